What follows belongs to an exercise in optimizing a design on an open flow for small area; a production flow would make more cautious choices.
Only simulation tests tie the RTL to the original design; equivalence was not proved.
The runs stand in the order in which they began. Some may have run side by side, so a run need not build on the results above it, and the first need not be the original design.
Some runs may be left out. An edit can pass the tests and still lose a function that they never use.
Power figures rest on the tool's default switching activity, not on a simulated workload.

<file path="design/flow/run.sh">
#!/bin/bash
# synth_recipe.tcl (not shown) runs the flow's synth.tcl, then flattens the netlist and writes it again
# the make line also repeats each setting of config.mk as NAME=value (left out here)
make -C /OpenROAD-flow-scripts/flow DESIGN_CONFIG=/design/flow/config.mk WORK_HOME=/design/flow/orfs CLKGATE_MAP_FILE= SYNTH_SCRIPT=/design/flow/synth_recipe.tcl finish
</file>
<file path="design/flow/config.mk">
export PLATFORM = sky130hd
export DESIGN_NAME = rx_descrambler
export DESIGN_NICKNAME = rx_descrambler
export VERILOG_FILES = /design/flow/design.v
export SDC_FILE = /design/flow/constraint.sdc
export NUM_CORES = 4
export LEC_CHECK = 0
export CAP_MARGIN = 20
export CORE_MARGIN = 2
export CORE_UTILIZATION = 40
export SLEW_MARGIN = 20
</file>
<file path="design/flow/constraint.sdc">
create_clock -name core_clock -period 12.0 [get_ports {clk}]
set_input_delay 2.4000 -clock core_clock [delete_from_list [all_inputs] [get_ports {clk}]]
set_output_delay 2.4000 -clock core_clock [all_outputs]
set_load 0.01 [all_outputs]
</file>
<file path="design/flow/design.v">
module LFSR_8(scrambler_reset, reset_n, pclk, data_out);
  input scrambler_reset, reset_n, pclk;
  output wire [7:0] data_out;
  reg [15:0] lfsr_q, lfsr_c;
  reg [7:0] data_c;
  wire [15:0] lfsr_e = scrambler_reset ? 16'hFFFF : lfsr_q;
  always @(*) begin
    lfsr_c[0] = lfsr_e[ 8];
    lfsr_c[1] = lfsr_e[ 9];
    lfsr_c[2] = lfsr_e[10];
    lfsr_c[3] = lfsr_e[ 8] ^ lfsr_e[11];
    lfsr_c[4] = lfsr_e[ 8] ^ lfsr_e[ 9] ^ lfsr_e[12];
    lfsr_c[5] = lfsr_e[ 8] ^ lfsr_e[ 9] ^ lfsr_e[10] ^ lfsr_e[13];
    lfsr_c[6] = lfsr_e[ 9] ^ lfsr_e[10] ^ lfsr_e[11] ^ lfsr_e[14];
    lfsr_c[7] = lfsr_e[10] ^ lfsr_e[11] ^ lfsr_e[12] ^ lfsr_e[15];
    lfsr_c[8] = lfsr_e[ 0] ^ lfsr_e[11] ^ lfsr_e[12] ^ lfsr_e[13];
    lfsr_c[9] = lfsr_e[ 1] ^ lfsr_e[12] ^ lfsr_e[13] ^ lfsr_e[14];
    lfsr_c[10] = lfsr_e[2] ^ lfsr_e[13] ^ lfsr_e[14] ^ lfsr_e[15];
    lfsr_c[11] = lfsr_e[3] ^ lfsr_e[14] ^ lfsr_e[15];
    lfsr_c[12] = lfsr_e[4] ^ lfsr_e[15];
    lfsr_c[13] = lfsr_e[5];
    lfsr_c[14] = lfsr_e[6];
    lfsr_c[15] = lfsr_e[7];
    data_c[0] = lfsr_e[15];
    data_c[1] = lfsr_e[14];
    data_c[2] = lfsr_e[13];
    data_c[3] = lfsr_e[12];
    data_c[4] = lfsr_e[11];
    data_c[5] = lfsr_e[10];
    data_c[6] = lfsr_e[9];
    data_c[7] = lfsr_e[8];
  end
  always @(posedge pclk or negedge reset_n)
    if(~reset_n) 
      lfsr_q <= 16'hFFFF; 
    else
      lfsr_q <= lfsr_c ;
	assign data_out = data_c;
endmodule
module LFSR_16(scrambler_reset, reset_n, pclk, data_out);
  input scrambler_reset, reset_n, pclk;
  output wire [15:0] data_out;
  reg [15:0] lfsr_q, lfsr_c;
  reg [15:0] data_c;
  wire [15:0] lfsr_e = scrambler_reset ? 16'hFFFF : lfsr_q;
  always @(*) begin
    lfsr_c[0] = lfsr_e[ 0] ^ lfsr_e[11] ^ lfsr_e[12] ^ lfsr_e[13];
    lfsr_c[1] = lfsr_e[ 1] ^ lfsr_e[12] ^ lfsr_e[13] ^ lfsr_e[14];
    lfsr_c[2] = lfsr_e[ 2] ^ lfsr_e[13] ^ lfsr_e[14] ^ lfsr_e[15];
    lfsr_c[3] = lfsr_e[ 0] ^ lfsr_e[ 3] ^ lfsr_e[11] ^ lfsr_e[12] ^ lfsr_e[13] ^ lfsr_e[14] ^ lfsr_e[15];
    lfsr_c[4] = lfsr_e[ 0] ^ lfsr_e[ 1] ^ lfsr_e[ 4] ^ lfsr_e[11] ^ lfsr_e[14] ^ lfsr_e[15];
    lfsr_c[5] = lfsr_e[ 0] ^ lfsr_e[ 1] ^ lfsr_e[ 2] ^ lfsr_e[ 5] ^ lfsr_e[11] ^ lfsr_e[13] ^ lfsr_e[15];
    lfsr_c[6] = lfsr_e[ 1] ^ lfsr_e[ 2] ^ lfsr_e[ 3] ^ lfsr_e[ 6] ^ lfsr_e[12] ^ lfsr_e[14];
    lfsr_c[7] = lfsr_e[ 2] ^ lfsr_e[ 3] ^ lfsr_e[ 4] ^ lfsr_e[ 7] ^ lfsr_e[13] ^ lfsr_e[15];
    lfsr_c[8] = lfsr_e[ 3] ^ lfsr_e[ 4] ^ lfsr_e[ 5] ^ lfsr_e[ 8] ^ lfsr_e[14];
    lfsr_c[9] = lfsr_e[ 4] ^ lfsr_e[ 5] ^ lfsr_e[ 6] ^ lfsr_e[ 9] ^ lfsr_e[15];
    lfsr_c[10] = lfsr_e[5] ^ lfsr_e[ 6] ^ lfsr_e[ 7] ^ lfsr_e[10];
    lfsr_c[11] = lfsr_e[6] ^ lfsr_e[ 7] ^ lfsr_e[ 8] ^ lfsr_e[11];
    lfsr_c[12] = lfsr_e[7] ^ lfsr_e[ 8] ^ lfsr_e[ 9] ^ lfsr_e[12];
    lfsr_c[13] = lfsr_e[8] ^ lfsr_e[ 9] ^ lfsr_e[10] ^ lfsr_e[13];
    lfsr_c[14] = lfsr_e[9] ^ lfsr_e[10] ^ lfsr_e[11] ^ lfsr_e[14];
    lfsr_c[15] = lfsr_e[10] ^ lfsr_e[11] ^ lfsr_e[12] ^ lfsr_e[15];
    data_c[0] = lfsr_e[15];
    data_c[1] = lfsr_e[14];
    data_c[2] = lfsr_e[13];
    data_c[3] = lfsr_e[12];
    data_c[4] = lfsr_e[11];
    data_c[5] = lfsr_e[10];
    data_c[6] = lfsr_e[9];
    data_c[7] = lfsr_e[8];
    data_c[8] = lfsr_e[7];
    data_c[9] = lfsr_e[6];
    data_c[10] = lfsr_e[5];
    data_c[11] = lfsr_e[4] ^ lfsr_e[15];
    data_c[12] = lfsr_e[3] ^ lfsr_e[14] ^ lfsr_e[15];
    data_c[13] = lfsr_e[2] ^ lfsr_e[13] ^ lfsr_e[14] ^ lfsr_e[15];
    data_c[14] = lfsr_e[1] ^ lfsr_e[12] ^ lfsr_e[13] ^ lfsr_e[14];
    data_c[15] = lfsr_e[0] ^ lfsr_e[11] ^ lfsr_e[12] ^ lfsr_e[13];
  end
  always @(posedge pclk or negedge reset_n)
    if(~reset_n) 
      lfsr_q <= 16'hFFFF;
    else
      lfsr_q <= lfsr_c ;
	assign data_out = data_c;
endmodule
module LFSR_32(scrambler_reset, reset_n, pclk, data_out);
  input scrambler_reset, reset_n, pclk;
  output wire [31:0] data_out;
  reg [15:0] lfsr_q, lfsr_c;
  reg [31:0] data_c;
  wire [15:0] lfsr_e = scrambler_reset ? 16'hFFFF : lfsr_q;
  always @(*) begin
    lfsr_c[0]  = lfsr_e[0] ^ lfsr_e[6] ^ lfsr_e[ 8] ^ lfsr_e[10];
    lfsr_c[1]  = lfsr_e[1] ^ lfsr_e[7] ^ lfsr_e[ 9] ^ lfsr_e[11];
    lfsr_c[2]  = lfsr_e[2] ^ lfsr_e[8] ^ lfsr_e[10] ^ lfsr_e[12];
    lfsr_c[3]  = lfsr_e[3] ^ lfsr_e[6] ^ lfsr_e[ 8] ^ lfsr_e[ 9] ^ lfsr_e[10] ^ lfsr_e[11] ^ lfsr_e[13];
    lfsr_c[4]  = lfsr_e[4] ^ lfsr_e[6] ^ lfsr_e[ 7] ^ lfsr_e[ 8] ^ lfsr_e[ 9] ^ lfsr_e[11] ^ lfsr_e[12] ^ lfsr_e[14];
    lfsr_c[5]  = lfsr_e[5] ^ lfsr_e[6] ^ lfsr_e[ 7] ^ lfsr_e[ 9] ^ lfsr_e[12] ^ lfsr_e[13] ^ lfsr_e[15];
    lfsr_c[6]  = lfsr_e[0] ^ lfsr_e[6] ^ lfsr_e[ 7] ^ lfsr_e[ 8] ^ lfsr_e[10] ^ lfsr_e[13] ^ lfsr_e[14];
    lfsr_c[7]  = lfsr_e[1] ^ lfsr_e[7] ^ lfsr_e[ 8] ^ lfsr_e[ 9] ^ lfsr_e[11] ^ lfsr_e[14] ^ lfsr_e[15];
    lfsr_c[8]  = lfsr_e[0] ^ lfsr_e[2] ^ lfsr_e[ 8] ^ lfsr_e[ 9] ^ lfsr_e[10] ^ lfsr_e[12] ^ lfsr_e[15];
    lfsr_c[9]  = lfsr_e[1] ^ lfsr_e[3] ^ lfsr_e[ 9] ^ lfsr_e[10] ^ lfsr_e[11] ^ lfsr_e[13];
    lfsr_c[10] = lfsr_e[0] ^ lfsr_e[2] ^ lfsr_e[ 4] ^ lfsr_e[10] ^ lfsr_e[11] ^ lfsr_e[12] ^ lfsr_e[14];
    lfsr_c[11] = lfsr_e[1] ^ lfsr_e[3] ^ lfsr_e[ 5] ^ lfsr_e[11] ^ lfsr_e[12] ^ lfsr_e[13] ^ lfsr_e[15];
    lfsr_c[12] = lfsr_e[2] ^ lfsr_e[4] ^ lfsr_e[ 6] ^ lfsr_e[12] ^ lfsr_e[13] ^ lfsr_e[14];
    lfsr_c[13] = lfsr_e[3] ^ lfsr_e[5] ^ lfsr_e[ 7] ^ lfsr_e[13] ^ lfsr_e[14] ^ lfsr_e[15];
    lfsr_c[14] = lfsr_e[4] ^ lfsr_e[6] ^ lfsr_e[ 8] ^ lfsr_e[14] ^ lfsr_e[15];
    lfsr_c[15] = lfsr_e[5] ^ lfsr_e[7] ^ lfsr_e[ 9] ^ lfsr_e[15];
    data_c[0]  = lfsr_e[15];
    data_c[1]  = lfsr_e[14];
    data_c[2]  = lfsr_e[13];
    data_c[3]  = lfsr_e[12];
    data_c[4]  = lfsr_e[11];
    data_c[5]  = lfsr_e[10];
    data_c[6]  = lfsr_e[ 9];
    data_c[7]  = lfsr_e[ 8];
    data_c[8]  = lfsr_e[ 7];
    data_c[9]  = lfsr_e[ 6];
    data_c[10] = lfsr_e[ 5];
    data_c[11] = lfsr_e[ 4] ^ lfsr_e[15];
    data_c[12] = lfsr_e[ 3] ^ lfsr_e[14] ^ lfsr_e[15];
    data_c[13] = lfsr_e[ 2] ^ lfsr_e[13] ^ lfsr_e[14] ^ lfsr_e[15];
    data_c[14] = lfsr_e[ 1] ^ lfsr_e[12] ^ lfsr_e[13] ^ lfsr_e[14];
    data_c[15] = lfsr_e[ 0] ^ lfsr_e[11] ^ lfsr_e[12] ^ lfsr_e[13];
    data_c[16] = lfsr_e[10] ^ lfsr_e[11] ^ lfsr_e[12] ^ lfsr_e[15];
    data_c[17] = lfsr_e[ 9] ^ lfsr_e[10] ^ lfsr_e[11] ^ lfsr_e[14];
    data_c[18] = lfsr_e[ 8] ^ lfsr_e[ 9] ^ lfsr_e[10] ^ lfsr_e[13];
    data_c[19] = lfsr_e[ 7] ^ lfsr_e[ 8] ^ lfsr_e[ 9] ^ lfsr_e[12];
    data_c[20] = lfsr_e[ 6] ^ lfsr_e[ 7] ^ lfsr_e[ 8] ^ lfsr_e[11];
    data_c[21] = lfsr_e[ 5] ^ lfsr_e[ 6] ^ lfsr_e[ 7] ^ lfsr_e[10];
    data_c[22] = lfsr_e[ 4] ^ lfsr_e[ 5] ^ lfsr_e[ 6] ^ lfsr_e[ 9] ^ lfsr_e[15];
    data_c[23] = lfsr_e[ 3] ^ lfsr_e[ 4] ^ lfsr_e[ 5] ^ lfsr_e[ 8] ^ lfsr_e[14];
    data_c[24] = lfsr_e[ 2] ^ lfsr_e[ 3] ^ lfsr_e[ 4] ^ lfsr_e[ 7] ^ lfsr_e[13] ^ lfsr_e[15];
    data_c[25] = lfsr_e[ 1] ^ lfsr_e[ 2] ^ lfsr_e[ 3] ^ lfsr_e[ 6] ^ lfsr_e[12] ^ lfsr_e[14];
    data_c[26] = lfsr_e[ 0] ^ lfsr_e[ 1] ^ lfsr_e[ 2] ^ lfsr_e[ 5] ^ lfsr_e[11] ^ lfsr_e[13] ^ lfsr_e[15];
    data_c[27] = lfsr_e[ 0] ^ lfsr_e[ 1] ^ lfsr_e[ 4] ^ lfsr_e[10] ^ lfsr_e[12] ^ lfsr_e[14];
    data_c[28] = lfsr_e[ 0] ^ lfsr_e[ 3] ^ lfsr_e[ 9] ^ lfsr_e[11] ^ lfsr_e[13];
    data_c[29] = lfsr_e[ 2] ^ lfsr_e[ 8] ^ lfsr_e[10] ^ lfsr_e[12];
    data_c[30] = lfsr_e[ 1] ^ lfsr_e[ 7] ^ lfsr_e[ 9] ^ lfsr_e[11];
    data_c[31] = lfsr_e[ 0] ^ lfsr_e[ 6] ^ lfsr_e[ 8] ^ lfsr_e[10];
  end
  always @(posedge pclk or negedge reset_n) 
	begin
		if(!reset_n)
			lfsr_q <= 16'hFFFF;
		else
			lfsr_q <= lfsr_c ;
	end
  assign data_out = data_c;
endmodule
module LFSR_8_gen3 #(parameter [23:0] seedValue = 24'h1dbfbc) (scrambler_reset, reset_n, pclk, data_out);
  input scrambler_reset, reset_n, pclk;
  output wire [7:0] data_out;
  reg [22:0] lfsr_q,lfsr_c;
  reg [7:0] data_c;
  wire [22:0] lfsr_e = scrambler_reset ? seedValue[22:0] : lfsr_q;
  always @(*) begin
    lfsr_c[0] = lfsr_e[15] ^  lfsr_e[17] ^ lfsr_e[19] ^ lfsr_e[21] ^ lfsr_e[22];
    lfsr_c[1] = lfsr_e[16] ^  lfsr_e[18] ^ lfsr_e[20] ^ lfsr_e[22];
    lfsr_c[2] = lfsr_e[15] ^  lfsr_e[22];
    lfsr_c[3] = lfsr_e[16];
    lfsr_c[4] = lfsr_e[17];
    lfsr_c[5] = lfsr_e[15] ^  lfsr_e[17] ^ lfsr_e[18] ^ lfsr_e[19] ^ lfsr_e[21] ^ lfsr_e[22];
    lfsr_c[6] = lfsr_e[16] ^  lfsr_e[18] ^ lfsr_e[19] ^ lfsr_e[20] ^ lfsr_e[22];
    lfsr_c[7] = lfsr_e[17] ^  lfsr_e[19] ^ lfsr_e[20] ^ lfsr_e[21];
    lfsr_c[8] =  lfsr_e[0] ^  lfsr_e[15] ^ lfsr_e[17] ^ lfsr_e[18] ^ lfsr_e[19] ^ lfsr_e[20];
    lfsr_c[9] =  lfsr_e[1] ^  lfsr_e[16] ^ lfsr_e[18] ^ lfsr_e[19] ^ lfsr_e[20] ^ lfsr_e[21];
    lfsr_c[10] = lfsr_e[2] ^  lfsr_e[17] ^ lfsr_e[19] ^ lfsr_e[20] ^ lfsr_e[21] ^ lfsr_e[22];
    lfsr_c[11] = lfsr_e[3] ^  lfsr_e[18] ^ lfsr_e[20] ^ lfsr_e[21] ^ lfsr_e[22];
    lfsr_c[12] = lfsr_e[4] ^  lfsr_e[19] ^ lfsr_e[21] ^ lfsr_e[22];
    lfsr_c[13] = lfsr_e[5] ^  lfsr_e[20] ^ lfsr_e[22];
    lfsr_c[14] = lfsr_e[6] ^  lfsr_e[21];
    lfsr_c[15] = lfsr_e[7] ^  lfsr_e[22];
    lfsr_c[16] = lfsr_e[8] ^  lfsr_e[15] ^ lfsr_e[17] ^ lfsr_e[19] ^ lfsr_e[21] ^ lfsr_e[22];
    lfsr_c[17] = lfsr_e[9] ^  lfsr_e[16] ^ lfsr_e[18] ^ lfsr_e[20] ^ lfsr_e[22];
    lfsr_c[18] = lfsr_e[10] ^ lfsr_e[17] ^ lfsr_e[19] ^ lfsr_e[21];
    lfsr_c[19] = lfsr_e[11] ^ lfsr_e[18] ^ lfsr_e[20] ^ lfsr_e[22];
    lfsr_c[20] = lfsr_e[12] ^ lfsr_e[19] ^ lfsr_e[21];
    lfsr_c[21] = lfsr_e[13] ^ lfsr_e[15] ^ lfsr_e[17] ^ lfsr_e[19] ^ lfsr_e[20] ^ lfsr_e[21];
    lfsr_c[22] = lfsr_e[14] ^ lfsr_e[16] ^ lfsr_e[18] ^ lfsr_e[20] ^ lfsr_e[21] ^ lfsr_e[22];
    data_c[0] = lfsr_e[22];
    data_c[1] = lfsr_e[21];
    data_c[2] = lfsr_e[20] ^ lfsr_e[22];
    data_c[3] = lfsr_e[19] ^ lfsr_e[21];
    data_c[4] = lfsr_e[18] ^ lfsr_e[20] ^ lfsr_e[22];
    data_c[5] = lfsr_e[17] ^ lfsr_e[19] ^ lfsr_e[21];
    data_c[6] = lfsr_e[16] ^ lfsr_e[18] ^ lfsr_e[20] ^ lfsr_e[22];
    data_c[7] = lfsr_e[15] ^ lfsr_e[17] ^ lfsr_e[19] ^ lfsr_e[21] ^ lfsr_e[22];
  end
  always @(posedge pclk or negedge reset_n) begin
    if(~reset_n) 
      lfsr_q <= seedValue[22:0]; 
    else
      lfsr_q <= lfsr_c ;
  end
  assign data_out = data_c;
endmodule
module LFSR_16_gen3 #(parameter [23:0] seedValue = 24'h1dbfbc) (scrambler_reset, reset_n, pclk, data_out);
  input scrambler_reset, reset_n, pclk;
  output wire [15:0] data_out;
  reg [22:0] lfsr_q,lfsr_c;
  reg [15:0] data_c;
  wire [22:0] lfsr_e = scrambler_reset ? seedValue[22:0] : lfsr_q;
  always @(*) begin
    lfsr_c[0] =  lfsr_e[7] ^   lfsr_e[9] ^ lfsr_e[11] ^ lfsr_e[13] ^ lfsr_e[14] ^ lfsr_e[15] ^ lfsr_e[17] ^ lfsr_e[18] ^ lfsr_e[19];
    lfsr_c[1] =  lfsr_e[8] ^  lfsr_e[10] ^ lfsr_e[12] ^ lfsr_e[14] ^ lfsr_e[15] ^ lfsr_e[16] ^ lfsr_e[18] ^ lfsr_e[19] ^ lfsr_e[20];
    lfsr_c[2] =  lfsr_e[7] ^  lfsr_e[14] ^ lfsr_e[16] ^ lfsr_e[18] ^ lfsr_e[20] ^ lfsr_e[21];
    lfsr_c[3] =  lfsr_e[8] ^  lfsr_e[15] ^ lfsr_e[17] ^ lfsr_e[19] ^ lfsr_e[21] ^ lfsr_e[22];
    lfsr_c[4] =  lfsr_e[9] ^  lfsr_e[16] ^ lfsr_e[18] ^ lfsr_e[20] ^ lfsr_e[22];
    lfsr_c[5] =  lfsr_e[7] ^   lfsr_e[9] ^ lfsr_e[10] ^ lfsr_e[11] ^ lfsr_e[13] ^ lfsr_e[14] ^ lfsr_e[15] ^ lfsr_e[18] ^ lfsr_e[21];
    lfsr_c[6] =  lfsr_e[8] ^  lfsr_e[10] ^ lfsr_e[11] ^ lfsr_e[12] ^ lfsr_e[14] ^ lfsr_e[15] ^ lfsr_e[16] ^ lfsr_e[19] ^ lfsr_e[22];
    lfsr_c[7] =  lfsr_e[9] ^  lfsr_e[11] ^ lfsr_e[12] ^ lfsr_e[13] ^ lfsr_e[15] ^ lfsr_e[16] ^ lfsr_e[17] ^ lfsr_e[20];
    lfsr_c[8] =  lfsr_e[7] ^   lfsr_e[9] ^ lfsr_e[10] ^ lfsr_e[11] ^ lfsr_e[12] ^ lfsr_e[15] ^ lfsr_e[16] ^ lfsr_e[19] ^ lfsr_e[21];
    lfsr_c[9] =  lfsr_e[8] ^  lfsr_e[10] ^ lfsr_e[11] ^ lfsr_e[12] ^ lfsr_e[13] ^ lfsr_e[16] ^ lfsr_e[17] ^ lfsr_e[20] ^ lfsr_e[22];
    lfsr_c[10] = lfsr_e[9] ^  lfsr_e[11] ^ lfsr_e[12] ^ lfsr_e[13] ^ lfsr_e[14] ^ lfsr_e[17] ^ lfsr_e[18] ^ lfsr_e[21];
    lfsr_c[11] = lfsr_e[10] ^ lfsr_e[12] ^ lfsr_e[13] ^ lfsr_e[14] ^ lfsr_e[15] ^ lfsr_e[18] ^ lfsr_e[19] ^ lfsr_e[22];
    lfsr_c[12] = lfsr_e[11] ^ lfsr_e[13] ^ lfsr_e[14] ^ lfsr_e[15] ^ lfsr_e[16] ^ lfsr_e[19] ^ lfsr_e[20];
    lfsr_c[13] = lfsr_e[12] ^ lfsr_e[14] ^ lfsr_e[15] ^ lfsr_e[16] ^ lfsr_e[17] ^ lfsr_e[20] ^ lfsr_e[21];
    lfsr_c[14] = lfsr_e[13] ^ lfsr_e[15] ^ lfsr_e[16] ^ lfsr_e[17] ^ lfsr_e[18] ^ lfsr_e[21] ^ lfsr_e[22];
    lfsr_c[15] = lfsr_e[14] ^ lfsr_e[16] ^ lfsr_e[17] ^ lfsr_e[18] ^ lfsr_e[19] ^ lfsr_e[22];
    lfsr_c[16] = lfsr_e[0] ^   lfsr_e[7] ^  lfsr_e[9] ^ lfsr_e[11] ^ lfsr_e[13] ^ lfsr_e[14] ^ lfsr_e[20];
    lfsr_c[17] = lfsr_e[1] ^   lfsr_e[8] ^ lfsr_e[10] ^ lfsr_e[12] ^ lfsr_e[14] ^ lfsr_e[15] ^ lfsr_e[21];
    lfsr_c[18] = lfsr_e[2] ^   lfsr_e[9] ^ lfsr_e[11] ^ lfsr_e[13] ^ lfsr_e[15] ^ lfsr_e[16] ^ lfsr_e[22];
    lfsr_c[19] = lfsr_e[3] ^  lfsr_e[10] ^ lfsr_e[12] ^ lfsr_e[14] ^ lfsr_e[16] ^ lfsr_e[17];
    lfsr_c[20] = lfsr_e[4] ^  lfsr_e[11] ^ lfsr_e[13] ^ lfsr_e[15] ^ lfsr_e[17] ^ lfsr_e[18];
    lfsr_c[21] = lfsr_e[5] ^   lfsr_e[7] ^  lfsr_e[9] ^ lfsr_e[11] ^ lfsr_e[12] ^ lfsr_e[13] ^ lfsr_e[15] ^ lfsr_e[16] ^ lfsr_e[17];
    lfsr_c[22] = lfsr_e[6] ^   lfsr_e[8] ^ lfsr_e[10] ^ lfsr_e[12] ^ lfsr_e[13] ^ lfsr_e[14] ^ lfsr_e[16] ^ lfsr_e[17] ^ lfsr_e[18];
    data_c[0] =  lfsr_e[22];
    data_c[1] =  lfsr_e[21];
    data_c[2] =  lfsr_e[20] ^ lfsr_e[22];
    data_c[3] =  lfsr_e[19] ^ lfsr_e[21];
    data_c[4] =  lfsr_e[18] ^ lfsr_e[20] ^ lfsr_e[22];
    data_c[5] =  lfsr_e[17] ^ lfsr_e[19] ^ lfsr_e[21];
    data_c[6] =  lfsr_e[16] ^ lfsr_e[18] ^ lfsr_e[20] ^ lfsr_e[22];
    data_c[7] =  lfsr_e[15] ^ lfsr_e[17] ^ lfsr_e[19] ^ lfsr_e[21] ^ lfsr_e[22];
    data_c[8] =  lfsr_e[14] ^ lfsr_e[16] ^ lfsr_e[18] ^ lfsr_e[20] ^ lfsr_e[21] ^ lfsr_e[22];
    data_c[9] =  lfsr_e[13] ^ lfsr_e[15] ^ lfsr_e[17] ^ lfsr_e[19] ^ lfsr_e[20] ^ lfsr_e[21];
    data_c[10] = lfsr_e[12] ^ lfsr_e[14] ^ lfsr_e[16] ^ lfsr_e[18] ^ lfsr_e[19] ^ lfsr_e[20] ^ lfsr_e[22];
    data_c[11] = lfsr_e[11] ^ lfsr_e[13] ^ lfsr_e[15] ^ lfsr_e[17] ^ lfsr_e[18] ^ lfsr_e[19] ^ lfsr_e[21] ^ lfsr_e[22];
    data_c[12] = lfsr_e[10] ^ lfsr_e[12] ^ lfsr_e[14] ^ lfsr_e[16] ^ lfsr_e[17] ^ lfsr_e[18] ^ lfsr_e[20] ^ lfsr_e[21] ^ lfsr_e[22];
    data_c[13] =  lfsr_e[9] ^ lfsr_e[11] ^ lfsr_e[13] ^ lfsr_e[15] ^ lfsr_e[16] ^ lfsr_e[17] ^ lfsr_e[19] ^ lfsr_e[20] ^ lfsr_e[21];
    data_c[14] =  lfsr_e[8] ^ lfsr_e[10] ^ lfsr_e[12] ^ lfsr_e[14] ^ lfsr_e[15] ^ lfsr_e[16] ^ lfsr_e[18] ^ lfsr_e[19] ^ lfsr_e[20];
    data_c[15] =  lfsr_e[7] ^  lfsr_e[9] ^ lfsr_e[11] ^ lfsr_e[13] ^ lfsr_e[14] ^ lfsr_e[15] ^ lfsr_e[17] ^ lfsr_e[18] ^ lfsr_e[19];
  end
  always @(posedge pclk or negedge reset_n) begin
    if(~reset_n) 
      lfsr_q <= seedValue[22:0]; 
    else
      lfsr_q <= lfsr_c ;
  end
  assign data_out = data_c;
endmodule
module LFSR_32_gen3 #(parameter [23:0] seedValue = 24'h1dbfbc) (scrambler_reset, reset_n, pclk, data_out);
  input scrambler_reset, reset_n, pclk;
  output wire [31:0] data_out;
  reg [22:0] lfsr_q,lfsr_c;
  reg [31:0] data_c;
  wire [22:0] lfsr_e = scrambler_reset ? seedValue[22:0] : lfsr_q;
  always @(*) begin
    lfsr_c[0] =  lfsr_e[1] ^ lfsr_e[2] ^ lfsr_e[3] ^ lfsr_e[11] ^ lfsr_e[13] ^ lfsr_e[14] ^ lfsr_e[16] ^ lfsr_e[18] ^ lfsr_e[20] ^ lfsr_e[21] ^ lfsr_e[22];
    lfsr_c[1] =  lfsr_e[0] ^ lfsr_e[2] ^ lfsr_e[3] ^  lfsr_e[4] ^ lfsr_e[12] ^ lfsr_e[14] ^ lfsr_e[15] ^ lfsr_e[17] ^ lfsr_e[19] ^ lfsr_e[21] ^ lfsr_e[22];
    lfsr_c[2] =  lfsr_e[0] ^ lfsr_e[2] ^ lfsr_e[4] ^  lfsr_e[5] ^ lfsr_e[11] ^ lfsr_e[14] ^ lfsr_e[15] ^ lfsr_e[21];
    lfsr_c[3] =  lfsr_e[1] ^ lfsr_e[3] ^ lfsr_e[5] ^  lfsr_e[6] ^ lfsr_e[12] ^ lfsr_e[15] ^ lfsr_e[16] ^ lfsr_e[22];
    lfsr_c[4] =  lfsr_e[0] ^ lfsr_e[2] ^ lfsr_e[4] ^  lfsr_e[6] ^  lfsr_e[7] ^ lfsr_e[13] ^ lfsr_e[16] ^ lfsr_e[17];
    lfsr_c[5] =  lfsr_e[2] ^ lfsr_e[5] ^ lfsr_e[7] ^  lfsr_e[8] ^ lfsr_e[11] ^ lfsr_e[13] ^ lfsr_e[16] ^ lfsr_e[17] ^ lfsr_e[20] ^ lfsr_e[21] ^ lfsr_e[22];
    lfsr_c[6] =  lfsr_e[0] ^ lfsr_e[3] ^ lfsr_e[6] ^  lfsr_e[8] ^  lfsr_e[9] ^ lfsr_e[12] ^ lfsr_e[14] ^ lfsr_e[17] ^ lfsr_e[18] ^ lfsr_e[21] ^ lfsr_e[22];
    lfsr_c[7] =  lfsr_e[0] ^ lfsr_e[1] ^ lfsr_e[4] ^  lfsr_e[7] ^  lfsr_e[9] ^ lfsr_e[10] ^ lfsr_e[13] ^ lfsr_e[15] ^ lfsr_e[18] ^ lfsr_e[19] ^ lfsr_e[22];
    lfsr_c[8] =  lfsr_e[0] ^ lfsr_e[3] ^ lfsr_e[5] ^  lfsr_e[8] ^ lfsr_e[10] ^ lfsr_e[13] ^ lfsr_e[18] ^ lfsr_e[19] ^ lfsr_e[21] ^ lfsr_e[22];
    lfsr_c[9] =  lfsr_e[0] ^ lfsr_e[1] ^ lfsr_e[4] ^  lfsr_e[6] ^  lfsr_e[9] ^ lfsr_e[11] ^ lfsr_e[14] ^ lfsr_e[19] ^ lfsr_e[20] ^ lfsr_e[22];
    lfsr_c[10] = lfsr_e[1] ^ lfsr_e[2] ^ lfsr_e[5] ^  lfsr_e[7] ^ lfsr_e[10] ^ lfsr_e[12] ^ lfsr_e[15] ^ lfsr_e[20] ^ lfsr_e[21];
    lfsr_c[11] = lfsr_e[2] ^ lfsr_e[3] ^ lfsr_e[6] ^  lfsr_e[8] ^ lfsr_e[11] ^ lfsr_e[13] ^ lfsr_e[16] ^ lfsr_e[21] ^ lfsr_e[22];
    lfsr_c[12] = lfsr_e[0] ^ lfsr_e[3] ^ lfsr_e[4] ^  lfsr_e[7] ^  lfsr_e[9] ^ lfsr_e[12] ^ lfsr_e[14] ^ lfsr_e[17] ^ lfsr_e[22];
    lfsr_c[13] = lfsr_e[0] ^ lfsr_e[1] ^ lfsr_e[4] ^  lfsr_e[5] ^  lfsr_e[8] ^ lfsr_e[10] ^ lfsr_e[13] ^ lfsr_e[15] ^ lfsr_e[18];
    lfsr_c[14] = lfsr_e[0] ^ lfsr_e[1] ^ lfsr_e[2] ^  lfsr_e[5] ^  lfsr_e[6] ^  lfsr_e[9] ^ lfsr_e[11] ^ lfsr_e[14] ^ lfsr_e[16] ^ lfsr_e[19];
    lfsr_c[15] = lfsr_e[0] ^ lfsr_e[1] ^ lfsr_e[2] ^  lfsr_e[3] ^  lfsr_e[6] ^  lfsr_e[7] ^ lfsr_e[10] ^ lfsr_e[12] ^ lfsr_e[15] ^ lfsr_e[17] ^ lfsr_e[20];
    lfsr_c[16] = lfsr_e[4] ^ lfsr_e[7] ^ lfsr_e[8] ^ lfsr_e[14] ^ lfsr_e[20] ^ lfsr_e[22];
    lfsr_c[17] = lfsr_e[5] ^ lfsr_e[8] ^ lfsr_e[9] ^ lfsr_e[15] ^ lfsr_e[21];
    lfsr_c[18] = lfsr_e[0] ^ lfsr_e[6] ^ lfsr_e[9] ^ lfsr_e[10] ^ lfsr_e[16] ^ lfsr_e[22];
    lfsr_c[19] = lfsr_e[0] ^ lfsr_e[1] ^ lfsr_e[7] ^ lfsr_e[10] ^ lfsr_e[11] ^ lfsr_e[17];
    lfsr_c[20] = lfsr_e[1] ^ lfsr_e[2] ^ lfsr_e[8] ^ lfsr_e[11] ^ lfsr_e[12] ^ lfsr_e[18];
    lfsr_c[21] = lfsr_e[0] ^ lfsr_e[1] ^ lfsr_e[9] ^ lfsr_e[11] ^ lfsr_e[12] ^ lfsr_e[14] ^ lfsr_e[16] ^ lfsr_e[18] ^ lfsr_e[19] ^ lfsr_e[20] ^ lfsr_e[21] ^ lfsr_e[22];
    lfsr_c[22] = lfsr_e[0] ^ lfsr_e[1] ^ lfsr_e[2] ^ lfsr_e[10] ^ lfsr_e[12] ^ lfsr_e[13] ^ lfsr_e[15] ^ lfsr_e[17] ^ lfsr_e[19] ^ lfsr_e[20] ^ lfsr_e[21] ^ lfsr_e[22];
    data_c[0] =  lfsr_e[22];
    data_c[1] =  lfsr_e[21];
    data_c[2] =  lfsr_e[20] ^ lfsr_e[22];
    data_c[3] =  lfsr_e[19] ^ lfsr_e[21];
    data_c[4] =  lfsr_e[18] ^ lfsr_e[20] ^ lfsr_e[22];
    data_c[5] =  lfsr_e[17] ^ lfsr_e[19] ^ lfsr_e[21];
    data_c[6] =  lfsr_e[16] ^ lfsr_e[18] ^ lfsr_e[20] ^ lfsr_e[22];
    data_c[7] =  lfsr_e[15] ^ lfsr_e[17] ^ lfsr_e[19] ^ lfsr_e[21] ^ lfsr_e[22];
    data_c[8] =  lfsr_e[14] ^ lfsr_e[16] ^ lfsr_e[18] ^ lfsr_e[20] ^ lfsr_e[21] ^ lfsr_e[22];
    data_c[9] =  lfsr_e[13] ^ lfsr_e[15] ^ lfsr_e[17] ^ lfsr_e[19] ^ lfsr_e[20] ^ lfsr_e[21];
    data_c[10] = lfsr_e[12] ^ lfsr_e[14] ^ lfsr_e[16] ^ lfsr_e[18] ^ lfsr_e[19] ^ lfsr_e[20] ^ lfsr_e[22];
    data_c[11] = lfsr_e[11] ^ lfsr_e[13] ^ lfsr_e[15] ^ lfsr_e[17] ^ lfsr_e[18] ^ lfsr_e[19] ^ lfsr_e[21] ^ lfsr_e[22];
    data_c[12] = lfsr_e[10] ^ lfsr_e[12] ^ lfsr_e[14] ^ lfsr_e[16] ^ lfsr_e[17] ^ lfsr_e[18] ^ lfsr_e[20] ^ lfsr_e[21] ^ lfsr_e[22];
    data_c[13] =  lfsr_e[9] ^ lfsr_e[11] ^ lfsr_e[13] ^ lfsr_e[15] ^ lfsr_e[16] ^ lfsr_e[17] ^ lfsr_e[19] ^ lfsr_e[20] ^ lfsr_e[21];
    data_c[14] =  lfsr_e[8] ^ lfsr_e[10] ^ lfsr_e[12] ^ lfsr_e[14] ^ lfsr_e[15] ^ lfsr_e[16] ^ lfsr_e[18] ^ lfsr_e[19] ^ lfsr_e[20];
    data_c[15] =  lfsr_e[7] ^  lfsr_e[9] ^ lfsr_e[11] ^ lfsr_e[13] ^ lfsr_e[14] ^ lfsr_e[15] ^ lfsr_e[17] ^ lfsr_e[18] ^ lfsr_e[19];
    data_c[16] =  lfsr_e[6] ^  lfsr_e[8] ^ lfsr_e[10] ^ lfsr_e[12] ^ lfsr_e[13] ^ lfsr_e[14] ^ lfsr_e[16] ^ lfsr_e[17] ^ lfsr_e[18];
    data_c[17] =  lfsr_e[5] ^  lfsr_e[7] ^  lfsr_e[9] ^ lfsr_e[11] ^ lfsr_e[12] ^ lfsr_e[13] ^ lfsr_e[15] ^ lfsr_e[16] ^ lfsr_e[17];
    data_c[18] =  lfsr_e[4] ^  lfsr_e[6] ^  lfsr_e[8] ^ lfsr_e[10] ^ lfsr_e[11] ^ lfsr_e[12] ^ lfsr_e[14] ^ lfsr_e[15] ^ lfsr_e[16];
    data_c[19] =  lfsr_e[3] ^  lfsr_e[5] ^  lfsr_e[7] ^  lfsr_e[9] ^ lfsr_e[10] ^ lfsr_e[11] ^ lfsr_e[13] ^ lfsr_e[14] ^ lfsr_e[15];
    data_c[20] =  lfsr_e[2] ^  lfsr_e[4] ^  lfsr_e[6] ^  lfsr_e[8] ^  lfsr_e[9] ^ lfsr_e[10] ^ lfsr_e[12] ^ lfsr_e[13] ^ lfsr_e[14] ^ lfsr_e[22];
    data_c[21] =  lfsr_e[1] ^  lfsr_e[3] ^  lfsr_e[5] ^  lfsr_e[7] ^  lfsr_e[8] ^  lfsr_e[9] ^ lfsr_e[11] ^ lfsr_e[12] ^ lfsr_e[13] ^ lfsr_e[21];
    data_c[22] =  lfsr_e[0] ^  lfsr_e[2] ^  lfsr_e[4] ^  lfsr_e[6] ^  lfsr_e[7] ^  lfsr_e[8] ^ lfsr_e[10] ^ lfsr_e[11] ^ lfsr_e[12] ^ lfsr_e[20] ^ lfsr_e[22];
    data_c[23] =  lfsr_e[1] ^  lfsr_e[3] ^  lfsr_e[5] ^  lfsr_e[6] ^  lfsr_e[7] ^  lfsr_e[9] ^ lfsr_e[10] ^ lfsr_e[11] ^ lfsr_e[19] ^ lfsr_e[21] ^ lfsr_e[22];
    data_c[24] =  lfsr_e[0] ^  lfsr_e[2] ^  lfsr_e[4] ^  lfsr_e[5] ^  lfsr_e[6] ^  lfsr_e[8] ^  lfsr_e[9] ^ lfsr_e[10] ^ lfsr_e[18] ^ lfsr_e[20] ^ lfsr_e[21];
    data_c[25] =  lfsr_e[1] ^  lfsr_e[3] ^  lfsr_e[4] ^  lfsr_e[5] ^  lfsr_e[7] ^  lfsr_e[8] ^  lfsr_e[9] ^ lfsr_e[17] ^ lfsr_e[19] ^ lfsr_e[20] ^ lfsr_e[22];
    data_c[26] =  lfsr_e[0] ^  lfsr_e[2] ^  lfsr_e[3] ^  lfsr_e[4] ^  lfsr_e[6] ^  lfsr_e[7] ^  lfsr_e[8] ^ lfsr_e[16] ^ lfsr_e[18] ^ lfsr_e[19] ^ lfsr_e[21];
    data_c[27] =  lfsr_e[1] ^  lfsr_e[2] ^  lfsr_e[3] ^  lfsr_e[5] ^  lfsr_e[6] ^  lfsr_e[7] ^ lfsr_e[15] ^ lfsr_e[17] ^ lfsr_e[18] ^ lfsr_e[20] ^ lfsr_e[22];
    data_c[28] =  lfsr_e[0] ^  lfsr_e[1] ^  lfsr_e[2] ^  lfsr_e[4] ^  lfsr_e[5] ^  lfsr_e[6] ^ lfsr_e[14] ^ lfsr_e[16] ^ lfsr_e[17] ^ lfsr_e[19] ^ lfsr_e[21];
    data_c[29] =  lfsr_e[0] ^  lfsr_e[1] ^  lfsr_e[3] ^  lfsr_e[4] ^  lfsr_e[5] ^ lfsr_e[13] ^ lfsr_e[15] ^ lfsr_e[16] ^ lfsr_e[18] ^ lfsr_e[20] ^ lfsr_e[22];
    data_c[30] =  lfsr_e[0] ^  lfsr_e[2] ^  lfsr_e[3] ^  lfsr_e[4] ^ lfsr_e[12] ^ lfsr_e[14] ^ lfsr_e[15] ^ lfsr_e[17] ^ lfsr_e[19] ^ lfsr_e[21] ^ lfsr_e[22];
    data_c[31] =  lfsr_e[1] ^  lfsr_e[2] ^  lfsr_e[3] ^ lfsr_e[11] ^ lfsr_e[13] ^ lfsr_e[14] ^ lfsr_e[16] ^ lfsr_e[18] ^ lfsr_e[20] ^ lfsr_e[21] ^ lfsr_e[22];
  end
  always @(posedge pclk or negedge reset_n) begin
    if(~reset_n) 
      lfsr_q <= seedValue[22:0]; 
    else
      lfsr_q <= lfsr_c ;
  end
  assign data_out = data_c;
endmodule
module Master(input wire clk, input wire reset, input wire turnOff, input wire [1:0]syncHeader, input wire [5:0]PIPEWIDTH, input wire [31:0]masterData, input [2:0]GEN,
		output wire patternReset, output wire [1:0]LFSRSel, output wire [3:0]advance, output reg [3:0]descramblingEnable);
	localparam SKP = 28, COM = 188, SKPGEN3 = 8'hAA, EIEOS = 8'h00, TS1 = 8'h1E, TS2 = 8'h2D;
	localparam os = 2'b00, osInside = 2'b01, data = 2'b10;
	reg [1:0]state;
	reg ptrnReset, ptrnResetGEN3, EIEOSFlag, dataFlag;
	reg [3:0]write, writeGEN3;
	reg EIEOSFlag_q, dataFlag_q;
	reg [3:0]writeGEN3_q, descramblingEnable_q;
	always@(posedge clk or negedge reset)
		if(!reset)
			begin
			EIEOSFlag_q <= 0;
			dataFlag_q <= 0;
			writeGEN3_q <= 4'hF;
			descramblingEnable_q <= 0;
			end
		else
			begin
			EIEOSFlag_q <= EIEOSFlag;
			dataFlag_q <= dataFlag;
			writeGEN3_q <= writeGEN3;
			descramblingEnable_q <= descramblingEnable;
			end
	always@*
		if(turnOff)	 
			begin
			ptrnReset = 1;
			write = 4'hF;
			end
		else
			begin	
			write = 4'hF;
			ptrnReset = 0;
			if(masterData[7:0] == COM || masterData[15:8] == COM || masterData[23:16] == COM || masterData[31:24] == COM)
				ptrnReset = 1;
			if(masterData[7:0] == SKP)
				write[0] = 0; 
			if(masterData[15:8] == SKP)
				write[1] = 0;
			if(masterData[23:16] == SKP)
				write[2] = 0;
			if(masterData[31:24] == SKP)
				write[3] = 0;
			end
	always@*
		begin
		if(syncHeader == 2'b10)
			begin
			state = os;
			dataFlag = 0;
			end
		else if(syncHeader == 2'b01)
			begin
			state = data;
			dataFlag = 1;
			end
		else
			begin
			dataFlag = dataFlag_q;
			state = (dataFlag)? data:osInside;
			end
		writeGEN3 = writeGEN3_q;
		ptrnResetGEN3 = 0;
		descramblingEnable = descramblingEnable_q;
		EIEOSFlag = EIEOSFlag_q;
		case(state)
			os: 
				begin
				writeGEN3 = 4'hF;
				ptrnResetGEN3 = 0;
				descramblingEnable = 0;
				EIEOSFlag = 0;
				if (masterData[7:0]==TS1 || masterData[15:8]==TS1 || masterData[23:16]==TS1 || masterData[31:24]==TS1)
					descramblingEnable = ~{masterData[31:24]==TS1, masterData[23:16]==TS1, masterData[15:8]==TS1, masterData[7:0]==TS1};
				else if (masterData[7:0]==TS2 || masterData[15:8]==TS2 || masterData[23:16]==TS2 || masterData[31:24]==TS2)
					descramblingEnable = ~{masterData[31:24]==TS2, masterData[23:16]==TS2, masterData[15:8]==TS2, masterData[7:0]==TS2};
				else if(masterData[7:0] == EIEOS || ((masterData[15:8] == EIEOS)&&PIPEWIDTH>=16) || ((masterData[23:16] == EIEOS || masterData[31:24] == EIEOS)&&PIPEWIDTH==32))
					EIEOSFlag = 1;
				else if(masterData[7:0] == SKPGEN3)
					writeGEN3 = ~{masterData[31:24]==SKPGEN3, masterData[23:16]==SKPGEN3, masterData[15:8]==SKPGEN3, masterData[7:0]==SKPGEN3};
				end
			osInside:
				begin
				ptrnResetGEN3 = (EIEOSFlag_q)? 1:0;
				writeGEN3 = (writeGEN3_q == 4'hF)? writeGEN3_q : 4'b0;
				descramblingEnable = (descramblingEnable_q == 0)? 0 : 4'hF;
				end
			data: 
				begin
				EIEOSFlag = 0;
				ptrnResetGEN3 = 0;
				writeGEN3 = 4'hF;
				descramblingEnable = 4'b1111;
				end
			default: ;
		endcase
		end
	assign LFSRSel = (PIPEWIDTH == 8)?	0 : 
					 (PIPEWIDTH == 16)?	1 : 2;
	assign advance = (GEN < 3)? write:writeGEN3;
	assign patternReset = (GEN < 3)? ptrnReset:ptrnResetGEN3;
endmodule
module Descrambler #(parameter [23:0] seedValue = 24'h1dbfbc) (input wire clk, input wire reset, input wire turnOff, input wire PIPEDataValid, input wire [1:0]PIPESyncHeader, input wire [5:0]PIPEWIDTH,
					input wire [31:0]PIPEData, input wire [3:0]PIPEDataK, input [2:0]GEN, output wire descramblerDataValid,
					output wire [1:0]descramblerSyncHeader, output wire [31:0]descramblerData, output wire [3:0]descramblerDataK);
	wire patternReset;
	wire [3:0]advance;
	wire [1:0]lfsrSel;
	wire [3:0]descramblingEnable;
	wire [31:0]lfsrOut_8, lfsrOut_16, lfsrOut_32, lfsrOut_8_gen3, lfsrOut_16_gen3, lfsrOut_32_gen3;
	reg [7:0] reg1, reg2, reg3, reg4;
	reg [7:0] hold1, hold2, hold3, hold4;	 
	reg [31:0]data, lfsrOut;
	LFSR_8 lfsr_8(.scrambler_reset(patternReset), .reset_n(reset), .pclk(clk), .data_out(lfsrOut_8[7:0]));
	LFSR_16 lfsr_16(.scrambler_reset(patternReset), .reset_n(reset), .pclk(clk), .data_out(lfsrOut_16[15:0]));
	LFSR_32 lfsr_32(.scrambler_reset(patternReset), .reset_n(reset), .pclk(clk), .data_out(lfsrOut_32));
	LFSR_8_gen3 #(.seedValue(seedValue)) lfsr_8_gen3(.scrambler_reset(patternReset), .reset_n(reset), .pclk(clk), .data_out(lfsrOut_8_gen3[7:0]));
	LFSR_16_gen3 #(.seedValue(seedValue)) lfsr_16_gen3(.scrambler_reset(patternReset), .reset_n(reset), .pclk(clk), .data_out(lfsrOut_16_gen3[15:0]));
	LFSR_32_gen3 #(.seedValue(seedValue)) lfsr_32_gen3(.scrambler_reset(patternReset), .reset_n(reset), .pclk(clk), .data_out(lfsrOut_32_gen3));		
	assign lfsrOut_8[31:8] = 24'b0;
	assign lfsrOut_16[31:16] = 16'b0;
	assign lfsrOut_8_gen3[31:8] = 24'b0;
	assign lfsrOut_16_gen3[31:16] = 16'b0;
	Master master(.clk(clk), .reset(reset), .turnOff(turnOff), .syncHeader(PIPESyncHeader), .PIPEWIDTH(PIPEWIDTH), .masterData(PIPEData), .GEN(GEN),
					.patternReset(patternReset), .LFSRSel(lfsrSel), .advance(advance), .descramblingEnable(descramblingEnable));
	always@*
		if(GEN < 3) 
		begin
			if(lfsrSel == 0)
				lfsrOut = lfsrOut_8;
			else if(lfsrSel == 1)
				lfsrOut = lfsrOut_16;
			else 
				lfsrOut = lfsrOut_32;
		end
		else 
		begin
			if(lfsrSel == 0)
				lfsrOut = lfsrOut_8_gen3;
			else if(lfsrSel == 1)
				lfsrOut = lfsrOut_16_gen3;
			else 
				lfsrOut = lfsrOut_32_gen3;
		end
	always@(posedge clk or negedge reset)
		if(!reset)
			begin
			hold1 <= 0;
			hold2 <= 0;
			hold3 <= 0;
			hold4 <= 0;
			end
		else 
			begin
			hold1 <= reg1;
			hold2 <= reg2;
			hold3 <= reg3;
			hold4 <= reg4;
			end
	always@*
		begin
		reg1 = (advance[0] == 1)? lfsrOut[7:0] : hold1;
		reg2 = (advance[1] == 1)? lfsrOut[15:8] : hold2;
		reg3 = (advance[2] == 1)? lfsrOut[23:16] : hold3;
		reg4 = (advance[3] == 1)? lfsrOut[31:24] : hold4;
		end
	always@*
		begin
			if(GEN < 3)
			begin
				if(PIPEDataK[0] == 0)
					data[7:0] = reg1 ^ PIPEData[7:0];
				else
					data[7:0] = PIPEData[7:0];
				if(PIPEDataK[1] == 0)
					data[15:8] = reg2 ^ PIPEData[15:8];
				else 
					data[15:8] = PIPEData[15:8];
				if(PIPEDataK[2] == 0)
					data[23:16] = reg3 ^ PIPEData[23:16];
				else 
					data[23:16] = PIPEData[23:16];
				if(PIPEDataK[3] == 0)
					data[31:24] = reg4 ^ PIPEData[31:24];
				else 
					data[31:24] = PIPEData[31:24];
			end
			else
			begin
				if(descramblingEnable[0])
					data[7:0] = reg1 ^ PIPEData[7:0];
				else
					data[7:0] = PIPEData[7:0];
				if(descramblingEnable[1])
					data[15:8] = reg2 ^ PIPEData[15:8];
				else 
					data[15:8] = PIPEData[15:8];
				if(descramblingEnable[2])
					data[23:16] = reg3 ^ PIPEData[23:16];
				else 
					data[23:16] = PIPEData[23:16];
				if(descramblingEnable[3])
					data[31:24] = reg4 ^ PIPEData[31:24];
				else 
					data[31:24] = PIPEData[31:24];
			end
		end
	assign descramblerData =  (turnOff == 1 && GEN < 3)? PIPEData :  
							  (PIPEWIDTH == 8)? {24'b0, data[7:0]} : 
							  (PIPEWIDTH == 16)? {16'b0, data[15:0]} :
							  (PIPEWIDTH == 32)? data : 32'b0;
	assign descramblerDataK = PIPEDataK;	
	assign descramblerDataValid = PIPEDataValid;
	assign descramblerSyncHeader = PIPESyncHeader;
endmodule
module PIPE_Rx_Data #(parameter GEN1_PIPEWIDTH = 8, parameter GEN2_PIPEWIDTH = 16, parameter GEN3_PIPEWIDTH = 32, parameter GEN4_PIPEWIDTH = 8,
					 parameter GEN5_PIPEWIDTH = 8)(input wire reset, input wire clk, input wire [2:0]GEN, input wire PhyStatus, input wire RxValid,
												input wire RxStartBlock, input wire [2:0]RxStatus, input wire [1:0]RxSyncHeader, input wire RxElectricalIdle,
												input wire [31:0]RxData, input wire [3:0]RxDataK, output wire [1:0]PIPESyncHeader, output [5:0]PIPEWIDTH,
												output wire PIPEElectricalIdle, output wire PIPEDataValid, output wire [31:0]PIPEData, output wire [3:0]PIPEDataK);
	reg  dataValid, dataValid_next;
	reg [1:0]syncHeader, syncHeader_next;
	reg [5:0] pipeWidth;
	reg [31:0] data, data_next;
	reg [3:0]dataK, dataK_next;
	always@(posedge clk or negedge reset)
	if(!reset)
	begin
		data <= 0;
		dataK <= 0;
		dataValid <= 0;
		syncHeader <= 0;
	end
	else 
	begin
		data <= data_next;
		dataK <= dataK_next;
		dataValid <= dataValid_next;
		syncHeader <= syncHeader_next;
	end
	always@*
		begin
		if(RxStatus == 0)
			dataValid_next = RxValid;
		else 
			dataValid_next = 0;
		if(RxStartBlock == 1)
			syncHeader_next = RxSyncHeader;
		else 
			syncHeader_next = 0;
		if(GEN == 1)
			begin
			data_next = RxData[GEN1_PIPEWIDTH-1:0];
			dataK_next = RxDataK[(GEN1_PIPEWIDTH/8)-1:0];
			pipeWidth = GEN1_PIPEWIDTH;
			end
		else if(GEN == 2)
			begin
			data_next = RxData[GEN2_PIPEWIDTH-1:0];
			dataK_next = RxDataK[(GEN2_PIPEWIDTH/8)-1:0];
			pipeWidth = GEN2_PIPEWIDTH;
			end
		else if(GEN == 3)
			begin
			data_next = RxData[GEN3_PIPEWIDTH-1:0];
			dataK_next = RxDataK[(GEN3_PIPEWIDTH/8)-1:0];
			pipeWidth = GEN3_PIPEWIDTH;
			end
		else if(GEN == 4)
			begin
			data_next = RxData[GEN4_PIPEWIDTH-1:0];
			dataK_next = RxDataK[(GEN4_PIPEWIDTH/8)-1:0];
			pipeWidth = GEN4_PIPEWIDTH;
			end
		else if(GEN == 5)
			begin
			data_next = RxData[GEN5_PIPEWIDTH-1:0];
			dataK_next = RxDataK[(GEN5_PIPEWIDTH/8)-1:0];
			pipeWidth = GEN5_PIPEWIDTH;
			end
		else 
			begin
			data_next = 0;
			dataK_next = 0;
			pipeWidth = 0;
			end
		end
	assign PIPEData = data_next;
	assign PIPEDataK = dataK_next;
	assign PIPEWIDTH = pipeWidth;
	assign PIPEDataValid = dataValid_next;
	assign PIPESyncHeader = syncHeader_next;
	assign PIPEElectricalIdle = RxElectricalIdle;
endmodule
module rx_descrambler (
	input  wire         clk,
	input  wire         rst_n,
	input  wire [2:0]   gen,
	input  wire         turn_off,
	input  wire [7:0]   rx_valid,
	input  wire [7:0]   rx_start_block,
	input  wire [23:0]  rx_status,
	input  wire [15:0]  rx_sync_header,
	input  wire [255:0] rx_data,
	input  wire [31:0]  rx_datak,
	output wire [7:0]   out_valid,
	output wire [15:0]  out_sync_header,
	output wire [255:0] out_data,
	output wire [31:0]  out_datak
);
	parameter GEN1_PIPEWIDTH = 8, GEN2_PIPEWIDTH = 16, GEN3_PIPEWIDTH = 32, GEN4_PIPEWIDTH = 8, GEN5_PIPEWIDTH = 8;
	wire [5:0] PIPEWIDTH [0:7];
	wire [255:0] PIPEData;
	wire [31:0] PIPEDataK;
	wire [7:0] PIPEDataValid;
	wire [15:0] PIPESyncHeader;
	localparam [191:0] seedValue = {24'h1bb807, 24'h0277ce, 24'h19cfc9, 24'h010f12, 24'h18c0db, 24'h1ec760, 24'h0607bb, 24'h1dbfbc};
	genvar i;
	generate
		for(i=0; i<8; i=i+1)
			begin : lane
			localparam integer j = i*2;
			localparam integer k = i*3;
			localparam integer l = i*4;
			localparam integer m = i*32;
			localparam integer s = i*24;
			wire elecIdle;
			PIPE_Rx_Data #(.GEN1_PIPEWIDTH(GEN1_PIPEWIDTH), .GEN2_PIPEWIDTH(GEN2_PIPEWIDTH), .GEN3_PIPEWIDTH(GEN3_PIPEWIDTH), .GEN4_PIPEWIDTH(GEN4_PIPEWIDTH),
						.GEN5_PIPEWIDTH(GEN5_PIPEWIDTH))
						PIPE(.reset(rst_n), .clk(clk), .GEN(gen), .RxValid(rx_valid[i]), .RxStatus(rx_status[k+:3]), .PhyStatus(1'b0), .RxElectricalIdle(1'b0),
							.RxData(rx_data[m+:32]), .RxDataK(rx_datak[l+:4]), .RxStartBlock(rx_start_block[i]), .RxSyncHeader(rx_sync_header[j+:2]), .PIPEWIDTH(PIPEWIDTH[i]),
							.PIPESyncHeader(PIPESyncHeader[j+:2]), .PIPEDataValid(PIPEDataValid[i]), .PIPEData(PIPEData[m+:32]), .PIPEDataK(PIPEDataK[l+:4]), .PIPEElectricalIdle(elecIdle));
			Descrambler #(.seedValue(seedValue[s+:24])) descrambler(.clk(clk), .reset(rst_n), .turnOff(turn_off), .PIPEDataValid(PIPEDataValid[i]), .PIPEWIDTH(PIPEWIDTH[i]),
								.PIPESyncHeader(PIPESyncHeader[j+:2]), .PIPEData(PIPEData[m+:32]), .PIPEDataK(PIPEDataK[l+:4]), .GEN(gen),
								.descramblerDataValid(out_valid[i]), .descramblerData(out_data[m+:32]), .descramblerDataK(out_datak[l+:4]),
								.descramblerSyncHeader(out_sync_header[j+:2]));
			end
	endgenerate
endmodule
</file>
==> results of run 1 <==
cells in the mapped netlist (16+ instances only):
| library cell | number |
|---|---|
| a211oi_1 | 45 |
| a21o_1 | 18 |
| a21oi_1 | 293 |
| a221oi_1 | 16 |
| a22oi_1 | 31 |
| a31o_2 | 18 |
| a31oi_1 | 66 |
| and2_1 | 94 |
| and3_1 | 34 |
| and4_1 | 17 |
| buf_1 | 68 |
| buf_2 | 66 |
| clkbuf_1 | 592 |
| dfrtp_1 | 547 |
| dfstp_2 | 656 |
| ha_1 | 16 |
| inv_1 | 173 |
| mux2_2 | 155 |
| mux2i_1 | 120 |
| nand2_1 | 778 |
| nand2b_1 | 79 |
| nand3_1 | 92 |
| nand3b_1 | 30 |
| nand4_1 | 59 |
| nand4b_1 | 21 |
| nor2_1 | 838 |
| nor2b_1 | 51 |
| nor3_1 | 86 |
| nor4_1 | 66 |
| nor4b_1 | 24 |
| nor4bb_1 | 26 |
| o211ai_1 | 42 |
| o21a_1 | 19 |
| o21ai_0 | 411 |
| o22ai_1 | 85 |
| or2_2 | 28 |
| or3_1 | 72 |
| or4_1 | 36 |
| xnor2_1 | 2570 |
| xor2_1 | 1033 |
worst register-to-register path, stage by stage, from the launching register on:
cell	delay [ps]
dfrtp_1	630
xnor2_1	1010
xor2_1	370
xor2_1	510
o22ai_1	180
a2bb2oi_1	560
mux2_2	300
sequential cells by signal, indices dropped and copies added (netlist names):
signal,flops
lane.descrambler.hold3,64
lane.descrambler.master.writeGEN3_q,32
lane.descrambler.lfsr_8_gen3.lfsr_q,184
lane.descrambler.hold2,64
lane.descrambler.lfsr_8.lfsr_q,128
lane.descrambler.lfsr_32_gen3.lfsr_q,184
lane.descrambler.hold4,64
lane.descrambler.lfsr_32.lfsr_q,128
lane.descrambler.master.descramblingEnable_q,32
lane.descrambler.hold1,64
lane.descrambler.lfsr_16.lfsr_q,128
lane.descrambler.master.EIEOSFlag_q,8
lane.descrambler.lfsr_16_gen3.lfsr_q,115
lane.descrambler.master.dataFlag_q,8
final timing paths:
check	endpoint	startpoint	slack [ps]	cells past startpoint
worst max-delay path	out_data[0]	gen[2]	1480	12
max in group asynchronous	lane[5].descrambler.lfsr_32_gen3.lfsr_q[1]$_DFF_PN0_	rst_n	8110	3
min in group asynchronous	lane[1].descrambler.hold3[5]$_DFF_PN0_	rst_n	1560	1
worst min-delay path	lane[5].descrambler.hold2[2]$_DFF_PN0_	lane[5].descrambler.hold2[2]$_DFF_PN0_	470	2
worst min register to register	lane[5].descrambler.hold2[2]$_DFF_PN0_	lane[5].descrambler.hold2[2]$_DFF_PN0_	470	2
worst max register to register	lane[6].descrambler.hold1[7]$_DFF_PN0_	lane[6].descrambler.lfsr_32_gen3.lfsr_q[22]$_DFF_PN0_	8360	6
layer usage:
layer	global-route usage [%]	wire length, um
met4	15.2	19300
met5	0	0
met2	47.0	159000
met1	40.0	150000
met3	5.21	24300
stage by stage:
step	setup slack, ps	util [%]	cell area, sq um	hold slack [ps]	std cells
after global routing	1360	46.6	104000	483	13100
after detailed placement	1690	44.2	98300	455	12800
final	1480	46.6	104000	472	13100
after floorplan	4330	-	89500	429	9806
after CTS	1680	46.5	103000	469	13100
after global placement	1650	44.2	98200	448	12800
final cells by class:
class	instances	area, sq um	area share, %
inverter	177	664	0.642
sequential	1203	30900	29.9
clock inverter	67	947	0.915
clock buffer	207	4250	4.10
timing repair buffer	784	7720	7.45
tap	2975	3720	3.60
antenna	10	25.0	0.0242
multi-input combinational	7685	55300	53.4
cells by family (layout without fill, tap and decap cells):
logic type,after synthesis,count (layout),share of synthesized area [%]
XOR/XNOR,3616,3616,35.6
AND/OR/NAND/NOR,2523,2523,13.6
AO/OA/AOI/OAI,1252,1252,8.74
flip-flops,1203,1203,34.5
buffers and inverters,918,1235,4.01
multiplexers,278,278,3.34
adder cells (fa/ha/maj),16,16,0.224
other,0,10,0
==> summary.md, run 1 <==
| Metric | Value |
|---|---|
| Status | `timing/DRC/antenna clean` |
| DRC violations left | `0` |
| Async SR Flop Fraction | `100%` |
| Yosys top cell by area | `xnor2_1` |
| Grt total ovfl | `0` |
| Port Buffers | `661` |
| RSZ-0062 raised after global routing | `no` |
| Antenna violations before repair | `18` |
| Fillcell total | `21.2k` |
| CTS clk-pin slew, worst paths | `60 ps` |
| Area grow syn2layout | `15.6%` |
| Initial Util | `40.3%` |
| Routability cong. | `0.977` |
| Core box area | `222000 sq um` |
| Die height | `477 um` |
| Headroom to the max-slew limit | `22.8%` |
| Clock skew | `31.8 ps` |
| Worst Setup Path Type | `input pin to primary output` |
| Clk Latency, worst-skew pair | `830 ps` |
| Largest net degree at the start of global routing | `159` |
| CTS resizes | `0` |
| Tightest Pin Transition | `1140 ps` |
| Cells along the critical path | `buf_4 -> or3_4 -> nand2_4 -> nor3_1 -> nand4b_1 -> o21ai_1 -> a21boi_4 -> o21ai_0 -> o21ai_0 -> o31a_1 -> o21ai_0 -> clkdlybuf4s50_1` |
| Hold Vio Cnt, Final | `0` |
| Max-slew violations | `0` |
| Avg WL per Cell | `26.9 um` |
| Most common cell after layout, fill and taps aside | `xnor2_1` |
| Endpoint class of the critical path | `primary output` |
| Most frequent cells in the layout | `2570 x xnor2_1, 1032 x xor2_1, 830 x nor2_1, 769 x nand2_1` |
| Final period util | `87.7%` |
| Setup TNS | `0 ps` |
| Max-Cap Viols | `0` |
| Die W | `477 um` |
| Final ANT Viol Nets | `0` |
| Cell mode on critical path | `o21ai_0` |
| Sequential-to-total area share from yosys stat | `34.5%` |
| Post-CTS Setup Inserts | `0` |
| Via density | `5.53` |
| Initial DRT Pass Iterations | `6` |
| Ranking of synthesized cells by area | `xnor2_1 25%, dfstp_2 19%, dfrtp_1 15%` |
| DIE AREA | `228000 sq um` |
| Post-synth top area share | `25.1%` |
| Worst setup SP type | `input pin` |
| Yosys cell types | `114` |
| Slowest-stage cell, CP | `nor3_1` |
| Ys Warns | `38` |
| Syn_area_per_cell | `9.13 sq um` |
| CTS Buffer Depth | `3` |
| Placement Rows | `173` |
| Crit Path Max Fanout | `32` |
| WL final | `352 mm` |
| TritonCTS clock tree | `yes` |
| Worst path bufs/invs | `2` |
| All-Layer GR Usage | `30.1%` |
| Worst Path Required | `9600 ps` |
| Ports | `662` |
| Tmin final | `10520 ps` |
| CTS Root Cell | `clkbuf_16` |
| Main flop type after synthesis | `dfstp_2` |
| Cts bufs inserted | `148` |
| Post-CTS Hold Fix Bufs | `0` |
| WP data arrival | `8120 ps` |
| Global-route wire length before repair | `514 mm` |
| Fmax | `0.0951 GHz` |
| Vias in the first global route | `73.2k` |
| Clock Sinks | `1203` |
| Final number of setup-violating endpoints | `0` |
| Crit-path leading delay family | `compound AO/OA/AOI/OAI gates` |
| DR vias | `72.5k` |
| Post-synth EDFFs | `0` |
| Slowest cell delay on critical path | `710 ps` |
| H-tree levels | `4` |
| FF+latch count, synth | `1203` |
| HPWL after DPL | `263 mm` |
| Worst min-delay path class | `flip-flop to flip-flop` |
| Post-synth design cell area | `89500 sq um` |
| Share of post-route cells with drive strength above 1 | `13.1%` |
| Synth Instances | `9806` |
| Final nets | `10.4k` |
| First-iteration detailed-routing DRC count | `6690` |
Power of run 1 is not shown: the default activity estimate is doubtful for this run.
==> run 2, diff against run 1 <==
==> design/flow/design.v (replaced) <==
module rx_descrambler (
	input  wire         clk,
	input  wire         rst_n,
	input  wire [2:0]   gen,
	input  wire         turn_off,
	input  wire [7:0]   rx_valid,
	input  wire [7:0]   rx_start_block,
	input  wire [23:0]  rx_status,
	input  wire [15:0]  rx_sync_header,
	input  wire [255:0] rx_data,
	input  wire [31:0]  rx_datak,
	output wire [7:0]   out_valid,
	output wire [15:0]  out_sync_header,
	output wire [255:0] out_data,
	output wire [31:0]  out_datak
);
	localparam [22:0] SEQ12 = 23'h0017ff;
	localparam [183:0] SEQ3 = {23'h58ea9c, 23'h27a1a0, 23'h7f4b3c, 23'h0f6d40,
	                           23'h70267c, 23'h3c718c, 23'h4c57f0, 23'h14bd6c};
	wire mA = (gen == 3'd1);
	wire mB = (gen == 3'd2);
	wire mC = (gen == 3'd3);
	wire mD = (gen == 3'd4) | (gen == 3'd5);
	wire m12 = mA | mB;
	wire den0 = mA | mB | mC | mD;
	wire den1 = mB | mC;
	reg started;
	always @(posedge clk or negedge rst_n)
		if (!rst_n) started <= 1'b0;
		else started <= 1'b1;
	genvar i;
	generate
		for (i = 0; i < 8; i = i + 1) begin : lane
			reg [22:0] S_q;		 
			reg [7:0] h0, h1;	 
			reg df_q, ef_q, de_q;	 
			wire [22:0] S_n;
			wire [7:0] h0_n, h1_n;
			wire df_n, ef_n, de_n;
			always @(posedge clk)
				S_q <= S_n;
			always @(posedge clk or negedge rst_n)
				if (!rst_n) begin
					h0 <= 8'h00;
					h1 <= 8'h00;
					df_q <= 1'b0;
					ef_q <= 1'b0;
					de_q <= 1'b0;
				end else begin
					h0 <= h0_n;
					h1 <= h1_n;
					df_q <= df_n;
					ef_q <= ef_n;
					de_q <= de_n;
				end
			rx_lane #(.SEQ3(SEQ3[23*i +: 23]), .SEQ12(SEQ12)) u (
				.started(started), .turn_off(turn_off),
				.mA(mA), .mB(mB), .mC(mC), .mD(mD), .m12(m12), .den0(den0), .den1(den1),
				.rx_valid(rx_valid[i]), .rx_start_block(rx_start_block[i]),
				.rx_status(rx_status[3*i +: 3]), .rx_sync_header(rx_sync_header[2*i +: 2]),
				.rx_data(rx_data[32*i +: 32]), .rx_datak(rx_datak[4*i +: 4]),
				.S_q(S_q), .h0(h0), .h1(h1), .df_q(df_q), .ef_q(ef_q), .de_q(de_q),
				.S_n(S_n), .h0_n(h0_n), .h1_n(h1_n), .df_n(df_n), .ef_n(ef_n), .de_n(de_n),
				.out_valid(out_valid[i]), .out_sync_header(out_sync_header[2*i +: 2]),
				.out_data(out_data[32*i +: 32]), .out_datak(out_datak[4*i +: 4]));
		end
	endgenerate
endmodule
module kx2 (input wire a, input wire b, output wire y);
	assign y = a ^ b;
endmodule
module kstream3 (input wire [22:0] s, output wire [54:0] o);
	wire [36:0] c;
	wire [33:0] g;
	wire [31:0] t;
	assign o[22:0] = s;
	genvar j;
	generate
		for (j = 0; j < 37; j = j + 1) begin : gc
			kx2 x(.a(o[j]), .b(o[j+16]), .y(c[j]));
		end
		for (j = 2; j < 34; j = j + 1) begin : gg
			kx2 x(.a(o[j]), .b(o[j+6]), .y(g[j]));
		end
		for (j = 0; j < 32; j = j + 1) begin : go
			kx2 x1(.a(c[j]), .b(c[j+5]), .y(t[j]));
			kx2 x2(.a(t[j]), .b(g[j+2]), .y(o[j+23]));
		end
	endgenerate
	assign g[1:0] = 2'b00;
endmodule
module kstream12 (input wire [15:0] s, output wire [31:0] p);
	wire [19:4] e;
	wire [15:0] t;
	assign p[15:0] = s;
	genvar j;
	generate
		for (j = 0; j < 16; j = j + 1) begin : gp
			kx2 xe(.a(p[j+4]), .b(p[j+5]), .y(e[j+4]));
			kx2 x1(.a(p[j]), .b(p[j+3]), .y(t[j]));
			kx2 x2(.a(t[j]), .b(e[j+4]), .y(p[j+16]));
		end
	endgenerate
endmodule
module rx_lane #(parameter [22:0] SEQ3 = 23'h0, parameter [22:0] SEQ12 = 23'h0) (
	input  wire        started,
	input  wire        turn_off,
	input  wire        mA, mB, mC, mD, m12, den0, den1,
	input  wire        rx_valid,
	input  wire        rx_start_block,
	input  wire [2:0]  rx_status,
	input  wire [1:0]  rx_sync_header,
	input  wire [31:0] rx_data,
	input  wire [3:0]  rx_datak,
	input  wire [22:0] S_q,
	input  wire [7:0]  h0, h1,
	input  wire        df_q, ef_q, de_q,
	output wire [22:0] S_n,
	output wire [7:0]  h0_n, h1_n,
	output wire        df_n, ef_n, de_n,
	output wire        out_valid,
	output wire [1:0]  out_sync_header,
	output wire [31:0] out_data,
	output wire [3:0]  out_datak
);
	wire z;
	wire [3:0] en;
	wire hs0, hs1;
	lane_ctl ctl(.turn_off(turn_off), .started(started), .mB(mB), .mC(mC), .m12(m12), .den0(den0), .den1(den1),
		.rx_valid(rx_valid), .rx_start_block(rx_start_block), .rx_status(rx_status), .rx_sync_header(rx_sync_header),
		.rx_data(rx_data), .rx_datak(rx_datak), .df_q(df_q), .ef_q(ef_q), .de_q(de_q),
		.df_n(df_n), .ef_n(ef_n), .de_n(de_n), .z(z), .en(en), .hs0(hs0), .hs1(hs1),
		.out_valid(out_valid), .out_sync_header(out_sync_header), .out_datak(out_datak));
	wire [22:0] s;
	seed_gate #(.SEQ3(SEQ3), .SEQ12(SEQ12)) sg(.S_q(S_q), .z(z), .m12(m12), .s(s));
	wire [54:0] o;	 
	wire [31:0] p;	 
	kstream3 k3(.s(s), .o(o));
	kstream12 k12(.s(s[15:0]), .p(p));
	state_next sn(.o(o[54:23]), .s(s[22:8]), .p(p[31:16]), .mA(mA), .mB(mB), .mC(mC), .mD(mD), .S_n(S_n));
	hold_byte b0(.d(rx_data[7:0]), .o(o[7:0]), .h(h0), .hs(hs0), .en(en[0]), .den(den0), .h_n(h0_n), .out(out_data[7:0]));
	hold_byte b1(.d(rx_data[15:8]), .o(o[15:8]), .h(h1), .hs(hs1), .en(en[1]), .den(den1), .h_n(h1_n), .out(out_data[15:8]));
	key_byte b2(.d(rx_data[23:16]), .o(o[23:16]), .en(en[2]), .den(mC), .out(out_data[23:16]));
	key_byte b3(.d(rx_data[31:24]), .o(o[31:24]), .en(en[3]), .den(mC), .out(out_data[31:24]));
endmodule
module seed_gate #(parameter [22:0] SEQ3 = 23'h0, parameter [22:0] SEQ12 = 23'h0) (
	input wire [22:0] S_q, input wire z, input wire m12, output wire [22:0] s);
	wire [22:0] seed = m12 ? SEQ12 : SEQ3;
	assign s = z ? seed : S_q;
endmodule
module state_next (input wire [54:23] o, input wire [22:8] s, input wire [31:16] p,
	input wire mA, mB, mC, mD, output wire [22:0] S_n);
	assign S_n = mC ? o[54:32] :
	             mD ? {o[30:23], s[22:8]} :
	             mB ? {o[30:24], p[31:16]} :
	                  {o[30:24], p[23:16], s[15:8]};
endmodule
module hold_byte (input wire [7:0] d, input wire [7:0] o, input wire [7:0] h, input wire hs, input wire en, input wire den,
	output wire [7:0] h_n, output wire [7:0] out);
	assign h_n = hs ? h : o;
	assign out = den ? (d ^ (en ? h_n : 8'h00)) : 8'h00;
endmodule
module key_byte (input wire [7:0] d, input wire [7:0] o, input wire en, input wire den, output wire [7:0] out);
	assign out = den ? (d ^ (en ? o : 8'h00)) : 8'h00;
endmodule
module lane_ctl (
	input  wire        turn_off, started, mB, mC, m12, den0, den1,
	input  wire        rx_valid,
	input  wire        rx_start_block,
	input  wire [2:0]  rx_status,
	input  wire [1:0]  rx_sync_header,
	input  wire [31:0] rx_data,
	input  wire [3:0]  rx_datak,
	input  wire        df_q, ef_q, de_q,
	output wire        df_n, ef_n, de_n,
	output wire        z,
	output wire [3:0]  en,
	output wire        hs0, hs1,
	output wire        out_valid,
	output wire [1:0]  out_sync_header,
	output wire [3:0]  out_datak
);
	localparam [7:0] COM = 8'hBC, SKP = 8'h1C, TS1 = 8'h1E, TS2 = 8'h2D, EIEOS = 8'h00;
	wire [1:0] sh = rx_start_block ? rx_sync_header : 2'b00;
	assign out_valid = (rx_status == 3'd0) & rx_valid;
	assign out_sync_header = sh;
	assign out_datak = rx_datak & {mC, mC, den1, den0};
	wire [7:0] d0 = rx_data[7:0], d1 = rx_data[15:8], d2 = rx_data[23:16], d3 = rx_data[31:24];
	wire com = (d0 == COM) | (mB & (d1 == COM));
	wire pr12 = turn_off | com;
	assign hs0 = m12 & ~turn_off & (d0 == SKP);
	assign hs1 = m12 & ~turn_off & (d1 == SKP);
	wire [3:0] t1 = {mC & (d3 == TS1), mC & (d2 == TS1), mC & (d1 == TS1), d0 == TS1};
	wire [3:0] t2 = {mC & (d3 == TS2), mC & (d2 == TS2), mC & (d1 == TS2), d0 == TS2};
	wire any1 = |t1, any2 = |t2;
	wire eie = (d0 == EIEOS) | (mC & ((d1 == EIEOS) | (d2 == EIEOS) | (d3 == EIEOS)));
	wire isOs = (sh == 2'b10);
	wire isData = (sh == 2'b01) | ((sh[1] == sh[0]) & df_q);
	wire isIn = ~isOs & ~isData;
	wire [3:0] de = isData ? 4'hF :
	                isIn ? {4{de_q}} :
	                any1 ? ~t1 : any2 ? ~t2 : 4'h0;
	assign ef_n = isOs ? (~any1 & ~any2 & eie) : (isIn & ef_q);
	wire pr3 = isIn & ef_q;
	assign df_n = (sh == 2'b01) | (df_q & ~isOs);
	assign de_n = |de;
	wire pr = m12 ? pr12 : pr3;
	assign z = pr | ~started;
	assign en = m12 ? (~rx_datak & {4{~turn_off}}) : de;
endmodule
--- a/design/flow/config.mk
+++ b/design/flow/config.mk
@@ -10,2 +10,3 @@
 export CORE_UTILIZATION = 40
 export SLEW_MARGIN = 20
+export SYNTH_HIERARCHICAL = 1
==> summary.md, run 2 <==
| Metric | Value |
|---|---|
| Grt total ovfl | `0 (unchanged)` |
| TritonCTS clock tree | `yes` |
| Largest Register | `lane.S_q` |
| Max-slew violations | `0 (unchanged)` |
| Status | `complete, but fails checks` |
| WP data arrival | `16510 ps (+8390 ps)` |
| Hold Vio Cnt, Final | `0 (unchanged)` |
| WL final | `199 mm (-44%)` |
| Syn_area_per_cell | `8.68 sq um (-4.9%)` |
| Avg WL per Cell | `22.6 um (-16%)` |
| Most common cell after layout, fill and taps aside | `buf_4` |
| Placement Rows | `120 (-31%)` |
| Ports | `662 (unchanged)` |
| Worst setup SP type | `input pin` |
| Tightest Pin Transition | `1140 ps (-0.0249 ps)` |
| Ys Warns | `7 (-82%)` |
| Initial DRT Pass Iterations | `6 (unchanged)` |
| Cts bufs inserted | `47 (-68%)` |
| Clock Sinks | `337 (-72%)` |
| Global-route wire length before repair | `280 mm (-45%)` |
| Routability cong. | `0.967 (-1.0%)` |
| Clock skew | `40.2 ps (+8.38 ps)` |
| Tmin final | `15990 ps (+5480 ps)` |
| Final nets | `7712 (-26%)` |
| Fin Hold WS | `498 ps (+26.5 ps)` |
| Most frequent cells in the layout | `1947 x buf_4, 1093 x xor2_1, 587 x clkdlybuf4s50_1, 538 x nand2_1, 341 x xor2_2` |
| Post-CTS Hold Fix Bufs | `0 (unchanged)` |
| Port Buffers | `661 (unchanged)` |
| Setup TNS | `-187490 ps (-187490 ps)` |
| Post-synth design cell area | `42900 sq um (-52%)` |
| Slowest-stage cell, CP | `xor2_2` |
| Worst min-delay path class | `flip-flop to flip-flop` |
| DRC violations left | `0 (unchanged)` |
| Synth Instances | `4940 (-50%)` |
| Clk Latency, worst-skew pair | `660 ps (-170 ps)` |
| Worst Setup Path Type | `input pin to flip-flop` |
| Antenna violations before repair | `12 (-6)` |
| Die W | `331 um (-31%)` |
| Headroom to the max-slew limit | `21.7% (-1.1 points)` |
| Final number of setup-violating endpoints | `97 (+97)` |
| Crit Path Max Fanout | `4 (-88%)` |
| Core box area | `107000 sq um (-52%)` |
| CTS clk-pin slew, worst paths | `60 ps (about the same)` |
| All-Layer GR Usage | `32.7% (+2.6 points)` |
| Max-Cap Viols | `0 (unchanged)` |
| Fillcell total | `8076 (-62%)` |
| Initial Util | `40.2% (-0.095 points)` |
| Vias in the first global route | `46.4k (-37%)` |
| First-iteration detailed-routing DRC count | `3757 (-44%)` |
| RSZ-0062 raised after global routing | `yes` |
| DR vias | `46.6k (-36%)` |
| CTS Buffer Depth | `3 (unchanged)` |
| Blocking Checks | `setup timing` |
| Slowest cell delay on critical path | `320 ps (-390 ps)` |
| Via density | `5.30 (-4.2%)` |
| Share of post-route cells with drive strength above 1 | `42.7% (+30 points)` |
| Worst slack, placed | `-4160 ps (-5850 ps)` |
| Cell mode on critical path | `xor2_1` |
| CTS Root Cell | `clkbuf_16` |
| Die height | `331 um (-31%)` |
| H-tree levels | `2 (-2)` |
| Final worst slack | `-3990 ps (-5480 ps)` |
| Top flop regs | `lane.S_q: 184 flops, lane.h0: 64 flops, lane.h1: 64 flops` |
| Endpoint class of the critical path | `flip-flop` |
| HPWL after DPL | `130 mm (-51%)` |
| Max FFs per register | `184` |
| Fmax | `0.0625 GHz (-34%)` |
| Final ANT Viol Nets | `0 (unchanged)` |
| Final period util | `133% (+46 points)` |
| Worst Path Required | `12510 ps (+2910 ps)` |
| Area grow syn2layout | `63.7%` |
| Largest net degree at the start of global routing | `91 (-43%)` |
| DIE AREA | `110000 sq um (-52%)` |
-- run 2: path summary, 6_finish.rpt --
path                       cells past startpoint                       to                    start  slack, ps
hold / removal                                 1  lane[0].h1[3]$_DFF_PN0_  lane[0].h1[3]$_DFF_PN0_        500
max in group asynchronous                      2  lane[3].h0[4]$_DFF_PN0_                    rst_n       9030
setup reg to reg                              56  lane[2].S_q[21]$_DFF_P_   lane[2].df_q$_DFF_PN0_      -1840
min in group asynchronous                      1   lane[6].df_q$_DFF_PN0_                    rst_n       1680
setup / recovery                              63  lane[2].S_q[21]$_DFF_P_                   gen[1]      -3990
hold reg to reg                                1  lane[0].h1[3]$_DFF_PN0_  lane[0].h1[3]$_DFF_PN0_        500
-- run 2: worst max-delay path: cells and delay by family --
family / cells / cell delay (ps)
compound gates: 3 / 630
buf+inv: 7 / 930
xor+xnor: 48 / 11810
mux: 1 / 260
simple gates: 4 / 420
-- run 2: final cells by class --
| class | instances | area, sq um | share of cell area (%) |
|---|---|---|---|
| multi-input combinational | 4039 | 36000 | 51.2 |
| tap | 1403 | 1760 | 2.50 |
| clock inverter | 15 | 190 | 0.271 |
| antenna | 5 | 12.5 | 0.0178 |
| clock buffer | 72 | 1420 | 2.03 |
| inverter | 211 | 795 | 1.13 |
| sequential | 337 | 7510 | 10.7 |
| timing repair buffer | 2710 | 22600 | 32.1 |
-- run 2: per-layer routing --
layer  part of all wire, %  GRT usage (%)  vias to the layer above
li1                      -              -                    20800
met1                    39           40.6                    22700
met2                    47           54.7                     2349
met3                   7.5           6.05                      717
met4                   6.2           15.2                       10
met5                 0.033              0                        -
-- run 2: per-stage QoR --
| step | util, % | instances | cell area [sq um] |
|---|---|---|---|
| 2_1_floorplan | - | 4940 | 44000 |
| 3_3_place_gp | 53.5 | 7614 | 57100 |
| 3_5_place_dp | 53.5 | 7614 | 57100 |
| 5_1_grt | 65.8 | 8787 | 70200 |
| 6_report | 65.8 | 8792 | 70200 |
| 4_1_cts | 62.7 | 8573 | 66900 |
-- run 2: what timing repair did --
| item | in CTS | in global routing |
|---|---|---|
| pin swaps | 735 | 703 |
| endpoints found under the hold margin | 0 | 0 |
| cloned | 4 | 0 |
| buffers inserted | 895 | 240 |
| gates resized for setup | 439 | 285 |
| endpoints found under the setup margin | 89 | 108 |
Power of run 2 is not shown: default switching activity piles up to over one toggle a cycle in this logic, so the estimate is an artifact.
==> run 3, diff against run 2 <==
==> design/flow/design.v (replaced) <==
module rx_descrambler (
	input  wire         clk,
	input  wire         rst_n,
	input  wire [2:0]   gen,
	input  wire         turn_off,
	input  wire [7:0]   rx_valid,
	input  wire [7:0]   rx_start_block,
	input  wire [23:0]  rx_status,
	input  wire [15:0]  rx_sync_header,
	input  wire [255:0] rx_data,
	input  wire [31:0]  rx_datak,
	output wire [7:0]   out_valid,
	output wire [15:0]  out_sync_header,
	output wire [255:0] out_data,
	output wire [31:0]  out_datak
);
	localparam [22:0] SEQ12 = 23'h0017ff;
	localparam [183:0] SEQ3 = {23'h58ea9c, 23'h27a1a0, 23'h7f4b3c, 23'h0f6d40, 23'h70267c, 23'h3c718c, 23'h4c57f0, 23'h14bd6c};
	wire mA = (gen == 3'd1);
	wire mB = (gen == 3'd2);
	wire mC = (gen == 3'd3);
	wire mD = (gen == 3'd4) | (gen == 3'd5);
	wire m12 = mA | mB;
	wire mAD = mA | mD;
	wire den0 = mA | mB | mC | mD;
	wire den1 = mB | mC;
	reg started;
	always @(posedge clk or negedge rst_n)
		if (!rst_n) started <= 1'b0;
		else started <= 1'b1;
	genvar i;
	generate
		for (i = 0; i < 8; i = i + 1) begin : lane
			reg [22:0] sq_n;	 
			reg [5:0] hq;
			reg df_q, ef_q, de_q;	 
			wire [22:0] sn_n;
			wire [5:0] hq_n;
			wire df_n, ef_n, de_n;
			always @(posedge clk)
				sq_n <= sn_n;
			always @(posedge clk or negedge rst_n)
				if (!rst_n) begin
					hq <= 6'h00;
					df_q <= 1'b0;
					ef_q <= 1'b0;
					de_q <= 1'b0;
				end else begin
					hq <= hq_n;
					df_q <= df_n;
					ef_q <= ef_n;
					de_q <= de_n;
				end
			rx_lane #(.SEQ3(SEQ3[23*i +: 23]), .SEQ12(SEQ12)) u (
				.started(started), .nstarted(~started), .turn_off(turn_off),
				.mA(mA), .mB(mB), .mC(mC), .mD(mD), .m12(m12), .mAD(mAD), .den0(den0), .den1(den1),
				.rx_valid(rx_valid[i]), .rx_start_block(rx_start_block[i]),
				.rx_status(rx_status[3*i +: 3]), .rx_sync_header(rx_sync_header[2*i +: 2]),
				.rx_data(rx_data[32*i +: 32]), .rx_datak(rx_datak[4*i +: 4]),
				.sq_n(sq_n), .hq(hq), .df_q(df_q), .ef_q(ef_q), .de_q(de_q),
				.sn_n(sn_n), .hq_n(hq_n), .df_n(df_n), .ef_n(ef_n), .de_n(de_n),
				.out_valid(out_valid[i]), .out_sync_header(out_sync_header[2*i +: 2]),
				.out_data(out_data[32*i +: 32]), .out_datak(out_datak[4*i +: 4]));
		end
	endgenerate
endmodule
module rx_lane #(parameter [22:0] SEQ3 = 23'h0, parameter [22:0] SEQ12 = 23'h0) (
	input  wire        started, nstarted,
	input  wire        turn_off,
	input  wire        mA, mB, mC, mD, m12, mAD, den0, den1,
	input  wire        rx_valid,
	input  wire        rx_start_block,
	input  wire [2:0]  rx_status,
	input  wire [1:0]  rx_sync_header,
	input  wire [31:0] rx_data,
	input  wire [3:0]  rx_datak,
	input  wire [22:0] sq_n,
	input  wire [5:0]  hq,
	input  wire        df_q, ef_q, de_q,
	output wire [22:0] sn_n,
	output wire [5:0]  hq_n,
	output wire        df_n, ef_n, de_n,
	output wire        out_valid,
	output wire [1:0]  out_sync_header,
	output wire [31:0] out_data,
	output wire [3:0]  out_datak
);
	wire z, nz, nzm, nzn;
	wire en2, en3, nen0, nen1, hs0, hs1, nden0, nden1, nden23;
	lane_ctl ctl(.turn_off(turn_off), .started(started), .mB(mB), .mC(mC), .m12(m12), .den0(den0), .den1(den1),
		.rx_valid(rx_valid), .rx_start_block(rx_start_block), .rx_status(rx_status), .rx_sync_header(rx_sync_header),
		.rx_data(rx_data), .rx_datak(rx_datak), .df_q(df_q), .ef_q(ef_q), .de_q(de_q), .hf_n(hp[9:7]),
		.df_n(df_n), .ef_n(ef_n), .de_n(de_n), .z(z), .nz(nz), .nzm(nzm), .nzn(nzn),
		.en2(en2), .en3(en3), .nen0(nen0), .nen1(nen1), .hs0(hs0), .hs1(hs1),
		.nden0(nden0), .nden1(nden1), .nden23(nden23),
		.out_valid(out_valid), .out_sync_header(out_sync_header), .out_datak(out_datak));
	wire [22:0] s;
	genvar j;
	generate
		for (j = 0; j < 23; j = j + 1) begin : gate
			localparam B3 = SEQ3[j];
			localparam B12 = (j < 16) ? SEQ12[j] : SEQ3[j];
			if (B3 == 1'b0 && B12 == 1'b0) begin : s00
				c_nor2 g(.a(sq_n[j]), .b(z), .y(s[j]));
			end else if (B3 == 1'b1 && B12 == 1'b1) begin : s11
				c_nand2 g(.a(sq_n[j]), .b(nz), .y(s[j]));
			end else if (B12 == 1'b1) begin : s10
				c_o21ai g(.a1(sq_n[j]), .a2(z), .b1(nzm), .y(s[j]));
			end else begin : s01
				c_o21ai g(.a1(sq_n[j]), .a2(z), .b1(nzn), .y(s[j]));
			end
		end
	endgenerate
	wire [54:0] o;	 
	wire [31:0] p;	 
	assign o[22:0] = s;
	assign p[15:0] = s[15:0];
	kstream ks(.s(s), .o(o[54:23]), .p(p[31:16]));
	generate
		for (j = 0; j < 8; j = j + 1) begin : nlo
			c_a222oi g(.a1(o[32+j]), .a2(mC), .b1(s[8+j]), .b2(mAD), .c1(p[16+j]), .c2(mB), .y(sn_n[j]));
		end
		for (j = 8; j < 16; j = j + 1) begin : nmid
			wire y1, n1;
			c_a222oi g1(.a1(o[32+j]), .a2(mC), .b1((j < 15) ? s[j+8] : o[23]), .b2(mD), .c1(p[16+j]), .c2(mB), .y(y1));
			c_nand2 g2(.a(p[8+j]), .b(mA), .y(n1));
			c_and2 g3(.a(y1), .b(n1), .y(sn_n[j]));
		end
		for (j = 16; j < 23; j = j + 1) begin : nhi
			c_a222oi g(.a1(o[32+j]), .a2(mC), .b1(o[j+8]), .b2(mD), .c1(hp[j-16]), .c2(m12), .y(sn_n[j]));
		end
	endgenerate
	wire [15:0] h, hp;
	generate
		for (j = 0; j < 7; j = j + 1) begin : hs
			c_nor2 g(.a(sq_n[16+j]), .b(nstarted), .y(h[j]));
		end
	endgenerate
	assign h[9:7] = {de_q, ef_q, df_q};
	assign h[15:10] = hq;
	assign hq_n = hp[15:10];
	hold_byte b0(.d(rx_data[7:0]), .o(o[7:0]), .h(h[7:0]), .hs(hs0), .nen(nen0), .nden(nden0), .h_n(hp[7:0]), .out(out_data[7:0]));
	hold_byte b1(.d(rx_data[15:8]), .o(o[15:8]), .h(h[15:8]), .hs(hs1), .nen(nen1), .nden(nden1), .h_n(hp[15:8]), .out(out_data[15:8]));
	key_byte b2(.d(rx_data[23:16]), .o(o[23:16]), .en(en2), .nden(nden23), .out(out_data[23:16]));
	key_byte b3(.d(rx_data[31:24]), .o(o[31:24]), .en(en3), .nden(nden23), .out(out_data[31:24]));
endmodule
module hold_byte (input wire [7:0] d, input wire [7:0] o, input wire [7:0] h, input wire hs, input wire nen, input wire nden,
	output wire [7:0] h_n, output wire [7:0] out);
	genvar j;
	generate
		for (j = 0; j < 8; j = j + 1) begin : b
			wire kn, ke, x;
			c_mux2i g1(.a0(o[j]), .a1(h[j]), .s(hs), .y(kn));
			c_inv g2(.a(kn), .y(h_n[j]));
			c_nor2 g3(.a(kn), .b(nen), .y(ke));
			c_xnor2 g4(.a(d[j]), .b(ke), .y(x));
			c_nor2 g5(.a(x), .b(nden), .y(out[j]));
		end
	endgenerate
endmodule
module key_byte (input wire [7:0] d, input wire [7:0] o, input wire en, input wire nden, output wire [7:0] out);
	genvar j;
	generate
		for (j = 0; j < 8; j = j + 1) begin : b
			wire ken, x;
			c_nand2 g1(.a(o[j]), .b(en), .y(ken));
			c_xor2 g2(.a(d[j]), .b(ken), .y(x));
			c_nor2 g3(.a(x), .b(nden), .y(out[j]));
		end
	endgenerate
endmodule
module lane_ctl (
	input  wire        turn_off, started, mB, mC, m12, den0, den1,
	input  wire        rx_valid,
	input  wire        rx_start_block,
	input  wire [2:0]  rx_status,
	input  wire [1:0]  rx_sync_header,
	input  wire [31:0] rx_data,
	input  wire [3:0]  rx_datak,
	input  wire        df_q, ef_q, de_q,
	input  wire [2:0]  hf_n,	 
	output wire        df_n, ef_n, de_n,
	output wire        z, nz, nzm, nzn,
	output wire        en2, en3, nen0, nen1,
	output wire        hs0, hs1,
	output wire        nden0, nden1, nden23,
	output wire        out_valid,
	output wire [1:0]  out_sync_header,
	output wire [3:0]  out_datak
);
	localparam [7:0] COM = 8'hBC, SKP = 8'h1C, TS1 = 8'h1E, TS2 = 8'h2D, EIEOS = 8'h00;
	wire [1:0] sh = rx_start_block ? rx_sync_header : 2'b00;
	assign out_valid = (rx_status == 3'd0) & rx_valid;
	assign out_sync_header = sh;
	assign out_datak = rx_datak & {mC, mC, den1, den0};
	assign nden0 = ~den0;
	assign nden1 = ~den1;
	assign nden23 = ~mC;
	wire [7:0] d0 = rx_data[7:0], d1 = rx_data[15:8], d2 = rx_data[23:16], d3 = rx_data[31:24];
	wire com = (d0 == COM) | (mB & (d1 == COM));
	wire pr12 = turn_off | com;
	assign hs0 = m12 & ~turn_off & (d0 == SKP);
	assign hs1 = m12 & ~turn_off & (d1 == SKP);
	wire [3:0] t1 = {mC & (d3 == TS1), mC & (d2 == TS1), mC & (d1 == TS1), d0 == TS1};
	wire [3:0] t2 = {mC & (d3 == TS2), mC & (d2 == TS2), mC & (d1 == TS2), d0 == TS2};
	wire any1 = |t1, any2 = |t2;
	wire eie = (d0 == EIEOS) | (mC & ((d1 == EIEOS) | (d2 == EIEOS) | (d3 == EIEOS)));
	wire isOs = (sh == 2'b10);
	wire isData = (sh == 2'b01) | ((sh[1] == sh[0]) & df_q);
	wire isIn = ~isOs & ~isData;
	wire [3:0] de = isData ? 4'hF :
	                isIn ? {4{de_q}} :
	                any1 ? ~t1 : any2 ? ~t2 : 4'h0;
	wire ef3 = isOs ? (~any1 & ~any2 & eie) : (isIn & ef_q);
	wire pr3 = isIn & ef_q;
	wire df3 = (sh == 2'b01) | (df_q & ~isOs);
	assign df_n = m12 ? hf_n[0] : df3;
	assign ef_n = m12 ? hf_n[1] : ef3;
	assign de_n = m12 ? hf_n[2] : |de;
	wire pr = m12 ? pr12 : pr3;
	assign z = pr | ~started;
	assign nz = ~z;
	assign nzm = ~(z & m12);
	assign nzn = ~(z & ~m12);
	wire [3:0] en = m12 ? (~rx_datak & {4{~turn_off}}) : de;
	assign en2 = en[2];
	assign en3 = en[3];
	assign nen0 = ~en[0];
	assign nen1 = ~en[1];
endmodule
module kstream (input wire [22:0] s, output wire [54:23] o, output wire [31:16] p);
	wire [158:0] x;
	c_xor2 g0 (.a(s[0]), .b(s[5]), .y(x[0]));
	c_xor2 g1 (.a(s[1]), .b(s[6]), .y(x[1]));
	c_xor2 g2 (.a(s[7]), .b(s[8]), .y(x[2]));
	c_xor2 g3 (.a(s[9]), .b(s[21]), .y(x[3]));
	c_xor2 g4 (.a(s[10]), .b(s[22]), .y(x[4]));
	c_xor2 g5 (.a(s[11]), .b(x[0]), .y(x[5]));
	c_xor2 g6 (.a(s[12]), .b(x[1]), .y(x[6]));
	c_xor2 g7 (.a(s[3]), .b(s[15]), .y(x[7]));
	c_xor2 g8 (.a(s[14]), .b(x[3]), .y(x[8]));
	c_xor2 g9 (.a(s[18]), .b(x[2]), .y(x[9]));
	c_xor2 g10 (.a(s[13]), .b(s[17]), .y(x[10]));
	c_xor2 g11 (.a(s[2]), .b(s[7]), .y(x[11]));
	c_xor2 g12 (.a(s[4]), .b(s[14]), .y(x[12]));
	c_xor2 g13 (.a(s[15]), .b(s[19]), .y(x[13]));
	c_xor2 g14 (.a(s[12]), .b(s[16]), .y(x[14]));
	c_xor2 g15 (.a(s[5]), .b(s[8]), .y(x[15]));
	c_xor2 g16 (.a(x[4]), .b(x[5]), .y(x[16]));
	c_xor2 g17 (.a(s[4]), .b(s[5]), .y(x[17]));
	c_xor2 g18 (.a(x[4]), .b(x[7]), .y(x[18]));
	c_xor2 g19 (.a(s[6]), .b(s[11]), .y(x[19]));
	c_xor2 g20 (.a(s[16]), .b(x[6]), .y(x[20]));
	c_xor2 g21 (.a(s[16]), .b(x[0]), .y(x[21]));
	c_xor2 g22 (.a(s[2]), .b(x[8]), .y(x[22]));
	c_xor2 g23 (.a(s[3]), .b(x[5]), .y(x[23]));
	c_xor2 g24 (.a(s[1]), .b(x[11]), .y(x[24]));
	c_xor2 g25 (.a(s[2]), .b(x[16]), .y(x[25]));
	c_xor2 g26 (.a(s[7]), .b(x[8]), .y(x[26]));
	c_xor2 g27 (.a(s[20]), .b(s[21]), .y(x[27]));
	c_xor2 g28 (.a(s[17]), .b(x[1]), .y(x[28]));
	c_xor2 g29 (.a(s[4]), .b(s[13]), .y(x[29]));
	c_xor2 g30 (.a(s[19]), .b(s[20]), .y(x[30]));
	c_xor2 g31 (.a(s[0]), .b(x[6]), .y(x[31]));
	c_xor2 g32 (.a(s[2]), .b(s[8]), .y(x[32]));
	c_xor2 g33 (.a(s[6]), .b(x[2]), .y(x[33]));
	c_xor2 g34 (.a(x[10]), .b(x[15]), .y(x[34]));
	c_xor2 g35 (.a(s[9]), .b(x[28]), .y(x[35]));
	c_xor2 g36 (.a(s[0]), .b(s[13]), .y(x[36]));
	c_xor2 g37 (.a(s[9]), .b(x[7]), .y(x[37]));
	c_xor2 g38 (.a(s[10]), .b(s[14]), .y(x[38]));
	c_xor2 g39 (.a(x[13]), .b(x[17]), .y(x[39]));
	c_xor2 g40 (.a(s[9]), .b(s[10]), .y(x[40]));
	c_xor2 g41 (.a(s[22]), .b(x[2]), .y(x[41]));
	c_xor2 g42 (.a(x[3]), .b(x[4]), .y(x[42]));
	c_xor2 g43 (.a(s[18]), .b(x[12]), .y(x[43]));
	c_xor2 g44 (.a(s[7]), .b(s[10]), .y(x[44]));
	c_xor2 g45 (.a(s[8]), .b(s[11]), .y(x[45]));
	c_xor2 g46 (.a(x[6]), .b(x[27]), .y(x[46]));
	c_xor2 g47 (.a(s[21]), .b(x[21]), .y(x[47]));
	c_xor2 g48 (.a(s[3]), .b(x[0]), .y(x[48]));
	c_xor2 g49 (.a(s[10]), .b(x[9]), .y(x[49]));
	c_xor2 g50 (.a(s[22]), .b(x[6]), .y(x[50]));
	c_xor2 g51 (.a(s[22]), .b(x[35]), .y(x[51]));
	c_xor2 g52 (.a(x[9]), .b(x[23]), .y(x[52]));
	c_xor2 g53 (.a(s[18]), .b(x[26]), .y(x[53]));
	c_xor2 g54 (.a(x[7]), .b(x[31]), .y(x[54]));
	c_xor2 g55 (.a(s[20]), .b(x[14]), .y(x[55]));
	c_xor2 g56 (.a(s[12]), .b(s[13]), .y(x[56]));
	c_xor2 g57 (.a(s[11]), .b(s[19]), .y(x[57]));
	c_xor2 g58 (.a(x[9]), .b(x[13]), .y(x[58]));
	c_xor2 g59 (.a(s[3]), .b(x[12]), .y(x[59]));
	c_xor2 g60 (.a(s[4]), .b(x[47]), .y(x[60]));
	c_xor2 g61 (.a(s[13]), .b(x[24]), .y(x[61]));
	c_xor2 g62 (.a(x[1]), .b(x[2]), .y(x[62]));
	c_xor2 g63 (.a(x[57]), .b(x[62]), .y(x[63]));
	c_xor2 g64 (.a(s[22]), .b(x[52]), .y(x[64]));
	c_xor2 g65 (.a(x[15]), .b(x[40]), .y(x[65]));
	c_xor2 g66 (.a(s[3]), .b(x[38]), .y(x[66]));
	c_xor2 g67 (.a(x[15]), .b(x[51]), .y(x[67]));
	c_xor2 g68 (.a(s[15]), .b(x[12]), .y(x[68]));
	c_xor2 g69 (.a(s[6]), .b(s[17]), .y(x[69]));
	c_xor2 g70 (.a(s[4]), .b(s[9]), .y(x[70]));
	c_xor2 g71 (.a(x[25]), .b(x[68]), .y(x[71]));
	c_xor2 g72 (.a(x[22]), .b(x[29]), .y(x[72]));
	c_xor2 g73 (.a(x[10]), .b(x[24]), .y(x[73]));
	c_xor2 g74 (.a(x[2]), .b(x[70]), .y(x[74]));
	c_xor2 g75 (.a(x[17]), .b(x[37]), .y(x[75]));
	c_xor2 g76 (.a(x[39]), .b(x[50]), .y(x[76]));
	c_xor2 g77 (.a(s[6]), .b(x[0]), .y(x[77]));
	c_xor2 g78 (.a(s[20]), .b(x[34]), .y(x[78]));
	c_xor2 g79 (.a(x[11]), .b(x[75]), .y(x[79]));
	c_xor2 g80 (.a(s[3]), .b(x[33]), .y(x[80]));
	c_xor2 g81 (.a(x[16]), .b(x[55]), .y(x[81]));
	c_xor2 g82 (.a(x[14]), .b(x[39]), .y(x[82]));
	c_xor2 g83 (.a(x[10]), .b(x[25]), .y(x[83]));
	c_xor2 g84 (.a(x[32]), .b(x[59]), .y(x[84]));
	c_xor2 g85 (.a(s[14]), .b(x[10]), .y(x[85]));
	c_xor2 g86 (.a(s[16]), .b(x[78]), .y(x[86]));
	c_xor2 g87 (.a(s[11]), .b(x[44]), .y(x[87]));
	c_xor2 g88 (.a(x[3]), .b(x[77]), .y(x[88]));
	c_xor2 g89 (.a(x[20]), .b(x[83]), .y(x[89]));
	c_xor2 g90 (.a(x[14]), .b(x[29]), .y(x[90]));
	c_xor2 g91 (.a(x[18]), .b(x[26]), .y(x[91]));
	c_xor2 g92 (.a(x[50]), .b(x[58]), .y(x[92]));
	c_xor2 g93 (.a(x[1]), .b(x[84]), .y(x[93]));
	c_xor2 g94 (.a(s[9]), .b(x[24]), .y(x[94]));
	c_xor2 g95 (.a(x[21]), .b(x[42]), .y(x[95]));
	c_xor2 g96 (.a(x[46]), .b(x[85]), .y(x[96]));
	c_xor2 g97 (.a(x[90]), .b(x[94]), .y(x[97]));
	c_xor2 g98 (.a(x[13]), .b(x[89]), .y(x[98]));
	c_xor2 g99 (.a(x[5]), .b(x[12]), .y(x[99]));
	c_xor2 g100 (.a(x[5]), .b(x[22]), .y(x[100]));
	c_xor2 g101 (.a(s[8]), .b(x[25]), .y(x[101]));
	c_xor2 g102 (.a(x[53]), .b(x[69]), .y(x[102]));
	c_xor2 g103 (.a(x[5]), .b(x[41]), .y(x[103]));
	c_xor2 g104 (.a(s[13]), .b(x[38]), .y(x[104]));
	c_xor2 g105 (.a(x[34]), .b(x[66]), .y(x[105]));
	c_xor2 g106 (.a(s[13]), .b(x[58]), .y(x[106]));
	c_xor2 g107 (.a(s[9]), .b(s[14]), .y(x[107]));
	c_xor2 g108 (.a(x[19]), .b(x[86]), .y(x[108]));
	c_xor2 g109 (.a(x[56]), .b(x[107]), .y(x[109]));
	c_xor2 g110 (.a(x[10]), .b(x[63]), .y(x[110]));
	c_xor2 g111 (.a(x[45]), .b(x[54]), .y(x[111]));
	c_xor2 g112 (.a(x[20]), .b(x[22]), .y(x[112]));
	c_xor2 g113 (.a(x[28]), .b(x[101]), .y(x[113]));
	c_xor2 g114 (.a(s[4]), .b(x[48]), .y(x[114]));
	c_xor2 g115 (.a(x[18]), .b(x[46]), .y(x[115]));
	c_xor2 g116 (.a(s[3]), .b(x[51]), .y(x[116]));
	c_xor2 g117 (.a(s[12]), .b(x[87]), .y(x[117]));
	c_xor2 g118 (.a(x[36]), .b(x[91]), .y(x[118]));
	c_xor2 g119 (.a(s[21]), .b(x[43]), .y(x[119]));
	c_xor2 g120 (.a(s[1]), .b(x[71]), .y(x[120]));
	c_xor2 g121 (.a(x[20]), .b(x[64]), .y(x[121]));
	c_xor2 g122 (.a(x[57]), .b(x[67]), .y(x[122]));
	c_xor2 g123 (.a(s[15]), .b(x[95]), .y(x[123]));
	c_xor2 g124 (.a(x[72]), .b(x[92]), .y(x[124]));
	c_xor2 g125 (.a(x[7]), .b(x[99]), .y(x[125]));
	c_xor2 g126 (.a(s[1]), .b(x[41]), .y(x[126]));
	c_xor2 g127 (.a(x[23]), .b(x[119]), .y(x[127]));
	c_xor2 g128 (.a(x[8]), .b(x[126]), .y(x[128]));
	c_xor2 g129 (.a(x[19]), .b(x[43]), .y(x[129]));
	c_xor2 g130 (.a(x[30]), .b(x[118]), .y(x[130]));
	c_xor2 g131 (.a(s[2]), .b(x[105]), .y(x[131]));
	c_xor2 g132 (.a(s[20]), .b(x[120]), .y(x[132]));
	c_xor2 g133 (.a(s[5]), .b(x[11]), .y(x[133]));
	c_xor2 g134 (.a(s[12]), .b(x[102]), .y(x[134]));
	c_xor2 g135 (.a(x[4]), .b(x[106]), .y(x[135]));
	c_xor2 g136 (.a(x[37]), .b(x[129]), .y(x[136]));
	c_xor2 g137 (.a(x[27]), .b(x[36]), .y(x[137]));
	c_xor2 g138 (.a(x[52]), .b(x[96]), .y(x[138]));
	c_xor2 g139 (.a(x[48]), .b(x[61]), .y(x[139]));
	c_xor2 g140 (.a(x[33]), .b(x[137]), .y(x[140]));
	c_xor2 g141 (.a(x[32]), .b(x[47]), .y(x[141]));
	c_xor2 g142 (.a(s[15]), .b(x[104]), .y(x[142]));
	c_xor2 g143 (.a(x[49]), .b(x[88]), .y(x[143]));
	c_xor2 g144 (.a(x[3]), .b(x[121]), .y(x[144]));
	c_xor2 g145 (.a(x[49]), .b(x[60]), .y(x[145]));
	c_xor2 g146 (.a(x[55]), .b(x[143]), .y(x[146]));
	c_xor2 g147 (.a(x[30]), .b(x[100]), .y(x[147]));
	c_xor2 g148 (.a(x[19]), .b(x[40]), .y(x[148]));
	c_xor2 g149 (.a(x[44]), .b(x[82]), .y(x[149]));
	c_xor2 g150 (.a(s[0]), .b(x[112]), .y(x[150]));
	c_xor2 g151 (.a(s[6]), .b(x[133]), .y(x[151]));
	c_xor2 g152 (.a(x[42]), .b(x[110]), .y(x[152]));
	c_xor2 g153 (.a(x[45]), .b(x[56]), .y(x[153]));
	c_xor2 g154 (.a(x[53]), .b(x[81]), .y(x[154]));
	c_xor2 g155 (.a(x[29]), .b(x[103]), .y(x[155]));
	c_xor2 g156 (.a(x[18]), .b(x[73]), .y(x[156]));
	c_xor2 g157 (.a(s[21]), .b(x[113]), .y(x[157]));
	c_xor2 g158 (.a(x[1]), .b(x[17]), .y(x[158]));
	assign o[23] = x[141];
	assign o[24] = x[116];
	assign o[25] = x[145];
	assign o[26] = x[122];
	assign o[27] = x[146];
	assign o[28] = x[152];
	assign o[29] = x[154];
	assign o[30] = x[98];
	assign o[31] = x[138];
	assign o[32] = x[124];
	assign o[33] = x[130];
	assign o[34] = x[132];
	assign o[35] = x[111];
	assign o[36] = x[97];
	assign o[37] = x[131];
	assign o[38] = x[136];
	assign o[39] = x[149];
	assign o[40] = x[108];
	assign o[41] = x[134];
	assign o[42] = x[135];
	assign o[43] = x[147];
	assign o[44] = x[115];
	assign o[45] = x[155];
	assign o[46] = x[150];
	assign o[47] = x[156];
	assign o[48] = x[127];
	assign o[49] = x[76];
	assign o[50] = x[140];
	assign o[51] = x[128];
	assign o[52] = x[123];
	assign o[53] = x[157];
	assign o[54] = x[144];
	assign p[16] = x[114];
	assign p[17] = x[158];
	assign p[18] = x[151];
	assign p[19] = x[80];
	assign p[20] = x[74];
	assign p[21] = x[65];
	assign p[22] = x[148];
	assign p[23] = x[117];
	assign p[24] = x[153];
	assign p[25] = x[109];
	assign p[26] = x[142];
	assign p[27] = x[125];
	assign p[28] = x[54];
	assign p[29] = x[139];
	assign p[30] = x[93];
	assign p[31] = x[79];
endmodule
module c_inv   (input wire a, output wire y); assign y = ~a; endmodule
module c_nand2 (input wire a, input wire b, output wire y); assign y = ~(a & b); endmodule
module c_nor2  (input wire a, input wire b, output wire y); assign y = ~(a | b); endmodule
module c_and2  (input wire a, input wire b, output wire y); assign y = a & b; endmodule
module c_xor2  (input wire a, input wire b, output wire y); assign y = a ^ b; endmodule
module c_xnor2 (input wire a, input wire b, output wire y); assign y = ~(a ^ b); endmodule
module c_mux2i (input wire a0, input wire a1, input wire s, output wire y); assign y = ~(s ? a1 : a0); endmodule
module c_o21ai (input wire a1, input wire a2, input wire b1, output wire y); assign y = ~((a1 | a2) & b1); endmodule
module c_a222oi (input wire a1, input wire a2, input wire b1, input wire b2, input wire c1, input wire c2, output wire y);
	assign y = ~((a1 & a2) | (b1 & b2) | (c1 & c2));
endmodule
--- a/design/flow/config.mk
+++ b/design/flow/config.mk
@@ -11,2 +11,3 @@
 export SLEW_MARGIN = 20
 export SYNTH_HIERARCHICAL = 1
+export SYNTH_MINIMUM_KEEP_SIZE = 0
==> summary.md, run 3 <==
| Metric | Value |
|---|---|
| Ports | `662 (unchanged)` |
| Crit Path Max Fanout | `47 (+43)` |
| Endpoint class of the critical path | `primary output` |
| Max FFs per register | `184 (unchanged)` |
| Worst Setup Path Type | `input pin to primary output` |
| Status | `timing/DRC/antenna clean` |
| Placement Rows | `107 (-11%)` |
| Initial DRT Pass Iterations | `13 (+7)` |
| HPWL after DPL | `111 mm (-14%)` |
| DIE AREA | `88300 sq um (-20%)` |
| Worst Path Required | `9600 ps (-2910 ps)` |
| Fin Hold WS | `481 ps (-16.8 ps)` |
| DR vias | `33.3k (-28%)` |
| Tmin final | `11050 ps (-4950 ps)` |
| Sequential Power Share | `12.5%` |
| Gate power share | `76.9%` |
| Synth Instances | `4302 (-13%)` |
| Grt total ovfl | `0 (unchanged)` |
| Fin cells | `5940 (-32%)` |
| Tightest Pin Transition | `1060 ps (-87.2 ps)` |
| Sw frac | `53.0%` |
| Worst min-delay path class | `flip-flop to flip-flop` |
| Sequential-to-total area share from yosys stat | `16.0%` |
| Most common cell after layout, fill and taps aside | `xor2_1` |
| H-tree levels | `2 (unchanged)` |
| Cell internal pwr | `5.00 mW` |
| Clock skew | `14.1 ps (-26.1 ps)` |
| DRC violations left | `0 (unchanged)` |
| CTS Buffer Depth | `3 (unchanged)` |
| Avg WL per Cell | `24.0 um (+5.8%)` |
| WP data arrival | `8650 ps (-7860 ps)` |
| Post-synth EDFFs | `0` |
| Final ANT Viol Nets | `0 (unchanged)` |
| Post-synth top cells | `1400 x xor2_1, 539 x nor2_1, 384 x buf_4` |
| Syn_area_per_cell | `7.99 sq um (-8.0%)` |
| Largest net degree at the start of global routing | `70 (-23%)` |
| Core box area | `85100 sq um (-20%)` |
| Final number of setup-violating endpoints | `0 (-100%)` |
| Clk Latency, worst-skew pair | `560 ps (-100 ps)` |
| RSZ-0062 raised after global routing | `no` |
| Clock Sinks | `257 (-24%)` |
| Yosys top cell by area | `xor2_1` |
| Antenna violations before repair | `4 (-8)` |
| Async SR Flop Fraction | `28.4%` |
| Post-synth top area share | `35.7%` |
| Ranking of synthesized cells by area | `xor2_1 36%, dfxtp_1 11%, buf_4 8.4%` |
| Max-slew violations | `0 (unchanged)` |
| Die height | `297 um (-10%)` |
| CTS resizes | `0 (-100%)` |
| CTS clk-pin slew, worst paths | `50 ps (about the same)` |
| Largest Register | `lane.sq_n` |
| Die W | `297 um (-10%)` |
| Main flop type after synthesis | `dfxtp_1` |
| CTS Root Cell | `clkbuf_16` |
| Area grow syn2layout | `22.5%` |
| Static Leakage | `17.4 nW` |
| Headroom to the max-slew limit | `29.0% (+7.4 points)` |
| Final nets | `5128 (-34%)` |
| Design area | `42100 sq um (-40%)` |
| Cts bufs inserted | `37 (-21%)` |
| WL final | `142 mm (-28%)` |
| Post-synth design cell area | `34400 sq um (-20%)` |
| Most frequent cells in the layout | `1400 x xor2_1, 659 x clkdlybuf4s50_1, 537 x nor2_1, 338 x nand2_1, 208 x inv_1` |
| Placed Cells incl. Taps | `5867 (-23%)` |
| Initial Util | `40.4% (+0.16 points)` |
| Fmax | `0.0905 GHz (+45%)` |
| Hold Vio Cnt, Final | `0 (unchanged)` |
| Share of post-route cells with drive strength above 1 | `7.18% (-36 points)` |
| Post-CTS Hold Fix Bufs | `0 (unchanged)` |
| Vias in the first global route | `32.5k (-30%)` |
| Most frequent cell after synthesis | `xor2_1` |
| Setup TNS | `0 ps (+187490 ps)` |
| Final period util | `92.1% (-41 points)` |
| Via density | `5.61 (+5.8%)` |
| Worst setup SP type | `input pin` |
| Global-route wire length before repair | `210 mm (-25%)` |
| Ys Warns | `7 (unchanged)` |
| Clock power share | `10.7%` |
| PnR Total Power | `10.6 mW` |
| TritonCTS clock tree | `yes` |
| FF+latch count, synth | `257` |
| Top flop regs | `lane.sq_n: 184 flops, lane.hq: 48 flops` |
| Sw power | `5.63 mW` |
| Routability cong. | `1.02 (+5.3%)` |
| Peak VDD IR | `0.000146 V` |
| Max-Cap Viols | `0 (unchanged)` |
| All-Layer GR Usage | `30.5% (-2.2 points)` |
| Yosys cell types | `55` |
| Pwr dens | `253 nW/um^2` |
| Placement Cell Area | `40800 sq um (-29%)` |
| First-iteration detailed-routing DRC count | `4105 (+9.3%)` |
| Port Buffers | `661 (unchanged)` |
| Post-CTS Setup Inserts | `0 (-100%)` |
==> run 3: path summary, 6_finish.rpt <==
check / startpoint / end / slack, ps / depth (start not counted)
max reg2reg: lane[1].df_q$_DFF_PN0_ / lane[1].sq_n[14]$_DFF_P_ / 7330 / 13
min in group asynchronous: rst_n / lane[2].df_q$_DFF_PN0_ / 1890 / 1
min: lane[0].hq[4]$_DFF_PN0_ / lane[0].hq[4]$_DFF_PN0_ / 480 / 2
max: gen[1] / out_data[91] / 950 / 20
min reg2reg: lane[0].hq[4]$_DFF_PN0_ / lane[0].hq[4]$_DFF_PN0_ / 480 / 2
max in group asynchronous: rst_n / lane[0].hq[4]$_DFF_PN0_ / 9030 / 2
==> run 3: logic make-up after synthesis <==
| family | share of synthesized area [%] |
|---|---|
| buf+inv | 10.8 |
| xor+xnor | 39.0 |
| other cells | 0.0109 |
| compound gates | 10.6 |
| simple gates | 19.3 |
| fa+ha+maj | 0.583 |
| mux | 3.73 |
| flops | 16.0 |
==> run 3: power groups by stage <==
stage          Sequential [mW]  Combinational [mW]  Clock, mW
3_5_place_dp              1.34                7.92          0
2_1_floorplan             1.28                8.57          0
3_3_place_gp              1.35                7.97          0
6_report                  1.32                8.17       1.13
5_1_grt                   1.35                8.71       1.19
4_1_cts                   1.32                8.00       1.16
==> run 3: metal layers <==
layer	share of wire (%)	global-route usage [%]
met5	0	0
met4	3.8	11.5
met3	8.3	4.86
met2	45	49.1
met1	43	40.8
==> run 3: cell type report <==
cell class | count | area [sq um]
tap | 1144 | 1430
multi-input combinational | 3444 | 25300
timing repair buffer | 813 | 7810
clock buffer | 51 | 1060
fill | 8457 | 43100
clock inverter | 17 | 179
sequential | 257 | 5510
inverter | 209 | 785
antenna | 5 | 12.5
==> run 3: critical path, stage by stage <==
cell and delay (ps):
clkdlybuf4s50_1 730, xnor2_1 170, nor2_4 340, buf_12 280, nand2b_1 230, a41o_1 270, nor2_1 100, o21ai_1 60
buf_4 210, inv_1 320, nand2_1 420, xor2_1 800, xor2_1 490, xor2_1 320, xor2_1 200, xor2_1 220
nand2_1 110, xor2_1 210, nor2_1 130, clkdlybuf4s50_1 590
==> run 3: Yosys stat by module, one instance, submodules excluded, excerpt <==
module / cells / area, sq um / copies in the design / flops+latches
lane_ctl: 100 / 668 / 8 / 0
kstream: 48 / 360 / 8 / 0
c_mux2i: 1 / 10.0 / 128 / 0
c_nand2: 1 / 3.75 / 266 / 0
c_xnor2: 1 / 8.76 / 128 / 0
c_nor2: 1 / 3.75 / 480 / 0
c_o21ai: 1 / 5.00 / 70 / 0
c_and2: 1 / 6.26 / 64 / 0
c_a222oi: 1 / 10.0 / 184 / 0
rx_descrambler: 270 / 5590 / 1 / 257
==> run 3: stage by stage <==
step                      setup slack [ps]  util, %
after CTS                             1090     49.4
after floorplan                        205        -
final                                  952     49.4
after global placement                1080     47.9
after detailed placement              1110     47.9
after global routing                   618     49.4
==> run 4, diff against run 3 <==
--- a/design/flow/design.v
+++ b/design/flow/design.v
@@ -25,4 +25,7 @@
 	wire den0 = mA | mB | mC | mD;
 	wire den1 = mB | mC;
+	wire nden0 = ~den0;
+	wire nden1 = ~den1;
+	wire nden23 = ~mC;
 	reg started;
 	always @(posedge clk or negedge rst_n)
@@ -54,5 +57,5 @@
 			rx_lane #(.SEQ3(SEQ3[23*i +: 23]), .SEQ12(SEQ12)) u (
 				.started(started), .nstarted(~started), .turn_off(turn_off),
-				.mA(mA), .mB(mB), .mC(mC), .mD(mD), .m12(m12), .mAD(mAD), .den0(den0), .den1(den1),
+				.mA(mA), .mB(mB), .mC(mC), .mD(mD), .m12(m12), .mAD(mAD), .den0(den0), .den1(den1), .nden0(nden0), .nden1(nden1), .nden23(nden23),
 				.rx_valid(rx_valid[i]), .rx_start_block(rx_start_block[i]),
 				.rx_status(rx_status[3*i +: 3]), .rx_sync_header(rx_sync_header[2*i +: 2]),
@@ -68,5 +71,5 @@
 	input  wire        started, nstarted,
 	input  wire        turn_off,
-	input  wire        mA, mB, mC, mD, m12, mAD, den0, den1,
+	input  wire        mA, mB, mC, mD, m12, mAD, den0, den1, nden0, nden1, nden23,
 	input  wire        rx_valid,
 	input  wire        rx_start_block,
@@ -87,11 +90,10 @@
 );
 	wire z, nz, nzm, nzn;
-	wire en2, en3, nen0, nen1, hs0, hs1, nden0, nden1, nden23;
+	wire en0, en1, en2, en3, hs0, hs1, nhs0, nhs1;
 	lane_ctl ctl(.turn_off(turn_off), .started(started), .mB(mB), .mC(mC), .m12(m12), .den0(den0), .den1(den1),
 		.rx_valid(rx_valid), .rx_start_block(rx_start_block), .rx_status(rx_status), .rx_sync_header(rx_sync_header),
 		.rx_data(rx_data), .rx_datak(rx_datak), .df_q(df_q), .ef_q(ef_q), .de_q(de_q), .hf_n(hp[9:7]),
 		.df_n(df_n), .ef_n(ef_n), .de_n(de_n), .z(z), .nz(nz), .nzm(nzm), .nzn(nzn),
-		.en2(en2), .en3(en3), .nen0(nen0), .nen1(nen1), .hs0(hs0), .hs1(hs1),
-		.nden0(nden0), .nden1(nden1), .nden23(nden23),
+		.en0(en0), .en1(en1), .en2(en2), .en3(en3), .hs0(hs0), .hs1(hs1), .nhs0(nhs0), .nhs1(nhs1),
 		.out_valid(out_valid), .out_sync_header(out_sync_header), .out_datak(out_datak));
 	wire [22:0] s;
@@ -140,20 +142,19 @@
 	assign h[15:10] = hq;
 	assign hq_n = hp[15:10];
-	hold_byte b0(.d(rx_data[7:0]), .o(o[7:0]), .h(h[7:0]), .hs(hs0), .nen(nen0), .nden(nden0), .h_n(hp[7:0]), .out(out_data[7:0]));
-	hold_byte b1(.d(rx_data[15:8]), .o(o[15:8]), .h(h[15:8]), .hs(hs1), .nen(nen1), .nden(nden1), .h_n(hp[15:8]), .out(out_data[15:8]));
+	hold_byte b0(.d(rx_data[7:0]), .o(o[7:0]), .h(h[7:0]), .hs(hs0), .nhs(nhs0), .en(en0), .nden(nden0), .h_n(hp[7:0]), .out(out_data[7:0]));
+	hold_byte b1(.d(rx_data[15:8]), .o(o[15:8]), .h(h[15:8]), .hs(hs1), .nhs(nhs1), .en(en1), .nden(nden1), .h_n(hp[15:8]), .out(out_data[15:8]));
 	key_byte b2(.d(rx_data[23:16]), .o(o[23:16]), .en(en2), .nden(nden23), .out(out_data[23:16]));
 	key_byte b3(.d(rx_data[31:24]), .o(o[31:24]), .en(en3), .nden(nden23), .out(out_data[31:24]));
 endmodule
-module hold_byte (input wire [7:0] d, input wire [7:0] o, input wire [7:0] h, input wire hs, input wire nen, input wire nden,
+module hold_byte (input wire [7:0] d, input wire [7:0] o, input wire [7:0] h, input wire hs, input wire nhs, input wire en, input wire nden,
 	output wire [7:0] h_n, output wire [7:0] out);
 	genvar j;
 	generate
 		for (j = 0; j < 8; j = j + 1) begin : b
-			wire kn, ke, x;
-			c_mux2i g1(.a0(o[j]), .a1(h[j]), .s(hs), .y(kn));
-			c_inv g2(.a(kn), .y(h_n[j]));
-			c_nor2 g3(.a(kn), .b(nen), .y(ke));
-			c_xnor2 g4(.a(d[j]), .b(ke), .y(x));
-			c_nor2 g5(.a(x), .b(nden), .y(out[j]));
+			wire ken, x;
+			c_a22o g1(.a1(h[j]), .a2(hs), .b1(o[j]), .b2(nhs), .y(h_n[j]));
+			c_nand2 g2(.a(h_n[j]), .b(en), .y(ken));
+			c_xor2 g3(.a(d[j]), .b(ken), .y(x));
+			c_nor2 g4(.a(x), .b(nden), .y(out[j]));
 		end
 	endgenerate
@@ -182,7 +183,6 @@
 	output wire        df_n, ef_n, de_n,
 	output wire        z, nz, nzm, nzn,
-	output wire        en2, en3, nen0, nen1,
-	output wire        hs0, hs1,
-	output wire        nden0, nden1, nden23,
+	output wire        en0, en1, en2, en3,
+	output wire        hs0, hs1, nhs0, nhs1,
 	output wire        out_valid,
 	output wire [1:0]  out_sync_header,
@@ -194,7 +194,4 @@
 	assign out_sync_header = sh;
 	assign out_datak = rx_datak & {mC, mC, den1, den0};
-	assign nden0 = ~den0;
-	assign nden1 = ~den1;
-	assign nden23 = ~mC;
 	wire [7:0] d0 = rx_data[7:0], d1 = rx_data[15:8], d2 = rx_data[23:16], d3 = rx_data[31:24];
 	wire com = (d0 == COM) | (mB & (d1 == COM));
@@ -202,4 +199,6 @@
 	assign hs0 = m12 & ~turn_off & (d0 == SKP);
 	assign hs1 = m12 & ~turn_off & (d1 == SKP);
+	assign nhs0 = ~hs0;
+	assign nhs1 = ~hs1;
 	wire [3:0] t1 = {mC & (d3 == TS1), mC & (d2 == TS1), mC & (d1 == TS1), d0 == TS1};
 	wire [3:0] t2 = {mC & (d3 == TS2), mC & (d2 == TS2), mC & (d1 == TS2), d0 == TS2};
@@ -223,9 +222,8 @@
 	assign nzm = ~(z & m12);
 	assign nzn = ~(z & ~m12);
-	wire [3:0] en = m12 ? (~rx_datak & {4{~turn_off}}) : de;
-	assign en2 = en[2];
-	assign en3 = en[3];
-	assign nen0 = ~en[0];
-	assign nen1 = ~en[1];
+	assign en0 = m12 ? (~rx_datak[0] & ~turn_off) : de[0];
+	assign en1 = m12 ? (~rx_datak[1] & ~turn_off) : de[1];
+	assign en2 = de[2];
+	assign en3 = de[3];
 endmodule
 module kstream (input wire [22:0] s, output wire [54:23] o, output wire [31:16] p);
@@ -445,4 +443,5 @@
 module c_xor2  (input wire a, input wire b, output wire y); assign y = a ^ b; endmodule
 module c_xnor2 (input wire a, input wire b, output wire y); assign y = ~(a ^ b); endmodule
+module c_a22o  (input wire a1, input wire a2, input wire b1, input wire b2, output wire y); assign y = (a1 & a2) | (b1 & b2); endmodule
 module c_mux2i (input wire a0, input wire a1, input wire s, output wire y); assign y = ~(s ? a1 : a0); endmodule
 module c_o21ai (input wire a1, input wire a2, input wire b1, output wire y); assign y = ~((a1 | a2) & b1); endmodule
==> design/flow/flow/run.sh (new file) <==
#!/bin/bash
# Layout flow: the standard flow (standard.sh, unchanged synthesis and
# steps) with the port buffers that global placement inserts made from the
# smallest buffer cell instead of ORFS's default choice.  Every input and
# output port still gets its own buffer.
set -euo pipefail
export BUFFER_PORTS_ARGS="-buffer_cell sky130_fd_sc_hd__buf_1"
bash standard.sh finish > flow_make.log 2>&1
==> design/flow/standard.sh (new file) <==
#!/bin/bash
# synth_recipe.tcl (not shown) runs the flow's synth.tcl, then flattens the netlist and writes it again
# the make line also repeats each setting of config.mk as NAME=value (left out here)
make -C /OpenROAD-flow-scripts/flow DESIGN_CONFIG=/design/flow/config.mk WORK_HOME=/design/flow/orfs CLKGATE_MAP_FILE= SYNTH_SCRIPT=/design/flow/synth_recipe.tcl "${@:-finish}"
--- a/design/flow/config.mk
+++ b/design/flow/config.mk
@@ -9,4 +9,5 @@
 export CORE_MARGIN = 2
 export CORE_UTILIZATION = 40
+export CTS_BUF_LIST = sky130_fd_sc_hd__clkbuf_4 sky130_fd_sc_hd__clkbuf_8
 export SLEW_MARGIN = 20
 export SYNTH_HIERARCHICAL = 1
removed: design/flow/run.sh
==> summary.md, run 4 <==
| Metric | Value |
|---|---|
| Peak VDD IR | `0.000143 V (-2.0%)` |
| R2r startpoint | `lane[5].df_q$_DFF_PN0_` |
| Antenna violations before repair | `22 (+18)` |
| Most common cell after layout, fill and taps aside | `xor2_1` |
| Initial DRT Pass Iterations | `10 (-3)` |
| H-tree levels | `2 (unchanged)` |
| Most frequent cell after synthesis | `xor2_1` |
| Yosys top cell by area | `xor2_1` |
| Final number of setup-violating endpoints | `0 (unchanged)` |
| Ranking of synthesized cells by area | `xor2_1 39%, dfxtp_1 11%, buf_4 8.5%` |
| Main flop type after synthesis | `dfxtp_1` |
| Sequential Power Share | `13.0% (+0.5 points)` |
| Pwr dens | `278 nW/um^2 (+10%)` |
| Hold path startpoint | `lane[2].hq[1]$_DFF_PN0_` |
| Post-synth top area share | `39.4% (+3.7 points)` |
| First-iteration detailed-routing DRC count | `4239 (+3.3%)` |
| Fin cells | `5849 (-1.5%)` |
| Clk Latency, worst-skew pair | `660 ps (+100 ps)` |
| WP data arrival | `8620 ps (-30 ps)` |
| Clock Sinks | `257 (unchanged)` |
| Synth Instances | `4226 (-1.8%)` |
| Via density | `5.75 (+2.6%)` |
| Core box area | `83800 sq um (-1.6%)` |
| Grt total ovfl | `0 (unchanged)` |
| Sw frac | `54.8% (+1.8 points)` |
| Fillcell total | `8833 (+4.4%)` |
| Clock power share | `9.8% (-0.9 points)` |
| Die height | `295 um (-0.55%)` |
| Max FFs per register | `184 (unchanged)` |
| CTS Root Cell | `clkbuf_8` |
| DR vias | `33.7k (+1.0%)` |
| Post-synth top cells | `1528 x xor2_1, 507 x nand2_1, 428 x nor2_1` |
| Post-CTS Hold Fix Bufs | `0 (unchanged)` |
| Placed Cells incl. Taps | `5731 (-2.3%)` |
| Worst min-delay path class | `flip-flop to flip-flop` |
| Ports | `662 (unchanged)` |
| Worst Path Required | `9600 ps (about the same)` |
| Post-CTS Setup Inserts | `0 (unchanged)` |
| All-Layer GR Usage | `30.0% (-0.48 points)` |
| Setup TNS | `0 ps (unchanged)` |
| FF+latch count, synth | `257 (unchanged)` |
| Worst setup SP type | `input pin` |
| Placement Rows | `106 (-0.93%)` |
| Vias in the first global route | `31.8k (-2.0%)` |
| Area grow syn2layout | `8.58%` |
| Tmin final | `11020 ps (-30.4 ps)` |
| Max-Cap Viols | `0 (unchanged)` |
| Final nets | `5015 (-2.2%)` |
| DIE AREA | `87300 sq um (-1.1%)` |
| WL final | `138 mm (-2.9%)` |
| PnR Total Power | `10.3 mW (-3.5%)` |
| Final ANT Viol Nets | `0 (unchanged)` |
| Critical Path Start | `gen[1]` |
| Clock skew | `52.9 ps (+38.8 ps)` |
| CTS clk-pin slew, worst paths | `70 ps (+20 ps)` |
| Worst Setup Path Type | `input pin to primary output` |
| DRC violations left | `0 (unchanged)` |
| Sequential-to-total area share from yosys stat | `16.2% (+0.18 points)` |
| Sw power | `5.62 mW (-0.16%)` |
| Gate power share | `77.2% (+0.3 points)` |
| Largest net degree at the start of global routing | `81 (+16%)` |
| Worst path bufs/invs | `4 (-1)` |
| CTS resizes | `0 (unchanged)` |
| Tightest Pin Transition | `1090 ps (+39.0 ps)` |
| Slowest cell delay on critical path | `830 ps (+30 ps)` |
| Yosys cell types | `49 (-11%)` |
| RSZ-0062 raised after global routing | `no` |
| TritonCTS clock tree | `yes` |
| Max-slew violations | `0 (unchanged)` |
| Share of post-route cells with drive strength above 1 | `6.80% (-0.38 points)` |
| Cts bufs inserted | `50 (+35%)` |
| Finished Core Util | `44.0% (-5.4 points)` |
| Static Leakage | `15.7 nW (-10%)` |
| Initial Util | `40.5% (+0.18 points)` |
| CTS Buffer Depth | `3 (unchanged)` |
| Cell mode on critical path | `xor2_1` |
| Port Buffers | `661 (unchanged)` |
| Routability cong. | `1.02 (about the same)` |
| Most frequent cells in the layout | `1528 x xor2_1, 659 x buf_1, 506 x nand2_1, 425 x nor2_1` |
| Post-synth EDFFs | `0 (unchanged)` |
| Endpoint class of the critical path | `primary output` |
| Global-route wire length before repair | `201 mm (-4.1%)` |
| Crit Path Max Fanout | `14 (-70%)` |
| Avg WL per Cell | `23.6 um (-1.4%)` |
| Largest Register | `lane.sq_n` |
| Ys Warns | `7 (unchanged)` |
| Status | `timing/DRC/antenna clean` |
| Top flop regs | `lane.sq_n: 184 flops, lane.hq: 48 flops` |
| HPWL after DPL | `104 mm (-6.3%)` |
| Hold Vio Cnt, Final | `0 (unchanged)` |
| Cells along the critical path | `buf_1 -> xnor2_1 -> nor2_4 -> buf_4 -> inv_1 -> nor2_1 -> nand2_1 -> a31oi_1 -> o21ai_1 -> nand2_1 -> o21ai_1 -> xor2_1 -> xor2_1 -> xor2_1 -> xor2_1 -> xor2_1 -> xor2_1 -> xor2_1 -> nand2_1 -> xor2_1 -> nor2_1 -> buf_1` |
| Final period util | `91.8% (-0.25 points)` |
| Cell internal pwr | `4.63 mW (-7.2%)` |
| Fmax | `0.0908 GHz (+0.28%)` |
| Syn_area_per_cell | `8.04 sq um (+0.66%)` |
| Die W | `295 um (-0.55%)` |
| Headroom to the max-slew limit | `27.0% (-2.0 points)` |
| Async SR Flop Fraction | `28.4% (unchanged)` |
| Post-synth design cell area | `34000 sq um (-1.1%)` |
| Slowest-stage cell, CP | `o21ai_1` |
| Crit-path leading delay family | `XOR/XNOR gates` |
[run 4: changes by cell type after synthesis, sizes merged, moves of 111 or more]
cell and change:
a22o +128, nand2 +169, xnor2 -128, xor2 +128, inv -143, mux2i -128, nor2 -111
[run 4: per-layer routing]
metal	wire [um]	global-route usage, %	vias up
met5	24	0	-
met4	7360	16.5	4
met3	13300	6.41	342
li1	-	-	15200
met2	60100	45.4	1924
met1	57400	39.6	16200
[run 4: area by class of cell]
cell class | count | area (sq um) | area share [%]
timing repair buffer | 772 | 3340 | 9.07
antenna | 24 | 60.1 | 0.163
multi-input combinational | 3502 | 25200 | 68.3
clock inverter | 12 | 121 | 0.329
sequential | 257 | 5510 | 14.9
inverter | 66 | 249 | 0.675
tap | 1134 | 1420 | 3.85
clock buffer | 82 | 997 | 2.70
[run 4: per-stage QoR]
stage / hold WS (ps) / area [sq um] / worst slack, ps
global placement: 495 / 35700 / 1180
CTS: 512 / 36800 / 1070
floorplan: 478 / 34000 / 30.4
global route: 526 / 36900 / 624
finish: 513 / 36900 / 982
detailed placement: 494 / 35700 / 1060
[run 4: power groups by stage]
stage	Clock, mW	Sequential [mW]	Combinational [mW]
2_1_floorplan	0	1.29	8.65
3_3_place_gp	0	1.35	7.68
3_5_place_dp	0	1.34	7.64
4_1_cts	1.04	1.33	7.71
5_1_grt	1.07	1.36	8.44
6_report	1.01	1.33	7.92
[run 4: per-module statistics from Yosys (local to each module, per instance), excerpt]
module | cells inside | copies in the design | cell area [sq um]
lane_ctl | 106 | 8 | 697
c_o21ai | 1 | 70 | 5.00
c_and2 | 1 | 64 | 6.26
c_nor2 | 1 | 352 | 3.75
c_nand2 | 1 | 394 | 3.75
c_xor2 | 1 | 1528 | 8.76
c_a222oi | 1 | 184 | 10.0
rx_descrambler | 274 | 1 | 5620
kstream | 48 | 8 | 360
c_a22o | 1 | 128 | 8.76
[run 4: final timing paths]
kind                                             to  slack [ps]  cells after the start
max in group asynchronous    lane[6].df_q$_DFF_PN0_        9070                      2
max reg2reg                lane[5].sq_n[21]$_DFF_P_        6600                     13
min                         lane[2].hq[1]$_DFF_PN0_         510                      1
max                                   out_data[190]         980                     22
min reg2reg                 lane[2].hq[1]$_DFF_PN0_         510                      1
min in group asynchronous    lane[0].ef_q$_DFF_PN0_        1710                      1
[run 4: cells by family after synthesis]
kind of cell | count (synthesis) | share of synthesized area (%)
buf+inv | 467 | 9.84
other cells | 1 | 0.0110
simple gates | 1364 | 19.8
xor+xnor | 1529 | 39.4
fa+ha+maj | 16 | 0.589
flops | 257 | 16.2
compound gates | 592 | 14.1
==> run 5, diff against run 4 <==
--- a/design/flow/design.v
+++ b/design/flow/design.v
@@ -17,4 +17,8 @@
 	localparam [22:0] SEQ12 = 23'h0017ff;
 	localparam [183:0] SEQ3 = {23'h58ea9c, 23'h27a1a0, 23'h7f4b3c, 23'h0f6d40, 23'h70267c, 23'h3c718c, 23'h4c57f0, 23'h14bd6c};
+	reg started;
+	always @(posedge clk or negedge rst_n)
+		if (!rst_n) started <= 1'b0;
+		else started <= 1'b1;
 	wire mA = (gen == 3'd1);
 	wire mB = (gen == 3'd2);
@@ -28,8 +32,8 @@
 	wire nden1 = ~den1;
 	wire nden23 = ~mC;
-	reg started;
-	always @(posedge clk or negedge rst_n)
-		if (!rst_n) started <= 1'b0;
-		else started <= 1'b1;
+	wire nm12 = ~m12;
+	wire gto = m12 & ~turn_off;
+	wire ngA = ~(m12 & (~started | turn_off));
+	wire gB = ~m12 & ~started;
 	genvar i;
 	generate
@@ -57,5 +61,5 @@
 			rx_lane #(.SEQ3(SEQ3[23*i +: 23]), .SEQ12(SEQ12)) u (
 				.started(started), .nstarted(~started), .turn_off(turn_off),
-				.mA(mA), .mB(mB), .mC(mC), .mD(mD), .m12(m12), .mAD(mAD), .den0(den0), .den1(den1), .nden0(nden0), .nden1(nden1), .nden23(nden23),
+				.mA(mA), .mB(mB), .mC(mC), .mD(mD), .m12(m12), .mAD(mAD), .den0(den0), .den1(den1), .nden0(nden0), .nden1(nden1), .nden23(nden23), .nm12(nm12), .gto(gto), .ngA(ngA), .gB(gB),
 				.rx_valid(rx_valid[i]), .rx_start_block(rx_start_block[i]),
 				.rx_status(rx_status[3*i +: 3]), .rx_sync_header(rx_sync_header[2*i +: 2]),
@@ -71,5 +75,5 @@
 	input  wire        started, nstarted,
 	input  wire        turn_off,
-	input  wire        mA, mB, mC, mD, m12, mAD, den0, den1, nden0, nden1, nden23,
+	input  wire        mA, mB, mC, mD, m12, nm12, mAD, den0, den1, nden0, nden1, nden23, gto, ngA, gB,
 	input  wire        rx_valid,
 	input  wire        rx_start_block,
@@ -91,5 +95,5 @@
 	wire z, nz, nzm, nzn;
 	wire en0, en1, en2, en3, hs0, hs1, nhs0, nhs1;
-	lane_ctl ctl(.turn_off(turn_off), .started(started), .mB(mB), .mC(mC), .m12(m12), .den0(den0), .den1(den1),
+	lane_ctl ctl(.mB(mB), .mC(mC), .nmC(nden23), .m12(m12), .nm12(nm12), .den0(den0), .den1(den1), .gto(gto), .ngA(ngA), .gB(gB),
 		.rx_valid(rx_valid), .rx_start_block(rx_start_block), .rx_status(rx_status), .rx_sync_header(rx_sync_header),
 		.rx_data(rx_data), .rx_datak(rx_datak), .df_q(df_q), .ef_q(ef_q), .de_q(de_q), .hf_n(hp[9:7]),
@@ -172,5 +176,8 @@
 endmodule
 module lane_ctl (
-	input  wire        turn_off, started, mB, mC, m12, den0, den1,
+	input  wire        mB, mC, nmC, m12, nm12, den0, den1,
+	input  wire        gto,	 
+	input  wire        ngA,	 
+	input  wire        gB,	 
 	input  wire        rx_valid,
 	input  wire        rx_start_block,
@@ -189,41 +196,88 @@
 	output wire [3:0]  out_datak
 );
-	localparam [7:0] COM = 8'hBC, SKP = 8'h1C, TS1 = 8'h1E, TS2 = 8'h2D, EIEOS = 8'h00;
-	wire [1:0] sh = rx_start_block ? rx_sync_header : 2'b00;
-	assign out_valid = (rx_status == 3'd0) & rx_valid;
-	assign out_sync_header = sh;
-	assign out_datak = rx_datak & {mC, mC, den1, den0};
-	wire [7:0] d0 = rx_data[7:0], d1 = rx_data[15:8], d2 = rx_data[23:16], d3 = rx_data[31:24];
-	wire com = (d0 == COM) | (mB & (d1 == COM));
-	wire pr12 = turn_off | com;
-	assign hs0 = m12 & ~turn_off & (d0 == SKP);
-	assign hs1 = m12 & ~turn_off & (d1 == SKP);
-	assign nhs0 = ~hs0;
-	assign nhs1 = ~hs1;
-	wire [3:0] t1 = {mC & (d3 == TS1), mC & (d2 == TS1), mC & (d1 == TS1), d0 == TS1};
-	wire [3:0] t2 = {mC & (d3 == TS2), mC & (d2 == TS2), mC & (d1 == TS2), d0 == TS2};
-	wire any1 = |t1, any2 = |t2;
-	wire eie = (d0 == EIEOS) | (mC & ((d1 == EIEOS) | (d2 == EIEOS) | (d3 == EIEOS)));
-	wire isOs = (sh == 2'b10);
-	wire isData = (sh == 2'b01) | ((sh[1] == sh[0]) & df_q);
-	wire isIn = ~isOs & ~isData;
-	wire [3:0] de = isData ? 4'hF :
-	                isIn ? {4{de_q}} :
-	                any1 ? ~t1 : any2 ? ~t2 : 4'h0;
-	wire ef3 = isOs ? (~any1 & ~any2 & eie) : (isIn & ef_q);
-	wire pr3 = isIn & ef_q;
-	wire df3 = (sh == 2'b01) | (df_q & ~isOs);
-	assign df_n = m12 ? hf_n[0] : df3;
-	assign ef_n = m12 ? hf_n[1] : ef3;
-	assign de_n = m12 ? hf_n[2] : |de;
-	wire pr = m12 ? pr12 : pr3;
-	assign z = pr | ~started;
-	assign nz = ~z;
-	assign nzm = ~(z & m12);
-	assign nzn = ~(z & ~m12);
-	assign en0 = m12 ? (~rx_datak[0] & ~turn_off) : de[0];
-	assign en1 = m12 ? (~rx_datak[1] & ~turn_off) : de[1];
+	wire com0, skp0, com1, skp1;
+	wire [3:0] nt1, nt2, zr;
+	det5 u0(.d(rx_data[7:0]), .com(com0), .skp(skp0), .nt1(nt1[0]), .nt2(nt2[0]), .zr(zr[0]));
+	det5 u1(.d(rx_data[15:8]), .com(com1), .skp(skp1), .nt1(nt1[1]), .nt2(nt2[1]), .zr(zr[1]));
+	det3 u2(.d(rx_data[23:16]), .nt1(nt1[2]), .nt2(nt2[2]), .zr(zr[2]));
+	det3 u3(.d(rx_data[31:24]), .nt1(nt1[3]), .nt2(nt2[3]), .zr(zr[3]));
+	wire sv;
+	c_and2 gsh1(.a(rx_start_block), .b(rx_sync_header[1]), .y(out_sync_header[1]));
+	c_and2 gsh0(.a(rx_start_block), .b(rx_sync_header[0]), .y(out_sync_header[0]));
+	c_nor2 gv0(.a(rx_status[0]), .b(rx_status[1]), .y(sv));
+	c_and3b gv1(.an(rx_status[2]), .b(sv), .c(rx_valid), .y(out_valid));
+	c_and2 gk0(.a(rx_datak[0]), .b(den0), .y(out_datak[0]));
+	c_and2 gk1(.a(rx_datak[1]), .b(den1), .y(out_datak[1]));
+	c_and2 gk2(.a(rx_datak[2]), .b(mC), .y(out_datak[2]));
+	c_and2 gk3(.a(rx_datak[3]), .b(mC), .y(out_datak[3]));
+	c_and2 ghs0(.a(gto), .b(skp0), .y(hs0));
+	c_nand2 gns0(.a(gto), .b(skp0), .y(nhs0));
+	c_and2 ghs1(.a(gto), .b(skp1), .y(hs1));
+	c_nand2 gns1(.a(gto), .b(skp1), .y(nhs1));
+	wire nOs, isOs, sh01, isData, isIn;
+	c_nand3b gos(.an(rx_sync_header[0]), .b(rx_start_block), .c(rx_sync_header[1]), .y(nOs));
+	c_inv gosi(.a(nOs), .y(isOs));
+	c_and3b gd1(.an(rx_sync_header[1]), .b(rx_start_block), .c(rx_sync_header[0]), .y(sh01));
+	c_o21a gd2(.a1(df_q), .a2(sh01), .b1(nOs), .y(isData));	 
+	c_nor2 gin(.a(isOs), .b(isData), .y(isIn));
+	wire v1, v2, w1, w2, any1, any2, x1, x2, nall1, nall2, wz, eie, n12;
+	c_nand3 ga1(.a(nt1[1]), .b(nt1[2]), .c(nt1[3]), .y(v1));
+	c_nand2 ga2(.a(mC), .b(v1), .y(w1));
+	c_nand2 ga3(.a(nt1[0]), .b(w1), .y(any1));
+	c_nand3 gb1(.a(nt2[1]), .b(nt2[2]), .c(nt2[3]), .y(v2));
+	c_nand2 gb2(.a(mC), .b(v2), .y(w2));
+	c_nand2 gb3(.a(nt2[0]), .b(w2), .y(any2));
+	c_or4 gc1(.a(nt1[0]), .b(nt1[1]), .c(nt1[2]), .d(nt1[3]), .y(x1));
+	c_or2 gc2(.a(x1), .b(nmC), .y(nall1));
+	c_or4 gc3(.a(nt2[0]), .b(nt2[1]), .c(nt2[2]), .d(nt2[3]), .y(x2));
+	c_or2 gc4(.a(x2), .b(nmC), .y(nall2));
+	c_or3 ge1(.a(zr[1]), .b(zr[2]), .c(zr[3]), .y(wz));
+	c_a21o ge2(.a1(mC), .a2(wz), .b1(zr[0]), .y(eie));
+	c_nor2 ge4(.a(any1), .b(any2), .y(n12));
+	wire a1m, a2m, ide, dd, keepm, de3, ef3;
+	c_and3 gm1(.a(isOs), .b(any1), .c(nm12), .y(a1m));
+	c_and4b gm2(.an(any1), .b(isOs), .c(any2), .d(nm12), .y(a2m));
+	c_and2 gm3(.a(isIn), .b(de_q), .y(ide));
+	c_o21a gm4(.a1(isData), .a2(ide), .b1(nm12), .y(keepm));
+	wire [3:0] de;
+	genvar j;
+	generate
+		for (j = 0; j < 4; j = j + 1) begin : gde
+			c_a221o g(.a1(a1m), .a2(nt1[j]), .b1(a2m), .b2(nt2[j]), .c1(keepm), .y(de[j]));
+		end
+	endgenerate
+	c_a221o gde3(.a1(a1m), .a2(nall1), .b1(a2m), .b2(nall2), .c1(keepm), .y(de3));
+	c_a32o gef(.a1(isOs), .a2(n12), .a3(eie), .b1(isIn), .b2(ef_q), .y(ef3));
+	wire nk0, nk1, c0, c1;
+	c_inv gnk0(.a(rx_datak[0]), .y(nk0));
+	c_inv gnk1(.a(rx_datak[1]), .y(nk1));
+	c_a21o gc0(.a1(gto), .a2(nk0), .b1(keepm), .y(c0));
+	c_a21o gc1x(.a1(gto), .a2(nk1), .b1(keepm), .y(c1));
+	c_a221o gen0(.a1(a1m), .a2(nt1[0]), .b1(a2m), .b2(nt2[0]), .c1(c0), .y(en0));
+	c_a221o gen1(.a1(a1m), .a2(nt1[1]), .b1(a2m), .b2(nt2[1]), .c1(c1), .y(en1));
 	assign en2 = de[2];
 	assign en3 = de[3];
+	c_a22o gf0(.a1(m12), .a2(hf_n[0]), .b1(nm12), .b2(isData), .y(df_n));
+	c_a22o gf1(.a1(m12), .a2(hf_n[1]), .b1(nm12), .b2(ef3), .y(ef_n));
+	c_a21o gf2(.a1(m12), .a2(hf_n[2]), .b1(de3), .y(de_n));
+	wire n1, n2;
+	c_nand2 gz1(.a(m12), .b(com0), .y(n1));
+	c_nand2 gz2(.a(mB), .b(com1), .y(n2));
+	c_and3 gz3(.a(n1), .b(n2), .c(ngA), .y(nzm));
+	c_a31oi gz4(.a1(nm12), .a2(isIn), .a3(ef_q), .b1(gB), .y(nzn));
+	c_nand2 gz5(.a(nzm), .b(nzn), .y(z));
+	c_and2 gz6(.a(nzm), .b(nzn), .y(nz));
+endmodule
+module det5 (input wire [7:0] d, output wire com, output wire skp, output wire nt1, output wire nt2, output wire zr);
+	assign com = (d == 8'hBC);
+	assign skp = (d == 8'h1C);
+	assign nt1 = (d != 8'h1E);
+	assign nt2 = (d != 8'h2D);
+	assign zr = (d == 8'h00);
+endmodule
+module det3 (input wire [7:0] d, output wire nt1, output wire nt2, output wire zr);
+	assign nt1 = (d != 8'h1E);
+	assign nt2 = (d != 8'h2D);
+	assign zr = (d == 8'h00);
 endmodule
 module kstream (input wire [22:0] s, output wire [54:23] o, output wire [31:16] p);
@@ -444,4 +498,17 @@
 module c_xnor2 (input wire a, input wire b, output wire y); assign y = ~(a ^ b); endmodule
 module c_a22o  (input wire a1, input wire a2, input wire b1, input wire b2, output wire y); assign y = (a1 & a2) | (b1 & b2); endmodule
+module c_or2   (input wire a, input wire b, output wire y); assign y = a | b; endmodule
+module c_or3   (input wire a, input wire b, input wire c, output wire y); assign y = a | b | c; endmodule
+module c_and3  (input wire a, input wire b, input wire c, output wire y); assign y = a & b & c; endmodule
+module c_nand3 (input wire a, input wire b, input wire c, output wire y); assign y = ~(a & b & c); endmodule
+module c_and3b (input wire an, input wire b, input wire c, output wire y); assign y = ~an & b & c; endmodule
+module c_nand3b (input wire an, input wire b, input wire c, output wire y); assign y = ~(~an & b & c); endmodule
+module c_and4b (input wire an, input wire b, input wire c, input wire d, output wire y); assign y = ~an & b & c & d; endmodule
+module c_or4   (input wire a, input wire b, input wire c, input wire d, output wire y); assign y = a | b | c | d; endmodule
+module c_o21a  (input wire a1, input wire a2, input wire b1, output wire y); assign y = (a1 | a2) & b1; endmodule
+module c_a21o  (input wire a1, input wire a2, input wire b1, output wire y); assign y = (a1 & a2) | b1; endmodule
+module c_a31oi (input wire a1, input wire a2, input wire a3, input wire b1, output wire y); assign y = ~((a1 & a2 & a3) | b1); endmodule
+module c_a32o  (input wire a1, input wire a2, input wire a3, input wire b1, input wire b2, output wire y); assign y = (a1 & a2 & a3) | (b1 & b2); endmodule
+module c_a221o (input wire a1, input wire a2, input wire b1, input wire b2, input wire c1, output wire y); assign y = (a1 & a2) | (b1 & b2) | c1; endmodule
 module c_mux2i (input wire a0, input wire a1, input wire s, output wire y); assign y = ~(s ? a1 : a0); endmodule
 module c_o21ai (input wire a1, input wire a2, input wire b1, output wire y); assign y = ~((a1 | a2) & b1); endmodule
==> design/flow/flow/run.sh (replaced) <==
#!/bin/bash
# Layout flow: the standard flow (standard.sh, unchanged synthesis and
# steps) with two changes to how the layout is made:
#  - the port buffers that global placement inserts use the smallest buffer
#    cell instead of ORFS's default choice (every port still gets a buffer);
#  - the buffers Yosys/ABC put in the netlist are removed at floorplan
#    (REMOVE_ABC_BUFFERS) instead of by timing-driven global placement.
set -euo pipefail
export BUFFER_PORTS_ARGS="-buffer_cell sky130_fd_sc_hd__buf_1"
export REMOVE_ABC_BUFFERS=1
bash standard.sh finish > flow_make.log 2>&1
--- a/design/flow/config.mk
+++ b/design/flow/config.mk
@@ -9,5 +9,6 @@
 export CORE_MARGIN = 2
 export CORE_UTILIZATION = 40
-export CTS_BUF_LIST = sky130_fd_sc_hd__clkbuf_4 sky130_fd_sc_hd__clkbuf_8
+export CTS_BUF_LIST = sky130_fd_sc_hd__clkbuf_4
+export GPL_TIMING_DRIVEN = 0
 export SLEW_MARGIN = 20
 export SYNTH_HIERARCHICAL = 1
==> summary.md, run 5 <==
| Metric | Value |
|---|---|
| Status | `timing/DRC/antenna clean` |
| Die W | `293 um (-0.98%)` |
| DRC violations left | `0 (unchanged)` |
| Max FFs per register | `184 (unchanged)` |
| Final period util | `97.2% (+5.4 points)` |
| Global-route wire length before repair | `190 mm (-5.6%)` |
| Hold Vio Cnt, Final | `0 (unchanged)` |
| First-iteration detailed-routing DRC count | `3805 (-10%)` |
| Worst setup SP type | `input pin` |
| Largest net degree at the start of global routing | `63 (-22%)` |
| Clock skew | `95.4 ps (+42.5 ps)` |
| TritonCTS clock tree | `yes` |
| Clk Latency, worst-skew pair | `860 ps (+200 ps)` |
| CTS clk-pin slew, worst paths | `50 ps (-20 ps)` |
| Setup TNS | `0 ps (unchanged)` |
| Async SR Flop Fraction | `28.4% (unchanged)` |
| Slowest-stage cell, CP | `xor2_1` |
| Placement Rows | `105 (-0.94%)` |
| Share of post-route cells with drive strength above 1 | `5.25% (-1.6 points)` |
| DIE AREA | `85600 sq um (-1.9%)` |
| HPWL after DPL | `98.7 mm (-5.5%)` |
| Antenna violations before repair | `13 (-41%)` |
| Post-CTS Hold Fix Bufs | `0 (unchanged)` |
| Ys Warns | `7 (unchanged)` |
| Vias in the first global route | `31.0k (-2.5%)` |
| Headroom to the max-slew limit | `18.5% (-8.5 points)` |
| Cell mode on critical path | `xor2_1` |
| Finished Core Util | `44.2% (+0.21 points)` |
| Most frequent cells in the layout | `1528 x xor2_1, 659 x buf_1, 466 x nand2_1, 425 x nor2_1` |
| Final worst slack | `330 ps (-652 ps)` |
| Grt total ovfl | `0 (unchanged)` |
| Syn_area_per_cell | `8.06 sq um (+0.31%)` |
| CTS Root Cell | `clkbuf_4` |
| Max-slew violations | `0 (unchanged)` |
| Post-synth top area share | `40.2% (+0.79 points)` |
| Initial Util | `40.5% (about the same)` |
| WP data arrival | `9270 ps (+650 ps)` |
| Synth Instances | `4130 (-2.3%)` |
| Ranking of synthesized cells by area | `xor2_1 40%, dfxtp_1 11%, buf_4 8.7%` |
| FF+latch count, synth | `257 (unchanged)` |
| Sequential-to-total area share from yosys stat | `16.5% (+0.33 points)` |
| Clock Sinks | `257 (unchanged)` |
| Core box area | `82200 sq um (-1.9%)` |
| Port Buffers | `661 (unchanged)` |
| Initial DRT Pass Iterations | `14 (+4)` |
| DR vias | `32.1k (-4.5%)` |
| Largest Register | `lane.sq_n` |
| Most frequent cell after synthesis | `xor2_1` |
| Post-synth design cell area | `33300 sq um (-2.0%)` |
| Fmax | `0.0857 GHz (-5.6%)` |
| Die height | `293 um (-0.98%)` |
| Slowest cell delay on critical path | `630 ps (-200 ps)` |
| Final ANT Viol Nets | `0 (unchanged)` |
| Worst Setup Path Type | `input pin to primary output` |
| Final nets | `4891 (-2.5%)` |
| Cts bufs inserted | `84 (+68%)` |
| Most common cell after layout, fill and taps aside | `xor2_1` |
| Worst Path Required | `9600 ps (about the same)` |
| Post-synth EDFFs | `0 (unchanged)` |
| Tightest Pin Transition | `1210 ps (+120 ps)` |
| Post-synth top cells | `1528 x xor2_1, 468 x nand2_1, 428 x nor2_1` |
| Fillcell total | `8586 (-2.8%)` |
| Via density | `5.64 (-2.0%)` |
| Ports | `662 (unchanged)` |
| WL final | `128 mm (-7.6%)` |
| Max-Cap Viols | `0 (unchanged)` |
| Yosys cell types | `44 (-10%)` |
| Yosys top cell by area | `xor2_1` |
| Cells along the critical path | `buf_1 -> nor2b_4 -> buf_12 -> inv_4 -> nor2_4 -> buf_12 -> buf_12 -> buf_16 -> nand2_1 -> and3_1 -> and2_1 -> nand2_1 -> xor2_1 -> xor2_1 -> xor2_1 -> xor2_1 -> xor2_1 -> xor2_1 -> xor2_1 -> nand2_1 -> xor2_1 -> nor2_1 -> buf_1` |
| Final number of setup-violating endpoints | `0 (unchanged)` |
| Area grow syn2layout | `9.20%` |
| H-tree levels | `3 (+1)` |
| RSZ-0062 raised after global routing | `no` |
| All-Layer GR Usage | `28.4% (-1.6 points)` |
| Worst slack, placed | `-435 ps (-1490 ps)` |
| Tmin final | `11670 ps (+652 ps)` |
| Routability cong. | `0.972 (-4.7%)` |
| Crit Path Max Fanout | `27 (+13)` |
| Worst min-delay path class | `flip-flop to flip-flop` |
| CTS Buffer Depth | `3 (unchanged)` |
| Top flop regs | `lane.sq_n: 184 flops, lane.hq: 48 flops` |
| Endpoint class of the critical path | `primary output` |
| Avg WL per Cell | `22.4 um (-5.2%)` |
| Main flop type after synthesis | `dfxtp_1` |
==> run 5: cell count changes in the layout (fill, tap and decap cells not counted), sizes merged, moves of 31 or more <==
cell	previous run	this run
a221o	0	40
buf	770	711
o211ai	48	1
nor4	64	16
nand2	507	468
or4	8	48
nand3	80	48
a21oi	33	2
and2	97	161
and4bb	56	0
clkbuf	84	131
==> run 5: cells by family (layout without fill, tap and decap cells) <==
logic type	Yosys count	in the layout	share of synthesized area (%)
and+or+nand+nor	1406	1406	20.9
DFF	257	257	16.5
AOI/OAI and AO/OA	506	506	13.1
other	1	17	0.0113
xor gates and xnor gates	1530	1530	40.3
buffers and inverters	430	912	9.21
==> run 5: path summary, 6_finish.rpt <==
| kind | startpoint | endpoint | slack (ps) | cells after the start |
|---|---|---|---|---|
| min reg2reg | lane[3].hq[3]$_DFF_PN0_ | lane[3].hq[3]$_DFF_PN0_ | 510 | 1 |
| max in group asynchronous | rst_n | lane[6].hq[4]$_DFF_PN0_ | 9760 | 3 |
| max reg2reg | started$_DFF_PN0_ | lane[2].sq_n[9]$_DFF_P_ | 5980 | 14 |
| min | lane[3].hq[3]$_DFF_PN0_ | lane[3].hq[3]$_DFF_PN0_ | 510 | 1 |
| max | gen[2] | out_data[190] | 330 | 23 |
| min in group asynchronous | rst_n | lane[3].hq[2]$_DFF_PN0_ | 1480 | 1 |
==> run 5: stage by stage <==
step                cell area (sq um)  cells  hold slack [ps]
floorplan                       30400   3743              478
global placement                34200   5474              493
detailed placement              35200   5520              496
CTS                             36300   5681              512
global route                    36400   5693              529
finish                          36400   5698              510
==> run 5: per-module statistics from Yosys (local to each module, per instance), excerpt <==
module | area (sq um) | cells | copies in the design | flip-flops and latches
kstream | 360 | 48 | 8 | 0
c_a32o | 10.0 | 1 | 8 | 0
c_and4b | 10.0 | 1 | 8 | 0
c_xor2 | 8.76 | 1 | 1528 | 0
c_or4 | 7.51 | 1 | 16 | 0
c_nand3b | 7.51 | 1 | 8 | 0
c_a21o | 7.51 | 1 | 32 | 0
c_o21a | 7.51 | 1 | 16 | 0
c_and3 | 6.26 | 1 | 16 | 0
c_a31oi | 6.26 | 1 | 8 | 0
c_or2 | 6.26 | 1 | 16 | 0
c_or3 | 6.26 | 1 | 8 | 0
c_inv | 3.75 | 1 | 24 | 0
c_nor2 | 3.75 | 1 | 376 | 0
==> run 5: repair_timing <==
action                                  in CTS  in global routing
cloned                                       0                  0
buffers inserted                             4                  0
resized for setup                            0                  1
endpoints found under the setup margin       8                  1
==> run 5: worst max-delay path: cells and delay by family <==
| family | cells | cell delay [ps] |
|---|---|---|
| xor+xnor | 8 | 2810 |
| simple gates | 8 | 2160 |
| buf+inv | 7 | 1770 |
==> run 5: cell type report <==
type	count	area (sq um)	area share [%]
flip-flops and latches	257	5510	15.2
clock inverters	27	144	0.396
inverters	43	166	0.458
well taps	1070	1340	3.68
diodes	16	40.0	0.110
repair buffers	712	3380	9.29
clock buffers	130	976	2.68
multi-input cells	3443	24800	68.2
==> run 5: layer usage <==
| metal | share of wire, % | global-route usage [%] |
|---|---|---|
| met2 | 46 | 45.9 |
| met5 | 0.010 | 0 |
| met4 | 4.5 | 13.4 |
| met3 | 8.9 | 5.69 |
| met1 | 41 | 36.3 |
Power of run 5 is not shown: the default activity estimate is doubtful for this run.
==> run 6, diff against run 5 <==
==> design/flow/flow/run.sh (replaced) <==
#!/bin/bash
# Layout flow: the standard flow (standard.sh, unchanged synthesis and
# steps) with the port buffers that global placement inserts made from the
# smallest buffer cell instead of ORFS's default choice.  Every input and
# output port still gets its own buffer.
set -euo pipefail
export BUFFER_PORTS_ARGS="-buffer_cell sky130_fd_sc_hd__buf_1"
bash standard.sh finish > flow_make.log 2>&1
--- a/design/flow/config.mk
+++ b/design/flow/config.mk
@@ -10,5 +10,4 @@
 export CORE_UTILIZATION = 40
 export CTS_BUF_LIST = sky130_fd_sc_hd__clkbuf_4
-export GPL_TIMING_DRIVEN = 0
 export SLEW_MARGIN = 20
 export SYNTH_HIERARCHICAL = 1
==> summary.md, run 6 <==
| Metric | Value |
|---|---|
| HPWL after DPL | `101 mm (+2.2%)` |
| DR vias | `32.4k (+0.83%)` |
| Cts bufs inserted | `80 (-4.8%)` |
| Synth Instances | `4130 (unchanged)` |
| RSZ-0062 raised after global routing | `no` |
| Core box area | `82200 sq um (unchanged)` |
| Most frequent cell after synthesis | `xor2_1` |
| Final period util | `89.3% (-8.0 points)` |
| DRC violations left | `0 (unchanged)` |
| Sequential-to-total area share from yosys stat | `16.5% (unchanged)` |
| First-iteration detailed-routing DRC count | `3910 (+2.8%)` |
| FF+latch count, synth | `257 (unchanged)` |
| Met2 usage | `48.1% (+2.2 points)` |
| Most frequent cells in the layout | `1528 x xor2_1, 660 x buf_1, 466 x nand2_1, 425 x nor2_1` |
| Headroom to the max-slew limit | `29.3% (+11 points)` |
| Area grow syn2layout | `8.49%` |
| Met3 Usage GRT | `5.77% (+0.083 points)` |
| Endpoint class of the critical path | `primary output` |
| Global-route wire length before repair | `196 mm (+3.0%)` |
| Worst reg2reg path depth | `14 (unchanged)` |
| Final ANT Viol Nets | `0 (unchanged)` |
| Max FFs per register | `184 (unchanged)` |
| Post-synth design cell area | `33300 sq um (unchanged)` |
| Multi-input logic area | `24800 sq um (about the same)` |
| Final nets | `4930 (+0.80%)` |
| Initial DRT Pass Iterations | `13 (-1)` |
| Register area | `5510 sq um (unchanged)` |
| Avg WL per Cell | `23.3 um (+3.8%)` |
| Worst Path Required | `9600 ps (about the same)` |
| Tightest Pin Transition | `1060 ps (-153 ps)` |
| H-tree levels | `3 (unchanged)` |
| Grt total ovfl | `0 (unchanged)` |
| Most common cell after layout, fill and taps aside | `xor2_1` |
| CTS Buffer Depth | `3 (unchanged)` |
| Worst Setup Path Type | `input pin to primary output` |
| Placement Rows | `105 (unchanged)` |
| Clk Latency, worst-skew pair | `830 ps (-30 ps)` |
| Initial Util | `40.5% (unchanged)` |
| All-Layer GR Usage | `29.5% (+1.1 points)` |
| Yosys top cell by area | `xor2_1` |
| Largest Register | `lane.sq_n` |
| Via density | `5.66 (+0.38%)` |
| Post-synth top area share | `40.2% (unchanged)` |
| Largest net degree at the start of global routing | `102 (+62%)` |
| CTS Root Cell | `clkbuf_4` |
| Post-synth top cells | `1528 x xor2_1, 468 x nand2_1, 428 x nor2_1` |
| Crit Path Max Fanout | `19 (-30%)` |
| Post-CTS Hold Fix Bufs | `0 (unchanged)` |
| Ports | `662 (unchanged)` |
| Worst setup SP type | `input pin` |
| DIE AREA | `85600 sq um (unchanged)` |
| CTS resizes | `0 (unchanged)` |
| M1 GR Usage | `38.6% (+2.3 points)` |
| Setup TNS | `0 ps (unchanged)` |
| Syn_area_per_cell | `8.06 sq um (unchanged)` |
| TritonCTS clock tree | `yes` |
| Port Buffers | `661 (unchanged)` |
| Hold Vio Cnt, Final | `0 (unchanged)` |
| Share of post-route cells with drive strength above 1 | `5.90% (+0.65 points)` |
| Max-slew violations | `0 (unchanged)` |
| WHS Path Cells | `1 (unchanged)` |
| Vias in the first global route | `31.4k (+1.2%)` |
| WP data arrival | `8310 ps (-960 ps)` |
| Post-synth EDFFs | `0 (unchanged)` |
| Clock Sinks | `257 (unchanged)` |
| Final number of setup-violating endpoints | `0 (unchanged)` |
| Max-Cap Viols | `0 (unchanged)` |
| Busiest grt layer | `met2` |
| Ranking of synthesized cells by area | `xor2_1 40%, dfxtp_1 11%, buf_4 8.7%` |
| Die height | `293 um (unchanged)` |
| Worst min-delay path class | `flip-flop to flip-flop` |
| Clock skew | `36.4 ps (-59.0 ps)` |
| Fmax | `0.0934 GHz (+8.9%)` |
| CTS clk-pin slew, worst paths | `60 ps (about the same)` |
| Post-CTS Setup Inserts | `0 (-4)` |
| WL final | `133 mm (+4.3%)` |
| Antenna violations before repair | `13 (unchanged)` |
| Die W | `293 um (unchanged)` |
| Ys Warns | `7 (unchanged)` |
| Tmin final | `10710 ps (-958 ps)` |
| Routability cong. | `1.04 (+7.1%)` |
| Yosys cell types | `44 (unchanged)` |
| Fillcell total | `8532 (-0.63%)` |
| Async SR Flop Fraction | `28.4% (unchanged)` |
| Top flop regs | `lane.sq_n: 184 flops, lane.hq: 48 flops` |
| Status | `timing/DRC/antenna clean` |
| Main flop type after synthesis | `dfxtp_1` |
[run 6: cell counts after synthesis]
No cell type changed its count.
[run 6: cell families (layout without fill, tap and decap cells)]
logic type,count (synthesis),count (layout),share of synthesized area (%)
other,1,7,0.0113
buffers and inverters,430,947,9.21
xor gates and xnor gates,1530,1530,40.3
and+or+nand+nor,1406,1406,20.9
AOI/OAI and AO/OA,506,506,13.1
DFF,257,257,16.5
[run 6: final timing paths]
kind | startpoint | to | slack (ps)
setup / recovery | gen[1] | out_data[94] | 1290
hold / removal | lane[3].hq[1]$_DFF_PN0_ | lane[3].hq[1]$_DFF_PN0_ | 510
setup reg to reg | started$_DFF_PN0_ | lane[6].sq_n[14]$_DFF_P_ | 6170
hold reg to reg | lane[3].hq[1]$_DFF_PN0_ | lane[3].hq[1]$_DFF_PN0_ | 510
max in group asynchronous | rst_n | lane[3].hq[3]$_DFF_PN0_ | 9200
min in group asynchronous | rst_n | lane[0].df_q$_DFF_PN0_ | 1600
[run 6: Yosys stat by module (local to each module, per instance), a selection]
module,copies in the design,flip-flops and latches
det5,16,0
c_or3,8,0
c_nor2,376,0
c_a21o,32,0
kstream,8,0
rx_descrambler,1,257
c_or2,16,0
c_a32o,8,0
c_or4,16,0
c_o21a,16,0
det3,16,0
[run 6: worst max-delay path: stages]
cell      delay (ps)
buf_1            570
nor2b_4          290
clkinv_2          80
nor2_4           560
nand2_1          100
and3_1           300
nand2_1          460
o21ai_1          340
xor2_1           520
xor2_1           570
xor2_1           310
xor2_1           350
xor2_1           210
xor2_1           210
xor2_1           260
nand2_1          140
xor2_1           190
nor2_1           150
buf_1            290
[run 6: per-layer routing]
metal  vias up  part of all wire (%)
met3       250                   9.2
met2      1792                    46
met4         8                   3.3
met1     15500                    41
li1      14800                     -
met5         -                 0.038
[run 6: metrics by stage]
| stage | hold WS (ps) | area (sq um) | setup WS, ps | cells | util (%) |
|---|---|---|---|---|---|
| final | 510 | 36100 | 1290 | 5723 | 43.9 |
| after global routing | 516 | 36100 | 859 | 5723 | 43.9 |
| after CTS | 513 | 36100 | 1380 | 5717 | 43.9 |
| after detailed placement | 495 | 35000 | 1380 | 5568 | 42.6 |
| after global placement | 495 | 35000 | 1520 | 5568 | 42.6 |
| after floorplan | 478 | 33300 | 635 | 4130 | - |
[run 6: cell type report]
class / count / share of cell area (%)
Antenna cell: 6 / 0.0416
Clock buffer: 120 / 2.49
Clock inverter: 29 / 0.509
Inverter: 43 / 0.450
Multi-Input combinational cell: 3443 / 68.7
Sequential cell: 257 / 15.2
Tap cell: 1070 / 3.71
Timing Repair Buffer: 755 / 8.90
Power of run 6 is not shown: the default activity estimate is doubtful for this run.
==> run 7, diff against run 6 <==
--- a/design/flow/config.mk
+++ b/design/flow/config.mk
@@ -8,6 +8,7 @@
 export CAP_MARGIN = 20
 export CORE_MARGIN = 2
-export CORE_UTILIZATION = 40
+export CORE_UTILIZATION = 65
 export CTS_BUF_LIST = sky130_fd_sc_hd__clkbuf_4
+export PLACE_DENSITY = 0.75
 export SLEW_MARGIN = 20
 export SYNTH_HIERARCHICAL = 1
==> summary.md, run 7 <==
| Metric | Value |
|---|---|
| Fillcell total | `4504 (-47%)` |
| Worst slack, placed | `1470 ps (+89.8 ps)` |
| Largest Register | `lane.sq_n` |
| Post-synth EDFFs | `0 (unchanged)` |
| Cell mode on critical path | `xor2_1` |
| Slowest-stage cell, CP | `nor2b_4` |
| Clock Sinks | `257 (unchanged)` |
| Sequential-to-total area share from yosys stat | `16.5% (unchanged)` |
| Final period util | `89.7% (+0.39 points)` |
| Top flop regs | `lane.sq_n: 184 flops, lane.hq: 48 flops` |
| Fmax | `0.0929 GHz (-0.44%)` |
| Vias in the first global route | `31.0k (-1.2%)` |
| Yosys top cell by area | `xor2_1` |
| Worst reg-to-reg setup slack | `6830 ps (+660 ps)` |
| Async SR Flop Fraction | `28.4% (unchanged)` |
| Final nets | `4918 (-0.24%)` |
| Most common cell after layout, fill and taps aside | `xor2_1` |
| Main flop type after synthesis | `dfxtp_1` |
| Tightest Pin Transition | `1280 ps (+218 ps)` |
| Final ANT Viol Nets | `0 (unchanged)` |
| Ranking of synthesized cells by area | `xor2_1 40%, dfxtp_1 11%, buf_4 8.7%` |
| Port Buffers | `661 (unchanged)` |
| Placed Cells incl. Taps | `5162 (-7.3%)` |
| Status | `timing/DRC/antenna clean` |
| Largest net degree at the start of global routing | `92 (-9.8%)` |
| Avg WL per Cell | `23.5 um (+1.2%)` |
| Slowest cell delay on critical path | `640 ps (+70 ps)` |
| Tmin final | `10760 ps (+47.0 ps)` |
| Die W | `230 um (-21%)` |
| Most frequent cell after synthesis | `xor2_1` |
| Post-CTS Hold Fix Bufs | `0 (unchanged)` |
| Worst Path Required | `9600 ps (about the same)` |
| Share of post-route cells with drive strength above 1 | `5.57% (-0.32 points)` |
| Worst setup SP type | `input pin` |
| CTS Buffer Depth | `3 (unchanged)` |
| Post-synth design cell area | `33300 sq um (unchanged)` |
| Setup TNS | `0 ps (unchanged)` |
| Worst Setup Path Type | `input pin to primary output` |
| All-Layer GR Usage | `44.7% (+15 points)` |
| Post-synth top area share | `40.2% (unchanged)` |
| H-tree levels | `3 (unchanged)` |
| Register area | `5510 sq um (unchanged)` |
| Core box area | `50400 sq um (-39%)` |
| Final number of setup-violating endpoints | `0 (unchanged)` |
| Max-slew violations | `0 (unchanged)` |
| Hold Path End | `lane[0].hq[4]$_DFF_PN0_` |
| Headroom to the max-slew limit | `14.1% (-15 points)` |
| Synth Instances | `4130 (unchanged)` |
| RSZ-0062 raised after global routing | `no` |
| Max FFs per register | `184 (unchanged)` |
| CTS resizes | `0 (unchanged)` |
| Fin cells | `5328 (-6.9%)` |
| DR vias | `33.2k (+2.6%)` |
| Reg2reg end | `lane[6].sq_n[2]$_DFF_P_` |
| Hold path startpoint | `lane[0].hq[4]$_DFF_PN0_` |
| Initial DRT Pass Iterations | `15 (+2)` |
| Crit Path Max Fanout | `69 (+50)` |
| Syn_area_per_cell | `8.06 sq um (unchanged)` |
| WP data arrival | `8360 ps (+50 ps)` |
| Max-Cap Viols | `0 (unchanged)` |
| Final worst slack | `1240 ps (-47.0 ps)` |
| Multi-input logic area | `24800 sq um (about the same)` |
| Initial Util | `66.1% (+26 points)` |
| WL final | `125 mm (-5.8%)` |
| Cells along the critical path | `buf_1 -> nor2b_4 -> inv_2 -> nor2_4 -> buf_12 -> nand2_1 -> and3_1 -> nand2_1 -> o21ai_1 -> xor2_1 -> xor2_1 -> xor2_1 -> xor2_1 -> xor2_1 -> xor2_1 -> xor2_1 -> nand2_1 -> xor2_1 -> nor2_1 -> buf_1` |
| First-iteration detailed-routing DRC count | `5031 (+29%)` |
| Worst min-delay path class | `flip-flop to flip-flop` |
| HPWL after DPL | `94.6 mm (-6.2%)` |
| Ports | `662 (unchanged)` |
| Global-route wire length before repair | `185 mm (-5.4%)` |
| CTS clk-pin slew, worst paths | `60 ps (about the same)` |
| Placement Rows | `82 (-22%)` |
| Die height | `230 um (-21%)` |
| WHS Path Cells | `1 (unchanged)` |
| Routability cong. | `1.05 (+1.2%)` |
| Most frequent cells in the layout | `1528 x xor2_1, 660 x buf_1, 466 x nand2_1, 425 x nor2_1` |
| Yosys cell types | `44 (unchanged)` |
| Post-CTS Setup Inserts | `0 (unchanged)` |
| Cts bufs inserted | `76 (-5.0%)` |
| R2r startpoint | `started$_DFF_PN0_` |
| FF+latch count, synth | `257 (unchanged)` |
| Clock skew | `71.3 ps (+34.9 ps)` |
| Hold Vio Cnt, Final | `0 (unchanged)` |
| Grt total ovfl | `0 (unchanged)` |
| Worst reg2reg path depth | `14 (unchanged)` |
| DRC violations left | `0 (unchanged)` |
| Antenna violations before repair | `26 (+13)` |
| Clk Latency, worst-skew pair | `850 ps (+20 ps)` |
| Area grow syn2layout | `6.98%` |
| DIE AREA | `53100 sq um (-38%)` |
| TritonCTS clock tree | `yes` |
| Ys Warns | `7 (unchanged)` |
| Post-synth top cells | `1528 x xor2_1, 468 x nand2_1, 428 x nor2_1` |
| Via density | `6.24 (+10%)` |
| CTS Root Cell | `clkbuf_4` |
| Endpoint class of the critical path | `primary output` |
## run 7: cell counts after synthesis
Identical to the previous run, type by type.
## run 7: cells by family (layout without fill, tap and decap cells)
family                 after synthesis  count (layout)  synth area share, %
AO/OA/AOI/OAI                      506             506                 13.1
XOR/XNOR                          1530            1530                 40.3
buffers and inverters              430             929                 9.21
flip-flops                         257             257                 16.5
other                                1              28               0.0113
AND/OR/NAND/NOR                   1406            1406                 20.9
## run 7: per-stage QoR
stage	hold slack (ps)	area, sq um	util [%]
after floorplan	478	33300	-
after global placement	491	34500	68.4
after detailed placement	495	34500	68.4
after CTS	511	35600	70.6
after global routing	527	35600	70.7
final	506	35600	70.7
## run 7: critical path: cells and delay by family
family                 cells  cell delay (ps)
AND/OR/NAND/NOR            7             1880
AO/OA/AOI/OAI              1              300
XOR/XNOR                   8             2570
buffers and inverters      4             1120
## run 7: final cells by class
| cell class | instances | area share, % |
|---|---|---|
| diodes | 27 | 0.190 |
| clock buffers | 110 | 2.32 |
| clock inverters | 29 | 0.780 |
| inverters | 43 | 0.453 |
| multi-input cells | 3443 | 69.6 |
| flip-flops and latches | 257 | 15.5 |
| well taps | 672 | 2.36 |
| repair buffers | 747 | 8.87 |
## run 7: worst max-delay path by stage
stage,start,to,cells past startpoint
floorplan,gen[2],out_data[158],19
global placement,gen[1],out_data[222],20
detailed placement,gen[1],out_data[222],20
CTS,gen[1],out_data[222],20
global route,gen[1],out_data[222],20
finish,gen[1],out_data[222],20
## run 7: per-layer routing
metal | share of wire (%) | up-vias | track usage (%)
li1 | - | 14800 | -
met1 | 39 | 15500 | 59.3
met2 | 43 | 2465 | 66.7
met3 | 12 | 421 | 11.5
met4 | 5.3 | 10 | 23.4
met5 | 0.051 | - | 0
## run 7: Yosys stat by module (local to each module, per instance), excerpt
module / times used / cells / cell area, sq um
det5: 16 / 12 / 80.1
c_and4b: 8 / 1 / 10.0
c_and3b: 16 / 1 / 8.76
c_o21a: 16 / 1 / 7.51
c_a31oi: 8 / 1 / 6.26
c_or3: 8 / 1 / 6.26
c_o21ai: 70 / 1 / 5.00
Power of run 7 is not shown: the default activity estimate is doubtful for this run.
==> run 8, diff against run 7 <==
==> design/flow/flow/run.sh (replaced) <==
#!/bin/bash
# Layout flow: the standard flow (standard.sh, unchanged synthesis and
# steps) with these changes to how the layout is made:
#  - the port buffers that global placement inserts use the smallest buffer
#    cell instead of ORFS's default choice (every port still gets a buffer);
#  - timing-driven global placement does not keep the buffers its trial
#    repairs insert (later repair steps still fix slew, load and timing);
#  - clock tree synthesis inserts no dummy load cells.
set -euo pipefail
export BUFFER_PORTS_ARGS="-buffer_cell sky130_fd_sc_hd__buf_1"
export GPL_KEEP_OVERFLOW=0
export CTS_ARGS="-sink_clustering_enable -repair_clock_nets -buf_list sky130_fd_sc_hd__clkbuf_4 -dont_use_dummy_load"
bash standard.sh finish > flow_make.log 2>&1
--- a/design/flow/config.mk
+++ b/design/flow/config.mk
@@ -8,7 +8,6 @@
 export CAP_MARGIN = 20
 export CORE_MARGIN = 2
-export CORE_UTILIZATION = 65
+export CORE_UTILIZATION = 40
 export CTS_BUF_LIST = sky130_fd_sc_hd__clkbuf_4
-export PLACE_DENSITY = 0.75
 export SLEW_MARGIN = 20
 export SYNTH_HIERARCHICAL = 1
==> summary.md, run 8 <==
| Metric | Value |
|---|---|
| H-tree levels | `3 (unchanged)` |
| Final nets | `4892 (-0.53%)` |
| Via density | `5.70 (-8.5%)` |
| Grt total ovfl | `0 (unchanged)` |
| Hold path startpoint | `lane[0].hq[4]$_DFF_PN0_` |
| Async SR Flop Fraction | `28.4% (unchanged)` |
| Final period util | `93.6% (+3.9 points)` |
| Ports | `662 (unchanged)` |
| Critical Path Start | `gen[1]` |
| Largest Register | `lane.sq_n` |
| Most frequent cell after synthesis | `xor2_1` |
| Cts bufs inserted | `87 (+14%)` |
| Yosys top cell by area | `xor2_1` |
| Reg2reg end | `lane[4].sq_n[2]$_DFF_P_` |
| Main flop type after synthesis | `dfxtp_1` |
| HPWL after DPL | `103 mm (+9.0%)` |
| Clock skew | `103 ps (+31.3 ps)` |
| Worst setup SP type | `input pin` |
| Vias in the first global route | `31.2k (+0.63%)` |
| Most frequent cells in the layout | `1528 x xor2_1, 660 x buf_1, 466 x nand2_1, 424 x nor2_1` |
| Headroom to the max-slew limit | `20.7% (+6.6 points)` |
| Final ANT Viol Nets | `0 (unchanged)` |
| CTS Root Cell | `clkbuf_4` |
| WP data arrival | `8830 ps (+470 ps)` |
| Fmax | `0.0891 GHz (-4.2%)` |
| Clk Latency, worst-skew pair | `870 ps (+20 ps)` |
| Area grow syn2layout | `7.69%` |
| Most common cell after layout, fill and taps aside | `xor2_1` |
| Worst reg2reg path depth | `14 (unchanged)` |
| Top flop regs | `lane.sq_n: 184 flops, lane.hq: 48 flops` |
| Placement Rows | `105 (+28%)` |
| Routability cong. | `0.957 (-9.1%)` |
| Antenna violations before repair | `11 (-58%)` |
| Ys Warns | `7 (unchanged)` |
| Tightest Pin Transition | `1180 ps (-97.8 ps)` |
| FF+latch count, synth | `257 (unchanged)` |
| CTS Buffer Depth | `3 (unchanged)` |
| Die height | `293 um (+27%)` |
| DR vias | `32.0k (-3.6%)` |
| Avg WL per Cell | `23.4 um (-0.63%)` |
| Max FFs per register | `184 (unchanged)` |
| DRC violations left | `0 (unchanged)` |
| Sequential-to-total area share from yosys stat | `16.5% (unchanged)` |
| Hold Path End | `lane[0].hq[4]$_DFF_PN0_` |
| Finished Core Util | `43.6% (-27 points)` |
| Worst min-delay path class | `flip-flop to flip-flop` |
| Max-slew violations | `0 (unchanged)` |
| Initial DRT Pass Iterations | `14 (-1)` |
| TritonCTS clock tree | `yes` |
| Core box area | `82200 sq um (+63%)` |
| Largest net degree at the start of global routing | `69 (-25%)` |
| Die W | `293 um (+27%)` |
| Initial Util | `40.5% (-26 points)` |
| Endpoint class of the critical path | `primary output` |
| Worst reg-to-reg setup slack | `6230 ps (-600 ps)` |
| Syn_area_per_cell | `8.06 sq um (unchanged)` |
| Synth Instances | `4130 (unchanged)` |
| Ranking of synthesized cells by area | `xor2_1 40%, dfxtp_1 11%, buf_4 8.7%` |
| Worst Path Required | `9600 ps (about the same)` |
| Post-synth EDFFs | `0 (unchanged)` |
| Post-synth top area share | `40.2% (unchanged)` |
| Hold Vio Cnt, Final | `0 (unchanged)` |
| Yosys cell types | `44 (unchanged)` |
| Final number of setup-violating endpoints | `0 (unchanged)` |
| R2r startpoint | `started$_DFF_PN0_` |
| RSZ-0062 raised after global routing | `no` |
| Post-synth design cell area | `33300 sq um (unchanged)` |
| Port Buffers | `661 (unchanged)` |
| Setup TNS | `0 ps (unchanged)` |
| DIE AREA | `85600 sq um (+61%)` |
| WL final | `131 mm (+4.7%)` |
| CTS resizes | `0 (unchanged)` |
| All-Layer GR Usage | `29.2% (-15 points)` |
| Worst Setup Path Type | `input pin to primary output` |
| Crit Path Max Fanout | `31 (-55%)` |
| Clock Sinks | `257 (unchanged)` |
| WHS Path Cells | `1 (unchanged)` |
| Post-synth top cells | `1528 x xor2_1, 468 x nand2_1, 428 x nor2_1` |
| Max-Cap Viols | `0 (unchanged)` |
| CTS clk-pin slew, worst paths | `60 ps (about the same)` |
| Status | `timing/DRC/antenna clean` |
| First-iteration detailed-routing DRC count | `3825 (-24%)` |
| Global-route wire length before repair | `194 mm (+5.1%)` |
| Share of post-route cells with drive strength above 1 | `4.25% (-1.3 points)` |
| Tmin final | `11230 ps (+470 ps)` |
run 8: cell counts after synthesis:
No cell type changed its count.
run 8: how the worst max path moves through the flow:
stage / end / slack [ps] / cells past startpoint
2_1_floorplan: out_data[158] / 640 / 19
3_3_place_gp: out_data[190] / -4240 / 18
3_5_place_dp: out_data[190] / 160 / 22
4_1_cts: out_data[190] / 150 / 22
5_1_grt: out_data[158] / 420 / 21
6_report: out_data[158] / 770 / 21
run 8: repair_timing:
item | in CTS | in global routing
endpoints found under the setup margin | 0 | 5
hold buffers | 0 | 0
buffers inserted | 0 | 3
run 8: critical path, cell delays in order:
cell and delay [ps]:
buf_1 570, nor2b_4 390, inv_4 210, nor2_4 560, buf_16 240, buf_16 190, nand2_1 70, and3_1 290
nand2_1 510, o21ai_1 370, xor2_1 500, xor2_1 520, xor2_1 290, xor2_1 330, xor2_1 230, xor2_1 190
xor2_1 360, nand2_1 130, xor2_1 170, nor2_1 80, buf_1 160
run 8: through the flow:
| step | area, sq um | std cells | hold WS [ps] | worst slack, ps |
|---|---|---|---|---|
| after floorplan | 33300 | 4130 | 478 | 635 |
| after global placement | 34200 | 5474 | 495 | -4240 |
| after detailed placement | 35200 | 5520 | 495 | 162 |
| after CTS | 35800 | 5607 | 512 | 155 |
| after global routing | 35900 | 5616 | 524 | 420 |
| final | 35900 | 5616 | 509 | 771 |
run 8: logic make-up after synthesis:
group,share of synthesized area [%]
AOI/OAI and AO/OA,13.1
xor gates and xnor gates,40.3
buffers and inverters,9.21
DFF,16.5
other,0.0113
and+or+nand+nor,20.9
run 8: per-module statistics from Yosys, one instance, submodules excluded, a selection:
module	cells	area [sq um]	times used
c_and4b	1	10.0	8
c_o21ai	1	5.00	70
kstream	48	360	8
det3	8	53.8	16
c_or4	1	7.51	16
rx_descrambler	282	5670	1
c_and3	1	6.26	16
c_or2	1	6.26	16
c_a21o	1	7.51	32
c_nor2	1	3.75	376
c_a32o	1	10.0	8
run 8: cell type report:
| type | count | area [sq um] |
|---|---|---|
| diodes | 6 | 15.0 |
| repair buffers | 710 | 3350 |
| multi-input cells | 3443 | 24800 |
| clock buffers | 87 | 653 |
| flip-flops and latches | 257 | 5510 |
| well taps | 1070 | 1340 |
| inverters | 43 | 166 |
| fillers | 8621 | 46400 |
run 8: routing by layer:
layer	track usage [%]	wire, um	vias up
met3	5.43	10500	256
met4	10.1	4600	4
met5	0	23	-
met1	38.0	55100	15500
met2	48.4	61100	1604
li1	-	-	14700
Power of run 8 is not shown: the default activity estimate is doubtful for this run.
==> run 9, diff against run 8 <==
--- a/design/flow/design.v
+++ b/design/flow/design.v
@@ -282,212 +282,210 @@
 endmodule
 module kstream (input wire [22:0] s, output wire [54:23] o, output wire [31:16] p);
-	wire [158:0] x;
+	wire [156:0] x;
 	c_xor2 g0 (.a(s[0]), .b(s[5]), .y(x[0]));
 	c_xor2 g1 (.a(s[1]), .b(s[6]), .y(x[1]));
 	c_xor2 g2 (.a(s[7]), .b(s[8]), .y(x[2]));
 	c_xor2 g3 (.a(s[9]), .b(s[21]), .y(x[3]));
-	c_xor2 g4 (.a(s[10]), .b(s[22]), .y(x[4]));
-	c_xor2 g5 (.a(s[11]), .b(x[0]), .y(x[5]));
+	c_xor2 g4 (.a(s[11]), .b(x[0]), .y(x[4]));
+	c_xor2 g5 (.a(s[10]), .b(s[22]), .y(x[5]));
 	c_xor2 g6 (.a(s[12]), .b(x[1]), .y(x[6]));
 	c_xor2 g7 (.a(s[3]), .b(s[15]), .y(x[7]));
 	c_xor2 g8 (.a(s[14]), .b(x[3]), .y(x[8]));
-	c_xor2 g9 (.a(s[18]), .b(x[2]), .y(x[9]));
-	c_xor2 g10 (.a(s[13]), .b(s[17]), .y(x[10]));
-	c_xor2 g11 (.a(s[2]), .b(s[7]), .y(x[11]));
-	c_xor2 g12 (.a(s[4]), .b(s[14]), .y(x[12]));
-	c_xor2 g13 (.a(s[15]), .b(s[19]), .y(x[13]));
-	c_xor2 g14 (.a(s[12]), .b(s[16]), .y(x[14]));
-	c_xor2 g15 (.a(s[5]), .b(s[8]), .y(x[15]));
-	c_xor2 g16 (.a(x[4]), .b(x[5]), .y(x[16]));
+	c_xor2 g9 (.a(s[13]), .b(s[17]), .y(x[9]));
+	c_xor2 g10 (.a(s[18]), .b(x[2]), .y(x[10]));
+	c_xor2 g11 (.a(s[4]), .b(s[14]), .y(x[11]));
+	c_xor2 g12 (.a(s[15]), .b(s[19]), .y(x[12]));
+	c_xor2 g13 (.a(s[2]), .b(s[7]), .y(x[13]));
+	c_xor2 g14 (.a(s[8]), .b(s[11]), .y(x[14]));
+	c_xor2 g15 (.a(x[4]), .b(x[5]), .y(x[15]));
+	c_xor2 g16 (.a(s[16]), .b(x[0]), .y(x[16]));
 	c_xor2 g17 (.a(s[4]), .b(s[5]), .y(x[17]));
-	c_xor2 g18 (.a(x[4]), .b(x[7]), .y(x[18]));
-	c_xor2 g19 (.a(s[6]), .b(s[11]), .y(x[19]));
-	c_xor2 g20 (.a(s[16]), .b(x[6]), .y(x[20]));
-	c_xor2 g21 (.a(s[16]), .b(x[0]), .y(x[21]));
-	c_xor2 g22 (.a(s[2]), .b(x[8]), .y(x[22]));
-	c_xor2 g23 (.a(s[3]), .b(x[5]), .y(x[23]));
-	c_xor2 g24 (.a(s[1]), .b(x[11]), .y(x[24]));
-	c_xor2 g25 (.a(s[2]), .b(x[16]), .y(x[25]));
-	c_xor2 g26 (.a(s[7]), .b(x[8]), .y(x[26]));
-	c_xor2 g27 (.a(s[20]), .b(s[21]), .y(x[27]));
-	c_xor2 g28 (.a(s[17]), .b(x[1]), .y(x[28]));
-	c_xor2 g29 (.a(s[4]), .b(s[13]), .y(x[29]));
-	c_xor2 g30 (.a(s[19]), .b(s[20]), .y(x[30]));
-	c_xor2 g31 (.a(s[0]), .b(x[6]), .y(x[31]));
-	c_xor2 g32 (.a(s[2]), .b(s[8]), .y(x[32]));
-	c_xor2 g33 (.a(s[6]), .b(x[2]), .y(x[33]));
-	c_xor2 g34 (.a(x[10]), .b(x[15]), .y(x[34]));
-	c_xor2 g35 (.a(s[9]), .b(x[28]), .y(x[35]));
-	c_xor2 g36 (.a(s[0]), .b(s[13]), .y(x[36]));
-	c_xor2 g37 (.a(s[9]), .b(x[7]), .y(x[37]));
-	c_xor2 g38 (.a(s[10]), .b(s[14]), .y(x[38]));
-	c_xor2 g39 (.a(x[13]), .b(x[17]), .y(x[39]));
-	c_xor2 g40 (.a(s[9]), .b(s[10]), .y(x[40]));
-	c_xor2 g41 (.a(s[22]), .b(x[2]), .y(x[41]));
-	c_xor2 g42 (.a(x[3]), .b(x[4]), .y(x[42]));
-	c_xor2 g43 (.a(s[18]), .b(x[12]), .y(x[43]));
-	c_xor2 g44 (.a(s[7]), .b(s[10]), .y(x[44]));
-	c_xor2 g45 (.a(s[8]), .b(s[11]), .y(x[45]));
-	c_xor2 g46 (.a(x[6]), .b(x[27]), .y(x[46]));
-	c_xor2 g47 (.a(s[21]), .b(x[21]), .y(x[47]));
-	c_xor2 g48 (.a(s[3]), .b(x[0]), .y(x[48]));
-	c_xor2 g49 (.a(s[10]), .b(x[9]), .y(x[49]));
-	c_xor2 g50 (.a(s[22]), .b(x[6]), .y(x[50]));
-	c_xor2 g51 (.a(s[22]), .b(x[35]), .y(x[51]));
-	c_xor2 g52 (.a(x[9]), .b(x[23]), .y(x[52]));
-	c_xor2 g53 (.a(s[18]), .b(x[26]), .y(x[53]));
-	c_xor2 g54 (.a(x[7]), .b(x[31]), .y(x[54]));
-	c_xor2 g55 (.a(s[20]), .b(x[14]), .y(x[55]));
-	c_xor2 g56 (.a(s[12]), .b(s[13]), .y(x[56]));
-	c_xor2 g57 (.a(s[11]), .b(s[19]), .y(x[57]));
-	c_xor2 g58 (.a(x[9]), .b(x[13]), .y(x[58]));
-	c_xor2 g59 (.a(s[3]), .b(x[12]), .y(x[59]));
-	c_xor2 g60 (.a(s[4]), .b(x[47]), .y(x[60]));
-	c_xor2 g61 (.a(s[13]), .b(x[24]), .y(x[61]));
-	c_xor2 g62 (.a(x[1]), .b(x[2]), .y(x[62]));
-	c_xor2 g63 (.a(x[57]), .b(x[62]), .y(x[63]));
-	c_xor2 g64 (.a(s[22]), .b(x[52]), .y(x[64]));
-	c_xor2 g65 (.a(x[15]), .b(x[40]), .y(x[65]));
-	c_xor2 g66 (.a(s[3]), .b(x[38]), .y(x[66]));
-	c_xor2 g67 (.a(x[15]), .b(x[51]), .y(x[67]));
-	c_xor2 g68 (.a(s[15]), .b(x[12]), .y(x[68]));
-	c_xor2 g69 (.a(s[6]), .b(s[17]), .y(x[69]));
-	c_xor2 g70 (.a(s[4]), .b(s[9]), .y(x[70]));
-	c_xor2 g71 (.a(x[25]), .b(x[68]), .y(x[71]));
-	c_xor2 g72 (.a(x[22]), .b(x[29]), .y(x[72]));
-	c_xor2 g73 (.a(x[10]), .b(x[24]), .y(x[73]));
-	c_xor2 g74 (.a(x[2]), .b(x[70]), .y(x[74]));
-	c_xor2 g75 (.a(x[17]), .b(x[37]), .y(x[75]));
-	c_xor2 g76 (.a(x[39]), .b(x[50]), .y(x[76]));
-	c_xor2 g77 (.a(s[6]), .b(x[0]), .y(x[77]));
-	c_xor2 g78 (.a(s[20]), .b(x[34]), .y(x[78]));
-	c_xor2 g79 (.a(x[11]), .b(x[75]), .y(x[79]));
-	c_xor2 g80 (.a(s[3]), .b(x[33]), .y(x[80]));
-	c_xor2 g81 (.a(x[16]), .b(x[55]), .y(x[81]));
-	c_xor2 g82 (.a(x[14]), .b(x[39]), .y(x[82]));
-	c_xor2 g83 (.a(x[10]), .b(x[25]), .y(x[83]));
-	c_xor2 g84 (.a(x[32]), .b(x[59]), .y(x[84]));
-	c_xor2 g85 (.a(s[14]), .b(x[10]), .y(x[85]));
-	c_xor2 g86 (.a(s[16]), .b(x[78]), .y(x[86]));
-	c_xor2 g87 (.a(s[11]), .b(x[44]), .y(x[87]));
-	c_xor2 g88 (.a(x[3]), .b(x[77]), .y(x[88]));
-	c_xor2 g89 (.a(x[20]), .b(x[83]), .y(x[89]));
-	c_xor2 g90 (.a(x[14]), .b(x[29]), .y(x[90]));
-	c_xor2 g91 (.a(x[18]), .b(x[26]), .y(x[91]));
-	c_xor2 g92 (.a(x[50]), .b(x[58]), .y(x[92]));
-	c_xor2 g93 (.a(x[1]), .b(x[84]), .y(x[93]));
-	c_xor2 g94 (.a(s[9]), .b(x[24]), .y(x[94]));
-	c_xor2 g95 (.a(x[21]), .b(x[42]), .y(x[95]));
-	c_xor2 g96 (.a(x[46]), .b(x[85]), .y(x[96]));
-	c_xor2 g97 (.a(x[90]), .b(x[94]), .y(x[97]));
-	c_xor2 g98 (.a(x[13]), .b(x[89]), .y(x[98]));
-	c_xor2 g99 (.a(x[5]), .b(x[12]), .y(x[99]));
-	c_xor2 g100 (.a(x[5]), .b(x[22]), .y(x[100]));
-	c_xor2 g101 (.a(s[8]), .b(x[25]), .y(x[101]));
-	c_xor2 g102 (.a(x[53]), .b(x[69]), .y(x[102]));
-	c_xor2 g103 (.a(x[5]), .b(x[41]), .y(x[103]));
-	c_xor2 g104 (.a(s[13]), .b(x[38]), .y(x[104]));
-	c_xor2 g105 (.a(x[34]), .b(x[66]), .y(x[105]));
-	c_xor2 g106 (.a(s[13]), .b(x[58]), .y(x[106]));
-	c_xor2 g107 (.a(s[9]), .b(s[14]), .y(x[107]));
-	c_xor2 g108 (.a(x[19]), .b(x[86]), .y(x[108]));
-	c_xor2 g109 (.a(x[56]), .b(x[107]), .y(x[109]));
-	c_xor2 g110 (.a(x[10]), .b(x[63]), .y(x[110]));
-	c_xor2 g111 (.a(x[45]), .b(x[54]), .y(x[111]));
-	c_xor2 g112 (.a(x[20]), .b(x[22]), .y(x[112]));
-	c_xor2 g113 (.a(x[28]), .b(x[101]), .y(x[113]));
-	c_xor2 g114 (.a(s[4]), .b(x[48]), .y(x[114]));
-	c_xor2 g115 (.a(x[18]), .b(x[46]), .y(x[115]));
-	c_xor2 g116 (.a(s[3]), .b(x[51]), .y(x[116]));
-	c_xor2 g117 (.a(s[12]), .b(x[87]), .y(x[117]));
-	c_xor2 g118 (.a(x[36]), .b(x[91]), .y(x[118]));
-	c_xor2 g119 (.a(s[21]), .b(x[43]), .y(x[119]));
-	c_xor2 g120 (.a(s[1]), .b(x[71]), .y(x[120]));
-	c_xor2 g121 (.a(x[20]), .b(x[64]), .y(x[121]));
-	c_xor2 g122 (.a(x[57]), .b(x[67]), .y(x[122]));
-	c_xor2 g123 (.a(s[15]), .b(x[95]), .y(x[123]));
-	c_xor2 g124 (.a(x[72]), .b(x[92]), .y(x[124]));
-	c_xor2 g125 (.a(x[7]), .b(x[99]), .y(x[125]));
-	c_xor2 g126 (.a(s[1]), .b(x[41]), .y(x[126]));
-	c_xor2 g127 (.a(x[23]), .b(x[119]), .y(x[127]));
-	c_xor2 g128 (.a(x[8]), .b(x[126]), .y(x[128]));
-	c_xor2 g129 (.a(x[19]), .b(x[43]), .y(x[129]));
-	c_xor2 g130 (.a(x[30]), .b(x[118]), .y(x[130]));
-	c_xor2 g131 (.a(s[2]), .b(x[105]), .y(x[131]));
-	c_xor2 g132 (.a(s[20]), .b(x[120]), .y(x[132]));
-	c_xor2 g133 (.a(s[5]), .b(x[11]), .y(x[133]));
-	c_xor2 g134 (.a(s[12]), .b(x[102]), .y(x[134]));
-	c_xor2 g135 (.a(x[4]), .b(x[106]), .y(x[135]));
-	c_xor2 g136 (.a(x[37]), .b(x[129]), .y(x[136]));
-	c_xor2 g137 (.a(x[27]), .b(x[36]), .y(x[137]));
-	c_xor2 g138 (.a(x[52]), .b(x[96]), .y(x[138]));
-	c_xor2 g139 (.a(x[48]), .b(x[61]), .y(x[139]));
-	c_xor2 g140 (.a(x[33]), .b(x[137]), .y(x[140]));
-	c_xor2 g141 (.a(x[32]), .b(x[47]), .y(x[141]));
-	c_xor2 g142 (.a(s[15]), .b(x[104]), .y(x[142]));
-	c_xor2 g143 (.a(x[49]), .b(x[88]), .y(x[143]));
-	c_xor2 g144 (.a(x[3]), .b(x[121]), .y(x[144]));
-	c_xor2 g145 (.a(x[49]), .b(x[60]), .y(x[145]));
-	c_xor2 g146 (.a(x[55]), .b(x[143]), .y(x[146]));
-	c_xor2 g147 (.a(x[30]), .b(x[100]), .y(x[147]));
-	c_xor2 g148 (.a(x[19]), .b(x[40]), .y(x[148]));
-	c_xor2 g149 (.a(x[44]), .b(x[82]), .y(x[149]));
-	c_xor2 g150 (.a(s[0]), .b(x[112]), .y(x[150]));
-	c_xor2 g151 (.a(s[6]), .b(x[133]), .y(x[151]));
-	c_xor2 g152 (.a(x[42]), .b(x[110]), .y(x[152]));
-	c_xor2 g153 (.a(x[45]), .b(x[56]), .y(x[153]));
-	c_xor2 g154 (.a(x[53]), .b(x[81]), .y(x[154]));
-	c_xor2 g155 (.a(x[29]), .b(x[103]), .y(x[155]));
-	c_xor2 g156 (.a(x[18]), .b(x[73]), .y(x[156]));
-	c_xor2 g157 (.a(s[21]), .b(x[113]), .y(x[157]));
-	c_xor2 g158 (.a(x[1]), .b(x[17]), .y(x[158]));
-	assign o[23] = x[141];
-	assign o[24] = x[116];
-	assign o[25] = x[145];
-	assign o[26] = x[122];
-	assign o[27] = x[146];
-	assign o[28] = x[152];
-	assign o[29] = x[154];
-	assign o[30] = x[98];
-	assign o[31] = x[138];
-	assign o[32] = x[124];
-	assign o[33] = x[130];
-	assign o[34] = x[132];
-	assign o[35] = x[111];
-	assign o[36] = x[97];
-	assign o[37] = x[131];
-	assign o[38] = x[136];
-	assign o[39] = x[149];
-	assign o[40] = x[108];
-	assign o[41] = x[134];
-	assign o[42] = x[135];
-	assign o[43] = x[147];
-	assign o[44] = x[115];
-	assign o[45] = x[155];
-	assign o[46] = x[150];
-	assign o[47] = x[156];
-	assign o[48] = x[127];
-	assign o[49] = x[76];
-	assign o[50] = x[140];
-	assign o[51] = x[128];
-	assign o[52] = x[123];
-	assign o[53] = x[157];
-	assign o[54] = x[144];
-	assign p[16] = x[114];
-	assign p[17] = x[158];
-	assign p[18] = x[151];
-	assign p[19] = x[80];
-	assign p[20] = x[74];
-	assign p[21] = x[65];
-	assign p[22] = x[148];
-	assign p[23] = x[117];
-	assign p[24] = x[153];
-	assign p[25] = x[109];
-	assign p[26] = x[142];
-	assign p[27] = x[125];
-	assign p[28] = x[54];
-	assign p[29] = x[139];
-	assign p[30] = x[93];
-	assign p[31] = x[79];
+	c_xor2 g18 (.a(s[2]), .b(s[8]), .y(x[18]));
+	c_xor2 g19 (.a(s[7]), .b(s[12]), .y(x[19]));
+	c_xor2 g20 (.a(s[12]), .b(s[13]), .y(x[20]));
+	c_xor2 g21 (.a(s[2]), .b(x[8]), .y(x[21]));
+	c_xor2 g22 (.a(s[22]), .b(x[6]), .y(x[22]));
+	c_xor2 g23 (.a(x[5]), .b(x[7]), .y(x[23]));
+	c_xor2 g24 (.a(s[1]), .b(x[13]), .y(x[24]));
+	c_xor2 g25 (.a(s[20]), .b(s[21]), .y(x[25]));
+	c_xor2 g26 (.a(s[3]), .b(x[4]), .y(x[26]));
+	c_xor2 g27 (.a(s[17]), .b(x[1]), .y(x[27]));
+	c_xor2 g28 (.a(s[0]), .b(x[6]), .y(x[28]));
+	c_xor2 g29 (.a(s[10]), .b(x[10]), .y(x[29]));
+	c_xor2 g30 (.a(s[22]), .b(x[27]), .y(x[30]));
+	c_xor2 g31 (.a(s[4]), .b(s[13]), .y(x[31]));
+	c_xor2 g32 (.a(s[3]), .b(x[18]), .y(x[32]));
+	c_xor2 g33 (.a(s[14]), .b(x[9]), .y(x[33]));
+	c_xor2 g34 (.a(s[6]), .b(s[18]), .y(x[34]));
+	c_xor2 g35 (.a(s[3]), .b(x[0]), .y(x[35]));
+	c_xor2 g36 (.a(s[9]), .b(s[11]), .y(x[36]));
+	c_xor2 g37 (.a(s[20]), .b(x[15]), .y(x[37]));
+	c_xor2 g38 (.a(s[16]), .b(x[9]), .y(x[38]));
+	c_xor2 g39 (.a(x[7]), .b(x[11]), .y(x[39]));
+	c_xor2 g40 (.a(s[6]), .b(s[20]), .y(x[40]));
+	c_xor2 g41 (.a(x[10]), .b(x[12]), .y(x[41]));
+	c_xor2 g42 (.a(x[10]), .b(x[26]), .y(x[42]));
+	c_xor2 g43 (.a(x[3]), .b(x[5]), .y(x[43]));
+	c_xor2 g44 (.a(s[0]), .b(s[13]), .y(x[44]));
+	c_xor2 g45 (.a(s[5]), .b(s[10]), .y(x[45]));
+	c_xor2 g46 (.a(s[19]), .b(s[20]), .y(x[46]));
+	c_xor2 g47 (.a(s[9]), .b(x[20]), .y(x[47]));
+	c_xor2 g48 (.a(s[6]), .b(x[2]), .y(x[48]));
+	c_xor2 g49 (.a(s[5]), .b(x[14]), .y(x[49]));
+	c_xor2 g50 (.a(x[16]), .b(x[29]), .y(x[50]));
+	c_xor2 g51 (.a(x[8]), .b(x[19]), .y(x[51]));
+	c_xor2 g52 (.a(x[12]), .b(x[17]), .y(x[52]));
+	c_xor2 g53 (.a(s[10]), .b(x[19]), .y(x[53]));
+	c_xor2 g54 (.a(s[9]), .b(x[30]), .y(x[54]));
+	c_xor2 g55 (.a(s[21]), .b(x[18]), .y(x[55]));
+	c_xor2 g56 (.a(s[22]), .b(x[2]), .y(x[56]));
+	c_xor2 g57 (.a(x[6]), .b(x[25]), .y(x[57]));
+	c_xor2 g58 (.a(x[7]), .b(x[28]), .y(x[58]));
+	c_xor2 g59 (.a(s[15]), .b(x[16]), .y(x[59]));
+	c_xor2 g60 (.a(x[8]), .b(x[44]), .y(x[60]));
+	c_xor2 g61 (.a(x[12]), .b(x[15]), .y(x[61]));
+	c_xor2 g62 (.a(x[43]), .b(x[59]), .y(x[62]));
+	c_xor2 g63 (.a(x[34]), .b(x[39]), .y(x[63]));
+	c_xor2 g64 (.a(s[13]), .b(x[24]), .y(x[64]));
+	c_xor2 g65 (.a(x[11]), .b(x[37]), .y(x[65]));
+	c_xor2 g66 (.a(x[33]), .b(x[42]), .y(x[66]));
+	c_xor2 g67 (.a(s[16]), .b(x[52]), .y(x[67]));
+	c_xor2 g68 (.a(x[22]), .b(x[42]), .y(x[68]));
+	c_xor2 g69 (.a(x[22]), .b(x[41]), .y(x[69]));
+	c_xor2 g70 (.a(x[21]), .b(x[28]), .y(x[70]));
+	c_xor2 g71 (.a(x[7]), .b(x[17]), .y(x[71]));
+	c_xor2 g72 (.a(x[1]), .b(x[11]), .y(x[72]));
+	c_xor2 g73 (.a(x[40]), .b(x[49]), .y(x[73]));
+	c_xor2 g74 (.a(s[17]), .b(x[34]), .y(x[74]));
+	c_xor2 g75 (.a(x[4]), .b(x[21]), .y(x[75]));
+	c_xor2 g76 (.a(x[31]), .b(x[56]), .y(x[76]));
+	c_xor2 g77 (.a(x[3]), .b(x[68]), .y(x[77]));
+	c_xor2 g78 (.a(s[19]), .b(x[54]), .y(x[78]));
+	c_xor2 g79 (.a(s[1]), .b(x[8]), .y(x[79]));
+	c_xor2 g80 (.a(s[18]), .b(x[37]), .y(x[80]));
+	c_xor2 g81 (.a(s[9]), .b(x[45]), .y(x[81]));
+	c_xor2 g82 (.a(s[19]), .b(x[1]), .y(x[82]));
+	c_xor2 g83 (.a(s[6]), .b(x[36]), .y(x[83]));
+	c_xor2 g84 (.a(s[9]), .b(x[71]), .y(x[84]));
+	c_xor2 g85 (.a(s[4]), .b(x[24]), .y(x[85]));
+	c_xor2 g86 (.a(s[1]), .b(s[15]), .y(x[86]));
+	c_xor2 g87 (.a(x[1]), .b(x[17]), .y(x[87]));
+	c_xor2 g88 (.a(x[14]), .b(x[20]), .y(x[88]));
+	c_xor2 g89 (.a(x[25]), .b(x[44]), .y(x[89]));
+	c_xor2 g90 (.a(s[7]), .b(x[60]), .y(x[90]));
+	c_xor2 g91 (.a(x[48]), .b(x[89]), .y(x[91]));
+	c_xor2 g92 (.a(x[32]), .b(x[45]), .y(x[92]));
+	c_xor2 g93 (.a(x[85]), .b(x[87]), .y(x[93]));
+	c_xor2 g94 (.a(x[23]), .b(x[46]), .y(x[94]));
+	c_xor2 g95 (.a(x[51]), .b(x[74]), .y(x[95]));
+	c_xor2 g96 (.a(x[51]), .b(x[80]), .y(x[96]));
+	c_xor2 g97 (.a(x[2]), .b(x[43]), .y(x[97]));
+	c_xor2 g98 (.a(s[2]), .b(x[65]), .y(x[98]));
+	c_xor2 g99 (.a(s[4]), .b(x[35]), .y(x[99]));
+	c_xor2 g100 (.a(s[13]), .b(s[15]), .y(x[100]));
+	c_xor2 g101 (.a(x[23]), .b(x[57]), .y(x[101]));
+	c_xor2 g102 (.a(s[3]), .b(x[54]), .y(x[102]));
+	c_xor2 g103 (.a(x[9]), .b(x[24]), .y(x[103]));
+	c_xor2 g104 (.a(x[3]), .b(x[50]), .y(x[104]));
+	c_xor2 g105 (.a(x[16]), .b(x[55]), .y(x[105]));
+	c_xor2 g106 (.a(x[31]), .b(x[69]), .y(x[106]));
+	c_xor2 g107 (.a(x[14]), .b(x[58]), .y(x[107]));
+	c_xor2 g108 (.a(x[11]), .b(x[26]), .y(x[108]));
+	c_xor2 g109 (.a(s[11]), .b(x[97]), .y(x[109]));
+	c_xor2 g110 (.a(x[4]), .b(x[39]), .y(x[110]));
+	c_xor2 g111 (.a(x[4]), .b(x[76]), .y(x[111]));
+	c_xor2 g112 (.a(s[11]), .b(x[53]), .y(x[112]));
+	c_xor2 g113 (.a(x[90]), .b(x[94]), .y(x[113]));
+	c_xor2 g114 (.a(x[9]), .b(x[82]), .y(x[114]));
+	c_xor2 g115 (.a(x[13]), .b(x[84]), .y(x[115]));
+	c_xor2 g116 (.a(s[9]), .b(x[2]), .y(x[116]));
+	c_xor2 g117 (.a(s[2]), .b(x[6]), .y(x[117]));
+	c_xor2 g118 (.a(s[16]), .b(x[47]), .y(x[118]));
+	c_xor2 g119 (.a(s[18]), .b(x[108]), .y(x[119]));
+	c_xor2 g120 (.a(x[38]), .b(x[117]), .y(x[120]));
+	c_xor2 g121 (.a(s[16]), .b(x[77]), .y(x[121]));
+	c_xor2 g122 (.a(s[14]), .b(x[47]), .y(x[122]));
+	c_xor2 g123 (.a(x[32]), .b(x[72]), .y(x[123]));
+	c_xor2 g124 (.a(s[16]), .b(x[96]), .y(x[124]));
+	c_xor2 g125 (.a(x[15]), .b(x[55]), .y(x[125]));
+	c_xor2 g126 (.a(s[13]), .b(x[41]), .y(x[126]));
+	c_xor2 g127 (.a(x[49]), .b(x[78]), .y(x[127]));
+	c_xor2 g128 (.a(x[53]), .b(x[67]), .y(x[128]));
+	c_xor2 g129 (.a(s[3]), .b(x[48]), .y(x[129]));
+	c_xor2 g130 (.a(x[46]), .b(x[75]), .y(x[130]));
+	c_xor2 g131 (.a(s[10]), .b(s[14]), .y(x[131]));
+	c_xor2 g132 (.a(s[10]), .b(x[83]), .y(x[132]));
+	c_xor2 g133 (.a(x[85]), .b(x[118]), .y(x[133]));
+	c_xor2 g134 (.a(s[12]), .b(x[104]), .y(x[134]));
+	c_xor2 g135 (.a(x[61]), .b(x[120]), .y(x[135]));
+	c_xor2 g136 (.a(x[35]), .b(x[64]), .y(x[136]));
+	c_xor2 g137 (.a(x[5]), .b(x[126]), .y(x[137]));
+	c_xor2 g138 (.a(x[21]), .b(x[106]), .y(x[138]));
+	c_xor2 g139 (.a(s[21]), .b(x[50]), .y(x[139]));
+	c_xor2 g140 (.a(x[86]), .b(x[98]), .y(x[140]));
+	c_xor2 g141 (.a(x[57]), .b(x[66]), .y(x[141]));
+	c_xor2 g142 (.a(x[109]), .b(x[114]), .y(x[142]));
+	c_xor2 g143 (.a(s[21]), .b(x[119]), .y(x[143]));
+	c_xor2 g144 (.a(x[100]), .b(x[131]), .y(x[144]));
+	c_xor2 g145 (.a(x[36]), .b(x[63]), .y(x[145]));
+	c_xor2 g146 (.a(x[23]), .b(x[103]), .y(x[146]));
+	c_xor2 g147 (.a(x[40]), .b(x[134]), .y(x[147]));
+	c_xor2 g148 (.a(x[22]), .b(x[52]), .y(x[148]));
+	c_xor2 g149 (.a(s[16]), .b(x[70]), .y(x[149]));
+	c_xor2 g150 (.a(x[56]), .b(x[79]), .y(x[150]));
+	c_xor2 g151 (.a(s[8]), .b(x[81]), .y(x[151]));
+	c_xor2 g152 (.a(x[33]), .b(x[92]), .y(x[152]));
+	c_xor2 g153 (.a(s[4]), .b(x[116]), .y(x[153]));
+	c_xor2 g154 (.a(s[4]), .b(x[139]), .y(x[154]));
+	c_xor2 g155 (.a(x[38]), .b(x[73]), .y(x[155]));
+	c_xor2 g156 (.a(x[27]), .b(x[125]), .y(x[156]));
+	assign o[23] = x[105];
+	assign o[24] = x[102];
+	assign o[25] = x[154];
+	assign o[26] = x[127];
+	assign o[27] = x[147];
+	assign o[28] = x[142];
+	assign o[29] = x[124];
+	assign o[30] = x[135];
+	assign o[31] = x[141];
+	assign o[32] = x[138];
+	assign o[33] = x[113];
+	assign o[34] = x[140];
+	assign o[35] = x[107];
+	assign o[36] = x[133];
+	assign o[37] = x[152];
+	assign o[38] = x[145];
+	assign o[39] = x[128];
+	assign o[40] = x[155];
+	assign o[41] = x[95];
+	assign o[42] = x[137];
+	assign o[43] = x[130];
+	assign o[44] = x[101];
+	assign o[45] = x[111];
+	assign o[46] = x[149];
+	assign o[47] = x[146];
+	assign o[48] = x[143];
+	assign o[49] = x[148];
+	assign o[50] = x[91];
+	assign o[51] = x[150];
+	assign o[52] = x[62];
+	assign o[53] = x[156];
+	assign o[54] = x[121];
+	assign p[16] = x[99];
+	assign p[17] = x[87];
+	assign p[18] = x[93];
+	assign p[19] = x[129];
+	assign p[20] = x[153];
+	assign p[21] = x[151];
+	assign p[22] = x[132];
+	assign p[23] = x[112];
+	assign p[24] = x[88];
+	assign p[25] = x[122];
+	assign p[26] = x[144];
+	assign p[27] = x[110];
+	assign p[28] = x[58];
+	assign p[29] = x[136];
+	assign p[30] = x[123];
+	assign p[31] = x[115];
 endmodule
 module c_inv   (input wire a, output wire y); assign y = ~a; endmodule
==> summary.md, run 9 <==
| Metric | Value |
|---|---|
| Largest Register | `lane.sq_n` |
| Initial DRT Pass Iterations | `14 (unchanged)` |
| Cells along the critical path | `buf_1 -> nor2b_4 -> buf_12 -> inv_4 -> nor2_4 -> buf_12 -> buf_12 -> buf_12 -> nand2_1 -> and3_1 -> nand2_1 -> o21ai_1 -> xor2_1 -> xor2_1 -> xor2_1 -> xor2_1 -> xor2_1 -> xor2_1 -> xor2_1 -> nand2_1 -> xor2_1 -> nor2_1 -> buf_1` |
| Post-synth top cells | `1512 x xor2_1, 468 x nand2_1, 428 x nor2_1` |
| HPWL after DPL | `101 mm (-1.7%)` |
| Cell mode on critical path | `xor2_1` |
| Headroom to the max-slew limit | `19.6% (-1.2 points)` |
| DIE AREA | `85200 sq um (-0.42%)` |
| TritonCTS clock tree | `yes` |
| CTS Root Cell | `clkbuf_4` |
| Fin Hold WS | `508 ps (-0.967 ps)` |
| Global-route wire length before repair | `191 mm (-1.6%)` |
| Vias in the first global route | `30.7k (-1.7%)` |
| Ports | `662 (unchanged)` |
| Syn_area_per_cell | `8.06 sq um (about the same)` |
| Yosys top cell by area | `xor2_1` |
| Critical Path Start | `gen[1]` |
| Tightest Pin Transition | `1200 ps (+17.3 ps)` |
| Yosys cell types | `44 (unchanged)` |
| Worst Path Required | `9600 ps (about the same)` |
| Final nets | `4872 (-0.41%)` |
| Core box area | `82100 sq um (-0.16%)` |
| Post-synth design cell area | `33200 sq um (-0.42%)` |
| H-tree levels | `3 (unchanged)` |
| Top flop regs | `lane.sq_n: 184 flops, lane.hq: 48 flops` |
| Finished Core Util | `43.5% (-0.10 points)` |
| Main flop type after synthesis | `dfxtp_1` |
| DRC violations left | `0 (unchanged)` |
| CTS clk-pin slew, worst paths | `50 ps (about the same)` |
| Cts bufs inserted | `82 (-5.7%)` |
| Routability cong. | `1.01 (+5.2%)` |
| Endpoint class of the critical path | `primary output` |
| Tmin final | `11290 ps (+65.4 ps)` |
| Fillcell total | `8559 (-0.72%)` |
| Crit Path Max Fanout | `32 (+3.2%)` |
| Slowest cell delay on critical path | `590 ps (+20 ps)` |
| Status | `timing/DRC/antenna clean` |
| Post-synth EDFFs | `0 (unchanged)` |
| Final number of setup-violating endpoints | `0 (unchanged)` |
| Max-slew violations | `0 (unchanged)` |
| Placement Rows | `105 (unchanged)` |
| R2r startpoint | `started$_DFF_PN0_` |
| RSZ-0062 raised after global routing | `no` |
| Area grow syn2layout | `7.72% (about the same)` |
| Post-synth top area share | `39.9% (-0.25 points)` |
| Placed Cells incl. Taps | `5503 (-0.31%)` |
| Worst min-delay path class | `flip-flop to flip-flop` |
| Max FFs per register | `184 (unchanged)` |
| First-iteration detailed-routing DRC count | `4117 (+7.6%)` |
| Fmax | `0.0885 GHz (-0.58%)` |
| Share of post-route cells with drive strength above 1 | `4.20% (-0.048 points)` |
| WP data arrival | `8890 ps (+60 ps)` |
| Fin cells | `5594 (-0.39%)` |
| Via density | `5.75 (+0.76%)` |
| Initial Util | `40.4% (-0.11 points)` |
| DR vias | `32.2k (+0.36%)` |
| Clk Latency, worst-skew pair | `840 ps (-30 ps)` |
| Largest net degree at the start of global routing | `69 (unchanged)` |
| Final period util | `94.1% (+0.54 points)` |
| Synth Instances | `4114 (-0.39%)` |
| Antenna violations before repair | `9 (-2)` |
| Die W | `292 um (-0.21%)` |
| Max-Cap Viols | `0 (unchanged)` |
| Hold Vio Cnt, Final | `0 (unchanged)` |
| Hold path startpoint | `lane[2].hq[2]$_DFF_PN0_` |
| Clock skew | `144 ps (+41.4 ps)` |
| Sequential-to-total area share from yosys stat | `16.6% (+0.070 points)` |
| Avg WL per Cell | `23.2 um (-0.91%)` |
| Most frequent cells in the layout | `1511 x xor2_1, 660 x buf_1, 466 x nand2_1, 423 x nor2_1` |
| Ys Warns | `7 (unchanged)` |
| Final ANT Viol Nets | `0 (unchanged)` |
| Die height | `292 um (-0.21%)` |
| Clock Sinks | `257 (unchanged)` |
| Most frequent cell after synthesis | `xor2_1` |
| Grt total ovfl | `0 (unchanged)` |
| Async SR Flop Fraction | `28.4% (unchanged)` |
| Worst Setup Path Type | `input pin to primary output` |
| FF+latch count, synth | `257 (unchanged)` |
| WL final | `130 mm (-1.3%)` |
| Worst setup SP type | `input pin` |
| Most common cell after layout, fill and taps aside | `xor2_1` |
| Port Buffers | `661 (unchanged)` |
| All-Layer GR Usage | `28.7% (-0.54 points)` |
| CTS Buffer Depth | `3 (unchanged)` |
| Slowest-stage cell, CP | `buf_1` |
| Ranking of synthesized cells by area | `xor2_1 40%, dfxtp_1 11%, buf_4 8.7%` |
[run 9: cell families (layout without fill, tap and decap cells)]
group / count (synthesis) / count (layout) / synth area share, %
other: 1 / 5 / 0.0113
XOR/XNOR: 1514 / 1514 / 40.0
AND/OR/NAND/NOR: 1406 / 1406 / 20.9
flip-flops: 257 / 257 / 16.6
buffers and inverters: 430 / 836 / 9.25
AO/OA/AOI/OAI: 506 / 506 / 13.2
[run 9: worst paths after layout]
check / to / slack, ps / cells past startpoint
max in group asynchronous: lane[2].hq[0]$_DFF_PN0_ / 9830 / 3
min in group asynchronous: lane[6].hq[3]$_DFF_PN0_ / 1440 / 1
hold / removal: lane[2].hq[2]$_DFF_PN0_ / 510 / 1
setup / recovery: out_data[253] / 710 / 23
setup reg to reg: lane[6].sq_n[22]$_DFF_P_ / 5940 / 16
hold reg to reg: lane[2].hq[2]$_DFF_PN0_ / 510 / 1
[run 9: through the flow]
step                      instance area [sq um]  setup TNS (ps)  setup WS (ps)
final                                     35700               0            706
after global routing                      35700               0            353
after CTS                                 35600               0            236
after detailed placement                  35000               0            247
after global placement                    34100         -765760          -4180
after floorplan                           33200               0            706
[run 9: worst max-delay path, delay by kind of cell]
family	cells	cell delay (ps)
xor gates and xnor gates	8	2420
buffers and inverters	7	1710
AOI/OAI and AO/OA	1	400
and+or+nand+nor	7	1860
[run 9: layout make-up]
class,count,area (sq um),area share [%]
Inverter,43,166,0.466
Multi-Input combinational cell,3427,24700,69.1
Antenna cell,4,10.0,0.0280
Tap cell,1070,1340,3.75
Timing Repair Buffer,711,3380,9.46
Sequential cell,257,5510,15.4
Clock buffer,82,616,1.72
[run 9: per-module statistics from Yosys (local to each module, per instance), excerpt]
module	cell area (sq um)	copies in the design
c_o21a	7.51	16
c_or4	7.51	16
c_and3b	8.76	16
c_a32o	10.0	8
c_nor2	3.75	376
c_or2	6.26	16
det5	80.1	16
c_nand3b	7.51	8
c_and3	6.26	16
rx_descrambler	5670	1
c_a221o	10.0	40
c_and2	6.26	144
c_xor2	8.76	1512
[run 9: per-layer routing]
metal  GRT usage (%)  vias to the layer above  wire length [um]
met5               0                        -                24
li1                -                    14700                 -
met3            4.74                      265             11500
met1            38.3                    15500             54500
met4            11.1                        4              4840
met2            46.1                     1747             58800
[run 9: timing repair]
| action | 4_1_cts | 5_1_grt |
|---|---|---|
| buffers inserted | 0 | 3 |
| hold buffers | 0 | 0 |
| resized for setup | 0 | 1 |
| endpoints found under the setup margin | 0 | 3 |
Power of run 9 is not shown: the default activity estimate is doubtful for this run.
==> run 10, diff against run 9 <==
--- a/design/flow/flow/run.sh
+++ b/design/flow/flow/run.sh
@@ -10,4 +10,4 @@
 export BUFFER_PORTS_ARGS="-buffer_cell sky130_fd_sc_hd__buf_1"
 export GPL_KEEP_OVERFLOW=0
-export CTS_ARGS="-sink_clustering_enable -repair_clock_nets -buf_list sky130_fd_sc_hd__clkbuf_4 -dont_use_dummy_load"
+export CTS_ARGS="-sink_clustering_enable -repair_clock_nets -buf_list sky130_fd_sc_hd__clkbuf_8 -sink_clustering_size 16 -sink_clustering_max_diameter 60 -dont_use_dummy_load"
 bash standard.sh finish > flow_make.log 2>&1
==> summary.md, run 10 <==
| Metric | Value |
|---|---|
| Area grow syn2layout | `7.49%` |
| Initial DRT Pass Iterations | `14 (unchanged)` |
| Routability cong. | `1.01 (unchanged)` |
| Ports | `662 (unchanged)` |
| Worst reg-to-reg setup slack | `5870 ps (-70 ps)` |
| All-Layer GR Usage | `28.5% (-0.19 points)` |
| Clock Sinks | `257 (unchanged)` |
| Yosys top cell by area | `xor2_1` |
| Final period util | `94.0% (about the same)` |
| Clk Latency, worst-skew pair | `640 ps (-200 ps)` |
| Post-synth top cells | `1512 x xor2_1, 468 x nand2_1, 428 x nor2_1` |
| Syn_area_per_cell | `8.06 sq um (unchanged)` |
| Via density | `5.77 (+0.30%)` |
| Placement Rows | `105 (unchanged)` |
| H-tree levels | `2 (-1)` |
| HPWL after DPL | `101 mm (unchanged)` |
| Post-synth top area share | `39.9% (unchanged)` |
| Top flop regs | `lane.sq_n: 184 flops, lane.hq: 48 flops` |
| Largest Register | `lane.sq_n` |
| Synth Instances | `4114 (unchanged)` |
| Max-Cap Viols | `0 (unchanged)` |
| Hold path startpoint | `lane[4].hq[1]$_DFF_PN0_` |
| Final nets | `4829 (-0.88%)` |
| Ranking of synthesized cells by area | `xor2_1 40%, dfxtp_1 11%, buf_4 8.7%` |
| Most frequent cell after synthesis | `xor2_1` |
| Cts bufs inserted | `40 (-51%)` |
| Worst min-delay path class | `flip-flop to flip-flop` |
| Initial Util | `40.4% (unchanged)` |
| Die height | `292 um (unchanged)` |
| CTS Buffer Depth | `3 (unchanged)` |
| Tmin final | `11290 ps (-8.23 ps)` |
| Largest net degree at the start of global routing | `69 (unchanged)` |
| Vias in the first global route | `30.3k (-1.2%)` |
| DRC violations left | `0 (unchanged)` |
| Final ANT Viol Nets | `0 (unchanged)` |
| Global-route wire length before repair | `190 mm (-0.52%)` |
| WHS Path Cells | `1 (unchanged)` |
| Die W | `292 um (unchanged)` |
| DR vias | `32.0k (-0.47%)` |
| Share of post-route cells with drive strength above 1 | `3.28% (-0.92 points)` |
| WP data arrival | `8890 ps (about the same)` |
| Sequential-to-total area share from yosys stat | `16.6% (unchanged)` |
| Hold Path End | `lane[4].hq[1]$_DFF_PN0_` |
| Core box area | `82100 sq um (unchanged)` |
| Most common cell after layout, fill and taps aside | `xor2_1` |
| Reg2reg end | `lane[6].sq_n[22]$_DFF_P_` |
| Hold Vio Cnt, Final | `0 (unchanged)` |
| DIE AREA | `85200 sq um (unchanged)` |
| Max-slew violations | `0 (unchanged)` |
| Most frequent cells in the layout | `1511 x xor2_1, 660 x buf_1, 466 x nand2_1, 423 x nor2_1` |
| Critical Path Start | `gen[1]` |
| R2r startpoint | `started$_DFF_PN0_` |
| Async SR Flop Fraction | `28.4% (unchanged)` |
| Main flop type after synthesis | `dfxtp_1` |
| Port Buffers | `661 (unchanged)` |
| CTS clk-pin slew, worst paths | `40 ps (about the same)` |
| First-iteration detailed-routing DRC count | `4125 (+0.19%)` |
| Final number of setup-violating endpoints | `0 (unchanged)` |
| Endpoint class of the critical path | `primary output` |
| Worst reg2reg path depth | `16 (unchanged)` |
| Post-synth design cell area | `33200 sq um (unchanged)` |
| Post-synth EDFFs | `0 (unchanged)` |
| Tightest Pin Transition | `1180 ps (-15.3 ps)` |
| Grt total ovfl | `0 (unchanged)` |
| TritonCTS clock tree | `yes` |
| CTS Root Cell | `clkbuf_8` |
| Antenna violations before repair | `7 (-2)` |
| Status | `timing/DRC/antenna clean` |
| Clock skew | `62.5 ps (-81.5 ps)` |
| Fillcell total | `8522 (-0.43%)` |
| Headroom to the max-slew limit | `20.6% (+1.0 points)` |
| WL final | `129 mm (-0.38%)` |
| Fmax | `0.0886 GHz (about the same)` |
| Avg WL per Cell | `23.3 um (+0.40%)` |
| Post-CTS Hold Fix Bufs | `0 (unchanged)` |
| Setup TNS | `0 ps (unchanged)` |
| Yosys cell types | `44 (unchanged)` |
| Worst Setup Path Type | `input pin to primary output` |
| Worst setup SP type | `input pin` |
| Crit Path Max Fanout | `32 (unchanged)` |
| Ys Warns | `7 (unchanged)` |
| RSZ-0062 raised after global routing | `no` |
| Worst Path Required | `9600 ps (about the same)` |
| FF+latch count, synth | `257 (unchanged)` |
| Max FFs per register | `184 (unchanged)` |
## run 10: cell count changes in the layout (fill, tap and decap cells not counted), sizes merged
cell,previous run,this run
buf,711,710
clkbuf,82,40
## run 10: through the flow
step	utilization (%)	instances	worst slack [ps]	cell area [sq um]	hold slack [ps]
2_1_floorplan	-	4114	706	33200	478
3_3_place_gp	41.5	5458	-4180	34100	495
3_5_place_dp	42.7	5503	247	35000	494
4_1_cts	43.3	5543	236	35600	509
5_1_grt	43.4	5549	342	35600	531
6_report	43.4	5551	714	35600	512
## run 10: repair_timing
item,in CTS,in global routing
setup endpoints to repair,0,3
resized for setup,0,1
buffers inserted,0,3
## run 10: cells by family (layout without fill, tap and decap cells)
family                    after synthesis  after routing  share of synthesized area (%)
buffers and inverters                 430            793                           9.25
other                                   1              5                         0.0113
DFF                                   257            257                           16.6
xor gates and xnor gates             1514           1514                           40.0
AOI/OAI and AO/OA                     506            506                           13.2
and+or+nand+nor                      1406           1406                           20.9
## run 10: area by class of cell
cell class | instances | area [sq um] | share of cell area, %
diodes | 4 | 10.0 | 0.0281
clock buffers | 40 | 551 | 1.54
inverters | 43 | 166 | 0.467
multi-input cells | 3427 | 24700 | 69.3
flip-flops and latches | 257 | 5510 | 15.5
well taps | 1070 | 1340 | 3.76
repair buffers | 710 | 3370 | 9.45
## run 10: worst max-delay path by stage
stage | end | depth (start not counted)
6_report | out_data[251] | 23
3_5_place_dp | out_data[251] | 22
3_3_place_gp | out_data[251] | 18
4_1_cts | out_data[251] | 22
5_1_grt | out_data[253] | 23
2_1_floorplan | out_data[157] | 19
## run 10: Yosys stat by module (local to each module, per instance), a selection
module | copies in the design | flops+latches | cells inside
c_and4b | 8 | 0 | 1
c_and3 | 16 | 0 | 1
kstream | 8 | 0 | 48
c_a221o | 40 | 0 | 1
c_a32o | 8 | 0 | 1
c_or2 | 16 | 0 | 1
det5 | 16 | 0 | 12
c_and3b | 16 | 0 | 1
c_or3 | 8 | 0 | 1
c_nand3 | 16 | 0 | 1
## run 10: per-layer routing
metal / global-route usage (%) / part of all wire [%] / vias to the layer above
met3: 4.31 / 8.6 / 252
li1: - / - / 14500
met5: 0 / 0.021 / -
met1: 38.4 / 42 / 15500
met2: 46.1 / 45 / 1732
met4: 10.0 / 3.7 / 4
## run 10: worst max-delay path, cell delays in order
cell     delay, ps
buf_1          590
nor2b_4        320
buf_12         150
inv_4          110
nor2_4         450
buf_12         270
buf_12         220
buf_12         220
nand2_1         80
and3_1         280
nand2_1        520
o21ai_1        480
xor2_2         580
xor2_1         410
xor2_1         220
xor2_1         270
xor2_1         210
xor2_1         270
xor2_1         230
nand2_1         90
xor2_1         170
nor2_1         100
buf_1          160
Power of run 10 is not shown: the default activity estimate is doubtful for this run.
==> run 11, diff against run 10 <==
--- a/design/flow/flow/run.sh
+++ b/design/flow/flow/run.sh
@@ -6,8 +6,10 @@
 #  - timing-driven global placement does not keep the buffers its trial
 #    repairs insert (later repair steps still fix slew, load and timing);
-#  - clock tree synthesis inserts no dummy load cells.
+#  - clock tree synthesis inserts no dummy load cells;
+#  - after global routing, gates with timing slack are downsized (RECOVER_POWER).
 set -euo pipefail
 export BUFFER_PORTS_ARGS="-buffer_cell sky130_fd_sc_hd__buf_1"
 export GPL_KEEP_OVERFLOW=0
+export RECOVER_POWER=100
 export CTS_ARGS="-sink_clustering_enable -repair_clock_nets -buf_list sky130_fd_sc_hd__clkbuf_8 -sink_clustering_size 16 -sink_clustering_max_diameter 60 -dont_use_dummy_load"
 bash standard.sh finish > flow_make.log 2>&1
==> summary.md, run 11 <==
| Metric | Value |
|---|---|
| Clock Sinks | `257 (unchanged)` |
| Multi-input logic area | `24600 sq um (-0.23%)` |
| Reg2reg end | `lane[4].sq_n[11]$_DFF_P_` |
| Hold Vio Cnt, Final | `0 (unchanged)` |
| Critical Path Start | `gen[1]` |
| Tightest Pin Transition | `2870 ps (+1690 ps)` |
| Ports | `662 (unchanged)` |
| Headroom to the max-slew limit | `-91.4% (-110 points)` |
| Hold Path End | `lane[4].hq[1]$_DFF_PN0_` |
| Fmax | `0.0872 GHz (-1.6%)` |
| Ranking of synthesized cells by area | `xor2_1 40%, dfxtp_1 11%, buf_4 8.7%` |
| DRC violations left | `0 (unchanged)` |
| Most frequent cells in the layout | `1512 x xor2_1, 655 x buf_1, 467 x nand2_1, 423 x nor2_1` |
| Final nets | `4829 (unchanged)` |
| All-Layer GR Usage | `28.5% (unchanged)` |
| Post-synth design cell area | `33200 sq um (unchanged)` |
| Final ANT Viol Nets | `0 (unchanged)` |
| Yosys top cell by area | `xor2_1` |
| Global-route wire length before repair | `190 mm (unchanged)` |
| Initial DRT Pass Iterations | `12 (-2)` |
| Post-CTS Hold Fix Bufs | `0 (unchanged)` |
| Vias in the first global route | `30.3k (unchanged)` |
| Cells along the critical path | `clkbuf_1 -> nor2b_1 -> buf_12 -> inv_4 -> nor2_4 -> buf_12 -> buf_12 -> buf_12 -> nand2_1 -> and3_1 -> nand2_1 -> o21ai_0 -> xor2_2 -> xor2_1 -> xor2_1 -> xor2_1 -> xor2_1 -> xor2_1 -> xor2_1 -> nand2_1 -> xor2_1 -> nor2_1 -> buf_1` |
| Area grow syn2layout | `7.01%` |
| Sequential-to-total area share from yosys stat | `16.6% (unchanged)` |
| Core box area | `82100 sq um (unchanged)` |
| CTS Buffer Depth | `3 (unchanged)` |
| RSZ-0062 raised after global routing | `no` |
| Clock skew | `65.9 ps (+3.40 ps)` |
| Endpoint class of the critical path | `primary output` |
| Fillcell total | `8548 (+0.31%)` |
| DR vias | `31.8k (-0.68%)` |
| HPWL after DPL | `101 mm (unchanged)` |
| Hold path startpoint | `lane[4].hq[1]$_DFF_PN0_` |
| Yosys cell types | `44 (unchanged)` |
| Slowest cell delay on critical path | `660 ps (+70 ps)` |
| Worst reg-to-reg setup slack | `5340 ps (-530 ps)` |
| Crit Path Max Fanout | `32 (unchanged)` |
| Ys Warns | `7 (unchanged)` |
| Post-synth EDFFs | `0 (unchanged)` |
| Largest Register | `lane.sq_n` |
| Slowest-stage cell, CP | `xor2_2` |
| Tmin final | `11470 ps (+182 ps)` |
| Finished Core Util | `43.2% (-0.19 points)` |
| Clk Latency, worst-skew pair | `650 ps (about the same)` |
| DIE AREA | `85200 sq um (unchanged)` |
| Cell mode on critical path | `xor2_1` |
| Largest net degree at the start of global routing | `69 (unchanged)` |
| Worst Setup Path Type | `input pin to primary output` |
| Routability cong. | `1.01 (unchanged)` |
| Final period util | `95.6% (+1.5 points)` |
| Max-slew violations | `313 (+313)` |
| H-tree levels | `2 (unchanged)` |
| Top flop regs | `lane.sq_n: 184 flops, lane.hq: 48 flops` |
| Die height | `292 um (unchanged)` |
| Grt total ovfl | `0 (unchanged)` |
| First-iteration detailed-routing DRC count | `4105 (-0.48%)` |
| Status | `complete, but fails checks` |
| Max-Cap Viols | `30 (+30)` |
| Die W | `292 um (unchanged)` |
| Synth Instances | `4114 (unchanged)` |
| TritonCTS clock tree | `yes` |
| Register area | `5510 sq um (unchanged)` |
| Avg WL per Cell | `23.3 um (about the same)` |
| WHS Path Cells | `1 (unchanged)` |
| Placement Rows | `105 (unchanged)` |
| Share of post-route cells with drive strength above 1 | `2.93% (-0.36 points)` |
| Worst Path Required | `9600 ps (about the same)` |
| R2r startpoint | `started$_DFF_PN0_` |
| Most common cell after layout, fill and taps aside | `xor2_1` |
| Main flop type after synthesis | `dfxtp_1` |
| Post-synth top area share | `39.9% (unchanged)` |
| CTS Root Cell | `clkbuf_8` |
| Placement Cell Area | `35000 sq um (unchanged)` |
| Via density | `5.73 (-0.68%)` |
| Design area | `35500 sq um (-0.44%)` |
| WL final | `129 mm (about the same)` |
| Syn_area_per_cell | `8.06 sq um (unchanged)` |
| Most frequent cell after synthesis | `xor2_1` |
| Worst reg2reg path depth | `16 (unchanged)` |
| Worst min-delay path class | `flip-flop to flip-flop` |
| CTS clk-pin slew, worst paths | `40 ps (about the same)` |
| Initial Util | `40.4% (unchanged)` |
| Antenna violations before repair | `7 (unchanged)` |
| Async SR Flop Fraction | `28.4% (unchanged)` |
| Cts bufs inserted | `40 (unchanged)` |
| Final number of setup-violating endpoints | `0 (unchanged)` |
| Post-synth top cells | `1512 x xor2_1, 468 x nand2_1, 428 x nor2_1` |
| Blocking Checks | `capacitance limit, slew limit` |
| Max FFs per register | `184 (unchanged)` |
| Worst setup SP type | `input pin` |
| FF+latch count, synth | `257 (unchanged)` |
| Port Buffers | `661 (unchanged)` |
| WP data arrival | `9070 ps (+180 ps)` |
## run 11: changes by cell type in the layout (fill, tap and decap cells not counted), sizes merged
cell	change
clkbuf	+12
buf	-12
## run 11: worst max-delay path: cells and delay by family
kind / cells / cell delay [ps]
XOR/XNOR: 8 / 2430
AND/OR/NAND/NOR: 7 / 1850
buffers and inverters: 7 / 1630
AO/OA/AOI/OAI: 1 / 650
## run 11: cells by family (layout without fill, tap and decap cells)
group	Yosys count	after routing	share of synthesized area, %
AOI/OAI and AO/OA	506	506	13.2
and+or+nand+nor	1406	1406	20.9
buffers and inverters	430	793	9.25
DFF	257	257	16.6
xor gates and xnor gates	1514	1514	40.0
other	1	5	0.0113
## run 11: repair_timing
| action | 4_1_cts | 5_1_grt |
|---|---|---|
| resized for setup | 0 | 1 |
| setup endpoints to repair | 0 | 3 |
| setup buffers | 0 | 3 |
## run 11: modules after synthesis, one instance, submodules excluded, excerpt
module          cell area (sq um)  flip-flops and latches  cells inside  times used
c_a21o                       7.51                       0             1          32
c_a221o                      10.0                       0             1          40
c_a22o                       8.76                       0             1         144
c_a31oi                      6.26                       0             1           8
c_a32o                       10.0                       0             1           8
c_and2                       6.26                       0             1         144
c_inv                        3.75                       0             1          24
c_nand3                      5.00                       0             1          16
c_o21a                       7.51                       0             1          16
c_o21ai                      5.00                       0             1          70
c_or2                        6.26                       0             1          16
c_or3                        6.26                       0             1           8
c_xor2                       8.76                       0             1        1512
det3                         53.8                       0             8          16
det5                         80.1                       0            12          16
rx_descrambler               5670                     257           282           1
## run 11: how the worst max path moves through the flow
stage,end,slack [ps],depth (start not counted)
2_1_floorplan,out_data[157],710,19
5_1_grt,out_data[251],280,23
3_3_place_gp,out_data[251],-4180,18
3_5_place_dp,out_data[251],250,22
6_report,out_data[251],530,23
4_1_cts,out_data[251],240,22
## run 11: layout make-up
class,count,share of cell area (%)
diodes,4,0.0282
clock buffers,40,1.55
inverters,43,0.469
multi-input cells,3427,69.4
flip-flops and latches,257,15.5
well taps,1070,3.77
repair buffers,710,9.21
## run 11: metal layers
metal / vias up / track usage, % / wire length, um
met1: 15400 / 38.4 / 55200
met2: 1639 / 46.1 / 58800
li1: 14500 / - / -
met5: - / 0 / 27
met3: 220 / 4.31 / 10700
met4: 4 / 10.0 / 4490
## run 11: metrics by stage
stage | setup slack, ps | TNS [ps] | std cells | hold WS [ps]
after floorplan | 706 | 0 | 4114 | 478
after global placement | -4180 | -765760 | 5458 | 495
after detailed placement | 247 | 0 | 5503 | 494
after CTS | 236 | 0 | 5543 | 509
after global routing | 282 | 0 | 5549 | 531
final | 532 | 0 | 5551 | 513
Power of run 11 is not shown: the default activity estimate is doubtful for this run.
==> run 12, diff against run 11 <==
==> design/flow/flow/run.sh (replaced) <==
#!/bin/bash
# Layout flow: the standard flow (standard.sh, unchanged synthesis and
# steps) with these changes to how the layout is made:
#  - the port buffers that global placement inserts use the smallest buffer
#    cell instead of ORFS's default choice (every port still gets a buffer);
#  - timing-driven global placement does not keep the buffers its trial
#    repairs insert (later repair steps still fix slew, load and timing);
#  - clock tree synthesis inserts no dummy load cells.
set -euo pipefail
export BUFFER_PORTS_ARGS="-buffer_cell sky130_fd_sc_hd__buf_1"
export GPL_KEEP_OVERFLOW=0
export CTS_ARGS="-sink_clustering_enable -repair_clock_nets -buf_list sky130_fd_sc_hd__clkbuf_4 -dont_use_dummy_load"
bash standard.sh finish > flow_make.log 2>&1
--- a/design/flow/config.mk
+++ b/design/flow/config.mk
@@ -6,9 +6,9 @@
 export NUM_CORES = 4
 export LEC_CHECK = 0
-export CAP_MARGIN = 20
+export CAP_MARGIN = 5
 export CORE_MARGIN = 2
 export CORE_UTILIZATION = 40
 export CTS_BUF_LIST = sky130_fd_sc_hd__clkbuf_4
-export SLEW_MARGIN = 20
+export SLEW_MARGIN = 5
 export SYNTH_HIERARCHICAL = 1
 export SYNTH_MINIMUM_KEEP_SIZE = 0
==> summary.md, run 12 <==
| Metric | Value |
|---|---|
| Post-CTS Hold Fix Bufs | `0 (unchanged)` |
| CTS clk-pin slew, worst paths | `60 ps (+20 ps)` |
| Worst Setup Path Type | `input pin to primary output` |
| Fin cells | `5585 (+0.61%)` |
| First-iteration detailed-routing DRC count | `3887 (-5.3%)` |
| FF+latch count, synth | `257 (unchanged)` |
| H-tree levels | `3 (+1)` |
| Fillcell total | `8542 (-0.070%)` |
| Top flop regs | `lane.sq_n: 184 flops, lane.hq: 48 flops` |
| Final ANT Viol Nets | `0 (unchanged)` |
| Die W | `292 um (unchanged)` |
| Sequential-to-total area share from yosys stat | `16.6% (unchanged)` |
| Share of post-route cells with drive strength above 1 | `3.71% (+0.78 points)` |
| Crit Path Max Fanout | `36 (+13%)` |
| Max FFs per register | `184 (unchanged)` |
| CTS resizes | `0 (unchanged)` |
| Final nets | `4857 (+0.58%)` |
| Vias in the first global route | `30.8k (+1.5%)` |
| Ys Warns | `7 (unchanged)` |
| Headroom to the max-slew limit | `8.97% (+100 points)` |
| Most common cell after layout, fill and taps aside | `xor2_1` |
| Hold Vio Cnt, Final | `0 (unchanged)` |
| Slowest-stage cell, CP | `xor2_1` |
| Most frequent cells in the layout | `1512 x xor2_1, 660 x buf_1, 466 x nand2_1, 425 x nor2_1` |
| Routability cong. | `1.01 (unchanged)` |
| Syn_area_per_cell | `8.06 sq um (unchanged)` |
| Port Buffers | `661 (unchanged)` |
| Critical Path Start | `gen[1]` |
| Post-synth top cells | `1512 x xor2_1, 468 x nand2_1, 428 x nor2_1` |
| Status | `timing/DRC/antenna clean` |
| Post-synth design cell area | `33200 sq um (unchanged)` |
| RSZ-0062 raised after global routing | `no` |
| Cts bufs inserted | `82 (+110%)` |
| Post-CTS Setup Inserts | `0 (unchanged)` |
| Worst setup SP type | `input pin` |
| Synth Instances | `4114 (unchanged)` |
| Die height | `292 um (unchanged)` |
| Ports | `662 (unchanged)` |
| Clk Latency, worst-skew pair | `830 ps (+180 ps)` |
| Max-slew violations | `0 (-100%)` |
| Clock Sinks | `257 (unchanged)` |
| Main flop type after synthesis | `dfxtp_1` |
| Cell mode on critical path | `xor2_1` |
| Largest net degree at the start of global routing | `80 (+16%)` |
| Fin Hold WS | `509 ps (-3.56 ps)` |
| Fmax | `0.0852 GHz (-2.3%)` |
| Tmin final | `11740 ps (+268 ps)` |
| WL final | `130 mm (+0.37%)` |
| Worst Path Required | `9600 ps (about the same)` |
| Post-synth EDFFs | `0 (unchanged)` |
| Avg WL per Cell | `23.2 um (-0.24%)` |
| Ranking of synthesized cells by area | `xor2_1 40%, dfxtp_1 11%, buf_4 8.7%` |
| Most frequent cell after synthesis | `xor2_1` |
| Async SR Flop Fraction | `28.4% (unchanged)` |
| CTS Root Cell | `clkbuf_4` |
| Final number of setup-violating endpoints | `0 (unchanged)` |
| Finished Core Util | `43.1% (-0.093 points)` |
| Area grow syn2layout | `6.78%` |
| Multi-input logic area | `24700 sq um (+0.11%)` |
| Worst path bufs/invs | `5 (-2)` |
| Hold path startpoint | `lane[2].hq[1]$_DFF_PN0_` |
| DIE AREA | `85200 sq um (unchanged)` |
| Yosys top cell by area | `xor2_1` |
| Register area | `5510 sq um (unchanged)` |
| Grt total ovfl | `0 (unchanged)` |
| HPWL after DPL | `101 mm (-0.47%)` |
| Initial Util | `40.4% (unchanged)` |
| Placement Cell Area | `34800 sq um (-0.73%)` |
| Post-synth top area share | `39.9% (unchanged)` |
| Slowest cell delay on critical path | `760 ps (+100 ps)` |
| Crit-path leading delay family | `XOR/XNOR gates` |
| DR vias | `32.1k (+0.99%)` |
| DRC violations left | `0 (unchanged)` |
| Max-Cap Viols | `0 (-100%)` |
| All-Layer GR Usage | `28.8% (+0.31 points)` |
| Core box area | `82100 sq um (unchanged)` |
| Largest Register | `lane.sq_n` |
| TritonCTS clock tree | `yes` |
| Tightest Pin Transition | `1360 ps (-1510 ps)` |
| Clock skew | `115 ps (+49.4 ps)` |
| Placement Rows | `105 (unchanged)` |
| Initial DRT Pass Iterations | `13 (+1)` |
| CTS Buffer Depth | `3 (unchanged)` |
| Via density | `5.75 (+0.38%)` |
| R2r startpoint | `started$_DFF_PN0_` |
| Worst min-delay path class | `flip-flop to flip-flop` |
| Yosys cell types | `44 (unchanged)` |
| Global-route wire length before repair | `192 mm (+0.98%)` |
| Antenna violations before repair | `6 (-1)` |
| Design area | `35400 sq um (-0.21%)` |
| Placed Cells incl. Taps | `5492 (-0.20%)` |
| Endpoint class of the critical path | `primary output` |
| WP data arrival | `9340 ps (+270 ps)` |
| Final period util | `97.8% (+2.2 points)` |
| Cells along the critical path | `buf_1 -> nor2b_4 -> inv_4 -> nor2_4 -> buf_12 -> buf_12 -> nand2_1 -> and3_1 -> nand2_1 -> o21ai_1 -> xor2_1 -> xor2_1 -> xor2_1 -> xor2_1 -> xor2_1 -> xor2_1 -> xor2_1 -> nand2_1 -> xor2_1 -> nor2_1 -> buf_1` |
run 12: cell types whose count changed in the layout (fill, tap and decap cells not counted), moves of 6 or more:
cell / change
o21ai_0: -49
and2_0: -89
clkbuf_1: -11
and2_1: +88
clkbuf_8: -40
o21ai_1: +50
buf_16: -6
diode_2: +6
clkbuf_4: +82
run 12: cell families after synthesis:
group / Yosys count / share of synthesized area (%)
xor+xnor: 1514 / 40.0
simple gates: 1406 / 20.9
compound gates: 506 / 13.2
buf+inv: 430 / 9.25
flops: 257 / 16.6
other cells: 1 / 0.0113
run 12: modules after synthesis (local to each module, per instance), a selection:
module,copies in the design,flip-flops and latches
c_a31oi,8,0
c_or3,8,0
c_nand2,466,0
c_a21o,32,0
c_a222oi,184,0
kstream,8,0
c_and2,144,0
c_xor2,1512,0
c_or4,16,0
det3,16,0
c_and3,16,0
det5,16,0
run 12: area by class of cell:
cell class	count	area share (%)
multi-input combinational	3428	69.7
sequential	257	15.6
timing repair buffer	695	8.72
tap	1070	3.78
clock buffer	82	1.74
inverter	43	0.463
antenna	10	0.0707
run 12: through the flow:
step	TNS [ps]	setup slack [ps]
2_1_floorplan	0	706
3_3_place_gp	-765760	-4180
3_5_place_dp	0	199
4_1_cts	0	192
5_1_grt	0	52.6
6_report	0	264
run 12: worst paths after layout:
kind	slack, ps	endpoint	depth (start not counted)
worst min register to register	510	lane[2].hq[1]$_DFF_PN0_	1
max in group asynchronous	9780	lane[2].df_q$_DFF_PN0_	2
min in group asynchronous	1620	lane[0].df_q$_DFF_PN0_	1
worst min-delay path	510	lane[2].hq[1]$_DFF_PN0_	1
worst max-delay path	260	out_data[251]	21
worst max register to register	6120	lane[6].sq_n[22]$_DFF_P_	14
run 12: layer usage:
metal	track usage, %	part of all wire (%)
met4	11.0	3.5
met1	38.0	42
met2	46.6	46
met5	0	0.039
met3	5.23	8.7
Power of run 12 is not shown: the default activity estimate is doubtful for this run.
==> run 13, diff against run 12 <==
--- a/design/flow/design.v
+++ b/design/flow/design.v
@@ -282,5 +282,5 @@
 endmodule
 module kstream (input wire [22:0] s, output wire [54:23] o, output wire [31:16] p);
-	wire [156:0] x;
+	wire [153:0] x;
 	c_xor2 g0 (.a(s[0]), .b(s[5]), .y(x[0]));
 	c_xor2 g1 (.a(s[1]), .b(s[6]), .y(x[1]));
@@ -292,200 +292,197 @@
 	c_xor2 g7 (.a(s[3]), .b(s[15]), .y(x[7]));
 	c_xor2 g8 (.a(s[14]), .b(x[3]), .y(x[8]));
-	c_xor2 g9 (.a(s[13]), .b(s[17]), .y(x[9]));
-	c_xor2 g10 (.a(s[18]), .b(x[2]), .y(x[10]));
-	c_xor2 g11 (.a(s[4]), .b(s[14]), .y(x[11]));
+	c_xor2 g9 (.a(s[13]), .b(x[2]), .y(x[9]));
+	c_xor2 g10 (.a(s[4]), .b(s[14]), .y(x[10]));
+	c_xor2 g11 (.a(s[2]), .b(s[7]), .y(x[11]));
 	c_xor2 g12 (.a(s[15]), .b(s[19]), .y(x[12]));
-	c_xor2 g13 (.a(s[2]), .b(s[7]), .y(x[13]));
-	c_xor2 g14 (.a(s[8]), .b(s[11]), .y(x[14]));
-	c_xor2 g15 (.a(x[4]), .b(x[5]), .y(x[15]));
-	c_xor2 g16 (.a(s[16]), .b(x[0]), .y(x[16]));
+	c_xor2 g13 (.a(s[20]), .b(x[5]), .y(x[13]));
+	c_xor2 g14 (.a(s[16]), .b(x[0]), .y(x[14]));
+	c_xor2 g15 (.a(s[7]), .b(s[12]), .y(x[15]));
+	c_xor2 g16 (.a(s[5]), .b(s[8]), .y(x[16]));
 	c_xor2 g17 (.a(s[4]), .b(s[5]), .y(x[17]));
-	c_xor2 g18 (.a(s[2]), .b(s[8]), .y(x[18]));
-	c_xor2 g19 (.a(s[7]), .b(s[12]), .y(x[19]));
-	c_xor2 g20 (.a(s[12]), .b(s[13]), .y(x[20]));
-	c_xor2 g21 (.a(s[2]), .b(x[8]), .y(x[21]));
-	c_xor2 g22 (.a(s[22]), .b(x[6]), .y(x[22]));
-	c_xor2 g23 (.a(x[5]), .b(x[7]), .y(x[23]));
-	c_xor2 g24 (.a(s[1]), .b(x[13]), .y(x[24]));
-	c_xor2 g25 (.a(s[20]), .b(s[21]), .y(x[25]));
-	c_xor2 g26 (.a(s[3]), .b(x[4]), .y(x[26]));
-	c_xor2 g27 (.a(s[17]), .b(x[1]), .y(x[27]));
-	c_xor2 g28 (.a(s[0]), .b(x[6]), .y(x[28]));
-	c_xor2 g29 (.a(s[10]), .b(x[10]), .y(x[29]));
-	c_xor2 g30 (.a(s[22]), .b(x[27]), .y(x[30]));
-	c_xor2 g31 (.a(s[4]), .b(s[13]), .y(x[31]));
-	c_xor2 g32 (.a(s[3]), .b(x[18]), .y(x[32]));
-	c_xor2 g33 (.a(s[14]), .b(x[9]), .y(x[33]));
-	c_xor2 g34 (.a(s[6]), .b(s[18]), .y(x[34]));
+	c_xor2 g18 (.a(s[13]), .b(s[17]), .y(x[18]));
+	c_xor2 g19 (.a(s[18]), .b(x[4]), .y(x[19]));
+	c_xor2 g20 (.a(s[17]), .b(x[1]), .y(x[20]));
+	c_xor2 g21 (.a(s[2]), .b(x[4]), .y(x[21]));
+	c_xor2 g22 (.a(s[6]), .b(s[20]), .y(x[22]));
+	c_xor2 g23 (.a(s[12]), .b(s[13]), .y(x[23]));
+	c_xor2 g24 (.a(s[16]), .b(x[6]), .y(x[24]));
+	c_xor2 g25 (.a(s[0]), .b(x[7]), .y(x[25]));
+	c_xor2 g26 (.a(s[3]), .b(x[19]), .y(x[26]));
+	c_xor2 g27 (.a(s[9]), .b(s[11]), .y(x[27]));
+	c_xor2 g28 (.a(s[1]), .b(x[11]), .y(x[28]));
+	c_xor2 g29 (.a(s[2]), .b(x[8]), .y(x[29]));
+	c_xor2 g30 (.a(s[22]), .b(x[9]), .y(x[30]));
+	c_xor2 g31 (.a(x[3]), .b(x[5]), .y(x[31]));
+	c_xor2 g32 (.a(s[6]), .b(x[27]), .y(x[32]));
+	c_xor2 g33 (.a(s[8]), .b(s[21]), .y(x[33]));
+	c_xor2 g34 (.a(x[5]), .b(x[21]), .y(x[34]));
 	c_xor2 g35 (.a(s[3]), .b(x[0]), .y(x[35]));
-	c_xor2 g36 (.a(s[9]), .b(s[11]), .y(x[36]));
-	c_xor2 g37 (.a(s[20]), .b(x[15]), .y(x[37]));
-	c_xor2 g38 (.a(s[16]), .b(x[9]), .y(x[38]));
-	c_xor2 g39 (.a(x[7]), .b(x[11]), .y(x[39]));
-	c_xor2 g40 (.a(s[6]), .b(s[20]), .y(x[40]));
-	c_xor2 g41 (.a(x[10]), .b(x[12]), .y(x[41]));
-	c_xor2 g42 (.a(x[10]), .b(x[26]), .y(x[42]));
-	c_xor2 g43 (.a(x[3]), .b(x[5]), .y(x[43]));
-	c_xor2 g44 (.a(s[0]), .b(s[13]), .y(x[44]));
-	c_xor2 g45 (.a(s[5]), .b(s[10]), .y(x[45]));
-	c_xor2 g46 (.a(s[19]), .b(s[20]), .y(x[46]));
-	c_xor2 g47 (.a(s[9]), .b(x[20]), .y(x[47]));
-	c_xor2 g48 (.a(s[6]), .b(x[2]), .y(x[48]));
-	c_xor2 g49 (.a(s[5]), .b(x[14]), .y(x[49]));
-	c_xor2 g50 (.a(x[16]), .b(x[29]), .y(x[50]));
-	c_xor2 g51 (.a(x[8]), .b(x[19]), .y(x[51]));
-	c_xor2 g52 (.a(x[12]), .b(x[17]), .y(x[52]));
-	c_xor2 g53 (.a(s[10]), .b(x[19]), .y(x[53]));
-	c_xor2 g54 (.a(s[9]), .b(x[30]), .y(x[54]));
-	c_xor2 g55 (.a(s[21]), .b(x[18]), .y(x[55]));
-	c_xor2 g56 (.a(s[22]), .b(x[2]), .y(x[56]));
-	c_xor2 g57 (.a(x[6]), .b(x[25]), .y(x[57]));
-	c_xor2 g58 (.a(x[7]), .b(x[28]), .y(x[58]));
-	c_xor2 g59 (.a(s[15]), .b(x[16]), .y(x[59]));
-	c_xor2 g60 (.a(x[8]), .b(x[44]), .y(x[60]));
-	c_xor2 g61 (.a(x[12]), .b(x[15]), .y(x[61]));
-	c_xor2 g62 (.a(x[43]), .b(x[59]), .y(x[62]));
-	c_xor2 g63 (.a(x[34]), .b(x[39]), .y(x[63]));
-	c_xor2 g64 (.a(s[13]), .b(x[24]), .y(x[64]));
-	c_xor2 g65 (.a(x[11]), .b(x[37]), .y(x[65]));
-	c_xor2 g66 (.a(x[33]), .b(x[42]), .y(x[66]));
-	c_xor2 g67 (.a(s[16]), .b(x[52]), .y(x[67]));
-	c_xor2 g68 (.a(x[22]), .b(x[42]), .y(x[68]));
-	c_xor2 g69 (.a(x[22]), .b(x[41]), .y(x[69]));
-	c_xor2 g70 (.a(x[21]), .b(x[28]), .y(x[70]));
-	c_xor2 g71 (.a(x[7]), .b(x[17]), .y(x[71]));
-	c_xor2 g72 (.a(x[1]), .b(x[11]), .y(x[72]));
-	c_xor2 g73 (.a(x[40]), .b(x[49]), .y(x[73]));
-	c_xor2 g74 (.a(s[17]), .b(x[34]), .y(x[74]));
-	c_xor2 g75 (.a(x[4]), .b(x[21]), .y(x[75]));
-	c_xor2 g76 (.a(x[31]), .b(x[56]), .y(x[76]));
-	c_xor2 g77 (.a(x[3]), .b(x[68]), .y(x[77]));
-	c_xor2 g78 (.a(s[19]), .b(x[54]), .y(x[78]));
-	c_xor2 g79 (.a(s[1]), .b(x[8]), .y(x[79]));
-	c_xor2 g80 (.a(s[18]), .b(x[37]), .y(x[80]));
-	c_xor2 g81 (.a(s[9]), .b(x[45]), .y(x[81]));
-	c_xor2 g82 (.a(s[19]), .b(x[1]), .y(x[82]));
-	c_xor2 g83 (.a(s[6]), .b(x[36]), .y(x[83]));
-	c_xor2 g84 (.a(s[9]), .b(x[71]), .y(x[84]));
-	c_xor2 g85 (.a(s[4]), .b(x[24]), .y(x[85]));
-	c_xor2 g86 (.a(s[1]), .b(s[15]), .y(x[86]));
-	c_xor2 g87 (.a(x[1]), .b(x[17]), .y(x[87]));
-	c_xor2 g88 (.a(x[14]), .b(x[20]), .y(x[88]));
-	c_xor2 g89 (.a(x[25]), .b(x[44]), .y(x[89]));
-	c_xor2 g90 (.a(s[7]), .b(x[60]), .y(x[90]));
-	c_xor2 g91 (.a(x[48]), .b(x[89]), .y(x[91]));
-	c_xor2 g92 (.a(x[32]), .b(x[45]), .y(x[92]));
-	c_xor2 g93 (.a(x[85]), .b(x[87]), .y(x[93]));
-	c_xor2 g94 (.a(x[23]), .b(x[46]), .y(x[94]));
-	c_xor2 g95 (.a(x[51]), .b(x[74]), .y(x[95]));
-	c_xor2 g96 (.a(x[51]), .b(x[80]), .y(x[96]));
-	c_xor2 g97 (.a(x[2]), .b(x[43]), .y(x[97]));
-	c_xor2 g98 (.a(s[2]), .b(x[65]), .y(x[98]));
-	c_xor2 g99 (.a(s[4]), .b(x[35]), .y(x[99]));
-	c_xor2 g100 (.a(s[13]), .b(s[15]), .y(x[100]));
-	c_xor2 g101 (.a(x[23]), .b(x[57]), .y(x[101]));
-	c_xor2 g102 (.a(s[3]), .b(x[54]), .y(x[102]));
-	c_xor2 g103 (.a(x[9]), .b(x[24]), .y(x[103]));
-	c_xor2 g104 (.a(x[3]), .b(x[50]), .y(x[104]));
-	c_xor2 g105 (.a(x[16]), .b(x[55]), .y(x[105]));
-	c_xor2 g106 (.a(x[31]), .b(x[69]), .y(x[106]));
-	c_xor2 g107 (.a(x[14]), .b(x[58]), .y(x[107]));
-	c_xor2 g108 (.a(x[11]), .b(x[26]), .y(x[108]));
-	c_xor2 g109 (.a(s[11]), .b(x[97]), .y(x[109]));
-	c_xor2 g110 (.a(x[4]), .b(x[39]), .y(x[110]));
-	c_xor2 g111 (.a(x[4]), .b(x[76]), .y(x[111]));
-	c_xor2 g112 (.a(s[11]), .b(x[53]), .y(x[112]));
-	c_xor2 g113 (.a(x[90]), .b(x[94]), .y(x[113]));
-	c_xor2 g114 (.a(x[9]), .b(x[82]), .y(x[114]));
-	c_xor2 g115 (.a(x[13]), .b(x[84]), .y(x[115]));
-	c_xor2 g116 (.a(s[9]), .b(x[2]), .y(x[116]));
-	c_xor2 g117 (.a(s[2]), .b(x[6]), .y(x[117]));
-	c_xor2 g118 (.a(s[16]), .b(x[47]), .y(x[118]));
-	c_xor2 g119 (.a(s[18]), .b(x[108]), .y(x[119]));
-	c_xor2 g120 (.a(x[38]), .b(x[117]), .y(x[120]));
-	c_xor2 g121 (.a(s[16]), .b(x[77]), .y(x[121]));
-	c_xor2 g122 (.a(s[14]), .b(x[47]), .y(x[122]));
-	c_xor2 g123 (.a(x[32]), .b(x[72]), .y(x[123]));
-	c_xor2 g124 (.a(s[16]), .b(x[96]), .y(x[124]));
-	c_xor2 g125 (.a(x[15]), .b(x[55]), .y(x[125]));
-	c_xor2 g126 (.a(s[13]), .b(x[41]), .y(x[126]));
-	c_xor2 g127 (.a(x[49]), .b(x[78]), .y(x[127]));
-	c_xor2 g128 (.a(x[53]), .b(x[67]), .y(x[128]));
-	c_xor2 g129 (.a(s[3]), .b(x[48]), .y(x[129]));
-	c_xor2 g130 (.a(x[46]), .b(x[75]), .y(x[130]));
-	c_xor2 g131 (.a(s[10]), .b(s[14]), .y(x[131]));
-	c_xor2 g132 (.a(s[10]), .b(x[83]), .y(x[132]));
-	c_xor2 g133 (.a(x[85]), .b(x[118]), .y(x[133]));
-	c_xor2 g134 (.a(s[12]), .b(x[104]), .y(x[134]));
-	c_xor2 g135 (.a(x[61]), .b(x[120]), .y(x[135]));
-	c_xor2 g136 (.a(x[35]), .b(x[64]), .y(x[136]));
-	c_xor2 g137 (.a(x[5]), .b(x[126]), .y(x[137]));
-	c_xor2 g138 (.a(x[21]), .b(x[106]), .y(x[138]));
-	c_xor2 g139 (.a(s[21]), .b(x[50]), .y(x[139]));
-	c_xor2 g140 (.a(x[86]), .b(x[98]), .y(x[140]));
-	c_xor2 g141 (.a(x[57]), .b(x[66]), .y(x[141]));
-	c_xor2 g142 (.a(x[109]), .b(x[114]), .y(x[142]));
-	c_xor2 g143 (.a(s[21]), .b(x[119]), .y(x[143]));
-	c_xor2 g144 (.a(x[100]), .b(x[131]), .y(x[144]));
-	c_xor2 g145 (.a(x[36]), .b(x[63]), .y(x[145]));
-	c_xor2 g146 (.a(x[23]), .b(x[103]), .y(x[146]));
-	c_xor2 g147 (.a(x[40]), .b(x[134]), .y(x[147]));
-	c_xor2 g148 (.a(x[22]), .b(x[52]), .y(x[148]));
-	c_xor2 g149 (.a(s[16]), .b(x[70]), .y(x[149]));
-	c_xor2 g150 (.a(x[56]), .b(x[79]), .y(x[150]));
-	c_xor2 g151 (.a(s[8]), .b(x[81]), .y(x[151]));
-	c_xor2 g152 (.a(x[33]), .b(x[92]), .y(x[152]));
-	c_xor2 g153 (.a(s[4]), .b(x[116]), .y(x[153]));
-	c_xor2 g154 (.a(s[4]), .b(x[139]), .y(x[154]));
-	c_xor2 g155 (.a(x[38]), .b(x[73]), .y(x[155]));
-	c_xor2 g156 (.a(x[27]), .b(x[125]), .y(x[156]));
-	assign o[23] = x[105];
-	assign o[24] = x[102];
-	assign o[25] = x[154];
-	assign o[26] = x[127];
-	assign o[27] = x[147];
-	assign o[28] = x[142];
-	assign o[29] = x[124];
-	assign o[30] = x[135];
-	assign o[31] = x[141];
-	assign o[32] = x[138];
-	assign o[33] = x[113];
-	assign o[34] = x[140];
-	assign o[35] = x[107];
-	assign o[36] = x[133];
-	assign o[37] = x[152];
-	assign o[38] = x[145];
-	assign o[39] = x[128];
-	assign o[40] = x[155];
-	assign o[41] = x[95];
-	assign o[42] = x[137];
-	assign o[43] = x[130];
-	assign o[44] = x[101];
-	assign o[45] = x[111];
-	assign o[46] = x[149];
-	assign o[47] = x[146];
-	assign o[48] = x[143];
-	assign o[49] = x[148];
-	assign o[50] = x[91];
-	assign o[51] = x[150];
-	assign o[52] = x[62];
-	assign o[53] = x[156];
-	assign o[54] = x[121];
-	assign p[16] = x[99];
-	assign p[17] = x[87];
-	assign p[18] = x[93];
-	assign p[19] = x[129];
-	assign p[20] = x[153];
-	assign p[21] = x[151];
-	assign p[22] = x[132];
-	assign p[23] = x[112];
-	assign p[24] = x[88];
-	assign p[25] = x[122];
-	assign p[26] = x[144];
-	assign p[27] = x[110];
-	assign p[28] = x[58];
-	assign p[29] = x[136];
-	assign p[30] = x[123];
-	assign p[31] = x[115];
+	c_xor2 g36 (.a(x[2]), .b(x[3]), .y(x[36]));
+	c_xor2 g37 (.a(s[4]), .b(x[30]), .y(x[37]));
+	c_xor2 g38 (.a(x[8]), .b(x[13]), .y(x[38]));
+	c_xor2 g39 (.a(s[8]), .b(s[11]), .y(x[39]));
+	c_xor2 g40 (.a(s[10]), .b(x[15]), .y(x[40]));
+	c_xor2 g41 (.a(s[10]), .b(s[14]), .y(x[41]));
+	c_xor2 g42 (.a(s[10]), .b(x[14]), .y(x[42]));
+	c_xor2 g43 (.a(s[21]), .b(x[26]), .y(x[43]));
+	c_xor2 g44 (.a(s[9]), .b(x[23]), .y(x[44]));
+	c_xor2 g45 (.a(s[18]), .b(x[42]), .y(x[45]));
+	c_xor2 g46 (.a(s[22]), .b(x[20]), .y(x[46]));
+	c_xor2 g47 (.a(x[16]), .b(x[18]), .y(x[47]));
+	c_xor2 g48 (.a(s[18]), .b(x[12]), .y(x[48]));
+	c_xor2 g49 (.a(s[2]), .b(s[3]), .y(x[49]));
+	c_xor2 g50 (.a(x[12]), .b(x[17]), .y(x[50]));
+	c_xor2 g51 (.a(x[7]), .b(x[10]), .y(x[51]));
+	c_xor2 g52 (.a(x[6]), .b(x[25]), .y(x[52]));
+	c_xor2 g53 (.a(s[4]), .b(x[2]), .y(x[53]));
+	c_xor2 g54 (.a(x[9]), .b(x[48]), .y(x[54]));
+	c_xor2 g55 (.a(x[9]), .b(x[22]), .y(x[55]));
+	c_xor2 g56 (.a(s[14]), .b(x[6]), .y(x[56]));
+	c_xor2 g57 (.a(x[40]), .b(x[50]), .y(x[57]));
+	c_xor2 g58 (.a(s[22]), .b(x[50]), .y(x[58]));
+	c_xor2 g59 (.a(s[18]), .b(x[51]), .y(x[59]));
+	c_xor2 g60 (.a(s[11]), .b(x[20]), .y(x[60]));
+	c_xor2 g61 (.a(s[19]), .b(x[16]), .y(x[61]));
+	c_xor2 g62 (.a(x[6]), .b(x[29]), .y(x[62]));
+	c_xor2 g63 (.a(s[9]), .b(x[17]), .y(x[63]));
+	c_xor2 g64 (.a(x[18]), .b(x[28]), .y(x[64]));
+	c_xor2 g65 (.a(s[17]), .b(x[8]), .y(x[65]));
+	c_xor2 g66 (.a(x[4]), .b(x[51]), .y(x[66]));
+	c_xor2 g67 (.a(x[7]), .b(x[63]), .y(x[67]));
+	c_xor2 g68 (.a(s[21]), .b(x[45]), .y(x[68]));
+	c_xor2 g69 (.a(s[17]), .b(x[9]), .y(x[69]));
+	c_xor2 g70 (.a(x[25]), .b(x[38]), .y(x[70]));
+	c_xor2 g71 (.a(s[5]), .b(s[6]), .y(x[71]));
+	c_xor2 g72 (.a(s[9]), .b(x[53]), .y(x[72]));
+	c_xor2 g73 (.a(s[3]), .b(x[46]), .y(x[73]));
+	c_xor2 g74 (.a(s[16]), .b(x[57]), .y(x[74]));
+	c_xor2 g75 (.a(x[26]), .b(x[36]), .y(x[75]));
+	c_xor2 g76 (.a(x[49]), .b(x[66]), .y(x[76]));
+	c_xor2 g77 (.a(x[11]), .b(x[67]), .y(x[77]));
+	c_xor2 g78 (.a(s[4]), .b(x[35]), .y(x[78]));
+	c_xor2 g79 (.a(s[11]), .b(x[22]), .y(x[79]));
+	c_xor2 g80 (.a(x[12]), .b(x[24]), .y(x[80]));
+	c_xor2 g81 (.a(s[6]), .b(x[2]), .y(x[81]));
+	c_xor2 g82 (.a(x[47]), .b(x[49]), .y(x[82]));
+	c_xor2 g83 (.a(s[20]), .b(x[69]), .y(x[83]));
+	c_xor2 g84 (.a(x[37]), .b(x[62]), .y(x[84]));
+	c_xor2 g85 (.a(s[19]), .b(x[9]), .y(x[85]));
+	c_xor2 g86 (.a(s[8]), .b(x[85]), .y(x[86]));
+	c_xor2 g87 (.a(s[0]), .b(x[24]), .y(x[87]));
+	c_xor2 g88 (.a(s[18]), .b(x[15]), .y(x[88]));
+	c_xor2 g89 (.a(s[13]), .b(x[28]), .y(x[89]));
+	c_xor2 g90 (.a(s[9]), .b(x[73]), .y(x[90]));
+	c_xor2 g91 (.a(x[43]), .b(x[56]), .y(x[91]));
+	c_xor2 g92 (.a(x[44]), .b(x[55]), .y(x[92]));
+	c_xor2 g93 (.a(x[92]), .b(x[68]), .y(x[93]));
+	c_xor2 g94 (.a(x[27]), .b(x[61]), .y(x[94]));
+	c_xor2 g95 (.a(s[15]), .b(x[31]), .y(x[95]));
+	c_xor2 g96 (.a(x[65]), .b(x[88]), .y(x[96]));
+	c_xor2 g97 (.a(x[10]), .b(x[28]), .y(x[97]));
+	c_xor2 g98 (.a(s[16]), .b(x[97]), .y(x[98]));
+	c_xor2 g99 (.a(s[14]), .b(x[44]), .y(x[99]));
+	c_xor2 g100 (.a(x[98]), .b(x[99]), .y(x[100]));
+	c_xor2 g101 (.a(x[24]), .b(x[75]), .y(x[101]));
+	c_xor2 g102 (.a(x[18]), .b(x[34]), .y(x[102]));
+	c_xor2 g103 (.a(s[13]), .b(x[41]), .y(x[103]));
+	c_xor2 g104 (.a(x[7]), .b(x[64]), .y(x[104]));
+	c_xor2 g105 (.a(x[60]), .b(x[85]), .y(x[105]));
+	c_xor2 g106 (.a(x[14]), .b(x[33]), .y(x[106]));
+	c_xor2 g107 (.a(s[1]), .b(x[13]), .y(x[107]));
+	c_xor2 g108 (.a(x[11]), .b(x[71]), .y(x[108]));
+	c_xor2 g109 (.a(x[32]), .b(x[59]), .y(x[109]));
+	c_xor2 g110 (.a(s[10]), .b(x[32]), .y(x[110]));
+	c_xor2 g111 (.a(x[13]), .b(x[52]), .y(x[111]));
+	c_xor2 g112 (.a(s[0]), .b(s[21]), .y(x[112]));
+	c_xor2 g113 (.a(x[111]), .b(x[112]), .y(x[113]));
+	c_xor2 g114 (.a(x[14]), .b(x[95]), .y(x[114]));
+	c_xor2 g115 (.a(x[29]), .b(x[87]), .y(x[115]));
+	c_xor2 g116 (.a(x[5]), .b(x[104]), .y(x[116]));
+	c_xor2 g117 (.a(s[3]), .b(x[81]), .y(x[117]));
+	c_xor2 g118 (.a(x[97]), .b(x[117]), .y(x[118]));
+	c_xor2 g119 (.a(x[48]), .b(x[84]), .y(x[119]));
+	c_xor2 g120 (.a(x[41]), .b(x[82]), .y(x[120]));
+	c_xor2 g121 (.a(x[5]), .b(x[54]), .y(x[121]));
+	c_xor2 g122 (.a(x[20]), .b(x[34]), .y(x[122]));
+	c_xor2 g123 (.a(s[6]), .b(x[96]), .y(x[123]));
+	c_xor2 g124 (.a(s[16]), .b(x[79]), .y(x[124]));
+	c_xor2 g125 (.a(s[9]), .b(s[10]), .y(x[125]));
+	c_xor2 g126 (.a(s[2]), .b(x[106]), .y(x[126]));
+	c_xor2 g127 (.a(x[83]), .b(x[91]), .y(x[127]));
+	c_xor2 g128 (.a(x[38]), .b(x[45]), .y(x[128]));
+	c_xor2 g129 (.a(s[11]), .b(x[40]), .y(x[129]));
+	c_xor2 g130 (.a(x[128]), .b(x[129]), .y(x[130]));
+	c_xor2 g131 (.a(x[1]), .b(x[17]), .y(x[131]));
+	c_xor2 g132 (.a(x[10]), .b(x[43]), .y(x[132]));
+	c_xor2 g133 (.a(x[70]), .b(x[86]), .y(x[133]));
+	c_xor2 g134 (.a(x[46]), .b(x[94]), .y(x[134]));
+	c_xor2 g135 (.a(s[15]), .b(x[103]), .y(x[135]));
+	c_xor2 g136 (.a(x[33]), .b(x[122]), .y(x[136]));
+	c_xor2 g137 (.a(x[80]), .b(x[102]), .y(x[137]));
+	c_xor2 g138 (.a(s[19]), .b(x[34]), .y(x[138]));
+	c_xor2 g139 (.a(x[138]), .b(x[38]), .y(x[139]));
+	c_xor2 g140 (.a(x[39]), .b(x[52]), .y(x[140]));
+	c_xor2 g141 (.a(x[31]), .b(x[105]), .y(x[141]));
+	c_xor2 g142 (.a(x[16]), .b(x[125]), .y(x[142]));
+	c_xor2 g143 (.a(x[47]), .b(x[124]), .y(x[143]));
+	c_xor2 g144 (.a(x[46]), .b(x[65]), .y(x[144]));
+	c_xor2 g145 (.a(x[144]), .b(x[81]), .y(x[145]));
+	c_xor2 g146 (.a(x[76]), .b(x[107]), .y(x[146]));
+	c_xor2 g147 (.a(x[4]), .b(x[37]), .y(x[147]));
+	c_xor2 g148 (.a(x[23]), .b(x[39]), .y(x[148]));
+	c_xor2 g149 (.a(x[55]), .b(x[112]), .y(x[149]));
+	c_xor2 g150 (.a(x[53]), .b(x[68]), .y(x[150]));
+	c_xor2 g151 (.a(s[22]), .b(x[101]), .y(x[151]));
+	c_xor2 g152 (.a(x[35]), .b(x[89]), .y(x[152]));
+	c_xor2 g153 (.a(x[6]), .b(x[58]), .y(x[153]));
+	assign o[23] = x[126];
+	assign o[24] = x[90];
+	assign o[25] = x[150];
+	assign o[26] = x[134];
+	assign o[27] = x[93];
+	assign o[28] = x[141];
+	assign o[29] = x[130];
+	assign o[30] = x[137];
+	assign o[31] = x[127];
+	assign o[32] = x[119];
+	assign o[33] = x[133];
+	assign o[34] = x[146];
+	assign o[35] = x[140];
+	assign o[36] = x[100];
+	assign o[37] = x[120];
+	assign o[38] = x[109];
+	assign o[39] = x[74];
+	assign o[40] = x[143];
+	assign o[41] = x[123];
+	assign o[42] = x[121];
+	assign o[43] = x[139];
+	assign o[44] = x[113];
+	assign o[45] = x[147];
+	assign o[46] = x[115];
+	assign o[47] = x[116];
+	assign o[48] = x[132];
+	assign o[49] = x[153];
+	assign o[50] = x[149];
+	assign o[51] = x[145];
+	assign o[52] = x[114];
+	assign o[53] = x[136];
+	assign o[54] = x[151];
+	assign p[16] = x[78];
+	assign p[17] = x[131];
+	assign p[18] = x[108];
+	assign p[19] = x[117];
+	assign p[20] = x[72];
+	assign p[21] = x[142];
+	assign p[22] = x[110];
+	assign p[23] = x[129];
+	assign p[24] = x[148];
+	assign p[25] = x[99];
+	assign p[26] = x[135];
+	assign p[27] = x[66];
+	assign p[28] = x[52];
+	assign p[29] = x[152];
+	assign p[30] = x[118];
+	assign p[31] = x[77];
 endmodule
 module c_inv   (input wire a, output wire y); assign y = ~a; endmodule
--- a/design/flow/config.mk
+++ b/design/flow/config.mk
@@ -6,9 +6,9 @@
 export NUM_CORES = 4
 export LEC_CHECK = 0
-export CAP_MARGIN = 5
+export CAP_MARGIN = 20
 export CORE_MARGIN = 2
 export CORE_UTILIZATION = 40
 export CTS_BUF_LIST = sky130_fd_sc_hd__clkbuf_4
-export SLEW_MARGIN = 5
+export SLEW_MARGIN = 20
 export SYNTH_HIERARCHICAL = 1
 export SYNTH_MINIMUM_KEEP_SIZE = 0
==> summary.md, run 13 <==
| Metric | Value |
|---|---|
| FF+latch count, synth | `257 (unchanged)` |
| All-Layer GR Usage | `29.9% (+1.1 points)` |
| DR vias | `32.0k (-0.21%)` |
| Final nets | `4850 (-0.14%)` |
| H-tree levels | `3 (unchanged)` |
| Placement Cell Area | `34800 sq um (about the same)` |
| Die height | `291 um (-0.31%)` |
| Crit-path leading delay family | `XOR/XNOR gates` |
| Crit Path Max Fanout | `41 (+14%)` |
| Ys Warns | `7 (unchanged)` |
| TritonCTS clock tree | `yes` |
| Setup TNS | `0 ps (unchanged)` |
| Most frequent cell after synthesis | `xor2_1` |
| Most frequent cells in the layout | `1488 x xor2_1, 660 x buf_1, 466 x nand2_1, 425 x nor2_1` |
| Initial DRT Pass Iterations | `14 (+1)` |
| Cts bufs inserted | `83 (+1.2%)` |
| Syn_area_per_cell | `8.06 sq um (about the same)` |
| RSZ-0062 raised after global routing | `no` |
| Post-synth top area share | `39.5% (-0.38 points)` |
| Clock Sinks | `257 (unchanged)` |
| Worst setup SP type | `input pin` |
| Final period util | `96.0% (-1.8 points)` |
| Slowest-stage cell, CP | `o21ai_1` |
| Async SR Flop Fraction | `28.4% (unchanged)` |
| Global-route wire length before repair | `196 mm (+2.2%)` |
| Yosys cell types | `44 (unchanged)` |
| WL final | `133 mm (+2.6%)` |
| Headroom to the max-slew limit | `20.0% (+11 points)` |
| Vias in the first global route | `30.9k (+0.65%)` |
| Port Buffers | `661 (unchanged)` |
| CTS clk-pin slew, worst paths | `50 ps (about the same)` |
| Sequential-to-total area share from yosys stat | `16.7% (+0.11 points)` |
| Core box area | `81800 sq um (-0.32%)` |
| DIE AREA | `84700 sq um (-0.62%)` |
| Fmax | `0.0868 GHz (+1.8%)` |
| Post-synth design cell area | `33000 sq um (-0.63%)` |
| Endpoint class of the critical path | `primary output` |
| First-iteration detailed-routing DRC count | `3876 (-0.28%)` |
| CTS resizes | `0 (unchanged)` |
| Max-Cap Viols | `0 (unchanged)` |
| Slowest cell delay on critical path | `1000 ps (+240 ps)` |
| Fillcell total | `8603 (+0.71%)` |
| Worst Setup Path Type | `input pin to primary output` |
| Clk Latency, worst-skew pair | `810 ps (-20 ps)` |
| Status | `timing/DRC/antenna clean` |
| Initial Util | `40.3% (-0.13 points)` |
| Via density | `5.75 (about the same)` |
| WP data arrival | `9120 ps (-220 ps)` |
| Share of post-route cells with drive strength above 1 | `4.22% (+0.52 points)` |
| Register area | `5510 sq um (unchanged)` |
| Post-synth top cells | `1488 x xor2_1, 468 x nand2_1, 428 x nor2_1` |
| Area grow syn2layout | `7.66%` |
| Tmin final | `11520 ps (-211 ps)` |
| Design area | `35500 sq um (+0.18%)` |
| Max FFs per register | `184 (unchanged)` |
| Routability cong. | `0.974 (-3.3%)` |
| Clock skew | `60.9 ps (-54.4 ps)` |
| Post-synth EDFFs | `0 (unchanged)` |
| Grt total ovfl | `0 (unchanged)` |
| Hold Vio Cnt, Final | `0 (unchanged)` |
| DRC violations left | `0 (unchanged)` |
| Die W | `291 um (-0.31%)` |
| Final ANT Viol Nets | `0 (unchanged)` |
| Tightest Pin Transition | `1200 ps (-160 ps)` |
| CTS Buffer Depth | `3 (unchanged)` |
| Worst path bufs/invs | `7 (+2)` |
| Worst min-delay path class | `flip-flop to flip-flop` |
| Antenna violations before repair | `13 (+7)` |
| Placement Rows | `105 (unchanged)` |
| Main flop type after synthesis | `dfxtp_1` |
| Top flop regs | `lane.sq_n: 184 flops, lane.hq: 48 flops` |
| Worst reg-to-reg setup slack | `6020 ps (-100 ps)` |
| Largest Register | `lane.sq_n` |
| Most common cell after layout, fill and taps aside | `xor2_1` |
| Ports | `662 (unchanged)` |
| HPWL after DPL | `105 mm (+3.7%)` |
| Cells along the critical path | `buf_1 -> nor2b_4 -> buf_12 -> inv_4 -> buf_16 -> nor2_4 -> buf_16 -> buf_16 -> nand2_1 -> and3_1 -> nand2_1 -> o21ai_1 -> xor2_1 -> xor2_1 -> xor2_1 -> xor2_1 -> xor2_1 -> nand2_1 -> xor2_1 -> nor2_1 -> buf_1` |
| Final number of setup-violating endpoints | `0 (unchanged)` |
| Post-CTS Hold Fix Bufs | `0 (unchanged)` |
| Ranking of synthesized cells by area | `xor2_1 40%, dfxtp_1 11%, buf_4 8.8%` |
| Worst Path Required | `9600 ps (about the same)` |
| Avg WL per Cell | `23.9 um (+2.8%)` |
| CTS Root Cell | `clkbuf_4` |
| Post-CTS Setup Inserts | `3 (+3)` |
| Max-slew violations | `0 (unchanged)` |
| Yosys top cell by area | `xor2_1` |
| Multi-input logic area | `24500 sq um (-0.76%)` |
| Largest net degree at the start of global routing | `54 (-33%)` |
| Synth Instances | `4090 (-0.58%)` |
| Cell mode on critical path | `xor2_1` |
==> run 13: layout make-up <==
class / count / share of cell area (%)
Inverter: 43 / 0.469
Clock buffer: 83 / 1.76
Timing Repair Buffer: 712 / 9.41
Sequential cell: 257 / 15.5
Multi-Input combinational cell: 3403 / 69.0
Tap cell: 1070 / 3.77
Antenna cell: 6 / 0.0423
==> run 13: worst register-to-register path: stages, from the launching register on <==
cell and delay [ps]:
dfrtp_1 440, inv_4 170, o211ai_1 570, buf_4 300, buf_4 160, and3_1 430, nand2_1 530, o21ai_1 1000
xor2_1 610, xor2_1 520, xor2_1 460, xor2_1 140, a222oi_1 400, and2_1 170
==> run 13: path summary, 6_finish.rpt <==
kind,from,end,cells after the start
max in group asynchronous,rst_n,lane[6].hq[4]$_DFF_PN0_,3
setup reg to reg,started$_DFF_PN0_,lane[6].sq_n[11]$_DFF_P_,13
setup / recovery,gen[2],out_data[221],21
hold / removal,lane[5].hq[2]$_DFF_PN0_,lane[5].hq[2]$_DFF_PN0_,1
hold reg to reg,lane[5].hq[2]$_DFF_PN0_,lane[5].hq[2]$_DFF_PN0_,1
min in group asynchronous,rst_n,lane[0].hq[5]$_DFF_PN0_,1
==> run 13: cell families (layout without fill, tap and decap cells) <==
| family | count (synthesis) | count (layout) | synth area share, % |
|---|---|---|---|
| xor gates and xnor gates | 1490 | 1490 | 39.6 |
| DFF | 257 | 257 | 16.7 |
| and+or+nand+nor | 1406 | 1406 | 21.1 |
| buffers and inverters | 430 | 838 | 9.31 |
| other | 1 | 7 | 0.0114 |
| AOI/OAI and AO/OA | 506 | 506 | 13.3 |
==> run 13: through the flow <==
| stage | utilization (%) | hold slack (ps) | setup WS [ps] | std cells |
|---|---|---|---|---|
| detailed placement | 42.5 | 495 | -22.1 | 5482 |
| finish | 43.3 | 505 | 475 | 5574 |
| global placement | 41.4 | 492 | -3960 | 5434 |
| floorplan | - | 478 | 847 | 4090 |
| CTS | 43.3 | 511 | 657 | 5568 |
| global route | 43.3 | 522 | 246 | 5574 |
==> run 13: modules after synthesis (local to each module, per instance), a selection <==
module / cell area [sq um] / cells inside / flops+latches
c_a21o: 7.51 / 1 / 0
c_a22o: 8.76 / 1 / 0
det5: 80.1 / 12 / 0
c_o21a: 7.51 / 1 / 0
c_and3b: 8.76 / 1 / 0
c_nand3b: 7.51 / 1 / 0
c_nand3: 5.00 / 1 / 0
c_nor2: 3.75 / 1 / 0
c_o21ai: 5.00 / 1 / 0
c_nand2: 3.75 / 1 / 0
c_a32o: 10.0 / 1 / 0
c_and4b: 10.0 / 1 / 0
rx_descrambler: 5670 / 282 / 257
==> run 13: per-layer routing <==
layer  up-vias  routed length [um]  part of all wire [%]  global-route usage (%)
li1      14600                   -                     -                       -
met1     15400               57100                    43                    40.6
met2      1802               59800                    45                    47.4
met3       261               11800                   8.8                    5.61
met4         8                4390                   3.3                    9.87
met5         -                  53                 0.040                       0
Power of run 13 is not shown: the default activity estimate is doubtful for this run.
==> run 14, diff against run 13 <==
--- a/design/flow/config.mk
+++ b/design/flow/config.mk
@@ -6,9 +6,9 @@
 export NUM_CORES = 4
 export LEC_CHECK = 0
-export CAP_MARGIN = 20
+export CAP_MARGIN = 10
 export CORE_MARGIN = 2
 export CORE_UTILIZATION = 40
 export CTS_BUF_LIST = sky130_fd_sc_hd__clkbuf_4
-export SLEW_MARGIN = 20
+export SLEW_MARGIN = 10
 export SYNTH_HIERARCHICAL = 1
 export SYNTH_MINIMUM_KEEP_SIZE = 0
==> summary.md, run 14 <==
| Metric | Value |
|---|---|
| Status | `timing/DRC/antenna clean` |
| End of the critical path | `out_data[221]` |
| Syn_area_per_cell | `8.06 sq um (unchanged)` |
| Via density | `5.73 (-0.25%)` |
| Tightest Pin Transition | `1270 ps (+77.8 ps)` |
| Main flop type after synthesis | `dfxtp_1` |
| Die height | `291 um (unchanged)` |
| Worst reg2reg path depth | `12 (-1)` |
| Worst Path Required | `9600 ps (about the same)` |
| Final period util | `95.0% (-1.1 points)` |
| Tmin final | `11390 ps (-130 ps)` |
| Placed Cells incl. Taps | `5475 (-0.13%)` |
| Post-synth EDFFs | `0 (unchanged)` |
| Worst min-delay path class | `flip-flop to flip-flop` |
| Clock skew | `62.6 ps (+1.69 ps)` |
| Ranking of synthesized cells by area | `xor2_1 40%, dfxtp_1 11%, buf_4 8.8%` |
| Clock Sinks | `257 (unchanged)` |
| TritonCTS clock tree | `yes` |
| Initial Util | `40.3% (unchanged)` |
| Area grow syn2layout | `7.35%` |
| Most frequent cells in the layout | `1488 x xor2_1, 660 x buf_1, 466 x nand2_1, 425 x nor2_1` |
| All-Layer GR Usage | `29.8% (-0.077 points)` |
| Worst setup SP type | `input pin` |
| Endpoint class of the critical path | `primary output` |
| First-iteration detailed-routing DRC count | `4004 (+3.3%)` |
| Die W | `291 um (unchanged)` |
| Clk Latency, worst-skew pair | `830 ps (+20 ps)` |
| Max FFs per register | `184 (unchanged)` |
| Hold Vio Cnt, Final | `0 (unchanged)` |
| Fmax | `0.0878 GHz (+1.1%)` |
| Synth Instances | `4090 (unchanged)` |
| FF+latch count, synth | `257 (unchanged)` |
| Avg WL per Cell | `23.9 um (about the same)` |
| Most frequent cell after synthesis | `xor2_1` |
| RSZ-0062 raised after global routing | `no` |
| Grt total ovfl | `0 (unchanged)` |
| Max-slew violations | `0 (unchanged)` |
| Hold path startpoint | `lane[1].hq[2]$_DFF_PN0_` |
| Largest net degree at the start of global routing | `54 (unchanged)` |
| Fillcell total | `8597 (-0.070%)` |
| Global-route wire length before repair | `196 mm (-0.23%)` |
| Register area | `5510 sq um (unchanged)` |
| Reg2reg end | `lane[6].sq_n[11]$_DFF_P_` |
| Vias in the first global route | `31.0k (+0.17%)` |
| Share of post-route cells with drive strength above 1 | `3.98% (-0.24 points)` |
| CTS clk-pin slew, worst paths | `50 ps (about the same)` |
| Cts bufs inserted | `85 (+2.4%)` |
| CTS Buffer Depth | `3 (unchanged)` |
| Worst Setup Path Type | `input pin to primary output` |
| Post-CTS Hold Fix Bufs | `0 (unchanged)` |
| Core box area | `81800 sq um (unchanged)` |
| CTS resizes | `0 (unchanged)` |
| Port Buffers | `661 (unchanged)` |
| Largest Register | `lane.sq_n` |
| DIE AREA | `84700 sq um (unchanged)` |
| Fin cells | `5566 (-0.14%)` |
| Initial DRT Pass Iterations | `13 (-1)` |
| R2r startpoint | `started$_DFF_PN0_` |
| H-tree levels | `3 (unchanged)` |
| Final ANT Viol Nets | `0 (unchanged)` |
| Headroom to the max-slew limit | `14.5% (-5.5 points)` |
| Post-synth top area share | `39.5% (unchanged)` |
| Ys Warns | `7 (unchanged)` |
| Placement Rows | `105 (unchanged)` |
| Yosys cell types | `44 (unchanged)` |
| Top flop regs | `lane.sq_n: 184 flops, lane.hq: 48 flops` |
| WP data arrival | `8990 ps (-130 ps)` |
| Final number of setup-violating endpoints | `0 (unchanged)` |
| Yosys top cell by area | `xor2_1` |
| Multi-input logic area | `24500 sq um (-0.10%)` |
| Post-synth top cells | `1488 x xor2_1, 468 x nand2_1, 428 x nor2_1` |
| Worst reg-to-reg setup slack | `5880 ps (-140 ps)` |
| Most common cell after layout, fill and taps aside | `xor2_1` |
| Sequential-to-total area share from yosys stat | `16.7% (unchanged)` |
| HPWL after DPL | `104 mm (-0.58%)` |
| DR vias | `31.9k (-0.39%)` |
| Max-Cap Viols | `0 (unchanged)` |
| Post-synth design cell area | `33000 sq um (unchanged)` |
| Critical Path Start | `gen[2]` |
| DRC violations left | `0 (unchanged)` |
| Routability cong. | `0.974 (unchanged)` |
| Async SR Flop Fraction | `28.4% (unchanged)` |
| WL final | `133 mm (-0.21%)` |
| CTS Root Cell | `clkbuf_4` |
| Final nets | `4845 (-0.10%)` |
| Crit Path Max Fanout | `41 (unchanged)` |
| Antenna violations before repair | `11 (-2)` |
| Finished Core Util | `43.2% (-0.12 points)` |
| Ports | `662 (unchanged)` |
-- run 14: cell counts after synthesis --
No cell type changed its count.
-- run 14: cell families after synthesis --
kind of cell    after synthesis  synth area share [%]
simple gates               1406                  21.1
xor+xnor                   1490                  39.6
buf+inv                     430                  9.31
other cells                   1                0.0114
compound gates              506                  13.3
flops                       257                  16.7
-- run 14: what timing repair did --
| item | 4_1_cts | 5_1_grt |
|---|---|---|
| endpoints found under the setup margin | 0 | 4 |
| setup buffers | 0 | 2 |
| hold endpoints to repair | 0 | 0 |
-- run 14: worst min path at each step --
stage / slack, ps / endpoint / cells after the start
floorplan: 480 / lane[0].hq[0]$_DFF_PN0_ / 1
global placement: 490 / lane[5].hq[0]$_DFF_PN0_ / 1
detailed placement: 500 / lane[3].hq[1]$_DFF_PN0_ / 1
CTS: 510 / lane[1].hq[2]$_DFF_PN0_ / 1
global route: 520 / lane[1].hq[1]$_DFF_PN0_ / 1
finish: 510 / lane[1].hq[2]$_DFF_PN0_ / 1
-- run 14: critical path, cell delays in order --
cell and delay [ps]:
buf_1 530, nor2b_4 100, buf_12 180, inv_4 270, buf_16 300, nor2_4 150
buf_12 240, buf_16 170, nand2_1 70, and3_1 380, nand2_1 510, o21ai_1 940
xor2_1 670, xor2_1 510, xor2_1 460, xor2_1 210, xor2_1 240, nand2_1 100
xor2_1 190, nor2_1 100, buf_1 160
-- run 14: area by class of cell --
type	instances	area share (%)
repair buffers	705	9.20
clock buffers	85	1.80
well taps	1070	3.78
flip-flops and latches	257	15.6
inverters	43	0.470
multi-input cells	3403	69.1
diodes	3	0.0212
-- run 14: Yosys stat by module, one instance, submodules excluded, a selection --
| module | cell area [sq um] | cells |
|---|---|---|
| kstream | 360 | 48 |
| det3 | 53.8 | 8 |
| c_a221o | 10.0 | 1 |
| c_and3b | 8.76 | 1 |
| c_nand3b | 7.51 | 1 |
| c_or4 | 7.51 | 1 |
| c_o21a | 7.51 | 1 |
| c_and2 | 6.26 | 1 |
| c_o21ai | 5.00 | 1 |
| c_nor2 | 3.75 | 1 |
| c_inv | 3.75 | 1 |
-- run 14: metrics by stage --
| stage | area, sq um | hold WS [ps] | setup TNS (ps) | setup WS, ps |
|---|---|---|---|---|
| CTS | 35300 | 511 | 0 | 182 |
| finish | 35400 | 508 | 0 | 606 |
| global route | 35400 | 523 | 0 | 347 |
| global placement | 33900 | 492 | -883970 | -3960 |
| detailed placement | 34700 | 495 | 0 | 196 |
| floorplan | 33000 | 478 | 0 | 847 |
-- run 14: metal layers --
layer	share of wire (%)	vias to the layer above	global-route usage [%]
met5	0.030	-	0
met4	3.1	6	9.60
met3	8.4	245	5.55
met2	45	1705	47.4
met1	44	15400	40.6
li1	-	14500	-
Power of run 14 is not shown: the default activity estimate is doubtful for this run.
==> run 15, diff against run 14 <==
--- a/design/flow/design.v
+++ b/design/flow/design.v
@@ -34,6 +34,7 @@
 	wire nm12 = ~m12;
 	wire gto = m12 & ~turn_off;
-	wire ngA = ~(m12 & (~started | turn_off));
-	wire gB = ~m12 & ~started;
+	wire ngA, gB, m12z, nm12z, mBz;
+	zmode u_zm(.gen(gen), .turn_off(turn_off), .started(started),
+		.m12(m12z), .nm12(nm12z), .mB(mBz), .ngA(ngA), .gB(gB));
 	genvar i;
 	generate
@@ -61,5 +62,5 @@
 			rx_lane #(.SEQ3(SEQ3[23*i +: 23]), .SEQ12(SEQ12)) u (
 				.started(started), .nstarted(~started), .turn_off(turn_off),
-				.mA(mA), .mB(mB), .mC(mC), .mD(mD), .m12(m12), .mAD(mAD), .den0(den0), .den1(den1), .nden0(nden0), .nden1(nden1), .nden23(nden23), .nm12(nm12), .gto(gto), .ngA(ngA), .gB(gB),
+				.mA(mA), .mB(mB), .mC(mC), .mD(mD), .m12(m12), .mAD(mAD), .den0(den0), .den1(den1), .nden0(nden0), .nden1(nden1), .nden23(nden23), .nm12(nm12), .gto(gto), .ngA(ngA), .gB(gB), .m12z(m12z), .nm12z(nm12z), .mBz(mBz),
 				.rx_valid(rx_valid[i]), .rx_start_block(rx_start_block[i]),
 				.rx_status(rx_status[3*i +: 3]), .rx_sync_header(rx_sync_header[2*i +: 2]),
@@ -72,8 +73,16 @@
 	endgenerate
 endmodule
+module zmode (input wire [2:0] gen, input wire turn_off, input wire started,
+	output wire m12, output wire nm12, output wire mB, output wire ngA, output wire gB);
+	assign m12 = ~gen[2] & (gen[1] ^ gen[0]);
+	assign nm12 = ~m12;
+	assign mB = ~gen[2] & gen[1] & ~gen[0];
+	assign ngA = ~(m12 & (~started | turn_off));
+	assign gB = ~m12 & ~started;
+endmodule
 module rx_lane #(parameter [22:0] SEQ3 = 23'h0, parameter [22:0] SEQ12 = 23'h0) (
 	input  wire        started, nstarted,
 	input  wire        turn_off,
-	input  wire        mA, mB, mC, mD, m12, nm12, mAD, den0, den1, nden0, nden1, nden23, gto, ngA, gB,
+	input  wire        mA, mB, mC, mD, m12, nm12, mAD, den0, den1, nden0, nden1, nden23, gto, ngA, gB, m12z, nm12z, mBz,
 	input  wire        rx_valid,
 	input  wire        rx_start_block,
@@ -96,4 +105,5 @@
 	wire en0, en1, en2, en3, hs0, hs1, nhs0, nhs1;
 	lane_ctl ctl(.mB(mB), .mC(mC), .nmC(nden23), .m12(m12), .nm12(nm12), .den0(den0), .den1(den1), .gto(gto), .ngA(ngA), .gB(gB),
+		.m12z(m12z), .nm12z(nm12z), .mBz(mBz),
 		.rx_valid(rx_valid), .rx_start_block(rx_start_block), .rx_status(rx_status), .rx_sync_header(rx_sync_header),
 		.rx_data(rx_data), .rx_datak(rx_datak), .df_q(df_q), .ef_q(ef_q), .de_q(de_q), .hf_n(hp[9:7]),
@@ -180,4 +190,5 @@
 	input  wire        ngA,	 
 	input  wire        gB,	 
+	input  wire        m12z, nm12z, mBz,	 
 	input  wire        rx_valid,
 	input  wire        rx_start_block,
@@ -262,8 +273,8 @@
 	c_a21o gf2(.a1(m12), .a2(hf_n[2]), .b1(de3), .y(de_n));
 	wire n1, n2;
-	c_nand2 gz1(.a(m12), .b(com0), .y(n1));
-	c_nand2 gz2(.a(mB), .b(com1), .y(n2));
+	c_nand2 gz1(.a(m12z), .b(com0), .y(n1));
+	c_nand2 gz2(.a(mBz), .b(com1), .y(n2));
 	c_and3 gz3(.a(n1), .b(n2), .c(ngA), .y(nzm));
-	c_a31oi gz4(.a1(nm12), .a2(isIn), .a3(ef_q), .b1(gB), .y(nzn));
+	c_a31oi gz4(.a1(nm12z), .a2(isIn), .a3(ef_q), .b1(gB), .y(nzn));
 	c_nand2 gz5(.a(nzm), .b(nzn), .y(z));
 	c_and2 gz6(.a(nzm), .b(nzn), .y(nz));
--- a/design/flow/config.mk
+++ b/design/flow/config.mk
@@ -6,9 +6,9 @@
 export NUM_CORES = 4
 export LEC_CHECK = 0
-export CAP_MARGIN = 10
+export CAP_MARGIN = 5
 export CORE_MARGIN = 2
 export CORE_UTILIZATION = 40
 export CTS_BUF_LIST = sky130_fd_sc_hd__clkbuf_4
-export SLEW_MARGIN = 10
+export SLEW_MARGIN = 5
 export SYNTH_HIERARCHICAL = 1
 export SYNTH_MINIMUM_KEEP_SIZE = 0
==> summary.md, run 15 <==
| Metric | Value |
|---|---|
| CTS resizes | `0 (unchanged)` |
| Max-Cap Viols | `0 (unchanged)` |
| Worst min-delay path class | `flip-flop to flip-flop` |
| Critical Path Start | `gen[1]` |
| Synth Area in Simple Gates | `21.2% (+0.084 points)` |
| Main flop type after synthesis | `dfxtp_1` |
| First-iteration detailed-routing DRC count | `3901 (-2.6%)` |
| Ys Warns | `7 (unchanged)` |
| Post-synth design cell area | `33000 sq um (about the same)` |
| Ports | `662 (unchanged)` |
| Worst path bufs/invs | `2 (-5)` |
| Max-slew violations | `0 (unchanged)` |
| Reg2reg end | `lane[6].sq_n[14]$_DFF_P_` |
| Most common cell after layout, fill and taps aside | `xor2_1` |
| Top flop regs | `lane.sq_n: 184 flops, lane.hq: 48 flops` |
| Cells along the critical path | `buf_1 -> xor2_1 -> nand2_1 -> a31oi_1 -> nand2_1 -> o21ai_1 -> xor2_1 -> xor2_1 -> xor2_1 -> xor2_1 -> xor2_1 -> nand2_1 -> xor2_1 -> nor2_1 -> buf_1` |
| Post-synthesis adder-cell area fraction | `0% (unchanged)` |
| Core box area | `81800 sq um (unchanged)` |
| DR vias | `31.9k (-0.063%)` |
| Most frequent cells in the layout | `1489 x xor2_1, 660 x buf_1, 467 x nand2_1, 425 x nor2_1` |
| Clk Latency, worst-skew pair | `850 ps (+20 ps)` |
| Yosys top cell by area | `xor2_1` |
| TritonCTS clock tree | `yes` |
| Main combinational cell family by area after synthesis | `XOR/XNOR gates` |
| Area grow syn2layout | `7.05%` |
| Cts bufs inserted | `85 (unchanged)` |
| CTS Buffer Depth | `3 (unchanged)` |
| Cell mode on critical path | `xor2_1` |
| Final ANT Viol Nets | `0 (unchanged)` |
| Share of post-route cells with drive strength above 1 | `3.83% (-0.15 points)` |
| Ranking of synthesized cells by area | `xor2_1 40%, dfxtp_1 11%, buf_4 8.7%` |
| Largest net degree at the start of global routing | `79 (+46%)` |
| Post-synth EDFFs | `0 (unchanged)` |
| Most frequent cell after synthesis | `xor2_1` |
| Via density | `5.73 (about the same)` |
| Post-synth top cells | `1489 x xor2_1, 468 x nand2_1, 428 x nor2_1` |
| FF+latch count, synth | `257 (unchanged)` |
| Initial Util | `40.3% (about the same)` |
| Antenna violations before repair | `11 (unchanged)` |
| Global-route wire length before repair | `194 mm (-0.98%)` |
| Post-synthesis compound-gate area fraction | `13.2% (-0.022 points)` |
| Hold Vio Cnt, Final | `0 (unchanged)` |
| Port Buffers | `661 (unchanged)` |
| Post-CTS Hold Fix Bufs | `0 (unchanged)` |
| WL final | `132 mm (-0.91%)` |
| Worst Setup Path Type | `input pin to primary output` |
| Final period util | `94.5% (-0.48 points)` |
| Vias in the first global route | `30.6k (-1.2%)` |
| Clock skew | `109 ps (+46.7 ps)` |
| Synth Instances | `4093 (+0.073%)` |
| XOR/XNOR share of the synthesized area | `39.6% (about the same)` |
| Worst reg2reg path depth | `12 (unchanged)` |
| Worst reg-to-reg setup slack | `6660 ps (+780 ps)` |
| Worst Path Required | `9600 ps (about the same)` |
| Slowest cell delay on critical path | `870 ps (-70 ps)` |
| Tightest Pin Transition | `1310 ps (+36.9 ps)` |
| HPWL after DPL | `103 mm (-0.65%)` |
| Slowest-stage cell, CP | `o21ai_1` |
| CTS clk-pin slew, worst paths | `50 ps (about the same)` |
| DRC violations left | `0 (unchanged)` |
| Async SR Flop Fraction | `28.4% (unchanged)` |
| Largest Register | `lane.sq_n` |
| Syn_area_per_cell | `8.05 sq um (about the same)` |
| Final number of setup-violating endpoints | `0 (unchanged)` |
| Status | `timing/DRC/antenna clean` |
| Fmax | `0.0882 GHz (+0.51%)` |
| End of the critical path | `out_data[251]` |
| Die height | `291 um (about the same)` |
| Post-synth top area share | `39.6% (about the same)` |
| All-Layer GR Usage | `29.4% (-0.38 points)` |
| Crit Path Max Fanout | `15 (-63%)` |
| Sequential-to-total area share from yosys stat | `16.7% (about the same)` |
| Final nets | `4842 (-0.062%)` |
| Headroom to the max-slew limit | `12.0% (-2.5 points)` |
| Mux contribution to synthesized area | `0% (unchanged)` |
| DIE AREA | `84700 sq um (about the same)` |
| Worst setup SP type | `input pin` |
| Max FFs per register | `184 (unchanged)` |
| WP data arrival | `8940 ps (-50 ps)` |
| Tmin final | `11340 ps (-57.7 ps)` |
| Fillcell total | `8643 (+0.54%)` |
| H-tree levels | `3 (unchanged)` |
| Endpoint class of the critical path | `primary output` |
| Crit-path leading delay family | `XOR/XNOR gates` |
| Initial DRT Pass Iterations | `14 (+1)` |
| Grt total ovfl | `0 (unchanged)` |
| R2r startpoint | `started$_DFF_PN0_` |
| CTS Root Cell | `clkbuf_4` |
| Fin Hold WS | `510 ps (+1.15 ps)` |
| CP Depth | `15 (-29%)` |
| RSZ-0062 raised after global routing | `no` |
| Hold path startpoint | `lane[1].hq[3]$_DFF_PN0_` |
| Routability cong. | `0.985 (+1.2%)` |
| Placement Rows | `105 (unchanged)` |
| Avg WL per Cell | `23.7 um (-0.90%)` |
| Clock Sinks | `257 (unchanged)` |
| Post-CTS Setup Inserts | `0 (unchanged)` |
| Die W | `291 um (about the same)` |
| Yosys cell types | `40 (-9.1%)` |
-- run 15: worst reg2reg max path, delay by kind of cell (launching register included) --
family,cells,cell delay (ps)
simple gates,5,1770
xor+xnor,5,1820
compound gates,2,1310
flops,1,390
-- run 15: worst min-delay path by stage --
| stage | end | slack, ps | depth (start not counted) |
|---|---|---|---|
| 3_3_place_gp | lane[0].hq[4]$_DFF_PN0_ | 500 | 1 |
| 3_5_place_dp | lane[4].hq[4]$_DFF_PN0_ | 500 | 1 |
| 5_1_grt | lane[6].hq[4]$_DFF_PN0_ | 520 | 1 |
| 2_1_floorplan | lane[0].hq[0]$_DFF_PN0_ | 480 | 1 |
| 6_report | lane[1].hq[3]$_DFF_PN0_ | 510 | 1 |
| 4_1_cts | lane[1].hq[3]$_DFF_PN0_ | 510 | 1 |
-- run 15: cell families after synthesis --
group / Yosys count
AO/OA/AOI/OAI: 505
XOR/XNOR: 1490
buffers and inverters: 429
flip-flops: 257
other: 1
AND/OR/NAND/NOR: 1411
-- run 15: final cells by class --
type | count | area, sq um | area share, %
Timing Repair Buffer | 698 | 3140 | 8.91
Tap cell | 1070 | 1340 | 3.80
Inverter | 43 | 164 | 0.465
Clock buffer | 85 | 638 | 1.81
Antenna cell | 5 | 12.5 | 0.0355
Multi-Input combinational cell | 3407 | 24500 | 69.4
Sequential cell | 257 | 5510 | 15.6
-- run 15: Yosys stat by module (local to each module, per instance), excerpt --
| module | cell area (sq um) | flip-flops and latches |
|---|---|---|
| c_and2 | 6.26 | 0 |
| c_a32o | 10.0 | 0 |
| c_or3 | 6.26 | 0 |
| c_a221o | 10.0 | 0 |
| c_inv | 3.75 | 0 |
| c_nor2 | 3.75 | 0 |
| c_or2 | 6.26 | 0 |
| c_o21a | 7.51 | 0 |
| c_or4 | 7.51 | 0 |
| c_o21ai | 5.00 | 0 |
| c_and3b | 8.76 | 0 |
| c_xor2 | 8.76 | 0 |
| c_a22o | 8.76 | 0 |
| c_a222oi | 10.0 | 0 |
-- run 15: per-stage QoR --
step / cells / area (sq um) / util, % / setup slack (ps) / TNS (ps)
global placement: 5438 / 33900 / 41.4 / -2880 / -459470
detailed placement: 5475 / 34600 / 42.3 / 935 / 0
CTS: 5560 / 35300 / 43.1 / 868 / 0
finish: 5565 / 35300 / 43.1 / 663 / 0
floorplan: 4093 / 33000 / - / 3510 / 0
global route: 5565 / 35300 / 43.1 / 500 / 0
-- run 15: metal layers --
| layer | vias up | part of all wire (%) | track usage [%] |
|---|---|---|---|
| met2 | 1747 | 43 | 45.3 |
| met3 | 238 | 8.2 | 4.80 |
| met4 | 2 | 3.7 | 11.1 |
| met1 | 15300 | 45 | 41.1 |
| met5 | - | 0.0091 | 0 |
| li1 | 14600 | - | - |
Power of run 15 is not shown: the default activity estimate is doubtful for this run.
==> run 16, diff against run 15 <==
--- a/design/flow/design.v
+++ b/design/flow/design.v
@@ -62,5 +62,5 @@
 			rx_lane #(.SEQ3(SEQ3[23*i +: 23]), .SEQ12(SEQ12)) u (
 				.started(started), .nstarted(~started), .turn_off(turn_off),
-				.mA(mA), .mB(mB), .mC(mC), .mD(mD), .m12(m12), .mAD(mAD), .den0(den0), .den1(den1), .nden0(nden0), .nden1(nden1), .nden23(nden23), .nm12(nm12), .gto(gto), .ngA(ngA), .gB(gB), .m12z(m12z), .nm12z(nm12z), .mBz(mBz),
+				.nmA_g(~mA), .nmB_g(~mB), .nmC_g(nden23), .nmD_g(~mD), .nm12_g(nm12), .nmAD_g(~mAD), .den0(den0), .den1(den1), .mC_g(mC), .nm12(nm12), .gto(gto), .ngA(ngA), .gB(gB), .m12z(m12z), .nm12z(nm12z), .mBz(mBz),
 				.rx_valid(rx_valid[i]), .rx_start_block(rx_start_block[i]),
 				.rx_status(rx_status[3*i +: 3]), .rx_sync_header(rx_sync_header[2*i +: 2]),
@@ -84,5 +84,5 @@
 	input  wire        started, nstarted,
 	input  wire        turn_off,
-	input  wire        mA, mB, mC, mD, m12, nm12, mAD, den0, den1, nden0, nden1, nden23, gto, ngA, gB, m12z, nm12z, mBz,
+	input  wire        nmA_g, nmB_g, nmC_g, nmD_g, nm12_g, nmAD_g, mC_g, den0, den1, nm12, gto, ngA, gB, m12z, nm12z, mBz,
 	input  wire        rx_valid,
 	input  wire        rx_start_block,
@@ -102,4 +102,14 @@
 	output wire [3:0]  out_datak
 );
+	wire mA, mB, mC, mD, m12, mAD, nden0, nden1, nden23;
+	c_inv gmA(.a(nmA_g), .y(mA));
+	c_inv gmB(.a(nmB_g), .y(mB));
+	c_inv gmC(.a(nmC_g), .y(mC));
+	c_inv gmD(.a(nmD_g), .y(mD));
+	c_inv gm12(.a(nm12_g), .y(m12));
+	c_inv gmAD(.a(nmAD_g), .y(mAD));
+	c_inv gnd0(.a(den0), .y(nden0));
+	c_inv gnd1(.a(den1), .y(nden1));
+	c_inv gnd23(.a(mC_g), .y(nden23));
 	wire z, nz, nzm, nzn;
 	wire en0, en1, en2, en3, hs0, hs1, nhs0, nhs1;
==> summary.md, run 16 <==
| Metric | Value |
|---|---|
| Status | `timing/DRC/antenna clean` |
| Post-synth top area share | `39.3% (-0.28 points)` |
| Final period util | `89.5% (-5.0 points)` |
| Antenna violations before repair | `15 (+4)` |
| Vias in the first global route | `30.7k (+0.17%)` |
| Clk Latency, worst-skew pair | `840 ps (about the same)` |
| Avg WL per Cell | `23.6 um (-0.29%)` |
| Final nets | `4881 (+0.81%)` |
| Worst Setup Path Type | `input pin to primary output` |
| Initial DRT Pass Iterations | `12 (-2)` |
| Fillcell total | `8658 (+0.17%)` |
| Syn_area_per_cell | `7.98 sq um (-0.84%)` |
| Worst Path Required | `9600 ps (about the same)` |
| Setup TNS | `0 ps (unchanged)` |
| Routability cong. | `1.00 (+1.7%)` |
| DR vias | `32.1k (+0.68%)` |
| Cts bufs inserted | `82 (-3.5%)` |
| Async SR Flop Fraction | `28.4% (unchanged)` |
| Endpoint class of the critical path | `primary output` |
| Post-CTS Hold Fix Bufs | `0 (unchanged)` |
| WL final | `132 mm (+0.51%)` |
| RSZ-0062 raised after global routing | `no` |
| Yosys top cell by area | `xor2_1` |
| Die W | `292 um (+0.39%)` |
| Most common cell after layout, fill and taps aside | `xor2_1` |
| Placement Rows | `105 (unchanged)` |
| Ys Warns | `7 (unchanged)` |
| Post-synthesis compound-gate area fraction | `13.1% (-0.10 points)` |
| Final number of setup-violating endpoints | `0 (unchanged)` |
| Clock skew | `81.1 ps (-28.2 ps)` |
| CTS clk-pin slew, worst paths | `40 ps (about the same)` |
| Post-synth design cell area | `33200 sq um (+0.78%)` |
| Largest Register | `lane.sq_n` |
| Clock Sinks | `257 (unchanged)` |
| DRC violations left | `0 (unchanged)` |
| Yosys cell types | `41 (+2.5%)` |
| CTS Root Cell | `clkbuf_4` |
| Mux contribution to synthesized area | `0% (unchanged)` |
| Via density | `5.72 (-0.13%)` |
| Post-synth top cells | `1490 x xor2_1, 469 x nand2_1, 425 x nor2_1` |
| CTS resizes | `0 (unchanged)` |
| Max FFs per register | `184 (unchanged)` |
| Final ANT Viol Nets | `0 (unchanged)` |
| Share of post-route cells with drive strength above 1 | `2.98% (-0.85 points)` |
| Die height | `292 um (+0.39%)` |
| Worst min-delay path class | `flip-flop to flip-flop` |
| Tightest Pin Transition | `1390 ps (+74.9 ps)` |
| Post-synthesis adder-cell area fraction | `0% (unchanged)` |
| HPWL after DPL | `103 mm (about the same)` |
| Synth Instances | `4160 (+1.6%)` |
| XOR/XNOR share of the synthesized area | `39.3% (-0.31 points)` |
| Hold Vio Cnt, Final | `0 (unchanged)` |
| Fmax | `0.0931 GHz (+5.6%)` |
| H-tree levels | `3 (unchanged)` |
| Post-synth EDFFs | `0 (unchanged)` |
| Max-slew violations | `0 (unchanged)` |
| Largest net degree at the start of global routing | `49 (-38%)` |
| Synth Area in Simple Gates | `21.0% (-0.16 points)` |
| Port Buffers | `661 (unchanged)` |
| FF+latch count, synth | `257 (unchanged)` |
| Most frequent cell after synthesis | `xor2_1` |
| Headroom to the max-slew limit | `6.99% (-5.0 points)` |
| Main flop type after synthesis | `dfxtp_1` |
| Top flop regs | `lane.sq_n: 184 flops, lane.hq: 48 flops` |
| DIE AREA | `85300 sq um (+0.77%)` |
| First-iteration detailed-routing DRC count | `3889 (-0.31%)` |
| CTS Buffer Depth | `3 (unchanged)` |
| Global-route wire length before repair | `195 mm (+0.75%)` |
| Post-CTS Setup Inserts | `0 (unchanged)` |
| Multi-input logic area | `24400 sq um (-0.18%)` |
| Max-Cap Viols | `0 (unchanged)` |
| Grt total ovfl | `0 (unchanged)` |
| Initial Util | `40.4% (+0.19 points)` |
| TritonCTS clock tree | `yes` |
| Most frequent cells in the layout | `1490 x xor2_1, 660 x buf_1, 469 x nand2_1, 425 x nor2_1` |
| Core box area | `82100 sq um (+0.32%)` |
| WP data arrival | `8340 ps (-600 ps)` |
| All-Layer GR Usage | `29.6% (+0.12 points)` |
| Tmin final | `10740 ps (-600 ps)` |
| Ranking of synthesized cells by area | `xor2_1 39%, dfxtp_1 11%, buf_4 8.7%` |
| Area grow syn2layout | `5.38%` |
| Sequential-to-total area share from yosys stat | `16.6% (-0.13 points)` |
| Worst setup SP type | `input pin` |
| Main combinational cell family by area after synthesis | `XOR/XNOR gates` |
| Crit Path Max Fanout | `16 (+1)` |
| Register area | `5510 sq um (unchanged)` |
| Ports | `662 (unchanged)` |
## run 16: cell count changes after synthesis, sizes merged, moves of 2 or more
cell,delta
buf,-2
inv,+71
nand2b,+3
nor2,-3
## run 16: logic make-up (layout without fill, tap and decap cells)
group                  Yosys count  after routing
other                            1             12
AND/OR/NAND/NOR               1409           1409
AO/OA/AOI/OAI                  505            505
flip-flops                     257            257
buffers and inverters          498            867
XOR/XNOR                      1490           1490
## run 16: metrics by stage
step	worst slack (ps)	hold WS [ps]	instances	utilization (%)	cell area, sq um
global route	937	523	5609	42.6	35000
CTS	1490	511	5599	42.6	35000
global placement	713	492	5507	41.6	34100
detailed placement	1490	494	5517	41.8	34400
finish	1260	506	5610	42.6	35000
floorplan	3510	478	4160	-	33200
## run 16: cell type report
class	instances	share of cell area (%)
repair buffers	671	7.57
inverters	114	1.22
well taps	1070	3.83
diodes	11	0.0787
multi-input cells	3405	69.8
flip-flops and latches	257	15.7
clock buffers	82	1.76
## run 16: critical path: stages
cell and delay, ps:
buf_1 500, inv_1 200, nand3_1 610, and3_1 480
nand2_1 470, o21ai_1 1220, xor2_1 490, xor2_1 510
xor2_1 450, xor2_1 210, xor2_1 210, nand2_1 100
xor2_1 180, nor2_1 100, buf_1 190
## run 16: worst paths after layout
| check | startpoint | end | slack (ps) | cells past startpoint |
|---|---|---|---|---|
| min reg2reg | lane[1].hq[2]$_DFF_PN0_ | lane[1].hq[2]$_DFF_PN0_ | 510 | 1 |
| max | gen[2] | out_data[221] | 1260 | 15 |
| min | lane[1].hq[2]$_DFF_PN0_ | lane[1].hq[2]$_DFF_PN0_ | 510 | 1 |
| max reg2reg | started$_DFF_PN0_ | lane[6].sq_n[1]$_DFF_P_ | 6480 | 11 |
| max in group asynchronous | rst_n | lane[3].df_q$_DFF_PN0_ | 9760 | 2 |
| min in group asynchronous | rst_n | lane[7].de_q$_DFF_PN0_ | 1560 | 1 |
## run 16: Yosys stat by module, one instance, submodules excluded, a selection
module / flip-flops and latches / cell area, sq um
c_a221o: 0 / 10.0
c_a222oi: 0 / 10.0
c_a22o: 0 / 8.76
c_a32o: 0 / 10.0
c_and2: 0 / 6.26
c_and3b: 0 / 8.76
c_and4b: 0 / 10.0
c_nor2: 0 / 3.75
c_o21ai: 0 / 5.00
c_or3: 0 / 6.26
c_or4: 0 / 7.51
c_xor2: 0 / 8.76
det5: 0 / 80.1
zmode: 0 / 46.3
## run 16: per-layer routing
metal,vias up,GRT usage [%],share of wire [%]
met3,332,5.73,9.2
met4,8,13.8,4.9
li1,14600,-,-
met1,15300,39.8,42
met5,-,0,0.043
met2,1821,45.4,43
Power of run 16 is not shown: the default activity estimate is doubtful for this run.
==> run 17, diff against run 16 <==
--- a/design/flow/config.mk
+++ b/design/flow/config.mk
@@ -6,9 +6,9 @@
 export NUM_CORES = 4
 export LEC_CHECK = 0
-export CAP_MARGIN = 5
+export CAP_MARGIN = 0
 export CORE_MARGIN = 2
 export CORE_UTILIZATION = 40
 export CTS_BUF_LIST = sky130_fd_sc_hd__clkbuf_4
-export SLEW_MARGIN = 5
+export SLEW_MARGIN = 0
 export SYNTH_HIERARCHICAL = 1
 export SYNTH_MINIMUM_KEEP_SIZE = 0
==> summary.md, run 17 <==
| Metric | Value |
|---|---|
| Status | `timing/DRC/antenna clean` |
| Initial Util | `40.4% (unchanged)` |
| Main flop type after synthesis | `dfxtp_1` |
| Largest Register | `lane.sq_n` |
| Top flop regs | `lane.sq_n: 184 flops, lane.hq: 48 flops` |
| Routability cong. | `1.00 (unchanged)` |
| Worst Path Required | `9600 ps (about the same)` |
| Ranking of synthesized cells by area | `xor2_1 39%, dfxtp_1 11%, buf_4 8.7%` |
| Mux contribution to synthesized area | `0% (unchanged)` |
| Synth Area in Simple Gates | `21.0% (unchanged)` |
| Tightest Pin Transition | `1300 ps (-83.7 ps)` |
| Reg2reg end | `lane[6].sq_n[1]$_DFF_P_` |
| DRC violations left | `0 (unchanged)` |
| Placement Rows | `105 (unchanged)` |
| Fmax | `0.0940 GHz (+0.88%)` |
| Via density | `5.71 (-0.15%)` |
| Endpoint class of the critical path | `primary output` |
| Slowest-stage cell, CP | `o21ai_1` |
| Final nets | `4881 (unchanged)` |
| CTS Root Cell | `clkbuf_4` |
| CTS clk-pin slew, worst paths | `40 ps (about the same)` |
| Slowest cell delay on critical path | `1100 ps (-120 ps)` |
| RSZ-0062 raised after global routing | `no` |
| CTS resizes | `0 (unchanged)` |
| Worst min-delay path class | `flip-flop to flip-flop` |
| Hold path startpoint | `lane[1].hq[2]$_DFF_PN0_` |
| Worst setup SP type | `input pin` |
| Clk Latency, worst-skew pair | `840 ps (about the same)` |
| Post-synth top cells | `1490 x xor2_1, 469 x nand2_1, 425 x nor2_1` |
| Worst reg-to-reg setup slack | `6530 ps (+50 ps)` |
| WHS Path Cells | `1 (unchanged)` |
| Crit Path Max Fanout | `16 (unchanged)` |
| Post-synth top area share | `39.3% (unchanged)` |
| Worst Setup Path Type | `input pin to primary output` |
| First-iteration detailed-routing DRC count | `4097 (+5.3%)` |
| Headroom to the max-slew limit | `12.6% (+5.6 points)` |
| Yosys top cell by area | `xor2_1` |
| Main combinational cell family by area after synthesis | `XOR/XNOR gates` |
| Die height | `292 um (unchanged)` |
| Post-synth design cell area | `33200 sq um (unchanged)` |
| Syn_area_per_cell | `7.98 sq um (unchanged)` |
| Avg WL per Cell | `23.6 um (-0.15%)` |
| Post-synth EDFFs | `0 (unchanged)` |
| Post-synthesis compound-gate area fraction | `13.1% (unchanged)` |
| Tmin final | `10640 ps (-93.9 ps)` |
| Clock skew | `110 ps (+28.8 ps)` |
| Global-route wire length before repair | `194 mm (-0.53%)` |
| Hold Vio Cnt, Final | `0 (unchanged)` |
| Most frequent cells in the layout | `1490 x xor2_1, 660 x buf_1, 469 x nand2_1, 425 x nor2_1` |
| CTS Buffer Depth | `3 (unchanged)` |
| All-Layer GR Usage | `29.4% (-0.17 points)` |
| Vias in the first global route | `30.7k (+0.068%)` |
| XOR/XNOR share of the synthesized area | `39.3% (unchanged)` |
| Port Buffers | `661 (unchanged)` |
| Post-synthesis adder-cell area fraction | `0% (unchanged)` |
| Cell mode on critical path | `xor2_1` |
| WP data arrival | `8240 ps (-100 ps)` |
| FF+latch count, synth | `257 (unchanged)` |
| Antenna violations before repair | `15 (unchanged)` |
| Setup TNS | `0 ps (unchanged)` |
| Core box area | `82100 sq um (unchanged)` |
| Sequential-to-total area share from yosys stat | `16.6% (unchanged)` |
| Cts bufs inserted | `82 (unchanged)` |
| Async SR Flop Fraction | `28.4% (unchanged)` |
| Most common cell after layout, fill and taps aside | `xor2_1` |
| Synth Instances | `4160 (unchanged)` |
| Initial DRT Pass Iterations | `15 (+3)` |
| Max-Cap Viols | `0 (unchanged)` |
| Clock Sinks | `257 (unchanged)` |
| Share of post-route cells with drive strength above 1 | `2.98% (unchanged)` |
| Hold Path End | `lane[1].hq[2]$_DFF_PN0_` |
| Final ANT Viol Nets | `0 (unchanged)` |
| Grt total ovfl | `0 (unchanged)` |
| Max FFs per register | `184 (unchanged)` |
| Max-slew violations | `0 (unchanged)` |
| Most frequent cell after synthesis | `xor2_1` |
| Cells along the critical path | `buf_1 -> inv_1 -> nand3_1 -> and3_1 -> nand2_1 -> o21ai_1 -> xor2_1 -> xor2_1 -> xor2_1 -> xor2_1 -> xor2_1 -> nand2_1 -> xor2_1 -> nor2_1 -> buf_1` |
| DR vias | `32.1k (-0.11%)` |
| HPWL after DPL | `103 mm (-0.52%)` |
| Worst reg2reg path depth | `11 (unchanged)` |
| WL final | `132 mm (-0.11%)` |
| Die W | `292 um (unchanged)` |
| H-tree levels | `3 (unchanged)` |
| Area grow syn2layout | `5.46% (about the same)` |
| Post-CTS Hold Fix Bufs | `0 (unchanged)` |
| R2r startpoint | `started$_DFF_PN0_` |
| Final period util | `88.7% (-0.78 points)` |
| TritonCTS clock tree | `yes` |
| DIE AREA | `85300 sq um (unchanged)` |
| Post-CTS Setup Inserts | `0 (unchanged)` |
| Final number of setup-violating endpoints | `0 (unchanged)` |
| Ys Warns | `7 (unchanged)` |
| Largest net degree at the start of global routing | `33 (-33%)` |
| Yosys cell types | `41 (unchanged)` |
| Ports | `662 (unchanged)` |
## run 17: worst max path at each step
stage,start,to,slack [ps],depth (start not counted)
after floorplan,gen[0],out_data[255],3510,16
after global placement,gen[1],out_data[251],710,15
after detailed placement,gen[2],out_data[221],1530,15
after CTS,gen[2],out_data[221],1500,15
after global routing,gen[1],out_data[221],1030,15
final,gen[2],out_data[221],1360,15
## run 17: per-module statistics from Yosys, one instance, submodules excluded, excerpt
| module | times used | area, sq um |
|---|---|---|
| c_a22o | 144 | 8.76 |
| det5 | 16 | 80.1 |
| c_a221o | 40 | 10.0 |
| c_a222oi | 184 | 10.0 |
| c_o21a | 16 | 7.51 |
| c_nor2 | 376 | 3.75 |
| det3 | 16 | 53.8 |
| c_or2 | 16 | 6.26 |
## run 17: final cells by class
class | instances | area [sq um]
diodes | 13 | 32.5
clock buffers | 82 | 616
fillers | 8541 | 47100
inverters | 114 | 428
multi-input cells | 3405 | 24400
flip-flops and latches | 257 | 5510
well taps | 1070 | 1340
repair buffers | 671 | 2680
## run 17: routing by layer
metal  part of all wire (%)  global-route usage [%]
met5                  0.061                       0
met4                    4.3                    13.2
met3                    9.8                    5.98
met2                     44                    45.5
met1                     42                    39.2
## run 17: per-stage QoR
stage                     utilization (%)  hold WS [ps]  area, sq um  instances  setup slack (ps)
final                                42.7           509        35000       5612              1360
after global routing                 42.6           522        35000       5609              1030
after CTS                            42.6           511        35000       5599              1500
after global placement               41.6           492        34100       5507               713
after floorplan                         -           478        33200       4160              3510
after detailed placement             41.9           494        34400       5517              1530
## run 17: logic make-up after synthesis
logic type	Yosys count
AO/OA/AOI/OAI	505
AND/OR/NAND/NOR	1409
flip-flops	257
buffers and inverters	498
other	1
XOR/XNOR	1490
## run 17: worst max-delay path, delay by kind of cell
kind / cells / cell delay (ps)
compound gates: 1 / 1100
xor+xnor: 6 / 2050
buf+inv: 3 / 860
simple gates: 5 / 1790
Power of run 17 is not shown: the default activity estimate is doubtful for this run.

## what the ideal ports hide
In the flow no input, the clock included, has a driving cell. The finished layouts below were timed again as built, in two steps.
Step 1, drivers: a clkbuf_16 drives clk and a buf_2 each remaining input, both assumed.
Step 2 times the ports against the registers' clock, not the clock port: input delays grow and output delays shrink by t, the midpoint of the rising clock arrivals with the driver on.
Slacks: ideal ports / drivers / drivers and shift; pairs: ideal ports / drivers.
run	t, ns	slack for setup (ns)	cell pins on the clock port's net
run 1	0.918	1.482 / 1.450 / 1.450	1
run 2	0.710	-3.994 / -3.952 / -4.662	1
run 3	0.619	0.952 / 0.922 / 0.922	1
run 4	0.704	0.982 / 0.935 / 0.935	1
run 5	0.875	0.330 / 0.296 / 0.296	1
run 6	0.877	1.288 / 1.217 / 1.217	1
run 7	0.877	1.241 / 1.203 / 1.203	1
run 8	0.876	0.771 / 0.702 / 0.702	1
run 9	0.832	0.706 / 0.676 / 0.676	1
run 10	0.669	0.714 / 0.684 / 0.684	1
run 11	0.672	0.532 / 0.504 / 0.504	1
run 12	0.839	0.264 / 0.237 / 0.237	1
run 13	0.845	0.475 / 0.386 / 0.386	1
run 14	0.842	0.606 / 0.513 / 0.513	1
run 15	0.847	0.663 / 0.626 / 0.626	1
run 16	0.861	1.264 / 1.195 / 1.195	1
run 17	0.841	1.358 / 1.287 / 1.287	1
The setup slack of run 2, which loses most, moves by +0.042 ns with the drivers and by -0.668 ns with both steps.
